From an optimization exercise on the open Yosys and OpenROAD flow, aimed at small area, a short achievable clock period and few clock cycles; shortcuts taken in it are not production practice.
Where RTL was checked, it was by simulation tests only, not by an equivalence proof against the original.
Runs are listed by start time; runs that overlapped did not see each other's results, and the first one shown may already differ from the original design.
Some runs may be left out. An edit can pass the tests and still lose a function that they never use.
The RTL of runs 2 to 8, 15, 16 and 28 was laid out without a check of its function.
Power is estimated from default activity; no workload was simulated.

===== flow/design.v =====
`timescale 1ns/100ps
`default_nettype none
module milestone1 (
      input logic CLOCK_50_I,     
		input logic resetn,
		output logic SRAM_we_n,  
		output logic [17:0] SRAM_address,
		output logic [15:0] SRAM_write_data,
		input logic[15:0] SRAM_read_data,
		input logic M1_enable,
		output logic M1_finish
);
typedef enum logic [6:0]{
	S_M1_IDLE,
	S_LI_0,
	S_LI_1,
	S_LI_2,
	S_LI_3,
	S_LI_4,
	S_LI_5,
	S_LI_6,
	S_LI_7,
	S_LI_8,
	S_LI_9,
	S_LI_10,
	S_LI_11,
	S_COMMON_0,
	S_COMMON_1,
	S_COMMON_2,
	S_COMMON_3,
	S_COMMON_4,
	S_COMMON_5,
	S_COMMON_6,
	S_COMMON_7,
	S_COMMON_8,
	S_COMMON_9,
	S_COMMON_10,
	S_COMMON_11,
	S_LO_0,
	S_LO_1,
	S_LO_2,
	S_LO_3,
	S_LO_4,
	S_LO_5,
	S_LO_6,
	S_LO_7,
	S_LO_8,
	S_LO_9,
	S_LO_10,
	S_LO_11,
	S_LO_12,
	S_LO_13,
	S_LO_14,
	S_LO_15,
	S_LO_16,
	S_LO_17,
	S_LO_18,
	S_LO_19,
	S_LO_20,
	S_LO_21
} milestone1_state_type;
localparam logic [17:0] U_OFFSET = 18'd38400,
	  V_OFFSET = 18'd57600,
	  RGB_OFFSET = 18'd146944;
milestone1_state_type M1_state;
logic [17:0] Y_counter;
logic [17:0] UV_counter;
logic [17:0] RGB_counter;
logic [17:0] LO_counter;  
logic [7:0] U_shift_reg [5:0];
logic [31:0] U_32_unsigned [5:0];
logic [7:0] V_shift_reg [5:0];
logic [31:0] V_32_unsigned [5:0];
logic [7:0] Y_reg [5:0];
logic [31:0] Y_32_unsigned [5:0];
assign U_32_unsigned[0] = {24'b0,U_shift_reg[0]},
	    U_32_unsigned[1] = {24'b0,U_shift_reg[1]},
		 U_32_unsigned[2] = {24'b0,U_shift_reg[2]},
		 U_32_unsigned[3] = {24'b0,U_shift_reg[3]},
		 U_32_unsigned[4] = {24'b0,U_shift_reg[4]},
		 U_32_unsigned[5] = {24'b0,U_shift_reg[5]};
assign V_32_unsigned[0] = {24'b0,V_shift_reg[0]},
	    V_32_unsigned[1] = {24'b0,V_shift_reg[1]},
		 V_32_unsigned[2] = {24'b0,V_shift_reg[2]},
		 V_32_unsigned[3] = {24'b0,V_shift_reg[3]},
		 V_32_unsigned[4] = {24'b0,V_shift_reg[4]},
		 V_32_unsigned[5] = {24'b0,V_shift_reg[5]};
assign Y_32_unsigned[0] = {24'b0,Y_reg[0]},
	    Y_32_unsigned[1] = {24'b0,Y_reg[1]},
		 Y_32_unsigned[2] = {24'b0,Y_reg[2]},
		 Y_32_unsigned[3] = {24'b0,Y_reg[3]},
		 Y_32_unsigned[4] = {24'b0,Y_reg[4]},
		 Y_32_unsigned[5] = {24'b0,Y_reg[5]};
logic [31:0] Mul_op_1, Mul_op_2, Mul_op_3, Mul_op_4, Mul_op_5, Mul_op_6, Mul_op_7, Mul_op_8;
logic [31:0] Mul_result_1, Mul_result_2, Mul_result_3, Mul_result_4;
logic [63:0] Mul_result_long_1, Mul_result_long_2, Mul_result_long_3, Mul_result_long_4;
assign Mul_result_long_1 = Mul_op_1 * Mul_op_2,
		 Mul_result_long_2 = Mul_op_3 * Mul_op_4,
		 Mul_result_long_3 = Mul_op_5 * Mul_op_6,
		 Mul_result_long_4 = Mul_op_7 * Mul_op_8;
assign Mul_result_1 = Mul_result_long_1[31:0],
		 Mul_result_2 = Mul_result_long_2[31:0],
	  	 Mul_result_3 = Mul_result_long_3[31:0],
		 Mul_result_4 = Mul_result_long_4[31:0];
logic [7:0] Y_buf, U_buf, V_buf;
logic signed [31:0] Uprime_even, Uprime_odd, Vprime_even, Vprime_odd; 
logic signed [31:0] US_Y_buf_1, US_Y_buf_2, US_Y_buf_3, US_Y_buf_4, US_Y_buf_5, US_Y_buf_6;
logic signed [31:0] R_0, R_1, R_2, R_3;
logic signed [31:0] G_0, G_1, G_2, G_3;
logic signed [31:0] B_0, B_1, B_2, B_3;
logic [7:0] R_out [3:0];
logic [7:0] G_out [3:0];
logic [7:0] B_out [3:0];
assign R_out[0] = R_0[31] ? 8'd0 : |R_0[30:24] ? 8'd255 : R_0[23:16],
       R_out[1] = R_1[31] ? 8'd0 : |R_1[30:24] ? 8'd255 : R_1[23:16],
       R_out[2] = R_2[31] ? 8'd0 : |R_2[30:24] ? 8'd255 : R_2[23:16],
       R_out[3] = R_3[31] ? 8'd0 : |R_3[30:24] ? 8'd255 : R_3[23:16];
assign G_out[0] = G_0[31] ? 8'd0 : |G_0[30:24] ? 8'd255 : G_0[23:16],
       G_out[1] = G_1[31] ? 8'd0 : |G_1[30:24] ? 8'd255 : G_1[23:16],
       G_out[2] = G_2[31] ? 8'd0 : |G_2[30:24] ? 8'd255 : G_2[23:16],
       G_out[3] = G_3[31] ? 8'd0 : |G_3[30:24] ? 8'd255 : G_3[23:16];
assign B_out[0] = B_0[31] ? 8'd0 : |B_0[30:24] ? 8'd255 : B_0[23:16],
       B_out[1] = B_1[31] ? 8'd0 : |B_1[30:24] ? 8'd255 : B_1[23:16],
       B_out[2] = B_2[31] ? 8'd0 : |B_2[30:24] ? 8'd255 : B_2[23:16],
       B_out[3] = B_3[31] ? 8'd0 : |B_3[30:24] ? 8'd255 : B_3[23:16];
always_ff @ (posedge CLOCK_50_I or negedge resetn) begin
    if (resetn == 1'b0) begin
		M1_state <= S_M1_IDLE;
		M1_finish <= 1'b0;
      SRAM_we_n <= 1'b1;
      SRAM_write_data <= 16'd0;
		SRAM_address <= 18'd0;
		Y_counter <= 18'd0;
		UV_counter <= 18'd0;
		RGB_counter <= 18'd0;
		LO_counter <= 18'd0;
		U_shift_reg[0] <= 8'd0;
		U_shift_reg[1] <= 8'd0;
		U_shift_reg[2] <= 8'd0;
		U_shift_reg[3] <= 8'd0;
		U_shift_reg[4] <= 8'd0;
		U_shift_reg[5] <= 8'd0;
		U_buf <= 8'd0;
		V_shift_reg[0] <= 8'd0;
		V_shift_reg[1] <= 8'd0;
		V_shift_reg[2] <= 8'd0;
		V_shift_reg[3] <= 8'd0;
		V_shift_reg[4] <= 8'd0;
		V_shift_reg[5] <= 8'd0;
		V_buf <= 8'd0;
		Y_reg[0] <= 8'd0;
		Y_reg[1] <= 8'd0;
		Y_reg[2] <= 8'd0;
		Y_reg[3] <= 8'd0;
		Y_reg[4] <= 8'd0;
		Y_reg[5] <= 8'd0;
		Uprime_odd <= 32'd0;
		Uprime_even <= 32'd0;
		Vprime_odd <= 32'd0;
		Vprime_even <= 32'd0;
		US_Y_buf_1 <= 32'd0;
		US_Y_buf_2 <= 32'd0;
		US_Y_buf_3 <= 32'd0;
		US_Y_buf_4 <= 32'd0;
		US_Y_buf_5 <= 32'd0;
		US_Y_buf_6 <= 32'd0;
		R_0 <= 32'd0;
		R_1 <= 32'd0;
		R_2 <= 32'd0;
		R_3 <= 32'd0;
		G_0 <= 32'd0;
		G_1 <= 32'd0;
		G_2 <= 32'd0;
		G_3 <= 32'd0;
		B_0 <= 32'd0;
		B_1 <= 32'd0;
		B_2 <= 32'd0;
		B_3 <= 32'd0;
		Mul_op_1 <= 32'd0;
		Mul_op_2 <= 32'd0;
		Mul_op_3 <= 32'd0;
		Mul_op_4 <= 32'd0;
		Mul_op_5 <= 32'd0;
		Mul_op_6 <= 32'd0;
		Mul_op_7 <= 32'd0;
		Mul_op_8 <= 32'd0;
    end else begin
        case (M1_state)
            S_M1_IDLE: begin
					if(M1_finish == 1'b1) begin
						SRAM_we_n <= 1'b1;
					end else begin
					if(M1_enable == 1'b1) begin
						LO_counter <= 18'd0;
						SRAM_we_n <= 1'b1;
						SRAM_address <= UV_counter + U_OFFSET;
						M1_state <= S_LI_0;
					end
				end
			end
		S_LI_0: begin
			SRAM_address <= UV_counter + V_OFFSET;
			UV_counter <= UV_counter + 18'd1;
         M1_state <= S_LI_1;
		end
		S_LI_1: begin
			SRAM_address <= UV_counter + U_OFFSET;
         M1_state <= S_LI_2;
		end
		S_LI_2: begin
			U_shift_reg[0] <= SRAM_read_data[15:8];  
			U_shift_reg[1] <= SRAM_read_data[15:8];  
			U_shift_reg[2] <= SRAM_read_data[15:8];  
			U_shift_reg[3] <= SRAM_read_data[7:0];  
			SRAM_address <= UV_counter + V_OFFSET;
			UV_counter <= UV_counter + 18'd1;
         M1_state <= S_LI_3;
		end
		S_LI_3: begin
			V_shift_reg[0] <= SRAM_read_data[15:8];  
			V_shift_reg[1] <= SRAM_read_data[15:8];  
			V_shift_reg[2] <= SRAM_read_data[15:8];  
			V_shift_reg[3] <= SRAM_read_data[7:0];  
			Mul_op_1 <= 32'd21;
			Mul_op_2 <= U_32_unsigned[0];
			Mul_op_3 <= 32'd52;
			Mul_op_4 <= U_32_unsigned[1];
			Mul_op_5 <= 32'd159;
			Mul_op_6 <= U_32_unsigned[2];
			Mul_op_7 <= 32'd159;
			Mul_op_8 <= U_32_unsigned[3];
			SRAM_address <= Y_counter;
			Y_counter <= Y_counter + 18'd1;
         M1_state <= S_LI_4;
		end
		S_LI_4: begin
			U_shift_reg[4] <= SRAM_read_data[15:8];  
			U_shift_reg[5] <= SRAM_read_data[7:0];  
			Uprime_odd <= $signed(Mul_result_1 - Mul_result_2 + Mul_result_3 + Mul_result_4);
			Mul_op_1 <= 32'd21;
			Mul_op_2 <= V_32_unsigned[0];
			Mul_op_3 <= 32'd52;
			Mul_op_4 <= V_32_unsigned[1];
			Mul_op_5 <= 32'd159;
			Mul_op_6 <= V_32_unsigned[2];
			Mul_op_7 <= 32'd159;
			Mul_op_8 <= V_32_unsigned[3];
			M1_state <= S_LI_5;
		end
		S_LI_5: begin
			V_shift_reg[4] <= SRAM_read_data[15:8];  
			V_shift_reg[5] <= SRAM_read_data[7:0];  
			Vprime_odd <= $signed(Mul_result_1 - Mul_result_2 + Mul_result_3 + Mul_result_4);
			Mul_op_1 <= 32'd52;
			Mul_op_2 <= U_32_unsigned[4];
			Mul_op_3 <= 32'd21;
			Mul_op_4 <= U_32_unsigned[5];
			M1_state <= S_LI_6;
		end
		S_LI_6: begin
			Mul_op_5 <= 32'd52;
			Mul_op_6 <= V_32_unsigned[4];
			Mul_op_7 <= 32'd21;
			Mul_op_8 <= V_32_unsigned[5];
			Uprime_even <= U_shift_reg[2]; 
			Uprime_odd <= $signed(Uprime_odd - Mul_result_1 + Mul_result_2 + 32'd128)>>>8;
			Y_reg[0] <= SRAM_read_data[15:8]; 
         Y_reg[1] <= SRAM_read_data[7:0]; 
			M1_state <= S_LI_7;
		end
		S_LI_7: begin
			Vprime_even <= V_shift_reg[2]; 
			Vprime_odd <= $signed(Vprime_odd - Mul_result_3 + Mul_result_4 + 32'd128)>>>8;
			Mul_op_1 <= 32'd76284;
         Mul_op_2 <= Y_32_unsigned[0]-(32'd16);
			Mul_op_3 <= 32'd76284;
         Mul_op_4 <= Y_32_unsigned[1]-(32'd16);
			SRAM_address <= UV_counter + U_OFFSET;
			M1_state <= S_LI_8;
		end
		S_LI_8: begin
			US_Y_buf_1 <= Mul_result_1;
			US_Y_buf_2 <= Mul_result_2;
         Mul_op_1 <= 32'd104595;
         Mul_op_2 <= Vprime_even - (32'd128);
			Mul_op_3 <= 32'd25624;
         Mul_op_4 <= Uprime_even - (32'd128);
			Mul_op_5 <= 32'd53281;
         Mul_op_6 <= Vprime_even - (32'd128);
			Mul_op_7 <= 32'd132251;
         Mul_op_8 <= Uprime_even - (32'd128);
			SRAM_address <= UV_counter + V_OFFSET;
			UV_counter <= UV_counter + 18'd1;
			M1_state <= S_LI_9;
		end
		S_LI_9: begin
			R_0 <= US_Y_buf_1 + Mul_result_1;
			G_0 <= US_Y_buf_1 - Mul_result_2 - Mul_result_3;
			B_0 <= US_Y_buf_1 + Mul_result_4;
         Mul_op_1 <= 32'd104595;
         Mul_op_2 <= Vprime_odd - (32'd128);
			Mul_op_3 <= 32'd25624;
         Mul_op_4 <= Uprime_odd - (32'd128);
			Mul_op_5 <= 32'd53281;
         Mul_op_6 <= Vprime_odd - (32'd128);
			Mul_op_7 <= 32'd132251;
         Mul_op_8 <= Uprime_odd - (32'd128);
			M1_state <= S_LI_10;
		end
		S_LI_10: begin
			R_1 <= US_Y_buf_2 + Mul_result_1;
			G_1 <= US_Y_buf_2 - Mul_result_2 - Mul_result_3;
			B_1 <= US_Y_buf_2 + Mul_result_4;
			U_shift_reg[0] <= U_shift_reg[1];  
			U_shift_reg[1] <= U_shift_reg[2];  
			U_shift_reg[2] <= U_shift_reg[3];  
			U_shift_reg[3] <= U_shift_reg[4];  
			U_shift_reg[4] <= U_shift_reg[5];  
			U_shift_reg[5] <= SRAM_read_data[15:8];  
			U_buf <= SRAM_read_data[7:0];  
			SRAM_address <= Y_counter;
			Y_counter <= Y_counter + 18'd1;
			M1_state <= S_LI_11;
		end
		S_LI_11: begin
			V_shift_reg[0] <= V_shift_reg[1];  
			V_shift_reg[1] <= V_shift_reg[2];  
			V_shift_reg[2] <= V_shift_reg[3];  
			V_shift_reg[3] <= V_shift_reg[4];  
			V_shift_reg[4] <= V_shift_reg[5];  
			V_shift_reg[5] <= SRAM_read_data[15:8];  
			V_buf <= SRAM_read_data[7:0];  
			LO_counter <= 18'd1;
			SRAM_address <= Y_counter;
			Y_counter <= Y_counter + 18'd1;
			M1_state <= S_COMMON_0;
		end
		S_COMMON_0: begin		
			Mul_op_1 <= 32'd21;
			Mul_op_2 <= U_32_unsigned[0];
			Mul_op_3 <= 32'd52;
			Mul_op_4 <= U_32_unsigned[1];
			Mul_op_5 <= 32'd159;
			Mul_op_6 <= U_32_unsigned[2];
			Mul_op_7 <= 32'd159;
			Mul_op_8 <= U_32_unsigned[3];
			M1_state <= S_COMMON_1;
		end
		S_COMMON_1: begin
			Uprime_odd <= $signed(Mul_result_1 - Mul_result_2 + Mul_result_3 + Mul_result_4);
			Mul_op_1 <= 32'd21;
			Mul_op_2 <= V_32_unsigned[0];
			Mul_op_3 <= 32'd52;
			Mul_op_4 <= V_32_unsigned[1];
			Mul_op_5 <= 32'd159;
			Mul_op_6 <= V_32_unsigned[2];
			Mul_op_7 <= 32'd159;
			Mul_op_8 <= V_32_unsigned[3];
			Y_reg[0] <= SRAM_read_data[15:8]; 
         Y_reg[1] <= SRAM_read_data[7:0]; 
			M1_state <= S_COMMON_2;
		end
		S_COMMON_2: begin
			Vprime_odd <= $signed(Mul_result_1 - Mul_result_2 + Mul_result_3 + Mul_result_4);
			Mul_op_1 <= 32'd52;
			Mul_op_2 <= U_32_unsigned[4];
			Mul_op_3 <= 32'd21;
			Mul_op_4 <= U_32_unsigned[5];
			Mul_op_5 <= 32'd52;
			Mul_op_6 <= V_32_unsigned[4];
			Mul_op_7 <= 32'd21;
			Mul_op_8 <= V_32_unsigned[5];
			Y_reg[2] <= SRAM_read_data[15:8]; 
         Y_reg[3] <= SRAM_read_data[7:0]; 
			SRAM_we_n <= 1'b0;
			SRAM_address <= RGB_counter+RGB_OFFSET;
			RGB_counter <= RGB_counter + 18'd1;
         SRAM_write_data <= {R_out[0],G_out[0]}; 
			M1_state <= S_COMMON_3;
		end
		S_COMMON_3: begin
			Uprime_even <= U_shift_reg[2]; 
			Uprime_odd <= $signed(Uprime_odd - Mul_result_1 + Mul_result_2 + 32'd128)>>>8;
			Vprime_even <= V_shift_reg[2]; 
			Vprime_odd <= $signed(Vprime_odd - Mul_result_3 + Mul_result_4 + 32'd128)>>>8;		
			Mul_op_1 <= 32'd76284;
         Mul_op_2 <= Y_32_unsigned[0]-(32'd16);
			Mul_op_3 <= 32'd76284;
         Mul_op_4 <= Y_32_unsigned[1] - (32'd16);
			Mul_op_5 <= 32'd76284;
         Mul_op_6 <= Y_32_unsigned[2]-(32'd16);
			Mul_op_7 <= 32'd76284;
         Mul_op_8 <= Y_32_unsigned[3] - (32'd16);
			SRAM_address <= RGB_counter+RGB_OFFSET;
			RGB_counter <= RGB_counter + 18'd1;
         SRAM_write_data <= {B_out[0],R_out[1]}; 
			M1_state <= S_COMMON_4;
		end
		S_COMMON_4: begin
			US_Y_buf_1 <= Mul_result_1;
			US_Y_buf_2 <= Mul_result_2;
			US_Y_buf_3 <= Mul_result_3;
			US_Y_buf_4 <= Mul_result_4;
         Mul_op_1 <= 32'd104595;
         Mul_op_2 <= Vprime_even - (32'd128);
			Mul_op_3 <= 32'd25624;
         Mul_op_4 <= Uprime_even - (32'd128);
			Mul_op_5 <= 32'd53281;
         Mul_op_6 <= Vprime_even - (32'd128);
			Mul_op_7 <= 32'd132251;
         Mul_op_8 <= Uprime_even - (32'd128);
			SRAM_address <= RGB_counter +RGB_OFFSET;
			RGB_counter <= RGB_counter + 18'd1;
         SRAM_write_data <= {G_out[1],B_out[1]}; 
			LO_counter <= LO_counter + 18'd4;
			M1_state <= S_COMMON_5;
		end
		S_COMMON_5: begin
			R_2 <= US_Y_buf_1 + Mul_result_1;
			G_2 <= US_Y_buf_1 - Mul_result_2 - Mul_result_3;
			B_2 <= US_Y_buf_1 + Mul_result_4;
         Mul_op_1 <= 32'd104595;
         Mul_op_2 <= Vprime_odd - (32'd128);
			Mul_op_3 <= 32'd25624;
         Mul_op_4 <= Uprime_odd - (32'd128);
			Mul_op_5 <= 32'd53281;
         Mul_op_6 <= Vprime_odd - (32'd128);
			Mul_op_7 <= 32'd132251;
         Mul_op_8 <= Uprime_odd - (32'd128);
			U_shift_reg[0] <= U_shift_reg[1];  
			U_shift_reg[1] <= U_shift_reg[2];  
			U_shift_reg[2] <= U_shift_reg[3];  
			U_shift_reg[3] <= U_shift_reg[4];  
			U_shift_reg[4] <= U_shift_reg[5];  
			U_shift_reg[5] <= U_buf;
			SRAM_we_n <= 1'b1; 
			if (LO_counter != 18'd313) begin
				SRAM_address <= UV_counter + U_OFFSET;
			end
			M1_state <= S_COMMON_6;
		end
		S_COMMON_6: begin
			R_3 <= US_Y_buf_2 + Mul_result_1;
			G_3 <= US_Y_buf_2 - Mul_result_2 - Mul_result_3;
			B_3 <= US_Y_buf_2 + Mul_result_4;
			Mul_op_1 <= 32'd21;
			Mul_op_2 <= U_32_unsigned[0];
			Mul_op_3 <= 32'd52;
			Mul_op_4 <= U_32_unsigned[1];
			Mul_op_5 <= 32'd159;
			Mul_op_6 <= U_32_unsigned[2];
			Mul_op_7 <= 32'd159;
			Mul_op_8 <= U_32_unsigned[3];
			V_shift_reg[0] <= V_shift_reg[1];  
			V_shift_reg[1] <= V_shift_reg[2];  
			V_shift_reg[2] <= V_shift_reg[3];  
			V_shift_reg[3] <= V_shift_reg[4];  
			V_shift_reg[4] <= V_shift_reg[5];  
			V_shift_reg[5] <= V_buf; 
			if (LO_counter != 18'd313) begin
				SRAM_address <= UV_counter + V_OFFSET;
				UV_counter <= UV_counter + 18'd1;
			end
			M1_state <= S_COMMON_7;
		end
		S_COMMON_7: begin
			Uprime_odd <= $signed(Mul_result_1 - Mul_result_2 + Mul_result_3 + Mul_result_4);
			Mul_op_1 <= 32'd21;
			Mul_op_2 <= V_32_unsigned[0];
			Mul_op_3 <= 32'd52;
			Mul_op_4 <= V_32_unsigned[1];
			Mul_op_5 <= 32'd159;
			Mul_op_6 <= V_32_unsigned[2];
			Mul_op_7 <= 32'd159;
			Mul_op_8 <= V_32_unsigned[3];
			SRAM_we_n <= 1'b0; 
			SRAM_address <= RGB_counter + RGB_OFFSET;
			RGB_counter <= RGB_counter + 18'd1;
         SRAM_write_data <= {R_out[2],G_out[2]}; 
			M1_state <= S_COMMON_8;
		end
		S_COMMON_8: begin
			Vprime_odd <= $signed(Mul_result_1 - Mul_result_2 + Mul_result_3 + Mul_result_4);
			Mul_op_1 <= 32'd52;
			Mul_op_2 <= U_32_unsigned[4];
			Mul_op_3 <= 32'd21;
			Mul_op_4 <= U_32_unsigned[5];
			Mul_op_5 <= 32'd52;
			Mul_op_6 <= V_32_unsigned[4];
			Mul_op_7 <= 32'd21;
			Mul_op_8 <= V_32_unsigned[5];
			Uprime_even <= U_shift_reg[2]; 
			Vprime_even <= V_shift_reg[2]; 
			if (LO_counter != 18'd313) begin
				U_shift_reg[0] <= U_shift_reg[1];  
				U_shift_reg[1] <= U_shift_reg[2];  
				U_shift_reg[2] <= U_shift_reg[3];  
				U_shift_reg[3] <= U_shift_reg[4];  
				U_shift_reg[4] <= U_shift_reg[5];  
				U_shift_reg[5] <= SRAM_read_data[15:8];  
				U_buf <= SRAM_read_data[7:0];  
			end
			SRAM_address <= RGB_counter+RGB_OFFSET;
			RGB_counter <= RGB_counter + 18'd1;
         SRAM_write_data <= {B_out[2],R_out[3]}; 
			M1_state <= S_COMMON_9;
		end
		S_COMMON_9: begin
			Uprime_odd <= $signed(Uprime_odd - Mul_result_1 + Mul_result_2 + 32'd128)>>>8;
			Vprime_odd <= $signed(Vprime_odd - Mul_result_3 + Mul_result_4 + 32'd128)>>>8;
         Mul_op_1 <= 32'd104595;
         Mul_op_2 <= Vprime_even - (32'd128);
			Mul_op_3 <= 32'd25624;
         Mul_op_4 <= Uprime_even - (32'd128);
			Mul_op_5 <= 32'd53281;
         Mul_op_6 <= Vprime_even - (32'd128);
			Mul_op_7 <= 32'd132251;
         Mul_op_8 <= Uprime_even - (32'd128);
			if (LO_counter != 18'd313) begin
				V_shift_reg[0] <= V_shift_reg[1];  
				V_shift_reg[1] <= V_shift_reg[2];  
				V_shift_reg[2] <= V_shift_reg[3];  
				V_shift_reg[3] <= V_shift_reg[4];  
				V_shift_reg[4] <= V_shift_reg[5];  
				V_shift_reg[5] <= SRAM_read_data[15:8];  
				V_buf <= SRAM_read_data[7:0];  
			end
			SRAM_address <= RGB_counter+RGB_OFFSET;
			RGB_counter <= RGB_counter + 18'd1;
         SRAM_write_data <= {G_out[3],B_out[3]}; 
			M1_state <= S_COMMON_10;
		end
		S_COMMON_10: begin
			R_0 <= US_Y_buf_3 + Mul_result_1;
			G_0 <= US_Y_buf_3 - Mul_result_2 - Mul_result_3;
			B_0 <= US_Y_buf_3 + Mul_result_4;
         Mul_op_1 <= 32'd104595;
         Mul_op_2 <= Vprime_odd - (32'd128);
			Mul_op_3 <= 32'd25624;
         Mul_op_4 <= Uprime_odd - (32'd128);
			Mul_op_5 <= 32'd53281;
         Mul_op_6 <= Vprime_odd - (32'd128);
			Mul_op_7 <= 32'd132251;
         Mul_op_8 <= Uprime_odd - (32'd128);
			SRAM_we_n <= 1'b1; 
			SRAM_address <= Y_counter;
			Y_counter <= Y_counter + 18'd1;
  		   M1_state <= S_COMMON_11;
		end
		S_COMMON_11: begin
			R_1 <= US_Y_buf_4 + Mul_result_1;
			G_1 <= US_Y_buf_4 - Mul_result_2 - Mul_result_3;
			B_1 <= US_Y_buf_4 + Mul_result_4;
			SRAM_we_n <= 1'b1; 
			SRAM_address <= Y_counter;
			Y_counter <= Y_counter + 18'd1;
			if (LO_counter == 18'd313) begin
				M1_state <= S_LO_0;
			end else begin
				M1_state <= S_COMMON_0;
			end
		end
		S_LO_0: begin
			SRAM_address <= Y_counter;
			Y_counter <= Y_counter + 18'd1;
			U_shift_reg[0] <= U_shift_reg[1];
			U_shift_reg[1] <= U_shift_reg[2];
			U_shift_reg[2] <= U_shift_reg[3];
			U_shift_reg[3] <= U_shift_reg[4];
			U_shift_reg[4] <= U_shift_reg[5];
			U_shift_reg[5] <= U_shift_reg[5];
			V_shift_reg[0] <= V_shift_reg[1];
			V_shift_reg[1] <= V_shift_reg[2];
			V_shift_reg[2] <= V_shift_reg[3];
			V_shift_reg[3] <= V_shift_reg[4];
			V_shift_reg[4] <= V_shift_reg[5];
			V_shift_reg[5] <= V_shift_reg[5];
			M1_state <= S_LO_1;
		end
		S_LO_1: begin	
			Y_reg[0] <= SRAM_read_data[15:8];
         Y_reg[1] <= SRAM_read_data[7:0]; 
			Mul_op_1 <= 32'd21;
			Mul_op_2 <= U_32_unsigned[0];
			Mul_op_3 <= 32'd52;
			Mul_op_4 <= U_32_unsigned[1];
			Mul_op_5 <= 32'd159;
			Mul_op_6 <= U_32_unsigned[2];
			Mul_op_7 <= 32'd159;
			Mul_op_8 <= U_32_unsigned[3];
			M1_state <= S_LO_2;
		end
		S_LO_2: begin
			Y_reg[2] <= SRAM_read_data[15:8];
         Y_reg[3] <= SRAM_read_data[7:0]; 
			Uprime_odd <= $signed(Mul_result_1 - Mul_result_2 + Mul_result_3 + Mul_result_4);
			Mul_op_1 <= 32'd21;
			Mul_op_2 <= V_32_unsigned[0];
			Mul_op_3 <= 32'd52;
			Mul_op_4 <= V_32_unsigned[1];
			Mul_op_5 <= 32'd159;
			Mul_op_6 <= V_32_unsigned[2];
			Mul_op_7 <= 32'd159;
			Mul_op_8 <= V_32_unsigned[3];
			M1_state <= S_LO_3;
		end
		S_LO_3: begin
			Y_reg[4] <= SRAM_read_data[15:8];
         Y_reg[5] <= SRAM_read_data[7:0]; 
			Vprime_odd <= $signed(Mul_result_1 - Mul_result_2 + Mul_result_3 + Mul_result_4);
			Mul_op_1 <= 32'd52;
			Mul_op_2 <= U_32_unsigned[4];
			Mul_op_3 <= 32'd21;
			Mul_op_4 <= U_32_unsigned[5];
			Mul_op_5 <= 32'd52;
			Mul_op_6 <= V_32_unsigned[4];
			Mul_op_7 <= 32'd21;
			Mul_op_8 <= V_32_unsigned[5];
			M1_state <= S_LO_4;
		end
		S_LO_4: begin
			Uprime_even <= U_shift_reg[2]; 
			Vprime_even <= V_shift_reg[2]; 
			Uprime_odd <= $signed(Uprime_odd - Mul_result_1 + Mul_result_2 + 32'd128)>>>8;
			Vprime_odd <= $signed(Vprime_odd - Mul_result_3 + Mul_result_4 + 32'd128)>>>8;
			Mul_op_1 <= 32'd76284;
         Mul_op_2 <= Y_32_unsigned[0]-(32'd16);
			Mul_op_3 <= 32'd76284;
         Mul_op_4 <= Y_32_unsigned[1] - (32'd16);
			Mul_op_5 <= 32'd76284;
         Mul_op_6 <= Y_32_unsigned[2]-(32'd16);
			Mul_op_7 <= 32'd76284;
         Mul_op_8 <= Y_32_unsigned[3]-(32'd16);
			SRAM_we_n <= 1'b0;  
			SRAM_address <= RGB_counter+RGB_OFFSET;
			RGB_counter <= RGB_counter + 18'd1;
         SRAM_write_data <= {R_out[0],G_out[0]};
			M1_state <= S_LO_5;
		end
		S_LO_5: begin
			US_Y_buf_1 <= Mul_result_1;
			US_Y_buf_2 <= Mul_result_2;
			US_Y_buf_3 <= Mul_result_3;
			US_Y_buf_4 <= Mul_result_4;
         Mul_op_1 <= 32'd104595;
         Mul_op_2 <= Vprime_even - (32'd128);
			Mul_op_3 <= 32'd25624;
         Mul_op_4 <= Uprime_even - (32'd128);
			Mul_op_5 <= 32'd53281;
         Mul_op_6 <= Vprime_even - (32'd128);
			Mul_op_7 <= 32'd132251;
         Mul_op_8 <= Uprime_even - (32'd128);
			SRAM_address <= RGB_counter+RGB_OFFSET;
			RGB_counter <= RGB_counter + 18'd1;
         SRAM_write_data <= {B_out[0],R_out[1]};
			M1_state <= S_LO_6;
		end
		S_LO_6: begin
			R_2 <= US_Y_buf_1 + Mul_result_1;
			G_2 <= US_Y_buf_1 - Mul_result_2 - Mul_result_3;
			B_2 <= US_Y_buf_1 + Mul_result_4;
			Mul_op_1 <= 32'd76284;
         Mul_op_2 <= Y_32_unsigned[4]-(32'd16);
			Mul_op_3 <= 32'd76284;
         Mul_op_4 <= Y_32_unsigned[5] - (32'd16);
			SRAM_address <= RGB_counter+RGB_OFFSET;
			RGB_counter <= RGB_counter + 18'd1;
         SRAM_write_data <= {G_out[1],B_out[1]};
			M1_state <= S_LO_7;
		end
		S_LO_7: begin
			US_Y_buf_5 <= Mul_result_1;
			US_Y_buf_6 <= Mul_result_2;
         Mul_op_1 <= 32'd104595;
         Mul_op_2 <= Vprime_odd - (32'd128);
			Mul_op_3 <= 32'd25624;
         Mul_op_4 <= Uprime_odd - (32'd128);
			Mul_op_5 <= 32'd53281;
         Mul_op_6 <= Vprime_odd - (32'd128);
			Mul_op_7 <= 32'd132251;
         Mul_op_8 <= Uprime_odd - (32'd128);
			U_shift_reg[0] <= U_shift_reg[1];
			U_shift_reg[1] <= U_shift_reg[2];
			U_shift_reg[2] <= U_shift_reg[3];
			U_shift_reg[3] <= U_shift_reg[4];
			U_shift_reg[4] <= U_shift_reg[5];
			U_shift_reg[5] <= U_shift_reg[5];
			SRAM_address <= RGB_counter+RGB_OFFSET;
			RGB_counter <= RGB_counter + 18'd1;
         SRAM_write_data <= {R_out[2],G_out[2]};
			M1_state <= S_LO_8;
		end
		S_LO_8: begin
			R_3 <= US_Y_buf_2 + Mul_result_1;
			G_3 <= US_Y_buf_2 - Mul_result_2 - Mul_result_3;
			B_3 <= US_Y_buf_2 + Mul_result_4;
			SRAM_we_n <= 1'b1; 
			Mul_op_1 <= 32'd21;
			Mul_op_2 <= U_32_unsigned[0];
			Mul_op_3 <= 32'd52;
			Mul_op_4 <= U_32_unsigned[1];
			Mul_op_5 <= 32'd159;
			Mul_op_6 <= U_32_unsigned[2];
			Mul_op_7 <= 32'd159;
			Mul_op_8 <= U_32_unsigned[3];
			V_shift_reg[0] <= V_shift_reg[1];
			V_shift_reg[1] <= V_shift_reg[2];
			V_shift_reg[2] <= V_shift_reg[3];
			V_shift_reg[3] <= V_shift_reg[4];
			V_shift_reg[4] <= V_shift_reg[5];
			V_shift_reg[5] <= V_shift_reg[5];
			M1_state <= S_LO_9;
		end
		S_LO_9: begin
			Uprime_odd <= $signed(Mul_result_1 - Mul_result_2 + Mul_result_3 + Mul_result_4);
			Mul_op_1 <= 32'd21;
			Mul_op_2 <= V_32_unsigned[0];
			Mul_op_3 <= 32'd52;
			Mul_op_4 <= V_32_unsigned[1];
			Mul_op_5 <= 32'd159;
			Mul_op_6 <= V_32_unsigned[2];
			Mul_op_7 <= 32'd159;
			Mul_op_8 <= V_32_unsigned[3];
			SRAM_we_n <= 1'b0;	
			SRAM_address <= RGB_counter+RGB_OFFSET;
			RGB_counter <= RGB_counter + 18'd1;
         SRAM_write_data <= {B_out[2],R_out[3]};
  		   M1_state <= S_LO_10;
		end
		S_LO_10: begin
			Vprime_odd <= $signed(Mul_result_1 - Mul_result_2 + Mul_result_3 + Mul_result_4);
			Mul_op_1 <= 32'd52;
			Mul_op_2 <= U_32_unsigned[4];
			Mul_op_3 <= 32'd21;
			Mul_op_4 <= U_32_unsigned[5];
			Mul_op_5 <= 32'd52;
			Mul_op_6 <= V_32_unsigned[4];
			Mul_op_7 <= 32'd21;
			Mul_op_8 <= V_32_unsigned[5];
			Uprime_even <= U_shift_reg[2]; 
			Vprime_even <= V_shift_reg[2]; 
			SRAM_address <= RGB_counter+RGB_OFFSET;
			RGB_counter <= RGB_counter + 18'd1;
         SRAM_write_data <= {G_out[3],B_out[3]};
			M1_state <= S_LO_11;
		end
		S_LO_11: begin
         Mul_op_1 <= 32'd104595;
         Mul_op_2 <= Vprime_even - (32'd128);
			Mul_op_3 <= 32'd25624;
         Mul_op_4 <= Uprime_even - (32'd128);
			Mul_op_5 <= 32'd53281;
         Mul_op_6 <= Vprime_even - (32'd128);
			Mul_op_7 <= 32'd132251;
         Mul_op_8 <= Uprime_even - (32'd128);
			SRAM_we_n <= 1'b1; 
			Uprime_odd <= $signed(Uprime_odd - Mul_result_1 + Mul_result_2 + 32'd128)>>>8;
			Vprime_odd <= $signed(Vprime_odd - Mul_result_3 + Mul_result_4 + 32'd128)>>>8;
			M1_state <= S_LO_12;
		end
		S_LO_12: begin
			R_0 <= US_Y_buf_3 + Mul_result_1;
			G_0 <= US_Y_buf_3 - Mul_result_2 - Mul_result_3;
			B_0 <= US_Y_buf_3 + Mul_result_4;
         Mul_op_1 <= 32'd104595;
         Mul_op_2 <= Vprime_odd - (32'd128);
			Mul_op_3 <= 32'd25624;
         Mul_op_4 <= Uprime_odd - (32'd128);
			Mul_op_5 <= 32'd53281;
         Mul_op_6 <= Vprime_odd - (32'd128);
			Mul_op_7 <= 32'd132251;
         Mul_op_8 <= Uprime_odd - (32'd128);
			U_shift_reg[0] <= U_shift_reg[1];
			U_shift_reg[1] <= U_shift_reg[2];
			U_shift_reg[2] <= U_shift_reg[3];
			U_shift_reg[3] <= U_shift_reg[4];
			U_shift_reg[4] <= U_shift_reg[5];
			U_shift_reg[5] <= U_shift_reg[5];
			M1_state <= S_LO_13;
		end
		S_LO_13: begin
			R_1 <= US_Y_buf_4 + Mul_result_1;
			G_1 <= US_Y_buf_4 - Mul_result_2 - Mul_result_3;
			B_1 <= US_Y_buf_4 + Mul_result_4;
			Mul_op_1 <= 32'd21;
			Mul_op_2 <= U_32_unsigned[0];
			Mul_op_3 <= 32'd52;
			Mul_op_4 <= U_32_unsigned[1];
			Mul_op_5 <= 32'd159;
			Mul_op_6 <= U_32_unsigned[2];
			Mul_op_7 <= 32'd159;
			Mul_op_8 <= U_32_unsigned[3];
			V_shift_reg[0] <= V_shift_reg[1];
			V_shift_reg[1] <= V_shift_reg[2];
			V_shift_reg[2] <= V_shift_reg[3];
			V_shift_reg[3] <= V_shift_reg[4];
			V_shift_reg[4] <= V_shift_reg[5];
			V_shift_reg[5] <= V_shift_reg[5];
			SRAM_we_n <= 1'b0; 
			SRAM_address <= RGB_counter+RGB_OFFSET;
			RGB_counter <= RGB_counter + 18'd1;
         SRAM_write_data <= {R_out[0],G_out[0]};
			M1_state <= S_LO_14;
		end
		S_LO_14: begin
			Uprime_odd <= $signed(Mul_result_1 - Mul_result_2 + Mul_result_3 + Mul_result_4);
			Mul_op_1 <= 32'd21;
			Mul_op_2 <= V_32_unsigned[0];
			Mul_op_3 <= 32'd52;
			Mul_op_4 <= V_32_unsigned[1];
			Mul_op_5 <= 32'd159;
			Mul_op_6 <= V_32_unsigned[2];
			Mul_op_7 <= 32'd159;
			Mul_op_8 <= V_32_unsigned[3];
			SRAM_address <= RGB_counter+RGB_OFFSET;
			RGB_counter <= RGB_counter + 18'd1;
         SRAM_write_data <= {B_out[0],R_out[1]};
			M1_state <= S_LO_15;
		end
		S_LO_15: begin
			Vprime_odd <= $signed(Mul_result_1 - Mul_result_2 + Mul_result_3 + Mul_result_4);
			Mul_op_1 <= 32'd52;
			Mul_op_2 <= U_32_unsigned[4];
			Mul_op_3 <= 32'd21;
			Mul_op_4 <= U_32_unsigned[5];
			Mul_op_5 <= 32'd52;
			Mul_op_6 <= V_32_unsigned[4];
			Mul_op_7 <= 32'd21;
			Mul_op_8 <= V_32_unsigned[5];
			Uprime_even <= U_shift_reg[2]; 
			Vprime_even <= V_shift_reg[2]; 
			SRAM_address <= RGB_counter+RGB_OFFSET;
			RGB_counter <= RGB_counter + 18'd1;
         SRAM_write_data <= {G_out[1],B_out[1]};
			M1_state <= S_LO_16;
		end
		S_LO_16: begin
         Mul_op_1 <= 32'd104595;
         Mul_op_2 <= Vprime_even - (32'd128);
			Mul_op_3 <= 32'd25624;
         Mul_op_4 <= Uprime_even - (32'd128);
			Mul_op_5 <= 32'd53281;
         Mul_op_6 <= Vprime_even - (32'd128);
			Mul_op_7 <= 32'd132251;
         Mul_op_8 <= Uprime_even - (32'd128);
			Uprime_odd <= $signed(Uprime_odd - Mul_result_1 + Mul_result_2 + 32'd128)>>>8;
			Vprime_odd <= $signed(Vprime_odd - Mul_result_3 + Mul_result_4 + 32'd128)>>>8;
			SRAM_we_n <= 1'b1; 
			M1_state <= S_LO_17;
		end
		S_LO_17: begin
			R_2 <= US_Y_buf_5 + Mul_result_1;
			G_2 <= US_Y_buf_5 - Mul_result_2 - Mul_result_3;
			B_2 <= US_Y_buf_5 + Mul_result_4;
         Mul_op_1 <= 32'd104595;
         Mul_op_2 <= Vprime_odd - (32'd128);
			Mul_op_3 <= 32'd25624;
         Mul_op_4 <= Uprime_odd - (32'd128);
			Mul_op_5 <= 32'd53281;
         Mul_op_6 <= Vprime_odd - (32'd128);
			Mul_op_7 <= 32'd132251;
         Mul_op_8 <= Uprime_odd - (32'd128);
			M1_state <= S_LO_18;
		end
		S_LO_18: begin
			R_3 <= US_Y_buf_6 + Mul_result_1;
			G_3 <= US_Y_buf_6 - Mul_result_2 - Mul_result_3;
			B_3 <= US_Y_buf_6 + Mul_result_4;
			SRAM_we_n <= 1'b0;
			SRAM_address <= RGB_counter+RGB_OFFSET;
			RGB_counter <= RGB_counter + 18'd1;
         SRAM_write_data <= {R_out[2],G_out[2]};
			M1_state <= S_LO_19;
		end
		S_LO_19: begin
			SRAM_address <= RGB_counter+RGB_OFFSET;
			RGB_counter <= RGB_counter + 18'd1;
         SRAM_write_data <= {B_out[2],R_out[3]};
			M1_state <= S_LO_20;
		end
		S_LO_20: begin
			SRAM_address <= RGB_counter+RGB_OFFSET;
			RGB_counter <= RGB_counter + 18'd1;
         SRAM_write_data <= {G_out[3],B_out[3]};
			if(Y_counter == 18'd38400) begin  
				M1_state <= S_LO_21;
			end else begin
				M1_state <= S_M1_IDLE;
			end
		end
		S_LO_21: begin
			UV_counter <= 18'd0; 
			Y_counter <= 18'd0;
			LO_counter <= 18'd0;
			M1_finish <= 1'b1;  
			M1_state <= S_M1_IDLE;
		end
       default: M1_state <= S_M1_IDLE;
       endcase
    end
end
endmodule

===== flow/run.sh =====
#!/bin/bash
# synth_recipe.tcl (not shown) runs the flow's synth.tcl, then flattens the netlist and writes it again
# the make line also repeats each setting of config.mk as NAME=value (left out here)
make -C /OpenROAD-flow-scripts/flow DESIGN_CONFIG=/design/flow/config.mk WORK_HOME=/design/flow/orfs CLKGATE_MAP_FILE= SYNTH_SCRIPT=/design/flow/synth_recipe.tcl finish

===== flow/config.mk =====
export PLATFORM = sky130hd
export DESIGN_NAME = milestone1
export DESIGN_NICKNAME = milestone1
export VERILOG_FILES = /design/flow/design.v
export SDC_FILE = /design/flow/constraint.sdc
export NUM_CORES = 4
export LEC_CHECK = 0
export CAP_MARGIN = 20
export CORE_MARGIN = 2
export CORE_UTILIZATION = 40
export PLACE_DENSITY = 0.6
export SLEW_MARGIN = 20

===== flow/constraint.sdc =====
create_clock -name core_clock -period 14.0 [get_ports {CLOCK_50_I}]
set_input_delay 2.8000 -clock core_clock [delete_from_list [all_inputs] [get_ports {CLOCK_50_I}]]
set_output_delay 2.8000 -clock core_clock [all_outputs]
set_load 0.01 [all_outputs]

==> results of run 1 <==
## cell usage in the layout (no fill, tap or decap), types with 111 or more instances in the layout
cell       count
inv_1       1895
ha_1        1568
fa_1        1270
nand2_1     1046
dfrtp_1      873
o21ai_0      672
nor2_1       573
a21oi_1      513
and2_1       504
xnor2_1      408
xor2_1       258
buf_4        196
a21o_1       194
nor3_1       132
nand3_1      119
o21a_1       119
clkbuf_16    111
## per-stage QoR
step	setup WS, ns	utilization (%)
finish	2.025	43.68
floorplan	3.421	-
global route	1.270	43.68
global placement	1.842	42.28
detailed placement	1.513	42.29
CTS	1.616	43.67
## layout make-up
class	instances	area [um2]	area share [%]
Tap cell	3724	4659	3.815
Multi-Input combinational cell	8926	82280	67.36
Antenna cell	4	10.01	0.008195
Sequential cell	884	22140	18.12
Timing Repair Buffer	254	2100	1.719
Clock buffer	159	3198	2.618
Inverter	1898	7124	5.833
Clock inverter	49	640.6	0.5245
## cells by family (layout without fill, tap and decap cells)
group / Yosys count / after routing / share of synthesized area (%)
other: 0 / 4 / 0
buffers and inverters: 2286 / 2360 / 7.651
muxes: 127 / 127 / 1.229
AOI/OAI and AO/OA: 2392 / 2392 / 13.69
DFF: 884 / 884 / 19.66
xor gates and xnor gates: 696 / 696 / 5.533
adders and majority gates: 2838 / 2838 / 40.04
and+or+nand+nor: 2873 / 2873 / 12.20
## metal layers
metal  track usage (%)  wire [um]  up-vias
met5                 0         32        -
met1             36.81     165100    43820
met4             10.22      16290        8
met3             3.607      26750      574
met2             40.06     164800     3059
li1                  -          -    40240
## worst max-delay path by stage
stage,slack (ns),depth (start not counted),end
after floorplan,3.42,40,Vprime_odd[26]$_DFFE_PN0P_
after global placement,1.84,38,G_0[31]$_DFFE_PN0P_
after detailed placement,1.51,38,G_0[31]$_DFFE_PN0P_
after CTS,1.62,38,G_0[31]$_DFFE_PN0P_
after global routing,1.27,38,G_0[31]$_DFFE_PN0P_
final,2.02,38,G_0[31]$_DFFE_PN0P_
## worst register-to-register path, delay by kind of cell, from the launching register on
| family | cells | cell delay, ns |
|---|---|---|
| compound gates | 14 | 3.63 |
| xor+xnor | 2 | 0.91 |
| fa+ha+maj | 11 | 4.67 |
| buf+inv | 8 | 1.36 |
| flops | 1 | 0.64 |
| simple gates | 3 | 0.70 |
==> flow_summary.ini, run 1 <==
[sta]
fmax_mhz = 83.51
slew_violations = 0
finalHoldViolations = 0
fin_skew_ns = 0.1245
slew_headroom_pct = 17.79
timing.final.crit_period_ns = 11.98
setup_tns_ns = 0
fin_crit_sh_pct = 85.54
worstMarginPinSlew_ns = 1.220
grt_setup_unrepaired = no
fin_hold_ws_ns = 0.4663
setup_violations = 0

[worst_setup_path]
worst_r2r_endpoint = G_0[31]$_DFFE_PN0P_
worstSetupPathType = flip-flop to flip-flop
critPathTopFamily = adder cells
worstPathMaxFanout = 35
worst_path_max_delay_cell = xor2_1
r2r_slack_ns = 2.02
max_stage_delay_ns = 0.76
arrival_ns = 12.66
ff2ff_path_depth = 38
startpoint = Mul_op_1[13]$_DFFE_PN0P_
cp-start-kind = flip-flop
critPathMostFrequentCell = fa_1
cp_num_buf_inv = 8
crit_path_end_kind = flip-flop
required_ns = 14.68
reg2reg_from = Mul_op_1[13]$_DFFE_PN0P_

[routing]
drt_iter0_drc = 7821
vias = 87700
vias_per_cell = 5.517
routedWlPerCell_um = 23.46
route.detailed.drc = 0
final_antenna_net_count = 0
drt-total-wl_mm = 372.9
drtPass1Iterations = 9

[place]
dp_cells = 15690
port_buffers = 54
gp_congestion = 0.9769
place_hpwl_mm = 305.0
placed_area_um2 = 118300

[worst_hold_path]
hp-start = RGB_counter[3]$_DFFE_PN0N_
hold_class = flip-flop to flip-flop
whs_endpoint = RGB_counter[3]$_DFFE_PN0N_
hold_path_depth = 1

[floorplan]
dieWidth_um = 534.3
ios = 55
start_util_pct = 40.23
die_area_um2 = 285500
die_h_um = 534.3
core_um2 = 279600
rows = 194

[global_routing]
antenna_found_initial = 15
grt_pass1_wl_mm = 560.3
grt_remaining_overflow = 0
grt_use_total_pct = 25.98
grt_pass1_vias = 86830
grt_max_degree = 153

[clock_tree]
clk_latency_ns = 0.85
cts-root-buf = clkbuf_16
hold_buffers = 0
cts_made_buffers = 111
cts_tree = built
cts_resized = 0
cts_setup_buffers = 0
clockBufferDepth = 3
path_clk_slew_ns = 0.06
clkSinkCount = 884
h-tree-depth = 3

[cells_and_area]
drive_above_1_share_pct = 5.144
fillers = 27540
syn2layout_area_growth_pct = 8.573
final_nets = 14930
final_cell_area_um2 = 122100
final_cells = 15900

[synth]
synth_area_leaders = fa_1 (23%), dfrtp_1 (20%), ha_1 (17%)
yosysSeqAreaShare_pct = 19.66
synth_edf_count = 0
netlist_instances = 12100
syn_area_per_cell_um2 = 9.300
yosysMostFrequentCell = inv_1
yosysWarnings = 10
synthTopCellsByCount = inv_1 (1895), ha_1 (1568), fa_1 (1270), nand2_1 (1048), dfrtp_1 (883)
ys_ff_latch = 884
synth_area_um2 = 112500
async_flop_share_pct = 100.0
synth_top_area_share_pct = 22.60
synth_ff_type = dfrtp_1
synth_largest_area_cell = fa_1
synth.distinct_cells = 100

[run]
cap_violations = 0

[outcome]
status = finished clean
Testbench counts, summed over its fixed seeds: cycles 1,862,416.
Power of run 1 is not shown: default switching activity piles up to over one toggle a cycle in this logic, so the estimate is an artifact.
==> inputs of run 2 (changes only) <==
==> flow/design.v (replaced) <==
`timescale 1ns/100ps
`default_nettype none
module milestone1 (
		input logic CLOCK_50_I,
		input logic resetn,
		output logic SRAM_we_n,
		output logic [17:0] SRAM_address,
		output logic [15:0] SRAM_write_data,
		input logic [15:0] SRAM_read_data,
		input logic M1_enable,
		output logic M1_finish
);
localparam logic [17:0] U_OFFSET = 18'd38400,
	  V_OFFSET = 18'd57600,
	  RGB_OFFSET = 18'd146944;
logic        run;
logic [2:0]  ph;
logic        par;         
logic        wr_ok;       
logic [2:0]  pro;         
logic [7:0]  m;           
logic [15:0] yaddr;
logic [14:0] uvw;         
logic [17:0] waddr;
logic [7:0]  qu [0:5];
logic [7:0]  qv [0:5];
logic [7:0]  ulb;
logic [15:0] vb;
logic [15:0] yreg;
logic [8:0]  u1r, v1r;    
logic [7:0]  b0;
logic [7:0] fa, fb, fc, fd, fe, ff;
logic [7:0] w0, w1, w2, w3, w4, w5;
logic       sel_u;
assign sel_u = (ph == 3'd2);
assign w0 = sel_u ? qu[0] : qv[0];
assign w1 = sel_u ? qu[1] : qv[1];
assign w2 = sel_u ? qu[2] : qv[2];
assign w3 = sel_u ? qu[3] : qv[3];
assign w4 = sel_u ? qu[4] : qv[4];
assign w5 = sel_u ? qu[5] : qv[5];
always_comb begin
	fc = w2;
	fa = (m == 8'd0) ? w2 : (m == 8'd1) ? w1 : w0;
	fb = (m == 8'd0) ? w2 : w1;
	fd = (m == 8'd159) ? w2 : w3;
	fe = (m == 8'd159) ? w2 : (m == 8'd158) ? w3 : w4;
	ff = (m == 8'd159) ? w2 : (m == 8'd158) ? w3 : (m == 8'd157) ? w4 : w5;
end
logic [16:0] fsum;
assign fsum = 17'd21 * ({9'd0, fa} + {9'd0, ff})
            - 17'd52 * ({9'd0, fb} + {9'd0, fe})
            + 17'd159 * ({9'd0, fc} + {9'd0, fd})
            + 17'd32896;
logic [8:0] fout;
assign fout = fsum[16:8];
logic [7:0] py;
logic [8:0] pu, pv;
always_comb begin
	if (ph == 3'd0) begin
		py = yreg[15:8];
		pu = {qu[2][7], ~qu[2][7], qu[2][6:0]};
		pv = {qv[2][7], ~qv[2][7], qv[2][6:0]};
	end else begin
		py = yreg[7:0];
		pu = u1r;
		pv = v1r;
	end
end
logic [26:0] tr, tg, tb;
assign tr = 27'd76284 * py + 27'd104595 * pv - 27'd27996864;
assign tg = 27'd76284 * py - 27'd25624 * pu - 27'd53281 * pv + 27'd18979136;
assign tb = 27'd76284 * py + 27'd132251 * pu - 27'd35076800;
function automatic logic [7:0] clip(input logic [26:0] t);
	clip = t[26] ? 8'd0 : (|t[25:24]) ? 8'd255 : t[23:16];
endfunction
logic [7:0] cr, cg, cb;
assign cr = clip(tr);
assign cg = clip(tg);
assign cb = clip(tb);
always_ff @(posedge CLOCK_50_I) begin
	if (ph == 3'd1) begin
		qu[0] <= qu[1]; qu[1] <= qu[2]; qu[2] <= qu[3]; qu[3] <= qu[4]; qu[4] <= qu[5];
		qv[0] <= qv[1]; qv[1] <= qv[2]; qv[2] <= qv[3]; qv[3] <= qv[4]; qv[4] <= qv[5];
		if (!par) begin
			qu[5] <= SRAM_read_data[15:8];
			ulb <= SRAM_read_data[7:0];
			qv[5] <= vb[15:8];
		end else begin
			qu[5] <= ulb;
			qv[5] <= vb[7:0];
			vb <= SRAM_read_data;
		end
	end
	if (ph == 3'd2) begin
		yreg <= SRAM_read_data;
		u1r <= fout;
	end
	if (ph == 3'd3) v1r <= fout;
	if (ph == 3'd0) b0 <= cb;
	case (ph)
		3'd0: SRAM_write_data <= {cr, cg};
		3'd1: SRAM_write_data <= {b0, cr};
		3'd2: SRAM_write_data <= {cg, cb};
		default: ;
	endcase
end
always_ff @(posedge CLOCK_50_I or negedge resetn) begin
	if (!resetn) begin
		run <= 1'b0;
		M1_finish <= 1'b0;
		SRAM_we_n <= 1'b1;
		SRAM_address <= 18'd0;
		ph <= 3'd0;
		par <= 1'b0;
		pro <= 3'd0;
		wr_ok <= 1'b0;
		m <= 8'd155;
		yaddr <= 16'hFFFC;
		uvw <= 15'd0;
		waddr <= RGB_OFFSET;
	end else if (run) begin
		ph <= (ph == 3'd4) ? 3'd0 : ph + 3'd1;
		if (ph == 3'd4) begin
			par <= ~par;
			m <= (m == 8'd159) ? 8'd0 : m + 8'd1;
			if (par) uvw <= uvw + 15'd1;
			if (pro != 3'd6) pro <= pro + 3'd1;
			if (pro == 3'd5) wr_ok <= 1'b1;
		end
		SRAM_we_n <= 1'b1;
		case (ph)
			3'd4: begin
				SRAM_address <= {2'b00, yaddr};
				yaddr <= yaddr + 16'd1;
			end
			3'd0, 3'd1, 3'd2: begin
				SRAM_address <= waddr;
				if (wr_ok) begin
					SRAM_we_n <= 1'b0;
					waddr <= waddr + 18'd1;
					if (ph == 3'd2 && waddr == 18'h3FFFF) begin
						M1_finish <= 1'b1;
						run <= 1'b0;
					end
				end
			end
			default: begin
				SRAM_address <= (par ? U_OFFSET : V_OFFSET) + {3'd0, uvw};
			end
		endcase
	end else begin
		SRAM_we_n <= 1'b1;
		if (M1_enable && !M1_finish) run <= 1'b1;
	end
end
endmodule
==> run 2 against run 1 <==
  * Via count shrank 78%
  * Global-route usage shrank 6.5 points
  * Critical path type unchanged
  * Largest cell class unchanged
  * Non-clock buffer count shrank 185
  * Still clean
==> flow_summary.ini, run 2 <==
[clock_tree]
cts_tree = built
cts_made_buffers = 26
cts_setup_buffers = 0
clk_latency_ns = 0.53
hold_buffers = 0
clkSinkCount = 264
h-tree-depth = 1
cts-root-buf = clkbuf_16
cts_resized = 0
path_clk_slew_ns = 0.07
clockBufferDepth = 3

[synth]
syn_area_per_cell_um2 = 10.26
synth_ff_type = edfxtp_1
synth_top_area_share_pct = 21.56
yosysMostFrequentCell = inv_1
synth_area_leaders = ha_1 (22%), edfxtp_1 (19%), fa_1 (18%)
netlist_instances = 2770
yosysSeqAreaShare_pct = 26.48
synth_area_um2 = 28430
synth_largest_area_cell = ha_1
ys_ff_latch = 264
synthTopCellsByCount = inv_1 (556), ha_1 (490), fa_1 (250), nand2_1 (205), edfxtp_1 (178)
yosysWarnings = 3
synth.distinct_cells = 80
async_flop_share_pct = 32.58
synth_edf_count = 178

[routing]
drt_iter0_drc = 1118
routedWlPerCell_um = 18.64
drtPass1Iterations = 5
final_antenna_net_count = 0
route.detailed.drc = 0
vias = 19570
drt-total-wl_mm = 70.58
vias_per_cell = 5.170

[floorplan]
ios = 55
core_um2 = 70150
die_area_um2 = 73230
dieWidth_um = 270.6
die_h_um = 270.6
rows = 97
start_util_pct = 40.53

[cells_and_area]
diodes = 0
multiInputGateArea_um2 = 18660
final_nets = 3585
syn2layout_area_growth_pct = 9.065
final-seq-area_um2 = 7530
most-common-layout-cells = inv_1 (555), ha_1 (490), fa_1 (250)
drive_above_1_share_pct = 5.481
final_common_cell = inv_1
fillers = 6665

[place]
place_hpwl_mm = 58.97
gp_congestion = 0.9135
port_buffers = 54

[worst_setup_path]
worst_r2r_endpoint = u1r[8]$_DFFE_PP_
startpoint = ph[0]$_DFFE_PN0P_
max_stage_delay_ns = 0.70
reg2reg_from = ph[0]$_DFFE_PN0P_
ff2ff_path_depth = 44
arrival_ns = 12.05
required_ns = 14.25
worstSetupPathType = flip-flop to flip-flop
worst_path_max_delay_cell = inv_2
r2r_slack_ns = 2.19
cp-start-kind = flip-flop
worstPathMaxFanout = 41
crit_path_end_kind = flip-flop
setup.worst_path.end = u1r[8]$_DFFE_PP_

[sta]
fmax_mhz = 84.70
setup_violations = 0
grt_setup_unrepaired = no
setup_tns_ns = 0
timing.final.crit_period_ns = 11.81
worstMarginPinSlew_ns = 1.070
slew_headroom_pct = 28.15
finalHoldViolations = 0
slew_violations = 0
fin_skew_ns = 0.01746
fin_crit_sh_pct = 84.33

[global_routing]
grt_pass1_wl_mm = 113.1
grt_max_degree = 92
grt_pass1_vias = 20790
grt_use_total_pct = 19.45
antenna_found_initial = 0
grt_remaining_overflow = 0

[outcome]
status = finished clean

[run]
cap_violations = 0

[worst_hold_path]
hold_class = flip-flop to flip-flop
[run 2: cell count changes in the layout (fill, tap and decap cells not counted), moves of 439 or more]
cell / before / now
nor2_1: 573 / 134
and2_1: 504 / 10
o21ai_0: 672 / 45
fa_1: 1270 / 250
ha_1: 1568 / 490
nand2_1: 1046 / 204
inv_1: 1895 / 555
dfrtp_1: 873 / 60
[run 2: routing by layer]
layer	vias to the layer above	GRT usage, %	share of wire, %	routed length, um
met1	9670	25.81	45	31730
li1	9414	-	-	-
met2	392	33.48	48	33860
met5	-	0	0	0
met4	0	5.772	3.1	2214
met3	98	2.059	3.9	2775
[run 2: logic make-up (layout without fill, tap and decap cells)]
kind of cell,after synthesis,count (layout),share of synthesized area [%]
AO/OA/AOI/OAI,382,382,9.113
XOR/XNOR,168,168,5.175
adder cells (fa/ha/maj),740,740,39.16
buffers and inverters,600,676,7.965
flip-flops,264,264,26.48
multiplexers,71,71,3.327
AND/OR/NAND/NOR,545,545,8.775
[run 2: layout make-up]
cell class	instances	area share (%)
clock buffer	32	2.272
clock inverter	16	0.5850
inverter	559	6.790
multi-input combinational	1906	60.17
sequential	264	24.28
tap	940	3.793
timing repair buffer	69	2.110
[run 2: per-stage QoR]
| step | std cells | setup slack, ns | hold slack (ns) | util, % | instance area (um2) |
|---|---|---|---|---|---|
| 2_1_floorplan | 2770 | 2.391 | 0.4207 | - | 28430 |
| 3_3_place_gp | 3738 | 2.470 | 0.4349 | 42.92 | 30110 |
| 3_5_place_dp | 3738 | 2.239 | 0.4321 | 42.93 | 30120 |
| 4_1_cts | 3786 | 2.225 | 0.4464 | 44.19 | 31000 |
| 5_1_grt | 3786 | 1.372 | 0.4563 | 44.21 | 31010 |
| 6_report | 3786 | 2.194 | 0.4491 | 44.21 | 31010 |
[run 2: worst max-delay path: cells and delay by family (launching register included)]
family / cells / cell delay (ns)
simple gates: 7 / 0.80
fa+ha+maj: 14 / 5.53
buf+inv: 10 / 1.68
mux: 1 / 0.30
xor+xnor: 4 / 0.85
compound gates: 8 / 1.94
flops: 1 / 0.41
[run 2: worst min path at each step]
| stage | depth (start not counted) | endpoint | from | slack (ns) |
|---|---|---|---|---|
| 3_5_place_dp | 0 | qv[4][6]$_DFFE_PP_ | qv[5][6]$_DFFE_PP_ | 0.43 |
| 2_1_floorplan | 0 | qu[4][0]$_DFFE_PP_ | qu[5][0]$_DFFE_PP_ | 0.42 |
| 4_1_cts | 0 | qv[4][6]$_DFFE_PP_ | qv[5][6]$_DFFE_PP_ | 0.45 |
| 6_report | 0 | qv[4][6]$_DFFE_PP_ | qv[5][6]$_DFFE_PP_ | 0.45 |
| 3_3_place_gp | 0 | qv[2][7]$_DFFE_PP_ | qv[3][7]$_DFFE_PP_ | 0.43 |
| 5_1_grt | 0 | qv[4][6]$_DFFE_PP_ | qv[5][6]$_DFFE_PP_ | 0.46 |
Power of run 2 is left out for the same reason.
==> inputs of run 3 (changes only) <==
==> flow/design.v (replaced) <==
`timescale 1ns/100ps
`default_nettype none
module milestone1 (
		input logic CLOCK_50_I,
		input logic resetn,
		output logic SRAM_we_n,
		output logic [17:0] SRAM_address,
		output logic [15:0] SRAM_write_data,
		input logic [15:0] SRAM_read_data,
		input logic M1_enable,
		output logic M1_finish
);
localparam logic [17:0] U_OFFSET = 18'd38400,
	  V_OFFSET = 18'd57600,
	  RGB_OFFSET = 18'd146944;
logic        run;
logic        p0, p1, p2, p3, p4;    
logic        par;                   
logic        wr_ok;                 
logic [2:0]  pro;                   
logic [7:0]  m;                     
logic [15:0] yaddr;
logic [14:0] uvw;                   
logic [17:0] waddr;
logic [7:0]  qu [0:5];
logic [7:0]  qv [0:5];
logic [7:0]  ulb;
logic [15:0] vb;
logic [7:0]  ylo, ysel_r;
logic [8:0]  s1r, s2r, s3r;         
logic [8:0]  v1r;                   
logic [22:0] ytr;                   
logic [8:0]  pur, pvr;              
logic [7:0]  b0;
logic [10:0] trr, tgr, tbr;         
logic [7:0] w0, w1, w2, w3, w4, w5;
assign w0 = p2 ? qv[0] : qu[0];
assign w1 = p2 ? qv[1] : qu[1];
assign w2 = p2 ? qv[2] : qu[2];
assign w3 = p2 ? qv[3] : qu[3];
assign w4 = p2 ? qv[4] : qu[4];
assign w5 = p2 ? qv[5] : qu[5];
logic m0, m1, m157, m158, m159;
assign m0 = (m == 8'd0);
assign m1 = (m == 8'd1);
assign m157 = (m == 8'd157);
assign m158 = (m == 8'd158);
assign m159 = (m == 8'd159);
logic [7:0] fa, fb, fc, fd, fe, ff;
always_comb begin
	fc = w2;
	fa = m0 ? w2 : m1 ? w1 : w0;
	fb = m0 ? w2 : w1;
	fd = m159 ? w2 : w3;
	fe = m159 ? w2 : m158 ? w3 : w4;
	ff = m159 ? w2 : m158 ? w3 : m157 ? w4 : w5;
end
wire fsum_w1, fsum_w2;
m1_ha fsum_w1_ha (.a(1'b1), .b(s1r[7]), .s(fsum_w1), .co(fsum_w2));
wire fsum_w3, fsum_w4;
m1_ha fsum_w3_ha (.a(s1r[8]), .b(s1r[6]), .s(fsum_w3), .co(fsum_w4));
wire fsum_w5, fsum_w6;
m1_ha fsum_w5_ha (.a(s1r[5]), .b(s1r[3]), .s(fsum_w5), .co(fsum_w6));
wire fsum_w7, fsum_w8;
m1_fa fsum_w7_fa (.a(1'b1), .b(s1r[6]), .c(s1r[4]), .s(fsum_w7), .co(fsum_w8));
wire fsum_w9, fsum_w10;
m1_fa fsum_w9_fa (.a(s1r[2]), .b(~s2r[4]), .c(s2r[2]), .s(fsum_w9), .co(fsum_w10));
wire fsum_w11, fsum_w12;
m1_fa fsum_w11_fa (.a(s1r[5]), .b(s1r[3]), .c(~s2r[5]), .s(fsum_w11), .co(fsum_w12));
wire fsum_w13, fsum_w14;
m1_fa fsum_w13_fa (.a(s2r[3]), .b(~s2r[1]), .c(~s3r[7]), .s(fsum_w13), .co(fsum_w14));
wire fsum_w15, fsum_w16;
m1_ha fsum_w15_ha (.a(s3r[2]), .b(s3r[0]), .s(fsum_w15), .co(fsum_w16));
wire fsum_w17, fsum_w18;
m1_fa fsum_w17_fa (.a(s1r[4]), .b(~s2r[6]), .c(s2r[4]), .s(fsum_w17), .co(fsum_w18));
wire fsum_w19, fsum_w20;
m1_fa fsum_w19_fa (.a(~s2r[2]), .b(~s3r[8]), .c(s3r[3]), .s(fsum_w19), .co(fsum_w20));
wire fsum_w21, fsum_w22;
m1_fa fsum_w21_fa (.a(s3r[1]), .b(fsum_w2), .c(fsum_w3), .s(fsum_w21), .co(fsum_w22));
wire fsum_w23, fsum_w24;
m1_fa fsum_w23_fa (.a(1'b1), .b(s1r[7]), .c(s1r[5]), .s(fsum_w23), .co(fsum_w24));
wire fsum_w25, fsum_w26;
m1_fa fsum_w25_fa (.a(~s2r[7]), .b(s2r[5]), .c(~s2r[3]), .s(fsum_w25), .co(fsum_w26));
wire fsum_w27, fsum_w28;
m1_fa fsum_w27_fa (.a(s3r[4]), .b(s3r[2]), .c(fsum_w4), .s(fsum_w27), .co(fsum_w28));
wire fsum_w29, fsum_w30;
m1_fa fsum_w29_fa (.a(1'b1), .b(s1r[8]), .c(s1r[6]), .s(fsum_w29), .co(fsum_w30));
wire fsum_w31, fsum_w32;
m1_fa fsum_w31_fa (.a(~s2r[8]), .b(s2r[6]), .c(~s2r[4]), .s(fsum_w31), .co(fsum_w32));
wire fsum_w33, fsum_w34;
m1_ha fsum_w33_ha (.a(s3r[5]), .b(s3r[3]), .s(fsum_w33), .co(fsum_w34));
wire fsum_w35, fsum_w36;
m1_fa fsum_w35_fa (.a(s1r[7]), .b(s2r[7]), .c(~s2r[5]), .s(fsum_w35), .co(fsum_w36));
wire fsum_w37, fsum_w38;
m1_ha fsum_w37_ha (.a(1'b1), .b(s1r[8]), .s(fsum_w37), .co(fsum_w38));
wire fsum_w39, fsum_w40;
m1_ha fsum_w39_ha (.a(1'b1), .b(s1r[2]), .s(fsum_w39), .co(fsum_w40));
wire fsum_w41, fsum_w42;
m1_ha fsum_w41_ha (.a(s1r[3]), .b(s1r[1]), .s(fsum_w41), .co(fsum_w42));
wire fsum_w43, fsum_w44;
m1_fa fsum_w43_fa (.a(s1r[4]), .b(s1r[2]), .c(s1r[0]), .s(fsum_w43), .co(fsum_w44));
wire fsum_w45, fsum_w46;
m1_ha fsum_w45_ha (.a(~s2r[2]), .b(s2r[0]), .s(fsum_w45), .co(fsum_w46));
wire fsum_w47, fsum_w48;
m1_fa fsum_w47_fa (.a(s1r[1]), .b(~s2r[3]), .c(s2r[1]), .s(fsum_w47), .co(fsum_w48));
wire fsum_w49, fsum_w50;
m1_fa fsum_w49_fa (.a(~s3r[5]), .b(s3r[0]), .c(fsum_w5), .s(fsum_w49), .co(fsum_w50));
wire fsum_w51, fsum_w52;
m1_fa fsum_w51_fa (.a(~s2r[0]), .b(~s3r[6]), .c(s3r[1]), .s(fsum_w51), .co(fsum_w52));
wire fsum_w53, fsum_w54;
m1_fa fsum_w53_fa (.a(fsum_w6), .b(fsum_w7), .c(fsum_w9), .s(fsum_w53), .co(fsum_w54));
wire fsum_w55, fsum_w56;
m1_fa fsum_w55_fa (.a(fsum_w1), .b(fsum_w15), .c(fsum_w8), .s(fsum_w55), .co(fsum_w56));
wire fsum_w57, fsum_w58;
m1_fa fsum_w57_fa (.a(fsum_w10), .b(fsum_w11), .c(fsum_w13), .s(fsum_w57), .co(fsum_w58));
wire fsum_w59, fsum_w60;
m1_fa fsum_w59_fa (.a(fsum_w16), .b(fsum_w12), .c(fsum_w14), .s(fsum_w59), .co(fsum_w60));
wire fsum_w61, fsum_w62;
m1_fa fsum_w61_fa (.a(fsum_w17), .b(fsum_w19), .c(fsum_w21), .s(fsum_w61), .co(fsum_w62));
wire fsum_w63, fsum_w64;
m1_fa fsum_w63_fa (.a(fsum_w18), .b(fsum_w20), .c(fsum_w23), .s(fsum_w63), .co(fsum_w64));
wire fsum_w65, fsum_w66;
m1_fa fsum_w65_fa (.a(fsum_w25), .b(fsum_w27), .c(fsum_w22), .s(fsum_w65), .co(fsum_w66));
wire fsum_w67, fsum_w68;
m1_fa fsum_w67_fa (.a(fsum_w33), .b(fsum_w24), .c(fsum_w26), .s(fsum_w67), .co(fsum_w68));
wire fsum_w69, fsum_w70;
m1_fa fsum_w69_fa (.a(fsum_w29), .b(fsum_w31), .c(fsum_w28), .s(fsum_w69), .co(fsum_w70));
wire fsum_w71, fsum_w72;
m1_fa fsum_w71_fa (.a(s3r[6]), .b(s3r[4]), .c(fsum_w34), .s(fsum_w71), .co(fsum_w72));
wire fsum_w73, fsum_w74;
m1_fa fsum_w73_fa (.a(fsum_w30), .b(fsum_w32), .c(fsum_w35), .s(fsum_w73), .co(fsum_w74));
wire fsum_w75, fsum_w76;
m1_fa fsum_w75_fa (.a(s2r[8]), .b(~s2r[6]), .c(s3r[7]), .s(fsum_w75), .co(fsum_w76));
wire fsum_w77, fsum_w78;
m1_fa fsum_w77_fa (.a(s3r[5]), .b(fsum_w37), .c(fsum_w36), .s(fsum_w77), .co(fsum_w78));
wire fsum_w79, fsum_w80;
m1_fa fsum_w79_fa (.a(1'b1), .b(~s2r[7]), .c(s3r[8]), .s(fsum_w79), .co(fsum_w80));
wire fsum_w81, fsum_w82;
m1_ha fsum_w81_ha (.a(s3r[6]), .b(fsum_w38), .s(fsum_w81), .co(fsum_w82));
wire fsum_w83, fsum_w84;
m1_ha fsum_w83_ha (.a(1'b1), .b(~s2r[8]), .s(fsum_w83), .co(fsum_w84));
wire fsum_w85, fsum_w86;
m1_ha fsum_w85_ha (.a(s1r[0]), .b(~s2r[0]), .s(fsum_w85), .co(fsum_w86));
wire fsum_w87, fsum_w88;
m1_fa fsum_w87_fa (.a(~s2r[1]), .b(~s3r[3]), .c(fsum_w40), .s(fsum_w87), .co(fsum_w88));
wire fsum_w89, fsum_w90;
m1_fa fsum_w89_fa (.a(~s3r[4]), .b(fsum_w42), .c(fsum_w45), .s(fsum_w89), .co(fsum_w90));
wire fsum_w91, fsum_w92;
m1_fa fsum_w91_fa (.a(fsum_w46), .b(fsum_w44), .c(fsum_w47), .s(fsum_w91), .co(fsum_w92));
wire fsum_w93, fsum_w94;
m1_fa fsum_w93_fa (.a(fsum_w48), .b(fsum_w51), .c(fsum_w50), .s(fsum_w93), .co(fsum_w94));
wire fsum_w95, fsum_w96;
m1_fa fsum_w95_fa (.a(fsum_w52), .b(fsum_w55), .c(fsum_w54), .s(fsum_w95), .co(fsum_w96));
wire fsum_w97, fsum_w98;
m1_fa fsum_w97_fa (.a(fsum_w56), .b(fsum_w59), .c(fsum_w58), .s(fsum_w97), .co(fsum_w98));
wire fsum_w99, fsum_w100;
m1_fa fsum_w99_fa (.a(fsum_w60), .b(fsum_w63), .c(fsum_w65), .s(fsum_w99), .co(fsum_w100));
wire fsum_w101, fsum_w102;
m1_fa fsum_w101_fa (.a(fsum_w67), .b(fsum_w64), .c(fsum_w69), .s(fsum_w101), .co(fsum_w102));
wire fsum_w103, fsum_w104;
m1_fa fsum_w103_fa (.a(fsum_w71), .b(fsum_w68), .c(fsum_w73), .s(fsum_w103), .co(fsum_w104));
wire fsum_w105, fsum_w106;
m1_fa fsum_w105_fa (.a(fsum_w75), .b(fsum_w72), .c(fsum_w77), .s(fsum_w105), .co(fsum_w106));
wire fsum_w107, fsum_w108;
m1_fa fsum_w107_fa (.a(fsum_w76), .b(fsum_w79), .c(fsum_w81), .s(fsum_w107), .co(fsum_w108));
wire fsum_w109, fsum_w110;
m1_fa fsum_w109_fa (.a(s3r[7]), .b(fsum_w83), .c(fsum_w80), .s(fsum_w109), .co(fsum_w110));
wire fsum_w111, fsum_w112;
m1_ha fsum_w111_ha (.a(1'b1), .b(s3r[8]), .s(fsum_w111), .co(fsum_w112));
wire fsum_w113, fsum_w114;
m1_ha fsum_w113_ha (.a(1'b1), .b(s1r[0]), .s(fsum_w113), .co(fsum_w114));
wire fsum_w115, fsum_w116;
m1_ha fsum_w115_ha (.a(s1r[1]), .b(~s3r[1]), .s(fsum_w115), .co(fsum_w116));
wire fsum_w117, fsum_w118;
m1_fa fsum_w117_fa (.a(~s3r[2]), .b(fsum_w39), .c(fsum_w85), .s(fsum_w117), .co(fsum_w118));
wire fsum_w119, fsum_w120;
m1_fa fsum_w119_fa (.a(fsum_w86), .b(fsum_w41), .c(fsum_w87), .s(fsum_w119), .co(fsum_w120));
wire fsum_w121, fsum_w122;
m1_fa fsum_w121_fa (.a(fsum_w43), .b(fsum_w88), .c(fsum_w89), .s(fsum_w121), .co(fsum_w122));
wire fsum_w123, fsum_w124;
m1_fa fsum_w123_fa (.a(fsum_w90), .b(fsum_w49), .c(fsum_w91), .s(fsum_w123), .co(fsum_w124));
wire fsum_w125, fsum_w126;
m1_fa fsum_w125_fa (.a(fsum_w92), .b(fsum_w53), .c(fsum_w93), .s(fsum_w125), .co(fsum_w126));
wire fsum_w127, fsum_w128;
m1_fa fsum_w127_fa (.a(fsum_w57), .b(fsum_w94), .c(fsum_w95), .s(fsum_w127), .co(fsum_w128));
wire fsum_w129, fsum_w130;
m1_fa fsum_w129_fa (.a(fsum_w61), .b(fsum_w96), .c(fsum_w97), .s(fsum_w129), .co(fsum_w130));
wire fsum_w131, fsum_w132;
m1_fa fsum_w131_fa (.a(fsum_w62), .b(fsum_w98), .c(fsum_w99), .s(fsum_w131), .co(fsum_w132));
wire fsum_w133, fsum_w134;
m1_fa fsum_w133_fa (.a(fsum_w66), .b(fsum_w101), .c(fsum_w100), .s(fsum_w133), .co(fsum_w134));
wire fsum_w135, fsum_w136;
m1_fa fsum_w135_fa (.a(fsum_w70), .b(fsum_w103), .c(fsum_w102), .s(fsum_w135), .co(fsum_w136));
wire fsum_w137, fsum_w138;
m1_fa fsum_w137_fa (.a(fsum_w74), .b(fsum_w105), .c(fsum_w104), .s(fsum_w137), .co(fsum_w138));
wire fsum_w139, fsum_w140;
m1_fa fsum_w139_fa (.a(fsum_w78), .b(fsum_w107), .c(fsum_w106), .s(fsum_w139), .co(fsum_w140));
wire fsum_w141, fsum_w142;
m1_fa fsum_w141_fa (.a(fsum_w82), .b(fsum_w109), .c(fsum_w108), .s(fsum_w141), .co(fsum_w142));
wire fsum_w143, fsum_w144;
m1_fa fsum_w143_fa (.a(fsum_w84), .b(fsum_w111), .c(fsum_w110), .s(fsum_w143), .co(fsum_w144));
wire fsum_w145, fsum_w146;
m1_ha fsum_w145_ha (.a(1'b1), .b(fsum_w112), .s(fsum_w145), .co(fsum_w146));
wire [16:0] fsum_w147 = {fsum_w145, fsum_w143, fsum_w141, fsum_w139, fsum_w137, fsum_w135, fsum_w133, fsum_w131, fsum_w129, fsum_w127, fsum_w125, fsum_w123, fsum_w121, fsum_w119, fsum_w117, fsum_w115, ~s3r[0]};
wire [16:0] fsum_w148 = {fsum_w144, fsum_w142, fsum_w140, fsum_w138, fsum_w136, fsum_w134, fsum_w132, fsum_w130, fsum_w128, fsum_w126, fsum_w124, fsum_w122, fsum_w120, fsum_w118, fsum_w116, fsum_w114, fsum_w113};
wire [16:0] fsum = fsum_w147 + fsum_w148;
logic [8:0] fout;
assign fout = fsum[16:8];
wire yt_w1, yt_w2;
m1_ha yt_w1_ha (.a(1'b1), .b(ysel_r[7]), .s(yt_w1), .co(yt_w2));
wire yt_w3, yt_w4;
m1_ha yt_w3_ha (.a(1'b1), .b(ysel_r[6]), .s(yt_w3), .co(yt_w4));
wire yt_w5, yt_w6;
m1_ha yt_w5_ha (.a(1'b1), .b(ysel_r[7]), .s(yt_w5), .co(yt_w6));
wire yt_w7, yt_w8;
m1_ha yt_w7_ha (.a(1'b1), .b(ysel_r[4]), .s(yt_w7), .co(yt_w8));
wire yt_w9, yt_w10;
m1_fa yt_w9_fa (.a(1'b1), .b(ysel_r[5]), .c(ysel_r[3]), .s(yt_w9), .co(yt_w10));
wire yt_w11, yt_w12;
m1_fa yt_w11_fa (.a(1'b1), .b(ysel_r[6]), .c(ysel_r[4]), .s(yt_w11), .co(yt_w12));
wire yt_w13, yt_w14;
m1_fa yt_w13_fa (.a(ysel_r[5]), .b(ysel_r[3]), .c(ysel_r[0]), .s(yt_w13), .co(yt_w14));
wire yt_w15, yt_w16;
m1_fa yt_w15_fa (.a(ysel_r[4]), .b(ysel_r[1]), .c(yt_w2), .s(yt_w15), .co(yt_w16));
wire yt_w17, yt_w18;
m1_fa yt_w17_fa (.a(ysel_r[5]), .b(ysel_r[2]), .c(yt_w4), .s(yt_w17), .co(yt_w18));
wire yt_w19, yt_w20;
m1_fa yt_w19_fa (.a(1'b1), .b(ysel_r[6]), .c(ysel_r[3]), .s(yt_w19), .co(yt_w20));
wire yt_w21, yt_w22;
m1_ha yt_w21_ha (.a(1'b1), .b(ysel_r[7]), .s(yt_w21), .co(yt_w22));
wire yt_w23, yt_w24;
m1_ha yt_w23_ha (.a(1'b1), .b(ysel_r[2]), .s(yt_w23), .co(yt_w24));
wire yt_w25, yt_w26;
m1_fa yt_w25_fa (.a(1'b1), .b(ysel_r[3]), .c(ysel_r[1]), .s(yt_w25), .co(yt_w26));
wire yt_w27, yt_w28;
m1_fa yt_w27_fa (.a(ysel_r[2]), .b(ysel_r[0]), .c(yt_w7), .s(yt_w27), .co(yt_w28));
wire yt_w29, yt_w30;
m1_fa yt_w29_fa (.a(ysel_r[1]), .b(yt_w8), .c(yt_w9), .s(yt_w29), .co(yt_w30));
wire yt_w31, yt_w32;
m1_fa yt_w31_fa (.a(ysel_r[2]), .b(yt_w10), .c(yt_w11), .s(yt_w31), .co(yt_w32));
wire yt_w33, yt_w34;
m1_fa yt_w33_fa (.a(yt_w1), .b(yt_w12), .c(yt_w13), .s(yt_w33), .co(yt_w34));
wire yt_w35, yt_w36;
m1_fa yt_w35_fa (.a(yt_w3), .b(yt_w14), .c(yt_w15), .s(yt_w35), .co(yt_w36));
wire yt_w37, yt_w38;
m1_fa yt_w37_fa (.a(yt_w5), .b(yt_w16), .c(yt_w17), .s(yt_w37), .co(yt_w38));
wire yt_w39, yt_w40;
m1_fa yt_w39_fa (.a(yt_w6), .b(yt_w19), .c(yt_w18), .s(yt_w39), .co(yt_w40));
wire yt_w41, yt_w42;
m1_fa yt_w41_fa (.a(ysel_r[4]), .b(yt_w21), .c(yt_w20), .s(yt_w41), .co(yt_w42));
wire yt_w43, yt_w44;
m1_fa yt_w43_fa (.a(1'b1), .b(ysel_r[5]), .c(yt_w22), .s(yt_w43), .co(yt_w44));
wire yt_w45, yt_w46;
m1_ha yt_w45_ha (.a(1'b1), .b(ysel_r[6]), .s(yt_w45), .co(yt_w46));
wire yt_w47, yt_w48;
m1_ha yt_w47_ha (.a(1'b1), .b(ysel_r[7]), .s(yt_w47), .co(yt_w48));
wire [24:0] yt_w49 = {1'b1, yt_w47, yt_w45, yt_w43, yt_w41, yt_w39, yt_w37, yt_w35, yt_w33, yt_w31, yt_w29, yt_w27, yt_w25, ysel_r[0], 1'b1, ~ysel_r[7], ~ysel_r[6], ~ysel_r[5], ~ysel_r[4], ~ysel_r[3], ~ysel_r[2], ~ysel_r[1], 1'b1, 1'b0, 1'b0};
wire [24:0] yt_w50 = {yt_w48, yt_w46, yt_w44, yt_w42, yt_w40, yt_w38, yt_w36, yt_w34, yt_w32, yt_w30, yt_w28, yt_w26, yt_w24, yt_w23, ysel_r[1], ysel_r[0], 1'b0, 1'b0, 1'b0, 1'b0, 1'b0, 1'b0, ~ysel_r[0], 1'b0, 1'b0};
wire [24:0] yt = yt_w49 + yt_w50;
wire tr_w1, tr_w2;
m1_ha tr_w1_ha (.a(1'b1), .b(ytr[4]), .s(tr_w1), .co(tr_w2));
wire tr_w3, tr_w4;
m1_fa tr_w3_fa (.a(ytr[5]), .b(~pvr[7]), .c(pvr[5]), .s(tr_w3), .co(tr_w4));
wire tr_w5, tr_w6;
m1_fa tr_w5_fa (.a(1'b1), .b(ytr[6]), .c(~pvr[8]), .s(tr_w5), .co(tr_w6));
wire tr_w7, tr_w8;
m1_ha tr_w7_ha (.a(pvr[6]), .b(pvr[4]), .s(tr_w7), .co(tr_w8));
wire tr_w9, tr_w10;
m1_fa tr_w9_fa (.a(1'b1), .b(ytr[7]), .c(pvr[7]), .s(tr_w9), .co(tr_w10));
wire tr_w11, tr_w12;
m1_ha tr_w11_ha (.a(pvr[5]), .b(pvr[2]), .s(tr_w11), .co(tr_w12));
wire tr_w13, tr_w14;
m1_fa tr_w13_fa (.a(ytr[8]), .b(pvr[8]), .c(pvr[6]), .s(tr_w13), .co(tr_w14));
wire tr_w15, tr_w16;
m1_ha tr_w15_ha (.a(ytr[9]), .b(pvr[7]), .s(tr_w15), .co(tr_w16));
wire tr_w17, tr_w18;
m1_fa tr_w17_fa (.a(1'b1), .b(ytr[10]), .c(pvr[8]), .s(tr_w17), .co(tr_w18));
wire tr_w19, tr_w20;
m1_ha tr_w19_ha (.a(ytr[11]), .b(pvr[6]), .s(tr_w19), .co(tr_w20));
wire tr_w21, tr_w22;
m1_fa tr_w21_fa (.a(1'b1), .b(ytr[12]), .c(pvr[7]), .s(tr_w21), .co(tr_w22));
wire tr_w23, tr_w24;
m1_fa tr_w23_fa (.a(ytr[13]), .b(pvr[8]), .c(~pvr[4]), .s(tr_w23), .co(tr_w24));
wire tr_w25, tr_w26;
m1_fa tr_w25_fa (.a(1'b1), .b(ytr[14]), .c(~pvr[5]), .s(tr_w25), .co(tr_w26));
wire tr_w27, tr_w28;
m1_fa tr_w27_fa (.a(ytr[15]), .b(~pvr[6]), .c(pvr[4]), .s(tr_w27), .co(tr_w28));
wire tr_w29, tr_w30;
m1_fa tr_w29_fa (.a(1'b1), .b(ytr[16]), .c(~pvr[7]), .s(tr_w29), .co(tr_w30));
wire tr_w31, tr_w32;
m1_ha tr_w31_ha (.a(pvr[5]), .b(~pvr[3]), .s(tr_w31), .co(tr_w32));
wire tr_w33, tr_w34;
m1_fa tr_w33_fa (.a(ytr[17]), .b(~pvr[8]), .c(pvr[6]), .s(tr_w33), .co(tr_w34));
wire tr_w35, tr_w36;
m1_ha tr_w35_ha (.a(~pvr[4]), .b(pvr[2]), .s(tr_w35), .co(tr_w36));
wire tr_w37, tr_w38;
m1_fa tr_w37_fa (.a(ytr[18]), .b(pvr[7]), .c(~pvr[5]), .s(tr_w37), .co(tr_w38));
wire tr_w39, tr_w40;
m1_ha tr_w39_ha (.a(ytr[19]), .b(pvr[8]), .s(tr_w39), .co(tr_w40));
wire tr_w41, tr_w42;
m1_ha tr_w41_ha (.a(1'b1), .b(ytr[20]), .s(tr_w41), .co(tr_w42));
wire tr_w43, tr_w44;
m1_ha tr_w43_ha (.a(ytr[2]), .b(~pvr[4]), .s(tr_w43), .co(tr_w44));
wire tr_w45, tr_w46;
m1_fa tr_w45_fa (.a(ytr[3]), .b(~pvr[5]), .c(pvr[3]), .s(tr_w45), .co(tr_w46));
wire tr_w47, tr_w48;
m1_fa tr_w47_fa (.a(~pvr[6]), .b(pvr[4]), .c(pvr[2]), .s(tr_w47), .co(tr_w48));
wire tr_w49, tr_w50;
m1_fa tr_w49_fa (.a(pvr[3]), .b(pvr[0]), .c(tr_w2), .s(tr_w49), .co(tr_w50));
wire tr_w51, tr_w52;
m1_fa tr_w51_fa (.a(pvr[1]), .b(tr_w7), .c(tr_w4), .s(tr_w51), .co(tr_w52));
wire tr_w53, tr_w54;
m1_fa tr_w53_fa (.a(tr_w8), .b(tr_w11), .c(tr_w6), .s(tr_w53), .co(tr_w54));
wire tr_w55, tr_w56;
m1_fa tr_w55_fa (.a(pvr[3]), .b(tr_w12), .c(tr_w10), .s(tr_w55), .co(tr_w56));
wire tr_w57, tr_w58;
m1_fa tr_w57_fa (.a(pvr[4]), .b(~pvr[0]), .c(tr_w15), .s(tr_w57), .co(tr_w58));
wire tr_w59, tr_w60;
m1_fa tr_w59_fa (.a(pvr[5]), .b(~pvr[1]), .c(tr_w16), .s(tr_w59), .co(tr_w60));
wire tr_w61, tr_w62;
m1_fa tr_w61_fa (.a(~pvr[2]), .b(pvr[0]), .c(tr_w19), .s(tr_w61), .co(tr_w62));
wire tr_w63, tr_w64;
m1_fa tr_w63_fa (.a(~pvr[3]), .b(pvr[1]), .c(tr_w20), .s(tr_w63), .co(tr_w64));
wire tr_w65, tr_w66;
m1_fa tr_w65_fa (.a(pvr[2]), .b(~pvr[0]), .c(tr_w22), .s(tr_w65), .co(tr_w66));
wire tr_w67, tr_w68;
m1_fa tr_w67_fa (.a(pvr[3]), .b(~pvr[1]), .c(tr_w24), .s(tr_w67), .co(tr_w68));
wire tr_w69, tr_w70;
m1_fa tr_w69_fa (.a(~pvr[2]), .b(pvr[0]), .c(tr_w26), .s(tr_w69), .co(tr_w70));
wire tr_w71, tr_w72;
m1_fa tr_w71_fa (.a(pvr[1]), .b(tr_w31), .c(tr_w28), .s(tr_w71), .co(tr_w72));
wire tr_w73, tr_w74;
m1_fa tr_w73_fa (.a(tr_w32), .b(tr_w35), .c(tr_w30), .s(tr_w73), .co(tr_w74));
wire tr_w75, tr_w76;
m1_fa tr_w75_fa (.a(pvr[3]), .b(tr_w36), .c(tr_w34), .s(tr_w75), .co(tr_w76));
wire tr_w77, tr_w78;
m1_fa tr_w77_fa (.a(~pvr[6]), .b(pvr[4]), .c(tr_w39), .s(tr_w77), .co(tr_w78));
wire tr_w79, tr_w80;
m1_fa tr_w79_fa (.a(~pvr[7]), .b(pvr[5]), .c(tr_w40), .s(tr_w79), .co(tr_w80));
wire tr_w81, tr_w82;
m1_fa tr_w81_fa (.a(ytr[21]), .b(~pvr[8]), .c(pvr[6]), .s(tr_w81), .co(tr_w82));
wire tr_w83, tr_w84;
m1_ha tr_w83_ha (.a(1'b1), .b(ytr[22]), .s(tr_w83), .co(tr_w84));
wire tr_w85, tr_w86;
m1_ha tr_w85_ha (.a(ytr[0]), .b(~pvr[2]), .s(tr_w85), .co(tr_w86));
wire tr_w87, tr_w88;
m1_fa tr_w87_fa (.a(ytr[1]), .b(~pvr[3]), .c(pvr[1]), .s(tr_w87), .co(tr_w88));
wire tr_w89, tr_w90;
m1_fa tr_w89_fa (.a(pvr[2]), .b(pvr[0]), .c(tr_w43), .s(tr_w89), .co(tr_w90));
wire tr_w91, tr_w92;
m1_fa tr_w91_fa (.a(pvr[1]), .b(tr_w44), .c(tr_w45), .s(tr_w91), .co(tr_w92));
wire tr_w93, tr_w94;
m1_fa tr_w93_fa (.a(tr_w1), .b(tr_w46), .c(tr_w47), .s(tr_w93), .co(tr_w94));
wire tr_w95, tr_w96;
m1_fa tr_w95_fa (.a(tr_w48), .b(tr_w3), .c(tr_w49), .s(tr_w95), .co(tr_w96));
wire tr_w97, tr_w98;
m1_fa tr_w97_fa (.a(tr_w5), .b(tr_w50), .c(tr_w51), .s(tr_w97), .co(tr_w98));
wire tr_w99, tr_w100;
m1_fa tr_w99_fa (.a(tr_w9), .b(tr_w52), .c(tr_w53), .s(tr_w99), .co(tr_w100));
wire tr_w101, tr_w102;
m1_fa tr_w101_fa (.a(tr_w13), .b(tr_w54), .c(tr_w55), .s(tr_w101), .co(tr_w102));
wire tr_w103, tr_w104;
m1_fa tr_w103_fa (.a(tr_w14), .b(tr_w57), .c(tr_w56), .s(tr_w103), .co(tr_w104));
wire tr_w105, tr_w106;
m1_fa tr_w105_fa (.a(tr_w17), .b(tr_w59), .c(tr_w58), .s(tr_w105), .co(tr_w106));
wire tr_w107, tr_w108;
m1_fa tr_w107_fa (.a(tr_w18), .b(tr_w60), .c(tr_w61), .s(tr_w107), .co(tr_w108));
wire tr_w109, tr_w110;
m1_fa tr_w109_fa (.a(tr_w21), .b(tr_w63), .c(tr_w62), .s(tr_w109), .co(tr_w110));
wire tr_w111, tr_w112;
m1_fa tr_w111_fa (.a(tr_w23), .b(tr_w64), .c(tr_w65), .s(tr_w111), .co(tr_w112));
wire tr_w113, tr_w114;
m1_fa tr_w113_fa (.a(tr_w25), .b(tr_w66), .c(tr_w67), .s(tr_w113), .co(tr_w114));
wire tr_w115, tr_w116;
m1_fa tr_w115_fa (.a(tr_w27), .b(tr_w68), .c(tr_w69), .s(tr_w115), .co(tr_w116));
wire tr_w117, tr_w118;
m1_fa tr_w117_fa (.a(tr_w29), .b(tr_w70), .c(tr_w71), .s(tr_w117), .co(tr_w118));
wire tr_w119, tr_w120;
m1_fa tr_w119_fa (.a(tr_w33), .b(tr_w72), .c(tr_w73), .s(tr_w119), .co(tr_w120));
wire tr_w121, tr_w122;
m1_fa tr_w121_fa (.a(tr_w37), .b(tr_w74), .c(tr_w75), .s(tr_w121), .co(tr_w122));
wire tr_w123, tr_w124;
m1_fa tr_w123_fa (.a(tr_w38), .b(tr_w77), .c(tr_w76), .s(tr_w123), .co(tr_w124));
wire tr_w125, tr_w126;
m1_fa tr_w125_fa (.a(tr_w41), .b(tr_w79), .c(tr_w78), .s(tr_w125), .co(tr_w126));
wire tr_w127, tr_w128;
m1_fa tr_w127_fa (.a(tr_w42), .b(tr_w81), .c(tr_w80), .s(tr_w127), .co(tr_w128));
wire tr_w129, tr_w130;
m1_fa tr_w129_fa (.a(pvr[7]), .b(tr_w83), .c(tr_w82), .s(tr_w129), .co(tr_w130));
wire tr_w131, tr_w132;
m1_ha tr_w131_ha (.a(pvr[8]), .b(tr_w84), .s(tr_w131), .co(tr_w132));
wire [26:0] tr_w133 = {1'b1, tr_w131, tr_w129, tr_w127, tr_w125, tr_w123, tr_w121, tr_w119, tr_w117, tr_w115, tr_w113, tr_w111, tr_w109, tr_w107, tr_w105, tr_w103, tr_w101, tr_w99, tr_w97, tr_w95, tr_w93, tr_w91, tr_w89, tr_w87, pvr[0], ~pvr[1], 1'b1};
wire [26:0] tr_w134 = {tr_w132, tr_w130, tr_w128, tr_w126, tr_w124, tr_w122, tr_w120, tr_w118, tr_w116, tr_w114, tr_w112, tr_w110, tr_w108, tr_w106, tr_w104, tr_w102, tr_w100, tr_w98, tr_w96, tr_w94, tr_w92, tr_w90, tr_w88, tr_w86, tr_w85, 1'b0, ~pvr[0]};
wire [26:0] tr = tr_w133 + tr_w134;
wire tg_w1, tg_w2;
m1_ha tg_w1_ha (.a(1'b1), .b(ytr[11]), .s(tg_w1), .co(tg_w2));
wire tg_w3, tg_w4;
m1_ha tg_w3_ha (.a(1'b1), .b(ytr[13]), .s(tg_w3), .co(tg_w4));
wire tg_w5, tg_w6;
m1_fa tg_w5_fa (.a(ytr[14]), .b(~pur[6]), .c(pur[3]), .s(tg_w5), .co(tg_w6));
wire tg_w7, tg_w8;
m1_fa tg_w7_fa (.a(1'b1), .b(ytr[15]), .c(~pur[7]), .s(tg_w7), .co(tg_w8));
wire tg_w9, tg_w10;
m1_ha tg_w9_ha (.a(pur[4]), .b(~pur[2]), .s(tg_w9), .co(tg_w10));
wire tg_w11, tg_w12;
m1_fa tg_w11_fa (.a(ytr[16]), .b(~pur[8]), .c(pur[5]), .s(tg_w11), .co(tg_w12));
wire tg_w13, tg_w14;
m1_ha tg_w13_ha (.a(~pur[3]), .b(~pvr[6]), .s(tg_w13), .co(tg_w14));
wire tg_w15, tg_w16;
m1_fa tg_w15_fa (.a(1'b1), .b(ytr[17]), .c(pur[6]), .s(tg_w15), .co(tg_w16));
wire tg_w17, tg_w18;
m1_ha tg_w17_ha (.a(~pur[4]), .b(~pvr[7]), .s(tg_w17), .co(tg_w18));
wire tg_w19, tg_w20;
m1_fa tg_w19_fa (.a(1'b1), .b(ytr[18]), .c(pur[7]), .s(tg_w19), .co(tg_w20));
wire tg_w21, tg_w22;
m1_ha tg_w21_ha (.a(~pur[5]), .b(~pvr[8]), .s(tg_w21), .co(tg_w22));
wire tg_w23, tg_w24;
m1_fa tg_w23_fa (.a(1'b1), .b(ytr[19]), .c(pur[8]), .s(tg_w23), .co(tg_w24));
wire tg_w25, tg_w26;
m1_ha tg_w25_ha (.a(ytr[3]), .b(pur[2]), .s(tg_w25), .co(tg_w26));
wire tg_w27, tg_w28;
m1_fa tg_w27_fa (.a(ytr[4]), .b(pur[3]), .c(~pur[1]), .s(tg_w27), .co(tg_w28));
wire tg_w29, tg_w30;
m1_fa tg_w29_fa (.a(1'b1), .b(ytr[5]), .c(pur[4]), .s(tg_w29), .co(tg_w30));
wire tg_w31, tg_w32;
m1_ha tg_w31_ha (.a(~pur[2]), .b(~pvr[7]), .s(tg_w31), .co(tg_w32));
wire tg_w33, tg_w34;
m1_fa tg_w33_fa (.a(1'b1), .b(ytr[6]), .c(pur[5]), .s(tg_w33), .co(tg_w34));
wire tg_w35, tg_w36;
m1_fa tg_w35_fa (.a(~pur[3]), .b(~pvr[8]), .c(~pvr[3]), .s(tg_w35), .co(tg_w36));
wire tg_w37, tg_w38;
m1_fa tg_w37_fa (.a(1'b1), .b(ytr[7]), .c(pur[6]), .s(tg_w37), .co(tg_w38));
wire tg_w39, tg_w40;
m1_ha tg_w39_ha (.a(~pur[4]), .b(~pvr[4]), .s(tg_w39), .co(tg_w40));
wire tg_w41, tg_w42;
m1_fa tg_w41_fa (.a(ytr[8]), .b(pur[7]), .c(~pur[5]), .s(tg_w41), .co(tg_w42));
wire tg_w43, tg_w44;
m1_ha tg_w43_ha (.a(~pur[0]), .b(~pvr[5]), .s(tg_w43), .co(tg_w44));
wire tg_w45, tg_w46;
m1_fa tg_w45_fa (.a(1'b1), .b(ytr[9]), .c(pur[8]), .s(tg_w45), .co(tg_w46));
wire tg_w47, tg_w48;
m1_fa tg_w47_fa (.a(~pur[6]), .b(~pur[1]), .c(~pvr[6]), .s(tg_w47), .co(tg_w48));
wire tg_w49, tg_w50;
m1_fa tg_w49_fa (.a(ytr[10]), .b(~pur[7]), .c(~pur[2]), .s(tg_w49), .co(tg_w50));
wire tg_w51, tg_w52;
m1_ha tg_w51_ha (.a(~pvr[7]), .b(~pvr[0]), .s(tg_w51), .co(tg_w52));
wire tg_w53, tg_w54;
m1_fa tg_w53_fa (.a(~pur[8]), .b(~pur[3]), .c(pur[0]), .s(tg_w53), .co(tg_w54));
wire tg_w55, tg_w56;
m1_fa tg_w55_fa (.a(~pvr[8]), .b(~pvr[1]), .c(tg_w1), .s(tg_w55), .co(tg_w56));
wire tg_w57, tg_w58;
m1_fa tg_w57_fa (.a(ytr[12]), .b(~pur[4]), .c(pur[1]), .s(tg_w57), .co(tg_w58));
wire tg_w59, tg_w60;
m1_fa tg_w59_fa (.a(~pvr[2]), .b(pvr[0]), .c(tg_w2), .s(tg_w59), .co(tg_w60));
wire tg_w61, tg_w62;
m1_fa tg_w61_fa (.a(~pur[5]), .b(pur[2]), .c(~pur[0]), .s(tg_w61), .co(tg_w62));
wire tg_w63, tg_w64;
m1_fa tg_w63_fa (.a(~pvr[3]), .b(pvr[1]), .c(tg_w3), .s(tg_w63), .co(tg_w64));
wire tg_w65, tg_w66;
m1_fa tg_w65_fa (.a(~pur[1]), .b(~pvr[4]), .c(pvr[2]), .s(tg_w65), .co(tg_w66));
wire tg_w67, tg_w68;
m1_fa tg_w67_fa (.a(~pvr[0]), .b(tg_w4), .c(tg_w5), .s(tg_w67), .co(tg_w68));
wire tg_w69, tg_w70;
m1_fa tg_w69_fa (.a(~pvr[5]), .b(pvr[3]), .c(~pvr[1]), .s(tg_w69), .co(tg_w70));
wire tg_w71, tg_w72;
m1_fa tg_w71_fa (.a(tg_w9), .b(tg_w6), .c(tg_w7), .s(tg_w71), .co(tg_w72));
wire tg_w73, tg_w74;
m1_fa tg_w73_fa (.a(pvr[4]), .b(~pvr[2]), .c(tg_w10), .s(tg_w73), .co(tg_w74));
wire tg_w75, tg_w76;
m1_fa tg_w75_fa (.a(tg_w13), .b(tg_w8), .c(tg_w11), .s(tg_w75), .co(tg_w76));
wire tg_w77, tg_w78;
m1_fa tg_w77_fa (.a(pvr[5]), .b(~pvr[3]), .c(tg_w14), .s(tg_w77), .co(tg_w78));
wire tg_w79, tg_w80;
m1_fa tg_w79_fa (.a(tg_w17), .b(tg_w12), .c(tg_w15), .s(tg_w79), .co(tg_w80));
wire tg_w81, tg_w82;
m1_fa tg_w81_fa (.a(pvr[6]), .b(~pvr[4]), .c(tg_w18), .s(tg_w81), .co(tg_w82));
wire tg_w83, tg_w84;
m1_fa tg_w83_fa (.a(tg_w21), .b(tg_w16), .c(tg_w19), .s(tg_w83), .co(tg_w84));
wire tg_w85, tg_w86;
m1_fa tg_w85_fa (.a(~pur[6]), .b(pvr[7]), .c(~pvr[5]), .s(tg_w85), .co(tg_w86));
wire tg_w87, tg_w88;
m1_fa tg_w87_fa (.a(tg_w22), .b(tg_w20), .c(tg_w23), .s(tg_w87), .co(tg_w88));
wire tg_w89, tg_w90;
m1_fa tg_w89_fa (.a(1'b1), .b(ytr[20]), .c(~pur[7]), .s(tg_w89), .co(tg_w90));
wire tg_w91, tg_w92;
m1_fa tg_w91_fa (.a(pvr[8]), .b(~pvr[6]), .c(tg_w24), .s(tg_w91), .co(tg_w92));
wire tg_w93, tg_w94;
m1_fa tg_w93_fa (.a(1'b1), .b(ytr[21]), .c(~pur[8]), .s(tg_w93), .co(tg_w94));
wire tg_w95, tg_w96;
m1_ha tg_w95_ha (.a(~pur[0]), .b(~pvr[5]), .s(tg_w95), .co(tg_w96));
wire tg_w97, tg_w98;
m1_fa tg_w97_fa (.a(~pvr[6]), .b(~pvr[1]), .c(tg_w26), .s(tg_w97), .co(tg_w98));
wire tg_w99, tg_w100;
m1_fa tg_w99_fa (.a(~pvr[2]), .b(tg_w31), .c(tg_w28), .s(tg_w99), .co(tg_w100));
wire tg_w101, tg_w102;
m1_fa tg_w101_fa (.a(tg_w32), .b(tg_w30), .c(tg_w33), .s(tg_w101), .co(tg_w102));
wire tg_w103, tg_w104;
m1_fa tg_w103_fa (.a(tg_w39), .b(tg_w34), .c(tg_w36), .s(tg_w103), .co(tg_w104));
wire tg_w105, tg_w106;
m1_fa tg_w105_fa (.a(tg_w40), .b(tg_w43), .c(tg_w38), .s(tg_w105), .co(tg_w106));
wire tg_w107, tg_w108;
m1_fa tg_w107_fa (.a(tg_w44), .b(tg_w42), .c(tg_w45), .s(tg_w107), .co(tg_w108));
wire tg_w109, tg_w110;
m1_fa tg_w109_fa (.a(tg_w51), .b(tg_w46), .c(tg_w48), .s(tg_w109), .co(tg_w110));
wire tg_w111, tg_w112;
m1_fa tg_w111_fa (.a(tg_w52), .b(tg_w50), .c(tg_w53), .s(tg_w111), .co(tg_w112));
wire tg_w113, tg_w114;
m1_fa tg_w113_fa (.a(tg_w54), .b(tg_w57), .c(tg_w59), .s(tg_w113), .co(tg_w114));
wire tg_w115, tg_w116;
m1_fa tg_w115_fa (.a(tg_w58), .b(tg_w61), .c(tg_w60), .s(tg_w115), .co(tg_w116));
wire tg_w117, tg_w118;
m1_fa tg_w117_fa (.a(tg_w62), .b(tg_w65), .c(tg_w64), .s(tg_w117), .co(tg_w118));
wire tg_w119, tg_w120;
m1_fa tg_w119_fa (.a(tg_w66), .b(tg_w69), .c(tg_w68), .s(tg_w119), .co(tg_w120));
wire tg_w121, tg_w122;
m1_fa tg_w121_fa (.a(tg_w70), .b(tg_w73), .c(tg_w72), .s(tg_w121), .co(tg_w122));
wire tg_w123, tg_w124;
m1_fa tg_w123_fa (.a(tg_w74), .b(tg_w77), .c(tg_w76), .s(tg_w123), .co(tg_w124));
wire tg_w125, tg_w126;
m1_fa tg_w125_fa (.a(tg_w78), .b(tg_w81), .c(tg_w80), .s(tg_w125), .co(tg_w126));
wire tg_w127, tg_w128;
m1_fa tg_w127_fa (.a(tg_w85), .b(tg_w82), .c(tg_w84), .s(tg_w127), .co(tg_w128));
wire tg_w129, tg_w130;
m1_fa tg_w129_fa (.a(tg_w86), .b(tg_w89), .c(tg_w91), .s(tg_w129), .co(tg_w130));
wire tg_w131, tg_w132;
m1_fa tg_w131_fa (.a(~pvr[7]), .b(tg_w90), .c(tg_w93), .s(tg_w131), .co(tg_w132));
wire tg_w133, tg_w134;
m1_fa tg_w133_fa (.a(1'b1), .b(ytr[22]), .c(~pvr[8]), .s(tg_w133), .co(tg_w134));
wire tg_w135, tg_w136;
m1_ha tg_w135_ha (.a(ytr[1]), .b(pur[0]), .s(tg_w135), .co(tg_w136));
wire tg_w137, tg_w138;
m1_fa tg_w137_fa (.a(ytr[2]), .b(pur[1]), .c(~pvr[4]), .s(tg_w137), .co(tg_w138));
wire tg_w139, tg_w140;
m1_fa tg_w139_fa (.a(~pvr[0]), .b(tg_w25), .c(tg_w95), .s(tg_w139), .co(tg_w140));
wire tg_w141, tg_w142;
m1_fa tg_w141_fa (.a(tg_w96), .b(tg_w27), .c(tg_w97), .s(tg_w141), .co(tg_w142));
wire tg_w143, tg_w144;
m1_fa tg_w143_fa (.a(tg_w29), .b(tg_w98), .c(tg_w99), .s(tg_w143), .co(tg_w144));
wire tg_w145, tg_w146;
m1_fa tg_w145_fa (.a(tg_w35), .b(tg_w100), .c(tg_w101), .s(tg_w145), .co(tg_w146));
wire tg_w147, tg_w148;
m1_fa tg_w147_fa (.a(tg_w37), .b(tg_w103), .c(tg_w102), .s(tg_w147), .co(tg_w148));
wire tg_w149, tg_w150;
m1_fa tg_w149_fa (.a(tg_w41), .b(tg_w104), .c(tg_w105), .s(tg_w149), .co(tg_w150));
wire tg_w151, tg_w152;
m1_fa tg_w151_fa (.a(tg_w47), .b(tg_w106), .c(tg_w107), .s(tg_w151), .co(tg_w152));
wire tg_w153, tg_w154;
m1_fa tg_w153_fa (.a(tg_w49), .b(tg_w109), .c(tg_w108), .s(tg_w153), .co(tg_w154));
wire tg_w155, tg_w156;
m1_fa tg_w155_fa (.a(tg_w55), .b(tg_w110), .c(tg_w111), .s(tg_w155), .co(tg_w156));
wire tg_w157, tg_w158;
m1_fa tg_w157_fa (.a(tg_w56), .b(tg_w112), .c(tg_w113), .s(tg_w157), .co(tg_w158));
wire tg_w159, tg_w160;
m1_fa tg_w159_fa (.a(tg_w63), .b(tg_w115), .c(tg_w114), .s(tg_w159), .co(tg_w160));
wire tg_w161, tg_w162;
m1_fa tg_w161_fa (.a(tg_w67), .b(tg_w116), .c(tg_w117), .s(tg_w161), .co(tg_w162));
wire tg_w163, tg_w164;
m1_fa tg_w163_fa (.a(tg_w71), .b(tg_w118), .c(tg_w119), .s(tg_w163), .co(tg_w164));
wire tg_w165, tg_w166;
m1_fa tg_w165_fa (.a(tg_w75), .b(tg_w120), .c(tg_w121), .s(tg_w165), .co(tg_w166));
wire tg_w167, tg_w168;
m1_fa tg_w167_fa (.a(tg_w79), .b(tg_w122), .c(tg_w123), .s(tg_w167), .co(tg_w168));
wire tg_w169, tg_w170;
m1_fa tg_w169_fa (.a(tg_w83), .b(tg_w124), .c(tg_w125), .s(tg_w169), .co(tg_w170));
wire tg_w171, tg_w172;
m1_fa tg_w171_fa (.a(tg_w87), .b(tg_w126), .c(tg_w127), .s(tg_w171), .co(tg_w172));
wire tg_w173, tg_w174;
m1_fa tg_w173_fa (.a(tg_w88), .b(tg_w128), .c(tg_w129), .s(tg_w173), .co(tg_w174));
wire tg_w175, tg_w176;
m1_fa tg_w175_fa (.a(tg_w92), .b(tg_w131), .c(tg_w130), .s(tg_w175), .co(tg_w176));
wire tg_w177, tg_w178;
m1_fa tg_w177_fa (.a(tg_w94), .b(tg_w133), .c(tg_w132), .s(tg_w177), .co(tg_w178));
wire [26:0] tg_w179 = {1'b1, tg_w134, tg_w177, tg_w175, tg_w173, tg_w171, tg_w169, tg_w167, tg_w165, tg_w163, tg_w161, tg_w159, tg_w157, tg_w155, tg_w153, tg_w151, tg_w149, tg_w147, tg_w145, tg_w143, tg_w141, tg_w139, tg_w137, ~pvr[3], ytr[0], ~pvr[1], 1'b1};
wire [26:0] tg_w180 = {1'b0, tg_w178, tg_w176, tg_w174, tg_w172, tg_w170, tg_w168, tg_w166, tg_w164, tg_w162, tg_w160, tg_w158, tg_w156, tg_w154, tg_w152, tg_w150, tg_w148, tg_w146, tg_w144, tg_w142, tg_w140, tg_w138, tg_w136, tg_w135, ~pvr[2], 1'b0, ~pvr[0]};
wire [26:0] tg = tg_w179 + tg_w180;
wire tb_w1, tb_w2;
m1_ha tb_w1_ha (.a(1'b1), .b(ytr[4]), .s(tb_w1), .co(tb_w2));
wire tb_w3, tb_w4;
m1_fa tb_w3_fa (.a(ytr[5]), .b(~pur[7]), .c(~pur[5]), .s(tb_w3), .co(tb_w4));
wire tb_w5, tb_w6;
m1_fa tb_w5_fa (.a(1'b1), .b(ytr[6]), .c(~pur[8]), .s(tb_w5), .co(tb_w6));
wire tb_w7, tb_w8;
m1_ha tb_w7_ha (.a(~pur[6]), .b(pur[3]), .s(tb_w7), .co(tb_w8));
wire tb_w9, tb_w10;
m1_fa tb_w9_fa (.a(1'b1), .b(ytr[7]), .c(~pur[7]), .s(tb_w9), .co(tb_w10));
wire tb_w11, tb_w12;
m1_ha tb_w11_ha (.a(pur[4]), .b(pur[2]), .s(tb_w11), .co(tb_w12));
wire tb_w13, tb_w14;
m1_fa tb_w13_fa (.a(ytr[8]), .b(~pur[8]), .c(pur[5]), .s(tb_w13), .co(tb_w14));
wire tb_w15, tb_w16;
m1_ha tb_w15_ha (.a(pur[3]), .b(pur[0]), .s(tb_w15), .co(tb_w16));
wire tb_w17, tb_w18;
m1_fa tb_w17_fa (.a(1'b1), .b(ytr[9]), .c(pur[6]), .s(tb_w17), .co(tb_w18));
wire tb_w19, tb_w20;
m1_ha tb_w19_ha (.a(pur[4]), .b(pur[1]), .s(tb_w19), .co(tb_w20));
wire tb_w21, tb_w22;
m1_fa tb_w21_fa (.a(1'b1), .b(ytr[10]), .c(pur[7]), .s(tb_w21), .co(tb_w22));
wire tb_w23, tb_w24;
m1_ha tb_w23_ha (.a(pur[5]), .b(pur[2]), .s(tb_w23), .co(tb_w24));
wire tb_w25, tb_w26;
m1_fa tb_w25_fa (.a(1'b1), .b(ytr[11]), .c(pur[8]), .s(tb_w25), .co(tb_w26));
wire tb_w27, tb_w28;
m1_ha tb_w27_ha (.a(pur[6]), .b(pur[3]), .s(tb_w27), .co(tb_w28));
wire tb_w29, tb_w30;
m1_ha tb_w29_ha (.a(ytr[12]), .b(pur[7]), .s(tb_w29), .co(tb_w30));
wire tb_w31, tb_w32;
m1_ha tb_w31_ha (.a(1'b1), .b(ytr[13]), .s(tb_w31), .co(tb_w32));
wire tb_w33, tb_w34;
m1_ha tb_w33_ha (.a(1'b1), .b(ytr[0]), .s(tb_w33), .co(tb_w34));
wire tb_w35, tb_w36;
m1_ha tb_w35_ha (.a(ytr[1]), .b(~pur[3]), .s(tb_w35), .co(tb_w36));
wire tb_w37, tb_w38;
m1_ha tb_w37_ha (.a(ytr[2]), .b(~pur[4]), .s(tb_w37), .co(tb_w38));
wire tb_w39, tb_w40;
m1_fa tb_w39_fa (.a(ytr[3]), .b(~pur[5]), .c(~pur[3]), .s(tb_w39), .co(tb_w40));
wire tb_w41, tb_w42;
m1_fa tb_w41_fa (.a(~pur[6]), .b(~pur[4]), .c(pur[1]), .s(tb_w41), .co(tb_w42));
wire tb_w43, tb_w44;
m1_fa tb_w43_fa (.a(pur[2]), .b(pur[0]), .c(tb_w2), .s(tb_w43), .co(tb_w44));
wire tb_w45, tb_w46;
m1_fa tb_w45_fa (.a(pur[1]), .b(tb_w7), .c(tb_w4), .s(tb_w45), .co(tb_w46));
wire tb_w47, tb_w48;
m1_fa tb_w47_fa (.a(tb_w8), .b(tb_w11), .c(tb_w6), .s(tb_w47), .co(tb_w48));
wire tb_w49, tb_w50;
m1_fa tb_w49_fa (.a(tb_w12), .b(tb_w15), .c(tb_w10), .s(tb_w49), .co(tb_w50));
wire tb_w51, tb_w52;
m1_fa tb_w51_fa (.a(tb_w16), .b(tb_w19), .c(tb_w14), .s(tb_w51), .co(tb_w52));
wire tb_w53, tb_w54;
m1_fa tb_w53_fa (.a(tb_w20), .b(tb_w23), .c(tb_w18), .s(tb_w53), .co(tb_w54));
wire tb_w55, tb_w56;
m1_fa tb_w55_fa (.a(tb_w24), .b(tb_w27), .c(tb_w22), .s(tb_w55), .co(tb_w56));
wire tb_w57, tb_w58;
m1_fa tb_w57_fa (.a(pur[4]), .b(tb_w28), .c(tb_w29), .s(tb_w57), .co(tb_w58));
wire tb_w59, tb_w60;
m1_fa tb_w59_fa (.a(pur[8]), .b(pur[5]), .c(tb_w30), .s(tb_w59), .co(tb_w60));
wire tb_w61, tb_w62;
m1_ha tb_w61_ha (.a(ytr[14]), .b(pur[6]), .s(tb_w61), .co(tb_w62));
wire tb_w63, tb_w64;
m1_ha tb_w63_ha (.a(ytr[15]), .b(pur[7]), .s(tb_w63), .co(tb_w64));
wire tb_w65, tb_w66;
m1_ha tb_w65_ha (.a(ytr[16]), .b(pur[8]), .s(tb_w65), .co(tb_w66));
wire tb_w67, tb_w68;
m1_ha tb_w67_ha (.a(1'b1), .b(ytr[17]), .s(tb_w67), .co(tb_w68));
wire tb_w69, tb_w70;
m1_ha tb_w69_ha (.a(~pur[2]), .b(~pur[0]), .s(tb_w69), .co(tb_w70));
wire tb_w71, tb_w72;
m1_fa tb_w71_fa (.a(~pur[1]), .b(tb_w34), .c(tb_w35), .s(tb_w71), .co(tb_w72));
wire tb_w73, tb_w74;
m1_fa tb_w73_fa (.a(~pur[2]), .b(tb_w36), .c(tb_w37), .s(tb_w73), .co(tb_w74));
wire tb_w75, tb_w76;
m1_fa tb_w75_fa (.a(pur[0]), .b(tb_w38), .c(tb_w39), .s(tb_w75), .co(tb_w76));
wire tb_w77, tb_w78;
m1_fa tb_w77_fa (.a(tb_w1), .b(tb_w40), .c(tb_w41), .s(tb_w77), .co(tb_w78));
wire tb_w79, tb_w80;
m1_fa tb_w79_fa (.a(tb_w42), .b(tb_w3), .c(tb_w43), .s(tb_w79), .co(tb_w80));
wire tb_w81, tb_w82;
m1_fa tb_w81_fa (.a(tb_w5), .b(tb_w44), .c(tb_w45), .s(tb_w81), .co(tb_w82));
wire tb_w83, tb_w84;
m1_fa tb_w83_fa (.a(tb_w9), .b(tb_w46), .c(tb_w47), .s(tb_w83), .co(tb_w84));
wire tb_w85, tb_w86;
m1_fa tb_w85_fa (.a(tb_w13), .b(tb_w48), .c(tb_w49), .s(tb_w85), .co(tb_w86));
wire tb_w87, tb_w88;
m1_fa tb_w87_fa (.a(tb_w17), .b(tb_w50), .c(tb_w51), .s(tb_w87), .co(tb_w88));
wire tb_w89, tb_w90;
m1_fa tb_w89_fa (.a(tb_w21), .b(tb_w52), .c(tb_w53), .s(tb_w89), .co(tb_w90));
wire tb_w91, tb_w92;
m1_fa tb_w91_fa (.a(tb_w25), .b(tb_w54), .c(tb_w55), .s(tb_w91), .co(tb_w92));
wire tb_w93, tb_w94;
m1_fa tb_w93_fa (.a(tb_w26), .b(tb_w57), .c(tb_w56), .s(tb_w93), .co(tb_w94));
wire tb_w95, tb_w96;
m1_fa tb_w95_fa (.a(tb_w31), .b(tb_w59), .c(tb_w58), .s(tb_w95), .co(tb_w96));
wire tb_w97, tb_w98;
m1_fa tb_w97_fa (.a(tb_w32), .b(tb_w61), .c(tb_w60), .s(tb_w97), .co(tb_w98));
wire tb_w99, tb_w100;
m1_fa tb_w99_fa (.a(pur[0]), .b(tb_w62), .c(tb_w63), .s(tb_w99), .co(tb_w100));
wire tb_w101, tb_w102;
m1_fa tb_w101_fa (.a(pur[1]), .b(tb_w64), .c(tb_w65), .s(tb_w101), .co(tb_w102));
wire tb_w103, tb_w104;
m1_fa tb_w103_fa (.a(pur[2]), .b(tb_w66), .c(tb_w67), .s(tb_w103), .co(tb_w104));
wire tb_w105, tb_w106;
m1_fa tb_w105_fa (.a(ytr[18]), .b(pur[3]), .c(tb_w68), .s(tb_w105), .co(tb_w106));
wire tb_w107, tb_w108;
m1_fa tb_w107_fa (.a(1'b1), .b(ytr[19]), .c(pur[4]), .s(tb_w107), .co(tb_w108));
wire tb_w109, tb_w110;
m1_fa tb_w109_fa (.a(1'b1), .b(ytr[20]), .c(pur[5]), .s(tb_w109), .co(tb_w110));
wire tb_w111, tb_w112;
m1_fa tb_w111_fa (.a(1'b1), .b(ytr[21]), .c(pur[6]), .s(tb_w111), .co(tb_w112));
wire tb_w113, tb_w114;
m1_fa tb_w113_fa (.a(1'b1), .b(ytr[22]), .c(pur[7]), .s(tb_w113), .co(tb_w114));
wire [26:0] tb_w115 = {1'b1, pur[8], tb_w113, tb_w111, tb_w109, tb_w107, tb_w105, tb_w103, tb_w101, tb_w99, tb_w97, tb_w95, tb_w93, tb_w91, tb_w89, tb_w87, tb_w85, tb_w83, tb_w81, tb_w79, tb_w77, tb_w75, tb_w73, tb_w71, tb_w33, ~pur[1], 1'b1};
wire [26:0] tb_w116 = {1'b0, tb_w114, tb_w112, tb_w110, tb_w108, tb_w106, tb_w104, tb_w102, tb_w100, tb_w98, tb_w96, tb_w94, tb_w92, tb_w90, tb_w88, tb_w86, tb_w84, tb_w82, tb_w80, tb_w78, tb_w76, tb_w74, tb_w72, tb_w70, tb_w69, 1'b0, ~pur[0]};
wire [26:0] tb = tb_w115 + tb_w116;
function automatic logic [7:0] clip(input logic [10:0] t);
	clip = t[10] ? 8'd0 : (|t[9:8]) ? 8'd255 : t[7:0];
endfunction
logic [7:0] cr, cg, cb;
assign cr = clip(trr);
assign cg = clip(tgr);
assign cb = clip(tbr);
always_ff @(posedge CLOCK_50_I) begin
	if (p1) begin
		qu[0] <= qu[1]; qu[1] <= qu[2]; qu[2] <= qu[3]; qu[3] <= qu[4]; qu[4] <= qu[5];
		qv[0] <= qv[1]; qv[1] <= qv[2]; qv[2] <= qv[3]; qv[3] <= qv[4]; qv[4] <= qv[5];
		if (!par) begin
			qu[5] <= SRAM_read_data[15:8];
			ulb <= SRAM_read_data[7:0];
			qv[5] <= vb[15:8];
		end else begin
			qu[5] <= ulb;
			qv[5] <= vb[7:0];
			vb <= SRAM_read_data;
		end
	end
	if (p2) ylo <= SRAM_read_data[7:0];
	ysel_r <= p2 ? SRAM_read_data[15:8] : ylo;
	s1r <= {1'b0, fa} + {1'b0, ff};
	s2r <= {1'b0, fb} + {1'b0, fe};
	s3r <= {1'b0, fc} + {1'b0, fd};
	if (p3) v1r <= fout;
	ytr <= yt[24:2];
	pur <= p3 ? {qu[2][7], ~qu[2][7], qu[2][6:0]} : fout;
	pvr <= p3 ? {qv[2][7], ~qv[2][7], qv[2][6:0]} : v1r;
	trr <= tr[26:16];
	tgr <= tg[26:16];
	tbr <= tb[26:16];
	b0 <= cb;
	SRAM_write_data <= p0 ? {cr, cg} : p1 ? {b0, cr} : {cg, cb};
end
always_ff @(posedge CLOCK_50_I or negedge resetn) begin
	if (!resetn) begin
		run <= 1'b0;
		M1_finish <= 1'b0;
		SRAM_we_n <= 1'b1;
		p0 <= 1'b1; p1 <= 1'b0; p2 <= 1'b0; p3 <= 1'b0; p4 <= 1'b0;
		par <= 1'b0;
		pro <= 3'd0;
		wr_ok <= 1'b0;
		m <= 8'd154;
		yaddr <= 16'hFFFC;
		uvw <= 15'd0;
		waddr <= RGB_OFFSET;
	end else if (run) begin
		{p0, p1, p2, p3, p4} <= {p4, p0, p1, p2, p3};
		if (p1) m <= m159 ? 8'd0 : m + 8'd1;
		if (p4) begin
			par <= ~par;
			if (par) uvw <= uvw + 15'd1;
			if (pro != 3'd6) pro <= pro + 3'd1;
			if (pro == 3'd5) wr_ok <= 1'b1;
			yaddr <= yaddr + 16'd1;
		end
		SRAM_we_n <= 1'b1;
		if ((p0 | p1 | p2) && wr_ok) begin
			SRAM_we_n <= 1'b0;
			waddr <= waddr + 18'd1;
			if (p2 && waddr == 18'h3FFFF) begin
				M1_finish <= 1'b1;
				run <= 1'b0;
			end
		end
	end else begin
		SRAM_we_n <= 1'b1;
		if (M1_enable && !M1_finish) run <= 1'b1;
	end
end
always_ff @(posedge CLOCK_50_I) begin
	if (p4) SRAM_address <= {2'b00, yaddr};
	else if (p3) SRAM_address <= (par ? U_OFFSET : V_OFFSET) + {3'd0, uvw};
	else SRAM_address <= waddr;
end
endmodule
module m1_fa (input logic a, b, c, output logic s, co);
	assign s = a ^ b ^ c;
	assign co = (a & b) | (a & c) | (b & c);
endmodule
module m1_ha (input logic a, b, output logic s, co);
	assign s = a ^ b;
	assign co = a & b;
endmodule
--- a/flow/config.mk
+++ b/flow/config.mk
@@ -12 +12,3 @@
 export SLEW_MARGIN = 20
+export SYNTH_HIERARCHICAL = 1
+export SYNTH_MINIMUM_KEEP_SIZE = 0
==> run 3 against run 2 <==
  * Still clean
  * First-iteration DRC count down 22%
  * Worst setup slack better by 7.2 ns
  * Global-route usage down 0.41 points
  * Cell area fell by 13%
  * Sequential cell count is 94 higher
  * Register-to-register slack improved by 7.2 ns
  * Clock skew increased by 0.014 ns
  * Cell count shrank 23%
==> flow_summary.ini, run 3 <==
[worst_setup_path]
cp-start-kind = flip-flop
crit_chain = inv_1, fa_1, fa_1, fa_1, ha_1, inv_1, nor3_1, and4_1, o21ai_0, a21oi_1, a31oi_1, a311oi_1
worstPathMaxFanout = 7
max_stage_delay_ns = 0.61
critPathMostFrequentCell = fa_1
worstSetupPathType = flip-flop to flip-flop
required_ns = 14.47
worst_path_max_delay_cell = dfxtp_1
cp_num_buf_inv = 2
reg2reg_from = pur[8]$_DFF_P_
arrival_ns = 5.03
r2r_slack_ns = 9.44
ff2ff_path_depth = 12
crit_path_end_kind = flip-flop
worst_r2r_endpoint = tbr[9]$_DFF_P_
critPathTopFamily = adder cells

[clock_tree]
path_clk_slew_ns = 0.06
cts_tree = built
clkSinkCount = 358
hold_buffers = 0
cts_made_buffers = 42
cts_resized = 0
h-tree-depth = 2
clk_latency_ns = 0.58
clockBufferDepth = 3
cts-root-buf = clkbuf_16
cts_setup_buffers = 0

[sta]
timing.final.crit_period_ns = 4.557
fin_skew_ns = 0.03188
grt_setup_unrepaired = no
finalHoldViolations = 0
worstMarginPinSlew_ns = 1.031
setup_slack_ns = 9.443
slew_headroom_pct = 31.24
setup_tns_ns = 0
setup_violations = 0
fin_crit_sh_pct = 32.55
fmax_mhz = 219.4
slew_violations = 0

[worst_hold_path]
whs_endpoint = qv[4][2]$_DFFE_PP_
hold_path_depth = 0
hold_class = flip-flop to flip-flop
hp-start = qv[5][2]$_DFFE_PP_

[routing]
drtPass1Iterations = 5
drt-total-wl_mm = 55.78
vias_per_cell = 5.235
final_antenna_net_count = 0
vias = 15210
route.detailed.drc = 0
drt_iter0_drc = 876
routedWlPerCell_um = 19.19

[floorplan]
ios = 55
core_um2 = 58910
dieWidth_um = 248.0
rows = 89
start_util_pct = 40.42
die_area_um2 = 61490
die_h_um = 248.0

[synth]
syn_area_per_cell_um2 = 11.99
synth_largest_area_cell = fa_1
yosysMostFrequentCell = fa_1
synth.distinct_cells = 78
yosysSeqAreaShare_pct = 37.47
synth_edf_count = 137
synth_ff_type = dfxtp_1
ys_ff_latch = 358
synthTopCellsByCount = fa_1 (246), ha_1 (209), dfxtp_1 (151), nand2_1 (146), edfxtp_1 (137)
netlist_instances = 1986
synth_top_area_share_pct = 20.68
async_flop_share_pct = 19.55
synth_area_leaders = fa_1 (21%), edfxtp_1 (17%), dfxtp_1 (13%)
synth_area_um2 = 23810
yosysWarnings = 9

[global_routing]
grt_max_degree = 71
grt_pass1_vias = 16000
antenna_found_initial = 0
grt_remaining_overflow = 0
grt_pass1_wl_mm = 89.87
grt_use_total_pct = 19.05

[place]
dp_slack_ns = 9.446
placed_area_um2 = 25400
port_buffers = 54
gp_congestion = 0.9287
place_hpwl_mm = 43.62

[cells_and_area]
drive_above_1_share_pct = 9.236
final_common_cell = fa_1
postLayoutCoreUtil_pct = 45.60
final_nets = 2573
diodes = 0
final_cell_area_um2 = 26860
syn2layout_area_growth_pct = 12.82
most-common-layout-cells = fa_1 (246), ha_1 (209), dfxtp_1 (151)

[power]
ir_drop_v = 0.0001902
leakage_nw = 10.96
power.density_nw_per_um2 = 194.5

[outcome]
status = finished clean

[run]
cap_violations = 0
==> run 3: final cells by class <==
cell class | instances | area, um2
Timing Repair Buffer | 62 | 595.6
Tap cell | 773 | 967.2
Clock buffer | 53 | 1166
Fill cell | 5311 | 32050
Multi-Input combinational cell | 1535 | 14530
Inverter | 100 | 375.4
Clock inverter | 25 | 297.8
Sequential cell | 358 | 8930
==> run 3: worst max-delay path by stage <==
stage / from / endpoint / slack (ns) / cells past startpoint
6_report: pur[8]$_DFF_P_ / tbr[9]$_DFF_P_ / 9.44 / 12
5_1_grt: pur[8]$_DFF_P_ / tbr[10]$_DFF_P_ / 9.22 / 12
4_1_cts: pur[8]$_DFF_P_ / tbr[10]$_DFF_P_ / 9.41 / 12
3_5_place_dp: pur[7]$_DFF_P_ / tbr[10]$_DFF_P_ / 9.45 / 12
3_3_place_gp: pur[8]$_DFF_P_ / tgr[3]$_DFF_P_ / 9.49 / 12
2_1_floorplan: pvr[2]$_DFF_P_ / tgr[3]$_DFF_P_ / 9.95 / 12
==> run 3: Yosys stat by module (local to each module, per instance) <==
module	cells inside	cell area [um2]
milestone1	1677	18130
m1_fa	1	20.02
m1_ha	1	12.51
==> run 3: per-layer routing <==
layer  vias to the layer above  wire, um  track usage (%)
li1                       7217         -                -
met1                      7615     25890            26.50
met2                       294     26130            30.78
met3                        88      2390            3.038
met4                         0      1364            5.424
met5                         -         0                0
==> run 3: per-stage QoR <==
step           power [W]  cells  hold slack, ns
2_1_floorplan   0.003367   2044          0.4207
3_3_place_gp    0.004030   2828          0.4272
6_report        0.005223   2906          0.4404
3_5_place_dp    0.004067   2828          0.4280
4_1_cts         0.005247   2906          0.4370
5_1_grt         0.005672   2906          0.4434
==> run 3: cell families after synthesis <==
logic type	Yosys count	synth area share, %
AO/OA/AOI/OAI	374	10.02
XOR/XNOR	118	4.341
AND/OR/NAND/NOR	421	8.414
adder cells (fa/ha/maj)	455	31.67
flip-flops	358	37.47
other	1	0.01575
multiplexers	108	5.649
buffers and inverters	151	2.423
==> run 3: where the power goes <==
part	leakage (nW)	switching, W	internal [W]
sequential	3.37	0.0000973	0.00122
clock	0.719	0.000461	0.000692
combinational	6.87	0.00152	0.00123
==> inputs of run 4 (changes only) <==
--- a/flow/design.v
+++ b/flow/design.v
@@ -17,9 +17,10 @@
 logic        p0, p1, p2, p3, p4;    
-logic        par;                   
 logic        wr_ok;                 
-logic [2:0]  pro;                   
 logic [7:0]  m;                     
-logic [15:0] yaddr;
-logic [14:0] uvw;                   
+logic [15:0] yaddr;                 
 logic [17:0] waddr;
+logic        par;                   
+logic [14:0] uvw;                   
+assign par = yaddr[0];
+assign uvw = yaddr[15:1] + 15'd2;
 logic [7:0]  qu [0:5];
@@ -57,4 +58,4 @@
 end
-wire fsum_w1, fsum_w2;
-m1_ha fsum_w1_ha (.a(1'b1), .b(s1r[7]), .s(fsum_w1), .co(fsum_w2));
+wire fsum_w1 = ~s1r[7];
+wire fsum_w2 = s1r[7];
 wire fsum_w3, fsum_w4;
@@ -63,4 +64,4 @@
 m1_ha fsum_w5_ha (.a(s1r[5]), .b(s1r[3]), .s(fsum_w5), .co(fsum_w6));
-wire fsum_w7, fsum_w8;
-m1_fa fsum_w7_fa (.a(1'b1), .b(s1r[6]), .c(s1r[4]), .s(fsum_w7), .co(fsum_w8));
+wire fsum_w7 = ~(s1r[6] ^ s1r[4]);
+wire fsum_w8 = s1r[6] | s1r[4];
 wire fsum_w9, fsum_w10;
@@ -79,4 +80,4 @@
 m1_fa fsum_w21_fa (.a(s3r[1]), .b(fsum_w2), .c(fsum_w3), .s(fsum_w21), .co(fsum_w22));
-wire fsum_w23, fsum_w24;
-m1_fa fsum_w23_fa (.a(1'b1), .b(s1r[7]), .c(s1r[5]), .s(fsum_w23), .co(fsum_w24));
+wire fsum_w23 = ~(s1r[7] ^ s1r[5]);
+wire fsum_w24 = s1r[7] | s1r[5];
 wire fsum_w25, fsum_w26;
@@ -85,4 +86,4 @@
 m1_fa fsum_w27_fa (.a(s3r[4]), .b(s3r[2]), .c(fsum_w4), .s(fsum_w27), .co(fsum_w28));
-wire fsum_w29, fsum_w30;
-m1_fa fsum_w29_fa (.a(1'b1), .b(s1r[8]), .c(s1r[6]), .s(fsum_w29), .co(fsum_w30));
+wire fsum_w29 = ~(s1r[8] ^ s1r[6]);
+wire fsum_w30 = s1r[8] | s1r[6];
 wire fsum_w31, fsum_w32;
@@ -93,6 +94,6 @@
 m1_fa fsum_w35_fa (.a(s1r[7]), .b(s2r[7]), .c(~s2r[5]), .s(fsum_w35), .co(fsum_w36));
-wire fsum_w37, fsum_w38;
-m1_ha fsum_w37_ha (.a(1'b1), .b(s1r[8]), .s(fsum_w37), .co(fsum_w38));
-wire fsum_w39, fsum_w40;
-m1_ha fsum_w39_ha (.a(1'b1), .b(s1r[2]), .s(fsum_w39), .co(fsum_w40));
+wire fsum_w37 = ~s1r[8];
+wire fsum_w38 = s1r[8];
+wire fsum_w39 = ~s1r[2];
+wire fsum_w40 = s1r[2];
 wire fsum_w41, fsum_w42;
@@ -135,8 +136,8 @@
 m1_fa fsum_w77_fa (.a(s3r[5]), .b(fsum_w37), .c(fsum_w36), .s(fsum_w77), .co(fsum_w78));
-wire fsum_w79, fsum_w80;
-m1_fa fsum_w79_fa (.a(1'b1), .b(~s2r[7]), .c(s3r[8]), .s(fsum_w79), .co(fsum_w80));
+wire fsum_w79 = ~(~s2r[7] ^ s3r[8]);
+wire fsum_w80 = ~s2r[7] | s3r[8];
 wire fsum_w81, fsum_w82;
 m1_ha fsum_w81_ha (.a(s3r[6]), .b(fsum_w38), .s(fsum_w81), .co(fsum_w82));
-wire fsum_w83, fsum_w84;
-m1_ha fsum_w83_ha (.a(1'b1), .b(~s2r[8]), .s(fsum_w83), .co(fsum_w84));
+wire fsum_w83 = ~~s2r[8];
+wire fsum_w84 = ~s2r[8];
 wire fsum_w85, fsum_w86;
@@ -167,6 +168,6 @@
 m1_fa fsum_w109_fa (.a(s3r[7]), .b(fsum_w83), .c(fsum_w80), .s(fsum_w109), .co(fsum_w110));
-wire fsum_w111, fsum_w112;
-m1_ha fsum_w111_ha (.a(1'b1), .b(s3r[8]), .s(fsum_w111), .co(fsum_w112));
-wire fsum_w113, fsum_w114;
-m1_ha fsum_w113_ha (.a(1'b1), .b(s1r[0]), .s(fsum_w113), .co(fsum_w114));
+wire fsum_w111 = ~s3r[8];
+wire fsum_w112 = s3r[8];
+wire fsum_w113 = ~s1r[0];
+wire fsum_w114 = s1r[0];
 wire fsum_w115, fsum_w116;
@@ -201,4 +202,4 @@
 m1_fa fsum_w143_fa (.a(fsum_w84), .b(fsum_w111), .c(fsum_w110), .s(fsum_w143), .co(fsum_w144));
-wire fsum_w145, fsum_w146;
-m1_ha fsum_w145_ha (.a(1'b1), .b(fsum_w112), .s(fsum_w145), .co(fsum_w146));
+wire fsum_w145 = ~fsum_w112;
+wire fsum_w146 = fsum_w112;
 wire [16:0] fsum_w147 = {fsum_w145, fsum_w143, fsum_w141, fsum_w139, fsum_w137, fsum_w135, fsum_w133, fsum_w131, fsum_w129, fsum_w127, fsum_w125, fsum_w123, fsum_w121, fsum_w119, fsum_w117, fsum_w115, ~s3r[0]};
@@ -208,14 +209,14 @@
 assign fout = fsum[16:8];
-wire yt_w1, yt_w2;
-m1_ha yt_w1_ha (.a(1'b1), .b(ysel_r[7]), .s(yt_w1), .co(yt_w2));
-wire yt_w3, yt_w4;
-m1_ha yt_w3_ha (.a(1'b1), .b(ysel_r[6]), .s(yt_w3), .co(yt_w4));
-wire yt_w5, yt_w6;
-m1_ha yt_w5_ha (.a(1'b1), .b(ysel_r[7]), .s(yt_w5), .co(yt_w6));
-wire yt_w7, yt_w8;
-m1_ha yt_w7_ha (.a(1'b1), .b(ysel_r[4]), .s(yt_w7), .co(yt_w8));
-wire yt_w9, yt_w10;
-m1_fa yt_w9_fa (.a(1'b1), .b(ysel_r[5]), .c(ysel_r[3]), .s(yt_w9), .co(yt_w10));
-wire yt_w11, yt_w12;
-m1_fa yt_w11_fa (.a(1'b1), .b(ysel_r[6]), .c(ysel_r[4]), .s(yt_w11), .co(yt_w12));
+wire yt_w1 = ~ysel_r[7];
+wire yt_w2 = ysel_r[7];
+wire yt_w3 = ~ysel_r[6];
+wire yt_w4 = ysel_r[6];
+wire yt_w5 = ~ysel_r[7];
+wire yt_w6 = ysel_r[7];
+wire yt_w7 = ~ysel_r[4];
+wire yt_w8 = ysel_r[4];
+wire yt_w9 = ~(ysel_r[5] ^ ysel_r[3]);
+wire yt_w10 = ysel_r[5] | ysel_r[3];
+wire yt_w11 = ~(ysel_r[6] ^ ysel_r[4]);
+wire yt_w12 = ysel_r[6] | ysel_r[4];
 wire yt_w13, yt_w14;
@@ -226,10 +227,10 @@
 m1_fa yt_w17_fa (.a(ysel_r[5]), .b(ysel_r[2]), .c(yt_w4), .s(yt_w17), .co(yt_w18));
-wire yt_w19, yt_w20;
-m1_fa yt_w19_fa (.a(1'b1), .b(ysel_r[6]), .c(ysel_r[3]), .s(yt_w19), .co(yt_w20));
-wire yt_w21, yt_w22;
-m1_ha yt_w21_ha (.a(1'b1), .b(ysel_r[7]), .s(yt_w21), .co(yt_w22));
-wire yt_w23, yt_w24;
-m1_ha yt_w23_ha (.a(1'b1), .b(ysel_r[2]), .s(yt_w23), .co(yt_w24));
-wire yt_w25, yt_w26;
-m1_fa yt_w25_fa (.a(1'b1), .b(ysel_r[3]), .c(ysel_r[1]), .s(yt_w25), .co(yt_w26));
+wire yt_w19 = ~(ysel_r[6] ^ ysel_r[3]);
+wire yt_w20 = ysel_r[6] | ysel_r[3];
+wire yt_w21 = ~ysel_r[7];
+wire yt_w22 = ysel_r[7];
+wire yt_w23 = ~ysel_r[2];
+wire yt_w24 = ysel_r[2];
+wire yt_w25 = ~(ysel_r[3] ^ ysel_r[1]);
+wire yt_w26 = ysel_r[3] | ysel_r[1];
 wire yt_w27, yt_w28;
@@ -250,8 +251,8 @@
 m1_fa yt_w41_fa (.a(ysel_r[4]), .b(yt_w21), .c(yt_w20), .s(yt_w41), .co(yt_w42));
-wire yt_w43, yt_w44;
-m1_fa yt_w43_fa (.a(1'b1), .b(ysel_r[5]), .c(yt_w22), .s(yt_w43), .co(yt_w44));
-wire yt_w45, yt_w46;
-m1_ha yt_w45_ha (.a(1'b1), .b(ysel_r[6]), .s(yt_w45), .co(yt_w46));
-wire yt_w47, yt_w48;
-m1_ha yt_w47_ha (.a(1'b1), .b(ysel_r[7]), .s(yt_w47), .co(yt_w48));
+wire yt_w43 = ~(ysel_r[5] ^ yt_w22);
+wire yt_w44 = ysel_r[5] | yt_w22;
+wire yt_w45 = ~ysel_r[6];
+wire yt_w46 = ysel_r[6];
+wire yt_w47 = ~ysel_r[7];
+wire yt_w48 = ysel_r[7];
 wire [24:0] yt_w49 = {1'b1, yt_w47, yt_w45, yt_w43, yt_w41, yt_w39, yt_w37, yt_w35, yt_w33, yt_w31, yt_w29, yt_w27, yt_w25, ysel_r[0], 1'b1, ~ysel_r[7], ~ysel_r[6], ~ysel_r[5], ~ysel_r[4], ~ysel_r[3], ~ysel_r[2], ~ysel_r[1], 1'b1, 1'b0, 1'b0};
@@ -259,12 +260,12 @@
 wire [24:0] yt = yt_w49 + yt_w50;
-wire tr_w1, tr_w2;
-m1_ha tr_w1_ha (.a(1'b1), .b(ytr[4]), .s(tr_w1), .co(tr_w2));
+wire tr_w1 = ~ytr[4];
+wire tr_w2 = ytr[4];
 wire tr_w3, tr_w4;
 m1_fa tr_w3_fa (.a(ytr[5]), .b(~pvr[7]), .c(pvr[5]), .s(tr_w3), .co(tr_w4));
-wire tr_w5, tr_w6;
-m1_fa tr_w5_fa (.a(1'b1), .b(ytr[6]), .c(~pvr[8]), .s(tr_w5), .co(tr_w6));
+wire tr_w5 = ~(ytr[6] ^ ~pvr[8]);
+wire tr_w6 = ytr[6] | ~pvr[8];
 wire tr_w7, tr_w8;
 m1_ha tr_w7_ha (.a(pvr[6]), .b(pvr[4]), .s(tr_w7), .co(tr_w8));
-wire tr_w9, tr_w10;
-m1_fa tr_w9_fa (.a(1'b1), .b(ytr[7]), .c(pvr[7]), .s(tr_w9), .co(tr_w10));
+wire tr_w9 = ~(ytr[7] ^ pvr[7]);
+wire tr_w10 = ytr[7] | pvr[7];
 wire tr_w11, tr_w12;
@@ -275,16 +276,16 @@
 m1_ha tr_w15_ha (.a(ytr[9]), .b(pvr[7]), .s(tr_w15), .co(tr_w16));
-wire tr_w17, tr_w18;
-m1_fa tr_w17_fa (.a(1'b1), .b(ytr[10]), .c(pvr[8]), .s(tr_w17), .co(tr_w18));
+wire tr_w17 = ~(ytr[10] ^ pvr[8]);
+wire tr_w18 = ytr[10] | pvr[8];
 wire tr_w19, tr_w20;
 m1_ha tr_w19_ha (.a(ytr[11]), .b(pvr[6]), .s(tr_w19), .co(tr_w20));
-wire tr_w21, tr_w22;
-m1_fa tr_w21_fa (.a(1'b1), .b(ytr[12]), .c(pvr[7]), .s(tr_w21), .co(tr_w22));
+wire tr_w21 = ~(ytr[12] ^ pvr[7]);
+wire tr_w22 = ytr[12] | pvr[7];
 wire tr_w23, tr_w24;
 m1_fa tr_w23_fa (.a(ytr[13]), .b(pvr[8]), .c(~pvr[4]), .s(tr_w23), .co(tr_w24));
-wire tr_w25, tr_w26;
-m1_fa tr_w25_fa (.a(1'b1), .b(ytr[14]), .c(~pvr[5]), .s(tr_w25), .co(tr_w26));
+wire tr_w25 = ~(ytr[14] ^ ~pvr[5]);
+wire tr_w26 = ytr[14] | ~pvr[5];
 wire tr_w27, tr_w28;
 m1_fa tr_w27_fa (.a(ytr[15]), .b(~pvr[6]), .c(pvr[4]), .s(tr_w27), .co(tr_w28));
-wire tr_w29, tr_w30;
-m1_fa tr_w29_fa (.a(1'b1), .b(ytr[16]), .c(~pvr[7]), .s(tr_w29), .co(tr_w30));
+wire tr_w29 = ~(ytr[16] ^ ~pvr[7]);
+wire tr_w30 = ytr[16] | ~pvr[7];
 wire tr_w31, tr_w32;
@@ -299,4 +300,4 @@
 m1_ha tr_w39_ha (.a(ytr[19]), .b(pvr[8]), .s(tr_w39), .co(tr_w40));
-wire tr_w41, tr_w42;
-m1_ha tr_w41_ha (.a(1'b1), .b(ytr[20]), .s(tr_w41), .co(tr_w42));
+wire tr_w41 = ~ytr[20];
+wire tr_w42 = ytr[20];
 wire tr_w43, tr_w44;
@@ -341,4 +342,4 @@
 m1_fa tr_w81_fa (.a(ytr[21]), .b(~pvr[8]), .c(pvr[6]), .s(tr_w81), .co(tr_w82));
-wire tr_w83, tr_w84;
-m1_ha tr_w83_ha (.a(1'b1), .b(ytr[22]), .s(tr_w83), .co(tr_w84));
+wire tr_w83 = ~ytr[22];
+wire tr_w84 = ytr[22];
 wire tr_w85, tr_w86;
@@ -394,10 +395,10 @@
 wire [26:0] tr = tr_w133 + tr_w134;
-wire tg_w1, tg_w2;
-m1_ha tg_w1_ha (.a(1'b1), .b(ytr[11]), .s(tg_w1), .co(tg_w2));
-wire tg_w3, tg_w4;
-m1_ha tg_w3_ha (.a(1'b1), .b(ytr[13]), .s(tg_w3), .co(tg_w4));
+wire tg_w1 = ~ytr[11];
+wire tg_w2 = ytr[11];
+wire tg_w3 = ~ytr[13];
+wire tg_w4 = ytr[13];
 wire tg_w5, tg_w6;
 m1_fa tg_w5_fa (.a(ytr[14]), .b(~pur[6]), .c(pur[3]), .s(tg_w5), .co(tg_w6));
-wire tg_w7, tg_w8;
-m1_fa tg_w7_fa (.a(1'b1), .b(ytr[15]), .c(~pur[7]), .s(tg_w7), .co(tg_w8));
+wire tg_w7 = ~(ytr[15] ^ ~pur[7]);
+wire tg_w8 = ytr[15] | ~pur[7];
 wire tg_w9, tg_w10;
@@ -408,12 +409,12 @@
 m1_ha tg_w13_ha (.a(~pur[3]), .b(~pvr[6]), .s(tg_w13), .co(tg_w14));
-wire tg_w15, tg_w16;
-m1_fa tg_w15_fa (.a(1'b1), .b(ytr[17]), .c(pur[6]), .s(tg_w15), .co(tg_w16));
+wire tg_w15 = ~(ytr[17] ^ pur[6]);
+wire tg_w16 = ytr[17] | pur[6];
 wire tg_w17, tg_w18;
 m1_ha tg_w17_ha (.a(~pur[4]), .b(~pvr[7]), .s(tg_w17), .co(tg_w18));
-wire tg_w19, tg_w20;
-m1_fa tg_w19_fa (.a(1'b1), .b(ytr[18]), .c(pur[7]), .s(tg_w19), .co(tg_w20));
+wire tg_w19 = ~(ytr[18] ^ pur[7]);
+wire tg_w20 = ytr[18] | pur[7];
 wire tg_w21, tg_w22;
 m1_ha tg_w21_ha (.a(~pur[5]), .b(~pvr[8]), .s(tg_w21), .co(tg_w22));
-wire tg_w23, tg_w24;
-m1_fa tg_w23_fa (.a(1'b1), .b(ytr[19]), .c(pur[8]), .s(tg_w23), .co(tg_w24));
+wire tg_w23 = ~(ytr[19] ^ pur[8]);
+wire tg_w24 = ytr[19] | pur[8];
 wire tg_w25, tg_w26;
@@ -422,12 +423,12 @@
 m1_fa tg_w27_fa (.a(ytr[4]), .b(pur[3]), .c(~pur[1]), .s(tg_w27), .co(tg_w28));
-wire tg_w29, tg_w30;
-m1_fa tg_w29_fa (.a(1'b1), .b(ytr[5]), .c(pur[4]), .s(tg_w29), .co(tg_w30));
+wire tg_w29 = ~(ytr[5] ^ pur[4]);
+wire tg_w30 = ytr[5] | pur[4];
 wire tg_w31, tg_w32;
 m1_ha tg_w31_ha (.a(~pur[2]), .b(~pvr[7]), .s(tg_w31), .co(tg_w32));
-wire tg_w33, tg_w34;
-m1_fa tg_w33_fa (.a(1'b1), .b(ytr[6]), .c(pur[5]), .s(tg_w33), .co(tg_w34));
+wire tg_w33 = ~(ytr[6] ^ pur[5]);
+wire tg_w34 = ytr[6] | pur[5];
 wire tg_w35, tg_w36;
 m1_fa tg_w35_fa (.a(~pur[3]), .b(~pvr[8]), .c(~pvr[3]), .s(tg_w35), .co(tg_w36));
-wire tg_w37, tg_w38;
-m1_fa tg_w37_fa (.a(1'b1), .b(ytr[7]), .c(pur[6]), .s(tg_w37), .co(tg_w38));
+wire tg_w37 = ~(ytr[7] ^ pur[6]);
+wire tg_w38 = ytr[7] | pur[6];
 wire tg_w39, tg_w40;
@@ -438,4 +439,4 @@
 m1_ha tg_w43_ha (.a(~pur[0]), .b(~pvr[5]), .s(tg_w43), .co(tg_w44));
-wire tg_w45, tg_w46;
-m1_fa tg_w45_fa (.a(1'b1), .b(ytr[9]), .c(pur[8]), .s(tg_w45), .co(tg_w46));
+wire tg_w45 = ~(ytr[9] ^ pur[8]);
+wire tg_w46 = ytr[9] | pur[8];
 wire tg_w47, tg_w48;
@@ -482,8 +483,8 @@
 m1_fa tg_w87_fa (.a(tg_w22), .b(tg_w20), .c(tg_w23), .s(tg_w87), .co(tg_w88));
-wire tg_w89, tg_w90;
-m1_fa tg_w89_fa (.a(1'b1), .b(ytr[20]), .c(~pur[7]), .s(tg_w89), .co(tg_w90));
+wire tg_w89 = ~(ytr[20] ^ ~pur[7]);
+wire tg_w90 = ytr[20] | ~pur[7];
 wire tg_w91, tg_w92;
 m1_fa tg_w91_fa (.a(pvr[8]), .b(~pvr[6]), .c(tg_w24), .s(tg_w91), .co(tg_w92));
-wire tg_w93, tg_w94;
-m1_fa tg_w93_fa (.a(1'b1), .b(ytr[21]), .c(~pur[8]), .s(tg_w93), .co(tg_w94));
+wire tg_w93 = ~(ytr[21] ^ ~pur[8]);
+wire tg_w94 = ytr[21] | ~pur[8];
 wire tg_w95, tg_w96;
@@ -526,4 +527,4 @@
 m1_fa tg_w131_fa (.a(~pvr[7]), .b(tg_w90), .c(tg_w93), .s(tg_w131), .co(tg_w132));
-wire tg_w133, tg_w134;
-m1_fa tg_w133_fa (.a(1'b1), .b(ytr[22]), .c(~pvr[8]), .s(tg_w133), .co(tg_w134));
+wire tg_w133 = ~(ytr[22] ^ ~pvr[8]);
+wire tg_w134 = ytr[22] | ~pvr[8];
 wire tg_w135, tg_w136;
@@ -575,12 +576,12 @@
 wire [26:0] tg = tg_w179 + tg_w180;
-wire tb_w1, tb_w2;
-m1_ha tb_w1_ha (.a(1'b1), .b(ytr[4]), .s(tb_w1), .co(tb_w2));
+wire tb_w1 = ~ytr[4];
+wire tb_w2 = ytr[4];
 wire tb_w3, tb_w4;
 m1_fa tb_w3_fa (.a(ytr[5]), .b(~pur[7]), .c(~pur[5]), .s(tb_w3), .co(tb_w4));
-wire tb_w5, tb_w6;
-m1_fa tb_w5_fa (.a(1'b1), .b(ytr[6]), .c(~pur[8]), .s(tb_w5), .co(tb_w6));
+wire tb_w5 = ~(ytr[6] ^ ~pur[8]);
+wire tb_w6 = ytr[6] | ~pur[8];
 wire tb_w7, tb_w8;
 m1_ha tb_w7_ha (.a(~pur[6]), .b(pur[3]), .s(tb_w7), .co(tb_w8));
-wire tb_w9, tb_w10;
-m1_fa tb_w9_fa (.a(1'b1), .b(ytr[7]), .c(~pur[7]), .s(tb_w9), .co(tb_w10));
+wire tb_w9 = ~(ytr[7] ^ ~pur[7]);
+wire tb_w10 = ytr[7] | ~pur[7];
 wire tb_w11, tb_w12;
@@ -591,12 +592,12 @@
 m1_ha tb_w15_ha (.a(pur[3]), .b(pur[0]), .s(tb_w15), .co(tb_w16));
-wire tb_w17, tb_w18;
-m1_fa tb_w17_fa (.a(1'b1), .b(ytr[9]), .c(pur[6]), .s(tb_w17), .co(tb_w18));
+wire tb_w17 = ~(ytr[9] ^ pur[6]);
+wire tb_w18 = ytr[9] | pur[6];
 wire tb_w19, tb_w20;
 m1_ha tb_w19_ha (.a(pur[4]), .b(pur[1]), .s(tb_w19), .co(tb_w20));
-wire tb_w21, tb_w22;
-m1_fa tb_w21_fa (.a(1'b1), .b(ytr[10]), .c(pur[7]), .s(tb_w21), .co(tb_w22));
+wire tb_w21 = ~(ytr[10] ^ pur[7]);
+wire tb_w22 = ytr[10] | pur[7];
 wire tb_w23, tb_w24;
 m1_ha tb_w23_ha (.a(pur[5]), .b(pur[2]), .s(tb_w23), .co(tb_w24));
-wire tb_w25, tb_w26;
-m1_fa tb_w25_fa (.a(1'b1), .b(ytr[11]), .c(pur[8]), .s(tb_w25), .co(tb_w26));
+wire tb_w25 = ~(ytr[11] ^ pur[8]);
+wire tb_w26 = ytr[11] | pur[8];
 wire tb_w27, tb_w28;
@@ -605,6 +606,6 @@
 m1_ha tb_w29_ha (.a(ytr[12]), .b(pur[7]), .s(tb_w29), .co(tb_w30));
-wire tb_w31, tb_w32;
-m1_ha tb_w31_ha (.a(1'b1), .b(ytr[13]), .s(tb_w31), .co(tb_w32));
-wire tb_w33, tb_w34;
-m1_ha tb_w33_ha (.a(1'b1), .b(ytr[0]), .s(tb_w33), .co(tb_w34));
+wire tb_w31 = ~ytr[13];
+wire tb_w32 = ytr[13];
+wire tb_w33 = ~ytr[0];
+wire tb_w34 = ytr[0];
 wire tb_w35, tb_w36;
@@ -641,4 +642,4 @@
 m1_ha tb_w65_ha (.a(ytr[16]), .b(pur[8]), .s(tb_w65), .co(tb_w66));
-wire tb_w67, tb_w68;
-m1_ha tb_w67_ha (.a(1'b1), .b(ytr[17]), .s(tb_w67), .co(tb_w68));
+wire tb_w67 = ~ytr[17];
+wire tb_w68 = ytr[17];
 wire tb_w69, tb_w70;
@@ -681,10 +682,10 @@
 m1_fa tb_w105_fa (.a(ytr[18]), .b(pur[3]), .c(tb_w68), .s(tb_w105), .co(tb_w106));
-wire tb_w107, tb_w108;
-m1_fa tb_w107_fa (.a(1'b1), .b(ytr[19]), .c(pur[4]), .s(tb_w107), .co(tb_w108));
-wire tb_w109, tb_w110;
-m1_fa tb_w109_fa (.a(1'b1), .b(ytr[20]), .c(pur[5]), .s(tb_w109), .co(tb_w110));
-wire tb_w111, tb_w112;
-m1_fa tb_w111_fa (.a(1'b1), .b(ytr[21]), .c(pur[6]), .s(tb_w111), .co(tb_w112));
-wire tb_w113, tb_w114;
-m1_fa tb_w113_fa (.a(1'b1), .b(ytr[22]), .c(pur[7]), .s(tb_w113), .co(tb_w114));
+wire tb_w107 = ~(ytr[19] ^ pur[4]);
+wire tb_w108 = ytr[19] | pur[4];
+wire tb_w109 = ~(ytr[20] ^ pur[5]);
+wire tb_w110 = ytr[20] | pur[5];
+wire tb_w111 = ~(ytr[21] ^ pur[6]);
+wire tb_w112 = ytr[21] | pur[6];
+wire tb_w113 = ~(ytr[22] ^ pur[7]);
+wire tb_w114 = ytr[22] | pur[7];
 wire [26:0] tb_w115 = {1'b1, pur[8], tb_w113, tb_w111, tb_w109, tb_w107, tb_w105, tb_w103, tb_w101, tb_w99, tb_w97, tb_w95, tb_w93, tb_w91, tb_w89, tb_w87, tb_w85, tb_w83, tb_w81, tb_w79, tb_w77, tb_w75, tb_w73, tb_w71, tb_w33, ~pur[1], 1'b1};
@@ -734,4 +735,2 @@
 		p0 <= 1'b1; p1 <= 1'b0; p2 <= 1'b0; p3 <= 1'b0; p4 <= 1'b0;
-		par <= 1'b0;
-		pro <= 3'd0;
 		wr_ok <= 1'b0;
@@ -739,3 +738,2 @@
 		yaddr <= 16'hFFFC;
-		uvw <= 15'd0;
 		waddr <= RGB_OFFSET;
@@ -745,6 +743,3 @@
 		if (p4) begin
-			par <= ~par;
-			if (par) uvw <= uvw + 15'd1;
-			if (pro != 3'd6) pro <= pro + 3'd1;
-			if (pro == 3'd5) wr_ok <= 1'b1;
+			if (yaddr == 16'd1) wr_ok <= 1'b1;
 			yaddr <= yaddr + 16'd1;
==> run 4 against run 3 <==
  * First-iteration DRC count decreased by 7.5%
  * Count of clock-buffer cells in the layout is 1 lower
  * Critical path depth up 1
  * Non-clock buffer count up 2
  * Via count fell by 5.0%
  * Cell area is 5.1% lower
  * Largest cell class unchanged
  * Utilization decreased by 0.31 points
  * Synthesized cell count is 1.3% lower
  * Fmax shrank 5.9%
  * Synthesized area is 4.5% lower
  * Die area is 4.4% lower
  * Cell count down 3.8%
==> flow_summary.ini, run 4 <==
[global_routing]
grt_remaining_overflow = 0
grt_pass1_wl_mm = 87.15
grt_max_degree = 91
antenna_found_initial = 0
grt_use_total_pct = 19.14
grt_pass1_vias = 15400

[sta]
finalHoldViolations = 0
setup_tns_ns = 0
fin_crit_sh_pct = 34.59
timing.final.crit_period_ns = 4.842
setup_violations = 0
fin_skew_ns = 0.02837
slew_violations = 0
fmax_mhz = 206.5
grt_setup_unrepaired = no
slew_headroom_pct = 34.09
worstMarginPinSlew_ns = 0.9733

[cells_and_area]
syn2layout_area_growth_pct = 12.07
final_nets = 2460
drive_above_1_share_pct = 9.216
diodes = 0
most-common-layout-cells = ha_1 (220), fa_1 (211), inv_1 (190)
final_common_cell = ha_1
final-seq-area_um2 = 8454
final_cell_area_um2 = 25490
final_cells = 2796
fillers = 5133
multiInputGateArea_um2 = 13360

[worst_setup_path]
arrival_ns = 5.30
crit_chain = inv_1, ha_1, fa_1, fa_1, fa_1, ha_1, a21o_1, a21o_1, or3_1, o221a_2, a21o_1, a211oi_1, nor2_1
worstSetupPathType = flip-flop to flip-flop
crit_path_end_kind = flip-flop
reg2reg_from = pvr[6]$_DFF_P_
critPathTopFamily = adder cells
cp-start-kind = flip-flop
worst_path_max_delay_cell = dfxtp_1
required_ns = 14.46
max_stage_delay_ns = 0.66
cp_num_buf_inv = 1
worstPathMaxFanout = 7
startpoint = pvr[6]$_DFF_P_

[clock_tree]
cts_made_buffers = 38
clockBufferDepth = 3
cts_tree = built
cts-root-buf = clkbuf_16
clkSinkCount = 339
cts_resized = 0
cts_setup_buffers = 0
hold_buffers = 0
h-tree-depth = 2
clk_latency_ns = 0.57
path_clk_slew_ns = 0.06

[worst_hold_path]
hold_class = flip-flop to flip-flop
hp-start = qv[5][0]$_DFFE_PP_

[floorplan]
core_um2 = 56280
die_h_um = 242.5
rows = 87
ios = 55
die_area_um2 = 58780
dieWidth_um = 242.5
start_util_pct = 40.41

[routing]
final_antenna_net_count = 0
drt_iter0_drc = 810
route.detailed.drc = 0
vias = 14460
routedWlPerCell_um = 19.60
drtPass1Iterations = 5
vias_per_cell = 5.170
drt-total-wl_mm = 54.80

[synth]
synth_area_um2 = 22740
yosysWarnings = 9
synth_edf_count = 137
synthTopCellsByCount = ha_1 (220), fa_1 (211), inv_1 (190), dfxtp_1 (151), edfxtp_1 (137)
synth_top_area_share_pct = 18.57
yosysSeqAreaShare_pct = 37.13
synth.distinct_cells = 77
synth_ff_type = dfxtp_1
synth_largest_area_cell = fa_1
yosysMostFrequentCell = ha_1
synth_area_leaders = fa_1 (19%), edfxtp_1 (18%), dfxtp_1 (13%)
async_flop_share_pct = 15.04
syn_area_per_cell_um2 = 11.60
netlist_instances = 1961
ys_ff_latch = 339

[run]
cap_violations = 0

[outcome]
status = finished clean

[place]
placed_area_um2 = 24090
port_buffers = 54
gp_congestion = 0.9229
place_hpwl_mm = 43.48
dp_cells = 2726
[run 4: per-module statistics from Yosys (local to each module, per instance)]
module / area, um2 / flops+latches
milestone1: 18060 / 339
m1_ha: 12.51 / 0
m1_fa: 20.02 / 0
[run 4: metal layers]
metal	track usage [%]	vias to the layer above	part of all wire, %	wire length (um)
met2	30.47	295	46	24960
li1	-	6924	-	-
met4	6.645	0	3.3	1822
met5	0	-	0	0
met3	3.057	94	4.3	2348
met1	26.53	7142	47	25670
[run 4: layout make-up]
type | count | share of cell area [%]
Timing Repair Buffer | 64 | 2.410
Multi-Input combinational cell | 1376 | 52.42
Clock inverter | 18 | 1.109
Sequential cell | 339 | 33.17
Tap cell | 756 | 3.711
Inverter | 191 | 2.813
Clock buffer | 52 | 4.369
[run 4: final timing paths]
kind,end,slack [ns],cells past startpoint
min in group asynchronous,waddr[16]$_DFFE_PN0P_,2.36,2
min,qv[4][0]$_DFFE_PP_,0.44,0
max in group asynchronous,p1$_DFFE_PN0P_,11.16,2
max reg2reg,tgr[8]$_DFF_P_,9.16,13
min reg2reg,qv[4][0]$_DFFE_PP_,0.44,0
max,tgr[8]$_DFF_P_,9.16,13
[run 4: kinds of logic after synthesis]
| group | synth area share [%] |
|---|---|
| AO/OA/AOI/OAI | 10.07 |
| XOR/XNOR | 4.621 |
| adder cells (fa/ha/maj) | 30.67 |
| buffers and inverters | 4.120 |
| flip-flops | 37.13 |
| multiplexers | 6.073 |
| AND/OR/NAND/NOR | 7.306 |
[run 4: per-stage QoR]
step	setup slack, ns	utilization, %	hold WS [ns]
detailed placement	9.178	42.80	0.4293
floorplan	9.719	-	0.4207
CTS	9.171	45.29	0.4449
finish	9.158	45.29	0.4406
global placement	9.181	42.80	0.4284
global route	8.959	45.29	0.4612
Power of run 4 is not shown: the default activity estimate is doubtful for this run.
==> inputs of run 5 (changes only) <==
--- a/flow/config.mk
+++ b/flow/config.mk
@@ -10,2 +10,3 @@
 export CORE_UTILIZATION = 40
+export CTS_BUF_LIST = sky130_fd_sc_hd__clkbuf_4 sky130_fd_sc_hd__clkbuf_8
 export PLACE_DENSITY = 0.6
==> run 5 against run 4 <==
  * Still clean on timing, DRC and antenna
  * Routed wire length increased by 0.45%
  * Global-route usage increased by 0.11 points
  * Critical path depth unchanged
==> flow_summary.ini, run 5 <==
[outcome]
status = finished clean

[sta]
fin_skew_ns = 0.04200
slew_headroom_pct = 41.12
worstMarginPinSlew_ns = 0.8813
slew_violations = 0
fmax_mhz = 205.5
setup_tns_ns = 0
finalHoldViolations = 0
timing.final.crit_period_ns = 4.866
setup_violations = 0
fin_crit_sh_pct = 34.76
grt_setup_unrepaired = no

[cells_and_area]
final_common_cell = ha_1
syn2layout_area_growth_pct = 11.98
final_nets = 2479
most-common-layout-cells = ha_1 (220), fa_1 (211), inv_1 (190)
drive_above_1_share_pct = 10.93
multiInputGateArea_um2 = 13370
fillers = 5140
final-seq-area_um2 = 8454

[floorplan]
dieWidth_um = 242.5
rows = 87
start_util_pct = 40.41
core_um2 = 56280
die_h_um = 242.5
ios = 55
die_area_um2 = 58780

[worst_setup_path]
worstSetupPathType = flip-flop to flip-flop
max_stage_delay_ns = 0.66
required_ns = 14.53
crit_chain = inv_1, ha_1, fa_1, fa_1, fa_1, ha_1, a21o_1, a21o_1, or3_1, o221a_2, a21o_1, a211oi_1, nor2_1
ff2ff_path_depth = 13
setup.worst_path.end = tgr[8]$_DFF_P_
reg2reg_from = pvr[6]$_DFF_P_
arrival_ns = 5.39
worstPathMaxFanout = 7
worst_path_max_delay_cell = dfxtp_1
r2r_slack_ns = 9.13
cp-start-kind = flip-flop
startpoint = pvr[6]$_DFF_P_
worst_r2r_endpoint = tgr[8]$_DFF_P_
crit_path_end_kind = flip-flop

[synth]
yosysSeqAreaShare_pct = 37.13
synth_top_area_share_pct = 18.57
yosysMostFrequentCell = ha_1
synth_largest_area_cell = fa_1
synth_edf_count = 137
yosysWarnings = 9
synth_area_um2 = 22740
synthTopCellsByCount = ha_1 (220), fa_1 (211), inv_1 (190), dfxtp_1 (151), edfxtp_1 (137)
syn_area_per_cell_um2 = 11.60
synth_ff_type = dfxtp_1
synth.distinct_cells = 77
ys_ff_latch = 339
netlist_instances = 1961
synth_area_leaders = fa_1 (19%), edfxtp_1 (18%), dfxtp_1 (13%)
async_flop_share_pct = 15.04

[routing]
routedWlPerCell_um = 19.42
drtPass1Iterations = 5
vias_per_cell = 5.149
route.detailed.drc = 0
final_antenna_net_count = 0
drt-total-wl_mm = 55.05
drt_iter0_drc = 814
vias = 14590

[worst_hold_path]
hold_class = flip-flop to flip-flop

[global_routing]
grt_use_total_pct = 19.25
antenna_found_initial = 1
grt_pass1_wl_mm = 87.84
grt_max_degree = 91
grt_remaining_overflow = 0
grt_pass1_vias = 15600

[clock_tree]
h-tree-depth = 2
cts_setup_buffers = 0
cts_made_buffers = 57
cts-root-buf = clkbuf_8
path_clk_slew_ns = 0.06
cts_tree = built
clkSinkCount = 339
clockBufferDepth = 3
cts_resized = 0
hold_buffers = 0
clk_latency_ns = 0.67

[place]
port_buffers = 54
gp_congestion = 0.9229
place_hpwl_mm = 43.48

[run]
cap_violations = 0
-- run 5: changes by cell type in the layout (fill, tap and decap cells not counted), moves of 2 or more --
| cell | before | now |
|---|---|---|
| clkbuf_1 | 4 | 0 |
| clkbuf_16 | 40 | 0 |
| clkbuf_4 | 2 | 19 |
| clkbuf_8 | 6 | 67 |
| clkinv_1 | 0 | 3 |
| clkinv_2 | 3 | 5 |
| inv_6 | 5 | 1 |
-- run 5: kinds of logic (layout without fill, tap and decap cells) --
logic type / after synthesis / in the layout / synth area share, %
adders and majority gates: 431 / 431 / 30.67
AOI/OAI and AO/OA: 359 / 359 / 10.07
and+or+nand+nor: 354 / 354 / 7.306
DFF: 339 / 339 / 37.13
buffers and inverters: 246 / 362 / 4.120
xor gates and xnor gates: 120 / 120 / 4.621
muxes: 112 / 112 / 6.073
other: 0 / 1 / 0
-- run 5: metal layers --
metal,global-route usage [%],wire length [um],up-vias
met5,0,0,-
met4,6.427,1720,0
met3,3.235,2642,91
met2,30.81,25200,316
met1,26.54,25490,7222
li1,-,-,6963
-- run 5: metrics by stage --
| step | hold WS (ns) | std cells | utilization (%) | instance area, um2 | setup WS [ns] |
|---|---|---|---|---|---|
| after floorplan | 0.4207 | 1961 | - | 22740 | 9.719 |
| after global placement | 0.4284 | 2726 | 42.80 | 24090 | 9.181 |
| after detailed placement | 0.4293 | 2726 | 42.80 | 24090 | 9.178 |
| after CTS | 0.4471 | 2833 | 45.23 | 25460 | 9.143 |
| after global routing | 0.4627 | 2834 | 45.26 | 25470 | 8.928 |
| final | 0.4455 | 2834 | 45.26 | 25470 | 9.134 |
-- run 5: critical path: cells and delay by family, from the launching register on --
kind	cells	cell delay, ns
fa+ha+maj	5	2.18
compound gates	5	1.10
flops	1	0.66
buf+inv	1	0.42
simple gates	2	0.38
-- run 5: worst min path at each step --
stage                                   from                  to  slack [ns]  depth (start not counted)
after floorplan           qu[5][0]$_DFFE_PP_  qu[4][0]$_DFFE_PP_        0.42                          0
after CTS                 qu[5][5]$_DFFE_PP_  qu[4][5]$_DFFE_PP_        0.45                          0
after global routing      qv[3][4]$_DFFE_PP_  qv[2][4]$_DFFE_PP_        0.46                          0
after detailed placement  qu[5][5]$_DFFE_PP_  qu[4][5]$_DFFE_PP_        0.43                          0
final                     qu[5][5]$_DFFE_PP_  qu[4][5]$_DFFE_PP_        0.45                          0
after global placement    qv[5][1]$_DFFE_PP_  qv[4][1]$_DFFE_PP_        0.43                          0
-- run 5: cell type report --
cell class	instances	area share, %
timing repair buffer	64	2.412
tap	756	3.714
inverter	191	2.815
sequential	339	33.19
multi-input combinational	1376	52.49
clock buffer	86	4.181
antenna	1	0.009825
clock inverter	21	1.184
-- run 5: per-module statistics from Yosys (local to each module, per instance) --
module      flops+latches  area (um2)  times used
m1_fa                   0       20.02         207
m1_ha                   0       12.51          43
milestone1            339       18060           1
Power of run 5 is not shown: the default activity estimate is doubtful for this run.
==> inputs of run 6 (changes only) <==
--- a/flow/design.v
+++ b/flow/design.v
@@ -35,3 +35,4 @@
 logic [7:0]  b0;
-logic [10:0] trr, tgr, tbr;         
+logic [10:0] tra, trb, tga, tgb, tba, tbb;    
+logic        trc, tgc, tbc;         
 logic [7:0] w0, w1, w2, w3, w4, w5;
@@ -394,3 +395,4 @@
 wire [26:0] tr_w134 = {tr_w132, tr_w130, tr_w128, tr_w126, tr_w124, tr_w122, tr_w120, tr_w118, tr_w116, tr_w114, tr_w112, tr_w110, tr_w108, tr_w106, tr_w104, tr_w102, tr_w100, tr_w98, tr_w96, tr_w94, tr_w92, tr_w90, tr_w88, tr_w86, tr_w85, 1'b0, ~pvr[0]};
-wire [26:0] tr = tr_w133 + tr_w134;
+wire [26:0] tr_a = tr_w133;
+wire [26:0] tr_b = tr_w134;
 wire tg_w1 = ~ytr[11];
@@ -575,3 +577,4 @@
 wire [26:0] tg_w180 = {1'b0, tg_w178, tg_w176, tg_w174, tg_w172, tg_w170, tg_w168, tg_w166, tg_w164, tg_w162, tg_w160, tg_w158, tg_w156, tg_w154, tg_w152, tg_w150, tg_w148, tg_w146, tg_w144, tg_w142, tg_w140, tg_w138, tg_w136, tg_w135, ~pvr[2], 1'b0, ~pvr[0]};
-wire [26:0] tg = tg_w179 + tg_w180;
+wire [26:0] tg_a = tg_w179;
+wire [26:0] tg_b = tg_w180;
 wire tb_w1 = ~ytr[4];
@@ -692,3 +695,12 @@
 wire [26:0] tb_w116 = {1'b0, tb_w114, tb_w112, tb_w110, tb_w108, tb_w106, tb_w104, tb_w102, tb_w100, tb_w98, tb_w96, tb_w94, tb_w92, tb_w90, tb_w88, tb_w86, tb_w84, tb_w82, tb_w80, tb_w78, tb_w76, tb_w74, tb_w72, tb_w70, tb_w69, 1'b0, ~pur[0]};
-wire [26:0] tb = tb_w115 + tb_w116;
+wire [26:0] tb_a = tb_w115;
+wire [26:0] tb_b = tb_w116;
+logic [16:0] trl, tgl, tbl;
+assign trl = {1'b0, tr_a[15:0]} + {1'b0, tr_b[15:0]};
+assign tgl = {1'b0, tg_a[15:0]} + {1'b0, tg_b[15:0]};
+assign tbl = {1'b0, tb_a[15:0]} + {1'b0, tb_b[15:0]};
+logic [10:0] trr, tgr, tbr;
+assign trr = tra + trb + {10'd0, trc};
+assign tgr = tga + tgb + {10'd0, tgc};
+assign tbr = tba + tbb + {10'd0, tbc};
 function automatic logic [7:0] clip(input logic [10:0] t);
@@ -723,5 +735,5 @@
 	pvr <= p3 ? {qv[2][7], ~qv[2][7], qv[2][6:0]} : v1r;
-	trr <= tr[26:16];
-	tgr <= tg[26:16];
-	tbr <= tb[26:16];
+	tra <= tr_a[26:16]; trb <= tr_b[26:16]; trc <= trl[16];
+	tga <= tg_a[26:16]; tgb <= tg_b[26:16]; tgc <= tgl[16];
+	tba <= tb_a[26:16]; tbb <= tb_b[26:16]; tbc <= tbl[16];
 	b0 <= cb;
==> flow/flow/run.sh (new file) <==
#!/bin/bash
# Standard layout, with repair_timing asked for extra setup margin so that the
# optimiser works on paths well inside the design's clock period.
# Each step's full output goes to a log file of its own in this folder.
set -euo pipefail
MARGIN=${MARGIN:-10}
bash standard.sh synth > synth.log 2>&1
bash standard.sh SETUP_SLACK_MARGIN=$MARGIN finish > layout.log 2>&1
==> flow/standard.sh (new file) <==
#!/bin/bash
# synth_recipe.tcl (not shown) runs the flow's synth.tcl, then flattens the netlist and writes it again
# the make line also repeats each setting of config.mk as NAME=value (left out here)
make -C /OpenROAD-flow-scripts/flow DESIGN_CONFIG=/design/flow/config.mk WORK_HOME=/design/flow/orfs CLKGATE_MAP_FILE= SYNTH_SCRIPT=/design/flow/synth_recipe.tcl "${@:-finish}"
--- a/flow/config.mk
+++ b/flow/config.mk
@@ -10,3 +10,2 @@
 export CORE_UTILIZATION = 40
-export CTS_BUF_LIST = sky130_fd_sc_hd__clkbuf_4 sky130_fd_sc_hd__clkbuf_8
 export PLACE_DENSITY = 0.6
removed: flow/run.sh
==> run 6 against run 5 <==
  * Sequential cell count increased by 31
  * Synthesized area barely moved
  * Global-route usage down 1.7 points
  * Fmax grew 12%
  * Still clean
  * Cell count down 2.3%
  * Utilization rose by 0.45 points
  * Synthesized cell count is 3.4% lower
  * Worst setup slack improved by 0.51 ns
  * Register-to-register slack improved by 0.51 ns
==> flow_summary.ini, run 6 <==
[sta]
fin_skew_ns = 0.02529
setup_tns_ns = 0
slew_violations = 0
slew_headroom_pct = 43.25
fmax_mhz = 229.3
finalHoldViolations = 0
setup_slack_ns = 9.639
grt_setup_unrepaired = yes
setup_violations = 0
timing.final.crit_period_ns = 4.361
fin_crit_sh_pct = 31.15
worstMarginPinSlew_ns = 0.8496

[floorplan]
rows = 87
core_um2 = 56280
die_area_um2 = 58840
start_util_pct = 40.45
ios = 55
die_h_um = 242.6
dieWidth_um = 242.6

[routing]
wl_met3_mm = 2.147
routedWlPerCell_um = 18.24
drt_iter0_drc = 806
final_antenna_net_count = 0
routed-wl-met2_mm = 23.45
met1_length_mm = 23.93
drtPass1Iterations = 5
drt-total-wl_mm = 50.50
route.detailed.drc = 0
vias = 14010
vias_per_cell = 5.060
highest_layer = met4

[clock_tree]
clk_latency_ns = 0.59
clockBufferDepth = 3
path_clk_slew_ns = 0.06
cts_tree = built
cts-root-buf = clkbuf_16
cts_made_buffers = 41
clkSinkCount = 370
h-tree-depth = 2

[synth]
synth_ff_type = dfxtp_1
synth_edf_count = 137
synthTopCellsByCount = fa_1 (217), ha_1 (216), inv_1 (196), dfxtp_1 (182), edfxtp_1 (137)
syn_area_per_cell_um2 = 12.01
netlist_instances = 1895
synth_top_area_share_pct = 19.08
yosysMostFrequentCell = fa_1
yosysWarnings = 9
ys_ff_latch = 370
async_flop_share_pct = 13.78
yosysSeqAreaShare_pct = 39.82
synth_area_um2 = 22770
synth_largest_area_cell = fa_1
synth.distinct_cells = 67
synth_area_leaders = fa_1 (19%), edfxtp_1 (18%), dfxtp_1 (16%)

[worst_setup_path]
crit_path_end_kind = flip-flop
required_ns = 14.47
worstPathMaxFanout = 2
cp-start-kind = flip-flop
arrival_ns = 4.83
worstSetupPathType = flip-flop to flip-flop

[global_routing]
grt_pass1_wl_mm = 81.62
grt_remaining_overflow = 0
antenna_found_initial = 0
grt_use_total_pct = 17.58
grt_pass1_vias = 14840
grt_max_degree = 62

[run]
cap_violations = 0

[place]
dp_cells = 2670
gp_congestion = 0.8577
dp_slack_ns = 9.554
port_buffers = 54
place_hpwl_mm = 38.64

[cells_and_area]
final_common_cell = fa_1
final_cells = 2768
final_nets = 2430
most-common-layout-cells = fa_1 (216), ha_1 (215), inv_1 (195)
syn2layout_area_growth_pct = 12.98
drive_above_1_share_pct = 11.34

[worst_hold_path]
hold_class = flip-flop to flip-flop

[outcome]
status = finished clean
-- run 6: cell count changes after synthesis, moves of 12 or more --
cell and change:
xnor2_1 -12, a21oi_1 -15, o21ai_0 +22, a211oi_1 -16, a21o_1 -40, dfxtp_1 +31, o221ai_1 +15, clkbuf_1 -14
-- run 6: logic make-up (layout without fill, tap and decap cells) --
kind of cell | Yosys count | count (layout) | synth area share (%)
fa+ha+maj | 433 | 433 | 30.95
flops | 370 | 370 | 39.82
simple gates | 329 | 329 | 6.551
compound gates | 304 | 304 | 8.469
buf+inv | 240 | 356 | 4.001
mux | 110 | 110 | 6.012
xor+xnor | 109 | 109 | 4.193
other cells | 0 | 1 | 0
-- run 6: layout make-up --
type | count | area [um2]
fill | 5166 | 30560
multi-input combinational | 1285 | 12880
sequential | 370 | 9089
clock buffer | 58 | 1140
tap | 756 | 945.9
timing repair buffer | 84 | 762.0
inverter | 196 | 735.7
clock inverter | 18 | 171.4
antenna | 1 | 2.502
-- run 6: path summary, 6_finish.rpt --
path,start,end,slack [ns],cells after the start
worst max register to register,s1r[2]$_DFF_P_,pur[0]$_DFF_P_,9.64,19
worst min register to register,qv[5][5]$_DFFE_PP_,qv[4][5]$_DFFE_PP_,0.45,0
min in group asynchronous,resetn,waddr[6]$_DFFE_PN0P_,2.34,2
worst min-delay path,qv[5][5]$_DFFE_PP_,qv[4][5]$_DFFE_PP_,0.45,0
max in group asynchronous,resetn,p1$_DFFE_PN0P_,11.16,2
worst max-delay path,s1r[2]$_DFF_P_,pur[0]$_DFF_P_,9.64,19
-- run 6: what timing repair did --
action | CTS | global route
endpoints found under the setup margin | 48 | 30
hold buffers | 0 | 0
gates resized for setup | 58 | 29
cloned | 0 | 0
buffers inserted | 14 | 7
pin swaps | 3 | 2
-- run 6: metrics by stage --
step	util (%)	instance area, um2	hold WS [ns]
after floorplan	-	22780	0.4088
after global placement	42.93	24160	0.4256
after detailed placement	42.93	24160	0.4309
after CTS	45.45	25580	0.4477
after global routing	45.70	25720	0.4590
final	45.71	25720	0.4460
-- run 6: worst max-delay path, stage by stage, from the launching register on --
cell	delay, ns
dfxtp_4	0.35
fa_1	0.49
fa_2	0.36
fa_1	0.50
fa_1	0.43
ha_2	0.20
a2111o_1	0.38
a31oi_4	0.17
buf_4	0.13
buf_6	0.08
buf_4	0.09
buf_4	0.09
buf_4	0.09
buf_4	0.09
buf_4	0.09
buf_6	0.08
buf_6	0.08
a21oi_4	0.05
xor2_2	0.21
mux2_4	0.29
-- run 6: per-module statistics from Yosys, one instance, submodules excluded --
| module | times used | flops+latches |
|---|---|---|
| m1_fa | 207 | 0 |
| m1_ha | 43 | 0 |
| milestone1 | 1 | 370 |
-- run 6: metal layers --
layer,global-route usage [%],vias up
met2,28.52,247
met4,4.204,0
met5,0,-
met3,2.632,70
li1,-,6699
met1,24.86,6989
Power of run 6 is not shown: the default activity estimate is doubtful for this run.
==> inputs of run 7 (changes only) <==
==> flow/run.sh (new file) <==
#!/bin/bash
# synth_recipe.tcl (not shown) runs the flow's synth.tcl, then flattens the netlist and writes it again
# the make line also repeats each setting of config.mk as NAME=value (left out here)
make -C /OpenROAD-flow-scripts/flow DESIGN_CONFIG=/design/flow/config.mk WORK_HOME=/design/flow/orfs CLKGATE_MAP_FILE= SYNTH_SCRIPT=/design/flow/synth_recipe.tcl finish
removed: flow/flow/run.sh
removed: flow/standard.sh
==> run 7 against run 6 <==
  * Still clean
  * Cell count decreased by 0.79%
  * First-iteration DRC count decreased by 2.9%
  * Non-clock buffer count decreased by 21
  * Routed wire length decreased by 0.88%
  * Utilization decreased by 0.28 points
  * Critical path depth decreased by 5
  * Highest routed layer unchanged
==> flow_summary.ini, run 7 <==
[synth]
synth_largest_area_cell = fa_1
yosysMostFrequentCell = fa_1
synthAdderAreaFrac_pct = 30.95
synth_compound_area_share_pct = 8.469
synth_top_area_share_pct = 19.08
ys_ff_latch = 370
yosys.area_share.simple_pct = 6.551
synth_edf_count = 137
synthTopCellsByCount = fa_1 (217), ha_1 (216), inv_1 (196), dfxtp_1 (182), edfxtp_1 (137)
yosysWarnings = 9
async_flop_share_pct = 13.78
synth_area_leaders = fa_1 (19%), edfxtp_1 (18%), dfxtp_1 (16%)
synth_top_family_by_area = adder cells
synth_xor_xnor_area_share_pct = 4.193
synthMuxAreaShare_pct = 6.012
syn_area_per_cell_um2 = 12.01
synth.distinct_cells = 67
yosysSeqAreaShare_pct = 39.82
synth_area_um2 = 22770
netlist_instances = 1895
synth_ff_type = dfxtp_1

[sta]
fin_crit_sh_pct = 32.72
fmax_mhz = 218.3
worstMarginPinSlew_ns = 0.8356
setup_violations = 0
timing.final.crit_period_ns = 4.581
grt_setup_unrepaired = no
slew_violations = 0
fin_skew_ns = 0.02503
finalHoldViolations = 0
slew_headroom_pct = 44.18
setup_tns_ns = 0

[clock_tree]
cts-root-buf = clkbuf_16
clockBufferDepth = 3
path_clk_slew_ns = 0.06
h-tree-depth = 2
hold_buffers = 0
cts_tree = built
clk_latency_ns = 0.58
clkSinkCount = 370
cts_made_buffers = 41
cts_setup_buffers = 0
cts_resized = 0

[global_routing]
grt_pass1_wl_mm = 80.70
busiest_layer = met2
met1_usage_pct = 24.54
grt_use_total_pct = 17.38
grt_remaining_overflow = 0
use_met2_pct = 28.16
use_met3_pct = 2.698
grt_max_degree = 59
grt_pass1_vias = 14690
antenna_found_initial = 0

[worst_hold_path]
hp-start = b0[6]$_DFF_P_
hold_class = flip-flop to flip-flop

[floorplan]
dieWidth_um = 242.6
rows = 87
die_h_um = 242.6
start_util_pct = 40.45
core_um2 = 56280
die_area_um2 = 58840
ios = 55

[worst_setup_path]
required_ns = 14.47
worstSetupPathType = flip-flop to flip-flop
worstPathMaxFanout = 4
arrival_ns = 5.05
startpoint = s2r[4]$_DFF_P_
crit_path_end_kind = flip-flop
cp-start-kind = flip-flop
reg2reg_from = s2r[4]$_DFF_P_

[routing]
route.detailed.drc = 0
drt_iter0_drc = 783
drtPass1Iterations = 7
final_antenna_net_count = 0
routedWlPerCell_um = 18.23
drt-total-wl_mm = 50.05
vias_per_cell = 5.052
vias = 13870

[place]
place_hpwl_mm = 38.63
gp_congestion = 0.8592
port_buffers = 54

[cells_and_area]
drive_above_1_share_pct = 9.698
diodes = 0
final_nets = 2409
syn2layout_area_growth_pct = 12.28
fillers = 5158
most-common-layout-cells = fa_1 (217), ha_1 (216), inv_1 (196)
final_common_cell = fa_1

[run]
cap_violations = 0

[outcome]
status = finished clean
[run 7: changes by cell type in the layout (fill, tap and decap cells not counted), sizes merged]
cell	delta
clkdlybuf4s50	+36
clkinv	-2
dlygate4sd2	-20
clkdlybuf4s15	-13
diode	-1
buf	-22
bufinv	+2
clkbuf	-2
[run 7: modules after synthesis (local to each module, per instance)]
| module | area (um2) | times used |
|---|---|---|
| milestone1 | 18080 | 1 |
| m1_fa | 20.02 | 207 |
| m1_ha | 12.51 | 43 |
[run 7: worst max-delay path, stage by stage (launching register included)]
cell and delay, ns:
dfxtp_1 0.35, inv_1 0.10, fa_1 0.49, fa_1 0.42
fa_1 0.52, fa_1 0.42, ha_1 0.22, a2111o_1 0.35
a31oi_2 0.20, a21oi_2 0.12, o41a_4 0.40, a211oi_1 0.33
o21bai_1 0.12, xor2_1 0.17, mux2_2 0.26
[run 7: kinds of logic after synthesis]
group / Yosys count
AOI/OAI and AO/OA: 304
DFF: 370
muxes: 110
xor gates and xnor gates: 109
buffers and inverters: 240
adders and majority gates: 433
and+or+nand+nor: 329
[run 7: routing by layer]
metal  up-vias  share of wire (%)
met2       267                 46
met4         0                1.7
met5         -                  0
met3        52                4.7
li1       6652                  -
met1      6902                 47
[run 7: worst paths after layout]
| check | end | slack, ns | depth (start not counted) |
|---|---|---|---|
| setup / recovery | pur[7]$_DFF_P_ | 9.42 | 14 |
| hold / removal | SRAM_write_data[14]$_DFF_P_ | 0.44 | 2 |
| setup reg to reg | pur[7]$_DFF_P_ | 9.42 | 14 |
| hold reg to reg | SRAM_write_data[14]$_DFF_P_ | 0.44 | 2 |
| max in group asynchronous | p1$_DFFE_PN0P_ | 11.14 | 2 |
| min in group asynchronous | waddr[15]$_DFFE_PN0P_ | 2.36 | 2 |
[run 7: per-stage QoR]
stage | hold slack, ns | instance area (um2) | utilization (%) | worst slack, ns | std cells
after floorplan | 0.4088 | 22770 | - | 9.738 | 1895
after global placement | 0.4255 | 24150 | 42.91 | 9.513 | 2670
after detailed placement | 0.4246 | 24150 | 42.91 | 9.449 | 2670
after CTS | 0.4373 | 25560 | 45.42 | 9.434 | 2746
after global routing | 0.4533 | 25560 | 45.42 | 9.256 | 2746
final | 0.4380 | 25560 | 45.42 | 9.419 | 2746
[run 7: layout make-up]
class | instances | area, um2 | share of cell area [%]
Multi-Input combinational cell | 1285 | 12790 | 50.03
Sequential cell | 370 | 9075 | 35.50
Clock buffer | 58 | 1187 | 4.645
Tap cell | 756 | 945.9 | 3.700
Inverter | 196 | 735.7 | 2.878
Timing Repair Buffer | 63 | 603.1 | 2.359
Clock inverter | 18 | 225.2 | 0.8811
Power of run 7 is not shown: the default activity estimate is doubtful for this run.
==> inputs of run 8 (changes only) <==
--- a/flow/design.v
+++ b/flow/design.v
@@ -35,4 +35,3 @@
 logic [7:0]  b0;
-logic [10:0] tra, trb, tga, tgb, tba, tbb;    
-logic        trc, tgc, tbc;         
+logic [10:0] trr, tgr, tbr;         
 logic [7:0] w0, w1, w2, w3, w4, w5;
@@ -395,4 +394,3 @@
 wire [26:0] tr_w134 = {tr_w132, tr_w130, tr_w128, tr_w126, tr_w124, tr_w122, tr_w120, tr_w118, tr_w116, tr_w114, tr_w112, tr_w110, tr_w108, tr_w106, tr_w104, tr_w102, tr_w100, tr_w98, tr_w96, tr_w94, tr_w92, tr_w90, tr_w88, tr_w86, tr_w85, 1'b0, ~pvr[0]};
-wire [26:0] tr_a = tr_w133;
-wire [26:0] tr_b = tr_w134;
+wire [26:0] tr = tr_w133 + tr_w134;
 wire tg_w1 = ~ytr[11];
@@ -577,4 +575,3 @@
 wire [26:0] tg_w180 = {1'b0, tg_w178, tg_w176, tg_w174, tg_w172, tg_w170, tg_w168, tg_w166, tg_w164, tg_w162, tg_w160, tg_w158, tg_w156, tg_w154, tg_w152, tg_w150, tg_w148, tg_w146, tg_w144, tg_w142, tg_w140, tg_w138, tg_w136, tg_w135, ~pvr[2], 1'b0, ~pvr[0]};
-wire [26:0] tg_a = tg_w179;
-wire [26:0] tg_b = tg_w180;
+wire [26:0] tg = tg_w179 + tg_w180;
 wire tb_w1 = ~ytr[4];
@@ -695,12 +692,3 @@
 wire [26:0] tb_w116 = {1'b0, tb_w114, tb_w112, tb_w110, tb_w108, tb_w106, tb_w104, tb_w102, tb_w100, tb_w98, tb_w96, tb_w94, tb_w92, tb_w90, tb_w88, tb_w86, tb_w84, tb_w82, tb_w80, tb_w78, tb_w76, tb_w74, tb_w72, tb_w70, tb_w69, 1'b0, ~pur[0]};
-wire [26:0] tb_a = tb_w115;
-wire [26:0] tb_b = tb_w116;
-logic [16:0] trl, tgl, tbl;
-assign trl = {1'b0, tr_a[15:0]} + {1'b0, tr_b[15:0]};
-assign tgl = {1'b0, tg_a[15:0]} + {1'b0, tg_b[15:0]};
-assign tbl = {1'b0, tb_a[15:0]} + {1'b0, tb_b[15:0]};
-logic [10:0] trr, tgr, tbr;
-assign trr = tra + trb + {10'd0, trc};
-assign tgr = tga + tgb + {10'd0, tgc};
-assign tbr = tba + tbb + {10'd0, tbc};
+wire [26:0] tb = tb_w115 + tb_w116;
 function automatic logic [7:0] clip(input logic [10:0] t);
@@ -735,5 +723,5 @@
 	pvr <= p3 ? {qv[2][7], ~qv[2][7], qv[2][6:0]} : v1r;
-	tra <= tr_a[26:16]; trb <= tr_b[26:16]; trc <= trl[16];
-	tga <= tg_a[26:16]; tgb <= tg_b[26:16]; tgc <= tgl[16];
-	tba <= tb_a[26:16]; tbb <= tb_b[26:16]; tbc <= tbl[16];
+	trr <= tr[26:16];
+	tgr <= tg[26:16];
+	tbr <= tb[26:16];
 	b0 <= cb;
==> flow/flow/run.sh (new file) <==
#!/bin/bash
# Standard layout, with repair_timing asked for extra setup margin so that the
# optimiser works on paths well inside the design's clock period.
# Each step's full output goes to a log file of its own in this folder.
set -euo pipefail
MARGIN=${MARGIN:-10}
bash standard.sh synth > synth.log 2>&1
bash standard.sh SETUP_SLACK_MARGIN=$MARGIN finish > layout.log 2>&1
==> flow/standard.sh (new file) <==
#!/bin/bash
# synth_recipe.tcl (not shown) runs the flow's synth.tcl, then flattens the netlist and writes it again
# the make line also repeats each setting of config.mk as NAME=value (left out here)
make -C /OpenROAD-flow-scripts/flow DESIGN_CONFIG=/design/flow/config.mk WORK_HOME=/design/flow/orfs CLKGATE_MAP_FILE= SYNTH_SCRIPT=/design/flow/synth_recipe.tcl "${@:-finish}"
removed: flow/run.sh
==> run 8 against run 7 <==
  * Still clean
  * Hold slack gained 0.0056 ns
  * Global-route usage grew 1.9 points
  * Utilization grew 1.8 points
  * Cell area increased by 4.0%
  * Register-to-register slack better by 0.50 ns
  * Non-clock buffer count up 81
  * Synthesized cell count is 3.5% higher
  * Synthesized area about the same
  * Count of clock-buffer cells in the layout decreased by 7
  * Clock skew up 0.0029 ns
  * Sequential share of layout area shrank 3.3 points
  * Largest cell class unchanged
==> flow_summary.ini, run 8 <==
[global_routing]
grt_pass1_wl_mm = 88.20
grt_use_total_pct = 19.26
antenna_found_initial = 0
grt_max_degree = 81
grt_remaining_overflow = 0
grt_pass1_vias = 15610

[sta]
setup_slack_ns = 9.918
grt_setup_unrepaired = yes
fmax_mhz = 245.0
slew_violations = 0
finalHoldViolations = 0
fin_skew_ns = 0.02795
setup_tns_ns = 0
setup_violations = 0
fin_crit_sh_pct = 29.16
worstMarginPinSlew_ns = 0.9960
slew_headroom_pct = 33.60
timing.final.crit_period_ns = 4.082

[routing]
drtPass1Iterations = 5
drt-total-wl_mm = 56.00
vias_per_cell = 5.158
drt_iter0_drc = 792
final_antenna_net_count = 0
routedWlPerCell_um = 19.46
route.detailed.drc = 0
vias = 14850

[cells_and_area]
postLayoutCoreUtil_pct = 47.26
diodes = 0
final_common_cell = ha_1
final-seq-area_um2 = 8552
syn2layout_area_growth_pct = 16.93
final_nets = 2541
fillers = 5136
multiInputGateArea_um2 = 13820
drive_above_1_share_pct = 18.28
final_cells = 2878
most-common-layout-cells = ha_1 (205), fa_1 (197), inv_1 (168)

[worst_setup_path]
arrival_ns = 4.55
worst_path_max_delay_cell = fa_1
max_stage_delay_ns = 0.57
crit_path_end_kind = flip-flop
critPathMostFrequentCell = fa_1
cp-start-kind = flip-flop
required_ns = 14.47
cp_num_buf_inv = 2
crit_chain = ha_4, fa_2, fa_1, fa_1, fa_1, ha_4, nand4_1, inv_1, o211ai_1, buf_4, a21oi_2, a211o_1, a21boi_4, mux2_2
worstPathMaxFanout = 4
critPathTopFamily = adder cells
worstSetupPathType = flip-flop to flip-flop

[run]
cap_violations = 0

[worst_hold_path]
hold_class = flip-flop to flip-flop

[floorplan]
rows = 87
dieWidth_um = 242.5
die_area_um2 = 58780
ios = 55
core_um2 = 56280
die_h_um = 242.5
start_util_pct = 40.41

[clock_tree]
h-tree-depth = 2
clk_latency_ns = 0.58
clockBufferDepth = 3
cts-root-buf = clkbuf_16
path_clk_slew_ns = 0.06
clkSinkCount = 339
cts_tree = built
cts_made_buffers = 39

[synth]
synth_largest_area_cell = fa_1
yosysWarnings = 9
synth_area_leaders = fa_1 (19%), edfxtp_1 (18%), dfxtp_1 (13%)
synth_area_um2 = 22740
synth.distinct_cells = 77
async_flop_share_pct = 15.04
synth_edf_count = 137
yosysMostFrequentCell = ha_1
netlist_instances = 1961
synth_top_area_share_pct = 18.57
yosysSeqAreaShare_pct = 37.13
ys_ff_latch = 339
syn_area_per_cell_um2 = 11.60
synthTopCellsByCount = ha_1 (220), fa_1 (211), inv_1 (190), dfxtp_1 (151), edfxtp_1 (137)
synth_ff_type = dfxtp_1

[place]
place_hpwl_mm = 43.10
dp_cells = 2726
gp_congestion = 0.9099
dp_slack_ns = 9.381
port_buffers = 54

[outcome]
status = finished clean
-- run 8: cell count changes after synthesis, moves of 12 or more --
cell / previous run / this run
a21o_1: 22 / 62
o21ai_0: 87 / 65
xnor2_1: 74 / 86
o221ai_1: 15 / 0
dfxtp_1: 182 / 151
a211oi_1: 9 / 25
clkbuf_1: 26 / 40
a21oi_1: 99 / 114
-- run 8: Yosys stat by module, one instance, submodules excluded --
module / copies in the design / cells inside / cell area (um2) / flops+latches
milestone1: 1 / 1711 / 18060 / 339
m1_fa: 207 / 1 / 20.02 / 0
m1_ha: 43 / 1 / 12.51 / 0
-- run 8: layout make-up --
type | instances | share of cell area, %
flip-flops and latches | 339 | 32.16
inverters | 191 | 2.954
clock buffers | 51 | 3.952
clock inverters | 21 | 0.9127
repair buffers | 144 | 4.516
well taps | 756 | 3.557
multi-input cells | 1376 | 51.95
-- run 8: through the flow --
step | instance area (um2) | hold slack (ns)
2_1_floorplan | 22800 | 0.4207
3_3_place_gp | 24140 | 0.4270
3_5_place_dp | 24140 | 0.4307
4_1_cts | 26040 | 0.4451
5_1_grt | 26600 | 0.4495
6_report | 26600 | 0.4436
-- run 8: worst paths after layout --
| check | startpoint | end | slack, ns | depth (start not counted) |
|---|---|---|---|---|
| hold / removal | qv[5][4]$_DFFE_PP_ | qv[4][4]$_DFFE_PP_ | 0.44 | 0 |
| setup reg to reg | s1r[6]$_DFF_P_ | pur[6]$_DFF_P_ | 9.92 | 14 |
| max in group asynchronous | resetn | p2$_DFFE_PN0P_ | 11.16 | 2 |
| hold reg to reg | qv[5][4]$_DFFE_PP_ | qv[4][4]$_DFFE_PP_ | 0.44 | 0 |
| setup / recovery | s1r[6]$_DFF_P_ | pur[6]$_DFF_P_ | 9.92 | 14 |
| min in group asynchronous | resetn | waddr[6]$_DFFE_PN0P_ | 2.34 | 2 |
-- run 8: routing by layer --
layer  track usage [%]  wire length (um)  up-vias
met5                 0                 0        -
met4             5.719              1499        0
met3             2.869              2087       83
met2             31.28             26030      267
met1             26.67             26380     7420
li1                  -                 -     7076
-- run 8: cell families (layout without fill, tap and decap cells) --
kind of cell	count (synthesis)	count (layout)	synth area share [%]
AO/OA/AOI/OAI	359	359	10.07
multiplexers	112	112	6.073
buffers and inverters	246	407	4.120
flip-flops	339	339	37.13
XOR/XNOR	120	120	4.621
adder cells (fa/ha/maj)	431	431	30.67
AND/OR/NAND/NOR	354	354	7.306
-- run 8: repair_timing --
item,4_1_cts,5_1_grt
hold buffers,0,0
gates resized for setup,136,71
setup endpoints to repair,75,45
buffers inserted,44,36
pin swaps,25,43
Power of run 8 is not shown: the default activity estimate is doubtful for this run.
==> inputs of run 9 (changes only) <==
--- a/flow/design.v
+++ b/flow/design.v
@@ -31,3 +31,4 @@
 logic [8:0]  s1r, s2r, s3r;         
-logic [8:0]  v1r;                   
+logic [8:0]  fha, fhb;              
+logic        fhc;                   
 logic [22:0] ytr;                   
@@ -35,3 +36,4 @@
 logic [7:0]  b0;
-logic [10:0] trr, tgr, tbr;         
+logic [10:0] tra, trb, tga, tgb, tba, tbb;    
+logic        trc, tgc, tbc;         
 logic [7:0] w0, w1, w2, w3, w4, w5;
@@ -206,5 +208,8 @@
 wire [16:0] fsum_w148 = {fsum_w144, fsum_w142, fsum_w140, fsum_w138, fsum_w136, fsum_w134, fsum_w132, fsum_w130, fsum_w128, fsum_w126, fsum_w124, fsum_w122, fsum_w120, fsum_w118, fsum_w116, fsum_w114, fsum_w113};
-wire [16:0] fsum = fsum_w147 + fsum_w148;
-logic [8:0] fout;
-assign fout = fsum[16:8];
+wire [16:0] fsum_a = fsum_w147;
+wire [16:0] fsum_b = fsum_w148;
+logic [8:0] fsl;
+assign fsl = {1'b0, fsum_a[7:0]} + {1'b0, fsum_b[7:0]};
+logic [8:0] fout;                   
+assign fout = fha + fhb + {8'd0, fhc};
 wire yt_w1 = ~ysel_r[7];
@@ -394,3 +399,4 @@
 wire [26:0] tr_w134 = {tr_w132, tr_w130, tr_w128, tr_w126, tr_w124, tr_w122, tr_w120, tr_w118, tr_w116, tr_w114, tr_w112, tr_w110, tr_w108, tr_w106, tr_w104, tr_w102, tr_w100, tr_w98, tr_w96, tr_w94, tr_w92, tr_w90, tr_w88, tr_w86, tr_w85, 1'b0, ~pvr[0]};
-wire [26:0] tr = tr_w133 + tr_w134;
+wire [26:0] tr_a = tr_w133;
+wire [26:0] tr_b = tr_w134;
 wire tg_w1 = ~ytr[11];
@@ -575,3 +581,4 @@
 wire [26:0] tg_w180 = {1'b0, tg_w178, tg_w176, tg_w174, tg_w172, tg_w170, tg_w168, tg_w166, tg_w164, tg_w162, tg_w160, tg_w158, tg_w156, tg_w154, tg_w152, tg_w150, tg_w148, tg_w146, tg_w144, tg_w142, tg_w140, tg_w138, tg_w136, tg_w135, ~pvr[2], 1'b0, ~pvr[0]};
-wire [26:0] tg = tg_w179 + tg_w180;
+wire [26:0] tg_a = tg_w179;
+wire [26:0] tg_b = tg_w180;
 wire tb_w1 = ~ytr[4];
@@ -692,3 +699,12 @@
 wire [26:0] tb_w116 = {1'b0, tb_w114, tb_w112, tb_w110, tb_w108, tb_w106, tb_w104, tb_w102, tb_w100, tb_w98, tb_w96, tb_w94, tb_w92, tb_w90, tb_w88, tb_w86, tb_w84, tb_w82, tb_w80, tb_w78, tb_w76, tb_w74, tb_w72, tb_w70, tb_w69, 1'b0, ~pur[0]};
-wire [26:0] tb = tb_w115 + tb_w116;
+wire [26:0] tb_a = tb_w115;
+wire [26:0] tb_b = tb_w116;
+logic [16:0] trl, tgl, tbl;
+assign trl = {1'b0, tr_a[15:0]} + {1'b0, tr_b[15:0]};
+assign tgl = {1'b0, tg_a[15:0]} + {1'b0, tg_b[15:0]};
+assign tbl = {1'b0, tb_a[15:0]} + {1'b0, tb_b[15:0]};
+logic [10:0] trr, tgr, tbr;
+assign trr = tra + trb + {10'd0, trc};
+assign tgr = tga + tgb + {10'd0, tgc};
+assign tbr = tba + tbb + {10'd0, tbc};
 function automatic logic [7:0] clip(input logic [10:0] t);
@@ -719,9 +735,13 @@
 	s3r <= {1'b0, fc} + {1'b0, fd};
-	if (p3) v1r <= fout;
+	fha <= fsum_a[16:8];
+	fhb <= fsum_b[16:8];
+	fhc <= fsl[8];
 	ytr <= yt[24:2];
-	pur <= p3 ? {qu[2][7], ~qu[2][7], qu[2][6:0]} : fout;
-	pvr <= p3 ? {qv[2][7], ~qv[2][7], qv[2][6:0]} : v1r;
-	trr <= tr[26:16];
-	tgr <= tg[26:16];
-	tbr <= tb[26:16];
+	if (p3) pur <= {qu[2][7], ~qu[2][7], qu[2][6:0]};
+	else if (p0) pur <= fout;
+	if (p3) pvr <= {qv[2][7], ~qv[2][7], qv[2][6:0]};
+	else if (p4) pvr <= fout;
+	tra <= tr_a[26:16]; trb <= tr_b[26:16]; trc <= trl[16];
+	tga <= tg_a[26:16]; tgb <= tg_b[26:16]; tgc <= tgl[16];
+	tba <= tb_a[26:16]; tbb <= tb_b[26:16]; tbc <= tbl[16];
 	b0 <= cb;
--- a/flow/flow/run.sh
+++ b/flow/flow/run.sh
@@ -5,3 +5,3 @@
 set -euo pipefail
-MARGIN=${MARGIN:-10}
+MARGIN=${MARGIN:-10.5}
 bash standard.sh synth > synth.log 2>&1
==> run 9 against run 8 <==
  * Still clean on timing, DRC and antenna
  * Hold slack improved by 0.00083 ns
  * Cell area rose by 0.41%
  * Utilization shrank 0.88 points
  * Global-route usage decreased by 1.3 points
  * First-iteration DRC count shrank 26%
  * Sequential cell count is 41 higher
  * Critical path depth shrank 13
  * Non-clock buffer count down 18
==> flow_summary.ini, run 9 <==
[outcome]
status = finished clean

[worst_hold_path]
hp-start = b0[2]$_DFF_P_
hold_class = flip-flop to flip-flop
hold_path_depth = 2

[clock_tree]
cts-root-buf = clkbuf_16
cts_made_buffers = 43
h-tree-depth = 2
clkSinkCount = 380
path_clk_slew_ns = 0.06
cts_tree = built
clk_latency_ns = 0.59
clockBufferDepth = 3

[routing]
route.detailed.drc = 0
routedWlPerCell_um = 18.42
drt_iter0_drc = 589
drtPass1Iterations = 5
drt-total-wl_mm = 52.93
vias = 14580
vias_per_cell = 5.076
final_antenna_net_count = 0

[sta]
fin_skew_ns = 0.02661
timing.final.crit_period_ns = 3.997
fmax_mhz = 250.2
worstMarginPinSlew_ns = 0.9489
fin_crit_sh_pct = 28.55
finalHoldViolations = 0
fin_hold_ws_ns = 0.4444
setup_tns_ns = 0
grt_setup_unrepaired = yes
slew_violations = 0
slew_headroom_pct = 36.74
setup_violations = 0

[global_routing]
grt_pass1_wl_mm = 84.12
grt_max_degree = 75
grt_use_total_pct = 17.96
antenna_found_initial = 0
grt_pass1_vias = 15430
grt_remaining_overflow = 0

[worst_setup_path]
cp_num_buf_inv = 1
crit_path_end_kind = output port
cp-start-kind = flip-flop
arrival_ns = 1.20
startpoint = SRAM_we_n$_DFF_PN1_
required_ns = 11.20
crit_chain = buf_6
reg2reg_from = pvr[6]$_DFFE_PP_
ff2ff_path_depth = 10
max_stage_delay_ns = 0.52
worst_path_max_delay_cell = dfstp_2
cp_num_cells = 1
critPathTopFamily = flip-flops
worstSetupPathType = flip-flop to output port
worstPathMaxFanout = 1

[synth]
synth.distinct_cells = 82
async_flop_share_pct = 13.42
yosysSeqAreaShare_pct = 40.19
synth_edf_count = 146
synth_ff_type = dfxtp_1
yosysWarnings = 9
synth_area_leaders = edfxtp_1 (19%), fa_1 (19%), dfxtp_1 (16%)
synth_top_area_share_pct = 18.83
synth_area_um2 = 23280
netlist_instances = 1955
synth_largest_area_cell = edfxtp_1
syn_area_per_cell_um2 = 11.91
ys_ff_latch = 380
synthTopCellsByCount = fa_1 (219), ha_1 (215), inv_1 (208), dfxtp_1 (183), edfxtp_1 (146)
yosysMostFrequentCell = fa_1

[place]
gp_congestion = 0.9028
port_buffers = 54
place_hpwl_mm = 40.51

[cells_and_area]
final_common_cell = fa_1
final_nets = 2527
most-common-layout-cells = fa_1 (218), ha_1 (215), inv_1 (200)
drive_above_1_share_pct = 15.13
syn2layout_area_growth_pct = 14.72
diodes = 0
fillers = 5197

[floorplan]
ios = 55
die_h_um = 245.2
rows = 88
core_um2 = 57590
start_util_pct = 40.42
die_area_um2 = 60140
dieWidth_um = 245.2

[run]
cap_violations = 0
[run 9: layout make-up]
cell class	instances	area, um2	area share (%)
clock buffers	62	1240	4.643
clock inverters	17	287.8	1.078
inverters	208	810.8	3.036
multi-input cells	1315	13000	48.67
flip-flops and latches	380	9389	35.16
well taps	765	957.2	3.584
repair buffers	126	1022	3.828
[run 9: worst paths after layout]
path / endpoint / slack (ns)
setup / recovery: SRAM_we_n / 10.00
hold reg to reg: SRAM_write_data[10]$_DFF_P_ / 0.44
hold / removal: SRAM_write_data[10]$_DFF_P_ / 0.44
min in group asynchronous: waddr[7]$_DFFE_PN0P_ / 2.31
max in group asynchronous: p2$_DFFE_PN0P_ / 11.16
setup reg to reg: tgc$_DFF_P_ / 10.62
[run 9: routing by layer]
metal	vias up	share of wire, %	GRT usage, %
met1	7189	43	22.61
met3	112	4.1	2.362
li1	6976	-	-
met5	-	0	0
met2	305	49	31.21
met4	0	3.9	7.138
[run 9: modules after synthesis (local to each module, per instance)]
module,flops+latches,times used,cells
m1_ha,0,43,1
m1_fa,0,207,1
milestone1,380,1,1705
[run 9: cell families after synthesis]
logic type / synth area share, %
flops: 40.19
simple gates: 7.509
fa+ha+maj: 30.39
compound gates: 8.869
xor+xnor: 4.058
buf+inv: 4.278
mux: 4.703
[run 9: timing repair]
action,in CTS,in global routing
gates resized for setup,161,45
hold buffers,0,0
gates cloned,0,2
pin swaps,0,6
setup endpoints to repair,51,54
buffers inserted,20,41
[run 9: stage by stage]
| stage | std cells | utilization [%] | instance area [um2] | worst slack (ns) |
|---|---|---|---|---|
| 2_1_floorplan | 1955 | - | 23280 | 10.50 |
| 3_3_place_gp | 2731 | 42.78 | 24630 | 10.07 |
| 3_5_place_dp | 2731 | 42.78 | 24630 | 10.11 |
| 4_1_cts | 2830 | 45.49 | 26200 | 9.961 |
| 5_1_grt | 2873 | 46.38 | 26710 | 9.957 |
| 6_report | 2873 | 46.38 | 26710 | 10.00 |
[run 9: tightest hold or removal path, stage by stage (launching register included)]
cell     delay, ns
dfxtp_1       0.30
nand2_1       0.04
nand3_1       0.07
Testbench counts for the RTL of run 9, summed over its fixed seeds: cycles 1,536,240.
Power of run 9 is not shown: the default activity estimate is doubtful for this run.
==> inputs of run 10 (changes only) <==
--- a/flow/flow/run.sh
+++ b/flow/flow/run.sh
@@ -5,3 +5,3 @@
 set -euo pipefail
-MARGIN=${MARGIN:-10.5}
+MARGIN=${MARGIN:-11}
 bash standard.sh synth > synth.log 2>&1
==> run 10 against run 9 <==
  * Non-clock buffer count up 81
  * Sequential cell count stayed put
  * Global-route usage rose by 1.0 points
  * Synthesized cell count unchanged
  * First-iteration DRC count rose by 31%
  * Hold slack got worse by 0.0075 ns
  * Cell area rose by 6.5%
  * Die area unchanged
  * Count of clock-buffer cells in the layout down 3
  * Synthesized area unchanged
  * Sequential share of layout area decreased by 2.0 points
  * Critical path type unchanged
  * Largest cell class unchanged
  * Highest routed layer unchanged
==> flow_summary.ini, run 10 <==
[sta]
worstMarginPinSlew_ns = 0.8591
fmax_mhz = 249.3
fin_skew_ns = 0.02270
timing.final.crit_period_ns = 4.012
setup_violations = 0
finalHoldViolations = 0
fin_hold_ws_ns = 0.4369
grt_setup_unrepaired = yes
setup_tns_ns = 0
slew_headroom_pct = 42.61
slew_violations = 0
fin_crit_sh_pct = 28.65

[floorplan]
ios = 55
start_util_pct = 40.42
dieWidth_um = 245.2
die_h_um = 245.2
rows = 88
die_area_um2 = 60140
core_um2 = 57590

[synth]
yosysSeqAreaShare_pct = 40.19
synthMuxAreaShare_pct = 4.703
synth_xor_xnor_area_share_pct = 4.058
synth_area_leaders = edfxtp_1 (19%), fa_1 (19%), dfxtp_1 (16%)
yosys.area_share.simple_pct = 7.509
syn_area_per_cell_um2 = 11.91
synth_edf_count = 146
yosysWarnings = 9
yosysMostFrequentCell = fa_1
synth_compound_area_share_pct = 8.869
ys_ff_latch = 380
netlist_instances = 1955
synth_ff_type = dfxtp_1
async_flop_share_pct = 13.42
synth_top_area_share_pct = 18.83
synth.distinct_cells = 82
synth_area_um2 = 23280
synth_largest_area_cell = edfxtp_1
synthTopCellsByCount = fa_1 (219), ha_1 (215), inv_1 (208), dfxtp_1 (183), edfxtp_1 (146)
synth_top_family_by_area = adder cells
synthAdderAreaFrac_pct = 30.39

[clock_tree]
clockBufferDepth = 3
clkSinkCount = 380
clk_latency_ns = 0.59
cts-root-buf = clkbuf_16
hold_buffers = 0
path_clk_slew_ns = 0.06
cts_tree = built
h-tree-depth = 2
cts_made_buffers = 44

[cells_and_area]
syn2layout_area_growth_pct = 22.17
final_common_cell = fa_1
drive_above_1_share_pct = 25.50
fillers = 5062
multiInputGateArea_um2 = 13810
final_cell_area_um2 = 28440
final-seq-area_um2 = 9438
final_cells = 2958
most-common-layout-cells = fa_1 (209), ha_1 (202), inv_1 (186)
final_nets = 2610

[worst_setup_path]
worstPathMaxFanout = 1
ff2ff_path_depth = 17
critPathTopFamily = flip-flops
r2r_slack_ns = 10.72
reg2reg_from = m[7]$_DFFE_PN1P_
worst_path_max_delay_cell = dfstp_2
arrival_ns = 1.21
cp-start-kind = flip-flop
worst_r2r_endpoint = s1r[8]$_DFF_P_
required_ns = 11.20
max_stage_delay_ns = 0.53
cp_num_buf_inv = 1
crit_path_end_kind = output port
crit_chain = buf_6
worstSetupPathType = flip-flop to output port

[global_routing]
grt_pass1_wl_mm = 88.84
antenna_found_initial = 1
grt_pass1_vias = 16040
grt_use_total_pct = 19.00
grt_remaining_overflow = 0
grt_max_degree = 63

[routing]
drtPass1Iterations = 7
routedWlPerCell_um = 18.97
drt-total-wl_mm = 56.11
vias_per_cell = 5.130
final_antenna_net_count = 0
vias = 15170
route.detailed.drc = 0
drt_iter0_drc = 770

[worst_hold_path]
whs_endpoint = SRAM_write_data[10]$_DFF_P_
hold_class = flip-flop to flip-flop
hold_path_depth = 2
hp-start = b0[2]$_DFF_P_

[run]
cap_violations = 0

[place]
port_buffers = 54
gp_congestion = 0.8751
dp_cells = 2731
place_hpwl_mm = 40.24
placed_area_um2 = 24770

[outcome]
status = finished clean
## run 10: changes by cell type in the layout (fill, tap and decap cells not counted), moves of 14 or more
cell     change
dfxtp_1     -28
inv_1       -14
dfxtp_2     +24
buf_6       +34
a21oi_1     -14
buf_2       -24
buf_4       +63
## run 10: what timing repair did
| action | 4_1_cts | 5_1_grt |
|---|---|---|
| cloned | 3 | 1 |
| pin swaps | 41 | 65 |
| resized for setup | 297 | 105 |
| buffers inserted | 93 | 47 |
| setup endpoints to repair | 109 | 83 |
## run 10: worst max path at each step
stage	start	endpoint	slack, ns	cells past startpoint
3_5_place_dp	SRAM_we_n$_DFF_PN1_	SRAM_we_n	10.17	1
5_1_grt	SRAM_we_n$_DFF_PN1_	SRAM_we_n	9.95	1
4_1_cts	SRAM_we_n$_DFF_PN1_	SRAM_we_n	9.95	1
3_3_place_gp	SRAM_we_n$_DFF_PN1_	SRAM_we_n	10.18	1
2_1_floorplan	SRAM_we_n$_DFF_PN1_	SRAM_we_n	10.68	0
6_report	SRAM_we_n$_DFF_PN1_	SRAM_we_n	9.99	1
## run 10: cell type report
| type | count | share of cell area [%] |
|---|---|---|
| antenna | 1 | 0.008799 |
| clock buffer | 59 | 4.479 |
| clock inverter | 22 | 0.7655 |
| inverter | 208 | 2.877 |
| multi-input combinational | 1316 | 48.57 |
| sequential | 380 | 33.19 |
| tap | 765 | 3.366 |
| timing repair buffer | 207 | 6.753 |
## run 10: metrics by stage
stage	util, %	worst slack (ns)
floorplan	-	10.68
global placement	43.01	10.18
detailed placement	43.01	10.17
CTS	47.91	9.947
global route	49.38	9.951
finish	49.39	9.988
## run 10: layer usage
| metal | up-vias | share of wire, % | GRT usage (%) |
|---|---|---|---|
| met4 | 0 | 3.7 | 7.174 |
| met2 | 337 | 49 | 33.05 |
| met1 | 7570 | 43 | 24.00 |
| met5 | - | 0 | 0 |
| li1 | 7146 | - | - |
| met3 | 121 | 4.2 | 2.569 |
## run 10: Yosys stat by module, one instance, submodules excluded
module	flops+latches	area (um2)	cells inside	copies in the design
milestone1	380	18600	1705	1
m1_fa	0	20.02	1	207
m1_ha	0	12.51	1	43
## run 10: cells by family after synthesis
logic type      after synthesis
mux                          85
flops                       380
buf+inv                     260
xor+xnor                    107
simple gates                369
compound gates              320
fa+ha+maj                   434
Power of run 10 is not shown: the default activity estimate is doubtful for this run.
==> inputs of run 11 (changes only) <==
--- a/flow/flow/run.sh
+++ b/flow/flow/run.sh
@@ -5,3 +5,3 @@
 set -euo pipefail
-MARGIN=${MARGIN:-11}
+MARGIN=${MARGIN:-10}
 bash standard.sh synth > synth.log 2>&1
==> run 11 against run 10 <==
  * Worst setup slack improved by 0.0042 ns
  * Largest cell class unchanged
  * Die area did not move
  * Global-route usage fell by 0.77 points
  * Critical path depth did not move
  * Synthesized cell count did not move
  * Critical path type unchanged
  * Clock skew rose by 0.0077 ns
==> flow_summary.ini, run 11 <==
[synth]
synthTopCellsByCount = fa_1 (219), ha_1 (215), inv_1 (208), dfxtp_1 (183), edfxtp_1 (146)
synth_area_leaders = edfxtp_1 (19%), fa_1 (19%), dfxtp_1 (16%)
async_flop_share_pct = 13.42
synth_largest_area_cell = edfxtp_1
syn_area_per_cell_um2 = 11.91
netlist_instances = 1955
yosysSeqAreaShare_pct = 40.19
synth_edf_count = 146
yosysWarnings = 9
synth_ff_type = dfxtp_1
yosysMostFrequentCell = fa_1
synth_top_area_share_pct = 18.83
synth_area_um2 = 23280
ys_ff_latch = 380
synth.distinct_cells = 82

[global_routing]
grt_pass1_wl_mm = 85.57
grt_remaining_overflow = 0
grt_pass1_vias = 15610
grt_max_degree = 75
antenna_found_initial = 4
grt_use_total_pct = 18.23

[worst_setup_path]
required_ns = 11.20
cp_num_cells = 1
cp-start-kind = flip-flop
worstSetupPathType = flip-flop to output port
worstPathMaxFanout = 1
crit_path_end_kind = output port
cp_num_buf_inv = 1
worst_path_max_delay_cell = dfstp_2
ff2ff_path_depth = 9
max_stage_delay_ns = 0.52
crit_chain = buf_6
arrival_ns = 1.21
r2r_slack_ns = 10.24
critPathTopFamily = flip-flops

[clock_tree]
cts_made_buffers = 43
h-tree-depth = 2
path_clk_slew_ns = 0.06
clockBufferDepth = 3
cts-root-buf = clkbuf_16
hold_buffers = 0
cts_tree = built
clk_latency_ns = 0.60
clkSinkCount = 380

[cells_and_area]
fillers = 5243
final_nets = 2465
final_common_cell = fa_1
drive_above_1_share_pct = 9.184
final_cells = 2813
most-common-layout-cells = fa_1 (219), ha_1 (215), inv_1 (208)
syn2layout_area_growth_pct = 11.85
final_cell_area_um2 = 26040

[floorplan]
start_util_pct = 40.42
ios = 55
die_area_um2 = 60140
rows = 88
dieWidth_um = 245.2
die_h_um = 245.2
core_um2 = 57590

[sta]
timing.final.crit_period_ns = 4.007
fin_crit_sh_pct = 28.62
slew_violations = 0
worstMarginPinSlew_ns = 1.089
fin_skew_ns = 0.03041
grt_setup_unrepaired = yes
slew_headroom_pct = 27.43
setup_tns_ns = 0
fmax_mhz = 249.5
finalHoldViolations = 0
setup_violations = 0

[place]
gp_congestion = 0.8840
place_hpwl_mm = 40.97
dp_cells = 2731
placed_area_um2 = 24630
port_buffers = 54

[routing]
drtPass1Iterations = 5
drt-total-wl_mm = 52.59
vias_per_cell = 5.110
vias = 14370
final_antenna_net_count = 0
drt_iter0_drc = 766
routedWlPerCell_um = 18.70
route.detailed.drc = 0

[outcome]
status = finished clean

[worst_hold_path]
hold_path_depth = 0
hold_class = flip-flop to flip-flop

[run]
cap_violations = 0
## run 11: final timing paths
kind                                      from                   end
max                        SRAM_we_n$_DFF_PN1_             SRAM_we_n
min                         qv[3][6]$_DFFE_PP_    qv[2][6]$_DFFE_PP_
max reg2reg                   pvr[3]$_DFFE_PP_           tgc$_DFF_P_
min reg2reg                 qv[3][6]$_DFFE_PP_    qv[2][6]$_DFFE_PP_
max in group asynchronous               resetn        p1$_DFFE_PN0P_
min in group asynchronous               resetn  waddr[7]$_DFFE_PN0P_
## run 11: logic make-up after synthesis
kind of cell | Yosys count | share of synthesized area (%)
AOI/OAI and AO/OA | 320 | 8.869
xor gates and xnor gates | 107 | 4.058
adders and majority gates | 434 | 30.39
buffers and inverters | 260 | 4.278
DFF | 380 | 40.19
muxes | 85 | 4.703
and+or+nand+nor | 369 | 7.509
## run 11: routing by layer
layer | vias to the layer above | wire length, um | GRT usage (%)
met4 | 2 | 1658 | 6.582
met3 | 102 | 2089 | 2.876
li1 | 6842 | - | -
met2 | 306 | 25880 | 31.67
met1 | 7122 | 22950 | 22.91
met5 | - | 13 | 0
## run 11: per-stage QoR
step           hold WS, ns  util [%]  setup slack, ns
5_1_grt             0.4513     45.21            9.964
2_1_floorplan       0.4151         -            10.15
4_1_cts             0.4309     45.16            9.806
3_5_place_dp        0.4284     42.78            10.01
6_report            0.4338     45.21            9.993
3_3_place_gp        0.4269     42.78            10.08
## run 11: per-module statistics from Yosys, one instance, submodules excluded
module / times used / flip-flops and latches / cells / cell area, um2
milestone1: 1 / 380 / 1705 / 18600
m1_fa: 207 / 0 / 1 / 20.02
m1_ha: 43 / 0 / 1 / 12.51
## run 11: what timing repair did
item | CTS | global route
resized for setup | 48 | 14
endpoints found under the setup margin | 37 | 7
setup buffers | 1 | 0
## run 11: area by class of cell
class | instances | area, um2 | area share [%]
diodes | 1 | 2.502 | 0.009611
clock buffers | 56 | 1186 | 4.556
clock inverters | 24 | 214.0 | 0.8218
inverters | 208 | 780.7 | 2.999
multi-input cells | 1315 | 12940 | 49.69
flip-flops and latches | 380 | 9366 | 35.97
well taps | 765 | 957.2 | 3.676
repair buffers | 64 | 591.8 | 2.273
Power of run 11 is not shown: the default activity estimate is doubtful for this run.
==> inputs of run 12 (changes only) <==
--- a/flow/config.mk
+++ b/flow/config.mk
@@ -10,2 +10,4 @@
 export CORE_UTILIZATION = 40
+export CTS_CLUSTER_DIAMETER = 150
+export CTS_CLUSTER_SIZE = 30
 export PLACE_DENSITY = 0.6
==> run 12 against run 11 <==
  * Highest routed layer unchanged
  * Sequential share of layout area up 1.4 points
  * Worst setup slack better by 0.0026 ns
  * Hold slack gained 0.020 ns
  * Critical endpoint unchanged
  * First-iteration DRC count increased by 1.8%
  * Still clean on timing, DRC and antenna
  * Cell area shrank 3.6%
==> flow_summary.ini, run 12 <==
[worst_setup_path]
crit_path_end_kind = output port
critPathTopFamily = flip-flops
worst_path_max_delay_cell = dfstp_2
cp_num_cells = 1
cp_num_buf_inv = 1
worst_r2r_endpoint = tgc$_DFF_P_
cp-start-kind = flip-flop
arrival_ns = 1.20
setup.worst_path.end = SRAM_we_n
r2r_slack_ns = 10.22
worstPathMaxFanout = 1
max_stage_delay_ns = 0.55
ff2ff_path_depth = 9
crit_chain = buf_6
worstSetupPathType = flip-flop to output port
required_ns = 11.20
reg2reg_from = pvr[3]$_DFFE_PP_
startpoint = SRAM_we_n$_DFF_PN1_

[global_routing]
grt_pass1_vias = 15310
grt_pass1_wl_mm = 84.20
grt_use_total_pct = 17.83
grt_max_degree = 75
grt_remaining_overflow = 0
antenna_found_initial = 2

[sta]
slew_violations = 0
fin_crit_sh_pct = 28.61
finalHoldViolations = 0
setup_tns_ns = 0
grt_setup_unrepaired = yes
slew_headroom_pct = 29.08
fmax_mhz = 249.7
fin_skew_ns = 0.04684
worstMarginPinSlew_ns = 1.064
setup_slack_ns = 9.995
timing.final.crit_period_ns = 4.005
setup_violations = 0

[synth]
synthAdderAreaFrac_pct = 30.39
yosysMostFrequentCell = fa_1
syn_area_per_cell_um2 = 11.91
synth_top_family_by_area = adder cells
synth_edf_count = 146
async_flop_share_pct = 13.42
yosys.area_share.simple_pct = 7.509
yosysSeqAreaShare_pct = 40.19
synth_ff_type = dfxtp_1
synthTopCellsByCount = fa_1 (219), ha_1 (215), inv_1 (208), dfxtp_1 (183), edfxtp_1 (146)
synth_area_leaders = edfxtp_1 (19%), fa_1 (19%), dfxtp_1 (16%)
synth_compound_area_share_pct = 8.869
synth_top_area_share_pct = 18.83
synth.distinct_cells = 82
synth_xor_xnor_area_share_pct = 4.058
ys_ff_latch = 380
yosysWarnings = 9
synth_largest_area_cell = edfxtp_1
synth_area_um2 = 23280
netlist_instances = 1955
synthMuxAreaShare_pct = 4.703

[routing]
vias = 14090
route.detailed.drc = 0
vias_per_cell = 5.106
drt_iter0_drc = 780
drtPass1Iterations = 5
drt-total-wl_mm = 51.71
final_antenna_net_count = 0
routedWlPerCell_um = 18.74

[place]
dp_slack_ns = 10.01
place_hpwl_mm = 40.97
port_buffers = 54
placed_area_um2 = 24630
gp_congestion = 0.8840

[cells_and_area]
drive_above_1_share_pct = 7.068
syn2layout_area_growth_pct = 7.783
fillers = 5322
final_common_cell = fa_1
final_cell_area_um2 = 25090
final_nets = 2438
diodes = 0
most-common-layout-cells = fa_1 (219), ha_1 (215), inv_1 (208)

[worst_hold_path]
hold_path_depth = 2
hold_class = flip-flop to flip-flop
hp-start = b0[2]$_DFF_P_

[floorplan]
die_h_um = 245.2
dieWidth_um = 245.2
ios = 55
rows = 88
core_um2 = 57590
die_area_um2 = 60140
start_util_pct = 40.42

[run]
cap_violations = 0

[clock_tree]
path_clk_slew_ns = 0.12
clkSinkCount = 380
hold_buffers = 0
cts-root-buf = clkbuf_16
h-tree-depth = 1
clk_latency_ns = 0.58
cts_tree = built
cts_made_buffers = 16
clockBufferDepth = 3

[outcome]
status = finished clean
==> run 12: layout make-up <==
class	count	area (um2)	share of cell area, %
multi-input cells	1315	12940	51.56
flip-flops and latches	380	9366	37.33
well taps	765	957.2	3.815
inverters	208	780.7	3.112
repair buffers	64	583.1	2.324
clock buffers	26	437.9	1.745
clock inverters	2	27.53	0.1097
==> run 12: kinds of logic (layout without fill, tap and decap cells) <==
logic type / Yosys count / count (layout)
simple gates: 369 / 369
fa+ha+maj: 434 / 434
buf+inv: 260 / 300
xor+xnor: 107 / 107
flops: 380 / 380
compound gates: 320 / 320
mux: 85 / 85
==> run 12: routing by layer <==
metal  wire length, um  up-vias  GRT usage [%]  part of all wire [%]
met4              1531        2          5.183                   3.0
met5                13        -              0                 0.025
li1                  -     6755              -                     -
met2             25500      292          31.39                    49
met3              1941       80          2.405                   3.8
met1             22720     6964          22.80                    44
==> run 12: through the flow <==
| stage | hold WS [ns] | cells | utilization, % |
|---|---|---|---|
| floorplan | 0.4151 | 1955 | - |
| global placement | 0.4269 | 2731 | 42.78 |
| detailed placement | 0.4284 | 2731 | 42.78 |
| CTS | 0.4520 | 2760 | 43.53 |
| global route | 0.4663 | 2760 | 43.57 |
| finish | 0.4538 | 2760 | 43.57 |
==> run 12: how the worst min path moves through the flow <==
stage	to	slack, ns
finish	SRAM_write_data[10]$_DFF_P_	0.45
global route	qv[2][4]$_DFFE_PP_	0.47
global placement	qu[2][7]$_DFFE_PP_	0.43
CTS	qv[2][6]$_DFFE_PP_	0.45
floorplan	SRAM_write_data[10]$_DFF_P_	0.42
detailed placement	SRAM_write_data[10]$_DFF_P_	0.43
==> run 12: Yosys stat by module, one instance, submodules excluded <==
module	area, um2	cells inside	times used	flip-flops and latches
m1_fa	20.02	1	207	0
m1_ha	12.51	1	43	0
milestone1	18600	1705	1	380
==> run 12: timing repair <==
action / CTS / global route
endpoints found under the setup margin: 37 / 20
setup buffers: 1 / 0
resized for setup: 43 / 27
cloned: 0 / 0
Power of run 12 is not shown: the default activity estimate is doubtful for this run.
==> inputs of run 13 (changes only) <==
--- a/flow/config.mk
+++ b/flow/config.mk
@@ -10,4 +10,4 @@
 export CORE_UTILIZATION = 40
-export CTS_CLUSTER_DIAMETER = 150
-export CTS_CLUSTER_SIZE = 30
+export CTS_CLUSTER_DIAMETER = 120
+export CTS_CLUSTER_SIZE = 20
 export PLACE_DENSITY = 0.6
==> run 13 against run 12 <==
  * Global-route usage about the same
  * Cell count increased by 0.43%
  * Still clean
  * Clock skew fell by 0.025 ns
  * Die area unchanged
  * Via count up 0.44%
  * Synthesized cell count unchanged
  * Routed wire length increased by 0.30%
  * Hold slack worse by 0.014 ns
  * Count of clock-buffer cells in the layout up 11
  * Synthesized area unchanged
  * Non-clock buffer count unchanged
  * Critical path type unchanged
==> flow_summary.ini, run 13 <==
[synth]
synth_top_family_by_area = adder cells
yosysMostFrequentCell = fa_1
synth_area_leaders = edfxtp_1 (19%), fa_1 (19%), dfxtp_1 (16%)
yosys.area_share.simple_pct = 7.509
ys_ff_latch = 380
syn_area_per_cell_um2 = 11.91
synth_xor_xnor_area_share_pct = 4.058
yosysWarnings = 9
synthAdderAreaFrac_pct = 30.39
synth_ff_type = dfxtp_1
synthMuxAreaShare_pct = 4.703
synth_area_um2 = 23280
yosysSeqAreaShare_pct = 40.19
synth_compound_area_share_pct = 8.869
synth_edf_count = 146
netlist_instances = 1955
synth_largest_area_cell = edfxtp_1
async_flop_share_pct = 13.42
synthTopCellsByCount = fa_1 (219), ha_1 (215), inv_1 (208), dfxtp_1 (183), edfxtp_1 (146)
synth_top_area_share_pct = 18.83
synth.distinct_cells = 82

[sta]
grt_setup_unrepaired = yes
fin_hold_ws_ns = 0.4398
fin_skew_ns = 0.02203
setup_violations = 0
finalHoldViolations = 0
worstMarginPinSlew_ns = 1.056
fmax_mhz = 250.4
slew_headroom_pct = 29.57
setup_tns_ns = 0
timing.final.crit_period_ns = 3.994
fin_crit_sh_pct = 28.53
slew_violations = 0

[clock_tree]
hold_buffers = 0
clk_latency_ns = 0.57
clkSinkCount = 380
h-tree-depth = 1
clockBufferDepth = 3
path_clk_slew_ns = 0.10
cts_tree = built
cts-root-buf = clkbuf_16
cts_made_buffers = 23

[place]
dp_cells = 2731
place_hpwl_mm = 40.97
gp_congestion = 0.8840
port_buffers = 54

[worst_setup_path]
cp_num_cells = 1
critPathTopFamily = flip-flops
ff2ff_path_depth = 9
worstPathMaxFanout = 1
r2r_slack_ns = 10.23
crit_chain = buf_6
cp-start-kind = flip-flop
cp_num_buf_inv = 1
reg2reg_from = pvr[3]$_DFFE_PP_
worstSetupPathType = flip-flop to output port
crit_path_end_kind = output port
worst_r2r_endpoint = tgc$_DFF_P_
worst_path_max_delay_cell = dfstp_2
required_ns = 11.20
arrival_ns = 1.19
max_stage_delay_ns = 0.53

[routing]
route.detailed.drc = 0
drtPass1Iterations = 5
vias_per_cell = 5.106
wl_met3_mm = 1.999
final_antenna_net_count = 0
drt-total-wl_mm = 51.87
met1_length_mm = 22.81
vias = 14160
highest_layer = met5
routed-wl-met2_mm = 25.63
routedWlPerCell_um = 18.71
drt_iter0_drc = 791

[floorplan]
ios = 55
start_util_pct = 40.42
rows = 88
die_area_um2 = 60140
core_um2 = 57590
die_h_um = 245.2
dieWidth_um = 245.2

[worst_hold_path]
hp-start = qv[3][6]$_DFFE_PP_
hold_class = flip-flop to flip-flop
whs_endpoint = qv[2][6]$_DFFE_PP_
hold_path_depth = 0

[run]
cap_violations = 0

[global_routing]
grt_pass1_wl_mm = 84.42
grt_max_degree = 75
grt_remaining_overflow = 0
grt_pass1_vias = 15310
grt_use_total_pct = 17.88
antenna_found_initial = 3

[cells_and_area]
final_common_cell = fa_1
final_cells = 2772
diodes = 0
final_nets = 2445
syn2layout_area_growth_pct = 8.643
drive_above_1_share_pct = 7.324
most-common-layout-cells = fa_1 (219), ha_1 (215), inv_1 (208)

[outcome]
status = finished clean
==> run 13: cell counts after synthesis <==
No cell type changed its count.
==> run 13: area by class of cell <==
class                      instances  area, um2
sequential                       380       9366
clock inverter                     3      33.78
timing repair buffer              64      586.8
inverter                         208      780.7
multi-input combinational       1315      12940
clock buffer                      37      628.1
fill                            5306      32290
tap                              765      957.2
==> run 13: layer usage <==
| metal | vias up | track usage (%) |
|---|---|---|
| li1 | 6774 | - |
| met1 | 7011 | 22.93 |
| met2 | 284 | 31.50 |
| met3 | 84 | 2.558 |
| met4 | 2 | 4.753 |
| met5 | - | 0 |
==> run 13: worst max path at each step <==
stage | from | endpoint | slack [ns]
final | SRAM_we_n$_DFF_PN1_ | SRAM_we_n | 10.01
after global routing | SRAM_we_n$_DFF_PN1_ | SRAM_we_n | 9.96
after CTS | SRAM_we_n$_DFF_PN1_ | SRAM_we_n | 9.81
after detailed placement | p2$_DFFE_PN0P_ | s1r[8]$_DFF_P_ | 10.01
after global placement | p2$_DFFE_PN0P_ | s1r[8]$_DFF_P_ | 10.08
after floorplan | p1$_DFFE_PN0P_ | waddr[15]$_DFFE_PN0P_ | 10.15
==> run 13: through the flow <==
| step | setup WS [ns] | util (%) | cell area, um2 |
|---|---|---|---|
| after floorplan | 10.15 | - | 23280 |
| after global placement | 10.08 | 42.78 | 24630 |
| after detailed placement | 10.01 | 42.78 | 24630 |
| after CTS | 9.814 | 43.86 | 25260 |
| after global routing | 9.959 | 43.92 | 25290 |
| final | 10.01 | 43.92 | 25290 |
==> run 13: cell families after synthesis <==
logic type / after synthesis
adder cells (fa/ha/maj): 434
multiplexers: 85
buffers and inverters: 260
XOR/XNOR: 107
AO/OA/AOI/OAI: 320
flip-flops: 380
AND/OR/NAND/NOR: 369
==> run 13: repair_timing <==
| item | 4_1_cts | 5_1_grt |
|---|---|---|
| endpoints found under the hold margin | 0 | 0 |
| cloned | 0 | 0 |
| resized for setup | 41 | 22 |
| buffers inserted | 1 | 0 |
| pin swaps | 0 | 0 |
| setup endpoints to repair | 37 | 14 |
==> run 13: Yosys stat by module (local to each module, per instance) <==
module	flip-flops and latches	cell area [um2]	cells inside	copies in the design
m1_fa	0	20.02	1	207
milestone1	380	18600	1705	1
m1_ha	0	12.51	1	43
Power of run 13 is not shown: the default activity estimate is doubtful for this run.
==> inputs of run 14 (changes only) <==
--- a/flow/config.mk
+++ b/flow/config.mk
@@ -10,4 +10,4 @@
 export CORE_UTILIZATION = 40
-export CTS_CLUSTER_DIAMETER = 120
-export CTS_CLUSTER_SIZE = 20
+export CTS_CLUSTER_DIAMETER = 100
+export CTS_CLUSTER_SIZE = 25
 export PLACE_DENSITY = 0.6
==> run 14 against run 13 <==
  * Routed wire length down 0.38%
  * Non-clock buffer count grew 3
  * Synthesized area stayed put
  * Die area is the same
  * First-iteration DRC count decreased by 12%
  * Largest cell class unchanged
  * Sequential share of layout area increased by 0.072 points
  * Utilization shrank 0.085 points
  * Highest routed layer unchanged
  * Via count fell by 0.18%
  * Cell count fell by 0.11%
==> flow_summary.ini, run 14 <==
[outcome]
status = finished clean

[worst_hold_path]
hp-start = qu[3][2]$_DFFE_PP_
whs_endpoint = qu[2][2]$_DFFE_PP_
hold_class = flip-flop to flip-flop
hold_path_depth = 0

[worst_setup_path]
r2r_slack_ns = 10.23
cp_num_cells = 1
worstPathMaxFanout = 1
crit_path_end_kind = output port
reg2reg_from = pvr[3]$_DFFE_PP_
startpoint = SRAM_we_n$_DFF_PN1_
cp-start-kind = flip-flop
cp_num_buf_inv = 1
max_stage_delay_ns = 0.54
ff2ff_path_depth = 9
critPathTopFamily = flip-flops
crit_chain = buf_6
arrival_ns = 1.19
worstSetupPathType = flip-flop to output port
worst_path_max_delay_cell = dfstp_2
worst_r2r_endpoint = tgc$_DFF_P_
required_ns = 11.20

[cells_and_area]
diodes = 0
multiInputGateArea_um2 = 12940
syn2layout_area_growth_pct = 8.433
fillers = 5318
final_nets = 2444
final_common_cell = fa_1
drive_above_1_share_pct = 7.435
final-seq-area_um2 = 9366
most-common-layout-cells = fa_1 (219), ha_1 (215), inv_1 (208)
postLayoutCoreUtil_pct = 43.83

[synth]
synth_edf_count = 146
async_flop_share_pct = 13.42
synth_area_leaders = edfxtp_1 (19%), fa_1 (19%), dfxtp_1 (16%)
synth_largest_area_cell = edfxtp_1
synth_top_area_share_pct = 18.83
yosysSeqAreaShare_pct = 40.19
netlist_instances = 1955
yosysWarnings = 9
ys_ff_latch = 380
yosysMostFrequentCell = fa_1
synth.distinct_cells = 82
synthTopCellsByCount = fa_1 (219), ha_1 (215), inv_1 (208), dfxtp_1 (183), edfxtp_1 (146)
synth_ff_type = dfxtp_1
syn_area_per_cell_um2 = 11.91
synth_area_um2 = 23280

[global_routing]
antenna_found_initial = 2
grt_max_degree = 75
grt_use_total_pct = 17.77
grt_remaining_overflow = 0
grt_pass1_vias = 15300
grt_pass1_wl_mm = 83.92

[sta]
fin_crit_sh_pct = 28.47
fin_skew_ns = 0.03721
slew_violations = 0
grt_setup_unrepaired = yes
setup_violations = 0
fin_hold_ws_ns = 0.4442
setup_tns_ns = 0
setup_slack_ns = 10.01
finalHoldViolations = 0
timing.final.crit_period_ns = 3.986
slew_headroom_pct = 24.67
fmax_mhz = 250.9
worstMarginPinSlew_ns = 1.130

[run]
cap_violations = 0

[place]
dp_slack_ns = 10.01
gp_congestion = 0.8840
port_buffers = 54
place_hpwl_mm = 40.97

[floorplan]
core_um2 = 57590
dieWidth_um = 245.2
die_area_um2 = 60140
die_h_um = 245.2
rows = 88
start_util_pct = 40.42
ios = 55

[clock_tree]
h-tree-depth = 1
clk_latency_ns = 0.56
path_clk_slew_ns = 0.10
clockBufferDepth = 3
cts_made_buffers = 19
hold_buffers = 0
clkSinkCount = 380
cts_tree = built
cts-root-buf = clkbuf_16

[routing]
drtPass1Iterations = 5
vias_per_cell = 5.103
drt_iter0_drc = 699
drt-total-wl_mm = 51.67
vias = 14130
route.detailed.drc = 0
final_antenna_net_count = 0
routedWlPerCell_um = 18.66
==> run 14: cell counts after synthesis <==
Identical to the previous run, type by type.
==> run 14: kinds of logic (layout without fill, tap and decap cells) <==
| group | Yosys count | count (layout) | share of synthesized area [%] |
|---|---|---|---|
| multiplexers | 85 | 85 | 4.703 |
| XOR/XNOR | 107 | 107 | 4.058 |
| adder cells (fa/ha/maj) | 434 | 434 | 30.39 |
| flip-flops | 380 | 380 | 40.19 |
| AO/OA/AOI/OAI | 320 | 320 | 8.869 |
| buffers and inverters | 260 | 309 | 4.278 |
| AND/OR/NAND/NOR | 369 | 369 | 7.509 |
==> run 14: worst max path at each step <==
stage               slack, ns                    end
floorplan               10.15  waddr[15]$_DFFE_PN0P_
global placement        10.08         s1r[8]$_DFF_P_
detailed placement      10.01         s1r[8]$_DFF_P_
CTS                      9.83              SRAM_we_n
global route             9.97              SRAM_we_n
finish                  10.01              SRAM_we_n
==> run 14: layer usage <==
metal  wire length [um]  track usage, %  share of wire, %  vias to the layer above
met5                 13               0             0.025                        -
met4               1423           4.806               2.8                        2
met3               1909           2.373               3.7                       74
met2              25560           31.35                49                      279
met1              22760           22.85                44                     7007
li1                   -               -                 -                     6767
==> run 14: final cells by class <==
type	count	area share, %
tap	765	3.792
multi-input combinational	1315	51.25
clock buffer	30	2.255
sequential	380	37.11
inverter	208	3.093
clock inverter	4	0.08922
timing repair buffer	67	2.409
==> run 14: Yosys stat by module, one instance, submodules excluded <==
| module | area, um2 | cells inside | flip-flops and latches |
|---|---|---|---|
| m1_fa | 20.02 | 1 | 0 |
| milestone1 | 18600 | 1705 | 380 |
| m1_ha | 12.51 | 1 | 0 |
==> run 14: repair_timing <==
| item | in CTS | in global routing |
|---|---|---|
| buffers inserted | 1 | 3 |
| hold endpoints to repair | 0 | 0 |
| endpoints found under the setup margin | 37 | 10 |
| pin swaps | 0 | 1 |
| resized for setup | 40 | 17 |
==> run 14: metrics by stage <==
step / instances / cell area (um2)
floorplan: 1955 / 23280
global placement: 2731 / 24630
detailed placement: 2731 / 24630
CTS: 2766 / 25190
global route: 2769 / 25240
finish: 2769 / 25240
Power of run 14 is not shown: the default activity estimate is doubtful for this run.
==> inputs of run 15 (changes only) <==
--- a/flow/design.v
+++ b/flow/design.v
@@ -16,2 +16,4 @@
 logic        run;
+logic        we;                    
+assign SRAM_we_n = ~we;
 logic        p0, p1, p2, p3, p4;    
@@ -753,3 +755,3 @@
 		M1_finish <= 1'b0;
-		SRAM_we_n <= 1'b1;
+		we <= 1'b0;
 		p0 <= 1'b1; p1 <= 1'b0; p2 <= 1'b0; p3 <= 1'b0; p4 <= 1'b0;
@@ -766,5 +768,5 @@
 		end
-		SRAM_we_n <= 1'b1;
+		we <= 1'b0;
 		if ((p0 | p1 | p2) && wr_ok) begin
-			SRAM_we_n <= 1'b0;
+			we <= 1'b1;
 			waddr <= waddr + 18'd1;
@@ -776,3 +778,3 @@
 	end else begin
-		SRAM_we_n <= 1'b1;
+		we <= 1'b0;
 		if (M1_enable && !M1_finish) run <= 1'b1;
==> run 15 against run 14 <==
  * Still clean
  * Register-to-register slack about the same
  * Synthesized area decreased by 0.47%
  * Cell area is 0.21% lower
  * Highest routed layer is now met4
==> flow_summary.ini, run 15 <==
[clock_tree]
h-tree-depth = 1
cts_made_buffers = 21
clockBufferDepth = 3
path_clk_slew_ns = 0.10
clk_latency_ns = 0.56
cts_tree = built
cts-root-buf = clkbuf_16
clkSinkCount = 380

[floorplan]
start_util_pct = 40.31
die_h_um = 244.7
ios = 55
rows = 88
dieWidth_um = 244.7
core_um2 = 57480
die_area_um2 = 59860

[cells_and_area]
diodes = 0
final_common_cell = fa_1
drive_above_1_share_pct = 6.740
syn2layout_area_growth_pct = 8.722
most-common-layout-cells = fa_1 (219), ha_1 (215), inv_1 (210)
final_nets = 2442

[sta]
worstMarginPinSlew_ns = 1.044
slew_violations = 0
setup_violations = 0
slew_headroom_pct = 30.40
timing.final.crit_period_ns = 3.943
setup_tns_ns = 0
fin_crit_sh_pct = 28.16
grt_setup_unrepaired = no
fmax_mhz = 253.6
finalHoldViolations = 0
setup_slack_ns = 10.06
fin_skew_ns = 0.02321

[place]
gp_congestion = 0.9045
place_hpwl_mm = 40.04
dp_slack_ns = 10.05
port_buffers = 54

[routing]
drtPass1Iterations = 5
final_antenna_net_count = 0
routedWlPerCell_um = 18.55
route.detailed.drc = 0
drt-total-wl_mm = 51.35
vias = 14240
vias_per_cell = 5.146
drt_iter0_drc = 789

[synth]
synthTopCellsByCount = fa_1 (219), ha_1 (215), inv_1 (210), dfxtp_1 (183), edfxtp_1 (146)
synth_top_area_share_pct = 18.92
synth_area_um2 = 23170
netlist_instances = 1947
synthMuxAreaShare_pct = 4.590
yosysWarnings = 9
synth_edf_count = 146
synth_xor_xnor_area_share_pct = 3.856
yosysSeqAreaShare_pct = 40.38
synth_largest_area_cell = edfxtp_1
yosys.area_share.simple_pct = 7.350
synth_top_family_by_area = adder cells
synthAdderAreaFrac_pct = 30.53
async_flop_share_pct = 13.42
ys_ff_latch = 380
synth_compound_area_share_pct = 9.148
syn_area_per_cell_um2 = 11.90
synth_area_leaders = edfxtp_1 (19%), fa_1 (19%), dfxtp_1 (16%)
synth.distinct_cells = 68
yosysMostFrequentCell = fa_1
synth_ff_type = dfxtp_1

[global_routing]
grt_pass1_vias = 15090
grt_remaining_overflow = 0
grt_max_degree = 64
grt_use_total_pct = 17.75
grt_pass1_wl_mm = 84.02
antenna_found_initial = 0

[worst_hold_path]
hp-start = qv[3][1]$_DFFE_PP_
hold_class = flip-flop to flip-flop
whs_endpoint = qv[2][1]$_DFFE_PP_
hold_path_depth = 0

[worst_setup_path]
worstSetupPathType = flip-flop to output port
cp-start-kind = flip-flop
critPathTopFamily = flip-flops
arrival_ns = 1.14
reg2reg_from = pur[1]$_DFFE_PP_
max_stage_delay_ns = 0.33
worst_path_max_delay_cell = dfxtp_1
r2r_slack_ns = 10.22
cp_num_buf_inv = 1
worstPathMaxFanout = 1
crit_path_end_kind = output port
ff2ff_path_depth = 9
required_ns = 11.20
crit_chain = dlygate4sd2_1
worst_r2r_endpoint = tgc$_DFF_P_

[outcome]
status = finished clean

[run]
cap_violations = 0
-- run 15: how the worst max path moves through the flow --
stage,cells past startpoint,slack (ns),startpoint,end
3_5_place_dp,14,10.05,p2$_DFFE_PN0P_,s1r[8]$_DFF_P_
5_1_grt,1,10.00,SRAM_address[7]$_DFF_P_,SRAM_address[7]
3_3_place_gp,14,10.02,p2$_DFFE_PN0P_,s1r[8]$_DFF_P_
4_1_cts,2,9.93,we$_DFF_PN0_,SRAM_we_n
2_1_floorplan,8,10.04,p1$_DFFE_PN0P_,waddr[15]$_DFFE_PN0P_
6_report,1,10.06,SRAM_address[5]$_DFF_P_,SRAM_address[5]
-- run 15: area by class of cell --
cell class	count	area, um2
flip-flops and latches	380	9363
well taps	765	957.2
inverters	210	788.3
repair buffers	63	573.1
fillers	5370	32290
clock inverters	7	90.09
multi-input cells	1313	12860
clock buffers	30	559.3
-- run 15: kinds of logic after synthesis --
family,Yosys count
flops,380
buf+inv,254
fa+ha+maj,434
simple gates,364
xor+xnor,102
mux,82
compound gates,331
-- run 15: metal layers --
metal	GRT usage, %	vias to the layer above	wire length [um]
met5	0	-	0
met4	3.085	0	908
met3	1.968	43	1860
met2	29.98	247	24770
met1	24.96	7174	23810
li1	-	6779	-
-- run 15: timing repair --
action | in CTS | in global routing
gates resized for setup | 40 | 16
hold buffers | 0 | 0
setup endpoints to repair | 37 | 12
buffers inserted | 1 | 0
-- run 15: modules after synthesis, one instance, submodules excluded --
| module | cell area (um2) | times used | cells inside |
|---|---|---|---|
| m1_fa | 20.02 | 207 | 1 |
| milestone1 | 18490 | 1 | 1697 |
| m1_ha | 12.51 | 43 | 1 |
-- run 15: through the flow --
step / cell area, um2 / hold WS, ns / utilization, % / std cells
6_report: 25190 / 0.4569 / 43.83 / 2768
2_1_floorplan: 23170 / 0.4207 / - / 1947
3_3_place_gp: 24560 / 0.4296 / 42.73 / 2730
3_5_place_dp: 24560 / 0.4356 / 42.73 / 2730
5_1_grt: 25190 / 0.4729 / 43.83 / 2768
4_1_cts: 25170 / 0.4579 / 43.79 / 2768
Power of run 15 is not shown: the default activity estimate is doubtful for this run.
==> inputs of run 16 (changes only) <==
--- a/flow/flow/run.sh
+++ b/flow/flow/run.sh
@@ -5,3 +5,3 @@
 set -euo pipefail
-MARGIN=${MARGIN:-10}
+MARGIN=${MARGIN:-10.3}
 bash standard.sh synth > synth.log 2>&1
==> run 16 against run 15 <==
  * Still clean
  * Hold slack worse by 0.0011 ns
  * Global-route usage grew 0.19 points
  * Cell count grew 1.3%
  * Clock skew rose by 0.0032 ns
  * Fmax increased by 1.9%
  * Sequential share of layout area decreased by 0.31 points
  * Critical path type unchanged
  * Highest routed layer unchanged
==> flow_summary.ini, run 16 <==
[cells_and_area]
final_cell_area_um2 = 25450
syn2layout_area_growth_pct = 9.856
most-common-layout-cells = fa_1 (219), ha_1 (215), inv_1 (209)
final_cells = 2805
final_nets = 2480
fillers = 5355
final_common_cell = fa_1
drive_above_1_share_pct = 11.08
diodes = 0

[synth]
synth_edf_count = 146
synth_area_leaders = edfxtp_1 (19%), fa_1 (19%), dfxtp_1 (16%)
synth_top_area_share_pct = 18.92
synthTopCellsByCount = fa_1 (219), ha_1 (215), inv_1 (210), dfxtp_1 (183), edfxtp_1 (146)
yosysMostFrequentCell = fa_1
ys_ff_latch = 380
yosysSeqAreaShare_pct = 40.38
netlist_instances = 1947
synth.distinct_cells = 68
yosysWarnings = 9
synth_largest_area_cell = edfxtp_1
syn_area_per_cell_um2 = 11.90
synth_area_um2 = 23170
synth_ff_type = dfxtp_1
async_flop_share_pct = 13.42

[sta]
grt_setup_unrepaired = yes
fin_skew_ns = 0.02645
timing.final.crit_period_ns = 3.869
setup_violations = 0
slew_headroom_pct = 30.46
fin_crit_sh_pct = 27.64
finalHoldViolations = 0
slew_violations = 0
worstMarginPinSlew_ns = 1.043
setup_tns_ns = 0
fmax_mhz = 258.4

[global_routing]
grt_pass1_wl_mm = 84.57
grt_use_total_pct = 17.94
grt_remaining_overflow = 0
grt_max_degree = 73
antenna_found_initial = 0
grt_pass1_vias = 15330

[clock_tree]
clockBufferDepth = 3
h-tree-depth = 1
clkSinkCount = 380
clk_latency_ns = 0.56
path_clk_slew_ns = 0.10
cts_made_buffers = 20
cts-root-buf = clkbuf_16
cts_tree = built

[routing]
drtPass1Iterations = 6
highest_layer = met4
drt-total-wl_mm = 52.60
route.detailed.drc = 0
vias_per_cell = 5.187
wl_met3_mm = 2.441
routed-wl-met2_mm = 24.68
routedWlPerCell_um = 18.75
vias = 14550
drt_iter0_drc = 873
met1_length_mm = 24.16
final_antenna_net_count = 0

[worst_setup_path]
cp-start-kind = flip-flop
critPathTopFamily = flip-flops
crit_path_end_kind = output port
crit_chain = buf_2
worstSetupPathType = flip-flop to output port
required_ns = 11.20
arrival_ns = 1.07
worst_path_max_delay_cell = dfrtp_1
max_stage_delay_ns = 0.39
cp_num_buf_inv = 1
worstPathMaxFanout = 2
reg2reg_from = pvr[2]$_DFFE_PP_
startpoint = M1_finish$_DFFE_PN0P_

[worst_hold_path]
hold_class = flip-flop to flip-flop
hp-start = qv[3][2]$_DFFE_PP_

[floorplan]
die_area_um2 = 59860
ios = 55
core_um2 = 57480
dieWidth_um = 244.7
start_util_pct = 40.31
die_h_um = 244.7
rows = 88

[place]
place_hpwl_mm = 40.99
placed_area_um2 = 24560
port_buffers = 54
dp_cells = 2730
gp_congestion = 0.9276

[outcome]
status = finished clean

[run]
cap_violations = 0
[run 16: cell counts after synthesis]
No cell type changed its count.
[run 16: worst reg2reg max path: stages, from the launching register on]
cell and delay [ns]:
edfxtp_1 0.65, inv_1 0.41, fa_1 0.66, fa_1 0.43, fa_1 0.45, ha_1 0.31
nand3_1 0.11, o41ai_1 0.44
[run 16: kinds of logic after synthesis]
family | Yosys count | synth area share (%)
AO/OA/AOI/OAI | 331 | 9.148
AND/OR/NAND/NOR | 364 | 7.350
flip-flops | 380 | 40.38
XOR/XNOR | 102 | 3.856
adder cells (fa/ha/maj) | 434 | 30.53
multiplexers | 82 | 4.590
buffers and inverters | 254 | 4.142
[run 16: final timing paths]
path | cells after the start | slack, ns | endpoint
min reg2reg | 0 | 0.46 | qv[2][2]$_DFFE_PP_
max | 1 | 10.13 | M1_finish
max reg2reg | 7 | 10.39 | tgc$_DFF_P_
min | 0 | 0.46 | qv[2][2]$_DFFE_PP_
max in group asynchronous | 2 | 11.14 | p2$_DFFE_PN0P_
min in group asynchronous | 2 | 2.37 | wr_ok$_DFFE_PN0P_
[run 16: area by class of cell]
| type | instances | area [um2] | share of cell area [%] |
|---|---|---|---|
| Multi-Input combinational cell | 1313 | 12880 | 50.62 |
| Sequential cell | 380 | 9382 | 36.86 |
| Tap cell | 765 | 957.2 | 3.761 |
| Timing Repair Buffer | 102 | 808.3 | 3.176 |
| Inverter | 210 | 792.0 | 3.112 |
| Clock buffer | 32 | 576.8 | 2.266 |
| Clock inverter | 3 | 52.55 | 0.2065 |
[run 16: stage by stage]
step                      setup WS [ns]  utilization [%]  hold WS, ns
final                             10.13            44.28       0.4558
after global routing              10.07            44.28       0.4642
after CTS                         10.08            43.60       0.4567
after detailed placement          10.22            42.73       0.4329
after global placement            10.25            42.73       0.4303
after floorplan                   10.59                -       0.4207
[run 16: metal layers]
| metal | vias up | GRT usage [%] |
|---|---|---|
| met5 | - | 0 |
| met4 | 0 | 4.358 |
| met3 | 63 | 2.427 |
| met2 | 327 | 29.90 |
| met1 | 7295 | 24.80 |
| li1 | 6864 | - |
[run 16: timing repair]
| action | 4_1_cts | 5_1_grt |
|---|---|---|
| hold buffers | 0 | 0 |
| gates resized for setup | 159 | 25 |
| endpoints found under the hold margin | 0 | 0 |
| pin swaps | 0 | 1 |
| cloned | 0 | 0 |
| endpoints found under the setup margin | 37 | 48 |
| buffers inserted | 0 | 40 |
[run 16: per-module statistics from Yosys, one instance, submodules excluded]
module	copies in the design	cells	flops+latches
m1_ha	43	1	0
milestone1	1	1697	380
m1_fa	207	1	0
Power of run 16 is not shown: the default activity estimate is doubtful for this run.
==> inputs of run 17 (changes only) <==
==> flow/design.v (replaced) <==
`timescale 1ns/100ps
`default_nettype none
module milestone1 (
		input logic CLOCK_50_I,
		input logic resetn,
		output logic SRAM_we_n,
		output logic [17:0] SRAM_address,
		output logic [15:0] SRAM_write_data,
		input logic [15:0] SRAM_read_data,
		input logic M1_enable,
		output logic M1_finish
);
localparam logic [17:0] U_OFFSET = 18'd38400,
	  V_OFFSET = 18'd57600,
	  RGB_OFFSET = 18'd146944;
logic        run;
logic        we;                    
assign SRAM_we_n = ~we;
logic        p0, p1, p2, p3, p4;    
logic        wr_ok;                 
logic [7:0]  m;                     
logic [15:0] yaddr;                 
logic [17:0] waddr;
logic        par;                   
logic [14:0] uvw;                   
assign par = yaddr[0];
assign uvw = yaddr[15:1] + 15'd2;
logic [7:0]  qu [0:5];
logic [7:0]  qv [0:5];
logic [7:0]  ulb;
logic [15:0] vb;
logic [7:0]  ylo, py;               
logic [8:0]  s1r, s2r, s3r;         
logic [8:0]  fha, fhb;              
logic        fhc;                   
logic [8:0]  pur, pvr;              
logic [7:0]  b0;
logic [10:0] tra, trb, tga, tgb, tba, tbb;    
logic        trc, tgc, tbc;         
logic [7:0] w0, w1, w2, w3, w4, w5;
assign w0 = p2 ? qv[0] : qu[0];
assign w1 = p2 ? qv[1] : qu[1];
assign w2 = p2 ? qv[2] : qu[2];
assign w3 = p2 ? qv[3] : qu[3];
assign w4 = p2 ? qv[4] : qu[4];
assign w5 = p2 ? qv[5] : qu[5];
logic m0, m1, m157, m158, m159;
assign m0 = (m == 8'd0);
assign m1 = (m == 8'd1);
assign m157 = (m == 8'd157);
assign m158 = (m == 8'd158);
assign m159 = (m == 8'd159);
logic [7:0] fa, fb, fc, fd, fe, ff;
always_comb begin
	fc = w2;
	fa = m0 ? w2 : m1 ? w1 : w0;
	fb = m0 ? w2 : w1;
	fd = m159 ? w2 : w3;
	fe = m159 ? w2 : m158 ? w3 : w4;
	ff = m159 ? w2 : m158 ? w3 : m157 ? w4 : w5;
end
wire fsum_w1 = ~s1r[7];
wire fsum_w2 = s1r[7];
wire fsum_w3, fsum_w4;
m1_ha fsum_w3_ha (.a(s1r[8]), .b(s1r[6]), .s(fsum_w3), .co(fsum_w4));
wire fsum_w5, fsum_w6;
m1_ha fsum_w5_ha (.a(s1r[5]), .b(s1r[3]), .s(fsum_w5), .co(fsum_w6));
wire fsum_w7 = ~(s1r[6] ^ s1r[4]);
wire fsum_w8 = s1r[6] | s1r[4];
wire fsum_w9, fsum_w10;
m1_fa fsum_w9_fa (.a(s1r[2]), .b(~s2r[4]), .c(s2r[2]), .s(fsum_w9), .co(fsum_w10));
wire fsum_w11, fsum_w12;
m1_fa fsum_w11_fa (.a(s1r[5]), .b(s1r[3]), .c(~s2r[5]), .s(fsum_w11), .co(fsum_w12));
wire fsum_w13, fsum_w14;
m1_fa fsum_w13_fa (.a(s2r[3]), .b(~s2r[1]), .c(~s3r[7]), .s(fsum_w13), .co(fsum_w14));
wire fsum_w15, fsum_w16;
m1_ha fsum_w15_ha (.a(s3r[2]), .b(s3r[0]), .s(fsum_w15), .co(fsum_w16));
wire fsum_w17, fsum_w18;
m1_fa fsum_w17_fa (.a(s1r[4]), .b(~s2r[6]), .c(s2r[4]), .s(fsum_w17), .co(fsum_w18));
wire fsum_w19, fsum_w20;
m1_fa fsum_w19_fa (.a(~s2r[2]), .b(~s3r[8]), .c(s3r[3]), .s(fsum_w19), .co(fsum_w20));
wire fsum_w21, fsum_w22;
m1_fa fsum_w21_fa (.a(s3r[1]), .b(fsum_w2), .c(fsum_w3), .s(fsum_w21), .co(fsum_w22));
wire fsum_w23 = ~(s1r[7] ^ s1r[5]);
wire fsum_w24 = s1r[7] | s1r[5];
wire fsum_w25, fsum_w26;
m1_fa fsum_w25_fa (.a(~s2r[7]), .b(s2r[5]), .c(~s2r[3]), .s(fsum_w25), .co(fsum_w26));
wire fsum_w27, fsum_w28;
m1_fa fsum_w27_fa (.a(s3r[4]), .b(s3r[2]), .c(fsum_w4), .s(fsum_w27), .co(fsum_w28));
wire fsum_w29 = ~(s1r[8] ^ s1r[6]);
wire fsum_w30 = s1r[8] | s1r[6];
wire fsum_w31, fsum_w32;
m1_fa fsum_w31_fa (.a(~s2r[8]), .b(s2r[6]), .c(~s2r[4]), .s(fsum_w31), .co(fsum_w32));
wire fsum_w33, fsum_w34;
m1_ha fsum_w33_ha (.a(s3r[5]), .b(s3r[3]), .s(fsum_w33), .co(fsum_w34));
wire fsum_w35, fsum_w36;
m1_fa fsum_w35_fa (.a(s1r[7]), .b(s2r[7]), .c(~s2r[5]), .s(fsum_w35), .co(fsum_w36));
wire fsum_w37 = ~s1r[8];
wire fsum_w38 = s1r[8];
wire fsum_w39 = ~s1r[2];
wire fsum_w40 = s1r[2];
wire fsum_w41, fsum_w42;
m1_ha fsum_w41_ha (.a(s1r[3]), .b(s1r[1]), .s(fsum_w41), .co(fsum_w42));
wire fsum_w43, fsum_w44;
m1_fa fsum_w43_fa (.a(s1r[4]), .b(s1r[2]), .c(s1r[0]), .s(fsum_w43), .co(fsum_w44));
wire fsum_w45, fsum_w46;
m1_ha fsum_w45_ha (.a(~s2r[2]), .b(s2r[0]), .s(fsum_w45), .co(fsum_w46));
wire fsum_w47, fsum_w48;
m1_fa fsum_w47_fa (.a(s1r[1]), .b(~s2r[3]), .c(s2r[1]), .s(fsum_w47), .co(fsum_w48));
wire fsum_w49, fsum_w50;
m1_fa fsum_w49_fa (.a(~s3r[5]), .b(s3r[0]), .c(fsum_w5), .s(fsum_w49), .co(fsum_w50));
wire fsum_w51, fsum_w52;
m1_fa fsum_w51_fa (.a(~s2r[0]), .b(~s3r[6]), .c(s3r[1]), .s(fsum_w51), .co(fsum_w52));
wire fsum_w53, fsum_w54;
m1_fa fsum_w53_fa (.a(fsum_w6), .b(fsum_w7), .c(fsum_w9), .s(fsum_w53), .co(fsum_w54));
wire fsum_w55, fsum_w56;
m1_fa fsum_w55_fa (.a(fsum_w1), .b(fsum_w15), .c(fsum_w8), .s(fsum_w55), .co(fsum_w56));
wire fsum_w57, fsum_w58;
m1_fa fsum_w57_fa (.a(fsum_w10), .b(fsum_w11), .c(fsum_w13), .s(fsum_w57), .co(fsum_w58));
wire fsum_w59, fsum_w60;
m1_fa fsum_w59_fa (.a(fsum_w16), .b(fsum_w12), .c(fsum_w14), .s(fsum_w59), .co(fsum_w60));
wire fsum_w61, fsum_w62;
m1_fa fsum_w61_fa (.a(fsum_w17), .b(fsum_w19), .c(fsum_w21), .s(fsum_w61), .co(fsum_w62));
wire fsum_w63, fsum_w64;
m1_fa fsum_w63_fa (.a(fsum_w18), .b(fsum_w20), .c(fsum_w23), .s(fsum_w63), .co(fsum_w64));
wire fsum_w65, fsum_w66;
m1_fa fsum_w65_fa (.a(fsum_w25), .b(fsum_w27), .c(fsum_w22), .s(fsum_w65), .co(fsum_w66));
wire fsum_w67, fsum_w68;
m1_fa fsum_w67_fa (.a(fsum_w33), .b(fsum_w24), .c(fsum_w26), .s(fsum_w67), .co(fsum_w68));
wire fsum_w69, fsum_w70;
m1_fa fsum_w69_fa (.a(fsum_w29), .b(fsum_w31), .c(fsum_w28), .s(fsum_w69), .co(fsum_w70));
wire fsum_w71, fsum_w72;
m1_fa fsum_w71_fa (.a(s3r[6]), .b(s3r[4]), .c(fsum_w34), .s(fsum_w71), .co(fsum_w72));
wire fsum_w73, fsum_w74;
m1_fa fsum_w73_fa (.a(fsum_w30), .b(fsum_w32), .c(fsum_w35), .s(fsum_w73), .co(fsum_w74));
wire fsum_w75, fsum_w76;
m1_fa fsum_w75_fa (.a(s2r[8]), .b(~s2r[6]), .c(s3r[7]), .s(fsum_w75), .co(fsum_w76));
wire fsum_w77, fsum_w78;
m1_fa fsum_w77_fa (.a(s3r[5]), .b(fsum_w37), .c(fsum_w36), .s(fsum_w77), .co(fsum_w78));
wire fsum_w79 = ~(~s2r[7] ^ s3r[8]);
wire fsum_w80 = ~s2r[7] | s3r[8];
wire fsum_w81, fsum_w82;
m1_ha fsum_w81_ha (.a(s3r[6]), .b(fsum_w38), .s(fsum_w81), .co(fsum_w82));
wire fsum_w83 = ~~s2r[8];
wire fsum_w84 = ~s2r[8];
wire fsum_w85, fsum_w86;
m1_ha fsum_w85_ha (.a(s1r[0]), .b(~s2r[0]), .s(fsum_w85), .co(fsum_w86));
wire fsum_w87, fsum_w88;
m1_fa fsum_w87_fa (.a(~s2r[1]), .b(~s3r[3]), .c(fsum_w40), .s(fsum_w87), .co(fsum_w88));
wire fsum_w89, fsum_w90;
m1_fa fsum_w89_fa (.a(~s3r[4]), .b(fsum_w42), .c(fsum_w45), .s(fsum_w89), .co(fsum_w90));
wire fsum_w91, fsum_w92;
m1_fa fsum_w91_fa (.a(fsum_w46), .b(fsum_w44), .c(fsum_w47), .s(fsum_w91), .co(fsum_w92));
wire fsum_w93, fsum_w94;
m1_fa fsum_w93_fa (.a(fsum_w48), .b(fsum_w51), .c(fsum_w50), .s(fsum_w93), .co(fsum_w94));
wire fsum_w95, fsum_w96;
m1_fa fsum_w95_fa (.a(fsum_w52), .b(fsum_w55), .c(fsum_w54), .s(fsum_w95), .co(fsum_w96));
wire fsum_w97, fsum_w98;
m1_fa fsum_w97_fa (.a(fsum_w56), .b(fsum_w59), .c(fsum_w58), .s(fsum_w97), .co(fsum_w98));
wire fsum_w99, fsum_w100;
m1_fa fsum_w99_fa (.a(fsum_w60), .b(fsum_w63), .c(fsum_w65), .s(fsum_w99), .co(fsum_w100));
wire fsum_w101, fsum_w102;
m1_fa fsum_w101_fa (.a(fsum_w67), .b(fsum_w64), .c(fsum_w69), .s(fsum_w101), .co(fsum_w102));
wire fsum_w103, fsum_w104;
m1_fa fsum_w103_fa (.a(fsum_w71), .b(fsum_w68), .c(fsum_w73), .s(fsum_w103), .co(fsum_w104));
wire fsum_w105, fsum_w106;
m1_fa fsum_w105_fa (.a(fsum_w75), .b(fsum_w72), .c(fsum_w77), .s(fsum_w105), .co(fsum_w106));
wire fsum_w107, fsum_w108;
m1_fa fsum_w107_fa (.a(fsum_w76), .b(fsum_w79), .c(fsum_w81), .s(fsum_w107), .co(fsum_w108));
wire fsum_w109, fsum_w110;
m1_fa fsum_w109_fa (.a(s3r[7]), .b(fsum_w83), .c(fsum_w80), .s(fsum_w109), .co(fsum_w110));
wire fsum_w111 = ~s3r[8];
wire fsum_w112 = s3r[8];
wire fsum_w113 = ~s1r[0];
wire fsum_w114 = s1r[0];
wire fsum_w115, fsum_w116;
m1_ha fsum_w115_ha (.a(s1r[1]), .b(~s3r[1]), .s(fsum_w115), .co(fsum_w116));
wire fsum_w117, fsum_w118;
m1_fa fsum_w117_fa (.a(~s3r[2]), .b(fsum_w39), .c(fsum_w85), .s(fsum_w117), .co(fsum_w118));
wire fsum_w119, fsum_w120;
m1_fa fsum_w119_fa (.a(fsum_w86), .b(fsum_w41), .c(fsum_w87), .s(fsum_w119), .co(fsum_w120));
wire fsum_w121, fsum_w122;
m1_fa fsum_w121_fa (.a(fsum_w43), .b(fsum_w88), .c(fsum_w89), .s(fsum_w121), .co(fsum_w122));
wire fsum_w123, fsum_w124;
m1_fa fsum_w123_fa (.a(fsum_w90), .b(fsum_w49), .c(fsum_w91), .s(fsum_w123), .co(fsum_w124));
wire fsum_w125, fsum_w126;
m1_fa fsum_w125_fa (.a(fsum_w92), .b(fsum_w53), .c(fsum_w93), .s(fsum_w125), .co(fsum_w126));
wire fsum_w127, fsum_w128;
m1_fa fsum_w127_fa (.a(fsum_w57), .b(fsum_w94), .c(fsum_w95), .s(fsum_w127), .co(fsum_w128));
wire fsum_w129, fsum_w130;
m1_fa fsum_w129_fa (.a(fsum_w61), .b(fsum_w96), .c(fsum_w97), .s(fsum_w129), .co(fsum_w130));
wire fsum_w131, fsum_w132;
m1_fa fsum_w131_fa (.a(fsum_w62), .b(fsum_w98), .c(fsum_w99), .s(fsum_w131), .co(fsum_w132));
wire fsum_w133, fsum_w134;
m1_fa fsum_w133_fa (.a(fsum_w66), .b(fsum_w101), .c(fsum_w100), .s(fsum_w133), .co(fsum_w134));
wire fsum_w135, fsum_w136;
m1_fa fsum_w135_fa (.a(fsum_w70), .b(fsum_w103), .c(fsum_w102), .s(fsum_w135), .co(fsum_w136));
wire fsum_w137, fsum_w138;
m1_fa fsum_w137_fa (.a(fsum_w74), .b(fsum_w105), .c(fsum_w104), .s(fsum_w137), .co(fsum_w138));
wire fsum_w139, fsum_w140;
m1_fa fsum_w139_fa (.a(fsum_w78), .b(fsum_w107), .c(fsum_w106), .s(fsum_w139), .co(fsum_w140));
wire fsum_w141, fsum_w142;
m1_fa fsum_w141_fa (.a(fsum_w82), .b(fsum_w109), .c(fsum_w108), .s(fsum_w141), .co(fsum_w142));
wire fsum_w143, fsum_w144;
m1_fa fsum_w143_fa (.a(fsum_w84), .b(fsum_w111), .c(fsum_w110), .s(fsum_w143), .co(fsum_w144));
wire fsum_w145 = ~fsum_w112;
wire fsum_w146 = fsum_w112;
wire [16:0] fsum_w147 = {fsum_w145, fsum_w143, fsum_w141, fsum_w139, fsum_w137, fsum_w135, fsum_w133, fsum_w131, fsum_w129, fsum_w127, fsum_w125, fsum_w123, fsum_w121, fsum_w119, fsum_w117, fsum_w115, ~s3r[0]};
wire [16:0] fsum_w148 = {fsum_w144, fsum_w142, fsum_w140, fsum_w138, fsum_w136, fsum_w134, fsum_w132, fsum_w130, fsum_w128, fsum_w126, fsum_w124, fsum_w122, fsum_w120, fsum_w118, fsum_w116, fsum_w114, fsum_w113};
wire [16:0] fsum_a = fsum_w147;
wire [16:0] fsum_b = fsum_w148;
logic [8:0] fsl;
assign fsl = {1'b0, fsum_a[7:0]} + {1'b0, fsum_b[7:0]};
logic [8:0] fout;                   
assign fout = fha + fhb + {8'd0, fhc};
wire tr_w1 = ~py[5];
wire tr_w2 = py[5];
wire tr_w3, tr_w4;
m1_fa tr_w3_fa (.a(py[6]), .b(py[4]), .c(py[2]), .s(tr_w3), .co(tr_w4));
wire tr_w5 = ~(py[7] ^ py[5]);
wire tr_w6 = py[7] | py[5];
wire tr_w7, tr_w8;
m1_ha tr_w7_ha (.a(py[3]), .b(py[0]), .s(tr_w7), .co(tr_w8));
wire tr_w9, tr_w10;
m1_fa tr_w9_fa (.a(py[6]), .b(py[4]), .c(py[1]), .s(tr_w9), .co(tr_w10));
wire tr_w11, tr_w12;
m1_ha tr_w11_ha (.a(~pvr[6]), .b(pvr[4]), .s(tr_w11), .co(tr_w12));
wire tr_w13 = ~(py[7] ^ py[5]);
wire tr_w14 = py[7] | py[5];
wire tr_w15, tr_w16;
m1_fa tr_w15_fa (.a(py[2]), .b(~pvr[7]), .c(pvr[5]), .s(tr_w15), .co(tr_w16));
wire tr_w17, tr_w18;
m1_fa tr_w17_fa (.a(py[6]), .b(py[3]), .c(~pvr[8]), .s(tr_w17), .co(tr_w18));
wire tr_w19 = ~~py[4];
wire tr_w20 = ~py[4];
wire tr_w21, tr_w22;
m1_fa tr_w21_fa (.a(~py[5]), .b(~pvr[7]), .c(pvr[5]), .s(tr_w21), .co(tr_w22));
wire tr_w23 = ~(~py[6] ^ ~pvr[8]);
wire tr_w24 = ~py[6] | ~pvr[8];
wire tr_w25, tr_w26;
m1_ha tr_w25_ha (.a(pvr[6]), .b(pvr[4]), .s(tr_w25), .co(tr_w26));
wire tr_w27 = ~(~py[7] ^ py[0]);
wire tr_w28 = ~py[7] | py[0];
wire tr_w29, tr_w30;
m1_fa tr_w29_fa (.a(pvr[7]), .b(pvr[5]), .c(pvr[2]), .s(tr_w29), .co(tr_w30));
wire tr_w31 = ~(py[1] ^ pvr[8]);
wire tr_w32 = py[1] | pvr[8];
wire tr_w33, tr_w34;
m1_ha tr_w33_ha (.a(pvr[6]), .b(pvr[3]), .s(tr_w33), .co(tr_w34));
wire tr_w35 = ~(py[2] ^ py[0]);
wire tr_w36 = py[2] | py[0];
wire tr_w37, tr_w38;
m1_fa tr_w37_fa (.a(pvr[7]), .b(pvr[4]), .c(~pvr[0]), .s(tr_w37), .co(tr_w38));
wire tr_w39, tr_w40;
m1_fa tr_w39_fa (.a(py[3]), .b(py[1]), .c(pvr[8]), .s(tr_w39), .co(tr_w40));
wire tr_w41, tr_w42;
m1_ha tr_w41_ha (.a(pvr[5]), .b(~pvr[1]), .s(tr_w41), .co(tr_w42));
wire tr_w43, tr_w44;
m1_fa tr_w43_fa (.a(py[4]), .b(py[2]), .c(py[0]), .s(tr_w43), .co(tr_w44));
wire tr_w45, tr_w46;
m1_fa tr_w45_fa (.a(pvr[6]), .b(~pvr[2]), .c(pvr[0]), .s(tr_w45), .co(tr_w46));
wire tr_w47, tr_w48;
m1_fa tr_w47_fa (.a(py[3]), .b(py[1]), .c(pvr[7]), .s(tr_w47), .co(tr_w48));
wire tr_w49, tr_w50;
m1_fa tr_w49_fa (.a(~pvr[3]), .b(pvr[1]), .c(tr_w1), .s(tr_w49), .co(tr_w50));
wire tr_w51, tr_w52;
m1_fa tr_w51_fa (.a(pvr[8]), .b(~pvr[4]), .c(pvr[2]), .s(tr_w51), .co(tr_w52));
wire tr_w53, tr_w54;
m1_fa tr_w53_fa (.a(~pvr[0]), .b(tr_w2), .c(tr_w3), .s(tr_w53), .co(tr_w54));
wire tr_w55, tr_w56;
m1_fa tr_w55_fa (.a(~pvr[5]), .b(pvr[3]), .c(~pvr[1]), .s(tr_w55), .co(tr_w56));
wire tr_w57, tr_w58;
m1_fa tr_w57_fa (.a(tr_w7), .b(tr_w4), .c(tr_w5), .s(tr_w57), .co(tr_w58));
wire tr_w59, tr_w60;
m1_fa tr_w59_fa (.a(~pvr[2]), .b(pvr[0]), .c(tr_w8), .s(tr_w59), .co(tr_w60));
wire tr_w61, tr_w62;
m1_fa tr_w61_fa (.a(tr_w11), .b(tr_w6), .c(tr_w9), .s(tr_w61), .co(tr_w62));
wire tr_w63, tr_w64;
m1_fa tr_w63_fa (.a(~pvr[3]), .b(pvr[1]), .c(tr_w12), .s(tr_w63), .co(tr_w64));
wire tr_w65, tr_w66;
m1_fa tr_w65_fa (.a(tr_w10), .b(tr_w13), .c(tr_w15), .s(tr_w65), .co(tr_w66));
wire tr_w67, tr_w68;
m1_fa tr_w67_fa (.a(pvr[6]), .b(~pvr[4]), .c(pvr[2]), .s(tr_w67), .co(tr_w68));
wire tr_w69, tr_w70;
m1_fa tr_w69_fa (.a(tr_w14), .b(tr_w16), .c(tr_w17), .s(tr_w69), .co(tr_w70));
wire tr_w71, tr_w72;
m1_fa tr_w71_fa (.a(py[7]), .b(py[4]), .c(pvr[7]), .s(tr_w71), .co(tr_w72));
wire tr_w73, tr_w74;
m1_fa tr_w73_fa (.a(~pvr[5]), .b(pvr[3]), .c(tr_w18), .s(tr_w73), .co(tr_w74));
wire tr_w75, tr_w76;
m1_fa tr_w75_fa (.a(py[5]), .b(pvr[8]), .c(~pvr[6]), .s(tr_w75), .co(tr_w76));
wire tr_w77 = ~py[6];
wire tr_w78 = py[6];
wire tr_w79 = ~~py[0];
wire tr_w80 = ~py[0];
wire tr_w81, tr_w82;
m1_ha tr_w81_ha (.a(~py[1]), .b(~pvr[3]), .s(tr_w81), .co(tr_w82));
wire tr_w83, tr_w84;
m1_fa tr_w83_fa (.a(~py[2]), .b(~pvr[4]), .c(pvr[2]), .s(tr_w83), .co(tr_w84));
wire tr_w85, tr_w86;
m1_fa tr_w85_fa (.a(~py[3]), .b(~pvr[5]), .c(pvr[3]), .s(tr_w85), .co(tr_w86));
wire tr_w87, tr_w88;
m1_fa tr_w87_fa (.a(~pvr[6]), .b(pvr[4]), .c(pvr[2]), .s(tr_w87), .co(tr_w88));
wire tr_w89, tr_w90;
m1_fa tr_w89_fa (.a(pvr[3]), .b(pvr[0]), .c(tr_w20), .s(tr_w89), .co(tr_w90));
wire tr_w91, tr_w92;
m1_fa tr_w91_fa (.a(pvr[1]), .b(tr_w25), .c(tr_w22), .s(tr_w91), .co(tr_w92));
wire tr_w93, tr_w94;
m1_fa tr_w93_fa (.a(tr_w26), .b(tr_w24), .c(tr_w27), .s(tr_w93), .co(tr_w94));
wire tr_w95, tr_w96;
m1_fa tr_w95_fa (.a(tr_w33), .b(tr_w28), .c(tr_w30), .s(tr_w95), .co(tr_w96));
wire tr_w97, tr_w98;
m1_fa tr_w97_fa (.a(tr_w34), .b(tr_w32), .c(tr_w35), .s(tr_w97), .co(tr_w98));
wire tr_w99, tr_w100;
m1_fa tr_w99_fa (.a(tr_w41), .b(tr_w36), .c(tr_w38), .s(tr_w99), .co(tr_w100));
wire tr_w101, tr_w102;
m1_fa tr_w101_fa (.a(tr_w42), .b(tr_w40), .c(tr_w43), .s(tr_w101), .co(tr_w102));
wire tr_w103, tr_w104;
m1_fa tr_w103_fa (.a(tr_w44), .b(tr_w46), .c(tr_w47), .s(tr_w103), .co(tr_w104));
wire tr_w105, tr_w106;
m1_fa tr_w105_fa (.a(tr_w48), .b(tr_w51), .c(tr_w50), .s(tr_w105), .co(tr_w106));
wire tr_w107, tr_w108;
m1_fa tr_w107_fa (.a(tr_w52), .b(tr_w55), .c(tr_w54), .s(tr_w107), .co(tr_w108));
wire tr_w109, tr_w110;
m1_fa tr_w109_fa (.a(tr_w56), .b(tr_w59), .c(tr_w58), .s(tr_w109), .co(tr_w110));
wire tr_w111, tr_w112;
m1_fa tr_w111_fa (.a(tr_w60), .b(tr_w63), .c(tr_w62), .s(tr_w111), .co(tr_w112));
wire tr_w113, tr_w114;
m1_fa tr_w113_fa (.a(tr_w67), .b(tr_w64), .c(tr_w66), .s(tr_w113), .co(tr_w114));
wire tr_w115, tr_w116;
m1_fa tr_w115_fa (.a(tr_w68), .b(tr_w71), .c(tr_w73), .s(tr_w115), .co(tr_w116));
wire tr_w117, tr_w118;
m1_fa tr_w117_fa (.a(pvr[4]), .b(tr_w72), .c(tr_w75), .s(tr_w117), .co(tr_w118));
wire tr_w119, tr_w120;
m1_fa tr_w119_fa (.a(~pvr[7]), .b(pvr[5]), .c(tr_w77), .s(tr_w119), .co(tr_w120));
wire tr_w121, tr_w122;
m1_fa tr_w121_fa (.a(py[7]), .b(~pvr[8]), .c(pvr[6]), .s(tr_w121), .co(tr_w122));
wire tr_w123, tr_w124;
m1_ha tr_w123_ha (.a(~pvr[2]), .b(pvr[0]), .s(tr_w123), .co(tr_w124));
wire tr_w125, tr_w126;
m1_fa tr_w125_fa (.a(pvr[1]), .b(tr_w80), .c(tr_w81), .s(tr_w125), .co(tr_w126));
wire tr_w127, tr_w128;
m1_fa tr_w127_fa (.a(pvr[0]), .b(tr_w82), .c(tr_w83), .s(tr_w127), .co(tr_w128));
wire tr_w129, tr_w130;
m1_fa tr_w129_fa (.a(pvr[1]), .b(tr_w84), .c(tr_w85), .s(tr_w129), .co(tr_w130));
wire tr_w131, tr_w132;
m1_fa tr_w131_fa (.a(tr_w19), .b(tr_w86), .c(tr_w87), .s(tr_w131), .co(tr_w132));
wire tr_w133, tr_w134;
m1_fa tr_w133_fa (.a(tr_w88), .b(tr_w21), .c(tr_w89), .s(tr_w133), .co(tr_w134));
wire tr_w135, tr_w136;
m1_fa tr_w135_fa (.a(tr_w23), .b(tr_w90), .c(tr_w91), .s(tr_w135), .co(tr_w136));
wire tr_w137, tr_w138;
m1_fa tr_w137_fa (.a(tr_w29), .b(tr_w92), .c(tr_w93), .s(tr_w137), .co(tr_w138));
wire tr_w139, tr_w140;
m1_fa tr_w139_fa (.a(tr_w31), .b(tr_w95), .c(tr_w94), .s(tr_w139), .co(tr_w140));
wire tr_w141, tr_w142;
m1_fa tr_w141_fa (.a(tr_w37), .b(tr_w96), .c(tr_w97), .s(tr_w141), .co(tr_w142));
wire tr_w143, tr_w144;
m1_fa tr_w143_fa (.a(tr_w39), .b(tr_w99), .c(tr_w98), .s(tr_w143), .co(tr_w144));
wire tr_w145, tr_w146;
m1_fa tr_w145_fa (.a(tr_w45), .b(tr_w100), .c(tr_w101), .s(tr_w145), .co(tr_w146));
wire tr_w147, tr_w148;
m1_fa tr_w147_fa (.a(tr_w49), .b(tr_w102), .c(tr_w103), .s(tr_w147), .co(tr_w148));
wire tr_w149, tr_w150;
m1_fa tr_w149_fa (.a(tr_w104), .b(tr_w53), .c(tr_w105), .s(tr_w149), .co(tr_w150));
wire tr_w151, tr_w152;
m1_fa tr_w151_fa (.a(tr_w57), .b(tr_w106), .c(tr_w107), .s(tr_w151), .co(tr_w152));
wire tr_w153, tr_w154;
m1_fa tr_w153_fa (.a(tr_w61), .b(tr_w108), .c(tr_w109), .s(tr_w153), .co(tr_w154));
wire tr_w155, tr_w156;
m1_fa tr_w155_fa (.a(tr_w65), .b(tr_w110), .c(tr_w111), .s(tr_w155), .co(tr_w156));
wire tr_w157, tr_w158;
m1_fa tr_w157_fa (.a(tr_w69), .b(tr_w112), .c(tr_w113), .s(tr_w157), .co(tr_w158));
wire tr_w159, tr_w160;
m1_fa tr_w159_fa (.a(tr_w70), .b(tr_w114), .c(tr_w115), .s(tr_w159), .co(tr_w160));
wire tr_w161, tr_w162;
m1_fa tr_w161_fa (.a(tr_w74), .b(tr_w117), .c(tr_w116), .s(tr_w161), .co(tr_w162));
wire tr_w163, tr_w164;
m1_fa tr_w163_fa (.a(tr_w76), .b(tr_w119), .c(tr_w118), .s(tr_w163), .co(tr_w164));
wire tr_w165, tr_w166;
m1_fa tr_w165_fa (.a(tr_w78), .b(tr_w121), .c(tr_w120), .s(tr_w165), .co(tr_w166));
wire tr_w167 = ~(pvr[7] ^ tr_w122);
wire tr_w168 = pvr[7] | tr_w122;
wire [26:0] tr_w169 = {1'b1, pvr[8], tr_w167, tr_w165, tr_w163, tr_w161, tr_w159, tr_w157, tr_w155, tr_w153, tr_w151, tr_w149, tr_w147, tr_w145, tr_w143, tr_w141, tr_w139, tr_w137, tr_w135, tr_w133, tr_w131, tr_w129, tr_w127, tr_w125, tr_w79, ~pvr[1], 1'b1};
wire [26:0] tr_w170 = {1'b0, tr_w168, tr_w166, tr_w164, tr_w162, tr_w160, tr_w158, tr_w156, tr_w154, tr_w152, tr_w150, tr_w148, tr_w146, tr_w144, tr_w142, tr_w140, tr_w138, tr_w136, tr_w134, tr_w132, tr_w130, tr_w128, tr_w126, tr_w124, tr_w123, 1'b0, ~pvr[0]};
wire [26:0] tr_a = tr_w169;
wire [26:0] tr_b = tr_w170;
wire tg_w1, tg_w2;
m1_ha tg_w1_ha (.a(py[7]), .b(py[5]), .s(tg_w1), .co(tg_w2));
wire tg_w3 = ~(py[6] ^ py[4]);
wire tg_w4 = py[6] | py[4];
wire tg_w5, tg_w6;
m1_ha tg_w5_ha (.a(py[7]), .b(py[5]), .s(tg_w5), .co(tg_w6));
wire tg_w7 = ~(py[4] ^ py[2]);
wire tg_w8 = py[4] | py[2];
wire tg_w9, tg_w10;
m1_ha tg_w9_ha (.a(py[0]), .b(~pur[8]), .s(tg_w9), .co(tg_w10));
wire tg_w11, tg_w12;
m1_fa tg_w11_fa (.a(py[5]), .b(py[3]), .c(py[1]), .s(tg_w11), .co(tg_w12));
wire tg_w13, tg_w14;
m1_ha tg_w13_ha (.a(~pur[4]), .b(pur[1]), .s(tg_w13), .co(tg_w14));
wire tg_w15 = ~(py[6] ^ py[4]);
wire tg_w16 = py[6] | py[4];
wire tg_w17, tg_w18;
m1_fa tg_w17_fa (.a(py[2]), .b(~pur[5]), .c(pur[2]), .s(tg_w17), .co(tg_w18));
wire tg_w19, tg_w20;
m1_ha tg_w19_ha (.a(~pur[0]), .b(~pvr[3]), .s(tg_w19), .co(tg_w20));
wire tg_w21, tg_w22;
m1_fa tg_w21_fa (.a(py[3]), .b(py[0]), .c(~pur[6]), .s(tg_w21), .co(tg_w22));
wire tg_w23, tg_w24;
m1_fa tg_w23_fa (.a(pur[3]), .b(~pur[1]), .c(~pvr[4]), .s(tg_w23), .co(tg_w24));
wire tg_w25, tg_w26;
m1_fa tg_w25_fa (.a(pvr[2]), .b(~pvr[0]), .c(tg_w1), .s(tg_w25), .co(tg_w26));
wire tg_w27, tg_w28;
m1_fa tg_w27_fa (.a(py[1]), .b(~pur[7]), .c(pur[4]), .s(tg_w27), .co(tg_w28));
wire tg_w29, tg_w30;
m1_fa tg_w29_fa (.a(~pur[2]), .b(~pvr[5]), .c(pvr[3]), .s(tg_w29), .co(tg_w30));
wire tg_w31, tg_w32;
m1_fa tg_w31_fa (.a(~pvr[1]), .b(tg_w2), .c(tg_w3), .s(tg_w31), .co(tg_w32));
wire tg_w33, tg_w34;
m1_fa tg_w33_fa (.a(py[2]), .b(~pur[8]), .c(pur[5]), .s(tg_w33), .co(tg_w34));
wire tg_w35, tg_w36;
m1_fa tg_w35_fa (.a(~pur[3]), .b(~pvr[6]), .c(pvr[4]), .s(tg_w35), .co(tg_w36));
wire tg_w37, tg_w38;
m1_fa tg_w37_fa (.a(~pvr[2]), .b(tg_w5), .c(tg_w4), .s(tg_w37), .co(tg_w38));
wire tg_w39 = ~(py[6] ^ py[3]);
wire tg_w40 = py[6] | py[3];
wire tg_w41, tg_w42;
m1_fa tg_w41_fa (.a(pur[6]), .b(~pur[4]), .c(~pvr[7]), .s(tg_w41), .co(tg_w42));
wire tg_w43, tg_w44;
m1_fa tg_w43_fa (.a(pvr[5]), .b(~pvr[3]), .c(tg_w6), .s(tg_w43), .co(tg_w44));
wire tg_w45 = ~(py[7] ^ py[4]);
wire tg_w46 = py[7] | py[4];
wire tg_w47, tg_w48;
m1_fa tg_w47_fa (.a(pur[7]), .b(~pur[5]), .c(~pvr[8]), .s(tg_w47), .co(tg_w48));
wire tg_w49, tg_w50;
m1_ha tg_w49_ha (.a(pvr[6]), .b(~pvr[4]), .s(tg_w49), .co(tg_w50));
wire tg_w51 = ~(py[5] ^ pur[8]);
wire tg_w52 = py[5] | pur[8];
wire tg_w53, tg_w54;
m1_ha tg_w53_ha (.a(~pur[6]), .b(pvr[7]), .s(tg_w53), .co(tg_w54));
wire tg_w55 = ~py[6];
wire tg_w56 = py[6];
wire tg_w57, tg_w58;
m1_ha tg_w57_ha (.a(~py[3]), .b(pur[2]), .s(tg_w57), .co(tg_w58));
wire tg_w59, tg_w60;
m1_fa tg_w59_fa (.a(~py[4]), .b(pur[3]), .c(~pur[1]), .s(tg_w59), .co(tg_w60));
wire tg_w61 = ~(~py[5] ^ pur[4]);
wire tg_w62 = ~py[5] | pur[4];
wire tg_w63, tg_w64;
m1_ha tg_w63_ha (.a(~pur[2]), .b(~pvr[7]), .s(tg_w63), .co(tg_w64));
wire tg_w65 = ~(~py[6] ^ pur[5]);
wire tg_w66 = ~py[6] | pur[5];
wire tg_w67, tg_w68;
m1_fa tg_w67_fa (.a(~pur[3]), .b(~pvr[8]), .c(~pvr[3]), .s(tg_w67), .co(tg_w68));
wire tg_w69 = ~(~py[7] ^ py[0]);
wire tg_w70 = ~py[7] | py[0];
wire tg_w71, tg_w72;
m1_fa tg_w71_fa (.a(pur[6]), .b(~pur[4]), .c(~pvr[4]), .s(tg_w71), .co(tg_w72));
wire tg_w73 = ~(py[1] ^ pur[7]);
wire tg_w74 = py[1] | pur[7];
wire tg_w75, tg_w76;
m1_fa tg_w75_fa (.a(~pur[5]), .b(~pur[0]), .c(~pvr[5]), .s(tg_w75), .co(tg_w76));
wire tg_w77, tg_w78;
m1_fa tg_w77_fa (.a(py[2]), .b(py[0]), .c(pur[8]), .s(tg_w77), .co(tg_w78));
wire tg_w79, tg_w80;
m1_fa tg_w79_fa (.a(~pur[6]), .b(~pur[1]), .c(~pvr[6]), .s(tg_w79), .co(tg_w80));
wire tg_w81, tg_w82;
m1_fa tg_w81_fa (.a(py[3]), .b(py[1]), .c(~pur[7]), .s(tg_w81), .co(tg_w82));
wire tg_w83, tg_w84;
m1_fa tg_w83_fa (.a(~pur[2]), .b(~pvr[7]), .c(~pvr[0]), .s(tg_w83), .co(tg_w84));
wire tg_w85, tg_w86;
m1_fa tg_w85_fa (.a(~pur[3]), .b(pur[0]), .c(~pvr[8]), .s(tg_w85), .co(tg_w86));
wire tg_w87, tg_w88;
m1_fa tg_w87_fa (.a(~pvr[1]), .b(tg_w9), .c(tg_w7), .s(tg_w87), .co(tg_w88));
wire tg_w89, tg_w90;
m1_fa tg_w89_fa (.a(~pvr[2]), .b(pvr[0]), .c(tg_w10), .s(tg_w89), .co(tg_w90));
wire tg_w91, tg_w92;
m1_fa tg_w91_fa (.a(tg_w13), .b(tg_w8), .c(tg_w11), .s(tg_w91), .co(tg_w92));
wire tg_w93, tg_w94;
m1_fa tg_w93_fa (.a(pvr[1]), .b(tg_w14), .c(tg_w19), .s(tg_w93), .co(tg_w94));
wire tg_w95, tg_w96;
m1_fa tg_w95_fa (.a(tg_w12), .b(tg_w15), .c(tg_w17), .s(tg_w95), .co(tg_w96));
wire tg_w97, tg_w98;
m1_fa tg_w97_fa (.a(tg_w20), .b(tg_w16), .c(tg_w18), .s(tg_w97), .co(tg_w98));
wire tg_w99, tg_w100;
m1_fa tg_w99_fa (.a(tg_w21), .b(tg_w23), .c(tg_w25), .s(tg_w99), .co(tg_w100));
wire tg_w101, tg_w102;
m1_fa tg_w101_fa (.a(tg_w22), .b(tg_w24), .c(tg_w27), .s(tg_w101), .co(tg_w102));
wire tg_w103, tg_w104;
m1_fa tg_w103_fa (.a(tg_w29), .b(tg_w26), .c(tg_w31), .s(tg_w103), .co(tg_w104));
wire tg_w105, tg_w106;
m1_fa tg_w105_fa (.a(tg_w28), .b(tg_w30), .c(tg_w33), .s(tg_w105), .co(tg_w106));
wire tg_w107, tg_w108;
m1_fa tg_w107_fa (.a(tg_w35), .b(tg_w37), .c(tg_w32), .s(tg_w107), .co(tg_w108));
wire tg_w109, tg_w110;
m1_fa tg_w109_fa (.a(tg_w34), .b(tg_w36), .c(tg_w39), .s(tg_w109), .co(tg_w110));
wire tg_w111, tg_w112;
m1_fa tg_w111_fa (.a(tg_w41), .b(tg_w43), .c(tg_w38), .s(tg_w111), .co(tg_w112));
wire tg_w113, tg_w114;
m1_fa tg_w113_fa (.a(tg_w49), .b(tg_w40), .c(tg_w42), .s(tg_w113), .co(tg_w114));
wire tg_w115, tg_w116;
m1_fa tg_w115_fa (.a(tg_w45), .b(tg_w47), .c(tg_w44), .s(tg_w115), .co(tg_w116));
wire tg_w117, tg_w118;
m1_fa tg_w117_fa (.a(~pvr[5]), .b(tg_w50), .c(tg_w53), .s(tg_w117), .co(tg_w118));
wire tg_w119, tg_w120;
m1_fa tg_w119_fa (.a(tg_w46), .b(tg_w48), .c(tg_w51), .s(tg_w119), .co(tg_w120));
wire tg_w121, tg_w122;
m1_fa tg_w121_fa (.a(~pur[7]), .b(pvr[8]), .c(~pvr[6]), .s(tg_w121), .co(tg_w122));
wire tg_w123, tg_w124;
m1_fa tg_w123_fa (.a(tg_w54), .b(tg_w55), .c(tg_w52), .s(tg_w123), .co(tg_w124));
wire tg_w125 = ~(py[7] ^ ~pur[8]);
wire tg_w126 = py[7] | ~pur[8];
wire tg_w127, tg_w128;
m1_ha tg_w127_ha (.a(~pvr[7]), .b(tg_w56), .s(tg_w127), .co(tg_w128));
wire tg_w129, tg_w130;
m1_ha tg_w129_ha (.a(~pur[0]), .b(~pvr[5]), .s(tg_w129), .co(tg_w130));
wire tg_w131, tg_w132;
m1_fa tg_w131_fa (.a(~pvr[6]), .b(~pvr[1]), .c(tg_w58), .s(tg_w131), .co(tg_w132));
wire tg_w133, tg_w134;
m1_fa tg_w133_fa (.a(~pvr[2]), .b(tg_w63), .c(tg_w60), .s(tg_w133), .co(tg_w134));
wire tg_w135, tg_w136;
m1_fa tg_w135_fa (.a(tg_w64), .b(tg_w62), .c(tg_w65), .s(tg_w135), .co(tg_w136));
wire tg_w137, tg_w138;
m1_fa tg_w137_fa (.a(tg_w66), .b(tg_w68), .c(tg_w69), .s(tg_w137), .co(tg_w138));
wire tg_w139, tg_w140;
m1_fa tg_w139_fa (.a(tg_w70), .b(tg_w72), .c(tg_w73), .s(tg_w139), .co(tg_w140));
wire tg_w141, tg_w142;
m1_fa tg_w141_fa (.a(tg_w74), .b(tg_w76), .c(tg_w77), .s(tg_w141), .co(tg_w142));
wire tg_w143, tg_w144;
m1_fa tg_w143_fa (.a(tg_w78), .b(tg_w80), .c(tg_w81), .s(tg_w143), .co(tg_w144));
wire tg_w145, tg_w146;
m1_fa tg_w145_fa (.a(tg_w82), .b(tg_w84), .c(tg_w85), .s(tg_w145), .co(tg_w146));
wire tg_w147, tg_w148;
m1_fa tg_w147_fa (.a(tg_w86), .b(tg_w89), .c(tg_w88), .s(tg_w147), .co(tg_w148));
wire tg_w149, tg_w150;
m1_fa tg_w149_fa (.a(tg_w90), .b(tg_w93), .c(tg_w92), .s(tg_w149), .co(tg_w150));
wire tg_w151, tg_w152;
m1_fa tg_w151_fa (.a(tg_w94), .b(tg_w97), .c(tg_w96), .s(tg_w151), .co(tg_w152));
wire tg_w153, tg_w154;
m1_fa tg_w153_fa (.a(tg_w98), .b(tg_w101), .c(tg_w100), .s(tg_w153), .co(tg_w154));
wire tg_w155, tg_w156;
m1_fa tg_w155_fa (.a(tg_w102), .b(tg_w105), .c(tg_w107), .s(tg_w155), .co(tg_w156));
wire tg_w157, tg_w158;
m1_fa tg_w157_fa (.a(tg_w106), .b(tg_w109), .c(tg_w111), .s(tg_w157), .co(tg_w158));
wire tg_w159, tg_w160;
m1_fa tg_w159_fa (.a(tg_w113), .b(tg_w110), .c(tg_w115), .s(tg_w159), .co(tg_w160));
wire tg_w161, tg_w162;
m1_fa tg_w161_fa (.a(tg_w117), .b(tg_w114), .c(tg_w119), .s(tg_w161), .co(tg_w162));
wire tg_w163, tg_w164;
m1_fa tg_w163_fa (.a(tg_w121), .b(tg_w118), .c(tg_w123), .s(tg_w163), .co(tg_w164));
wire tg_w165, tg_w166;
m1_fa tg_w165_fa (.a(tg_w122), .b(tg_w125), .c(tg_w127), .s(tg_w165), .co(tg_w166));
wire tg_w167 = ~(~pvr[8] ^ tg_w126);
wire tg_w168 = ~pvr[8] | tg_w126;
wire tg_w169 = ~~py[0];
wire tg_w170 = ~py[0];
wire tg_w171, tg_w172;
m1_fa tg_w171_fa (.a(~py[1]), .b(pur[0]), .c(~pvr[3]), .s(tg_w171), .co(tg_w172));
wire tg_w173, tg_w174;
m1_fa tg_w173_fa (.a(~py[2]), .b(pur[1]), .c(~pvr[4]), .s(tg_w173), .co(tg_w174));
wire tg_w175, tg_w176;
m1_fa tg_w175_fa (.a(~pvr[0]), .b(tg_w57), .c(tg_w129), .s(tg_w175), .co(tg_w176));
wire tg_w177, tg_w178;
m1_fa tg_w177_fa (.a(tg_w130), .b(tg_w59), .c(tg_w131), .s(tg_w177), .co(tg_w178));
wire tg_w179, tg_w180;
m1_fa tg_w179_fa (.a(tg_w61), .b(tg_w132), .c(tg_w133), .s(tg_w179), .co(tg_w180));
wire tg_w181, tg_w182;
m1_fa tg_w181_fa (.a(tg_w67), .b(tg_w134), .c(tg_w135), .s(tg_w181), .co(tg_w182));
wire tg_w183, tg_w184;
m1_fa tg_w183_fa (.a(tg_w71), .b(tg_w136), .c(tg_w137), .s(tg_w183), .co(tg_w184));
wire tg_w185, tg_w186;
m1_fa tg_w185_fa (.a(tg_w75), .b(tg_w138), .c(tg_w139), .s(tg_w185), .co(tg_w186));
wire tg_w187, tg_w188;
m1_fa tg_w187_fa (.a(tg_w79), .b(tg_w140), .c(tg_w141), .s(tg_w187), .co(tg_w188));
wire tg_w189, tg_w190;
m1_fa tg_w189_fa (.a(tg_w83), .b(tg_w142), .c(tg_w143), .s(tg_w189), .co(tg_w190));
wire tg_w191, tg_w192;
m1_fa tg_w191_fa (.a(tg_w144), .b(tg_w87), .c(tg_w145), .s(tg_w191), .co(tg_w192));
wire tg_w193, tg_w194;
m1_fa tg_w193_fa (.a(tg_w146), .b(tg_w91), .c(tg_w147), .s(tg_w193), .co(tg_w194));
wire tg_w195, tg_w196;
m1_fa tg_w195_fa (.a(tg_w95), .b(tg_w148), .c(tg_w149), .s(tg_w195), .co(tg_w196));
wire tg_w197, tg_w198;
m1_fa tg_w197_fa (.a(tg_w99), .b(tg_w150), .c(tg_w151), .s(tg_w197), .co(tg_w198));
wire tg_w199, tg_w200;
m1_fa tg_w199_fa (.a(tg_w152), .b(tg_w103), .c(tg_w153), .s(tg_w199), .co(tg_w200));
wire tg_w201, tg_w202;
m1_fa tg_w201_fa (.a(tg_w104), .b(tg_w154), .c(tg_w155), .s(tg_w201), .co(tg_w202));
wire tg_w203, tg_w204;
m1_fa tg_w203_fa (.a(tg_w108), .b(tg_w157), .c(tg_w156), .s(tg_w203), .co(tg_w204));
wire tg_w205, tg_w206;
m1_fa tg_w205_fa (.a(tg_w112), .b(tg_w159), .c(tg_w158), .s(tg_w205), .co(tg_w206));
wire tg_w207, tg_w208;
m1_fa tg_w207_fa (.a(tg_w116), .b(tg_w161), .c(tg_w160), .s(tg_w207), .co(tg_w208));
wire tg_w209, tg_w210;
m1_fa tg_w209_fa (.a(tg_w120), .b(tg_w163), .c(tg_w162), .s(tg_w209), .co(tg_w210));
wire tg_w211, tg_w212;
m1_fa tg_w211_fa (.a(tg_w124), .b(tg_w165), .c(tg_w164), .s(tg_w211), .co(tg_w212));
wire tg_w213, tg_w214;
m1_fa tg_w213_fa (.a(tg_w128), .b(tg_w167), .c(tg_w166), .s(tg_w213), .co(tg_w214));
wire [26:0] tg_w215 = {1'b1, tg_w168, tg_w213, tg_w211, tg_w209, tg_w207, tg_w205, tg_w203, tg_w201, tg_w199, tg_w197, tg_w195, tg_w193, tg_w191, tg_w189, tg_w187, tg_w185, tg_w183, tg_w181, tg_w179, tg_w177, tg_w175, tg_w173, tg_w171, ~pvr[2], ~pvr[1], 1'b1};
wire [26:0] tg_w216 = {1'b0, tg_w214, tg_w212, tg_w210, tg_w208, tg_w206, tg_w204, tg_w202, tg_w200, tg_w198, tg_w196, tg_w194, tg_w192, tg_w190, tg_w188, tg_w186, tg_w184, tg_w182, tg_w180, tg_w178, tg_w176, tg_w174, tg_w172, tg_w170, tg_w169, 1'b0, ~pvr[0]};
wire [26:0] tg_a = tg_w215;
wire [26:0] tg_b = tg_w216;
wire tb_w1 = ~py[4];
wire tb_w2 = py[4];
wire tb_w3 = ~~py[4];
wire tb_w4 = ~py[4];
wire tb_w5, tb_w6;
m1_fa tb_w5_fa (.a(~py[5]), .b(~pur[7]), .c(~pur[5]), .s(tb_w5), .co(tb_w6));
wire tb_w7 = ~(~py[6] ^ ~pur[8]);
wire tb_w8 = ~py[6] | ~pur[8];
wire tb_w9, tb_w10;
m1_ha tb_w9_ha (.a(~pur[6]), .b(pur[3]), .s(tb_w9), .co(tb_w10));
wire tb_w11 = ~(~py[7] ^ py[0]);
wire tb_w12 = ~py[7] | py[0];
wire tb_w13, tb_w14;
m1_fa tb_w13_fa (.a(~pur[7]), .b(pur[4]), .c(pur[2]), .s(tb_w13), .co(tb_w14));
wire tb_w15 = ~(py[1] ^ ~pur[8]);
wire tb_w16 = py[1] | ~pur[8];
wire tb_w17, tb_w18;
m1_fa tb_w17_fa (.a(pur[5]), .b(pur[3]), .c(pur[0]), .s(tb_w17), .co(tb_w18));
wire tb_w19, tb_w20;
m1_fa tb_w19_fa (.a(py[2]), .b(py[0]), .c(pur[6]), .s(tb_w19), .co(tb_w20));
wire tb_w21, tb_w22;
m1_ha tb_w21_ha (.a(pur[4]), .b(pur[1]), .s(tb_w21), .co(tb_w22));
wire tb_w23 = ~(py[3] ^ py[1]);
wire tb_w24 = py[3] | py[1];
wire tb_w25, tb_w26;
m1_fa tb_w25_fa (.a(pur[7]), .b(pur[5]), .c(pur[2]), .s(tb_w25), .co(tb_w26));
wire tb_w27, tb_w28;
m1_fa tb_w27_fa (.a(py[2]), .b(py[0]), .c(pur[8]), .s(tb_w27), .co(tb_w28));
wire tb_w29, tb_w30;
m1_fa tb_w29_fa (.a(pur[6]), .b(pur[3]), .c(tb_w1), .s(tb_w29), .co(tb_w30));
wire tb_w31, tb_w32;
m1_fa tb_w31_fa (.a(py[5]), .b(py[3]), .c(py[1]), .s(tb_w31), .co(tb_w32));
wire tb_w33, tb_w34;
m1_fa tb_w33_fa (.a(pur[7]), .b(pur[4]), .c(tb_w2), .s(tb_w33), .co(tb_w34));
wire tb_w35 = ~(py[6] ^ py[4]);
wire tb_w36 = py[6] | py[4];
wire tb_w37, tb_w38;
m1_fa tb_w37_fa (.a(py[2]), .b(pur[8]), .c(pur[5]), .s(tb_w37), .co(tb_w38));
wire tb_w39, tb_w40;
m1_fa tb_w39_fa (.a(py[7]), .b(py[5]), .c(py[3]), .s(tb_w39), .co(tb_w40));
wire tb_w41, tb_w42;
m1_ha tb_w41_ha (.a(py[0]), .b(pur[6]), .s(tb_w41), .co(tb_w42));
wire tb_w43, tb_w44;
m1_fa tb_w43_fa (.a(py[6]), .b(py[4]), .c(py[1]), .s(tb_w43), .co(tb_w44));
wire tb_w45, tb_w46;
m1_ha tb_w45_ha (.a(pur[7]), .b(pur[0]), .s(tb_w45), .co(tb_w46));
wire tb_w47, tb_w48;
m1_fa tb_w47_fa (.a(py[7]), .b(py[5]), .c(py[2]), .s(tb_w47), .co(tb_w48));
wire tb_w49, tb_w50;
m1_ha tb_w49_ha (.a(pur[8]), .b(pur[1]), .s(tb_w49), .co(tb_w50));
wire tb_w51 = ~(py[6] ^ py[3]);
wire tb_w52 = py[6] | py[3];
wire tb_w53 = ~~py[1];
wire tb_w54 = ~py[1];
wire tb_w55, tb_w56;
m1_ha tb_w55_ha (.a(~py[2]), .b(~pur[4]), .s(tb_w55), .co(tb_w56));
wire tb_w57, tb_w58;
m1_fa tb_w57_fa (.a(~py[3]), .b(~pur[5]), .c(~pur[3]), .s(tb_w57), .co(tb_w58));
wire tb_w59, tb_w60;
m1_fa tb_w59_fa (.a(~pur[6]), .b(~pur[4]), .c(pur[1]), .s(tb_w59), .co(tb_w60));
wire tb_w61, tb_w62;
m1_fa tb_w61_fa (.a(pur[2]), .b(pur[0]), .c(tb_w4), .s(tb_w61), .co(tb_w62));
wire tb_w63, tb_w64;
m1_fa tb_w63_fa (.a(pur[1]), .b(tb_w9), .c(tb_w6), .s(tb_w63), .co(tb_w64));
wire tb_w65, tb_w66;
m1_fa tb_w65_fa (.a(tb_w10), .b(tb_w8), .c(tb_w11), .s(tb_w65), .co(tb_w66));
wire tb_w67, tb_w68;
m1_fa tb_w67_fa (.a(tb_w12), .b(tb_w14), .c(tb_w15), .s(tb_w67), .co(tb_w68));
wire tb_w69, tb_w70;
m1_fa tb_w69_fa (.a(tb_w21), .b(tb_w16), .c(tb_w18), .s(tb_w69), .co(tb_w70));
wire tb_w71, tb_w72;
m1_fa tb_w71_fa (.a(tb_w22), .b(tb_w20), .c(tb_w23), .s(tb_w71), .co(tb_w72));
wire tb_w73, tb_w74;
m1_fa tb_w73_fa (.a(tb_w24), .b(tb_w26), .c(tb_w27), .s(tb_w73), .co(tb_w74));
wire tb_w75, tb_w76;
m1_fa tb_w75_fa (.a(tb_w28), .b(tb_w31), .c(tb_w33), .s(tb_w75), .co(tb_w76));
wire tb_w77, tb_w78;
m1_fa tb_w77_fa (.a(tb_w32), .b(tb_w35), .c(tb_w37), .s(tb_w77), .co(tb_w78));
wire tb_w79, tb_w80;
m1_fa tb_w79_fa (.a(tb_w41), .b(tb_w36), .c(tb_w38), .s(tb_w79), .co(tb_w80));
wire tb_w81, tb_w82;
m1_fa tb_w81_fa (.a(tb_w42), .b(tb_w45), .c(tb_w40), .s(tb_w81), .co(tb_w82));
wire tb_w83, tb_w84;
m1_fa tb_w83_fa (.a(tb_w46), .b(tb_w49), .c(tb_w44), .s(tb_w83), .co(tb_w84));
wire tb_w85, tb_w86;
m1_fa tb_w85_fa (.a(pur[2]), .b(tb_w50), .c(tb_w48), .s(tb_w85), .co(tb_w86));
wire tb_w87, tb_w88;
m1_fa tb_w87_fa (.a(py[7]), .b(py[4]), .c(pur[3]), .s(tb_w87), .co(tb_w88));
wire tb_w89 = ~py[5];
wire tb_w90 = py[5];
wire tb_w91 = ~py[6];
wire tb_w92 = py[6];
wire tb_w93 = ~py[7];
wire tb_w94 = py[7];
wire tb_w95, tb_w96;
m1_ha tb_w95_ha (.a(~py[0]), .b(~pur[2]), .s(tb_w95), .co(tb_w96));
wire tb_w97, tb_w98;
m1_fa tb_w97_fa (.a(~pur[3]), .b(~pur[1]), .c(tb_w53), .s(tb_w97), .co(tb_w98));
wire tb_w99, tb_w100;
m1_fa tb_w99_fa (.a(~pur[2]), .b(tb_w54), .c(tb_w55), .s(tb_w99), .co(tb_w100));
wire tb_w101, tb_w102;
m1_fa tb_w101_fa (.a(pur[0]), .b(tb_w56), .c(tb_w57), .s(tb_w101), .co(tb_w102));
wire tb_w103, tb_w104;
m1_fa tb_w103_fa (.a(tb_w3), .b(tb_w58), .c(tb_w59), .s(tb_w103), .co(tb_w104));
wire tb_w105, tb_w106;
m1_fa tb_w105_fa (.a(tb_w60), .b(tb_w5), .c(tb_w61), .s(tb_w105), .co(tb_w106));
wire tb_w107, tb_w108;
m1_fa tb_w107_fa (.a(tb_w7), .b(tb_w62), .c(tb_w63), .s(tb_w107), .co(tb_w108));
wire tb_w109, tb_w110;
m1_fa tb_w109_fa (.a(tb_w13), .b(tb_w64), .c(tb_w65), .s(tb_w109), .co(tb_w110));
wire tb_w111, tb_w112;
m1_fa tb_w111_fa (.a(tb_w17), .b(tb_w66), .c(tb_w67), .s(tb_w111), .co(tb_w112));
wire tb_w113, tb_w114;
m1_fa tb_w113_fa (.a(tb_w19), .b(tb_w69), .c(tb_w68), .s(tb_w113), .co(tb_w114));
wire tb_w115, tb_w116;
m1_fa tb_w115_fa (.a(tb_w25), .b(tb_w70), .c(tb_w71), .s(tb_w115), .co(tb_w116));
wire tb_w117, tb_w118;
m1_fa tb_w117_fa (.a(tb_w29), .b(tb_w72), .c(tb_w73), .s(tb_w117), .co(tb_w118));
wire tb_w119, tb_w120;
m1_fa tb_w119_fa (.a(tb_w30), .b(tb_w74), .c(tb_w75), .s(tb_w119), .co(tb_w120));
wire tb_w121, tb_w122;
m1_fa tb_w121_fa (.a(tb_w34), .b(tb_w77), .c(tb_w76), .s(tb_w121), .co(tb_w122));
wire tb_w123, tb_w124;
m1_fa tb_w123_fa (.a(tb_w39), .b(tb_w79), .c(tb_w78), .s(tb_w123), .co(tb_w124));
wire tb_w125, tb_w126;
m1_fa tb_w125_fa (.a(tb_w43), .b(tb_w80), .c(tb_w81), .s(tb_w125), .co(tb_w126));
wire tb_w127, tb_w128;
m1_fa tb_w127_fa (.a(tb_w47), .b(tb_w82), .c(tb_w83), .s(tb_w127), .co(tb_w128));
wire tb_w129, tb_w130;
m1_fa tb_w129_fa (.a(tb_w51), .b(tb_w84), .c(tb_w85), .s(tb_w129), .co(tb_w130));
wire tb_w131, tb_w132;
m1_fa tb_w131_fa (.a(tb_w52), .b(tb_w87), .c(tb_w86), .s(tb_w131), .co(tb_w132));
wire tb_w133, tb_w134;
m1_fa tb_w133_fa (.a(pur[4]), .b(tb_w89), .c(tb_w88), .s(tb_w133), .co(tb_w134));
wire tb_w135, tb_w136;
m1_fa tb_w135_fa (.a(pur[5]), .b(tb_w90), .c(tb_w91), .s(tb_w135), .co(tb_w136));
wire tb_w137, tb_w138;
m1_fa tb_w137_fa (.a(pur[6]), .b(tb_w92), .c(tb_w93), .s(tb_w137), .co(tb_w138));
wire tb_w139 = ~(pur[7] ^ tb_w94);
wire tb_w140 = pur[7] | tb_w94;
wire [26:0] tb_w141 = {1'b1, pur[8], tb_w139, tb_w137, tb_w135, tb_w133, tb_w131, tb_w129, tb_w127, tb_w125, tb_w123, tb_w121, tb_w119, tb_w117, tb_w115, tb_w113, tb_w111, tb_w109, tb_w107, tb_w105, tb_w103, tb_w101, tb_w99, tb_w97, ~pur[0], ~pur[1], 1'b1};
wire [26:0] tb_w142 = {1'b0, tb_w140, tb_w138, tb_w136, tb_w134, tb_w132, tb_w130, tb_w128, tb_w126, tb_w124, tb_w122, tb_w120, tb_w118, tb_w116, tb_w114, tb_w112, tb_w110, tb_w108, tb_w106, tb_w104, tb_w102, tb_w100, tb_w98, tb_w96, tb_w95, 1'b0, ~pur[0]};
wire [26:0] tb_a = tb_w141;
wire [26:0] tb_b = tb_w142;
logic [16:0] trl, tgl, tbl;
assign trl = {1'b0, tr_a[15:0]} + {1'b0, tr_b[15:0]};
assign tgl = {1'b0, tg_a[15:0]} + {1'b0, tg_b[15:0]};
assign tbl = {1'b0, tb_a[15:0]} + {1'b0, tb_b[15:0]};
logic [10:0] trr, tgr, tbr;
assign trr = tra + trb + {10'd0, trc};
assign tgr = tga + tgb + {10'd0, tgc};
assign tbr = tba + tbb + {10'd0, tbc};
function automatic logic [7:0] clip(input logic [10:0] t);
	clip = t[10] ? 8'd0 : (|t[9:8]) ? 8'd255 : t[7:0];
endfunction
logic [7:0] cr, cg, cb;
assign cr = clip(trr);
assign cg = clip(tgr);
assign cb = clip(tbr);
always_ff @(posedge CLOCK_50_I) begin
	if (p1) begin
		qu[0] <= qu[1]; qu[1] <= qu[2]; qu[2] <= qu[3]; qu[3] <= qu[4]; qu[4] <= qu[5];
		qv[0] <= qv[1]; qv[1] <= qv[2]; qv[2] <= qv[3]; qv[3] <= qv[4]; qv[4] <= qv[5];
		if (!par) begin
			qu[5] <= SRAM_read_data[15:8];
			ulb <= SRAM_read_data[7:0];
			qv[5] <= vb[15:8];
		end else begin
			qu[5] <= ulb;
			qv[5] <= vb[7:0];
			vb <= SRAM_read_data;
		end
	end
	if (p2) ylo <= SRAM_read_data[7:0];
	if (p2) py <= SRAM_read_data[15:8];
	else if (!p3) py <= ylo;
	s1r <= {1'b0, fa} + {1'b0, ff};
	s2r <= {1'b0, fb} + {1'b0, fe};
	s3r <= {1'b0, fc} + {1'b0, fd};
	fha <= fsum_a[16:8];
	fhb <= fsum_b[16:8];
	fhc <= fsl[8];
	if (p3) pur <= {qu[2][7], ~qu[2][7], qu[2][6:0]};
	else if (p0) pur <= fout;
	if (p3) pvr <= {qv[2][7], ~qv[2][7], qv[2][6:0]};
	else if (p4) pvr <= fout;
	tra <= tr_a[26:16]; trb <= tr_b[26:16]; trc <= trl[16];
	tga <= tg_a[26:16]; tgb <= tg_b[26:16]; tgc <= tgl[16];
	tba <= tb_a[26:16]; tbb <= tb_b[26:16]; tbc <= tbl[16];
	b0 <= cb;
	SRAM_write_data <= p0 ? {cr, cg} : p1 ? {b0, cr} : {cg, cb};
end
always_ff @(posedge CLOCK_50_I or negedge resetn) begin
	if (!resetn) begin
		run <= 1'b0;
		M1_finish <= 1'b0;
		we <= 1'b0;
		p0 <= 1'b1; p1 <= 1'b0; p2 <= 1'b0; p3 <= 1'b0; p4 <= 1'b0;
		wr_ok <= 1'b0;
		m <= 8'd154;
		yaddr <= 16'hFFFC;
		waddr <= RGB_OFFSET;
	end else if (run) begin
		{p0, p1, p2, p3, p4} <= {p4, p0, p1, p2, p3};
		if (p1) m <= m159 ? 8'd0 : m + 8'd1;
		if (p4) begin
			if (yaddr == 16'd1) wr_ok <= 1'b1;
			yaddr <= yaddr + 16'd1;
		end
		we <= 1'b0;
		if ((p0 | p1 | p2) && wr_ok) begin
			we <= 1'b1;
			waddr <= waddr + 18'd1;
			if (p2 && waddr == 18'h3FFFF) begin
				M1_finish <= 1'b1;
				run <= 1'b0;
			end
		end
	end else begin
		we <= 1'b0;
		if (M1_enable && !M1_finish) run <= 1'b1;
	end
end
always_ff @(posedge CLOCK_50_I) begin
	if (p4) SRAM_address <= {2'b00, yaddr};
	else if (p3) SRAM_address <= (par ? U_OFFSET : V_OFFSET) + {3'd0, uvw};
	else SRAM_address <= waddr;
end
endmodule
module m1_fa (input logic a, b, c, output logic s, co);
	assign s = a ^ b ^ c;
	assign co = (a & b) | (a & c) | (b & c);
endmodule
module m1_ha (input logic a, b, output logic s, co);
	assign s = a ^ b;
	assign co = a & b;
endmodule
==> run 17 against run 16 <==
  * Cell count down 5.4%
  * Global-route usage up 1.1 points
  * Via count down 5.1%
  * Hold slack worse by 0.0016 ns
  * Synthesized cell count down 7.9%
  * Die area down 2.7%
  * Utilization up 0.90 points
  * Worst setup slack worse by 0.057 ns
  * Sequential share of layout area down 0.98 points
  * Count of clock-buffer cells in the layout down 5
  * Fmax down 1.4%
==> flow_summary.ini, run 17 <==
[synth]
synth_largest_area_cell = fa_1
syn_area_per_cell_um2 = 12.56
synth.distinct_cells = 74
yosysMostFrequentCell = fa_1
ys_ff_latch = 356
synth_edf_count = 154
yosysWarnings = 9
synth_area_um2 = 22530
netlist_instances = 1793
synth_area_leaders = fa_1 (23%), edfxtp_1 (21%), dfxtp_1 (13%)
async_flop_share_pct = 14.33
yosysSeqAreaShare_pct = 39.75
synthTopCellsByCount = fa_1 (263), ha_1 (180), inv_1 (164), edfxtp_1 (154), dfxtp_1 (151)
synth_ff_type = edfxtp_1
synth_top_area_share_pct = 23.37

[place]
place_hpwl_mm = 40.08
gp_congestion = 0.9059
dp_cells = 2564
placed_area_um2 = 23910
port_buffers = 54

[floorplan]
die_h_um = 241.3
dieWidth_um = 241.3
ios = 55
die_area_um2 = 58230
core_um2 = 55420
rows = 86
start_util_pct = 40.65

[clock_tree]
clockBufferDepth = 3
cts_tree = built
clk_latency_ns = 0.57
cts-root-buf = clkbuf_16
clkSinkCount = 356
cts_made_buffers = 20
h-tree-depth = 1
path_clk_slew_ns = 0.10
hold_buffers = 0

[worst_setup_path]
arrival_ns = 1.13
cp-start-kind = flip-flop
worstSetupPathType = flip-flop to output port
worst_r2r_endpoint = s1r[8]$_DFF_P_
reg2reg_from = m[2]$_DFFE_PN0P_
max_stage_delay_ns = 0.41
cp_num_buf_inv = 1
crit_chain = buf_2
ff2ff_path_depth = 16
worstPathMaxFanout = 3
worst_path_max_delay_cell = dfrtp_1
required_ns = 11.20
r2r_slack_ns = 10.44
crit_path_end_kind = output port
critPathTopFamily = flip-flops

[worst_hold_path]
whs_endpoint = qu[2][6]$_DFFE_PP_
hold_path_depth = 0
hold_class = flip-flop to flip-flop
hp-start = qu[3][6]$_DFFE_PP_

[cells_and_area]
final_cells = 2653
drive_above_1_share_pct = 13.66
most-common-layout-cells = fa_1 (262), ha_1 (179), inv_1 (157)
final_nets = 2353
final_cell_area_um2 = 25040
syn2layout_area_growth_pct = 11.16
final_common_cell = fa_1

[routing]
drt-total-wl_mm = 53.20
drtPass1Iterations = 5
final_antenna_net_count = 0
route.detailed.drc = 0
vias = 13810
routedWlPerCell_um = 20.05
vias_per_cell = 5.204
drt_iter0_drc = 982

[sta]
worstMarginPinSlew_ns = 1.002
fin_skew_ns = 0.02715
setup_tns_ns = 0
slew_headroom_pct = 33.20
setup_violations = 0
fin_crit_sh_pct = 28.04
timing.final.crit_period_ns = 3.926
grt_setup_unrepaired = yes
finalHoldViolations = 0
fmax_mhz = 254.7
slew_violations = 0

[global_routing]
grt_pass1_wl_mm = 84.46
grt_pass1_vias = 14580
grt_use_total_pct = 19.05
grt_remaining_overflow = 0
antenna_found_initial = 0
grt_max_degree = 57

[outcome]
status = finished clean

[run]
cap_violations = 0
==> run 17: logic make-up (layout without fill, tap and decap cells) <==
kind of cell	Yosys count	count (layout)	share of synthesized area (%)
xor+xnor	89	89	3.460
compound gates	300	300	8.598
flops	356	356	39.75
fa+ha+maj	443	443	33.37
simple gates	314	314	6.476
mux	84	84	4.810
buf+inv	207	318	3.533
other cells	0	1	0
==> run 17: cell type report <==
| cell class | instances | area, um2 |
|---|---|---|
| sequential | 356 | 8985 |
| tap | 748 | 935.9 |
| fill | 5032 | 30380 |
| antenna | 1 | 2.502 |
| clock buffer | 27 | 548.0 |
| clock inverter | 8 | 115.1 |
| multi-input combinational | 1230 | 12830 |
| timing repair buffer | 118 | 979.7 |
| inverter | 165 | 645.6 |
==> run 17: how the worst max path moves through the flow <==
stage                           from     endpoint  slack, ns  cells after the start
2_1_floorplan        py[2]$_DFFE_PP_  tgc$_DFF_P_      10.42                     10
3_3_place_gp         py[2]$_DFFE_PP_  tgc$_DFF_P_       9.97                     10
3_5_place_dp         py[2]$_DFFE_PP_  tgc$_DFF_P_       9.94                     10
4_1_cts        M1_finish$_DFFE_PN0P_    M1_finish      10.04                      1
5_1_grt        M1_finish$_DFFE_PN0P_    M1_finish      10.03                      1
6_report       M1_finish$_DFFE_PN0P_    M1_finish      10.07                      1
==> run 17: metrics by stage <==
step / hold WS [ns] / setup WS [ns] / utilization [%]
detailed placement: 0.4301 / 9.937 / 43.15
CTS: 0.4502 / 10.04 / 44.67
global route: 0.4637 / 10.03 / 45.18
finish: 0.4542 / 10.07 / 45.19
floorplan: 0.4204 / 10.42 / -
global placement: 0.4263 / 9.966 / 43.15
==> run 17: what timing repair did <==
action | CTS | global route
gates resized for setup | 177 | 35
setup endpoints to repair | 49 | 45
gates cloned | 0 | 0
pin swaps | 0 | 5
setup buffers | 31 | 22
==> run 17: routing by layer <==
layer  vias up  wire, um  track usage [%]
met5         -         0                0
met4         0      1399            4.789
met3        66      3060            3.977
li1       6377         -                -
met1      6994     24410            26.51
met2       370     24330            30.49
==> run 17: per-module statistics from Yosys, one instance, submodules excluded <==
module / flip-flops and latches / cells inside / area [um2]
m1_ha: 0 / 1 / 12.51
m1_fa: 0 / 1 / 20.02
milestone1: 356 / 1508 / 17080
Testbench counts for the RTL of run 17, summed over its fixed seeds: cycles 1,536,240.
Power of run 17 is not shown: the default activity estimate is doubtful for this run.
==> inputs of run 18 (changes only) <==
--- a/flow/flow/run.sh
+++ b/flow/flow/run.sh
@@ -5,3 +5,3 @@
 set -euo pipefail
-MARGIN=${MARGIN:-10.3}
+MARGIN=${MARGIN:-10}
 bash standard.sh synth > synth.log 2>&1
==> run 18 against run 17 <==
  * Synthesized cell count unchanged
  * Count of clock-buffer cells in the layout grew 1
  * Global-route usage fell by 0.54 points
  * Synthesized area stayed put
==> flow_summary.ini, run 18 <==
[outcome]
status = finished clean

[routing]
final_antenna_net_count = 0
route.detailed.drc = 0
drt-total-wl_mm = 51.33
vias = 13710
vias_per_cell = 5.218
drt_iter0_drc = 976
drtPass1Iterations = 5
routedWlPerCell_um = 19.53

[floorplan]
rows = 86
die_h_um = 241.3
die_area_um2 = 58230
ios = 55
core_um2 = 55420
start_util_pct = 40.65
dieWidth_um = 241.3

[worst_setup_path]
arrival_ns = 1.16
cp-start-kind = flip-flop
max_stage_delay_ns = 0.32
cp_num_buf_inv = 1
worst_path_max_delay_cell = dfxtp_1
crit_path_end_kind = output port
worstPathMaxFanout = 1
critPathTopFamily = flip-flops
required_ns = 11.20
crit_chain = dlygate4sd2_1
worstSetupPathType = flip-flop to output port

[sta]
finalHoldViolations = 0
fmax_mhz = 252.4
setup_violations = 0
grt_setup_unrepaired = yes
slew_headroom_pct = 33.45
worstMarginPinSlew_ns = 0.9962
slew_violations = 0
timing.final.crit_period_ns = 3.961
setup_tns_ns = 0
fin_crit_sh_pct = 28.29
fin_skew_ns = 0.04013

[clock_tree]
hold_buffers = 0
h-tree-depth = 1
cts_made_buffers = 21
cts_tree = built
path_clk_slew_ns = 0.09
cts-root-buf = clkbuf_16
clkSinkCount = 356
clockBufferDepth = 3
clk_latency_ns = 0.57

[synth]
synth_area_leaders = fa_1 (23%), edfxtp_1 (21%), dfxtp_1 (13%)
synth_top_area_share_pct = 23.37
yosysSeqAreaShare_pct = 39.75
synth.distinct_cells = 74
async_flop_share_pct = 14.33
synthTopCellsByCount = fa_1 (263), ha_1 (180), inv_1 (164), edfxtp_1 (154), dfxtp_1 (151)
synth_area_um2 = 22530
syn_area_per_cell_um2 = 12.56
yosysWarnings = 9
netlist_instances = 1793
ys_ff_latch = 356
yosysMostFrequentCell = fa_1
synth_ff_type = edfxtp_1
synth_largest_area_cell = fa_1
synth_edf_count = 154

[worst_hold_path]
hold_class = flip-flop to flip-flop

[global_routing]
antenna_found_initial = 0
grt_max_degree = 59
grt_pass1_wl_mm = 83.06
grt_pass1_vias = 14420
grt_remaining_overflow = 0
grt_use_total_pct = 18.51

[cells_and_area]
diodes = 0
syn2layout_area_growth_pct = 9.981
final_common_cell = fa_1
most-common-layout-cells = fa_1 (263), ha_1 (180), inv_1 (163)
drive_above_1_share_pct = 9.096
final_nets = 2328

[run]
cap_violations = 0

[place]
place_hpwl_mm = 39.84
gp_congestion = 0.9374
port_buffers = 54
-- run 18: cell counts after synthesis --
No cell type changed its count.
-- run 18: per-layer routing --
layer / GRT usage [%] / part of all wire, % / up-vias
li1: - / - / 6335
met1: 26.32 / 46 / 6902
met2: 29.75 / 46 / 417
met3: 2.735 / 5.8 / 59
met4: 4.826 / 2.4 / 0
met5: 0 / 0 / -
-- run 18: layout make-up --
cell class / instances / area, um2
Tap cell: 748 / 935.9
Multi-Input combinational cell: 1230 / 12780
Sequential cell: 356 / 8962
Inverter: 165 / 623.1
Timing Repair Buffer: 92 / 778.2
Clock buffer: 28 / 561.8
Fill cell: 5038 / 30640
Clock inverter: 9 / 131.4
-- run 18: kinds of logic after synthesis --
kind of cell               after synthesis  share of synthesized area, %
adders and majority gates              443                         33.37
DFF                                    356                         39.75
and+or+nand+nor                        314                         6.476
AOI/OAI and AO/OA                      300                         8.598
buffers and inverters                  207                         3.533
xor gates and xnor gates                89                         3.460
muxes                                   84                         4.810
-- run 18: timing repair --
item,CTS,global route
gates resized for setup,45,15
setup endpoints to repair,39,19
gates cloned,0,0
pin swaps,0,1
buffers inserted,3,22
-- run 18: worst reg2reg max path: cells and delay by family, from the launching register on --
| family | cells | cell delay (ns) |
|---|---|---|
| adder cells (fa/ha/maj) | 4 | 1.73 |
| AO/OA/AOI/OAI | 4 | 0.83 |
| flip-flops | 1 | 0.79 |
| buffers and inverters | 1 | 0.35 |
-- run 18: per-stage QoR --
step / hold WS, ns / cells / worst slack (ns) / area [um2] / util, %
5_1_grt: 0.4423 / 2628 / 9.935 / 24780 / 44.71
6_report: 0.4393 / 2628 / 10.04 / 24780 / 44.71
2_1_floorplan: 0.4204 / 1793 / 10.24 / 22530 / -
4_1_cts: 0.4335 / 2606 / 9.900 / 24600 / 44.39
3_5_place_dp: 0.4271 / 2566 / 9.888 / 23930 / 43.18
3_3_place_gp: 0.4284 / 2566 / 9.939 / 23930 / 43.18
-- run 18: Yosys stat by module (local to each module, per instance) --
module      cell area, um2  flip-flops and latches  times used  cells inside
milestone1           17080                     356           1          1508
m1_fa                20.02                       0         251             1
m1_ha                12.51                       0          34             1
-- run 18: final timing paths --
| check | start | endpoint | slack (ns) | cells past startpoint |
|---|---|---|---|---|
| worst max register to register | pur[1]$_DFFE_PP_ | tgc$_DFF_P_ | 10.14 | 9 |
| min in group asynchronous | resetn | run$_DFF_PN0_ | 2.33 | 2 |
| worst min register to register | qv[5][0]$_DFFE_PP_ | qv[4][0]$_DFFE_PP_ | 0.44 | 0 |
| max in group asynchronous | resetn | p2$_DFFE_PN0P_ | 11.17 | 2 |
| worst max-delay path | SRAM_address[12]$_DFF_P_ | SRAM_address[12] | 10.04 | 1 |
| worst min-delay path | qv[5][0]$_DFFE_PP_ | qv[4][0]$_DFFE_PP_ | 0.44 | 0 |
Power of run 18 is not shown: the default activity estimate is doubtful for this run.
==> inputs of run 19 (changes only) <==
--- a/flow/flow/run.sh
+++ b/flow/flow/run.sh
@@ -5,3 +5,3 @@
 set -euo pipefail
-MARGIN=${MARGIN:-10}
+MARGIN=${MARGIN:-10.3}
 bash standard.sh synth > synth.log 2>&1
--- a/flow/config.mk
+++ b/flow/config.mk
@@ -9,6 +9,6 @@
 export CORE_MARGIN = 2
-export CORE_UTILIZATION = 40
+export CORE_UTILIZATION = 70
 export CTS_CLUSTER_DIAMETER = 100
 export CTS_CLUSTER_SIZE = 25
-export PLACE_DENSITY = 0.6
+export PLACE_DENSITY = 0.85
 export SLEW_MARGIN = 20
==> run 19 against run 18 <==
  * Still clean on timing, DRC and antenna
  * Count of clock-buffer cells in the layout is 1 lower
  * Die area decreased by 42%
  * Hold slack worse by 0.0029 ns
  * First-iteration DRC count grew 32%
  * Sequential cell count is the same
  * Fmax grew 1.5%
  * Critical path type unchanged
==> flow_summary.ini, run 19 <==
[outcome]
status = finished clean

[global_routing]
grt_remaining_overflow = 0
grt_use_total_pct = 34.17
grt_pass1_wl_mm = 86.44
grt_max_degree = 82
grt_pass1_vias = 15420
antenna_found_initial = 0

[sta]
setup_tns_ns = 0
setup_violations = 0
fmax_mhz = 256.3
fin_crit_sh_pct = 27.87
fin_skew_ns = 0.04611
slew_headroom_pct = 34.84
grt_setup_unrepaired = yes
timing.final.crit_period_ns = 3.902
finalHoldViolations = 0
worstMarginPinSlew_ns = 0.9774
slew_violations = 0

[floorplan]
core_um2 = 31640
die_area_um2 = 33630
start_util_pct = 71.20
ios = 55
die_h_um = 183.4
rows = 65
dieWidth_um = 183.4

[clock_tree]
path_clk_slew_ns = 0.10
cts-root-buf = clkbuf_16
clockBufferDepth = 3
clkSinkCount = 356
cts_tree = built
clk_latency_ns = 0.56
cts_made_buffers = 18
h-tree-depth = 1
hold_buffers = 0

[synth]
yosysWarnings = 9
synth_ff_type = edfxtp_1
synth_top_area_share_pct = 23.37
synth_area_leaders = fa_1 (23%), edfxtp_1 (21%), dfxtp_1 (13%)
synth_area_um2 = 22530
syn_area_per_cell_um2 = 12.56
synth_largest_area_cell = fa_1
synth_edf_count = 154
synthTopCellsByCount = fa_1 (263), ha_1 (180), inv_1 (164), edfxtp_1 (154), dfxtp_1 (151)
yosysSeqAreaShare_pct = 39.75
yosysMostFrequentCell = fa_1
netlist_instances = 1793
async_flop_share_pct = 14.33
ys_ff_latch = 356
synth.distinct_cells = 74

[cells_and_area]
fillers = 1883
final-seq-area_um2 = 8987
syn2layout_area_growth_pct = 9.526
multiInputGateArea_um2 = 12830
drive_above_1_share_pct = 14.75
final_common_cell = fa_1
most-common-layout-cells = fa_1 (263), ha_1 (179), edfxtp_1 (154)
final_nets = 2376
diodes = 0

[place]
place_hpwl_mm = 41.79
gp_congestion = 0.9436
port_buffers = 54

[routing]
route.detailed.drc = 0
final_antenna_net_count = 0
drt-total-wl_mm = 57.35
drtPass1Iterations = 5
routedWlPerCell_um = 24.64
vias = 14900
drt_iter0_drc = 1291
vias_per_cell = 6.400

[worst_setup_path]
ff2ff_path_depth = 10
startpoint = we$_DFF_PN0_
arrival_ns = 1.10
worst_path_max_delay_cell = dfrtp_1
cp_num_buf_inv = 2
max_stage_delay_ns = 0.38
critPathTopFamily = flip-flops
worstPathMaxFanout = 1
reg2reg_from = py[0]$_DFFE_PP_
setup.worst_path.end = SRAM_we_n
r2r_slack_ns = 10.26
cp_num_cells = 2
crit_chain = inv_1, buf_2
worst_r2r_endpoint = tbc$_DFF_P_
required_ns = 11.20
crit_path_end_kind = output port
worstSetupPathType = flip-flop to output port
cp-start-kind = flip-flop

[worst_hold_path]
hold_class = flip-flop to flip-flop

[run]
cap_violations = 0
[run 19: cell counts after synthesis]
Identical to the previous run, type by type.
[run 19: worst min-delay path by stage]
| stage | to | startpoint | cells after the start |
|---|---|---|---|
| 6_report | qv[4][1]$_DFFE_PP_ | qv[5][1]$_DFFE_PP_ | 0 |
| 5_1_grt | qv[2][0]$_DFFE_PP_ | qv[3][0]$_DFFE_PP_ | 0 |
| 4_1_cts | qv[4][1]$_DFFE_PP_ | qv[5][1]$_DFFE_PP_ | 0 |
| 3_5_place_dp | qu[2][3]$_DFFE_PP_ | qu[3][3]$_DFFE_PP_ | 0 |
| 3_3_place_gp | qv[2][6]$_DFFE_PP_ | qv[3][6]$_DFFE_PP_ | 0 |
| 2_1_floorplan | qv[2][0]$_DFFE_PP_ | qv[3][0]$_DFFE_PP_ | 0 |
[run 19: timing repair]
item	in CTS	in global routing
gates resized for setup	177	36
pin swaps	0	2
setup buffers	32	49
endpoints found under the setup margin	48	46
[run 19: layout make-up]
type,count,area share (%)
Clock buffer,27,1.963
Clock inverter,5,0.2282
Inverter,165,2.662
Multi-Input combinational cell,1230,51.99
Sequential cell,356,36.43
Tap cell,402,2.039
Timing Repair Buffer,143,4.691
[run 19: per-stage QoR]
step / cell area, um2 / utilization (%) / setup WS, ns / instances / hold WS (ns)
final: 24670 / 77.99 / 10.10 / 2328 / 0.4364
after global placement: 23460 / 74.14 / 10.03 / 2215 / 0.4230
after detailed placement: 23460 / 74.14 / 9.963 / 2215 / 0.4331
after floorplan: 22530 / - / 10.42 / 1793 / 0.4204
after global routing: 24670 / 77.99 / 10.06 / 2328 / 0.4571
after CTS: 24170 / 76.40 / 10.08 / 2279 / 0.4414
[run 19: metal layers]
layer | vias to the layer above | track usage [%] | wire [um] | part of all wire [%]
met5 | - | 0 | 0 | 0
met1 | 7421 | 43.21 | 21090 | 37
met4 | 0 | 17.18 | 3787 | 6.6
met3 | 234 | 6.116 | 4464 | 7.8
met2 | 823 | 57.27 | 28010 | 49
li1 | 6422 | - | - | -
[run 19: worst register-to-register path, cell delays in order (launching register included)]
cell and delay, ns:
edfxtp_1 0.52, buf_4 0.23, buf_4 0.17, fa_1 0.46
fa_1 0.46, fa_1 0.50, ha_1 0.32, a21o_1 0.17
a21o_1 0.20, a221oi_1 0.36, o21ai_0 0.17
[run 19: kinds of logic after synthesis]
group	synth area share [%]
AOI/OAI and AO/OA	8.598
xor gates and xnor gates	3.460
adders and majority gates	33.37
buffers and inverters	3.533
DFF	39.75
muxes	4.810
and+or+nand+nor	6.476
[run 19: per-module statistics from Yosys (local to each module, per instance)]
module	flip-flops and latches	cells	cell area, um2
m1_fa	0	1	20.02
milestone1	356	1508	17080
m1_ha	0	1	12.51
Power of run 19 is not shown: the default activity estimate is doubtful for this run.
==> inputs of run 20 (changes only) <==
--- a/flow/config.mk
+++ b/flow/config.mk
@@ -9,6 +9,6 @@
 export CORE_MARGIN = 2
-export CORE_UTILIZATION = 70
+export CORE_UTILIZATION = 50
 export CTS_CLUSTER_DIAMETER = 100
 export CTS_CLUSTER_SIZE = 25
-export PLACE_DENSITY = 0.85
+export PLACE_DENSITY = 0.7
 export SLEW_MARGIN = 20
==> run 20 against run 19 <==
  * Worst setup slack improved by 0.011 ns
  * Synthesized area unchanged
  * Critical path depth is the same
  * Clock skew shrank 0.029 ns
  * Cell area about the same
==> flow_summary.ini, run 20 <==
[worst_setup_path]
required_ns = 11.20
r2r_slack_ns = 10.41
worstPathMaxFanout = 1
cp-start-kind = flip-flop
arrival_ns = 1.09
worstSetupPathType = flip-flop to output port
crit_path_end_kind = output port

[place]
gp_congestion = 0.9494
place_hpwl_mm = 39.24
port_buffers = 54
placed_area_um2 = 23690
dp_slack_ns = 9.909

[clock_tree]
hold_buffers = 0
clk_latency_ns = 0.55
cts-root-buf = clkbuf_16
path_clk_slew_ns = 0.10
clkSinkCount = 356
h-tree-depth = 1
clockBufferDepth = 3
cts_made_buffers = 19
cts_tree = built

[cells_and_area]
final_common_cell = fa_1
syn2layout_area_growth_pct = 9.576
diodes = 0
postLayoutCoreUtil_pct = 55.70
drive_above_1_share_pct = 12.82
most-common-layout-cells = fa_1 (263), ha_1 (180), inv_1 (158)
final_nets = 2353
final_cell_area_um2 = 24680

[synth]
synth_ff_type = edfxtp_1
ys_ff_latch = 356
yosysWarnings = 9
synth.distinct_cells = 74
synth_area_um2 = 22530
netlist_instances = 1793
yosysSeqAreaShare_pct = 39.75
synth_area_leaders = fa_1 (23%), edfxtp_1 (21%), dfxtp_1 (13%)
synth_edf_count = 154
synth_top_area_share_pct = 23.37
syn_area_per_cell_um2 = 12.56
async_flop_share_pct = 14.33
synthTopCellsByCount = fa_1 (263), ha_1 (180), inv_1 (164), edfxtp_1 (154), dfxtp_1 (151)
yosysMostFrequentCell = fa_1
synth_largest_area_cell = fa_1

[sta]
setup_violations = 0
setup_tns_ns = 0
slew_headroom_pct = 32.70
slew_violations = 0
setup_slack_ns = 10.11
fmax_mhz = 257.0
fin_skew_ns = 0.01664
timing.final.crit_period_ns = 3.892
grt_setup_unrepaired = yes
fin_crit_sh_pct = 27.80
worstMarginPinSlew_ns = 1.009
finalHoldViolations = 0

[global_routing]
grt_pass1_wl_mm = 83.84
grt_remaining_overflow = 0
grt_use_total_pct = 23.00
antenna_found_initial = 1
grt_max_degree = 66
grt_pass1_vias = 14910

[routing]
final_antenna_net_count = 0
vias = 13940
vias_per_cell = 5.587
drt-total-wl_mm = 51.72
routedWlPerCell_um = 20.73
drtPass1Iterations = 6
route.detailed.drc = 0
drt_iter0_drc = 1060

[floorplan]
die_area_um2 = 46770
dieWidth_um = 216.3
start_util_pct = 50.83
core_um2 = 44320
rows = 77
die_h_um = 216.3
ios = 55

[outcome]
status = finished clean

[worst_hold_path]
hold_class = flip-flop to flip-flop

[run]
cap_violations = 0
-- run 20: changes by cell type in the layout (fill, tap and decap cells not counted), moves of 2 or more --
| cell | previous run | this run |
|---|---|---|
| buf_4 | 86 | 64 |
| buf_6 | 21 | 14 |
| buf_2 | 18 | 23 |
| dfxtp_1 | 132 | 137 |
| dfxtp_2 | 19 | 14 |
| inv_1 | 153 | 158 |
| clkinvlp_4 | 10 | 6 |
| clkbuf_16 | 18 | 20 |
| inv_2 | 3 | 1 |
| nand2_1 | 117 | 119 |
| nand2_4 | 2 | 0 |
-- run 20: metrics by stage --
stage                     cells  hold WS, ns
after global placement     2405       0.4287
after global routing       2495       0.4687
after detailed placement   2405       0.4294
final                      2495       0.4473
after floorplan            1793       0.4204
after CTS                  2468       0.4490
-- run 20: cell families (layout without fill, tap and decap cells) --
| logic type | after synthesis | count (layout) | synth area share (%) |
|---|---|---|---|
| compound gates | 300 | 300 | 8.598 |
| xor+xnor | 89 | 89 | 3.460 |
| fa+ha+maj | 443 | 443 | 33.37 |
| buf+inv | 207 | 317 | 3.533 |
| flops | 356 | 356 | 39.75 |
| mux | 84 | 84 | 4.810 |
| simple gates | 314 | 314 | 6.476 |
-- run 20: path summary, 6_finish.rpt --
kind / cells after the start / start / to
worst min register to register: 0 / qv[3][7]$_DFFE_PP_ / qv[2][7]$_DFFE_PP_
max in group asynchronous: 2 / resetn / p1$_DFFE_PN0P_
worst min-delay path: 0 / qv[3][7]$_DFFE_PP_ / qv[2][7]$_DFFE_PP_
worst max-delay path: 2 / we$_DFF_PN0_ / SRAM_we_n
worst max register to register: 15 / p2$_DFFE_PN0P_ / s2r[8]$_DFF_P_
min in group asynchronous: 2 / resetn / waddr[14]$_DFFE_PN0P_
-- run 20: per-layer routing --
layer	GRT usage, %	share of wire [%]	vias to the layer above
met5	0	0.021	-
met1	31.54	44	7063
met3	3.467	5.3	74
met4	6.347	2.7	2
met2	38.39	48	426
li1	-	-	6375
-- run 20: Yosys stat by module (local to each module, per instance) --
module / cells inside / area, um2
m1_ha: 1 / 12.51
m1_fa: 1 / 20.02
milestone1: 1508 / 17080
-- run 20: critical path, cell delays in order, from the launching register on --
cell	delay [ns]
dfrtp_1	0.38
inv_1	0.05
buf_2	0.12
-- run 20: final cells by class --
class / instances / area [um2]
inverter: 165 / 641.9
clock buffer: 29 / 534.3
multi-input combinational: 1230 / 12790
timing repair buffer: 119 / 943.4
clock inverter: 4 / 53.80
tap: 592 / 740.7
fill: 3701 / 19630
sequential: 356 / 8980
-- run 20: repair_timing --
item                       in CTS  in global routing
setup buffers                  30                 27
pin swaps                       0                  1
resized for setup             162                 24
cloned                          0                  0
setup endpoints to repair      47                 45
Power of run 20 is not shown: the default activity estimate is doubtful for this run.
==> inputs of run 21 (changes only) <==
--- a/flow/flow/run.sh
+++ b/flow/flow/run.sh
@@ -5,3 +5,3 @@
 set -euo pipefail
-MARGIN=${MARGIN:-10.3}
+MARGIN=${MARGIN:-10.5}
 bash standard.sh synth > synth.log 2>&1
--- a/flow/config.mk
+++ b/flow/config.mk
@@ -9,6 +9,6 @@
 export CORE_MARGIN = 2
-export CORE_UTILIZATION = 50
+export CORE_UTILIZATION = 60
 export CTS_CLUSTER_DIAMETER = 100
 export CTS_CLUSTER_SIZE = 25
-export PLACE_DENSITY = 0.7
+export PLACE_DENSITY = 0.75
 export SLEW_MARGIN = 20
==> run 21 against run 20 <==
  * Still clean on timing, DRC and antenna
  * Clock skew is 0.0090 ns higher
  * Routed wire length is 2.5% higher
  * Count of clock-buffer cells in the layout is 1 higher
  * Utilization is 12 points higher
  * Worst setup slack better by 0.012 ns
  * Cell count is 4.4% lower
  * Non-clock buffer count is 10 higher
  * Via count is 2.8% higher
  * Die area is 16% lower
  * Synthesized area stayed put
  * Fmax is 0.32% higher
  * Sequential cell count stayed put
  * Critical endpoint unchanged
  * Largest cell class unchanged
==> flow_summary.ini, run 21 <==
[outcome]
status = finished clean

[worst_hold_path]
hp-start = qu[3][3]$_DFFE_PP_
whs_endpoint = qu[2][3]$_DFFE_PP_
hold_class = flip-flop to flip-flop
hold_path_depth = 0

[sta]
timing.final.crit_period_ns = 3.879
worstMarginPinSlew_ns = 1.038
grt_setup_unrepaired = yes
finalHoldViolations = 0
slew_violations = 0
setup_slack_ns = 10.12
setup_tns_ns = 0
fin_skew_ns = 0.02564
setup_violations = 0
fmax_mhz = 257.8
slew_headroom_pct = 30.68
fin_crit_sh_pct = 27.71

[place]
gp_congestion = 0.9246
dp_slack_ns = 9.992
placed_area_um2 = 23550
port_buffers = 54
place_hpwl_mm = 39.02

[global_routing]
grt_pass1_wl_mm = 83.30
grt_use_total_pct = 28.25
grt_remaining_overflow = 0
antenna_found_initial = 2
grt_max_degree = 66
grt_pass1_vias = 14800

[cells_and_area]
syn2layout_area_growth_pct = 10.19
drive_above_1_share_pct = 14.56
fillers = 2621
final_nets = 2365
diodes = 0
final_cell_area_um2 = 24820
most-common-layout-cells = fa_1 (262), ha_1 (178), edfxtp_1 (154)
final_common_cell = fa_1

[worst_setup_path]
required_ns = 11.20
worstSetupPathType = flip-flop to output port
worst_path_max_delay_cell = dfrtp_1
max_stage_delay_ns = 0.39
reg2reg_from = py[1]$_DFFE_PP_
cp-start-kind = flip-flop
crit_path_end_kind = output port
ff2ff_path_depth = 9
worstPathMaxFanout = 1
crit_chain = inv_2, buf_6
worst_r2r_endpoint = tgc$_DFF_P_
arrival_ns = 1.08
r2r_slack_ns = 10.51

[synth]
synth_largest_area_cell = fa_1
yosysSeqAreaShare_pct = 39.75
synth_area_um2 = 22530
synth.distinct_cells = 74
yosysMostFrequentCell = fa_1
synth_area_leaders = fa_1 (23%), edfxtp_1 (21%), dfxtp_1 (13%)
synthTopCellsByCount = fa_1 (263), ha_1 (180), inv_1 (164), edfxtp_1 (154), dfxtp_1 (151)
netlist_instances = 1793
synth_top_area_share_pct = 23.37
ys_ff_latch = 356
async_flop_share_pct = 14.33
synth_ff_type = edfxtp_1
syn_area_per_cell_um2 = 12.56
synth_edf_count = 154
yosysWarnings = 9

[clock_tree]
clkSinkCount = 356
cts_tree = built
clockBufferDepth = 3
clk_latency_ns = 0.55
cts-root-buf = clkbuf_16
cts_made_buffers = 20
h-tree-depth = 1
path_clk_slew_ns = 0.10

[floorplan]
die_h_um = 197.8
core_um2 = 36790
start_util_pct = 61.24
die_area_um2 = 39110
ios = 55
rows = 70
dieWidth_um = 197.8

[routing]
route.detailed.drc = 0
final_antenna_net_count = 0
routedWlPerCell_um = 22.24
drtPass1Iterations = 8
vias = 14320
vias_per_cell = 6.008
drt-total-wl_mm = 53.01
drt_iter0_drc = 1171

[run]
cap_violations = 0
## run 21: how the worst max path moves through the flow
stage / to / depth (start not counted) / start / slack, ns
floorplan: s2r[8]$_DFF_P_ / 16 / p2$_DFFE_PN0P_ / 10.52
global placement: trc$_DFF_P_ / 10 / py[5]$_DFFE_PP_ / 10.06
detailed placement: tgc$_DFF_P_ / 10 / py[2]$_DFFE_PP_ / 9.99
CTS: SRAM_we_n / 2 / we$_DFF_PN0_ / 10.07
global route: SRAM_we_n / 2 / we$_DFF_PN0_ / 10.07
finish: SRAM_we_n / 2 / we$_DFF_PN0_ / 10.12
## run 21: metal layers
| layer | share of wire (%) | up-vias | track usage (%) |
|---|---|---|---|
| li1 | - | 6418 | - |
| met1 | 42 | 7186 | 39.55 |
| met2 | 47 | 590 | 44.85 |
| met3 | 8.1 | 128 | 5.996 |
| met4 | 3.4 | 2 | 8.577 |
| met5 | 0.023 | - | 0 |
## run 21: final cells by class
class                   count  area [um2]  area share [%]
inverters                 165       655.6           2.641
clock buffers              30       559.3           2.253
flip-flops and latches    356        8979           36.17
well taps                 468       585.6           2.359
clock inverters             5       115.1          0.4638
repair buffers            129        1035           4.169
multi-input cells        1231       12890           51.94
## run 21: kinds of logic after synthesis
kind of cell	share of synthesized area, %
compound gates	8.598
fa+ha+maj	33.37
mux	4.810
xor+xnor	3.460
buf+inv	3.533
simple gates	6.476
flops	39.75
## run 21: through the flow
| stage | util [%] | cells | hold slack (ns) |
|---|---|---|---|
| floorplan | - | 1793 | 0.4204 |
| global placement | 64.03 | 2283 | 0.4242 |
| detailed placement | 64.03 | 2283 | 0.4302 |
| CTS | 66.70 | 2364 | 0.4507 |
| global route | 67.48 | 2384 | 0.4682 |
| finish | 67.48 | 2384 | 0.4478 |
## run 21: per-module statistics from Yosys, one instance, submodules excluded
module / flip-flops and latches / cells / area, um2 / copies in the design
milestone1: 356 / 1508 / 17080 / 1
m1_fa: 0 / 1 / 20.02 / 251
m1_ha: 0 / 1 / 12.51 / 34
## run 21: what timing repair did
| action | in CTS | in global routing |
|---|---|---|
| pin swaps | 2 | 5 |
| setup endpoints to repair | 50 | 47 |
| cloned | 0 | 1 |
| gates resized for setup | 181 | 38 |
| buffers inserted | 46 | 19 |
| hold buffers | 0 | 0 |
## run 21: worst max-delay path: cells and delay by family (launching register included)
kind / cells / cell delay [ns]
flip-flops: 1 / 0.39
buffers and inverters: 2 / 0.15
Power of run 21 is not shown: the default activity estimate is doubtful for this run.
==> inputs of run 22 (changes only) <==
--- a/flow/flow/run.sh
+++ b/flow/flow/run.sh
@@ -5,3 +5,3 @@
 set -euo pipefail
-MARGIN=${MARGIN:-10.5}
+MARGIN=${MARGIN:-10.3}
 bash standard.sh synth > synth.log 2>&1
==> run 22 against run 21 <==
  * Sequential share of layout area increased by 0.42 points
  * Synthesized cell count unchanged
  * Critical path type unchanged
  * Global-route usage is 0.61 points lower
  * Routed wire length is 1.8% lower
  * Clock skew decreased by 0.0063 ns
  * Utilization down 0.78 points
  * Cell area is 1.2% lower
  * Highest routed layer is now met4
  * Via count down 1.1%
  * Sequential cell count is the same
  * Worst setup slack better by 0.0060 ns
  * Non-clock buffer count fell by 8
==> flow_summary.ini, run 22 <==
[routing]
vias_per_cell = 5.966
route.detailed.drc = 0
routedWlPerCell_um = 21.93
drtPass1Iterations = 5
vias = 14160
met1_length_mm = 22.33
drt_iter0_drc = 1112
final_antenna_net_count = 0
highest_layer = met4
routed-wl-met2_mm = 24.30
wl_met3_mm = 3.843
drt-total-wl_mm = 52.07

[global_routing]
grt_pass1_wl_mm = 82.01
grt_pass1_vias = 14660
grt_remaining_overflow = 0
grt_use_total_pct = 27.64
antenna_found_initial = 1
grt_max_degree = 61

[synth]
synth_area_um2 = 22530
yosysSeqAreaShare_pct = 39.75
synth_top_area_share_pct = 23.37
synth_largest_area_cell = fa_1
synthTopCellsByCount = fa_1 (263), ha_1 (180), inv_1 (164), edfxtp_1 (154), dfxtp_1 (151)
netlist_instances = 1793
async_flop_share_pct = 14.33
synth.distinct_cells = 74
synth_area_leaders = fa_1 (23%), edfxtp_1 (21%), dfxtp_1 (13%)
yosysWarnings = 9
yosysMostFrequentCell = fa_1
synth_edf_count = 154
synth_ff_type = edfxtp_1
ys_ff_latch = 356
syn_area_per_cell_um2 = 12.56

[worst_setup_path]
reg2reg_from = pvr[8]$_DFFE_PP_
worst_r2r_endpoint = tgc$_DFF_P_
arrival_ns = 1.07
crit_chain = inv_1, buf_2
worst_path_max_delay_cell = dfrtp_1
ff2ff_path_depth = 9
crit_path_end_kind = output port
cp-start-kind = flip-flop
startpoint = we$_DFF_PN0_
r2r_slack_ns = 10.37
max_stage_delay_ns = 0.37
setup.worst_path.end = SRAM_we_n
worstSetupPathType = flip-flop to output port
worstPathMaxFanout = 1
required_ns = 11.20

[clock_tree]
clkSinkCount = 356
cts_made_buffers = 19
clk_latency_ns = 0.53
clockBufferDepth = 3
hold_buffers = 0
path_clk_slew_ns = 0.10
cts-root-buf = clkbuf_16
cts_tree = built
h-tree-depth = 1

[floorplan]
rows = 70
dieWidth_um = 197.8
die_h_um = 197.8
start_util_pct = 61.24
ios = 55
core_um2 = 36790
die_area_um2 = 39110

[cells_and_area]
drive_above_1_share_pct = 12.81
final_nets = 2355
final_cells = 2374
final_common_cell = fa_1
most-common-layout-cells = fa_1 (263), ha_1 (180), inv_1 (160)
syn2layout_area_growth_pct = 8.909

[run]
cap_violations = 0

[sta]
grt_setup_unrepaired = yes
fin_crit_sh_pct = 27.67
worstMarginPinSlew_ns = 0.8887
setup_tns_ns = 0
slew_headroom_pct = 40.63
fin_skew_ns = 0.01936
setup_violations = 0
finalHoldViolations = 0
fmax_mhz = 258.2
timing.final.crit_period_ns = 3.873
slew_violations = 0

[place]
dp_cells = 2284
port_buffers = 54
place_hpwl_mm = 38.75
gp_congestion = 0.9279

[outcome]
status = finished clean

[worst_hold_path]
hold_class = flip-flop to flip-flop
-- run 22: cell counts after synthesis --
Identical to the previous run, type by type.
-- run 22: worst min-delay path by stage --
stage | endpoint | startpoint | slack, ns | cells after the start
finish | qv[2][7]$_DFFE_PP_ | qv[3][7]$_DFFE_PP_ | 0.45 | 0
global route | qu[2][4]$_DFFE_PP_ | qu[3][4]$_DFFE_PP_ | 0.45 | 0
CTS | qu[2][4]$_DFFE_PP_ | qu[3][4]$_DFFE_PP_ | 0.45 | 0
detailed placement | qv[2][7]$_DFFE_PP_ | qv[3][7]$_DFFE_PP_ | 0.43 | 0
global placement | qv[2][5]$_DFFE_PP_ | qv[3][5]$_DFFE_PP_ | 0.42 | 0
floorplan | qv[2][0]$_DFFE_PP_ | qv[3][0]$_DFFE_PP_ | 0.42 | 0
-- run 22: layout make-up --
class / instances / area [um2]
antenna: 1 / 2.502
clock buffer: 29 / 513.0
clock inverter: 4 / 61.31
fill: 2673 / 12250
inverter: 165 / 634.4
multi-input combinational: 1230 / 12810
sequential: 356 / 8979
tap: 468 / 585.6
timing repair buffer: 121 / 949.7
-- run 22: per-stage QoR --
stage | setup slack (ns) | instance area (um2) | hold WS (ns) | util (%)
2_1_floorplan | 10.42 | 22530 | 0.4204 | -
3_3_place_gp | 10.00 | 23560 | 0.4231 | 64.05
3_5_place_dp | 9.899 | 23560 | 0.4298 | 64.05
4_1_cts | 10.11 | 24260 | 0.4506 | 65.94
5_1_grt | 10.08 | 24530 | 0.4528 | 66.69
6_report | 10.13 | 24530 | 0.4530 | 66.69
-- run 22: cell families after synthesis --
kind of cell,Yosys count,synth area share [%]
buf+inv,207,3.533
flops,356,39.75
mux,84,4.810
fa+ha+maj,443,33.37
simple gates,314,6.476
compound gates,300,8.598
xor+xnor,89,3.460
-- run 22: what timing repair did --
action,in CTS,in global routing
setup endpoints to repair,49,46
gates cloned,0,0
resized for setup,167,19
buffers inserted,29,27
hold endpoints to repair,0,0
pin swaps,0,2
-- run 22: critical path: cells and delay by family, from the launching register on --
family | cells | cell delay (ns)
flops | 1 | 0.37
buf+inv | 2 | 0.17
-- run 22: layer usage --
| layer | vias up | track usage (%) |
|---|---|---|
| met1 | 7062 | 39.23 |
| met5 | - | 0 |
| li1 | 6380 | - |
| met4 | 0 | 8.159 |
| met2 | 612 | 44.24 |
| met3 | 109 | 4.718 |
-- run 22: Yosys stat by module (local to each module, per instance) --
module      flip-flops and latches  times used  area, um2  cells
m1_fa                            0         251      20.02      1
m1_ha                            0          34      12.51      1
milestone1                     356           1      17080   1508
Power of run 22 is not shown: the default activity estimate is doubtful for this run.
==> inputs of run 23 (changes only) <==
--- a/flow/flow/run.sh
+++ b/flow/flow/run.sh
@@ -5,3 +5,3 @@
 set -euo pipefail
-MARGIN=${MARGIN:-10.3}
+MARGIN=${MARGIN:-10.1}
 bash standard.sh synth > synth.log 2>&1
==> run 23 against run 22 <==
  * Still clean
  * Synthesized area unchanged
  * Routed wire length down 1.1%
  * Sequential cell count unchanged
  * Clock skew up 0.0045 ns
  * Count of clock-buffer cells in the layout unchanged
  * Non-clock buffer count up 6
  * Critical path depth unchanged
  * Synthesized cell count unchanged
  * Die area unchanged
  * Sequential share of layout area about the same
  * Utilization down 0.051 points
  * Critical endpoint unchanged
  * Highest routed layer is now met5
==> flow_summary.ini, run 23 <==
[run]
cap_violations = 0

[cells_and_area]
fillers = 2661
postLayoutCoreUtil_pct = 66.64
most-common-layout-cells = fa_1 (263), ha_1 (180), inv_1 (163)
final_common_cell = fa_1
final_nets = 2361
drive_above_1_share_pct = 12.57
syn2layout_area_growth_pct = 8.826

[synth]
synth_area_leaders = fa_1 (23%), edfxtp_1 (21%), dfxtp_1 (13%)
yosysMostFrequentCell = fa_1
async_flop_share_pct = 14.33
synth_top_area_share_pct = 23.37
yosys.area_share.simple_pct = 6.476
synth_top_family_by_area = adder cells
yosysWarnings = 9
yosysSeqAreaShare_pct = 39.75
synth_compound_area_share_pct = 8.598
synthMuxAreaShare_pct = 4.810
syn_area_per_cell_um2 = 12.56
synth_edf_count = 154
synth_xor_xnor_area_share_pct = 3.460
synth_ff_type = edfxtp_1
synth_largest_area_cell = fa_1
synth_area_um2 = 22530
synthTopCellsByCount = fa_1 (263), ha_1 (180), inv_1 (164), edfxtp_1 (154), dfxtp_1 (151)
synth.distinct_cells = 74
ys_ff_latch = 356
synthAdderAreaFrac_pct = 33.37
netlist_instances = 1793

[worst_setup_path]
crit_path_end_kind = output port
arrival_ns = 1.08
cp-start-kind = flip-flop
crit_chain = inv_1, buf_2
worst_path_max_delay_cell = dfrtp_1
reg2reg_from = pvr[7]$_DFFE_PP_
worstPathMaxFanout = 1
required_ns = 11.20
worst_r2r_endpoint = trc$_DFF_P_
max_stage_delay_ns = 0.38
r2r_slack_ns = 10.19
startpoint = we$_DFF_PN0_
ff2ff_path_depth = 11
worstSetupPathType = flip-flop to output port

[sta]
grt_setup_unrepaired = yes
fin_crit_sh_pct = 27.74
worstMarginPinSlew_ns = 0.8785
finalHoldViolations = 0
fmax_mhz = 257.5
setup_tns_ns = 0
setup_violations = 0
setup_slack_ns = 10.12
fin_skew_ns = 0.02387
timing.final.crit_period_ns = 3.883
slew_violations = 0
slew_headroom_pct = 41.31

[place]
place_hpwl_mm = 39.34
port_buffers = 54
dp_slack_ns = 9.842
gp_congestion = 0.9728

[clock_tree]
clkSinkCount = 356
clk_latency_ns = 0.54
h-tree-depth = 1
clockBufferDepth = 3
cts_made_buffers = 19
path_clk_slew_ns = 0.10
cts_tree = built
cts-root-buf = clkbuf_16
hold_buffers = 0

[worst_hold_path]
whs_endpoint = qv[2][5]$_DFFE_PP_
hold_path_depth = 0
hold_class = flip-flop to flip-flop
hp-start = qv[3][5]$_DFFE_PP_

[global_routing]
grt_use_total_pct = 27.21
grt_max_degree = 62
grt_remaining_overflow = 0
grt_pass1_vias = 14620
grt_pass1_wl_mm = 81.03
antenna_found_initial = 2

[floorplan]
core_um2 = 36790
ios = 55
rows = 70
die_h_um = 197.8
start_util_pct = 61.24
die_area_um2 = 39110
dieWidth_um = 197.8

[routing]
final_antenna_net_count = 0
drt-total-wl_mm = 51.50
route.detailed.drc = 0
vias_per_cell = 5.946
vias = 14150
drtPass1Iterations = 5
routedWlPerCell_um = 21.65
drt_iter0_drc = 1032

[outcome]
status = finished clean
-- run 23: cell counts after synthesis --
No cell type changed its count.
-- run 23: final cells by class --
cell class                      instances  area [um2]  area share [%]
Antenna cell                            1       2.502         0.01021
Clock buffer                           29       534.3           2.179
Clock inverter                          3       58.81          0.2399
Inverter                              165       623.1           2.542
Multi-Input combinational cell       1230       12790           52.18
Sequential cell                       356        8972           36.60
Tap cell                              468       585.6           2.389
Timing Repair Buffer                  127       945.9           3.859
-- run 23: modules after synthesis (local to each module, per instance) --
module	cell area, um2	times used	flops+latches
milestone1	17080	1	356
m1_ha	12.51	34	0
m1_fa	20.02	251	0
-- run 23: per-layer routing --
metal  share of wire [%]  global-route usage (%)
met5               0.025                       0
met4                 2.7                   7.463
met3                 7.3                   4.003
met2                  47                   44.07
met1                  43                   38.87
-- run 23: how the worst max path moves through the flow --
stage,end
floorplan,waddr[15]$_DFFE_PN0P_
global placement,trc$_DFF_P_
detailed placement,trc$_DFF_P_
CTS,SRAM_we_n
global route,SRAM_we_n
finish,SRAM_we_n
-- run 23: repair_timing --
item                                    4_1_cts  5_1_grt
gates resized for setup                     115       31
setup buffers                                 4       60
endpoints found under the setup margin       40       33
-- run 23: cell families after synthesis --
group,Yosys count
AOI/OAI and AO/OA,300
xor gates and xnor gates,89
and+or+nand+nor,314
buffers and inverters,207
DFF,356
muxes,84
adders and majority gates,443
-- run 23: worst max-delay path: cells and delay by family (launching register included) --
kind,cells,cell delay [ns]
DFF,1,0.38
buffers and inverters,2,0.17
-- run 23: metrics by stage --
stage	cells	area, um2	hold WS [ns]
global placement	2282	23550	0.4244
detailed placement	2282	23550	0.4288
finish	2379	24510	0.4585
global route	2378	24510	0.4606
CTS	2318	24130	0.4561
floorplan	1793	22530	0.4204
Power of run 23 is not shown: the default activity estimate is doubtful for this run.
==> inputs of run 24 (changes only) <==
--- a/flow/flow/run.sh
+++ b/flow/flow/run.sh
@@ -5,3 +5,3 @@
 set -euo pipefail
-MARGIN=${MARGIN:-10.1}
+MARGIN=${MARGIN:-10.3}
 bash standard.sh synth > synth.log 2>&1
--- a/flow/config.mk
+++ b/flow/config.mk
@@ -16 +16,2 @@
 export SYNTH_MINIMUM_KEEP_SIZE = 0
+export TNS_END_PERCENT = 10
==> run 24 against run 23 <==
  * Count of clock-buffer cells in the layout unchanged
  * Critical endpoint unchanged
  * Via count is 2.3% higher
  * Utilization rose by 1.3 points
  * Clock skew is 0.0053 ns lower
  * Routed wire length up 2.7%
  * Hold slack lost 0.0063 ns
  * Fmax is essentially flat
  * Global-route usage decreased by 0.060 points
  * Sequential cell count is the same
  * Still clean
  * Sequential share of layout area is 0.69 points lower
  * Synthesized cell count unchanged
==> flow_summary.ini, run 24 <==
[global_routing]
use_met2_pct = 43.97
grt_max_degree = 61
grt_pass1_wl_mm = 80.85
met1_usage_pct = 38.50
antenna_found_initial = 0
grt_pass1_vias = 14480
use_met3_pct = 4.974
grt_remaining_overflow = 0
grt_use_total_pct = 27.15
busiest_layer = met2

[cells_and_area]
final-seq-area_um2 = 8972
final_nets = 2408
postLayoutCoreUtil_pct = 67.93
syn2layout_area_growth_pct = 10.93
most-common-layout-cells = fa_1 (263), ha_1 (180), inv_1 (156)
multiInputGateArea_um2 = 12810
drive_above_1_share_pct = 15.02
final_cell_area_um2 = 24990
fillers = 2583
diodes = 0
final_common_cell = fa_1

[place]
placed_area_um2 = 23560
place_hpwl_mm = 38.75
port_buffers = 54
gp_congestion = 0.9279

[synth]
netlist_instances = 1793
synthTopCellsByCount = fa_1 (263), ha_1 (180), inv_1 (164), edfxtp_1 (154), dfxtp_1 (151)
synth_ff_type = edfxtp_1
yosysWarnings = 9
ys_ff_latch = 356
synth_edf_count = 154
synth_largest_area_cell = fa_1
synth.distinct_cells = 74
yosysSeqAreaShare_pct = 39.75
async_flop_share_pct = 14.33
syn_area_per_cell_um2 = 12.56
synth_top_area_share_pct = 23.37
synth_area_um2 = 22530
yosysMostFrequentCell = fa_1
synth_area_leaders = fa_1 (23%), edfxtp_1 (21%), dfxtp_1 (13%)

[routing]
final_antenna_net_count = 0
vias_per_cell = 5.963
drt-total-wl_mm = 52.90
drtPass1Iterations = 7
route.detailed.drc = 0
routedWlPerCell_um = 21.81
vias = 14470
drt_iter0_drc = 1172

[worst_setup_path]
worst_path_max_delay_cell = dfrtp_1
crit_path_end_kind = output port
r2r_slack_ns = 10.30
crit_chain = inv_1, buf_2
worst_r2r_endpoint = tgc$_DFF_P_
cp-start-kind = flip-flop
ff2ff_path_depth = 10
arrival_ns = 1.08
max_stage_delay_ns = 0.37
reg2reg_from = pvr[3]$_DFFE_PP_
critPathTopFamily = flip-flops
cp_num_buf_inv = 2
worstPathMaxFanout = 1
required_ns = 11.20
worstSetupPathType = flip-flop to output port

[sta]
fmax_mhz = 257.6
fin_hold_ws_ns = 0.4522
fin_crit_sh_pct = 27.73
setup_violations = 0
fin_skew_ns = 0.01859
setup_tns_ns = 0
worstMarginPinSlew_ns = 0.8977
slew_headroom_pct = 40.02
grt_setup_unrepaired = yes
timing.final.crit_period_ns = 3.882
finalHoldViolations = 0
slew_violations = 0

[floorplan]
rows = 70
ios = 55
die_area_um2 = 39110
start_util_pct = 61.24
die_h_um = 197.8
dieWidth_um = 197.8
core_um2 = 36790

[worst_hold_path]
hp-start = qv[3][7]$_DFFE_PP_
hold_path_depth = 0
hold_class = flip-flop to flip-flop
whs_endpoint = qv[2][7]$_DFFE_PP_

[clock_tree]
clockBufferDepth = 3
cts-root-buf = clkbuf_16
path_clk_slew_ns = 0.10
h-tree-depth = 1
cts_made_buffers = 19
clkSinkCount = 356
hold_buffers = 0
clk_latency_ns = 0.54
cts_tree = built

[run]
cap_violations = 0

[outcome]
status = finished clean
-- run 24: routing by layer --
| metal | share of wire (%) | wire length, um |
|---|---|---|
| met1 | 42 | 22420 |
| met2 | 47 | 25000 |
| met3 | 7.4 | 3935 |
| met4 | 2.9 | 1542 |
| met5 | 0 | 0 |
-- run 24: area by class of cell --
type                       instances  share of cell area (%)
clock inverter                     4                  0.2454
tap                              468                   2.343
multi-input combinational       1230                   51.26
inverter                         165                   2.584
timing repair buffer             174                   5.608
clock buffer                      29                   2.053
sequential                       356                   35.91
-- run 24: logic make-up after synthesis --
family | Yosys count | synth area share (%)
buffers and inverters | 207 | 3.533
and+or+nand+nor | 314 | 6.476
adders and majority gates | 443 | 33.37
AOI/OAI and AO/OA | 300 | 8.598
DFF | 356 | 39.75
muxes | 84 | 4.810
xor gates and xnor gates | 89 | 3.460
-- run 24: how the worst max path moves through the flow --
stage / cells past startpoint / to / slack, ns / from
final: 2 / SRAM_we_n / 10.12 / we$_DFF_PN0_
after floorplan: 10 / tgc$_DFF_P_ / 10.42 / py[2]$_DFFE_PP_
after global routing: 1 / M1_finish / 10.08 / M1_finish$_DFFE_PN0P_
after CTS: 2 / SRAM_we_n / 10.11 / we$_DFF_PN0_
after detailed placement: 10 / tgc$_DFF_P_ / 9.90 / py[4]$_DFFE_PP_
after global placement: 10 / tgc$_DFF_P_ / 10.00 / py[4]$_DFFE_PP_
-- run 24: per-module statistics from Yosys (local to each module, per instance) --
module      times used  flip-flops and latches
milestone1           1                     356
m1_fa              251                       0
m1_ha               34                       0
-- run 24: per-stage QoR --
| stage | cells | setup WS, ns |
|---|---|---|
| global placement | 2284 | 10.00 |
| CTS | 2323 | 10.11 |
| floorplan | 1793 | 10.42 |
| global route | 2426 | 10.08 |
| detailed placement | 2284 | 9.899 |
| finish | 2426 | 10.12 |
-- run 24: what timing repair did --
action,CTS,global route
setup endpoints to repair,49,48
pin swaps,0,2
setup buffers,6,103
gates resized for setup,135,20
endpoints found under the hold margin,0,0
-- run 24: worst reg2reg max path, cell delays in order, from the launching register on --
cell and delay [ns]:
edfxtp_1 0.58, clkinvlp_4 0.28, ha_1 0.35, fa_1 0.47
fa_1 0.54, fa_1 0.43, ha_1 0.30, nand4_1 0.11
nor2_1 0.07, a221oi_1 0.25, o221ai_1 0.17
Power of run 24 is not shown: the default activity estimate is doubtful for this run.
==> inputs of run 25 (changes only) <==
==> flow/run.sh (new file) <==
#!/bin/bash
# synth_recipe.tcl (not shown) runs the flow's synth.tcl, then flattens the netlist and writes it again
# the make line also repeats each setting of config.mk as NAME=value (left out here)
make -C /OpenROAD-flow-scripts/flow DESIGN_CONFIG=/design/flow/config.mk WORK_HOME=/design/flow/orfs CLKGATE_MAP_FILE= SYNTH_SCRIPT=/design/flow/synth_recipe.tcl finish
--- a/flow/config.mk
+++ b/flow/config.mk
@@ -16,2 +16 @@
 export SYNTH_MINIMUM_KEEP_SIZE = 0
-export TNS_END_PERCENT = 10
removed: flow/flow/run.sh
removed: flow/standard.sh
==> run 25 against run 24 <==
  * Sequential cell count stayed put
  * Sequential share of layout area is 1.2 points higher
  * Cell count is 4.6% lower
  * Global-route usage hardly changed
  * Register-to-register slack worse by 0.54 ns
  * Routed wire length is 4.7% lower
  * Critical endpoint unchanged
  * Largest cell class unchanged
==> flow_summary.ini, run 25 <==
[worst_setup_path]
crit_path_end_kind = output port
worstSetupPathType = flip-flop to output port
required_ns = 11.20
worstPathMaxFanout = 1
r2r_slack_ns = 9.76
arrival_ns = 1.49
cp-start-kind = flip-flop

[clock_tree]
h-tree-depth = 1
clockBufferDepth = 3
clk_latency_ns = 0.54
cts_tree = built
cts_made_buffers = 19
hold_buffers = 0
cts-root-buf = clkbuf_16
cts_resized = 0
cts_setup_buffers = 0
path_clk_slew_ns = 0.10
clkSinkCount = 356

[sta]
fin_skew_ns = 0.02419
grt_setup_unrepaired = no
finalHoldViolations = 0
slew_violations = 0
setup_tns_ns = 0
setup_violations = 0
slew_headroom_pct = 39.43
worstMarginPinSlew_ns = 0.9063
timing.final.crit_period_ns = 4.294
fin_crit_sh_pct = 30.67
fin_hold_ws_ns = 0.4522
fmax_mhz = 232.9

[global_routing]
antenna_found_initial = 2
grt_remaining_overflow = 0
grt_max_degree = 62
grt_use_total_pct = 27.16
grt_pass1_vias = 14590
grt_pass1_wl_mm = 80.83

[floorplan]
die_area_um2 = 39110
dieWidth_um = 197.8
die_h_um = 197.8
core_um2 = 36790
rows = 70
ios = 55
start_util_pct = 61.24

[synth]
synth_largest_area_cell = fa_1
async_flop_share_pct = 14.33
synth_area_leaders = fa_1 (23%), edfxtp_1 (21%), dfxtp_1 (13%)
synth_area_um2 = 22530
synth_top_area_share_pct = 23.37
netlist_instances = 1793
ys_ff_latch = 356
synth.distinct_cells = 74
synth_ff_type = edfxtp_1
yosysWarnings = 9
yosysSeqAreaShare_pct = 39.75
synthTopCellsByCount = fa_1 (263), ha_1 (180), inv_1 (164), edfxtp_1 (154), dfxtp_1 (151)
syn_area_per_cell_um2 = 12.56
yosysMostFrequentCell = fa_1
synth_edf_count = 154

[place]
dp_cells = 2282
gp_congestion = 0.9728
placed_area_um2 = 23550
place_hpwl_mm = 39.34
port_buffers = 54

[cells_and_area]
final_cells = 2315
final_nets = 2297
drive_above_1_share_pct = 6.880
final_common_cell = fa_1
final-seq-area_um2 = 8962
final_cell_area_um2 = 24140
syn2layout_area_growth_pct = 7.171
most-common-layout-cells = fa_1 (263), ha_1 (180), inv_1 (164)
multiInputGateArea_um2 = 12780
fillers = 2706

[routing]
vias_per_cell = 5.959
final_antenna_net_count = 0
routedWlPerCell_um = 21.79
drt_iter0_drc = 1012
vias = 13800
drtPass1Iterations = 5
drt-total-wl_mm = 50.44
route.detailed.drc = 0

[worst_hold_path]
hold_class = flip-flop to flip-flop

[run]
cap_violations = 0

[outcome]
status = finished clean
-- run 25: critical path, stage by stage (launching register included) --
cell	delay, ns
dfrtp_1	0.38
inv_1	0.06
clkdlybuf4s50_1	0.52
-- run 25: final timing paths --
| path | from | to | depth (start not counted) |
|---|---|---|---|
| max in group asynchronous | resetn | p1$_DFFE_PN0P_ | 2 |
| min | qv[3][2]$_DFFE_PP_ | qv[2][2]$_DFFE_PP_ | 0 |
| max reg2reg | py[5]$_DFFE_PP_ | trc$_DFF_P_ | 10 |
| max | we$_DFF_PN0_ | SRAM_we_n | 2 |
| min in group asynchronous | resetn | waddr[15]$_DFFE_PN0P_ | 2 |
| min reg2reg | qv[3][2]$_DFFE_PP_ | qv[2][2]$_DFFE_PP_ | 0 |
-- run 25: cell families after synthesis --
group,share of synthesized area [%]
mux,4.810
simple gates,6.476
flops,39.75
compound gates,8.598
xor+xnor,3.460
fa+ha+maj,33.37
buf+inv,3.533
-- run 25: stage by stage --
| step | util, % | worst slack, ns |
|---|---|---|
| 2_1_floorplan | - | 10.24 |
| 3_3_place_gp | 64.01 | 10.05 |
| 3_5_place_dp | 64.01 | 9.842 |
| 4_1_cts | 65.62 | 9.675 |
| 5_1_grt | 65.62 | 9.642 |
| 6_report | 65.63 | 9.706 |
-- run 25: modules after synthesis, one instance, submodules excluded --
module,cells,flops+latches
m1_fa,1,0
m1_ha,1,0
milestone1,1508,356
-- run 25: final cells by class --
class	count	area share, %
multi-input cells	1230	52.92
flip-flops and latches	356	37.12
inverters	165	2.565
repair buffers	63	2.498
well taps	468	2.426
clock buffers	29	2.213
clock inverters	3	0.2436
diodes	1	0.01037
-- run 25: per-layer routing --
metal | global-route usage (%) | part of all wire (%) | up-vias
li1 | - | - | 6266
met1 | 38.79 | 44 | 6967
met2 | 43.97 | 47 | 470
met3 | 4.054 | 5.9 | 90
met4 | 7.380 | 2.7 | 2
met5 | 0 | 0.026 | -
Power of run 25 is not shown: the default activity estimate is doubtful for this run.
==> inputs of run 26 (changes only) <==
==> flow/flow/run.sh (new file) <==
#!/bin/bash
# Standard layout, with repair_timing asked for extra setup margin so that the
# optimiser works on paths well inside the design's clock period.
# Each step's full output goes to a log file of its own in this folder.
set -euo pipefail
MARGIN=${MARGIN:-10.3}
bash standard.sh synth > synth.log 2>&1
bash standard.sh SETUP_SLACK_MARGIN=$MARGIN finish > layout.log 2>&1
==> flow/standard.sh (new file) <==
#!/bin/bash
# synth_recipe.tcl (not shown) runs the flow's synth.tcl, then flattens the netlist and writes it again
# the make line also repeats each setting of config.mk as NAME=value (left out here)
make -C /OpenROAD-flow-scripts/flow DESIGN_CONFIG=/design/flow/config.mk WORK_HOME=/design/flow/orfs CLKGATE_MAP_FILE= SYNTH_SCRIPT=/design/flow/synth_recipe.tcl "${@:-finish}"
--- a/flow/config.mk
+++ b/flow/config.mk
@@ -10,4 +10,4 @@
 export CORE_UTILIZATION = 60
-export CTS_CLUSTER_DIAMETER = 100
-export CTS_CLUSTER_SIZE = 25
+export CTS_CLUSTER_DIAMETER = 80
+export CTS_CLUSTER_SIZE = 30
 export PLACE_DENSITY = 0.75
removed: flow/run.sh
==> run 26 against run 25 <==
  * Count of clock-buffer cells in the layout fell by 6
  * Cell area rose by 2.6%
  * Sequential share of layout area fell by 0.87 points
  * Critical path depth fell by 1
  * Global-route usage rose by 0.80 points
  * Largest cell class unchanged
  * Highest routed layer is now met4
==> flow_summary.ini, run 26 <==
[outcome]
status = finished clean

[cells_and_area]
final_nets = 2351
final-seq-area_um2 = 8980
multiInputGateArea_um2 = 12810
final_cells = 2374
final_common_cell = fa_1
fillers = 2611
drive_above_1_share_pct = 13.54
most-common-layout-cells = fa_1 (263), ha_1 (180), inv_1 (158)
syn2layout_area_growth_pct = 9.942

[worst_hold_path]
hold_class = flip-flop to flip-flop
hold_path_depth = 0

[synth]
syn_area_per_cell_um2 = 12.56
yosysSeqAreaShare_pct = 39.75
synth_edf_count = 154
synth.distinct_cells = 74
yosysWarnings = 9
synthTopCellsByCount = fa_1 (263), ha_1 (180), inv_1 (164), edfxtp_1 (154), dfxtp_1 (151)
ys_ff_latch = 356
async_flop_share_pct = 14.33
synth_largest_area_cell = fa_1
synth_area_um2 = 22530
synth_ff_type = edfxtp_1
netlist_instances = 1793
synth_top_area_share_pct = 23.37
synth_area_leaders = fa_1 (23%), edfxtp_1 (21%), dfxtp_1 (13%)
yosysMostFrequentCell = fa_1

[routing]
vias = 14210
routedWlPerCell_um = 21.99
drt_iter0_drc = 985
wl_met3_mm = 3.880
drtPass1Iterations = 6
vias_per_cell = 5.985
drt-total-wl_mm = 52.21
routed-wl-met2_mm = 24.55
highest_layer = met4
met1_length_mm = 22.07
final_antenna_net_count = 0
route.detailed.drc = 0

[floorplan]
die_h_um = 197.8
ios = 55
die_area_um2 = 39110
dieWidth_um = 197.8
core_um2 = 36790
start_util_pct = 61.24
rows = 70

[clock_tree]
h-tree-depth = 1
cts-root-buf = clkbuf_16
clkSinkCount = 356
clockBufferDepth = 3
cts_tree = built
hold_buffers = 0
clk_latency_ns = 0.57
path_clk_slew_ns = 0.10
cts_made_buffers = 22

[place]
gp_congestion = 0.9279
place_hpwl_mm = 38.75
dp_slack_ns = 9.899
dp_cells = 2284
port_buffers = 54

[worst_setup_path]
required_ns = 11.20
cp-start-kind = flip-flop
cp_num_cells = 1
crit_chain = buf_2
ff2ff_path_depth = 10
cp_num_buf_inv = 1
worst_path_max_delay_cell = dfrtp_1
worstPathMaxFanout = 2
worstSetupPathType = flip-flop to output port
arrival_ns = 1.11
max_stage_delay_ns = 0.40
crit_path_end_kind = output port
critPathTopFamily = flip-flops

[sta]
worstMarginPinSlew_ns = 0.9272
fmax_mhz = 255.9
slew_violations = 0
grt_setup_unrepaired = yes
setup_slack_ns = 10.09
fin_crit_sh_pct = 27.91
slew_headroom_pct = 38.06
setup_tns_ns = 0
setup_violations = 0
timing.final.crit_period_ns = 3.908
fin_skew_ns = 0.03379
finalHoldViolations = 0

[global_routing]
grt_use_total_pct = 27.96
antenna_found_initial = 1
grt_max_degree = 61
grt_remaining_overflow = 0
grt_pass1_wl_mm = 82.52
grt_pass1_vias = 14750

[run]
cap_violations = 0
## run 26: final timing paths
check / startpoint / end / slack [ns]
max: M1_finish$_DFFE_PN0P_ / M1_finish / 10.09
min: qv[3][7]$_DFFE_PP_ / qv[2][7]$_DFFE_PP_ / 0.44
max reg2reg: py[5]$_DFFE_PP_ / tgc$_DFF_P_ / 10.38
min reg2reg: qv[3][7]$_DFFE_PP_ / qv[2][7]$_DFFE_PP_ / 0.44
max in group asynchronous: resetn / p2$_DFFE_PN0P_ / 11.16
min in group asynchronous: resetn / yaddr[1]$_DFFE_PN0P_ / 2.35
## run 26: area by class of cell
class                      instances  share of cell area, %
tap                              468                  2.364
clock buffer                      23                  2.278
sequential                       356                  36.26
clock inverter                    17                  1.116
antenna                            1                0.01010
multi-input combinational       1230                  51.73
inverter                         165                  2.592
timing repair buffer             114                  3.648
## run 26: logic make-up after synthesis
kind of cell | share of synthesized area [%]
adders and majority gates | 33.37
buffers and inverters | 3.533
xor gates and xnor gates | 3.460
muxes | 4.810
and+or+nand+nor | 6.476
AOI/OAI and AO/OA | 8.598
DFF | 39.75
## run 26: per-stage QoR
step	util, %	hold slack, ns	area (um2)
2_1_floorplan	-	0.4204	22530
3_3_place_gp	64.05	0.4231	23560
3_5_place_dp	64.05	0.4298	23560
4_1_cts	66.65	0.4497	24520
5_1_grt	67.32	0.4653	24760
6_report	67.33	0.4446	24770
## run 26: per-module statistics from Yosys, one instance, submodules excluded
module	cell area, um2	times used	flip-flops and latches	cells inside
milestone1	17080	1	356	1508
m1_fa	20.02	251	0	1
m1_ha	12.51	34	0	1
## run 26: repair_timing
action,in CTS,in global routing
pin swaps,0,2
resized for setup,165,26
hold endpoints to repair,0,0
buffers inserted,29,20
setup endpoints to repair,49,46
## run 26: routing by layer
metal  GRT usage [%]  up-vias
met5               0        -
li1                -     6378
met2           44.52      603
met3           5.485      106
met4           9.217        0
met1           39.01     7122
Power of run 26 is not shown: the default activity estimate is doubtful for this run.
==> inputs of run 27 (changes only) <==
--- a/flow/config.mk
+++ b/flow/config.mk
@@ -10,4 +10,5 @@
 export CORE_UTILIZATION = 60
-export CTS_CLUSTER_DIAMETER = 80
-export CTS_CLUSTER_SIZE = 30
+export CTS_BUF_LIST = sky130_fd_sc_hd__clkbuf_8
+export CTS_CLUSTER_DIAMETER = 60
+export CTS_CLUSTER_SIZE = 16
 export PLACE_DENSITY = 0.75
==> run 27 against run 26 <==
  * Critical path depth grew 1
  * Utilization down 0.29 points
  * Via count down 0.32%
  * Routed wire length shrank 0.30%
  * Worst setup slack lost 0.054 ns
  * Synthesized cell count unchanged
  * Fmax is 1.4% lower
  * Critical endpoint is now SRAM_we_n
==> flow_summary.ini, run 27 <==
[outcome]
status = finished clean

[synth]
synth_ff_type = edfxtp_1
yosysMostFrequentCell = fa_1
async_flop_share_pct = 14.33
netlist_instances = 1793
yosysWarnings = 9
ys_ff_latch = 356
yosysSeqAreaShare_pct = 39.75
syn_area_per_cell_um2 = 12.56
synth_largest_area_cell = fa_1
synth_top_area_share_pct = 23.37
synthTopCellsByCount = fa_1 (263), ha_1 (180), inv_1 (164), edfxtp_1 (154), dfxtp_1 (151)
synth_area_um2 = 22530
synth_edf_count = 154
synth.distinct_cells = 74
synth_area_leaders = fa_1 (23%), edfxtp_1 (21%), dfxtp_1 (13%)

[cells_and_area]
diodes = 0
syn2layout_area_growth_pct = 9.470
most-common-layout-cells = fa_1 (263), ha_1 (180), inv_1 (168)
final_nets = 2368
final_common_cell = fa_1
drive_above_1_share_pct = 14.19

[routing]
vias = 14160
vias_per_cell = 5.904
drt_iter0_drc = 1059
final_antenna_net_count = 0
routedWlPerCell_um = 21.70
route.detailed.drc = 0
drtPass1Iterations = 6
drt-total-wl_mm = 52.06

[global_routing]
grt_pass1_vias = 14800
grt_pass1_wl_mm = 82.34
antenna_found_initial = 1
grt_remaining_overflow = 0
grt_max_degree = 61
grt_use_total_pct = 28.00

[clock_tree]
path_clk_slew_ns = 0.11
clk_latency_ns = 0.63
clkSinkCount = 356
clockBufferDepth = 3
h-tree-depth = 2
hold_buffers = 0
cts_made_buffers = 34
cts_tree = built
cts-root-buf = clkbuf_8

[floorplan]
start_util_pct = 61.24
die_area_um2 = 39110
ios = 55
core_um2 = 36790
dieWidth_um = 197.8
rows = 70
die_h_um = 197.8

[sta]
worstMarginPinSlew_ns = 0.9099
grt_setup_unrepaired = yes
fin_skew_ns = 0.03611
setup_violations = 0
finalHoldViolations = 0
setup_tns_ns = 0
fmax_mhz = 252.5
slew_headroom_pct = 39.21
timing.final.crit_period_ns = 3.961
slew_violations = 0
fin_crit_sh_pct = 28.29

[worst_setup_path]
arrival_ns = 1.16
worstSetupPathType = flip-flop to output port
required_ns = 11.20
ff2ff_path_depth = 9
crit_path_end_kind = output port
r2r_slack_ns = 10.32
worstPathMaxFanout = 1
cp-start-kind = flip-flop

[worst_hold_path]
hold_class = flip-flop to flip-flop
hold_path_depth = 0

[place]
gp_congestion = 0.9279
place_hpwl_mm = 38.75
port_buffers = 54

[run]
cap_violations = 0
==> run 27: final timing paths <==
path | startpoint | end
setup / recovery | we$_DFF_PN0_ | SRAM_we_n
hold / removal | qv[3][7]$_DFFE_PP_ | qv[2][7]$_DFFE_PP_
hold reg to reg | qv[3][7]$_DFFE_PP_ | qv[2][7]$_DFFE_PP_
min in group asynchronous | resetn | waddr[6]$_DFFE_PN0P_
setup reg to reg | pvr[8]$_DFFE_PP_ | tgc$_DFF_P_
max in group asynchronous | resetn | p2$_DFFE_PN0P_
==> run 27: area by class of cell <==
| type | count | area, um2 |
|---|---|---|
| sequential | 356 | 8979 |
| multi-input combinational | 1230 | 12820 |
| clock buffer | 36 | 495.5 |
| clock inverter | 25 | 210.2 |
| fill | 2671 | 12130 |
| timing repair buffer | 119 | 934.6 |
| tap | 468 | 585.6 |
| inverter | 165 | 638.1 |
==> run 27: kinds of logic after synthesis <==
logic type | synth area share [%]
compound gates | 8.598
mux | 4.810
simple gates | 6.476
flops | 39.75
xor+xnor | 3.460
buf+inv | 3.533
fa+ha+maj | 33.37
==> run 27: modules after synthesis (local to each module, per instance) <==
module      copies in the design  area, um2  flip-flops and latches
milestone1                     1      17080                     356
m1_fa                        251      20.02                       0
m1_ha                         34      12.51                       0
==> run 27: what timing repair did <==
action	in CTS	in global routing
pin swaps	0	2
buffers inserted	30	24
gates cloned	0	0
setup endpoints to repair	49	46
resized for setup	164	26
==> run 27: through the flow <==
stage | util [%] | area (um2) | hold slack [ns] | worst slack [ns] | cells
after floorplan | - | 22530 | 0.4204 | 10.42 | 1793
after global placement | 64.05 | 23560 | 0.4231 | 10.00 | 2284
after detailed placement | 64.05 | 23560 | 0.4298 | 9.899 | 2284
after CTS | 66.29 | 24380 | 0.4433 | 9.992 | 2375
after global routing | 67.04 | 24660 | 0.4662 | 9.983 | 2399
final | 67.04 | 24660 | 0.4357 | 10.04 | 2399
==> run 27: layer usage <==
| layer | GRT usage (%) | wire length, um |
|---|---|---|
| met2 | 43.96 | 24290 |
| met3 | 6.796 | 3898 |
| met1 | 38.55 | 22150 |
| met5 | 0 | 0 |
| met4 | 9.635 | 1721 |
==> run 27: worst max-delay path: stages, from the launching register on <==
cell,delay [ns]
dfrtp_1,0.38
inv_1,0.05
buf_2,0.12
Power of run 27 is not shown: the default activity estimate is doubtful for this run.
==> inputs of run 28 (changes only) <==
--- a/flow/design.v
+++ b/flow/design.v
@@ -39,9 +39,2 @@
 logic        trc, tgc, tbc;         
-logic [7:0] w0, w1, w2, w3, w4, w5;
-assign w0 = p2 ? qv[0] : qu[0];
-assign w1 = p2 ? qv[1] : qu[1];
-assign w2 = p2 ? qv[2] : qu[2];
-assign w3 = p2 ? qv[3] : qu[3];
-assign w4 = p2 ? qv[4] : qu[4];
-assign w5 = p2 ? qv[5] : qu[5];
 logic m0, m1, m157, m158, m159;
@@ -52,11 +45,20 @@
 assign m159 = (m == 8'd159);
+logic mid_l, mid_r;
+assign mid_l = ~(m0 | m1);
+assign mid_r = ~(m157 | m158 | m159);
+function automatic logic [7:0] pick(input logic [7:0] x, input logic s);
+	pick = x & {8{s}};
+endfunction
 logic [7:0] fa, fb, fc, fd, fe, ff;
-always_comb begin
-	fc = w2;
-	fa = m0 ? w2 : m1 ? w1 : w0;
-	fb = m0 ? w2 : w1;
-	fd = m159 ? w2 : w3;
-	fe = m159 ? w2 : m158 ? w3 : w4;
-	ff = m159 ? w2 : m158 ? w3 : m157 ? w4 : w5;
-end
+assign fa = pick(qu[0], ~p2 & mid_l) | pick(qu[1], ~p2 & m1) | pick(qu[2], ~p2 & m0)
+          | pick(qv[0],  p2 & mid_l) | pick(qv[1],  p2 & m1) | pick(qv[2],  p2 & m0);
+assign fb = pick(qu[1], ~p2 & ~m0) | pick(qu[2], ~p2 & m0)
+          | pick(qv[1],  p2 & ~m0) | pick(qv[2],  p2 & m0);
+assign fc = pick(qu[2], ~p2) | pick(qv[2], p2);
+assign fd = pick(qu[3], ~p2 & ~m159) | pick(qu[2], ~p2 & m159)
+          | pick(qv[3],  p2 & ~m159) | pick(qv[2],  p2 & m159);
+assign fe = pick(qu[4], ~p2 & ~(m158 | m159)) | pick(qu[3], ~p2 & m158) | pick(qu[2], ~p2 & m159)
+          | pick(qv[4],  p2 & ~(m158 | m159)) | pick(qv[3],  p2 & m158) | pick(qv[2],  p2 & m159);
+assign ff = pick(qu[5], ~p2 & mid_r) | pick(qu[4], ~p2 & m157) | pick(qu[3], ~p2 & m158) | pick(qu[2], ~p2 & m159)
+          | pick(qv[5],  p2 & mid_r) | pick(qv[4],  p2 & m157) | pick(qv[3],  p2 & m158) | pick(qv[2],  p2 & m159);
 wire fsum_w1 = ~s1r[7];
--- a/flow/config.mk
+++ b/flow/config.mk
@@ -10,5 +10,4 @@
 export CORE_UTILIZATION = 60
-export CTS_BUF_LIST = sky130_fd_sc_hd__clkbuf_8
-export CTS_CLUSTER_DIAMETER = 60
-export CTS_CLUSTER_SIZE = 16
+export CTS_CLUSTER_DIAMETER = 100
+export CTS_CLUSTER_SIZE = 25
 export PLACE_DENSITY = 0.75
==> run 28 against run 27 <==
  * Still clean on timing, DRC and antenna
  * Critical path depth shrank 1
  * Count of clock-buffer cells in the layout shrank 7
  * Sequential share of layout area rose by 0.15 points
  * Worst setup slack improved by 0.094 ns
  * Hold slack better by 0.015 ns
  * Synthesized area decreased by 0.43%
  * Critical path type unchanged
  * Critical endpoint is now M1_finish
  * Largest cell class unchanged
==> flow_summary.ini, run 28 <==
[routing]
final_antenna_net_count = 0
routedWlPerCell_um = 21.05
vias = 14070
route.detailed.drc = 0
vias_per_cell = 5.903
drt-total-wl_mm = 50.17
drt_iter0_drc = 1034
drtPass1Iterations = 5

[sta]
setup_tns_ns = 0
setup_violations = 0
fin_crit_sh_pct = 27.62
fin_skew_ns = 0.02612
fmax_mhz = 258.6
timing.final.crit_period_ns = 3.867
slew_violations = 0
worstMarginPinSlew_ns = 0.9365
slew_headroom_pct = 37.50
finalHoldViolations = 0
grt_setup_unrepaired = yes

[place]
place_hpwl_mm = 38.10
port_buffers = 54
gp_congestion = 0.9229

[worst_setup_path]
worstSetupPathType = flip-flop to output port
cp-start-kind = flip-flop
cp_num_buf_inv = 1
crit_path_end_kind = output port
crit_chain = buf_2
worstPathMaxFanout = 2
worst_path_max_delay_cell = dfrtp_1
critPathTopFamily = flip-flops
max_stage_delay_ns = 0.39
arrival_ns = 1.07
required_ns = 11.20

[synth]
yosysMostFrequentCell = fa_1
synth_area_leaders = fa_1 (23%), edfxtp_1 (21%), dfxtp_1 (13%)
yosysSeqAreaShare_pct = 39.93
netlist_instances = 1788
synth_edf_count = 154
synth_ff_type = edfxtp_1
synth_largest_area_cell = fa_1
yosysWarnings = 9
syn_area_per_cell_um2 = 12.54
ys_ff_latch = 356
synth_area_um2 = 22430
synthTopCellsByCount = fa_1 (263), ha_1 (180), inv_1 (157), edfxtp_1 (154), dfxtp_1 (151)
synth_top_area_share_pct = 23.47
async_flop_share_pct = 14.33
synth.distinct_cells = 78

[cells_and_area]
fillers = 2661
diodes = 0
final_common_cell = fa_1
final-seq-area_um2 = 8980
drive_above_1_share_pct = 12.68
final_nets = 2366
multiInputGateArea_um2 = 12730
syn2layout_area_growth_pct = 9.500
most-common-layout-cells = fa_1 (263), ha_1 (180), edfxtp_1 (154)

[clock_tree]
clockBufferDepth = 3
h-tree-depth = 1
clk_latency_ns = 0.54
clkSinkCount = 356
hold_buffers = 0
cts_tree = built
cts_made_buffers = 19
path_clk_slew_ns = 0.09
cts-root-buf = clkbuf_16

[global_routing]
grt_max_degree = 55
grt_use_total_pct = 26.65
antenna_found_initial = 0
grt_pass1_wl_mm = 79.71
grt_pass1_vias = 14920
grt_remaining_overflow = 0

[floorplan]
rows = 70
start_util_pct = 61.12
core_um2 = 36700
die_h_um = 197.3
dieWidth_um = 197.3
ios = 55
die_area_um2 = 38950

[worst_hold_path]
hold_class = flip-flop to flip-flop

[outcome]
status = finished clean

[run]
cap_violations = 0
[run 28: changes by cell type after synthesis, sizes merged, moves of 13 or more]
cell	before	now
a221o	0	14
buf	9	22
clkbuf	33	17
mux2i	34	48
mux4	16	0
nand2	120	93
nor2	79	93
[run 28: area by class of cell]
class	instances	share of cell area, %
Multi-Input combinational cell	1235	51.84
Sequential cell	356	36.56
Timing Repair Buffer	134	4.371
Inverter	158	2.506
Tap cell	468	2.384
Clock buffer	29	2.089
Clock inverter	4	0.2445
[run 28: per-stage QoR]
| step | hold WS [ns] | area, um2 | util [%] | worst slack [ns] | instances |
|---|---|---|---|---|---|
| 2_1_floorplan | 0.4019 | 22430 | - | 10.56 | 1788 |
| 3_3_place_gp | 0.4289 | 23480 | 63.98 | 10.02 | 2285 |
| 3_5_place_dp | 0.4291 | 23480 | 63.98 | 10.02 | 2285 |
| 4_1_cts | 0.4531 | 24060 | 65.57 | 10.11 | 2330 |
| 5_1_grt | 0.4621 | 24560 | 66.92 | 10.10 | 2384 |
| 6_report | 0.4509 | 24560 | 66.92 | 10.13 | 2384 |
[run 28: kinds of logic (layout without fill, tap and decap cells)]
| kind of cell | after synthesis | in the layout | synth area share (%) |
|---|---|---|---|
| multiplexers | 75 | 75 | 3.498 |
| flip-flops | 356 | 356 | 39.93 |
| AND/OR/NAND/NOR | 318 | 318 | 6.845 |
| AO/OA/AOI/OAI | 311 | 311 | 9.333 |
| XOR/XNOR | 88 | 88 | 3.436 |
| adder cells (fa/ha/maj) | 443 | 443 | 33.52 |
| buffers and inverters | 197 | 325 | 3.447 |
[run 28: per-layer routing]
metal | track usage [%] | up-vias | part of all wire (%)
li1 | - | 6421 | -
met5 | 0 | - | 0
met4 | 8.744 | 0 | 3.4
met2 | 45.71 | 441 | 49
met1 | 35.02 | 7108 | 41
met3 | 4.046 | 103 | 6.0
[run 28: final timing paths]
| kind | endpoint | cells past startpoint | start | slack [ns] |
|---|---|---|---|---|
| min reg2reg | qu[3][2]$_DFFE_PP_ | 0 | qu[4][2]$_DFFE_PP_ | 0.45 |
| min in group asynchronous | waddr[1]$_DFFE_PN0P_ | 2 | resetn | 2.35 |
| max reg2reg | trc$_DFF_P_ | 9 | pvr[2]$_DFFE_PP_ | 10.38 |
| max | M1_finish | 1 | M1_finish$_DFFE_PN0P_ | 10.13 |
| min | qu[3][2]$_DFFE_PP_ | 0 | qu[4][2]$_DFFE_PP_ | 0.45 |
| max in group asynchronous | p1$_DFFE_PN0P_ | 2 | resetn | 11.17 |
[run 28: per-module statistics from Yosys (local to each module, per instance)]
module | flops+latches | cells inside
m1_fa | 0 | 1
m1_ha | 0 | 1
milestone1 | 356 | 1503
[run 28: repair_timing]
action	4_1_cts	5_1_grt
pin swaps	0	2
cloned	0	0
buffers inserted	12	54
setup endpoints to repair	45	45
gates resized for setup	170	24
Power of run 28 is not shown: the default activity estimate is doubtful for this run.

==> separate check: timing with driven ports <==
The flow's constraints put no driver on any port. The routed layouts listed below were extracted and timed again, unchanged, in two steps. Step 1 assumes that a clkbuf_16 drives the clock port and a buf_2 every other input. Step 2 moves the port delays by t, midway between the first and last clock arrival at a register: inputs arrive t later, outputs are due t later. That takes back most of the time a late clock gives input paths. a / b / c = no drivers / after step 1 / after step 2; a / b = the first two.
run	t (ns)	setup slack, ns	hold slack, ns	worst data-port slew with drivers (ns)
run 1	0.888	2.025 / 2.025 / 2.025	0.466 / 0.466 / 0.466	0.11
run 2	0.577	2.194 / 2.194 / 2.194	0.449 / 0.449 / 0.449	0.05
run 3	0.623	9.443 / 9.443 / 9.443	0.440 / 0.440 / 0.440	0.05
run 4	0.611	9.158 / 9.158 / 9.158	0.441 / 0.441 / 0.441	0.07
run 5	0.697	9.134 / 9.134 / 9.134	0.446 / 0.446 / 0.446	0.06
run 6	0.626	9.639 / 9.639 / 9.639	0.446 / 0.446 / 0.446	0.06
run 7	0.629	9.419 / 9.419 / 9.419	0.438 / 0.438 / 0.438	0.03
run 8	0.621	9.918 / 9.918 / 9.918	0.444 / 0.444 / 0.444	0.06
run 9	0.630	10.003 / 9.946 / 10.184	0.444 / 0.444 / 0.444	0.03
run 10	0.644	9.988 / 9.926 / 10.392	0.437 / 0.437 / 0.437	0.04
run 11	0.639	9.993 / 9.933 / 10.172	0.434 / 0.434 / 0.434	0.03
run 12	0.613	9.995 / 9.935 / 10.205	0.454 / 0.454 / 0.454	0.03
run 13	0.618	10.006 / 9.948 / 10.189	0.440 / 0.440 / 0.440	0.03
run 14	0.602	10.014 / 9.954 / 10.207	0.444 / 0.444 / 0.444	0.03
run 15	0.607	10.057 / 10.001 / 10.212	0.457 / 0.457 / 0.457	0.04
run 16	0.598	10.131 / 10.076 / 10.209	0.456 / 0.456 / 0.456	0.04
run 17	0.613	10.074 / 10.016 / 10.118	0.454 / 0.454 / 0.454	0.07
run 18	0.613	10.039 / 9.980 / 10.133	0.439 / 0.439 / 0.439	0.07
run 19	0.591	10.098 / 10.045 / 10.156	0.436 / 0.436 / 0.436	0.04
run 20	0.599	10.108 / 10.053 / 10.154	0.447 / 0.447 / 0.447	0.05
run 21	0.586	10.121 / 10.070 / 10.145	0.448 / 0.448 / 0.448	0.05
run 22	0.581	10.127 / 10.073 / 10.148	0.453 / 0.453 / 0.453	0.04
run 23	0.589	10.117 / 10.060 / 10.151	0.458 / 0.458 / 0.458	0.04
run 24	0.581	10.118 / 10.067 / 10.143	0.452 / 0.452 / 0.452	0.04
run 25	0.591	9.706 / 9.645 / 9.765	0.452 / 0.452 / 0.452	0.04
run 26	0.613	10.093 / 10.037 / 10.163	0.445 / 0.445 / 0.445	0.04
run 27	0.663	10.039 / 9.989 / 10.145	0.436 / 0.436 / 0.436	0.04
run 28	0.577	10.133 / 10.079 / 10.185	0.451 / 0.451 / 0.451	0.03
After both steps every run listed still meets setup and hold.
